Background: an optimization exercise with open tools, aiming at small area and a short achievable clock period. Do not read the settings as production practice. Where RTL was checked, it was by simulation tests only, not by an equivalence proof against the original. Runs are listed by start time; runs that overlapped did not see each other's results, and the first one shown may already differ from the original design. Some runs may be left out. An edit can pass the tests and still lose a function that they never use. The RTL of runs 1 to 14, 17, 27, 32, 33, 41, 42 and 45 to 48 was laid out without a check of its function.

--- flow/run.sh ---
#!/bin/bash
# synth_recipe.tcl (not shown) runs the flow's synth.tcl, then flattens the netlist and writes it again
# the make line also repeats each setting of config.mk as NAME=value (left out here)
make -C /OpenROAD-flow-scripts/flow DESIGN_CONFIG=/design/flow/config.mk WORK_HOME=/design/flow/orfs CLKGATE_MAP_FILE= SYNTH_SCRIPT=/design/flow/synth_recipe.tcl finish
--- flow/config.mk ---
export PLATFORM = sky130hd
export DESIGN_NAME = top_module
export DESIGN_NICKNAME = top_module
export VERILOG_FILES = /design/flow/design.v
export SDC_FILE = /design/flow/constraint.sdc
export NUM_CORES = 4
export LEC_CHECK = 0
export CAP_MARGIN = 20
export CORE_MARGIN = 2
export CORE_UTILIZATION = 40
export SLEW_MARGIN = 20
--- flow/constraint.sdc ---
create_clock -name core_clock -period 16.0 [get_ports {clk}]
set_input_delay 3.2000 -clock core_clock [delete_from_list [all_inputs] [get_ports {clk}]]
set_output_delay 3.2000 -clock core_clock [all_outputs]
set_load 0.01 [all_outputs]
--- flow/design.v ---
`default_nettype none
module top_module(
    input [11:0] angleIn,
    input [11:0] setPoint,
    input [7:0] kp,
    input [7:0] ki,
    input [7:0] kd,
    input clk,
    input rst,
    output reg signed [8:0] dutyCycleOut
    ); 
    wire signed [12:0] error;
    errorCalc errCalcInst(angleIn, setPoint, error);   
    reg signed [12:0] prevError;
    wire signed [20:0] proportional;
    reg signed [28:0] integral;
    wire signed [21:0] derivative;
    reg signed [29:0] pidOut;
    wire signed [8:0] kpS = {1'b0, kp};
    wire signed [8:0] kiS = {1'b0, ki};
    wire signed [8:0] kdS = {1'b0, kd};
    assign proportional = error * kpS;
    assign derivative = (error - prevError) * kdS;
    always @(posedge clk) begin
        if (rst) begin
            integral <= 0;
            prevError <= 0;
            pidOut <= 0;
            dutyCycleOut <= 0;
        end else begin
        integral <= integral + (error * kiS);
        if(integral > 255) integral <= 255;
        if(integral < -255) integral <= -255;
        prevError <= error;
        pidOut <= proportional + integral + derivative;
        if(pidOut > 255) dutyCycleOut <= 255;
        else if(pidOut < -255) dutyCycleOut <= -255;
        else dutyCycleOut <= pidOut[8:0];
        end
    end
endmodule
module errorCalc(
    input [11:0] angleIn,
    input [11:0] setPoint,
    output signed [12:0] error
);
    wire [12:0] carryWire;
    assign carryWire[0] = 1'b1;
    assign error[0] = carryWire[0]^(setPoint[0]^(~angleIn[0]));
    assign carryWire[1] = (carryWire[0]&(setPoint[0]^(~angleIn[0])))|((~angleIn[0])&setPoint[0]);
    assign error[1] = carryWire[1]^(setPoint[1]^(~angleIn[1]));
    assign carryWire[2] = (carryWire[1]&(setPoint[1]^(~angleIn[1])))|((~angleIn[1])&setPoint[1]);
    assign error[2] = carryWire[2]^(setPoint[2]^(~angleIn[2]));
    assign carryWire[3] = (carryWire[2]&(setPoint[2]^(~angleIn[2])))|((~angleIn[2])&setPoint[2]);
    assign error[3] = carryWire[3]^(setPoint[3]^(~angleIn[3]));
    assign carryWire[4] = (carryWire[3]&(setPoint[3]^(~angleIn[3])))|((~angleIn[3])&setPoint[3]);
    assign error[4] = carryWire[4]^(setPoint[4]^(~angleIn[4]));
    assign carryWire[5] = (carryWire[4]&(setPoint[4]^(~angleIn[4])))|((~angleIn[4])&setPoint[4]);
    assign error[5] = carryWire[5]^(setPoint[5]^(~angleIn[5]));
    assign carryWire[6] = (carryWire[5]&(setPoint[5]^(~angleIn[5])))|((~angleIn[5])&setPoint[5]);
    assign error[6] = carryWire[6]^(setPoint[6]^(~angleIn[6]));
    assign carryWire[7] = (carryWire[6]&(setPoint[6]^(~angleIn[6])))|((~angleIn[6])&setPoint[6]);
    assign error[7] = carryWire[7]^(setPoint[7]^(~angleIn[7]));
    assign carryWire[8] = (carryWire[7]&(setPoint[7]^(~angleIn[7])))|((~angleIn[7])&setPoint[7]);
    assign error[8] = carryWire[8]^(setPoint[8]^(~angleIn[8]));
    assign carryWire[9] = (carryWire[8]&(setPoint[8]^(~angleIn[8])))|((~angleIn[8])&setPoint[8]);
    assign error[9] = carryWire[9]^(setPoint[9]^(~angleIn[9]));
    assign carryWire[10] = (carryWire[9]&(setPoint[9]^(~angleIn[9])))|((~angleIn[9])&setPoint[9]);
    assign error[10] = carryWire[10]^(setPoint[10]^(~angleIn[10]));
    assign carryWire[11] = (carryWire[10]&(setPoint[10]^(~angleIn[10])))|((~angleIn[10])&setPoint[10]);
    assign error[11] = carryWire[11]^(setPoint[11]^(~angleIn[11]));
    assign carryWire[12] = (carryWire[11]&(setPoint[11]^(~angleIn[11])))|((~angleIn[11])&setPoint[11]);
    assign error[12] = ~carryWire[12];
endmodule
==> results of run 1 <==
[worst max-delay path, delay by kind of cell]
kind | cells | cell delay [ns]
AO/OA/AOI/OAI | 9 | 2.12
XOR/XNOR | 2 | 0.32
adder cells (fa/ha/maj) | 20 | 7.91
buffers and inverters | 4 | 0.72
AND/OR/NAND/NOR | 9 | 1.47
[kinds of logic (layout without fill, tap and decap cells)]
kind of cell / after synthesis / in the layout / synth area share [%]
AO/OA/AOI/OAI: 285 / 285 / 10.4
XOR/XNOR: 109 / 109 / 5.28
adder cells (fa/ha/maj): 509 / 509 / 48.3
buffers and inverters: 456 / 526 / 9.47
flip-flops: 81 / 81 / 8.97
multiplexers: 3 / 3 / 0.173
AND/OR/NAND/NOR: 616 / 616 / 17.5
[flip-flops by register name (all words and copies together), names as in the netlist]
signal	flops
pidOut	30
integral	29
prevError	13
dutyCycleOut	9
[repair_timing]
item                       CTS  global route
gates resized for setup      0            22
setup buffers                0             1
setup endpoints to repair    0            10
[worst min path at each step]
stage	end	slack (ns)	depth (start not counted)
2_1_floorplan	dutyCycleOut[3]	0.44	1
3_3_place_gp	dutyCycleOut[5]	0.46	1
3_5_place_dp	dutyCycleOut[5]	0.46	1
4_1_cts	dutyCycleOut[5]	0.47	1
5_1_grt	dutyCycleOut[5]	0.50	1
6_report	dutyCycleOut[5]	0.47	1
[layer usage]
metal / vias to the layer above / wire (um)
met4: 4 / 662
li1: 6597 / -
met1: 6936 / 20400
met3: 42 / 1410
met5: - / 27
met2: 213 / 21700
[cells in the mapped netlist (5+ instances only)]
master	count
a211oi_1	7
a21o_1	43
a21oi_1	83
a31oi_1	9
and2_1	181
and3_1	13
clkbuf_1	56
dfxtp_1	81
fa_1	314
ha_1	195
inv_1	399
nand2_1	162
nand2b_1	9
nand3_1	21
nand4_1	14
nor2_1	101
nor2b_1	56
nor3_1	21
nor4_1	17
o211ai_1	6
o21a_1	15
o21ai_0	43
o21ai_1	18
o21bai_1	11
o31ai_1	5
or2_2	6
xnor2_1	67
xor2_1	42
[final cells by class]
| class | count | area [um^2] | area share, % |
|---|---|---|---|
| Multi-Input combinational cell | 1522 | 14900 | 74.3 |
| Sequential cell | 81 | 1620 | 8.11 |
| Inverter | 399 | 1500 | 7.49 |
| Timing Repair Buffer | 111 | 973 | 4.87 |
| Tap cell | 592 | 741 | 3.71 |
| Clock buffer | 9 | 225 | 1.13 |
| Clock inverter | 7 | 77.6 | 0.388 |
[metrics by stage]
stage,TNS (ns),hold WS [ns]
floorplan,0,0.441
global placement,-0.220,0.461
detailed placement,-1.14,0.457
CTS,0,0.472
global route,-0.0164,0.499
finish,0,0.465
==> flow_summary.ini, run 1 <==
[layout]
final_util_pct = 45.0
antennaDiodeCount = 0
final_cells = 2721
final_cell_mix = 399 x inv_1, 308 x fa_1, 191 x ha_1
nets = 2683
fin_area_um2 = 20000
area_growth_pct = 10.6
nFillCells = 4323
final_layout_size_suffix_gt1_share_pct = 5.26
final_common_cell = inv_1

[placed_design]
place_ws_ns = -0.337
dp.cells = 2704
gp_congestion = 0.872
placed_cell_area_um2 = 19600
port_buffers = 58
dp_hpwl_mm = 37.6

[grt]
grtUsageMet3_pct = 1.80
grt_pass1_vias = 14400
grt_pass1_wl_mm = 74.2
busiest_layer = met2
antenna_found_initial = 2
grt_max_degree = 55
grt.overflow.total = 0
use_met2_pct = 33.6
grtUsageMet1_pct = 27.0
grt_use_total_pct = 19.6

[setup_path]
reg2reg_from = prevError[0]
crit_path_start_kind = primary input
crit_fanout = 4
cpPeakStageDelay_ns = 0.70
r2r_cells = 37
reg2reg_slack_ns = 6.89
critical_path_class = in2reg
cpMostUsedCell = fa_1
worstSetupEndpointType = flop
required_ns = 16.22
critPathSlowestCell = fa_2
crit_end = pidOut[28]
crit_start = angleIn[0]
critPathArrivalTime_ns = 15.74
r2r_end = pidOut[28]

[logic_synthesis]
yosysWarnings = 1
yosysSeqAreaShare_pct = 8.97
async_reset_ff_share_pct = 0
synth_area_um2 = 18100
netlist_top_cells_area = fa_1 35%, ha_1 13%, dfxtp_1 9.0%
synth-edff-count = 0
synth_flop_cell = dfxtp_1
synth_cell_types = 66
synth_top_area_cell = fa_1
syn_area_per_cell_um2 = 8.78
synth_top_area_share_pct = 34.8
synth_cells = 2059
yosys_register_bits = 81

[clock_tree]
cts.sinks = 81
cts_buffer_depth = 2
cts_tree = done
clk_latency_ns = 0.35
path_clk_slew_ns = 0.06
htree_num_levels = 3
hold_buffers = 0
cts_root_buf = clkbuf_16
cts_buffers = 9

[floorplanning]
row_count = 77
dieArea_um2 = 46900
dieHeight_um = 217
die_w_um = 217
ios = 59
initial_core_util_pct = 40.7
core-area_um2 = 44400

[timing]
hold_viol_final = 0
slew_viol_final = 0
fmax_mhz = 64.4
setup_viol = 0
fin_worst_skew_ns = 0.0109
period_needed_ns = 15.52
worst_slew_pin_slew_ns = 1.05
timing.final.crit_share_pct = 97.0
worst_slack_ns = 0.476
relSlewSlack_pct = 29.5

[drt]
wire_per_inst_um = 16.2
vias = 13800
drc = 0
drt_wl_total_mm = 44.2
first_iter_violations = 769
drt_first_pass_iters = 5
via_per_inst = 5.07
ant_nets = 0

[flow_run]
drv_cap = 0

[status]
outcome = complete, no violations

[min_path]
holdCritPathClass = reg2reg
hp-start = pidOut[5]
Power of run 1 is not shown: default switching activity piles up to over one toggle a cycle in this logic, so the estimate is an artifact.
==> run 2: changes to the inputs <==
==> flow/design.v (replaced) <==
`default_nettype none
module top_module(
    input [11:0] angleIn,
    input [11:0] setPoint,
    input [7:0] kp,
    input [7:0] ki,
    input [7:0] kd,
    input clk,
    input rst,
    output signed [8:0] dutyCycleOut
    );
    reg signed [12:0] e_r;       
    reg signed [13:0] d_r;       
    reg [7:0] kp_r, ki_r, kd_r;
    reg rst_r;
    reg signed [20:0] integ;     
    reg signed [22:0] s_r;       
    wire signed [12:0] e = $signed({1'b0, setPoint}) - $signed({1'b0, angleIn});
    wire signed [13:0] d = $signed({2'b0, setPoint}) - $signed({2'b0, angleIn}) - e_r;
    wire signed [22:0] s = e_r * $signed({1'b0, kp_r}) + d_r * $signed({1'b0, kd_r}) + integ;
    wire signed [20:0] isum = integ + e_r * $signed({1'b0, ki_r});
    always @(posedge clk) begin
        rst_r <= rst;
        e_r <= rst ? 13'sd0 : e;
        d_r <= d;
        kp_r <= kp;
        ki_r <= ki;
        kd_r <= kd;
        if (rst_r) integ <= 0;
        else if (integ > 255) integ <= 255;
        else if (integ < -255) integ <= -255;
        else integ <= isum;
        s_r <= (rst | rst_r) ? 23'sd0 : s;
    end
    assign dutyCycleOut = (s_r > 255) ? 9'sd255 : (s_r < -255) ? -9'sd255 : s_r[8:0];
endmodule
==> flow_summary.ini, run 2 <==
[floorplanning]
die_w_um = 209
dieHeight_um = 209
row_count = 75
ios = 59
core-area_um2 = 41800
initial_core_util_pct = 40.3
dieArea_um2 = 43700

[layout]
area_growth_pct = 8.28
antennaDiodeCount = 0
top_register = s_r
reg_top3 = s_r x23, integ x21, d_r x14
final_layout_size_suffix_gt1_share_pct = 2.18
nets = 2413
final_cell_mix = 499 x inv_1, 331 x fa_1, 204 x and2_1
largest_register_ffs = 23
nFillCells = 4161
register_area_um2 = 1920
final_common_cell = inv_1
multi_input_area_um2 = 12900

[clock_tree]
path_clk_slew_ns = 0.08
htree_num_levels = 3
post_cts_resize_count = 0
cts_buffers = 9
cts_tree = done
cts_buffer_depth = 2
cts.sinks = 96
hold_buffers = 0
cts_root_buf = clkbuf_16
clk_latency_ns = 0.39
post_cts_buffers = 0

[placed_design]
place_ws_ns = 9.22
gp_congestion = 0.816
port_buffers = 58
dp_hpwl_mm = 31.8

[timing]
setup_viol = 0
grt_setup_unrepaired = false
timing.final.crit_share_pct = 39.7
worst_slew_pin_slew_ns = 0.883
period_needed_ns = 6.35
worst_slack_ns = 9.65
fmax_mhz = 157
relSlewSlack_pct = 40.3
hold_viol_final = 0
holdWs_ns = 0.614
fin_worst_skew_ns = 0.0169
fin_tns_setup_ns = 0
slew_viol_final = 0

[drt]
ant_nets = 0
wl_met2_mm = 18.4
drt_wl_total_mm = 37.6
drt_first_pass_iters = 5
met1Wirelength_mm = 16.9
wire_per_inst_um = 15.5
top_layer_used = met4
wl_met3_mm = 1.39
drc = 0
vias = 11700
via_per_inst = 4.83
first_iter_violations = 593

[logic_synthesis]
yosysSeqAreaShare_pct = 11.4
synth_top_area_share_pct = 39.4
synth-edff-count = 0
synth_cell_types = 58
synth_area_um2 = 16800
async_reset_ff_share_pct = 0
synth_cells = 1845
yosysMostFrequentCell = inv_1
synth_top_area_cell = fa_1
yosys_register_bits = 96
syn_area_per_cell_um2 = 9.12
netlist_top_cells_area = fa_1 39%, ha_1 12%, dfxtp_1 11%
synth_flop_cell = dfxtp_1
synth_commonest_cells = 499 x inv_1, 331 x fa_1, 204 x and2_1, 158 x ha_1, 139 x nand2_1
yosysWarnings = 1

[setup_path]
critical_path.cell_chain = clkdlybuf4s50_1, ha_1, inv_1, fa_1, a21o_1, a21oi_1, nor2b_1, o21a_1, o41ai_2, xnor2_1, ha_1, and2_1, a22o_1, a31oi_1, a21oi_1, xor2_1
cpPeakStageDelay_ns = 0.46
critPathSlowestCell = clkdlybuf4s50_1
required_ns = 16.27
critPathArrivalTime_ns = 6.62
crit_fanout = 5
cp_num_buf_inv = 2
worstSetupEndpointType = flop
critical_path_class = in2reg
crit_family = compound AO/OA/AOI/OAI gates
crit_path_start_kind = primary input

[grt]
grt_use_total_pct = 19.2
grt_pass1_wl_mm = 66.1
grt.overflow.total = 0
antenna_found_initial = 0
grt_pass1_vias = 13100
grt_max_degree = 20

[min_path]
holdCritPathClass = reg2reg

[flow_run]
drv_cap = 0

[status]
outcome = complete, no violations
run 2: cell types whose count changed in the layout (fill, tap and decap cells not counted), moves of 23 or more:
cell | previous run | this run
nor2_1 | 101 | 63
inv_1 | 399 | 499
o21ai_0 | 43 | 20
nor2b_1 | 56 | 23
buf_4 | 53 | 5
and2_1 | 180 | 204
a21o_1 | 43 | 10
a21oi_1 | 80 | 46
fa_1 | 308 | 331
nand2_1 | 162 | 139
xor2_1 | 42 | 14
ha_1 | 191 | 158
run 2: cell type report:
| type | instances | area share, % |
|---|---|---|
| clock buffer | 9 | 1.24 |
| clock inverter | 6 | 0.247 |
| inverter | 499 | 10.3 |
| multi-input combinational | 1205 | 70.6 |
| sequential | 96 | 10.5 |
| tap | 539 | 3.70 |
| timing repair buffer | 63 | 3.39 |
run 2: cell families (layout without fill, tap and decap cells):
kind of cell	count (synthesis)	count (layout)	synth area share, %
XOR/XNOR	65	65	3.38
AO/OA/AOI/OAI	145	145	6.13
flip-flops	96	96	11.4
buffers and inverters	544	577	12.1
adder cells (fa/ha/maj)	489	489	51.1
AND/OR/NAND/NOR	506	506	15.8
run 2: path summary, 6_finish.rpt:
path | from | endpoint | slack (ns) | depth (start not counted)
worst max-delay path | angleIn[0] | d_r[11] | 9.65 | 16
worst min-delay path | rst_r | integ[0] | 0.61 | 1
worst max register to register | e_r[12] | s_r[22] | 9.70 | 21
worst min register to register | rst_r | integ[0] | 0.61 | 1
run 2: metrics by stage:
step / utilization (%) / std cells / instance area, um^2
4_1_cts: 43.6 / 2417 / 18200
3_5_place_dp: 43.0 / 2402 / 18000
5_1_grt: 43.6 / 2417 / 18200
3_3_place_gp: 43.0 / 2402 / 18000
6_report: 43.6 / 2417 / 18200
2_1_floorplan: - / 1845 / 16800
run 2: per-layer routing:
metal / vias to the layer above / track usage, %
li1: 5523 / -
met1: 5944 / 25.1
met2: 189 / 33.5
met3: 28 / 2.87
met4: 0 / 4.85
met5: - / 0
Power of run 2 is left out for the same reason.
==> run 3: changes to the inputs <==
--- a/flow/config.mk
+++ b/flow/config.mk
@@ -7,2 +7,3 @@
 export LEC_CHECK = 0
+export ABC_CLOCK_PERIOD_IN_PS = 4000
 export CAP_MARGIN = 20
==> flow_summary.ini, run 3 <==
[status]
outcome = complete, no violations

[logic_synthesis]
synth_area_um2 = 16800
synth_cells = 1845
synth_flop_cell = dfxtp_1
yosys_register_bits = 96
netlist_top_cells_area = fa_1 39%, ha_1 12%, dfxtp_1 11%
async_reset_ff_share_pct = 0
synth-edff-count = 0
synth_top_area_share_pct = 39.4
synth_top_area_cell = fa_1
yosysMostFrequentCell = inv_1
synth_commonest_cells = 499 x inv_1, 331 x fa_1, 204 x and2_1, 158 x ha_1, 139 x nand2_1
synth_cell_types = 58
yosysSeqAreaShare_pct = 11.4
syn_area_per_cell_um2 = 9.12
yosysWarnings = 1

[grt]
grt_max_degree = 20
grt_pass1_wl_mm = 66.1
grt.overflow.total = 0
grt_use_total_pct = 19.2
grt_pass1_vias = 13100
antenna_found_initial = 0

[timing]
grt_setup_unrepaired = false
timing.final.crit_share_pct = 39.7
fin_tns_setup_ns = 0
fin_worst_skew_ns = 0.0169
slew_viol_final = 0
relSlewSlack_pct = 40.3
hold_viol_final = 0
period_needed_ns = 6.35
worst_slew_pin_slew_ns = 0.883
fmax_mhz = 157
setup_viol = 0

[drt]
vias = 11700
drt_first_pass_iters = 5
drc = 0
via_per_inst = 4.83
wire_per_inst_um = 15.5
first_iter_violations = 593
drt_wl_total_mm = 37.6
ant_nets = 0

[setup_path]
critical_path_class = in2reg
reg2reg_slack_ns = 9.70
crit_start = angleIn[0]
required_ns = 16.27
crit_fanout = 5
reg2reg_from = e_r[12]
critPathArrivalTime_ns = 6.62
worstSetupEndpointType = flop
crit_path_start_kind = primary input

[layout]
area_growth_pct = 8.28
largest_register_ffs = 23
nFillCells = 4161
final_layout_size_suffix_gt1_share_pct = 2.18
top_register = s_r
final_common_cell = inv_1
final_cell_mix = 499 x inv_1, 331 x fa_1, 204 x and2_1
nets = 2413
reg_top3 = s_r x23, integ x21, d_r x14
antennaDiodeCount = 0
final_cells = 2417

[clock_tree]
hold_buffers = 0
cts_buffers = 9
htree_num_levels = 3
path_clk_slew_ns = 0.08
cts_buffer_depth = 2
cts_root_buf = clkbuf_16
post_cts_resize_count = 0
post_cts_buffers = 0
cts_tree = done
cts.sinks = 96
clk_latency_ns = 0.39

[flow_run]
drv_cap = 0

[floorplanning]
initial_core_util_pct = 40.3
dieHeight_um = 209
core-area_um2 = 41800
ios = 59
die_w_um = 209
row_count = 75
dieArea_um2 = 43700

[placed_design]
dp.cells = 2402
gp_congestion = 0.816
dp_hpwl_mm = 31.8
port_buffers = 58

[min_path]
holdCritPathClass = reg2reg
hp-start = rst_r
-- run 3: cell counts in the layout (fill, tap and decap cells not counted) --
Identical to the previous run, type by type.
-- run 3: logic make-up after synthesis --
kind of cell    after synthesis  synth area share, %
buf+inv                     544                 12.1
simple gates                506                 15.8
fa+ha+maj                   489                 51.1
compound gates              145                 6.13
flops                        96                 11.4
xor+xnor                     65                 3.38
-- run 3: stage by stage --
stage | cell area, um^2 | utilization, % | hold WS [ns] | setup slack [ns]
after global placement | 18000 | 43.0 | 0.570 | 9.25
after CTS | 18200 | 43.6 | 0.611 | 9.64
after detailed placement | 18000 | 43.0 | 0.579 | 9.22
after floorplan | 16800 | - | 0.464 | 10.00
final | 18200 | 43.6 | 0.614 | 9.65
after global routing | 18200 | 43.6 | 0.631 | 9.29
-- run 3: area by class of cell --
| type | count | area [um^2] | share of cell area (%) |
|---|---|---|---|
| Multi-Input combinational cell | 1205 | 12900 | 70.6 |
| Sequential cell | 96 | 1920 | 10.5 |
| Inverter | 499 | 1870 | 10.3 |
| Tap cell | 539 | 674 | 3.70 |
| Timing Repair Buffer | 63 | 618 | 3.39 |
| Clock buffer | 9 | 225 | 1.24 |
| Clock inverter | 6 | 45.0 | 0.247 |
-- run 3: final timing paths --
check                                 to  depth (start not counted)
worst min register to register  integ[0]                          1
worst max-delay path             d_r[11]                         16
worst max register to register   s_r[22]                         21
worst min-delay path            integ[0]                          1
-- run 3: critical path: stages --
cell and delay [ns]:
clkdlybuf4s50_1 0.46, ha_1 0.16, inv_1 0.05, fa_1 0.39, a21o_1 0.17, a21oi_1 0.21
nor2b_1 0.08, o21a_1 0.21, o41ai_2 0.34, xnor2_1 0.19, ha_1 0.31, and2_1 0.18
a22o_1 0.19, a31oi_1 0.19, a21oi_1 0.14, xor2_1 0.15
-- run 3: per-layer routing --
metal  up-vias  part of all wire, %  track usage (%)
li1       5523                    -                -
met5         -                    0                0
met4         0                  2.1             4.85
met1      5944                   45             25.1
met3        28                  3.7             2.87
met2       189                   49             33.5
Power of run 3 is left out for the same reason.
==> run 4: too many edits to list; what changed since run 3 <==
flow/design.v: 36 -> 1228 lines; modules unchanged: 0
  top_module: edited, 35 -> 1227 lines, shown in part
==> module top_module, changes in run 4, first 27 of 1199 lines <==
@@ -18,4 +18,1196 @@
     wire signed [13:0] d = $signed({2'b0, setPoint}) - $signed({2'b0, angleIn}) - e_r;
-    wire signed [22:0] s = e_r * $signed({1'b0, kp_r}) + d_r * $signed({1'b0, kd_r}) + integ;
-    wire signed [20:0] isum = integ + e_r * $signed({1'b0, ki_r});
+    wire sxs1;
+    wire sxc2;
+    wire sxs3;
+    wire sxc4;
+    wire sxs5;
+    wire sxc6;
+    wire sxs7;
+    wire sxc8;
+    wire sxs9;
+    wire sxc10;
+    wire sxs11;
+    wire sxc12;
+    wire sxs13;
+    wire sxc14;
+    wire sxs15;
+    wire sxc16;
+    wire sxs17;
+    wire sxc18;
+    wire sxs19;
+    wire sxc20;
+    wire sxs21;
+    wire sxc22;
+    wire sxs23;
--- a/flow/config.mk
+++ b/flow/config.mk
@@ -7,3 +7,2 @@
 export LEC_CHECK = 0
-export ABC_CLOCK_PERIOD_IN_PS = 4000
 export CAP_MARGIN = 20
==> flow_summary.ini, run 4 <==
[grt]
grt_max_degree = 25
grt_use_total_pct = 20.4
grt_pass1_vias = 10900
antenna_found_initial = 0
grt.overflow.total = 0
grt_pass1_wl_mm = 56.8

[clock_tree]
cts_root_buf = clkbuf_16
post_cts_buffers = 0
post_cts_resize_count = 0
path_clk_slew_ns = 0.07
cts_buffers = 9
cts_buffer_depth = 2
cts_tree = done
clk_latency_ns = 0.38
hold_buffers = 0
cts.sinks = 96
htree_num_levels = 3

[placed_design]
dp_hpwl_mm = 26.9
dp.cells = 1956
port_buffers = 58
gp_congestion = 0.913
place_ws_ns = 8.99
placed_cell_area_um2 = 14800

[timing]
relSlewSlack_pct = 33.8
fin_tns_setup_ns = 0
period_needed_ns = 6.69
setup_viol = 0
worst_slack_ns = 9.31
fmax_mhz = 149
worst_slew_pin_slew_ns = 0.990
timing.final.crit_share_pct = 41.8
hold_viol_final = 0
fin_worst_skew_ns = 0.0138
grt_setup_unrepaired = false
slew_viol_final = 0

[setup_path]
crit_family = compound AO/OA/AOI/OAI gates
crit_fanout = 4
critical_path_class = in2reg
critPathArrivalTime_ns = 7.02
required_ns = 16.32
cpMostUsedCell = ha_1
critPathSlowestCell = clkdlybuf4s50_1
reg2reg_slack_ns = 9.55
cp_num_buf_inv = 2
worstSetupEndpointType = flop
crit_start = angleIn[0]
critical_path.cell_chain = clkdlybuf4s50_1, ha_1, inv_1, fa_1, a21o_1, a21oi_1, o21ai_0, a311oi_1, o21bai_1, xor2_1, ha_1, and3_1, a31oi_1, nand2_1, a41oi_1, o221a_2
cpPeakStageDelay_ns = 0.46
reg2reg_from = e_r[2]
crit_path_start_kind = primary input

[floorplanning]
row_count = 67
die_w_um = 189
dieHeight_um = 189
dieArea_um2 = 35800
core-area_um2 = 33700
ios = 59
initial_core_util_pct = 40.7

[logic_synthesis]
netlist_top_cells_area = fa_1 43%, dfxtp_1 14%, inv_1 8.2%
synth_cell_types = 64
synth-edff-count = 0
yosysMostFrequentCell = inv_1
synth_area_um2 = 13700
async_reset_ff_share_pct = 0
yosysSeqAreaShare_pct = 14.0
yosys_register_bits = 96
synth_cells = 1492
synth_top_area_cell = fa_1
synth_flop_cell = dfxtp_1
synth_commonest_cells = 300 x inv_1, 296 x fa_1, 201 x nand2_1, 149 x and2_1, 96 x dfxtp_1
synth_top_area_share_pct = 43.2
yosysWarnings = 1
syn_area_per_cell_um2 = 9.20

[layout]
final_cell_mix = 300 x inv_1, 296 x fa_1, 201 x nand2_1
top_register = s_r
nets = 1919
final_layout_size_suffix_gt1_share_pct = 2.95
final_common_cell = inv_1
register_area_um2 = 1920
final_cells = 1972
multi_input_area_um2 = 10500
fin_area_um2 = 15100
reg_top3 = s_r x23, integ x21, d_r x14
area_growth_pct = 10.0
largest_register_ffs = 23
nFillCells = 3313
antennaDiodeCount = 0

[drt]
vias = 9902
wire_per_inst_um = 16.8
via_per_inst = 5.02
drt_wl_total_mm = 33.1
first_iter_violations = 709
drt_first_pass_iters = 5
ant_nets = 0
drc = 0

[status]
outcome = complete, no violations

[min_path]
holdCritPathClass = reg2reg
hp-start = rst_r

[flow_run]
drv_cap = 0
[run 4: changes by cell type in the layout (fill, tap and decap cells not counted), moves of 11 or more]
| cell | previous run | this run |
|---|---|---|
| fa_1 | 331 | 296 |
| ha_1 | 158 | 54 |
| nor2b_1 | 23 | 12 |
| inv_1 | 499 | 300 |
| xnor2_1 | 51 | 28 |
| nand2_1 | 139 | 201 |
| and2_1 | 204 | 149 |
[run 4: through the flow]
step	utilization, %	hold slack, ns
floorplan	-	0.588
detailed placement	43.8	0.684
global placement	43.8	0.683
global route	44.8	0.739
CTS	44.8	0.705
finish	44.8	0.707
[run 4: cell type report]
| class | count | area share, % |
|---|---|---|
| multi-input combinational | 1044 | 69.5 |
| inverter | 300 | 7.45 |
| timing repair buffer | 68 | 4.34 |
| tap | 448 | 3.71 |
| clock buffer | 11 | 1.61 |
| clock inverter | 5 | 0.687 |
| sequential | 96 | 12.7 |
[run 4: kinds of logic (layout without fill, tap and decap cells)]
| group | Yosys count | after routing | synth area share (%) |
|---|---|---|---|
| buffers and inverters | 352 | 384 | 9.63 |
| and+or+nand+nor | 508 | 508 | 18.4 |
| AOI/OAI and AO/OA | 132 | 132 | 6.32 |
| muxes | 6 | 6 | 0.474 |
| adders and majority gates | 350 | 350 | 48.1 |
| xor gates and xnor gates | 48 | 48 | 3.06 |
| DFF | 96 | 96 | 14.0 |
[run 4: final timing paths]
path	end	depth (start not counted)
setup / recovery	d_r[13]	16
hold / removal	integ[4]	1
setup reg to reg	s_r[21]	19
hold reg to reg	integ[4]	1
[run 4: layer usage]
| metal | up-vias | part of all wire (%) | global-route usage [%] |
|---|---|---|---|
| met5 | - | 0 | 0 |
| met4 | 0 | 2.6 | 6.41 |
| met3 | 45 | 5.4 | 2.80 |
| met2 | 295 | 48 | 34.2 |
| met1 | 5019 | 44 | 27.5 |
| li1 | 4543 | - | - |
[run 4: worst register-to-register path, stage by stage, from the launching register on]
cell and delay (ns):
dfxtp_1 0.51, and2_1 0.26, fa_1 0.50, inv_1 0.05, fa_1 0.40, fa_1 0.40, fa_1 0.49, inv_1 0.05
fa_1 0.37, fa_1 0.38, fa_1 0.40, fa_1 0.39, fa_1 0.38, ha_1 0.36, nand4_1 0.13, or3_1 0.41
a21o_2 0.28, o311ai_4 0.27, mux2i_1 0.22, nand3_1 0.09
Power of run 4 is left out for the same reason.
==> run 5: too many edits to list; what changed since run 4 <==
flow/design.v: 1228 -> 1228 lines; modules unchanged: 0
  top_module: edited, 1227 -> 1227 lines, not shown
==> flow_summary.ini, run 5 <==
[timing]
relSlewSlack_pct = 42.5
slew_viol_final = 0
fin_tns_setup_ns = 0
holdWs_ns = 0.604
worst_slew_pin_slew_ns = 0.862
fin_worst_skew_ns = 0.0171
setup_viol = 0
timing.final.crit_share_pct = 39.9
hold_viol_final = 0
period_needed_ns = 6.38
fmax_mhz = 157
grt_setup_unrepaired = false

[setup_path]
cpMostUsedCell = ha_1
cp_num_buf_inv = 2
critical_path.cell_chain = clkdlybuf4s50_1, ha_1, inv_1, fa_1, a21o_1, a21oi_1, xnor2_1, ha_1, o21ai_0, or2b_2, a31oi_4, nor4bb_1, or3_1
crit_path_start_kind = primary input
cpPeakStageDelay_ns = 0.46
critical_path_class = in2reg
worstSetupEndpointType = flop
required_ns = 16.26
crit_family = adder cells
critPathSlowestCell = clkdlybuf4s50_1
critPathArrivalTime_ns = 6.64
crit_fanout = 4

[logic_synthesis]
synth_commonest_cells = 310 x inv_1, 296 x fa_1, 219 x nand2_1, 132 x and2_1, 96 x dfxtp_1
async_reset_ff_share_pct = 0
yosysMostFrequentCell = inv_1
yosys_register_bits = 96
synth_cell_types = 61
synth_top_area_share_pct = 43.4
yosysWarnings = 1
synth-edff-count = 0
synth_flop_cell = dfxtp_1
synth_area_um2 = 13700
syn_area_per_cell_um2 = 9.23
synth_top_area_cell = fa_1
netlist_top_cells_area = fa_1 43%, dfxtp_1 14%, inv_1 8.5%
synth_cells = 1481
yosysSeqAreaShare_pct = 14.1

[clock_tree]
path_clk_slew_ns = 0.09
htree_num_levels = 3
cts_tree = done
hold_buffers = 0
post_cts_resize_count = 0
post_cts_buffers = 0
cts.sinks = 96
cts_buffer_depth = 2
cts_root_buf = clkbuf_16
cts_buffers = 9
clk_latency_ns = 0.37

[layout]
final_cell_mix = 310 x inv_1, 296 x fa_1, 219 x nand2_1
largest_register_ffs = 23
final_common_cell = inv_1
top_register = s_r
reg_top3 = s_r x23, integ x21, d_r x14
final_layout_size_suffix_gt1_share_pct = 2.78
nets = 1905
area_growth_pct = 9.60

[drt]
vias = 9797
drt_first_pass_iters = 5
ant_nets = 0
drc = 0
wire_per_inst_um = 16.7
first_iter_violations = 560
via_per_inst = 5.00
drt_wl_total_mm = 32.8

[grt]
grt_pass1_wl_mm = 55.8
grt_use_total_pct = 20.2
grt_max_degree = 20
antenna_found_initial = 0
grt_pass1_vias = 10800
grt.overflow.total = 0

[floorplanning]
initial_core_util_pct = 40.7
row_count = 67
dieHeight_um = 189
dieArea_um2 = 35700
core-area_um2 = 33600
ios = 59
die_w_um = 189

[status]
outcome = complete, no violations

[min_path]
holdCritPathClass = reg2reg

[flow_run]
drv_cap = 0

[placed_design]
port_buffers = 58
gp_congestion = 0.832
dp_hpwl_mm = 26.7
-- run 5: cell count changes after synthesis, moves of 5 or more --
cell,change
a21o_1,+8
a211oi_1,+5
nor2_1,-24
and2_1,-17
inv_1,+10
o21a_1,-5
nor3_1,-12
nand2_1,+18
-- run 5: cell families (layout without fill, tap and decap cells) --
group                    count (synthesis)  in the layout  share of synthesized area (%)
other                                    0              1                              0
AO/OA/AOI/OAI                          136            136                           6.47
AND/OR/NAND/NOR                        484            484                           17.7
buffers and inverters                  361            390                           9.92
XOR/XNOR                                51             51                           3.27
multiplexers                             3              3                          0.238
adder cells (fa/ha/maj)                350            350                           48.3
flip-flops                              96             96                           14.1
-- run 5: final timing paths --
check / start / endpoint / slack (ns) / cells past startpoint
min: rst_r / integ[0] / 0.60 / 1
max reg2reg: e_r[3] / s_r[22] / 9.79 / 18
max: angleIn[0] / d_r[9] / 9.62 / 13
min reg2reg: rst_r / integ[0] / 0.60 / 1
-- run 5: worst register-to-register path, cell delays in order, from the launching register on --
cell and delay (ns):
dfxtp_1 0.77, nand2_1 0.19, fa_1 0.56, inv_1 0.05, fa_1 0.48, inv_1 0.05
fa_1 0.51, fa_1 0.44, fa_1 0.41, fa_1 0.38, fa_1 0.36, inv_1 0.07
fa_1 0.43, nor4b_2 0.21, nand4_1 0.18, a21oi_1 0.12, o211ai_1 0.29, a21oi_1 0.10
a2111oi_0 0.45
-- run 5: final cells by class --
cell class	count	area, um^2
well taps	448	561
repair buffers	64	626
diodes	1	2.50
fillers	3264	18600
clock inverters	7	83.8
inverters	310	1160
multi-input cells	1024	10400
flip-flops and latches	96	1920
clock buffers	9	225
-- run 5: metrics by stage --
stage                     cell area (um^2)  std cells  utilization, %  setup WS [ns]
after floorplan                      13700       1481               -          10.09
after global placement               14700       1942            43.6           9.25
after detailed placement             14700       1942            43.6           9.23
after CTS                            15000       1958            44.6           9.59
after global routing                 15000       1958            44.6           9.37
final                                15000       1959            44.6           9.62
-- run 5: per-layer routing --
layer | global-route usage [%] | part of all wire, % | vias to the layer above
li1 | - | - | 4499
met1 | 26.3 | 44 | 5023
met2 | 35.1 | 49 | 234
met3 | 2.19 | 4.0 | 41
met4 | 6.88 | 3.0 | 0
met5 | 0 | 0 | -
Power of run 5 is left out for the same reason.
--- run 6: outline of the changes from run 5 ---
flow/design.v: 1228 -> 997 lines; modules unchanged: 0
  top_module: edited, 1227 -> 988 lines, shown in part
  pid_fa: new, 4 lines
  pid_ha: new, 4 lines
==> module top_module, changes in run 6, first 12 of 2188 lines <==
@@ -11,1203 +11,961 @@
     reg signed [12:0] e_r;       
-    reg signed [13:0] d_r;       
-    reg [7:0] kp_r, ki_r, kd_r;
-    reg rst_r;
-    reg signed [20:0] integ;     
-    reg signed [22:0] s_r;       
+    reg [12:0] pen_r;            
+    reg [8:0] kpd_r;             
+    reg [7:0] kd_r, ki_r;
+    reg rst_r;                   
+    reg [20:0] in_r;             
==> module pid_fa as of run 6 <==
module pid_fa(input a, input b, input ci, output s, output co);
    assign s = a ^ b ^ ci;
    assign co = (a & b) | (ci & (a ^ b));
endmodule
==> module pid_ha as of run 6 <==
module pid_ha(input a, input b, output s, output co);
    assign s = a ^ b;
    assign co = a & b;
endmodule
--- a/flow/config.mk
+++ b/flow/config.mk
@@ -11 +11,2 @@
 export SLEW_MARGIN = 20
+export SYNTH_HIERARCHICAL = 1
==> flow_summary.ini, run 6 <==
[logic_synthesis]
synth_top_area_cell = fa_1
synth-edff-count = 0
yosysSeqAreaShare_pct = 12.5
synth_cell_types = 56
synth_flop_cell = dfxtp_1
synth_top_area_share_pct = 45.0
synth_cells = 1397
synth_area_um2 = 13100
syn_area_per_cell_um2 = 9.37
yosys_register_bits = 82
synth_commonest_cells = 303 x nand2_1, 294 x fa_1, 175 x inv_1, 82 x dfxtp_1, 80 x ha_1
yosysMostFrequentCell = nand2_1
async_reset_ff_share_pct = 0
yosysWarnings = 7
netlist_top_cells_area = fa_1 45%, dfxtp_1 13%, nand2_1 8.7%

[timing]
grt_setup_unrepaired = false
timing.final.crit_share_pct = 45.8
relSlewSlack_pct = 41.9
worst_slew_pin_slew_ns = 0.869
fin_tns_setup_ns = 0
setup_viol = 0
fmax_mhz = 136
slew_viol_final = 0
fin_worst_skew_ns = 0.0138
period_needed_ns = 7.33
hold_viol_final = 0

[grt]
grt_pass1_vias = 10300
grt_pass1_wl_mm = 53.7
antenna_found_initial = 0
grt_max_degree = 26
grt.overflow.total = 0
grt_use_total_pct = 20.5

[status]
outcome = complete, no violations

[layout]
multi_input_area_um2 = 10500
final_cell_mix = 303 x nand2_1, 294 x fa_1, 175 x inv_1
largest_register_ffs = 21
nFillCells = 3171
final_cells = 1844
fin_area_um2 = 14300
final_common_cell = nand2_1
register_area_um2 = 1640
area_growth_pct = 9.06
top_register = in_r
reg_top3 = in_r x21, e_r x13, pen_r x13
antennaDiodeCount = 0
nets = 1821
final_layout_size_suffix_gt1_share_pct = 2.57

[drt]
wire_per_inst_um = 17.6
first_iter_violations = 664
via_per_inst = 5.19
drc = 0
drt_first_pass_iters = 5
vias = 9566
ant_nets = 0
drt_wl_total_mm = 32.4

[floorplanning]
dieHeight_um = 185
ios = 59
die_w_um = 185
initial_core_util_pct = 40.4
dieArea_um2 = 34200
row_count = 66
core-area_um2 = 32400

[placed_design]
dp_hpwl_mm = 26.7
placed_cell_area_um2 = 14000
dp.cells = 1828
gp_congestion = 0.849
port_buffers = 58

[clock_tree]
post_cts_resize_count = 0
path_clk_slew_ns = 0.08
cts_root_buf = clkbuf_16
cts_tree = done
post_cts_buffers = 0
hold_buffers = 0
clk_latency_ns = 0.37
cts_buffer_depth = 2
htree_num_levels = 3
cts_buffers = 9
cts.sinks = 82

[setup_path]
required_ns = 16.24
worstSetupEndpointType = flop
critical_path_class = reg2reg
crit_fanout = 18
crit_path_start_kind = flop
critPathArrivalTime_ns = 7.57

[flow_run]
drv_cap = 0

[min_path]
holdCritPathClass = reg2reg
## run 6: changes by cell type after synthesis, moves of 14 or more
| cell | change |
|---|---|
| dfxtp_1 | -14 |
| and2_1 | -82 |
| o21ai_0 | +27 |
| inv_1 | -135 |
| nand2_1 | +84 |
| ha_1 | +26 |
| nor3_1 | +14 |
## run 6: per-module statistics from Yosys, one instance, submodules excluded
module	flip-flops and latches	cells inside	copies in the design
pid_fa	0	1	290
top_module	82	1106	1
pid_ha	0	1	1
## run 6: cell type report
type / instances / area share (%)
Clock inverter: 7 / 0.508
Clock buffer: 9 / 1.58
Tap cell: 442 / 3.87
Inverter: 175 / 4.60
Sequential cell: 82 / 11.5
Timing Repair Buffer: 61 / 4.22
Multi-Input combinational cell: 1068 / 73.7
## run 6: path summary, 6_finish.rpt
| check | start | to | slack (ns) | cells past startpoint |
|---|---|---|---|---|
| max reg2reg | e_r[7] | y_r[0] | 8.67 | 20 |
| min reg2reg | e_r[12] | pen_r[12] | 0.65 | 1 |
| max | e_r[7] | y_r[0] | 8.67 | 20 |
| min | e_r[12] | pen_r[12] | 0.65 | 1 |
## run 6: layer usage
layer / up-vias / track usage (%) / part of all wire, %
li1: 4353 / - / -
met1: 4863 / 26.8 / 42
met2: 305 / 35.4 / 50
met3: 45 / 3.40 / 5.7
met4: 0 / 5.37 / 2.3
met5: - / 0 / 0
## run 6: per-stage QoR
stage / hold WS [ns] / utilization, % / setup WS (ns)
after global placement: 0.627 / 43.2 / 8.90
after global routing: 0.706 / 44.1 / 8.32
after floorplan: 0.564 / - / 9.39
after CTS: 0.645 / 44.1 / 8.70
final: 0.646 / 44.1 / 8.67
after detailed placement: 0.628 / 43.2 / 8.74
## run 6: logic make-up (layout without fill, tap and decap cells)
logic type / Yosys count / after routing / share of synthesized area [%]
simple gates: 481 / 481 / 16.5
fa+ha+maj: 374 / 374 / 52.6
buf+inv: 247 / 252 / 7.10
compound gates: 167 / 167 / 8.17
flops: 82 / 82 / 12.5
xor+xnor: 42 / 42 / 2.81
mux: 4 / 4 / 0.306
## run 6: critical path, stage by stage (launching register included)
cell and delay (ns):
dfxtp_1 0.82, nand2_1 0.18, fa_1 0.48, fa_1 0.53, fa_1 0.47, fa_1 0.41, fa_1 0.46, fa_1 0.49
inv_1 0.04, ha_1 0.34, a211oi_1 0.34, nand2_1 0.17, o211a_1 0.27, nor2_1 0.19, o211ai_1 0.22, a311oi_1 0.42
nand4_1 0.14, or4_4 0.44, mux2i_1 0.20, a21oi_2 0.16, o41a_1 0.44
Power of run 6 is left out for the same reason.
==> run 7: changes to the inputs <==
==> flow/flow/run.sh (new file) <==
#!/bin/bash
# Standard layout, with timing repair aimed past the clock period (the SDC is
# unchanged) and ordinary buffers on the ports instead of delay cells.
set -euo pipefail
MARGIN=$(cat flow/margin.txt)
bash standard.sh SETUP_SLACK_MARGIN=$MARGIN \
  BUFFER_PORTS_ARGS="-buffer_cell sky130_fd_sc_hd__buf_2" finish > standard_make.log 2>&1
==> flow/flow/margin.txt (new file) <==
10
==> flow/standard.sh (new file) <==
#!/bin/bash
# synth_recipe.tcl (not shown) runs the flow's synth.tcl, then flattens the netlist and writes it again
# the make line also repeats each setting of config.mk as NAME=value (left out here)
make -C /OpenROAD-flow-scripts/flow DESIGN_CONFIG=/design/flow/config.mk WORK_HOME=/design/flow/orfs CLKGATE_MAP_FILE= SYNTH_SCRIPT=/design/flow/synth_recipe.tcl "${@:-finish}"
removed: flow/run.sh
==> flow_summary.ini, run 7 <==
[setup_path]
crit_path_start_kind = flop
crit_fanout = 6
reg2reg_slack_ns = 9.59
critical_path_class = reg2reg
required_ns = 16.26
reg2reg_from = kpd_r[2]
cp.depth = 21
cp_num_buf_inv = 2
cpMostUsedCell = fa_1
cpPeakStageDelay_ns = 0.58
worstSetupEndpointType = flop
crit_start = kpd_r[2]
critPathSlowestCell = fa_1
critical_path.cell_chain = buf_4, nand2_4, fa_1, fa_1, fa_1, fa_2, fa_1, fa_1, inv_2, ha_4, a211oi_2, nand2_1, o211a_1, nor2_2, o211ai_1, a311oi_2, nand4_1, or4_4, mux2i_2, a21oi_2, o41a_1
r2r_cells = 21
crit_family = adder cells
critPathArrivalTime_ns = 6.67
r2r_end = y_r[0]
crit_end = y_r[0]

[drt]
first_iter_violations = 765
ant_nets = 0
drt_first_pass_iters = 5
wire_per_inst_um = 17.9
vias = 10000
via_per_inst = 5.25
drt_wl_total_mm = 34.2
drc = 0

[timing]
slew_viol_final = 0
grt_setup_unrepaired = true
fin_tns_setup_ns = 0
setup_viol = 0
hold_viol_final = 0
worst_slew_pin_slew_ns = 1.02
timing.final.crit_share_pct = 40.1
relSlewSlack_pct = 31.9
period_needed_ns = 6.41
fmax_mhz = 156
fin_worst_skew_ns = 0.0137

[layout]
largest_register_ffs = 21
area_growth_pct = 14.7
top_register = in_r
final_cells = 1909
final_layout_size_suffix_gt1_share_pct = 17.7
reg_top3 = in_r x21, e_r x13, pen_r x13
final_util_pct = 46.4
final_cell_mix = 302 x nand2_1, 263 x fa_1, 174 x inv_1
final_common_cell = nand2_1
nets = 1886
antennaDiodeCount = 0

[grt]
grt.overflow.total = 0
antenna_found_initial = 0
grt_use_total_pct = 21.3
grt_max_degree = 26
grt_pass1_vias = 10800
grt_pass1_wl_mm = 55.9

[floorplanning]
die_w_um = 185
core-area_um2 = 32400
ios = 59
dieHeight_um = 185
dieArea_um2 = 34200
row_count = 66
initial_core_util_pct = 40.4

[logic_synthesis]
synth_flop_cell = dfxtp_1
yosysMostFrequentCell = nand2_1
yosys_register_bits = 82
async_reset_ff_share_pct = 0
netlist_top_cells_area = fa_1 45%, dfxtp_1 13%, nand2_1 8.7%
synth_top_area_share_pct = 45.0
synth_area_um2 = 13100
synth_cells = 1397
syn_area_per_cell_um2 = 9.37
synth_commonest_cells = 303 x nand2_1, 294 x fa_1, 175 x inv_1, 82 x dfxtp_1, 80 x ha_1
synth_cell_types = 56
synth-edff-count = 0
synth_top_area_cell = fa_1
yosysSeqAreaShare_pct = 12.5
yosysWarnings = 7

[flow_run]
drv_cap = 0

[clock_tree]
cts_buffers = 9
cts.sinks = 82
htree_num_levels = 3
hold_buffers = 0
cts_tree = done
path_clk_slew_ns = 0.07
cts_root_buf = clkbuf_16
clk_latency_ns = 0.37
cts_buffer_depth = 2

[placed_design]
dp.cells = 1827
gp_congestion = 0.899
port_buffers = 58
dp_hpwl_mm = 26.5

[min_path]
holdCritPathClass = reg2reg

[status]
outcome = complete, no violations
==> run 7: cell counts after synthesis <==
No cell type changed its count.
==> run 7: routing by layer <==
metal  track usage, %  vias up  routed length (um)
li1                 -     4485                   -
met1             27.7     5139               14700
met2             36.4      327               16800
met3             3.60       67                1860
met4             6.57        0                 878
met5                0        -                   0
==> run 7: worst min path at each step <==
stage / cells past startpoint / slack [ns] / from / endpoint
after floorplan: 2 / 0.56 / e_r[12] / pen_r[12]
after global placement: 1 / 0.60 / rst_r / in_r[2]
after detailed placement: 1 / 0.61 / rst_r / in_r[7]
after CTS: 1 / 0.50 / e_r[9] / pen_r[9]
after global routing: 1 / 0.51 / e_r[9] / pen_r[9]
final: 1 / 0.49 / e_r[9] / pen_r[9]
==> run 7: modules after synthesis, one instance, submodules excluded <==
module	cells inside	cell area, um^2
top_module	1106	7270
pid_ha	1	12.5
pid_fa	1	20.0
==> run 7: cell families after synthesis <==
family	count (synthesis)	share of synthesized area (%)
xor+xnor	42	2.81
simple gates	481	16.5
mux	4	0.306
fa+ha+maj	374	52.6
flops	82	12.5
compound gates	167	8.17
buf+inv	247	7.10
==> run 7: layout make-up <==
type                       instances  area [um^2]
clock buffer                       9          225
clock inverter                     7         81.3
fill                            3088        17400
inverter                         175          657
multi-input combinational       1068        10900
sequential                        82         1750
tap                              442          553
timing repair buffer             126          861
==> run 7: timing repair <==
action | 4_1_cts | 5_1_grt
gates resized for setup | 111 | 30
buffers inserted | 50 | 16
hold endpoints to repair | 0 | 0
gates cloned | 0 | 0
pin swaps | 23 | 24
endpoints found under the setup margin | 9 | 9
==> run 7: per-stage QoR <==
stage	hold slack (ns)	setup slack [ns]	instance area [um^2]
after global routing	0.509	9.43	15000
after floorplan	0.564	9.87	13300
final	0.492	9.59	15000
after CTS	0.497	9.66	14800
after global placement	0.598	9.09	13800
after detailed placement	0.608	8.96	13800
Power of run 7 is left out for the same reason.
==> run 8: changes to the inputs <==
==> flow/flow/margin.txt (replaced) <==
11.5
==> flow_summary.ini, run 8 <==
[status]
outcome = complete, no violations

[timing]
worst_slew_pin_slew_ns = 1.02
fin_tns_setup_ns = 0
timing.final.crit_share_pct = 39.7
relSlewSlack_pct = 32.1
slew_viol_final = 0
setup_viol = 0
fmax_mhz = 158
period_needed_ns = 6.34
grt_setup_unrepaired = true
hold_viol_final = 0
fin_worst_skew_ns = 0.0183

[layout]
top_register = in_r
multi_input_area_um2 = 11300
final_common_cell = nand2_1
antennaDiodeCount = 0
reg_top3 = in_r x21, e_r x13, pen_r x13
area_growth_pct = 21.2
nets = 1913
final_util_pct = 49.0
final_cell_mix = 291 x nand2_1, 245 x fa_1, 166 x inv_1
register_area_um2 = 1770
nFillCells = 3027
final_layout_size_suffix_gt1_share_pct = 25.4
largest_register_ffs = 21

[logic_synthesis]
synth_cell_types = 56
yosysSeqAreaShare_pct = 12.5
yosysMostFrequentCell = nand2_1
syn_area_per_cell_um2 = 9.37
yosys_register_bits = 82
synth_commonest_cells = 303 x nand2_1, 294 x fa_1, 175 x inv_1, 82 x dfxtp_1, 80 x ha_1
synth_top_area_share_pct = 45.0
synth-edff-count = 0
netlist_top_cells_area = fa_1 45%, dfxtp_1 13%, nand2_1 8.7%
synth_area_um2 = 13100
async_reset_ff_share_pct = 0
yosysWarnings = 7
synth_cells = 1397
synth_flop_cell = dfxtp_1
synth_top_area_cell = fa_1

[drt]
drt_wl_total_mm = 35.7
drc = 0
via_per_inst = 5.23
vias = 10100
ant_nets = 0
drt_first_pass_iters = 7
wire_per_inst_um = 18.4
first_iter_violations = 759

[placed_design]
gp_congestion = 0.881
dp_hpwl_mm = 26.4
port_buffers = 58

[floorplanning]
initial_core_util_pct = 40.4
dieHeight_um = 185
die_w_um = 185
core-area_um2 = 32400
row_count = 66
ios = 59
dieArea_um2 = 34200

[setup_path]
crit_path_start_kind = flop
critPathArrivalTime_ns = 6.58
crit_fanout = 5
required_ns = 16.24
reg2reg_slack_ns = 9.66
critical_path_class = reg2reg
reg2reg_from = kpd_r[2]
worstSetupEndpointType = flop
crit_start = kpd_r[2]

[clock_tree]
cts_tree = done
hold_buffers = 0
cts_root_buf = clkbuf_16
cts_buffers = 9
htree_num_levels = 3
path_clk_slew_ns = 0.06
cts.sinks = 82
clk_latency_ns = 0.37
cts_buffer_depth = 2

[flow_run]
drv_cap = 0

[grt]
grt.overflow.total = 0
antenna_found_initial = 0
grt_pass1_vias = 10800
grt_use_total_pct = 21.9
grt_pass1_wl_mm = 57.1
grt_max_degree = 26

[min_path]
holdCritPathClass = reg2reg
hp-start = e_r[12]
## run 8: cell counts after synthesis
No cell type changed its count.
## run 8: per-layer routing
metal,global-route usage (%),share of wire [%],vias to the layer above
met5,0,0,-
met4,6.44,2.2,0
met3,3.11,6.2,57
met2,37.7,50,336
met1,28.9,42,5189
li1,-,-,4541
## run 8: path summary, 6_finish.rpt
| kind | end | cells past startpoint |
|---|---|---|
| setup / recovery | y_r[0] | 21 |
| hold / removal | pen_r[12] | 1 |
| setup reg to reg | y_r[0] | 21 |
| hold reg to reg | pen_r[12] | 1 |
## run 8: metrics by stage
step / setup WS [ns] / instance area [um^2] / hold WS, ns / std cells
floorplan: 9.90 / 13500 / 0.548 / 1397
finish: 9.66 / 15900 / 0.505 / 1936
global placement: 8.99 / 13900 / 0.595 / 1829
global route: 9.45 / 15900 / 0.525 / 1936
detailed placement: 9.02 / 13900 / 0.606 / 1829
CTS: 9.73 / 15400 / 0.505 / 1912
## run 8: modules after synthesis (local to each module, per instance)
module      cells  flops+latches  times used
top_module   1106             82           1
pid_fa          1              0         290
pid_ha          1              0           1
## run 8: area by class of cell
class,instances,share of cell area [%]
Sequential cell,82,11.1
Timing Repair Buffer,153,7.63
Tap cell,442,3.48
Multi-Input combinational cell,1068,71.3
Clock inverter,7,0.780
Clock buffer,9,1.42
Inverter,175,4.26
## run 8: worst max-delay path, stage by stage (launching register included)
cell,delay (ns)
dfxtp_4,0.37
buf_12,0.13
nand2_4,0.06
fa_1,0.50
fa_1,0.55
fa_1,0.45
fa_2,0.36
fa_1,0.46
fa_1,0.51
inv_2,0.05
ha_4,0.23
a211oi_4,0.23
nand2_2,0.13
o211a_4,0.29
nor2_4,0.13
o211ai_1,0.15
a311oi_1,0.31
nand4_1,0.13
or4_4,0.55
mux2i_1,0.18
a21oi_2,0.10
o41a_1,0.38
## run 8: repair_timing
action / in CTS / in global routing
pin swaps: 55 / 76
resized for setup: 174 / 94
setup endpoints to repair: 24 / 24
buffers inserted: 67 / 24
## run 8: logic make-up after synthesis
| family | count (synthesis) | synth area share [%] |
|---|---|---|
| mux | 4 | 0.306 |
| xor+xnor | 42 | 2.81 |
| buf+inv | 247 | 7.10 |
| compound gates | 167 | 8.17 |
| flops | 82 | 12.5 |
| fa+ha+maj | 374 | 52.6 |
| simple gates | 481 | 16.5 |
Power of run 8 is left out for the same reason.
==> run 9: changes to the inputs <==
--- a/flow/design.v
+++ b/flow/design.v
@@ -967,6 +967,10 @@
     wire [22:0] scb = {1'b1, w434, w432, w430, w429, w427, w425, w423, w421, w419, w417, w415, w413, w411, w409, w407, w405, w403, w401, w399, w397, w395, w393};
-    wire signed [22:0] s = ~sca + ~scb;
+    wire [8:0] s_lo = ~(sca[8:0] + scb[8:0] + 9'd1);
+    wire [22:0] t_hi = sca + scb + 23'd257;
+    wire [22:0] t_lo = sca + scb - 23'd254;
+    wire s_pos = t_hi[22];       
+    wire s_neg = ~t_lo[22];      
     wire [20:0] ica = {~in_r[20], w617, w615, w612, w611, w609, w606, w604, w602, w600, w598, w596, w594, w592, w590, w588, w586, w584, w582, ~(e_r[0] & ki_r[1]), in_r[0]};
     wire [20:0] icb = {w618, w616, w614, w613, w610, w608, w607, w605, w603, w601, w599, w597, w595, w593, w591, w589, w587, w585, w583, w581, ~(e_r[0] & ki_r[0])};
-    wire signed [20:0] isum = ~ica + ~icb;
+    wire [20:0] isum_n = ica + icb + 21'd1;    
     always @(posedge clk) begin
@@ -981,7 +985,7 @@
         else if (integ < -255) in_r <= ~(-21'sd255);
-        else in_r <= ~isum;
+        else in_r <= isum_n;
         if (rst | rst_r) y_r <= 9'sd0;
-        else if (s > 255) y_r <= 9'sd255;
-        else if (s < -255) y_r <= -9'sd255;
-        else y_r <= s[8:0];
+        else if (s_pos) y_r <= 9'sd255;
+        else if (s_neg) y_r <= -9'sd255;
+        else y_r <= s_lo;
     end
==> flow_summary.ini, run 9 <==
[status]
outcome = complete, no violations

[placed_design]
dp.cells = 1748
gp_congestion = 0.886
port_buffers = 58
dp_hpwl_mm = 25.7

[grt]
grt_use_total_pct = 21.8
grtUsageMet1_pct = 27.4
grt_pass1_vias = 11000
busiest_layer = met2
grtUsageMet3_pct = 4.90
use_met2_pct = 36.9
grt_max_degree = 17
antenna_found_initial = 0
grt_pass1_wl_mm = 56.8
grt.overflow.total = 0

[logic_synthesis]
async_reset_ff_share_pct = 0
netlist_top_cells_area = fa_1 45%, dfxtp_1 13%, nand2_1 8.7%
yosysWarnings = 7
yosys_register_bits = 82
synth_commonest_cells = 301 x nand2_1, 295 x fa_1, 91 x inv_1, 82 x dfxtp_1, 81 x ha_1
synth_cell_types = 64
yosysSeqAreaShare_pct = 12.6
synth_top_area_share_pct = 45.5
synth_cells = 1323
synth_area_um2 = 13000
synth_flop_cell = dfxtp_1
synth-edff-count = 0
syn_area_per_cell_um2 = 9.81
synth_top_area_cell = fa_1
yosysMostFrequentCell = nand2_1

[layout]
final_cell_mix = 295 x nand2_1, 246 x fa_1, 100 x buf_4
final_cells = 1891
final_common_cell = nand2_1
reg_top3 = in_r x21, e_r x13, pen_r x13
nets = 1877
largest_register_ffs = 21
final_layout_size_suffix_gt1_share_pct = 27.4
top_register = in_r
register_area_um2 = 1770
nFillCells = 2906
antennaDiodeCount = 0
multi_input_area_um2 = 11500
area_growth_pct = 22.7

[clock_tree]
clk_latency_ns = 0.38
cts_buffers = 9
path_clk_slew_ns = 0.07
cts_tree = done
cts_root_buf = clkbuf_16
htree_num_levels = 3
cts.sinks = 82
cts_buffer_depth = 2

[floorplanning]
core-area_um2 = 31800
dieHeight_um = 184
initial_core_util_pct = 40.8
dieArea_um2 = 33900
row_count = 65
ios = 59
die_w_um = 184

[timing]
slew_viol_final = 0
grt_setup_unrepaired = true
fin_tns_setup_ns = 0
fmax_mhz = 167
period_needed_ns = 5.98
worst_slew_pin_slew_ns = 1.07
fin_worst_skew_ns = 0.0202
hold_viol_final = 0
setup_viol = 0
timing.final.crit_share_pct = 37.4
relSlewSlack_pct = 28.3

[drt]
first_iter_violations = 671
vias = 9998
drc = 0
drt_first_pass_iters = 5
wire_per_inst_um = 18.3
via_per_inst = 5.29
drt_wl_total_mm = 34.6
ant_nets = 0

[setup_path]
critical_path.cell_chain = clkbuf_4, buf_4, and2_1, ha_1, inv_1, fa_1, fa_1, fa_1, fa_1, fa_1, ha_4, a21oi_1, o21ai_2, a22o_1, a211o_1, a21oi_2, xnor2_2, nand4_1, and4b_4, xnor2_4, and3_1
required_ns = 16.26
r2r_end = y_r[8]
critPathArrivalTime_ns = 6.24
cpMostUsedCell = fa_1
cpPeakStageDelay_ns = 0.54
crit_fanout = 8
crit_family = adder cells
critical_path_class = reg2reg
reg2reg_from = kpd_r[7]
critPathSlowestCell = fa_1
cp_num_buf_inv = 3
worstSetupEndpointType = flop
crit_path_start_kind = flop
reg2reg_slack_ns = 10.02
r2r_cells = 21

[min_path]
worstHoldEndpoint = in_r[0]
hp-start = rst_r
holdCritPathClass = reg2reg
worstHoldPathCells = 2

[flow_run]
drv_cap = 0
## run 9: area by class of cell
cell class,count,share of cell area [%]
inverters,91,2.30
repair buffers,188,9.27
well taps,435,3.42
multi-input cells,1079,72.0
flip-flops and latches,82,11.1
clock inverters,7,0.534
clock buffers,9,1.41
## run 9: cells by family (layout without fill, tap and decap cells)
group	after synthesis	in the layout	synth area share [%]
xor+xnor	48	48	3.38
simple gates	472	472	16.3
mux	2	2	0.154
buf+inv	162	295	4.84
fa+ha+maj	376	376	53.3
flops	82	82	12.6
compound gates	181	181	9.42
## run 9: modules after synthesis (local to each module, per instance)
module	copies in the design	cell area [um^2]
pid_ha	1	12.5
pid_fa	290	20.0
top_module	1	7170
## run 9: repair_timing
| item | 4_1_cts | 5_1_grt |
|---|---|---|
| setup endpoints to repair | 25 | 25 |
| pin swaps | 55 | 46 |
| resized for setup | 181 | 57 |
| endpoints found under the hold margin | 0 | 0 |
| buffers inserted | 107 | 20 |
| hold buffers | 0 | 0 |
## run 9: routing by layer
metal / vias to the layer above / wire (um)
li1: 4504 / -
met1: 5059 / 14100
met2: 361 / 17000
met3: 74 / 2370
met4: 0 / 1070
met5: - / 0
## run 9: per-stage QoR
step | util, % | hold WS [ns] | instance area, um^2 | setup slack (ns)
2_1_floorplan | - | 0.479 | 13400 | 10.22
3_3_place_gp | 43.4 | 0.512 | 13800 | 9.34
3_5_place_dp | 43.4 | 0.522 | 13800 | 9.26
4_1_cts | 48.8 | 0.534 | 15500 | 10.10
5_1_grt | 50.1 | 0.611 | 15900 | 9.81
6_report | 50.1 | 0.535 | 15900 | 10.02
## run 9: worst reg2reg max path: stages, from the launching register on
cell and delay [ns]:
dfxtp_4 0.39, clkbuf_4 0.19, buf_4 0.15, and2_1 0.15
ha_1 0.29, inv_1 0.06, fa_1 0.43, fa_1 0.42
fa_1 0.53, fa_1 0.44, fa_1 0.54, ha_4 0.23
a21oi_1 0.17, o21ai_2 0.11, a22o_1 0.22, a211o_1 0.29
a21oi_2 0.19, xnor2_2 0.17, nand4_1 0.12, and4b_4 0.46
xnor2_4 0.13, and3_1 0.21
## run 9: worst max-delay path by stage
stage,slack (ns),start,to,cells after the start
3_3_place_gp,9.34,e_r[9],y_r[8],18
3_5_place_dp,9.26,e_r[9],y_r[8],18
6_report,10.02,kpd_r[7],y_r[8],21
4_1_cts,10.10,kpd_r[2],y_r[8],19
2_1_floorplan,10.22,e_r[9],y_r[8],21
5_1_grt,9.81,e_r[6],y_r[8],19
Power of run 9 is left out for the same reason.
==> run 10: changes to the inputs <==
--- a/flow/flow/run.sh
+++ b/flow/flow/run.sh
@@ -6,2 +6,2 @@
 bash standard.sh SETUP_SLACK_MARGIN=$MARGIN \
-  BUFFER_PORTS_ARGS="-buffer_cell sky130_fd_sc_hd__buf_2" finish > standard_make.log 2>&1
+  BUFFER_PORTS_ARGS="-buffer_cell sky130_fd_sc_hd__buf_2" MATCH_CELL_FOOTPRINT=0 finish > standard_make.log 2>&1
==> flow_summary.ini, run 10 <==
[status]
outcome = complete, no violations

[placed_design]
port_buffers = 58
place_ws_ns = 9.13
placed_cell_area_um2 = 13800
dp_hpwl_mm = 25.8
gp_congestion = 0.863

[floorplanning]
die_w_um = 184
dieArea_um2 = 33900
core-area_um2 = 31800
ios = 59
initial_core_util_pct = 40.8
dieHeight_um = 184
row_count = 65

[layout]
top_register = in_r
final_layout_size_suffix_gt1_share_pct = 25.1
largest_register_ffs = 21
antennaDiodeCount = 0
final_common_cell = nand2_1
reg_top3 = in_r x21, e_r x13, pen_r x13
nets = 1845
fin_area_um2 = 15700
area_growth_pct = 20.7
final_cell_mix = 295 x nand2_1, 258 x fa_1, 88 x inv_1
nFillCells = 2869

[setup_path]
r2r_cells = 19
required_ns = 16.26
critical_path_class = reg2reg
critPathSlowestCell = fa_2
cpPeakStageDelay_ns = 0.55
crit_path_start_kind = flop
crit_fanout = 8
cp_num_buf_inv = 1
critical_path.cell_chain = buf_8, and2_1, fa_2, fa_1, fa_1, fa_2, fa_1, fa_1, ha_4, and3_4, a221oi_4, nor2_1, a211oi_1, o21ai_2, xnor2_2, a2111oi_2, and4b_4, xnor2_4, and3_1
reg2reg_from = kpd_r[2]
worstSetupEndpointType = flop
crit_start = kpd_r[2]
cpMostUsedCell = fa_1
crit_family = adder cells
critPathArrivalTime_ns = 6.24
cp.depth = 19

[timing]
fmax_mhz = 167
holdWs_ns = 0.515
hold_viol_final = 0
slew_viol_final = 0
timing.final.crit_share_pct = 37.4
fin_tns_setup_ns = 0
worst_slew_pin_slew_ns = 1.03
worst_slack_ns = 10.02
grt_setup_unrepaired = true
setup_viol = 0
period_needed_ns = 5.98
fin_worst_skew_ns = 0.00874
relSlewSlack_pct = 31.1

[clock_tree]
cts.sinks = 82
cts_root_buf = clkbuf_16
htree_num_levels = 3
path_clk_slew_ns = 0.07
cts_buffer_depth = 2
cts_buffers = 9
cts_tree = done
clk_latency_ns = 0.36

[logic_synthesis]
syn_area_per_cell_um2 = 9.81
synth-edff-count = 0
async_reset_ff_share_pct = 0
yosysMostFrequentCell = nand2_1
yosysSeqAreaShare_pct = 12.6
synth_cell_types = 64
yosysWarnings = 7
synth_flop_cell = dfxtp_1
netlist_top_cells_area = fa_1 45%, dfxtp_1 13%, nand2_1 8.7%
synth_top_area_cell = fa_1
synth_area_um2 = 13000
synth_commonest_cells = 301 x nand2_1, 295 x fa_1, 91 x inv_1, 82 x dfxtp_1, 81 x ha_1
yosys_register_bits = 82
synth_cells = 1323
synth_top_area_share_pct = 45.5

[grt]
grtUsageMet1_pct = 28.0
grt_use_total_pct = 21.7
grt_max_degree = 19
grtUsageMet3_pct = 4.05
use_met2_pct = 36.8
antenna_found_initial = 0
grt.overflow.total = 0
grt_pass1_vias = 10700
grt_pass1_wl_mm = 56.3
busiest_layer = met2

[drt]
drt_first_pass_iters = 5
drt_wl_total_mm = 34.8
first_iter_violations = 710
ant_nets = 0
drc = 0
vias = 9867
wire_per_inst_um = 18.7
via_per_inst = 5.31

[min_path]
holdCritPathClass = reg2reg
hp-start = e_r[12]
worstHoldPathCells = 1

[flow_run]
drv_cap = 0
[run 10: cell count changes in the layout (fill, tap and decap cells not counted), sizes merged]
cell,previous run,this run
inv,94,93
clkinv,1,2
bufinv,1,2
clkinvlp,2,0
buf,187,156
[run 10: cell type report]
cell class	count	area, um^2	area share [%]
tap	435	544	3.47
inverter	91	357	2.28
clock inverter	6	97.6	0.623
timing repair buffer	156	1210	7.74
multi-input combinational	1079	11500	73.1
clock buffer	10	229	1.46
sequential	82	1770	11.3
[run 10: logic make-up after synthesis]
logic type,synth area share [%]
flip-flops,12.6
adder cells (fa/ha/maj),53.3
multiplexers,0.154
AND/OR/NAND/NOR,16.3
XOR/XNOR,3.38
buffers and inverters,4.84
AO/OA/AOI/OAI,9.42
[run 10: per-layer routing]
| metal | part of all wire (%) | vias to the layer above |
|---|---|---|
| li1 | - | 4429 |
| met4 | 2.9 | 0 |
| met1 | 42 | 5059 |
| met3 | 5.4 | 71 |
| met5 | 0 | - |
| met2 | 50 | 308 |
[run 10: per-module statistics from Yosys (local to each module, per instance)]
module,copies in the design,flip-flops and latches
pid_ha,1,0
pid_fa,290,0
top_module,1,82
[run 10: repair_timing]
action | in CTS | in global routing
hold buffers | 0 | 0
setup buffers | 74 | 22
endpoints found under the setup margin | 24 | 23
pin swaps | 48 | 33
resized for setup | 154 | 59
[run 10: path summary, 6_finish.rpt]
kind / end / slack (ns)
max: y_r[8] / 10.02
min: pen_r[12] / 0.51
max reg2reg: y_r[8] / 10.02
min reg2reg: pen_r[12] / 0.51
[run 10: stage by stage]
step                      std cells  util (%)
after floorplan                1323         -
after global placement         1747      43.4
after detailed placement       1747      43.4
after CTS                      1837      47.9
after global routing           1859      49.3
final                          1859      49.3
Power of run 10 is left out for the same reason.
==> run 11: changes to the inputs <==
--- a/flow/design.v
+++ b/flow/design.v
@@ -17,3 +17,5 @@
     reg [20:0] in_r;             
-    reg signed [8:0] y_r;
+    reg [8:0] ylo_r;             
+    reg inr_r;                   
+    reg pos_r;                   
     wire signed [12:0] e = $signed({1'b0, setPoint}) - $signed({1'b0, angleIn});
@@ -638,2 +640,106 @@
     wire w618;
+    wire w619;
+    wire w620;
+    wire w621;
+    wire w622;
+    wire w623;
+    wire w624;
+    wire w625;
+    wire w626;
+    wire w627;
+    wire w628;
+    wire w629;
+    wire w630;
+    wire w631;
+    wire w632;
+    wire w633;
+    wire w634;
+    wire w635;
+    wire w636;
+    wire w637;
+    wire w638;
+    wire w639;
+    wire w640;
+    wire w641;
+    wire w642;
+    wire w643;
+    wire w644;
+    wire w645;
+    wire w646;
+    wire w647;
+    wire w648;
+    wire w649;
+    wire w650;
+    wire w651;
+    wire w652;
+    wire w653;
+    wire w654;
+    wire w655;
+    wire w656;
+    wire w657;
+    wire w658;
+    wire w659;
+    wire w660;
+    wire w661;
+    wire w662;
+    wire w663;
+    wire w664;
+    wire w665;
+    wire w666;
+    wire w667;
+    wire w668;
+    wire w669;
+    wire w670;
+    wire w671;
+    wire w672;
+    wire w673;
+    wire w674;
+    wire w675;
+    wire w676;
+    wire w677;
+    wire w678;
+    wire w679;
+    wire w680;
+    wire w681;
+    wire w682;
+    wire w683;
+    wire w684;
+    wire w685;
+    wire w686;
+    wire w687;
+    wire w688;
+    wire w689;
+    wire w690;
+    wire w691;
+    wire w692;
+    wire w693;
+    wire w694;
+    wire w695;
+    wire w696;
+    wire w697;
+    wire w698;
+    wire w699;
+    wire w700;
+    wire w701;
+    wire w702;
+    wire w703;
+    wire w704;
+    wire w705;
+    wire w706;
+    wire w707;
+    wire w708;
+    wire w709;
+    wire w710;
+    wire w711;
+    wire w712;
+    wire w713;
+    wire w714;
+    wire w715;
+    wire w716;
+    wire w717;
+    wire w718;
+    wire w719;
+    wire w720;
+    wire [22:0] sca = {1'b0, w392, w433, w431, w428, w426, w424, w422, w420, w418, w416, w414, w412, w410, w408, w406, w404, w402, w400, w398, w396, w394, w351};
+    wire [22:0] scb = {1'b1, w434, w432, w430, w429, w427, w425, w423, w421, w419, w417, w415, w413, w411, w409, w407, w405, w403, w401, w399, w397, w395, w393};
     assign w1 = ~(in_r[5] ^ ~kd_r[5]);
@@ -647,8 +753,7 @@
     assign w14 = ~(e_r[0] & kpd_r[7]) | ~(pen_r[7] & kd_r[0]);
-    pid_fa u_fa6 (.a(in_r[8]), .b(~(e_r[8] & kpd_r[0])), .ci(~(e_r[7] & kpd_r[1])), .s(w15), .co(w16));
-    pid_fa u_fa7 (.a(~(e_r[6] & kpd_r[2])), .b(~(e_r[5] & kpd_r[3])), .ci(~(e_r[4] & kpd_r[4])), .s(w17), .co(w18));
-    pid_fa u_fa8 (.a(~(e_r[3] & kpd_r[5])), .b(~(e_r[2] & kpd_r[6])), .ci(~(e_r[1] & kpd_r[7])), .s(w19), .co(w20));
-    pid_fa u_fa9 (.a(~(e_r[0] & kpd_r[8])), .b(~(pen_r[8] & kd_r[0])), .ci(~(pen_r[7] & kd_r[1])), .s(w21), .co(w22));
-    assign w23 = ~(~(pen_r[6] & kd_r[2]) ^ ~(pen_r[5] & kd_r[3]));
-    assign w24 = ~(pen_r[6] & kd_r[2]) | ~(pen_r[5] & kd_r[3]);
+    pid_ha u_ha1 (.a(in_r[8]), .b(~(e_r[8] & kpd_r[0])), .s(w15), .co(w16));
+    pid_fa u_fa6 (.a(~(e_r[7] & kpd_r[1])), .b(~(e_r[6] & kpd_r[2])), .ci(~(e_r[5] & kpd_r[3])), .s(w17), .co(w18));
+    pid_fa u_fa7 (.a(~(e_r[4] & kpd_r[4])), .b(~(e_r[3] & kpd_r[5])), .ci(~(e_r[2] & kpd_r[6])), .s(w19), .co(w20));
+    pid_fa u_fa8 (.a(~(e_r[1] & kpd_r[7])), .b(~(e_r[0] & kpd_r[8])), .ci(~(pen_r[8] & kd_r[0])), .s(w21), .co(w22));
+    pid_fa u_fa9 (.a(~(pen_r[7] & kd_r[1])), .b(~(pen_r[6] & kd_r[2])), .ci(~(pen_r[5] & kd_r[3])), .s(w23), .co(w24));
     pid_fa u_fa10 (.a(in_r[9]), .b(~(e_r[9] & kpd_r[0])), .ci(~(e_r[8] & kpd_r[1])), .s(w25), .co(w26));
@@ -673,3 +778,3 @@
     pid_fa u_fa29 (.a(~(pen_r[10] & kd_r[2])), .b(~(pen_r[9] & kd_r[3])), .ci(~(pen_r[8] & kd_r[4])), .s(w63), .co(w64));
-    pid_ha u_ha1 (.a(in_r[13]), .b((e_r[12] & kpd_r[1])), .s(w65), .co(w66));
+    pid_ha u_ha2 (.a(in_r[13]), .b((e_r[12] & kpd_r[1])), .s(w65), .co(w66));
     pid_fa u_fa30 (.a(~(e_r[11] & kpd_r[2])), .b(~(e_r[10] & kpd_r[3])), .ci(~(e_r[9] & kpd_r[4])), .s(w67), .co(w68));
@@ -700,8 +805,8 @@
     pid_fa u_fa49 (.a(~(pen_r[4] & kd_r[4])), .b(~(pen_r[3] & kd_r[5])), .ci(~(pen_r[2] & kd_r[6])), .s(w111), .co(w112));
-    pid_fa u_fa50 (.a(~(pen_r[1] & kd_r[7])), .b(w14), .ci(w23), .s(w113), .co(w114));
+    pid_fa u_fa50 (.a(~(pen_r[1] & kd_r[7])), .b(w14), .ci(w15), .s(w113), .co(w114));
     pid_fa u_fa51 (.a(w8), .b(w10), .ci(w12), .s(w115), .co(w116));
-    pid_fa u_fa52 (.a(w15), .b(w17), .ci(w19), .s(w117), .co(w118));
+    pid_fa u_fa52 (.a(w17), .b(w19), .ci(w21), .s(w117), .co(w118));
     pid_fa u_fa53 (.a(~(pen_r[4] & kd_r[5])), .b(~(pen_r[3] & kd_r[6])), .ci(~(pen_r[2] & kd_r[7])), .s(w119), .co(w120));
-    pid_fa u_fa54 (.a(w24), .b(w16), .ci(w18), .s(w121), .co(w122));
-    pid_fa u_fa55 (.a(w20), .b(w22), .ci(w25), .s(w123), .co(w124));
+    pid_fa u_fa54 (.a(w16), .b(w18), .ci(w20), .s(w121), .co(w122));
+    pid_fa u_fa55 (.a(w22), .b(w24), .ci(w25), .s(w123), .co(w124));
     pid_fa u_fa56 (.a(w27), .b(w29), .ci(w31), .s(w125), .co(w126));
@@ -752,3 +857,3 @@
     pid_fa u_fa99 (.a(w104), .b(w106), .ci(w111), .s(w213), .co(w214));
-    pid_fa u_fa100 (.a(w21), .b(w113), .ci(w108), .s(w215), .co(w216));
+    pid_fa u_fa100 (.a(w23), .b(w113), .ci(w108), .s(w215), .co(w216));
     pid_fa u_fa101 (.a(w115), .b(w110), .ci(w117), .s(w217), .co(w218));
@@ -965,9 +1070,107 @@
     pid_fa u_fa290 (.a(in_r[19]), .b((e_r[12] & ki_r[7])), .ci(w580), .s(w617), .co(w618));
-    wire [22:0] sca = {1'b0, w392, w433, w431, w428, w426, w424, w422, w420, w418, w416, w414, w412, w410, w408, w406, w404, w402, w400, w398, w396, w394, w351};
-    wire [22:0] scb = {1'b1, w434, w432, w430, w429, w427, w425, w423, w421, w419, w417, w415, w413, w411, w409, w407, w405, w403, w401, w399, w397, w395, w393};
-    wire [8:0] s_lo = ~(sca[8:0] + scb[8:0] + 9'd1);
-    wire [22:0] t_hi = sca + scb + 23'd257;
-    wire [22:0] t_lo = sca + scb - 23'd254;
-    wire s_pos = t_hi[22];       
-    wire s_neg = ~t_lo[22];      
+    assign w620 = sca[0] ^ scb[0];
+    assign w619 = sca[0] | scb[0];       
+    assign w622 = sca[1] ^ scb[1];
+    assign w621 = sca[1] & scb[1];
+    assign w624 = sca[2] ^ scb[2];
+    assign w623 = sca[2] & scb[2];
+    assign w626 = sca[3] ^ scb[3];
+    assign w625 = sca[3] & scb[3];
+    assign w628 = sca[4] ^ scb[4];
+    assign w627 = sca[4] & scb[4];
+    assign w630 = sca[5] ^ scb[5];
+    assign w629 = sca[5] & scb[5];
+    assign w632 = sca[6] ^ scb[6];
+    assign w631 = sca[6] & scb[6];
+    assign w634 = sca[7] ^ scb[7];
+    assign w633 = sca[7] & scb[7];
+    assign w636 = sca[8] ^ scb[8];
+    assign w635 = sca[8] & scb[8];
+    assign w638 = sca[9] ^ scb[9];
+    assign w637 = sca[9] & scb[9];
+    assign w640 = sca[10] ^ scb[10];
+    assign w639 = sca[10] & scb[10];
+    assign w642 = sca[11] ^ scb[11];
+    assign w641 = sca[11] & scb[11];
+    assign w644 = sca[12] ^ scb[12];
+    assign w643 = sca[12] & scb[12];
+    assign w646 = sca[13] ^ scb[13];
+    assign w645 = sca[13] & scb[13];
+    assign w648 = sca[14] ^ scb[14];
+    assign w647 = sca[14] & scb[14];
+    assign w650 = sca[15] ^ scb[15];
+    assign w649 = sca[15] & scb[15];
+    assign w652 = sca[16] ^ scb[16];
+    assign w651 = sca[16] & scb[16];
+    assign w654 = sca[17] ^ scb[17];
+    assign w653 = sca[17] & scb[17];
+    assign w656 = sca[18] ^ scb[18];
+    assign w655 = sca[18] & scb[18];
+    assign w658 = sca[19] ^ scb[19];
+    assign w657 = sca[19] & scb[19];
+    assign w660 = sca[20] ^ scb[20];
+    assign w659 = sca[20] & scb[20];
+    assign w662 = sca[21] ^ scb[21];
+    assign w661 = sca[21] & scb[21];
+    assign w664 = sca[22] ^ scb[22];
+    assign w663 = sca[22] & scb[22];
+    assign w665 = w620 ^ 1'b1;
+    assign w666 = w622 ^ w619;
+    assign w668 = w621 | (w622 & w619);
+    assign w667 = w624 ^ w668;
+    assign w670 = w623 | (w624 & w668);
+    assign w669 = w626 ^ w670;
+    assign w672 = w625 | (w626 & w623);
+    assign w673 = w626 & w624;
+    assign w674 = w672 | (w673 & w668);
+    assign w671 = w628 ^ w674;
+    assign w676 = w627 | (w628 & w674);
+    assign w675 = w630 ^ w676;
+    assign w678 = w629 | (w630 & w627);
+    assign w679 = w630 & w628;
+    assign w680 = w678 | (w679 & w674);
+    assign w677 = w632 ^ w680;
+    assign w682 = w631 | (w632 & w678);
+    assign w683 = w632 & w679;
+    assign w684 = w682 | (w683 & w674);
+    assign w681 = w634 ^ w684;
+    assign w686 = w633 | (w634 & w631);
+    assign w687 = w634 & w632;
+    assign w688 = w686 | (w687 & w678);
+    assign w689 = w687 & w679;
+    assign w690 = w688 | (w689 & w674);
+    assign w685 = w636 ^ w690;
+    assign w692 = w637 | (w638 & w635);
+    assign w693 = w638 & w636;
+    assign w694 = w641 | (w642 & w639);
+    assign w695 = w642 & w640;
+    assign w696 = w694 | (w695 & w692);
+    assign w697 = w695 & w693;
+    assign w698 = w645 | (w646 & w643);
+    assign w699 = w646 & w644;
+    assign w700 = w649 | (w650 & w647);
+    assign w701 = w650 & w648;
+    assign w702 = w700 | (w701 & w698);
+    assign w703 = w701 & w699;
+    assign w704 = w702 | (w703 & w696);
+    assign w705 = w703 & w697;
+    assign w706 = w704 | (w705 & w690);
+    assign w707 = w653 | (w654 & w651);
+    assign w708 = w654 & w652;
+    assign w709 = w657 | (w658 & w655);
+    assign w710 = w658 & w656;
+    assign w711 = w709 | (w710 & w707);
+    assign w712 = w710 & w708;
+    assign w713 = w661 | (w662 & w659);
+    assign w714 = w662 & w660;
+    assign w715 = w713 | (w714 & w711);
+    assign w716 = w714 & w712;
+    assign w717 = w715 | (w716 & w706);
+    assign w691 = w664 ^ w717;
+    assign w718 = w635 | (w636 & w690);
+    assign w719 = (w638 ^ w718) & (w640 ^ w637) & (w642 ^ w639) & (w644 ^ w641) & (w646 ^ w643) & (w648 ^ w645) & (w650 ^ w647) & (w652 ^ w649) & (w654 ^ w651) & (w656 ^ w653) & (w658 ^ w655) & (w660 ^ w657) & (w662 ^ w659) & (w664 ^ w661);
+    assign w720 = ~w620 & (w622 ^ w619) & (w624 ^ w621) & (w626 ^ w623) & (w628 ^ w625) & (w630 ^ w627) & (w632 ^ w629) & (w634 ^ w631) & (w636 ^ w633);
+    wire in_range = w719;                       
+    wire s_pos = w691;                          
+    wire [8:0] y_lo = {w685, ~w681, ~w677, ~w675, ~w671, ~w669, ~w667, ~w666, ~w665 | w720};
     wire [20:0] ica = {~in_r[20], w617, w615, w612, w611, w609, w606, w604, w602, w600, w598, w596, w594, w592, w590, w588, w586, w584, w582, ~(e_r[0] & ki_r[1]), in_r[0]};
@@ -986,8 +1189,13 @@
         else in_r <= isum_n;
-        if (rst | rst_r) y_r <= 9'sd0;
-        else if (s_pos) y_r <= 9'sd255;
-        else if (s_neg) y_r <= -9'sd255;
-        else y_r <= s_lo;
+        if (rst | rst_r) begin
+            ylo_r <= 9'd0;
+            inr_r <= 1'b1;
+            pos_r <= 1'b0;
+        end else begin
+            ylo_r <= y_lo;
+            inr_r <= in_range;
+            pos_r <= s_pos;
+        end
     end
-    assign dutyCycleOut = y_r;
+    assign dutyCycleOut = inr_r ? ylo_r : pos_r ? 9'sd255 : -9'sd255;
 endmodule
==> flow/run.sh (new file) <==
#!/bin/bash
# synth_recipe.tcl (not shown) runs the flow's synth.tcl, then flattens the netlist and writes it again
# the make line also repeats each setting of config.mk as NAME=value (left out here)
make -C /OpenROAD-flow-scripts/flow DESIGN_CONFIG=/design/flow/config.mk WORK_HOME=/design/flow/orfs CLKGATE_MAP_FILE= SYNTH_SCRIPT=/design/flow/synth_recipe.tcl finish
removed: flow/flow/run.sh
removed: flow/flow/margin.txt
removed: flow/standard.sh
==> flow_summary.ini, run 11 <==
[logic_synthesis]
synth_cells = 1283
synthMuxAreaShare_pct = 0.263
synth_top_area_share_pct = 47.7
synthSimpleGateAreaFrac_pct = 16.5
synth_commonest_cells = 318 x nand2_1, 306 x fa_1, 97 x inv_1, 84 x dfxtp_1, 80 x ha_1
netlist_top_cells_area = fa_1 48%, dfxtp_1 13%, nand2_1 9.3%
yosysSeqAreaShare_pct = 13.1
synth_area_um2 = 12800
synth_compound_area_share_pct = 7.46
synth_cell_types = 66
synth-edff-count = 0
syn_area_per_cell_um2 = 10.0
yosys_register_bits = 84
synthAdderAreaFrac_pct = 55.5
synthXorXnorAreaFrac_pct = 2.18
synth_flop_cell = dfxtp_1
synth_top_area_cell = fa_1
synth_top_family_by_area = adder cells
async_reset_ff_share_pct = 0
yosysWarnings = 7
yosysMostFrequentCell = nand2_1

[drt]
ant_nets = 0
first_iter_violations = 564
drc = 0
drt_wl_total_mm = 31.8
vias = 9120
wire_per_inst_um = 18.8
via_per_inst = 5.39
drt_first_pass_iters = 5

[floorplanning]
initial_core_util_pct = 40.7
row_count = 65
core-area_um2 = 31600
ios = 59
die_w_um = 183
dieHeight_um = 183
dieArea_um2 = 33500

[clock_tree]
cts_buffer_depth = 2
cts_tree = done
post_cts_buffers = 0
cts_buffers = 9
clk_latency_ns = 0.36
hold_buffers = 0
htree_num_levels = 3
post_cts_resize_count = 0
path_clk_slew_ns = 0.08
cts_root_buf = clkbuf_16
cts.sinks = 84

[setup_path]
r2r_end = pos_r
r2r_cells = 14
crit_fanout = 18
worstSetupEndpointType = flop
crit_path_start_kind = flop
required_ns = 16.29
critical_path_class = reg2reg
reg2reg_from = e_r[11]
reg2reg_slack_ns = 10.45
critPathArrivalTime_ns = 5.84

[grt]
grt_max_degree = 22
grt_pass1_vias = 9936
grt_use_total_pct = 20.6
antenna_found_initial = 0
grt.overflow.total = 0
grt_pass1_wl_mm = 53.1

[layout]
multi_input_area_um2 = 10500
fin_area_um2 = 14000
antennaDiodeCount = 0
final_util_pct = 44.3
nFillCells = 3023
nets = 1720
top_register = in_r
final_layout_size_suffix_gt1_share_pct = 3.41
register_area_um2 = 1680
largest_register_ffs = 21
area_growth_pct = 8.81
final_common_cell = nand2_1
final_cell_mix = 318 x nand2_1, 306 x fa_1, 97 x inv_1
reg_top3 = in_r x21, e_r x13, pen_r x13

[min_path]
worstHoldEndpoint = pen_r[0]
hp-start = e_r[0]
worstHoldPathCells = 2
holdCritPathClass = reg2reg

[timing]
grt_setup_unrepaired = false
fmax_mhz = 180
worst_slack_ns = 10.45
fin_worst_skew_ns = 0.0110
slew_viol_final = 0
relSlewSlack_pct = 35.1
period_needed_ns = 5.55
timing.final.crit_share_pct = 34.7
hold_viol_final = 0
setup_viol = 0
fin_tns_setup_ns = 0
worst_slew_pin_slew_ns = 0.967

[placed_design]
dp_hpwl_mm = 25.5
gp_congestion = 0.841
port_buffers = 58
placed_cell_area_um2 = 13700
place_ws_ns = 10.38

[flow_run]
drv_cap = 0

[status]
outcome = complete, no violations
[run 11: changes by cell type after synthesis, sizes merged, moves of 7 or more]
| cell | change |
|---|---|
| a21o | -12 |
| a21oi | -23 |
| buf | -8 |
| clkbuf | +7 |
| fa | +11 |
| nand2 | +17 |
| nand2b | -9 |
| nor2 | -8 |
| nor3 | +10 |
| o21a | +9 |
| o21ai | -12 |
| xor2 | -10 |
[run 11: how the worst max path moves through the flow]
stage,from,endpoint,slack (ns)
global placement,angleIn[1],e_r[11],10.45
floorplan,e_r[10],pos_r,11.02
finish,e_r[11],pos_r,10.45
detailed placement,rst,pos_r,10.38
CTS,e_r[11],pos_r,10.52
global route,e_r[11],pos_r,10.22
[run 11: Yosys stat by module, one instance, submodules excluded]
| module | times used | area (um^2) | cells |
|---|---|---|---|
| pid_fa | 290 | 20.0 | 1 |
| top_module | 1 | 7000 | 991 |
| pid_ha | 2 | 12.5 | 1 |
[run 11: per-layer routing]
layer	vias to the layer above	wire length, um	track usage [%]
li1	4063	-	-
met1	4676	13500	27.3
met2	319	15100	33.8
met3	62	1980	3.83
met4	0	1170	7.65
met5	-	0	0
[run 11: logic make-up (layout without fill, tap and decap cells)]
family	count (synthesis)	after routing
compound gates	132	132
fa+ha+maj	386	386
xor+xnor	32	32
mux	3	3
simple gates	479	479
flops	84	84
buf+inv	167	173
[run 11: critical path, stage by stage (launching register included)]
cell       delay, ns
dfxtp_1         0.85
nand2_1         0.19
fa_1            0.50
fa_1            0.46
fa_1            0.48
fa_1            0.49
fa_1            0.51
fa_1            0.41
ha_1            0.20
fa_1            0.35
a31oi_1         0.13
nor2_1          0.09
a2111oi_0       0.49
o21ai_0         0.19
o21ai_0         0.12
[run 11: final cells by class]
| type | instances | area share (%) |
|---|---|---|
| flip-flops and latches | 84 | 12.0 |
| repair buffers | 60 | 4.26 |
| well taps | 402 | 3.60 |
| multi-input cells | 1032 | 75.3 |
| clock buffers | 9 | 1.61 |
| inverters | 97 | 2.61 |
| clock inverters | 7 | 0.547 |
[run 11: stage by stage]
stage / cells / hold slack, ns
final: 1691 / 0.607
after global routing: 1691 / 0.644
after CTS: 1691 / 0.610
after detailed placement: 1675 / 0.596
after global placement: 1675 / 0.596
after floorplan: 1283 / 0.564
Power of run 11 is left out for the same reason.
==> run 12: changes to the inputs <==
==> flow/flow/run.sh (new file) <==
#!/bin/bash
# Standard layout, with timing repair aimed past the clock period (the SDC is
# unchanged) and ordinary buffers on the ports instead of delay cells.
set -euo pipefail
MARGIN=$(cat flow/margin.txt)
bash standard.sh SETUP_SLACK_MARGIN=$MARGIN \
  BUFFER_PORTS_ARGS="-buffer_cell sky130_fd_sc_hd__buf_2" MATCH_CELL_FOOTPRINT=0 finish > standard_make.log 2>&1
==> flow/flow/margin.txt (new file) <==
11.5
==> flow/standard.sh (new file) <==
#!/bin/bash
# synth_recipe.tcl (not shown) runs the flow's synth.tcl, then flattens the netlist and writes it again
# the make line also repeats each setting of config.mk as NAME=value (left out here)
make -C /OpenROAD-flow-scripts/flow DESIGN_CONFIG=/design/flow/config.mk WORK_HOME=/design/flow/orfs CLKGATE_MAP_FILE= SYNTH_SCRIPT=/design/flow/synth_recipe.tcl "${@:-finish}"
removed: flow/run.sh
==> flow_summary.ini, run 12 <==
[layout]
top_register = in_r
antennaDiodeCount = 0
final_cell_mix = 318 x nand2_1, 286 x fa_1, 94 x inv_1
final_common_cell = nand2_1
largest_register_ffs = 21
final_layout_size_suffix_gt1_share_pct = 18.9
nets = 1776
reg_top3 = in_r x21, e_r x13, pen_r x13
area_growth_pct = 14.2

[logic_synthesis]
netlist_top_cells_area = fa_1 48%, dfxtp_1 13%, nand2_1 9.3%
yosysSeqAreaShare_pct = 13.1
synth_cells = 1283
yosysWarnings = 7
synth_commonest_cells = 318 x nand2_1, 306 x fa_1, 97 x inv_1, 84 x dfxtp_1, 80 x ha_1
synthXorXnorAreaFrac_pct = 2.18
synthMuxAreaShare_pct = 0.263
async_reset_ff_share_pct = 0
synth_top_area_share_pct = 47.7
synth_top_area_cell = fa_1
synth_top_family_by_area = adder cells
yosys_register_bits = 84
synthAdderAreaFrac_pct = 55.5
synth_flop_cell = dfxtp_1
synth_compound_area_share_pct = 7.46
synth_area_um2 = 12800
synth_cell_types = 66
synthSimpleGateAreaFrac_pct = 16.5
synth-edff-count = 0
yosysMostFrequentCell = nand2_1
syn_area_per_cell_um2 = 10.0

[grt]
grt.overflow.total = 0
antenna_found_initial = 0
grt_pass1_vias = 9944
grt_max_degree = 22
grt_pass1_wl_mm = 53.8
grt_use_total_pct = 20.9

[floorplanning]
row_count = 65
dieArea_um2 = 33500
die_w_um = 183
dieHeight_um = 183
initial_core_util_pct = 40.7
core-area_um2 = 31600
ios = 59

[clock_tree]
path_clk_slew_ns = 0.08
cts_buffer_depth = 2
cts_tree = done
cts.sinks = 84
cts_root_buf = clkbuf_16
htree_num_levels = 3
cts_buffers = 9
clk_latency_ns = 0.37

[min_path]
worstHoldEndpoint = pen_r[5]
worstHoldPathCells = 1
hp-start = e_r[5]
holdCritPathClass = reg2reg

[drt]
wire_per_inst_um = 19.2
drt_wl_total_mm = 33.5
ant_nets = 0
vias = 9379
via_per_inst = 5.37
drc = 0
drt_first_pass_iters = 7
first_iter_violations = 766

[timing]
grt_setup_unrepaired = true
slew_viol_final = 0
fin_worst_skew_ns = 0.00919
fin_tns_setup_ns = 0
relSlewSlack_pct = 41.5
fmax_mhz = 210
setup_viol = 0
timing.final.crit_share_pct = 29.7
hold_viol_final = 0
worst_slew_pin_slew_ns = 0.877
period_needed_ns = 4.76

[flow_run]
drv_cap = 0

[setup_path]
worstSetupEndpointType = flop
crit_fanout = 6
critPathArrivalTime_ns = 5.06
required_ns = 16.31
reg2reg_slack_ns = 11.24
r2r_end = pos_r
critical_path_class = reg2reg
r2r_cells = 13
reg2reg_from = kpd_r[2]
crit_path_start_kind = flop

[placed_design]
port_buffers = 58
dp_hpwl_mm = 26.0
gp_congestion = 0.861

[status]
outcome = complete, no violations
==> run 12: final cells by class <==
class / count / area, um^2
multi-input combinational: 1032 / 10800
sequential: 84 / 1800
fill: 2967 / 16900
timing repair buffer: 116 / 837
tap: 402 / 503
clock buffer: 9 / 225
clock inverter: 7 / 76.3
inverter: 97 / 384
==> run 12: how the worst max path moves through the flow <==
| stage | from | end | depth (start not counted) |
|---|---|---|---|
| finish | kpd_r[2] | pos_r | 13 |
| detailed placement | e_r[2] | pos_r | 12 |
| global route | kpd_r[4] | inr_r | 16 |
| global placement | e_r[3] | pos_r | 12 |
| CTS | kd_r[7] | pos_r | 15 |
| floorplan | setPoint[0] | e_r[10] | 9 |
==> run 12: cell families (layout without fill, tap and decap cells) <==
logic type               count (synthesis)  count (layout)
buffers and inverters                  167             229
adder cells (fa/ha/maj)                386             386
AND/OR/NAND/NOR                        479             479
XOR/XNOR                                32              32
flip-flops                              84              84
multiplexers                             3               3
AO/OA/AOI/OAI                          132             132
==> run 12: worst max-delay path: stages (launching register included) <==
cell	delay, ns
dfxtp_4	0.41
buf_6	0.14
nand2_1	0.08
fa_1	0.51
fa_1	0.55
fa_1	0.43
fa_1	0.41
fa_2	0.55
fa_1	0.41
ha_1	0.20
fa_1	0.41
a2111oi_4	0.33
nand2_1	0.12
o21ai_2	0.12
==> run 12: modules after synthesis, one instance, submodules excluded <==
module	flip-flops and latches	times used	cells
pid_fa	0	290	1
pid_ha	0	2	1
top_module	84	1	991
==> run 12: routing by layer <==
layer	global-route usage (%)	vias up	share of wire, %
met5	0	-	0
li1	-	4169	-
met2	35.8	319	50
met4	4.86	0	2.0
met3	2.70	52	5.3
met1	28.3	4839	43
==> run 12: stage by stage <==
step                      hold WS [ns]  cell area (um^2)  utilization, %  instances  worst slack [ns]
after floorplan                  0.564             13000               -       1283             11.13
after global placement           0.600             13500            42.7       1677             10.65
after detailed placement         0.608             13500            42.7       1677             10.58
after CTS                        0.505             14200            45.0       1719             11.20
after global routing             0.522             14700            46.4       1747             11.08
final                            0.504             14700            46.4       1747             11.24
==> run 12: what timing repair did <==
item                       CTS  global route
resized for setup           99            51
setup endpoints to repair   26            26
hold buffers                 0             0
buffers inserted            26            28
pin swaps                   11            18
Power of run 12 is left out for the same reason.
==> run 13: changes to the inputs <==
--- a/flow/design.v
+++ b/flow/design.v
@@ -20,3 +20,2 @@
     reg pos_r;                   
-    wire signed [12:0] e = $signed({1'b0, setPoint}) - $signed({1'b0, angleIn});
     wire signed [20:0] integ = ~in_r;
@@ -742,2 +741,108 @@
     wire w720;
+    wire w721;
+    wire w722;
+    wire w723;
+    wire w724;
+    wire w725;
+    wire w726;
+    wire w727;
+    wire w728;
+    wire w729;
+    wire w730;
+    wire w731;
+    wire w732;
+    wire w733;
+    wire w734;
+    wire w735;
+    wire w736;
+    wire w737;
+    wire w738;
+    wire w739;
+    wire w740;
+    wire w741;
+    wire w742;
+    wire w743;
+    wire w744;
+    wire w745;
+    wire w746;
+    wire w747;
+    wire w748;
+    wire w749;
+    wire w750;
+    wire w751;
+    wire w752;
+    wire w753;
+    wire w754;
+    wire w755;
+    wire w756;
+    wire w757;
+    wire w758;
+    wire w759;
+    wire w760;
+    wire w761;
+    wire w762;
+    wire w763;
+    wire w764;
+    wire w765;
+    wire w766;
+    wire w767;
+    wire w768;
+    wire w769;
+    wire w770;
+    wire w771;
+    wire w772;
+    wire w773;
+    wire w774;
+    wire w775;
+    wire w776;
+    wire w777;
+    wire w778;
+    wire w779;
+    wire w780;
+    wire w781;
+    wire w782;
+    wire w783;
+    wire w784;
+    wire w785;
+    wire w786;
+    wire w787;
+    wire w788;
+    wire w789;
+    wire w790;
+    wire w791;
+    wire w792;
+    wire w793;
+    wire w794;
+    wire w795;
+    wire w796;
+    wire w797;
+    wire w798;
+    wire w799;
+    wire w800;
+    wire w801;
+    wire w802;
+    wire w803;
+    wire w804;
+    wire w805;
+    wire w806;
+    wire w807;
+    wire w808;
+    wire w809;
+    wire w810;
+    wire w811;
+    wire w812;
+    wire w813;
+    wire w814;
+    wire w815;
+    wire w816;
+    wire w817;
+    wire w818;
+    wire w819;
+    wire w820;
+    wire w821;
+    wire w822;
+    wire w823;
+    wire w824;
+    wire w825;
+    wire w826;
     wire [22:0] sca = {1'b0, w392, w433, w431, w428, w426, w424, w422, w420, w418, w416, w414, w412, w410, w408, w406, w404, w402, w400, w398, w396, w394, w351};
@@ -1070,107 +1175,215 @@
     pid_fa u_fa290 (.a(in_r[19]), .b((e_r[12] & ki_r[7])), .ci(w580), .s(w617), .co(w618));
-    assign w620 = sca[0] ^ scb[0];
-    assign w619 = sca[0] | scb[0];       
-    assign w622 = sca[1] ^ scb[1];
-    assign w621 = sca[1] & scb[1];
-    assign w624 = sca[2] ^ scb[2];
-    assign w623 = sca[2] & scb[2];
-    assign w626 = sca[3] ^ scb[3];
-    assign w625 = sca[3] & scb[3];
-    assign w628 = sca[4] ^ scb[4];
-    assign w627 = sca[4] & scb[4];
-    assign w630 = sca[5] ^ scb[5];
-    assign w629 = sca[5] & scb[5];
-    assign w632 = sca[6] ^ scb[6];
-    assign w631 = sca[6] & scb[6];
-    assign w634 = sca[7] ^ scb[7];
-    assign w633 = sca[7] & scb[7];
-    assign w636 = sca[8] ^ scb[8];
-    assign w635 = sca[8] & scb[8];
-    assign w638 = sca[9] ^ scb[9];
-    assign w637 = sca[9] & scb[9];
-    assign w640 = sca[10] ^ scb[10];
-    assign w639 = sca[10] & scb[10];
-    assign w642 = sca[11] ^ scb[11];
-    assign w641 = sca[11] & scb[11];
-    assign w644 = sca[12] ^ scb[12];
-    assign w643 = sca[12] & scb[12];
-    assign w646 = sca[13] ^ scb[13];
-    assign w645 = sca[13] & scb[13];
-    assign w648 = sca[14] ^ scb[14];
-    assign w647 = sca[14] & scb[14];
-    assign w650 = sca[15] ^ scb[15];
-    assign w649 = sca[15] & scb[15];
-    assign w652 = sca[16] ^ scb[16];
-    assign w651 = sca[16] & scb[16];
-    assign w654 = sca[17] ^ scb[17];
-    assign w653 = sca[17] & scb[17];
-    assign w656 = sca[18] ^ scb[18];
-    assign w655 = sca[18] & scb[18];
-    assign w658 = sca[19] ^ scb[19];
-    assign w657 = sca[19] & scb[19];
-    assign w660 = sca[20] ^ scb[20];
-    assign w659 = sca[20] & scb[20];
-    assign w662 = sca[21] ^ scb[21];
-    assign w661 = sca[21] & scb[21];
-    assign w664 = sca[22] ^ scb[22];
-    assign w663 = sca[22] & scb[22];
-    assign w665 = w620 ^ 1'b1;
-    assign w666 = w622 ^ w619;
-    assign w668 = w621 | (w622 & w619);
-    assign w667 = w624 ^ w668;
-    assign w670 = w623 | (w624 & w668);
-    assign w669 = w626 ^ w670;
-    assign w672 = w625 | (w626 & w623);
-    assign w673 = w626 & w624;
-    assign w674 = w672 | (w673 & w668);
-    assign w671 = w628 ^ w674;
-    assign w676 = w627 | (w628 & w674);
-    assign w675 = w630 ^ w676;
-    assign w678 = w629 | (w630 & w627);
-    assign w679 = w630 & w628;
-    assign w680 = w678 | (w679 & w674);
-    assign w677 = w632 ^ w680;
-    assign w682 = w631 | (w632 & w678);
-    assign w683 = w632 & w679;
-    assign w684 = w682 | (w683 & w674);
-    assign w681 = w634 ^ w684;
-    assign w686 = w633 | (w634 & w631);
-    assign w687 = w634 & w632;
-    assign w688 = w686 | (w687 & w678);
-    assign w689 = w687 & w679;
-    assign w690 = w688 | (w689 & w674);
-    assign w685 = w636 ^ w690;
-    assign w692 = w637 | (w638 & w635);
-    assign w693 = w638 & w636;
-    assign w694 = w641 | (w642 & w639);
-    assign w695 = w642 & w640;
-    assign w696 = w694 | (w695 & w692);
-    assign w697 = w695 & w693;
-    assign w698 = w645 | (w646 & w643);
-    assign w699 = w646 & w644;
-    assign w700 = w649 | (w650 & w647);
-    assign w701 = w650 & w648;
-    assign w702 = w700 | (w701 & w698);
-    assign w703 = w701 & w699;
-    assign w704 = w702 | (w703 & w696);
-    assign w705 = w703 & w697;
-    assign w706 = w704 | (w705 & w690);
-    assign w707 = w653 | (w654 & w651);
-    assign w708 = w654 & w652;
-    assign w709 = w657 | (w658 & w655);
-    assign w710 = w658 & w656;
-    assign w711 = w709 | (w710 & w707);
-    assign w712 = w710 & w708;
-    assign w713 = w661 | (w662 & w659);
-    assign w714 = w662 & w660;
-    assign w715 = w713 | (w714 & w711);
-    assign w716 = w714 & w712;
-    assign w717 = w715 | (w716 & w706);
-    assign w691 = w664 ^ w717;
-    assign w718 = w635 | (w636 & w690);
-    assign w719 = (w638 ^ w718) & (w640 ^ w637) & (w642 ^ w639) & (w644 ^ w641) & (w646 ^ w643) & (w648 ^ w645) & (w650 ^ w647) & (w652 ^ w649) & (w654 ^ w651) & (w656 ^ w653) & (w658 ^ w655) & (w660 ^ w657) & (w662 ^ w659) & (w664 ^ w661);
-    assign w720 = ~w620 & (w622 ^ w619) & (w624 ^ w621) & (w626 ^ w623) & (w628 ^ w625) & (w630 ^ w627) & (w632 ^ w629) & (w634 ^ w631) & (w636 ^ w633);
-    wire in_range = w719;                       
-    wire s_pos = w691;                          
-    wire [8:0] y_lo = {w685, ~w681, ~w677, ~w675, ~w671, ~w669, ~w667, ~w666, ~w665 | w720};
+    assign w620 = setPoint[0] ^ ~angleIn[0];
+    assign w619 = setPoint[0] | ~angleIn[0];
+    assign w622 = setPoint[1] ^ ~angleIn[1];
+    assign w621 = setPoint[1] & ~angleIn[1];
+    assign w624 = setPoint[2] ^ ~angleIn[2];
+    assign w623 = setPoint[2] & ~angleIn[2];
+    assign w626 = setPoint[3] ^ ~angleIn[3];
+    assign w625 = setPoint[3] & ~angleIn[3];
+    assign w628 = setPoint[4] ^ ~angleIn[4];
+    assign w627 = setPoint[4] & ~angleIn[4];
+    assign w630 = setPoint[5] ^ ~angleIn[5];
+    assign w629 = setPoint[5] & ~angleIn[5];
+    assign w632 = setPoint[6] ^ ~angleIn[6];
+    assign w631 = setPoint[6] & ~angleIn[6];
+    assign w634 = setPoint[7] ^ ~angleIn[7];
+    assign w633 = setPoint[7] & ~angleIn[7];
+    assign w636 = setPoint[8] ^ ~angleIn[8];
+    assign w635 = setPoint[8] & ~angleIn[8];
+    assign w638 = setPoint[9] ^ ~angleIn[9];
+    assign w637 = setPoint[9] & ~angleIn[9];
+    assign w640 = setPoint[10] ^ ~angleIn[10];
+    assign w639 = setPoint[10] & ~angleIn[10];
+    assign w642 = setPoint[11] ^ ~angleIn[11];
+    assign w641 = setPoint[11] & ~angleIn[11];
+    assign w643 = w620 ^ 1'b1;
+    assign w644 = w622 ^ w619;
+    assign w645 = w621 | (w622 & w619);
+    assign w646 = w624 ^ w645;
+    assign w647 = w623 | (w624 & w645);
+    assign w648 = w626 ^ w647;
+    assign w649 = w625 | (w626 & w623);
+    assign w650 = w626 & w624;
+    assign w651 = w649 | (w650 & w645);
+    assign w652 = w628 ^ w651;
+    assign w653 = w627 | (w628 & w651);
+    assign w654 = w630 ^ w653;
+    assign w655 = w629 | (w630 & w627);
+    assign w656 = w630 & w628;
+    assign w657 = w655 | (w656 & w651);
+    assign w658 = w632 ^ w657;
+    assign w659 = w631 | (w632 & w655);
+    assign w660 = w632 & w656;
+    assign w661 = w659 | (w660 & w651);
+    assign w662 = w634 ^ w661;
+    assign w663 = w633 | (w634 & w631);
+    assign w664 = w634 & w632;
+    assign w665 = w663 | (w664 & w655);
+    assign w666 = w664 & w656;
+    assign w667 = w665 | (w666 & w651);
+    assign w668 = w636 ^ w667;
+    assign w669 = w635 | (w636 & w667);
+    assign w670 = w638 ^ w669;
+    assign w671 = w637 | (w638 & w635);
+    assign w672 = w638 & w636;
+    assign w673 = w671 | (w672 & w667);
+    assign w674 = w640 ^ w673;
+    assign w675 = w639 | (w640 & w671);
+    assign w676 = w640 & w672;
+    assign w677 = w675 | (w676 & w667);
+    assign w678 = w642 ^ w677;
+    assign w679 = w641 | (w642 & w639);
+    assign w680 = w642 & w640;
+    assign w681 = w679 | (w680 & w671);
+    assign w682 = w680 & w672;
+    assign w683 = w681 | (w682 & w667);
+    assign w685 = kp[0] ^ kd[0];
+    assign w684 = kp[0] & kd[0];
+    assign w687 = kp[1] ^ kd[1];
+    assign w686 = kp[1] & kd[1];
+    assign w689 = kp[2] ^ kd[2];
+    assign w688 = kp[2] & kd[2];
+    assign w691 = kp[3] ^ kd[3];
+    assign w690 = kp[3] & kd[3];
+    assign w693 = kp[4] ^ kd[4];
+    assign w692 = kp[4] & kd[4];
+    assign w695 = kp[5] ^ kd[5];
+    assign w694 = kp[5] & kd[5];
+    assign w697 = kp[6] ^ kd[6];
+    assign w696 = kp[6] & kd[6];
+    assign w699 = kp[7] ^ kd[7];
+    assign w698 = kp[7] & kd[7];
+    assign w700 = w685 ^ 1'b0;
+    assign w701 = w687 ^ w684;
+    assign w702 = w686 | (w687 & w684);
+    assign w703 = w689 ^ w702;
+    assign w704 = w688 | (w689 & w702);
+    assign w705 = w691 ^ w704;
+    assign w706 = w690 | (w691 & w688);
+    assign w707 = w691 & w689;
+    assign w708 = w706 | (w707 & w702);
+    assign w709 = w693 ^ w708;
+    assign w710 = w692 | (w693 & w708);
+    assign w711 = w695 ^ w710;
+    assign w712 = w694 | (w695 & w692);
+    assign w713 = w695 & w693;
+    assign w714 = w712 | (w713 & w708);
+    assign w715 = w697 ^ w714;
+    assign w716 = w696 | (w697 & w712);
+    assign w717 = w697 & w713;
+    assign w718 = w716 | (w717 & w708);
+    assign w719 = w699 ^ w718;
+    assign w720 = w698 | (w699 & w696);
+    assign w721 = w699 & w697;
+    assign w722 = w720 | (w721 & w712);
+    assign w723 = w721 & w713;
+    assign w724 = w722 | (w723 & w708);
+    assign w726 = sca[0] ^ scb[0];
+    assign w725 = sca[0] | scb[0];       
+    assign w728 = sca[1] ^ scb[1];
+    assign w727 = sca[1] & scb[1];
+    assign w730 = sca[2] ^ scb[2];
+    assign w729 = sca[2] & scb[2];
+    assign w732 = sca[3] ^ scb[3];
+    assign w731 = sca[3] & scb[3];
+    assign w734 = sca[4] ^ scb[4];
+    assign w733 = sca[4] & scb[4];
+    assign w736 = sca[5] ^ scb[5];
+    assign w735 = sca[5] & scb[5];
+    assign w738 = sca[6] ^ scb[6];
+    assign w737 = sca[6] & scb[6];
+    assign w740 = sca[7] ^ scb[7];
+    assign w739 = sca[7] & scb[7];
+    assign w742 = sca[8] ^ scb[8];
+    assign w741 = sca[8] & scb[8];
+    assign w744 = sca[9] ^ scb[9];
+    assign w743 = sca[9] & scb[9];
+    assign w746 = sca[10] ^ scb[10];
+    assign w745 = sca[10] & scb[10];
+    assign w748 = sca[11] ^ scb[11];
+    assign w747 = sca[11] & scb[11];
+    assign w750 = sca[12] ^ scb[12];
+    assign w749 = sca[12] & scb[12];
+    assign w752 = sca[13] ^ scb[13];
+    assign w751 = sca[13] & scb[13];
+    assign w754 = sca[14] ^ scb[14];
+    assign w753 = sca[14] & scb[14];
+    assign w756 = sca[15] ^ scb[15];
+    assign w755 = sca[15] & scb[15];
+    assign w758 = sca[16] ^ scb[16];
+    assign w757 = sca[16] & scb[16];
+    assign w760 = sca[17] ^ scb[17];
+    assign w759 = sca[17] & scb[17];
+    assign w762 = sca[18] ^ scb[18];
+    assign w761 = sca[18] & scb[18];
+    assign w764 = sca[19] ^ scb[19];
+    assign w763 = sca[19] & scb[19];
+    assign w766 = sca[20] ^ scb[20];
+    assign w765 = sca[20] & scb[20];
+    assign w768 = sca[21] ^ scb[21];
+    assign w767 = sca[21] & scb[21];
+    assign w770 = sca[22] ^ scb[22];
+    assign w769 = sca[22] & scb[22];
+    assign w771 = w726 ^ 1'b1;
+    assign w772 = w728 ^ w725;
+    assign w774 = w727 | (w728 & w725);
+    assign w773 = w730 ^ w774;
+    assign w776 = w729 | (w730 & w774);
+    assign w775 = w732 ^ w776;
+    assign w778 = w731 | (w732 & w729);
+    assign w779 = w732 & w730;
+    assign w780 = w778 | (w779 & w774);
+    assign w777 = w734 ^ w780;
+    assign w782 = w733 | (w734 & w780);
+    assign w781 = w736 ^ w782;
+    assign w784 = w735 | (w736 & w733);
+    assign w785 = w736 & w734;
+    assign w786 = w784 | (w785 & w780);
+    assign w783 = w738 ^ w786;
+    assign w788 = w737 | (w738 & w784);
+    assign w789 = w738 & w785;
+    assign w790 = w788 | (w789 & w780);
+    assign w787 = w740 ^ w790;
+    assign w792 = w739 | (w740 & w737);
+    assign w793 = w740 & w738;
+    assign w794 = w792 | (w793 & w784);
+    assign w795 = w793 & w785;
+    assign w796 = w794 | (w795 & w780);
+    assign w791 = w742 ^ w796;
+    assign w798 = w743 | (w744 & w741);
+    assign w799 = w744 & w742;
+    assign w800 = w747 | (w748 & w745);
+    assign w801 = w748 & w746;
+    assign w802 = w800 | (w801 & w798);
+    assign w803 = w801 & w799;
+    assign w804 = w751 | (w752 & w749);
+    assign w805 = w752 & w750;
+    assign w806 = w755 | (w756 & w753);
+    assign w807 = w756 & w754;
+    assign w808 = w806 | (w807 & w804);
+    assign w809 = w807 & w805;
+    assign w810 = w808 | (w809 & w802);
+    assign w811 = w809 & w803;
+    assign w812 = w810 | (w811 & w796);
+    assign w813 = w759 | (w760 & w757);
+    assign w814 = w760 & w758;
+    assign w815 = w763 | (w764 & w761);
+    assign w816 = w764 & w762;
+    assign w817 = w815 | (w816 & w813);
+    assign w818 = w816 & w814;
+    assign w819 = w767 | (w768 & w765);
+    assign w820 = w768 & w766;
+    assign w821 = w819 | (w820 & w817);
+    assign w822 = w820 & w818;
+    assign w823 = w821 | (w822 & w812);
+    assign w797 = w770 ^ w823;
+    assign w824 = w741 | (w742 & w796);
+    assign w825 = (w744 ^ w824) & (w746 ^ w743) & (w748 ^ w745) & (w750 ^ w747) & (w752 ^ w749) & (w754 ^ w751) & (w756 ^ w753) & (w758 ^ w755) & (w760 ^ w757) & (w762 ^ w759) & (w764 ^ w761) & (w766 ^ w763) & (w768 ^ w765) & (w770 ^ w767);
+    assign w826 = ~w726 & (w728 ^ w725) & (w730 ^ w727) & (w732 ^ w729) & (w734 ^ w731) & (w736 ^ w733) & (w738 ^ w735) & (w740 ^ w737) & (w742 ^ w739);
+    wire in_range = w825;                       
+    wire s_pos = w797;                          
+    wire [8:0] y_lo = {w791, ~w787, ~w783, ~w781, ~w777, ~w775, ~w773, ~w772, ~w771 | w826};
+    wire [12:0] e = {~w683, w678, w674, w670, w668, w662, w658, w654, w652, w648, w646, w644, w643};           
+    wire [8:0] kpd = {w724, w719, w715, w711, w709, w705, w703, w701, w700};        
     wire [20:0] ica = {~in_r[20], w617, w615, w612, w611, w609, w606, w604, w602, w600, w598, w596, w594, w592, w590, w588, w586, w584, w582, ~(e_r[0] & ki_r[1]), in_r[0]};
@@ -1180,5 +1393,5 @@
         rst_r <= rst;
-        e_r <= rst ? 13'sd0 : e;
-        pen_r <= ~e_r;
-        kpd_r <= kp + kd;
+        e_r <= e;
+        pen_r <= rst_r ? 13'h1fff : ~e_r;    
+        kpd_r <= kpd;
         kd_r <= kd;
==> flow_summary.ini, run 13 <==
[status]
outcome = complete, no violations

[floorplanning]
ios = 59
core-area_um2 = 30700
dieHeight_um = 181
die_w_um = 181
dieArea_um2 = 32800
row_count = 64
initial_core_util_pct = 40.9

[grt]
grt_pass1_wl_mm = 53.4
grt.overflow.total = 0
antenna_found_initial = 0
grt_max_degree = 27
grt_pass1_vias = 10100
grt_use_total_pct = 21.2

[logic_synthesis]
netlist_top_cells_area = fa_1 50%, dfxtp_1 13%, nand2_1 9.7%
yosysWarnings = 7
yosysSeqAreaShare_pct = 13.4
synth_area_um2 = 12600
async_reset_ff_share_pct = 0
synth-edff-count = 0
synth_flop_cell = dfxtp_1
yosys_register_bits = 84
syn_area_per_cell_um2 = 10.2
yosysMostFrequentCell = nand2_1
synth_cells = 1236
synth_top_area_cell = fa_1
synth_commonest_cells = 325 x nand2_1, 311 x fa_1, 86 x inv_1, 84 x dfxtp_1, 78 x ha_1
synth_top_area_share_pct = 49.5
synth_cell_types = 54

[timing]
setup_viol = 0
timing.final.crit_share_pct = 30.6
hold_viol_final = 0
fmax_mhz = 205
worst_slew_pin_slew_ns = 0.967
relSlewSlack_pct = 35.2
grt_setup_unrepaired = true
fin_tns_setup_ns = 0
slew_viol_final = 0
period_needed_ns = 4.89
fin_worst_skew_ns = 0.0148

[min_path]
hp-start = e_r[10]
holdCritPathClass = reg2reg

[setup_path]
reg2reg_from = e_r[8]
worstSetupEndpointType = flop
required_ns = 16.27
critical_path_class = reg2reg
crit_path_start_kind = flop
crit_start = e_r[8]
critPathArrivalTime_ns = 5.16
crit_fanout = 5

[layout]
final_cell_mix = 321 x nand2_1, 274 x fa_1, 79 x inv_1
top_register = in_r
final_layout_size_suffix_gt1_share_pct = 22.0
area_growth_pct = 16.5
antennaDiodeCount = 0
nets = 1761
reg_top3 = in_r x21, e_r x13, pen_r x13
final_util_pct = 47.6
final_common_cell = nand2_1
largest_register_ffs = 21

[clock_tree]
path_clk_slew_ns = 0.08
htree_num_levels = 3
clk_latency_ns = 0.37
cts_buffers = 9
cts.sinks = 84
cts_root_buf = clkbuf_16
cts_buffer_depth = 2
cts_tree = done

[drt]
drt_wl_total_mm = 33.1
drt_first_pass_iters = 5
via_per_inst = 5.28
vias = 9104
ant_nets = 0
drc = 0
wire_per_inst_um = 19.2
first_iter_violations = 639

[flow_run]
drv_cap = 0

[placed_design]
dp_hpwl_mm = 25.2
gp_congestion = 0.872
port_buffers = 58
[run 13: layer usage]
metal	routed length, um	GRT usage, %	share of wire (%)	vias up
li1	-	-	-	4036
met1	13800	26.9	42	4698
met2	16400	36.3	50	316
met3	2020	4.56	6.1	54
met4	885	6.28	2.7	0
met5	0	0	0	-
[run 13: logic make-up (layout without fill, tap and decap cells)]
group,Yosys count,after routing,synth area share [%]
fa+ha+maj,389,389,57.3
xor+xnor,37,37,2.58
simple gates,460,460,16.2
flops,84,84,13.4
compound gates,110,110,5.74
buf+inv,155,246,4.72
mux,1,1,0.0797
[run 13: stage by stage]
stage	std cells	hold WS (ns)	setup slack, ns	area, um^2
6_report	1723	0.504	11.11	14600
5_1_grt	1723	0.530	10.95	14600
4_1_cts	1710	0.511	11.11	14300
3_5_place_dp	1626	0.620	10.50	13200
3_3_place_gp	1626	0.613	10.56	13200
2_1_floorplan	1236	0.425	11.27	12700
[run 13: final timing paths]
check	to	slack, ns	cells after the start
hold reg to reg	pen_r[10]	0.50	1
hold / removal	pen_r[10]	0.50	1
setup / recovery	pos_r	11.11	16
setup reg to reg	pos_r	11.11	16
[run 13: critical path, stage by stage (launching register included)]
cell and delay (ns):
dfxtp_4 0.37, buf_4 0.14, buf_4 0.12, nand2_2 0.06
fa_2 0.46, fa_2 0.55, fa_2 0.44, fa_2 0.39
fa_2 0.48, fa_2 0.39, ha_2 0.19, fa_1 0.35
a31oi_1 0.16, nor4_1 0.07, nor3_1 0.22, o21ai_2 0.12
o41ai_2 0.29
[run 13: timing repair]
| item | 4_1_cts | 5_1_grt |
|---|---|---|
| resized for setup | 109 | 65 |
| setup buffers | 68 | 13 |
| hold buffers | 0 | 0 |
| endpoints found under the setup margin | 22 | 27 |
| pin swaps | 16 | 38 |
[run 13: final cells by class]
class	count	area, um^2
Clock buffer	9	225
Clock inverter	7	70.1
Sequential cell	84	1810
Timing Repair Buffer	144	1060
Multi-Input combinational cell	997	10600
Inverter	86	330
Fill cell	2846	16100
Tap cell	396	495
[run 13: Yosys stat by module, one instance, submodules excluded]
module      cells inside  area, um^2  copies in the design  flip-flops and latches
pid_fa                 1        20.0                   290                       0
pid_ha                 1        12.5                     2                       0
top_module           944        6740                     1                      84
Power of run 13 is left out for the same reason.
==> run 14: changes to the inputs <==
--- a/flow/config.mk
+++ b/flow/config.mk
@@ -9,3 +9,3 @@
 export CORE_MARGIN = 2
-export CORE_UTILIZATION = 40
+export CORE_UTILIZATION = 60
 export SLEW_MARGIN = 20
==> flow_summary.ini, run 14 <==
[floorplanning]
core-area_um2 = 20400
initial_core_util_pct = 61.7
dieArea_um2 = 22100
ios = 59
row_count = 52
dieHeight_um = 149
die_w_um = 149

[drt]
drt_wl_total_mm = 32.6
drc = 0
via_per_inst = 5.84
first_iter_violations = 652
wire_per_inst_um = 20.5
ant_nets = 0
drt_first_pass_iters = 5
vias = 9256

[clock_tree]
cts.sinks = 84
cts_root_buf = clkbuf_16
htree_num_levels = 3
cts_tree = done
cts_buffers = 9
cts_buffer_depth = 2
path_clk_slew_ns = 0.08
clk_latency_ns = 0.37

[layout]
nets = 1749
final_cells = 1586
final_util_pct = 70.6
final_common_cell = nand2_1
top_register = in_r
final_layout_size_suffix_gt1_share_pct = 20.9
final_cell_mix = 318 x nand2_1, 279 x fa_1, 77 x inv_1
nFillCells = 1575
reg_top3 = in_r x21, e_r x13, pen_r x13
largest_register_ffs = 21
area_growth_pct = 14.4

[timing]
fmax_mhz = 209
worst_slew_pin_slew_ns = 0.941
setup_viol = 0
timing.final.crit_share_pct = 29.9
hold_viol_final = 0
worst_slack_ns = 11.21
fin_tns_setup_ns = 0
relSlewSlack_pct = 37.1
fin_worst_skew_ns = 0.0156
period_needed_ns = 4.79
slew_viol_final = 0
grt_setup_unrepaired = true

[logic_synthesis]
synth_cells = 1236
synth_commonest_cells = 325 x nand2_1, 311 x fa_1, 86 x inv_1, 84 x dfxtp_1, 78 x ha_1
yosysSeqAreaShare_pct = 13.4
synth_flop_cell = dfxtp_1
synth_top_area_share_pct = 49.5
synth-edff-count = 0
syn_area_per_cell_um2 = 10.2
synth_area_um2 = 12600
netlist_top_cells_area = fa_1 50%, dfxtp_1 13%, nand2_1 9.7%
yosysWarnings = 7
yosysMostFrequentCell = nand2_1
async_reset_ff_share_pct = 0
synth_top_area_cell = fa_1
synth_cell_types = 54
yosys_register_bits = 84

[setup_path]
crit_path_start_kind = flop
critical_path_class = reg2reg
crit_fanout = 6
required_ns = 16.28
worstSetupEndpointType = flop
crit_family = adder cells
cpMostUsedCell = fa_1
critPathArrivalTime_ns = 5.07
cpPeakStageDelay_ns = 0.60
cp_num_buf_inv = 1
critPathSlowestCell = fa_1
critical_path.cell_chain = buf_6, nand2_1, fa_1, fa_1, fa_1, fa_1, fa_1, fa_1, fa_1, a31oi_1, nor4_1, nor3_1, o21ai_1, o41ai_2

[status]
outcome = complete, no violations

[placed_design]
dp.cells = 1498
gp_congestion = 0.911
place_ws_ns = 10.66
dp_hpwl_mm = 24.6
port_buffers = 58

[grt]
grtUsageMet1_pct = 39.5
grtUsageMet3_pct = 5.18
grt_pass1_wl_mm = 52.3
grt.overflow.total = 0
grt_max_degree = 27
grt_pass1_vias = 10000
use_met2_pct = 54.6
grt_use_total_pct = 31.6
antenna_found_initial = 1
busiest_layer = met2

[flow_run]
drv_cap = 0

[min_path]
holdCritPathClass = reg2reg
## run 14: metrics by stage
stage,cell area (um^2),hold WS [ns]
floorplan,12700,0.425
global placement,13000,0.668
detailed placement,13000,0.686
CTS,13900,0.533
global route,14400,0.546
finish,14400,0.535
## run 14: routing by layer
metal	up-vias	wire, um
li1	4010	-
met1	4748	12400
met2	397	16500
met3	101	2190
met4	0	1520
met5	-	0
## run 14: worst register-to-register path: cells and delay by family (launching register included)
| family | cells | cell delay [ns] |
|---|---|---|
| AO/OA/AOI/OAI | 3 | 0.55 |
| flip-flops | 1 | 0.40 |
| AND/OR/NAND/NOR | 3 | 0.30 |
| buffers and inverters | 1 | 0.14 |
| adder cells (fa/ha/maj) | 7 | 3.32 |
## run 14: final cells by class
| class | count | area, um^2 | share of cell area, % |
|---|---|---|---|
| Timing Repair Buffer | 132 | 950 | 6.61 |
| Inverter | 86 | 330 | 2.30 |
| Antenna cell | 1 | 2.50 | 0.0174 |
| Clock buffer | 10 | 239 | 1.66 |
| Clock inverter | 6 | 53.8 | 0.374 |
| Tap cell | 270 | 338 | 2.35 |
| Sequential cell | 84 | 1820 | 12.6 |
| Multi-Input combinational cell | 997 | 10600 | 74.1 |
## run 14: cells by family after synthesis
family / after synthesis / share of synthesized area [%]
AOI/OAI and AO/OA: 110 / 5.74
DFF: 84 / 13.4
and+or+nand+nor: 460 / 16.2
xor gates and xnor gates: 37 / 2.58
muxes: 1 / 0.0797
buffers and inverters: 155 / 4.72
adders and majority gates: 389 / 57.3
## run 14: modules after synthesis (local to each module, per instance)
module	flops+latches	cells	times used	area (um^2)
pid_ha	0	1	2	12.5
top_module	84	944	1	6740
pid_fa	0	1	290	20.0
## run 14: final timing paths
kind                            slack (ns)  endpoint      from  cells past startpoint
worst max-delay path                 11.21     pos_r  kpd_r[5]                     14
worst min-delay path                  0.54  pen_r[0]    e_r[0]                      1
worst max register to register       11.21     pos_r  kpd_r[5]                     14
worst min register to register        0.54  pen_r[0]    e_r[0]                      1
## run 14: what timing repair did
action | 4_1_cts | 5_1_grt
gates resized for setup | 94 | 88
pin swaps | 6 | 34
buffers inserted | 50 | 21
setup endpoints to repair | 24 | 24
hold buffers | 0 | 0
Power of run 14 is left out for the same reason.
## Run 15: large edit since run 14, in outline
flow/design.v: 1422 -> 1413 lines; modules unchanged: 2
  top_module: edited, 1413 -> 1404 lines, shown in part
==> module top_module, changes in run 15, first 19 of 637 lines <==
@@ -838,10 +838,2 @@
     wire w818;
-    wire w819;
-    wire w820;
-    wire w821;
-    wire w822;
-    wire w823;
-    wire w824;
-    wire w825;
-    wire w826;
     wire [22:0] sca = {1'b0, w392, w433, w431, w428, w426, w424, w422, w420, w418, w416, w414, w412, w410, w408, w406, w404, w402, w400, w398, w396, w394, w351};
@@ -1074,317 +1066,316 @@
     pid_fa u_fa206 (.a(w350), .b(w391), .ci(w390), .s(w433), .co(w434));
-    assign w435 = ~in_r[12];
-    assign w436 = in_r[12];
-    assign w437 = ~(in_r[5] ^ ~(e_r[5] & ki_r[0]));
-    assign w438 = in_r[5] | ~(e_r[5] & ki_r[0]);
-    pid_fa u_fa207 (.a(in_r[6]), .b(~(e_r[6] & ki_r[0])), .ci(~(e_r[5] & ki_r[1])), .s(w439), .co(w440));
-    assign w441 = ~(~(e_r[4] & ki_r[2]) ^ ~(e_r[3] & ki_r[3]));
==> flow_summary.ini, run 15 <==
[floorplanning]
dieArea_um2 = 21800
initial_core_util_pct = 61.1
ios = 59
die_w_um = 148
dieHeight_um = 148
core-area_um2 = 20200
row_count = 52

[logic_synthesis]
synth_cells = 1229
synth_flop_cell = dfxtp_1
yosysSeqAreaShare_pct = 13.6
yosysMostFrequentCell = nand2_1
synthXorXnorAreaFrac_pct = 2.91
async_reset_ff_share_pct = 0
synth_top_area_share_pct = 49.2
synth_area_um2 = 12400
synthMuxAreaShare_pct = 0.0810
synth_compound_area_share_pct = 5.03
synth_top_area_cell = fa_1
synthSimpleGateAreaFrac_pct = 16.2
synth_top_family_by_area = adder cells
syn_area_per_cell_um2 = 10.1
synth-edff-count = 0
yosysWarnings = 7
synth_cell_types = 43
netlist_top_cells_area = fa_1 49%, dfxtp_1 14%, nand2_1 9.7%
yosys_register_bits = 84
synth_commonest_cells = 318 x nand2_1, 304 x fa_1, 95 x inv_1, 84 x dfxtp_1, 78 x ha_1
synthAdderAreaFrac_pct = 57.1

[clock_tree]
cts_tree = done
clk_latency_ns = 0.36
cts.sinks = 84
cts_buffer_depth = 2
cts_root_buf = clkbuf_16
cts_buffers = 9
htree_num_levels = 3
path_clk_slew_ns = 0.07

[drt]
wire_per_inst_um = 20.6
ant_nets = 0
first_iter_violations = 641
via_per_inst = 5.77
drt_first_pass_iters = 7
vias = 9091
drt_wl_total_mm = 32.4
drc = 0

[placed_design]
dp_hpwl_mm = 24.2
gp_congestion = 0.862
placed_cell_area_um2 = 12800
port_buffers = 58
place_ws_ns = 10.88

[layout]
area_growth_pct = 14.3
final_cell_mix = 317 x nand2_1, 270 x fa_1, 92 x inv_1
top_register = in_r
largest_register_ffs = 21
fin_area_um2 = 14100
final_layout_size_suffix_gt1_share_pct = 20.4
antennaDiodeCount = 0
reg_top3 = in_r x21, e_r x13, pen_r x13
nets = 1733
final_common_cell = nand2_1
nFillCells = 1581

[timing]
grt_setup_unrepaired = true
fin_tns_setup_ns = 0
fmax_mhz = 215
fin_worst_skew_ns = 0.00568
worst_slew_pin_slew_ns = 1.09
slew_viol_final = 0
timing.final.crit_share_pct = 29.1
period_needed_ns = 4.65
hold_viol_final = 0
relSlewSlack_pct = 27.3
worst_slack_ns = 11.35
setup_viol = 0

[setup_path]
worstSetupEndpointType = flop
critPathArrivalTime_ns = 4.94
crit_path_start_kind = flop
critical_path_class = reg2reg
required_ns = 16.29
crit_fanout = 10

[grt]
grt_pass1_wl_mm = 51.2
grt.overflow.total = 0
grt_pass1_vias = 9850
antenna_found_initial = 0
grt_max_degree = 25
grt_use_total_pct = 31.0

[min_path]
holdCritPathClass = reg2reg

[status]
outcome = complete, no violations

[flow_run]
drv_cap = 0
==> run 15: cell count changes in the layout (fill, tap and decap cells not counted), sizes merged, moves of 4 or more <==
| cell | previous run | this run |
|---|---|---|
| inv | 90 | 98 |
| nor3 | 7 | 3 |
| nand3 | 4 | 8 |
| nand2 | 325 | 318 |
| o21ai | 28 | 37 |
| fa | 311 | 304 |
==> run 15: modules after synthesis, one instance, submodules excluded <==
module | cells inside | times used | flops+latches | cell area (um^2)
top_module | 944 | 1 | 84 | 6670
pid_ha | 1 | 2 | 0 | 12.5
pid_fa | 1 | 283 | 0 | 20.0
==> run 15: metal layers <==
layer,part of all wire [%],vias to the layer above,global-route usage (%)
met1,39,4670,39.2
li1,-,3960,-
met2,51,363,53.7
met4,4.9,0,14.1
met5,0,-,0
met3,5.5,98,3.80
==> run 15: path summary, 6_finish.rpt <==
kind                                from   endpoint  slack, ns  depth (start not counted)
worst max-delay path            kpd_r[5]      inr_r      11.35                         13
worst min-delay path             e_r[11]  pen_r[11]       0.50                          1
worst min register to register   e_r[11]  pen_r[11]       0.50                          1
worst max register to register  kpd_r[5]      inr_r      11.35                         13
==> run 15: layout make-up <==
cell class                 count  area, um^2  share of cell area [%]
inverter                      95         364                    2.58
timing repair buffer         132         960                    6.80
multi-input combinational    979       10300                    73.2
clock inverter                 7        71.3                   0.505
tap                          270         338                    2.39
clock buffer                   9         225                    1.59
sequential                    84        1820                    12.9
==> run 15: logic make-up (layout without fill, tap and decap cells) <==
kind of cell,count (synthesis),in the layout
AND/OR/NAND/NOR,453,453
multiplexers,1,1
XOR/XNOR,41,41
buffers and inverters,166,243
AO/OA/AOI/OAI,102,102
flip-flops,84,84
adder cells (fa/ha/maj),382,382
==> run 15: metrics by stage <==
| step | instances | hold slack, ns | utilization (%) |
|---|---|---|---|
| floorplan | 1229 | 0.425 | - |
| global placement | 1489 | 0.690 | 63.2 |
| CTS | 1528 | 0.512 | 66.6 |
| detailed placement | 1489 | 0.696 | 63.2 |
| global route | 1576 | 0.519 | 69.8 |
| finish | 1576 | 0.504 | 69.8 |
==> run 15: repair_timing <==
item | 4_1_cts | 5_1_grt
hold endpoints to repair | 0 | 0
setup buffers | 23 | 48
pin swaps | 4 | 33
setup endpoints to repair | 30 | 29
hold buffers | 0 | 0
gates resized for setup | 90 | 78
==> run 15: critical path, stage by stage, from the launching register on <==
cell     delay, ns
dfxtp_4       0.44
buf_4         0.17
nand2_1       0.08
fa_1          0.43
fa_1          0.50
fa_1          0.45
fa_1          0.48
fa_1          0.51
fa_1          0.41
ha_1          0.20
fa_1          0.47
and4b_1       0.19
nand4_1       0.11
o21ai_1       0.13
Power of run 15 is left out for the same reason.
==> run 16: changes to the inputs <==
==> flow/flow/margin.txt (replaced) <==
12.5
==> flow_summary.ini, run 16 <==
[logic_synthesis]
synth_top_area_share_pct = 49.2
yosysMostFrequentCell = nand2_1
yosysWarnings = 7
synth_cell_types = 43
synth_cells = 1229
synth_flop_cell = dfxtp_1
synth_commonest_cells = 318 x nand2_1, 304 x fa_1, 95 x inv_1, 84 x dfxtp_1, 78 x ha_1
netlist_top_cells_area = fa_1 49%, dfxtp_1 14%, nand2_1 9.7%
synth_top_area_cell = fa_1
yosys_register_bits = 84
synth_area_um2 = 12400
yosysSeqAreaShare_pct = 13.6
syn_area_per_cell_um2 = 10.1
async_reset_ff_share_pct = 0
synth-edff-count = 0

[placed_design]
port_buffers = 58
gp_congestion = 0.881
dp.cells = 1492
dp_hpwl_mm = 23.8
place_ws_ns = 10.77
placed_cell_area_um2 = 13100

[setup_path]
critPathArrivalTime_ns = 4.97
worstSetupEndpointType = flop
crit_path_start_kind = flop
critical_path_class = reg2reg
reg2reg_slack_ns = 11.32
critical_path.cell_chain = buf_12, nand2_1, fa_1, inv_1, ha_1, inv_1, fa_2, fa_1, fa_1, ha_1, nand2_1, a21oi_2, o211ai_1, nand2_2, fa_2, xnor2_2, nor4_2, nand4_1, o21ai_1
cpMostUsedCell = fa_1
required_ns = 16.28
crit_fanout = 5
r2r_end = inr_r
critPathSlowestCell = fa_1
reg2reg_from = e_r[4]
crit_start = e_r[4]
r2r_cells = 19
cpPeakStageDelay_ns = 0.52

[timing]
worst_slack_ns = 11.32
fin_tns_setup_ns = 0
setup_viol = 0
fmax_mhz = 214
grt_setup_unrepaired = true
timing.final.crit_share_pct = 29.3
hold_viol_final = 0
relSlewSlack_pct = 24.5
worst_slew_pin_slew_ns = 1.12
slew_viol_final = 0
fin_worst_skew_ns = 0.0155
period_needed_ns = 4.68

[layout]
fin_area_um2 = 15000
reg_top3 = in_r x21, e_r x13, pen_r x13
largest_register_ffs = 21
final_layout_size_suffix_gt1_share_pct = 29.2
area_growth_pct = 21.7
nets = 1756
nFillCells = 1435
antennaDiodeCount = 0
final_common_cell = nand2_1
top_register = in_r
final_cell_mix = 287 x nand2_1, 251 x fa_1, 87 x inv_1
final_cells = 1598

[floorplanning]
dieArea_um2 = 21800
die_w_um = 148
row_count = 52
initial_core_util_pct = 61.1
core-area_um2 = 20200
dieHeight_um = 148
ios = 59

[min_path]
worstHoldPathCells = 1
hp-start = e_r[5]
holdCritPathClass = reg2reg
worstHoldEndpoint = pen_r[5]

[clock_tree]
cts_tree = done
clk_latency_ns = 0.36
cts.sinks = 84
cts_buffer_depth = 2
cts_root_buf = clkbuf_16
hold_buffers = 0
path_clk_slew_ns = 0.08
htree_num_levels = 3
cts_buffers = 9

[drt]
via_per_inst = 5.77
first_iter_violations = 677
drt_first_pass_iters = 6
ant_nets = 0
wire_per_inst_um = 20.9
drc = 0
drt_wl_total_mm = 33.4
vias = 9222

[flow_run]
drv_cap = 0

[grt]
grt.overflow.total = 0
grt_use_total_pct = 32.5
grt_pass1_vias = 10100
grt_max_degree = 25
antenna_found_initial = 0
grt_pass1_wl_mm = 53.4

[status]
outcome = complete, no violations
## run 16: cell count changes in the layout (fill, tap and decap cells not counted), moves of 11 or more
cell and delta:
buf_6 +24, nand2_2 +25, fa_2 +19, ha_4 +11, fa_1 -19, o21ai_0 -15
ha_1 -14, nand2_1 -30
## run 16: timing repair
item                                    in CTS  in global routing
endpoints found under the setup margin      53                 52
cloned                                       1                  0
pin swaps                                   76                 42
setup buffers                               82                  8
gates resized for setup                    193                 53
## run 16: metrics by stage
| stage | utilization (%) | hold slack [ns] |
|---|---|---|
| after global routing | 74.3 | 0.505 |
| final | 74.3 | 0.491 |
| after detailed placement | 64.8 | 0.530 |
| after CTS | 72.9 | 0.482 |
| after global placement | 64.8 | 0.529 |
| after floorplan | - | 0.408 |
## run 16: cell families (layout without fill, tap and decap cells)
group           after synthesis  count (layout)  share of synthesized area [%]
xor+xnor                     41              41                           2.91
compound gates              102             102                           5.03
simple gates                453             453                           16.2
fa+ha+maj                   382             382                           57.1
flops                        84              84                           13.6
buf+inv                     166             265                           5.06
mux                           1               1                         0.0810
## run 16: worst max-delay path by stage
| stage | endpoint | cells past startpoint |
|---|---|---|
| final | inr_r | 19 |
| after global routing | pos_r | 15 |
| after CTS | pos_r | 15 |
| after detailed placement | inr_r | 14 |
| after global placement | e_r[8] | 10 |
| after floorplan | e_r[8] | 9 |
## run 16: per-layer routing
metal  track usage, %  vias up  wire length, um
met5                0        -                0
met4             12.5        0             1110
met3             6.51       58             2510
met2             54.0      385            16300
met1             42.5     4761            13500
li1                 -     4018                -
## run 16: critical path, delay by kind of cell (launching register included)
family	cells	cell delay, ns
compound gates	3	0.47
xor+xnor	1	0.16
fa+ha+maj	7	2.75
buf+inv	3	0.23
flops	1	0.37
simple gates	5	0.63
## run 16: Yosys stat by module, one instance, submodules excluded
module | cells | flip-flops and latches
top_module | 944 | 84
pid_fa | 1 | 0
pid_ha | 1 | 0
## run 16: cell type report
type	count	area, um^2	area share (%)
multi-input combinational	979	10900	72.2
sequential	84	1830	12.2
timing repair buffer	155	1330	8.85
inverter	95	364	2.42
tap	270	338	2.25
clock buffer	10	229	1.52
clock inverter	5	85.1	0.566
Power of run 16 is left out for the same reason.
## Run 17: large edit since run 16, in outline
flow/design.v: 1413 -> 1456 lines; modules unchanged: 2
  top_module: edited, 1404 -> 1443 lines, shown in part
  pid_hao: new, 4 lines
==> module top_module, changes in run 17, first 40 of 471 lines <==
@@ -838,2 +838,43 @@
     wire w818;
+    wire w819;
+    wire w820;
+    wire w821;
+    wire w822;
+    wire w823;
+    wire w824;
+    wire w825;
+    wire w826;
+    wire w827;
+    wire w828;
+    wire w829;
+    wire w830;
+    wire w831;
+    wire w832;
+    wire w833;
+    wire w834;
+    wire w835;
+    wire w836;
+    wire w837;
+    wire w838;
+    wire w839;
+    wire w840;
+    wire w841;
+    wire w842;
+    wire w843;
+    wire w844;
+    wire w845;
+    wire w846;
+    wire w847;
+    wire w848;
+    wire w849;
+    wire w850;
+    wire w851;
+    wire w852;
+    wire w853;
+    wire w854;
+    wire w855;
+    wire w856;
==> module pid_hao as of run 17 <==
module pid_hao(input a, input b, output s, output co);
    assign s = a ^ b;
    assign co = a | b;
endmodule
==> flow/flow/margin.txt (replaced) <==
11.5
==> flow_summary.ini, run 17 <==
[status]
outcome = complete, no violations

[layout]
top_register = in_r
final_common_cell = nand2_1
final_cells = 1616
fin_area_um2 = 14300
largest_register_ffs = 21
nets = 1756
area_growth_pct = 15.2
final_cell_mix = 299 x nand2_1, 262 x fa_1, 70 x inv_1
final_layout_size_suffix_gt1_share_pct = 21.5
antennaDiodeCount = 0
reg_top3 = in_r x21, e_r x13, pen_r x13

[clock_tree]
cts_root_buf = clkbuf_16
cts_buffers = 9
hold_buffers = 0
path_clk_slew_ns = 0.08
cts_buffer_depth = 2
cts.sinks = 84
cts_tree = done
clk_latency_ns = 0.36
htree_num_levels = 3

[logic_synthesis]
synth_cells = 1265
synth_top_area_cell = fa_1
netlist_top_cells_area = fa_1 46%, dfxtp_1 14%, nand2_1 9.2%
yosysMostFrequentCell = nand2_1
synth_flop_cell = dfxtp_1
synth-edff-count = 0
syn_area_per_cell_um2 = 9.83
yosysWarnings = 7
yosysSeqAreaShare_pct = 13.5
yosys_register_bits = 84
async_reset_ff_share_pct = 0
synth_commonest_cells = 304 x nand2_1, 284 x fa_1, 84 x dfxtp_1, 81 x ha_1, 76 x inv_1
synth_cell_types = 57
synth_top_area_share_pct = 45.7
synth_area_um2 = 12400

[placed_design]
dp.cells = 1528
placed_cell_area_um2 = 12900
dp_hpwl_mm = 24.2
port_buffers = 58
gp_congestion = 0.907
place_ws_ns = 10.72

[drt]
drt_wl_total_mm = 32.8
drc = 0
first_iter_violations = 588
ant_nets = 0
drt_first_pass_iters = 5
wire_per_inst_um = 20.3
via_per_inst = 5.89
vias = 9513

[grt]
grt_pass1_wl_mm = 53.4
grt_pass1_vias = 10200
grt.overflow.total = 0
antenna_found_initial = 0
grt_use_total_pct = 32.0
grt_max_degree = 26

[timing]
relSlewSlack_pct = 36.8
fin_worst_skew_ns = 0.00930
period_needed_ns = 4.85
fin_tns_setup_ns = 0
fmax_mhz = 206
grt_setup_unrepaired = true
worst_slew_pin_slew_ns = 0.946
worst_slack_ns = 11.15
slew_viol_final = 0
hold_viol_final = 0
setup_viol = 0
timing.final.crit_share_pct = 30.3

[setup_path]
r2r_cells = 16
cp.depth = 16
critPathArrivalTime_ns = 5.03
critical_path.cell_chain = buf_6, buf_6, buf_6, nand2_2, fa_1, fa_1, fa_1, fa_1, ha_4, a21o_1, a211oi_2, o31ai_4, or2_4, a221o_1, xnor2_1, o21ai_1
crit_fanout = 7
critPathSlowestCell = fa_1
cp_num_buf_inv = 3
worstSetupEndpointType = flop
critical_path_class = reg2reg
crit_path_start_kind = flop
crit_family = adder cells
required_ns = 16.18
cpMostUsedCell = fa_1
cpPeakStageDelay_ns = 0.55

[floorplanning]
initial_core_util_pct = 61.3
ios = 59
dieHeight_um = 148
row_count = 52
core-area_um2 = 20300
die_w_um = 148
dieArea_um2 = 21900

[flow_run]
drv_cap = 0

[min_path]
holdCritPathClass = reg2reg
worstHoldPathCells = 1
==> run 17: cell types whose count changed after synthesis, moves of 6 or more <==
cell and delta:
nand2b_1 +7, nor2_1 +27, o22ai_1 +8, inv_1 -19
nand2_1 -14, xor2_1 +12, a21oi_1 +6, fa_1 -20
xnor2_1 +8
==> run 17: per-stage QoR <==
stage               hold slack (ns)  utilization [%]
floorplan                     0.425                -
global route                  0.559             70.6
detailed placement            0.612             63.7
global placement              0.618             63.7
CTS                           0.524             69.1
finish                        0.519             70.6
==> run 17: timing repair <==
action                                  in CTS  in global routing
resized for setup                          122                 54
setup buffers                               61                 11
pin swaps                                   31                 37
endpoints found under the setup margin      26                 18
hold endpoints to repair                     0                  0
==> run 17: layout make-up <==
cell class	instances	area (um^2)
multi-input combinational	1036	10600
inverter	76	303
clock buffer	9	225
fill	1602	5970
tap	270	338
sequential	84	1810
clock inverter	7	71.3
timing repair buffer	134	928
==> run 17: worst paths after layout <==
check,start,endpoint,slack [ns]
worst max register to register,e_r[7],in_r[16],11.15
worst min register to register,e_r[12],pen_r[12],0.52
worst max-delay path,e_r[7],in_r[16],11.15
worst min-delay path,e_r[12],pen_r[12],0.52
==> run 17: kinds of logic after synthesis <==
group	Yosys count	share of synthesized area, %
compound gates	129	6.72
xor+xnor	61	4.30
fa+ha+maj	365	53.9
buf+inv	145	4.38
flops	84	13.5
mux	2	0.161
other cells	2	0.0604
simple gates	477	17.0
==> run 17: routing by layer <==
metal / share of wire, % / global-route usage (%)
met5: 0 / 0
met3: 5.4 / 3.92
met2: 51 / 55.4
met1: 40 / 41.3
met4: 4.1 / 12.4
==> run 17: per-module statistics from Yosys (local to each module, per instance) <==
module / copies in the design / cell area [um^2] / flip-flops and latches
top_module: 1 / 6190 / 84
pid_ha: 43 / 12.5 / 0
pid_hao: 2 / 23.8 / 0
pid_fa: 283 / 20.0 / 0
Power of run 17 is left out for the same reason.
==> run 18: changes to the inputs <==
==> flow/design.v: back to that of run 15 <==
==> flow/flow/margin.txt (replaced) <==
11
==> flow_summary.ini, run 18 <==
[grt]
antenna_found_initial = 0
grt_max_degree = 25
grt.overflow.total = 0
grt_pass1_wl_mm = 49.0
grt_use_total_pct = 29.6
grt_pass1_vias = 9403

[timing]
fin_worst_skew_ns = 0.0132
grt_setup_unrepaired = true
relSlewSlack_pct = 33.6
period_needed_ns = 4.82
setup_viol = 0
timing.final.crit_share_pct = 30.1
worst_slew_pin_slew_ns = 0.994
slew_viol_final = 0
hold_viol_final = 0
fmax_mhz = 207
fin_tns_setup_ns = 0

[logic_synthesis]
synth-edff-count = 0
synth_commonest_cells = 318 x nand2_1, 304 x fa_1, 95 x inv_1, 84 x dfxtp_1, 78 x ha_1
synthXorXnorAreaFrac_pct = 2.91
synth_top_area_share_pct = 49.2
syn_area_per_cell_um2 = 10.1
yosysWarnings = 7
synth_area_um2 = 12400
synth_flop_cell = dfxtp_1
synthMuxAreaShare_pct = 0.0810
synth_top_family_by_area = adder cells
yosys_register_bits = 84
synthSimpleGateAreaFrac_pct = 16.2
synthAdderAreaFrac_pct = 57.1
yosysSeqAreaShare_pct = 13.6
yosysMostFrequentCell = nand2_1
synth_cell_types = 43
netlist_top_cells_area = fa_1 49%, dfxtp_1 14%, nand2_1 9.7%
async_reset_ff_share_pct = 0
synth_compound_area_share_pct = 5.03
synth_cells = 1229
synth_top_area_cell = fa_1

[drt]
wire_per_inst_um = 19.7
drt_wl_total_mm = 29.7
vias = 8654
via_per_inst = 5.75
first_iter_violations = 553
ant_nets = 0
drc = 0
drt_first_pass_iters = 5

[clock_tree]
cts_buffers = 9
cts_root_buf = clkbuf_16
cts.sinks = 84
path_clk_slew_ns = 0.07
cts_buffer_depth = 2
cts_tree = done
clk_latency_ns = 0.36
htree_num_levels = 3
hold_buffers = 0

[min_path]
worstHoldPathCells = 1
hp-start = e_r[10]
worstHoldEndpoint = pen_r[10]
holdCritPathClass = reg2reg

[layout]
fin_area_um2 = 13200
nFillCells = 1636
area_growth_pct = 6.60
final_common_cell = nand2_1
reg_top3 = in_r x21, e_r x13, pen_r x13
final_cell_mix = 318 x nand2_1, 304 x fa_1, 95 x inv_1
top_register = in_r
nets = 1663
final_layout_size_suffix_gt1_share_pct = 9.22
largest_register_ffs = 21
antennaDiodeCount = 0

[setup_path]
cp_num_buf_inv = 1
crit_fanout = 18
crit_family = adder cells
crit_path_start_kind = flop
critical_path.cell_chain = buf_4, nand2_1, fa_1, fa_1, fa_1, fa_1, fa_1, ha_1, o211ai_1, nand2_1, fa_1, xnor2_1, nor4_1, nand4_1, o21ai_0
worstSetupEndpointType = flop
critical_path_class = reg2reg
cpMostUsedCell = fa_1
reg2reg_slack_ns = 11.18
cpPeakStageDelay_ns = 0.57
critPathSlowestCell = fa_1
r2r_cells = 15
r2r_end = inr_r
required_ns = 16.28
reg2reg_from = e_r[0]
critPathArrivalTime_ns = 5.10

[placed_design]
dp_hpwl_mm = 23.2
port_buffers = 58
placed_cell_area_um2 = 12700
gp_congestion = 0.880

[floorplanning]
row_count = 52
die_w_um = 148
dieHeight_um = 148
dieArea_um2 = 21800
initial_core_util_pct = 61.1
ios = 59
core-area_um2 = 20200

[flow_run]
drv_cap = 0

[status]
outcome = complete, no violations
[run 18: cell type report]
class	instances	area (um^2)	share of cell area, %
Clock buffer	9	225	1.71
Inverter	95	357	2.71
Sequential cell	84	1750	13.3
Timing Repair Buffer	62	320	2.43
Multi-Input combinational cell	979	10100	76.3
Tap cell	270	338	2.56
Clock inverter	7	128	0.969
[run 18: worst register-to-register path, stage by stage (launching register included)]
cell and delay [ns]:
dfxtp_1 0.31, buf_4 0.27, nand2_1 0.15, fa_1 0.41, fa_1 0.57, fa_1 0.44
fa_1 0.55, fa_1 0.44, ha_1 0.32, o211ai_1 0.14, nand2_1 0.12, fa_1 0.38
xnor2_1 0.15, nor4_1 0.19, nand4_1 0.13, o21ai_0 0.16
[run 18: repair_timing]
item / CTS / global route
gates resized for setup: 12 / 35
buffers inserted: 0 / 0
setup endpoints to repair: 7 / 8
[run 18: metrics by stage]
step	instances	setup slack [ns]	hold slack, ns	util [%]
after floorplan	1229	11.07	0.425	-
after global placement	1490	10.62	0.634	63.0
after detailed placement	1490	10.54	0.627	63.0
after CTS	1506	10.94	0.593	64.8
after global routing	1506	10.94	0.575	65.1
final	1506	11.18	0.548	65.1
[run 18: kinds of logic (layout without fill, tap and decap cells)]
| group | after synthesis | count (layout) |
|---|---|---|
| AO/OA/AOI/OAI | 102 | 102 |
| multiplexers | 1 | 1 |
| AND/OR/NAND/NOR | 453 | 453 |
| adder cells (fa/ha/maj) | 382 | 382 |
| XOR/XNOR | 41 | 41 |
| buffers and inverters | 166 | 173 |
| flip-flops | 84 | 84 |
[run 18: worst max path at each step]
stage | start | to | slack, ns | cells past startpoint
6_report | e_r[0] | inr_r | 11.18 | 15
5_1_grt | kd_r[1] | inr_r | 10.94 | 14
4_1_cts | kd_r[0] | inr_r | 10.94 | 14
3_5_place_dp | angleIn[2] | e_r[11] | 10.54 | 10
3_3_place_gp | angleIn[0] | e_r[11] | 10.62 | 10
2_1_floorplan | setPoint[0] | e_r[11] | 11.07 | 10
[run 18: per-layer routing]
| metal | wire length [um] | global-route usage [%] |
|---|---|---|
| met3 | 1790 | 4.01 |
| met4 | 901 | 9.86 |
| met1 | 12000 | 39.1 |
| met5 | 0 | 0 |
| met2 | 14900 | 50.9 |
[run 18: Yosys stat by module (local to each module, per instance)]
| module | area [um^2] | flip-flops and latches |
|---|---|---|
| pid_fa | 20.0 | 0 |
| pid_ha | 12.5 | 0 |
| top_module | 6670 | 84 |
Power of run 18 is left out for the same reason.
==> run 19: changes to the inputs <==
==> flow/flow/margin.txt (replaced) <==
10
==> flow_summary.ini, run 19 <==
[status]
outcome = complete, no violations

[drt]
vias = 8675
top_layer_used = met4
wl_met2_mm = 14.9
ant_nets = 0
wl_met3_mm = 1.74
first_iter_violations = 587
via_per_inst = 5.76
drt_first_pass_iters = 5
wire_per_inst_um = 19.7
met1Wirelength_mm = 12.1
drc = 0
drt_wl_total_mm = 29.6

[logic_synthesis]
synth_cell_types = 43
synth-edff-count = 0
synth_cells = 1229
synth_top_area_share_pct = 49.2
syn_area_per_cell_um2 = 10.1
yosysSeqAreaShare_pct = 13.6
synth_commonest_cells = 318 x nand2_1, 304 x fa_1, 95 x inv_1, 84 x dfxtp_1, 78 x ha_1
yosys_register_bits = 84
netlist_top_cells_area = fa_1 49%, dfxtp_1 14%, nand2_1 9.7%
synth_area_um2 = 12400
yosysWarnings = 7
synth_flop_cell = dfxtp_1
yosysMostFrequentCell = nand2_1
async_reset_ff_share_pct = 0
synth_top_area_cell = fa_1

[floorplanning]
ios = 59
dieArea_um2 = 21800
core-area_um2 = 20200
initial_core_util_pct = 61.1
row_count = 52
die_w_um = 148
dieHeight_um = 148

[min_path]
holdCritPathClass = reg2reg

[layout]
final_common_cell = nand2_1
largest_register_ffs = 21
final_layout_size_suffix_gt1_share_pct = 6.55
area_growth_pct = 6.04
nets = 1663
final_cell_mix = 318 x nand2_1, 304 x fa_1, 95 x inv_1
antennaDiodeCount = 0
reg_top3 = in_r x21, e_r x13, pen_r x13
top_register = in_r

[flow_run]
drv_cap = 0

[timing]
period_needed_ns = 5.36
fin_worst_skew_ns = 0.0118
fmax_mhz = 187
slew_viol_final = 0
fin_tns_setup_ns = 0
relSlewSlack_pct = 31.2
grt_setup_unrepaired = false
timing.final.crit_share_pct = 33.5
hold_viol_final = 0
worst_slew_pin_slew_ns = 1.03
setup_viol = 0

[setup_path]
crit_path_start_kind = flop
worstSetupEndpointType = flop
required_ns = 16.28
critPathArrivalTime_ns = 5.64
critical_path_class = reg2reg
crit_fanout = 18
reg2reg_slack_ns = 10.64

[clock_tree]
post_cts_resize_count = 0
cts_buffer_depth = 2
post_cts_buffers = 0
cts_tree = done
cts.sinks = 84
hold_buffers = 0
htree_num_levels = 3
clk_latency_ns = 0.36
cts_root_buf = clkbuf_16
path_clk_slew_ns = 0.07
cts_buffers = 9

[grt]
grt.overflow.total = 0
grt_max_degree = 25
antenna_found_initial = 0
grt_pass1_vias = 9392
grt_pass1_wl_mm = 49.0
grt_use_total_pct = 29.5

[placed_design]
gp_congestion = 0.880
port_buffers = 58
dp_hpwl_mm = 23.2
run 19: changes by cell type in the layout (fill, tap and decap cells not counted), moves of 2 or more:
cell,change
dfxtp_2,-22
o21ai_1,-2
dfxtp_4,-11
dfxtp_1,+33
o21ai_0,+2
run 19: cell families (layout without fill, tap and decap cells):
kind of cell / after synthesis / count (layout) / synth area share [%]
xor+xnor: 41 / 41 / 2.91
compound gates: 102 / 102 / 5.03
buf+inv: 166 / 173 / 5.06
fa+ha+maj: 382 / 382 / 57.1
mux: 1 / 1 / 0.0810
simple gates: 453 / 453 / 16.2
flops: 84 / 84 / 13.6
run 19: cell type report:
| class | instances | area [um^2] |
|---|---|---|
| Multi-Input combinational cell | 979 | 10100 |
| Fill cell | 1644 | 7130 |
| Sequential cell | 84 | 1680 |
| Inverter | 95 | 357 |
| Tap cell | 270 | 338 |
| Timing Repair Buffer | 62 | 320 |
| Clock buffer | 9 | 225 |
| Clock inverter | 7 | 128 |
run 19: per-module statistics from Yosys, one instance, submodules excluded:
module	cell area (um^2)	flip-flops and latches
top_module	6670	84
pid_fa	20.0	0
pid_ha	12.5	0
run 19: metrics by stage:
| stage | util [%] | area [um^2] | cells | hold slack (ns) | setup slack (ns) |
|---|---|---|---|---|---|
| 4_1_cts | 64.7 | 13100 | 1506 | 0.666 | 10.73 |
| 3_5_place_dp | 63.0 | 12700 | 1490 | 0.627 | 10.54 |
| 2_1_floorplan | - | 12400 | 1229 | 0.425 | 11.07 |
| 5_1_grt | 64.8 | 13100 | 1506 | 0.687 | 10.41 |
| 3_3_place_gp | 63.0 | 12700 | 1490 | 0.634 | 10.62 |
| 6_report | 64.8 | 13100 | 1506 | 0.659 | 10.64 |
run 19: final timing paths:
path,startpoint,endpoint,depth (start not counted)
setup / recovery,e_r[5],inr_r,14
hold reg to reg,e_r[0],pen_r[0],2
hold / removal,e_r[0],pen_r[0],2
setup reg to reg,e_r[5],inr_r,14
run 19: critical path, cell delays in order, from the launching register on:
cell,delay (ns)
dfxtp_1,1.00
nand2_1,0.18
fa_1,0.50
fa_1,0.59
fa_1,0.44
fa_1,0.51
fa_1,0.41
ha_1,0.35
o211ai_1,0.16
nand2_1,0.11
fa_1,0.38
xnor2_1,0.15
nor4_1,0.19
nand4_1,0.13
o21ai_0,0.16
run 19: per-layer routing:
layer | vias up | GRT usage (%)
met2 | 325 | 50.8
met3 | 56 | 4.01
met1 | 4477 | 39.1
li1 | 3817 | -
met4 | 0 | 9.86
met5 | - | 0
Power of run 19 is left out for the same reason.
==> run 20: changes to the inputs <==
==> flow/flow/margin.txt (replaced) <==
10.5
==> flow_summary.ini, run 20 <==
[floorplanning]
initial_core_util_pct = 61.1
die_w_um = 148
row_count = 52
ios = 59
core-area_um2 = 20200
dieArea_um2 = 21800
dieHeight_um = 148

[logic_synthesis]
yosysSeqAreaShare_pct = 13.6
synthMuxAreaShare_pct = 0.0810
synth_top_family_by_area = adder cells
synthXorXnorAreaFrac_pct = 2.91
async_reset_ff_share_pct = 0
synth_top_area_cell = fa_1
synth-edff-count = 0
synth_compound_area_share_pct = 5.03
yosysWarnings = 7
synth_top_area_share_pct = 49.2
yosysMostFrequentCell = nand2_1
yosys_register_bits = 84
synthAdderAreaFrac_pct = 57.1
synth_cells = 1229
synthSimpleGateAreaFrac_pct = 16.2
synth_flop_cell = dfxtp_1
syn_area_per_cell_um2 = 10.1
netlist_top_cells_area = fa_1 49%, dfxtp_1 14%, nand2_1 9.7%
synth_area_um2 = 12400
synth_commonest_cells = 318 x nand2_1, 304 x fa_1, 95 x inv_1, 84 x dfxtp_1, 78 x ha_1
synth_cell_types = 43

[layout]
top_register = in_r
final_layout_size_suffix_gt1_share_pct = 6.88
area_growth_pct = 6.08
antennaDiodeCount = 0
largest_register_ffs = 21
reg_top3 = in_r x21, e_r x13, pen_r x13
nets = 1663
final_common_cell = nand2_1
final_cell_mix = 318 x nand2_1, 304 x fa_1, 95 x inv_1
final_cells = 1506

[grt]
grt_max_degree = 25
grt_use_total_pct = 29.5
grt_pass1_vias = 9392
antenna_found_initial = 0
grt_pass1_wl_mm = 49.0
grt.overflow.total = 0

[placed_design]
dp_hpwl_mm = 23.2
dp.cells = 1490
gp_congestion = 0.880
port_buffers = 58

[drt]
drt_wl_total_mm = 29.6
top_layer_used = met4
met1Wirelength_mm = 12.2
drc = 0
via_per_inst = 5.71
wl_met2_mm = 14.9
wl_met3_mm = 1.54
drt_first_pass_iters = 4
vias = 8604
ant_nets = 0
wire_per_inst_um = 19.7
first_iter_violations = 526

[timing]
hold_viol_final = 0
relSlewSlack_pct = 37.2
slew_viol_final = 0
setup_viol = 0
period_needed_ns = 5.26
worst_slew_pin_slew_ns = 0.941
fmax_mhz = 190
timing.final.crit_share_pct = 32.9
fin_tns_setup_ns = 0
fin_worst_skew_ns = 0.0130
grt_setup_unrepaired = false

[clock_tree]
cts_buffer_depth = 2
cts_root_buf = clkbuf_16
cts_buffers = 9
clk_latency_ns = 0.36
hold_buffers = 0
cts.sinks = 84
htree_num_levels = 3
cts_tree = done
path_clk_slew_ns = 0.07

[setup_path]
worstSetupEndpointType = flop
crit_path_start_kind = flop
critical_path_class = reg2reg
required_ns = 16.28
crit_fanout = 18
critPathArrivalTime_ns = 5.54

[min_path]
holdCritPathClass = reg2reg

[flow_run]
drv_cap = 0

[status]
outcome = complete, no violations
run 20: worst max-delay path, cell delays in order (launching register included):
cell and delay, ns:
dfxtp_1 0.92, nand2_1 0.19, fa_1 0.60, fa_1 0.43, fa_1 0.54, fa_1 0.44
fa_1 0.46, ha_1 0.32, o211ai_1 0.14, nand2_1 0.11, fa_1 0.38, xnor2_1 0.15
nor4_1 0.19, nand4_1 0.13, o21ai_0 0.16
run 20: logic make-up after synthesis:
group | count (synthesis)
XOR/XNOR | 41
AO/OA/AOI/OAI | 102
AND/OR/NAND/NOR | 453
multiplexers | 1
adder cells (fa/ha/maj) | 382
buffers and inverters | 166
flip-flops | 84
run 20: routing by layer:
metal  up-vias  GRT usage [%]
met5         -              0
li1       3814              -
met4         0           9.86
met1      4450           39.1
met2       286           50.8
met3        54           4.01
run 20: final timing paths:
path,from,cells past startpoint,slack [ns],to
worst max-delay path,e_r[6],14,10.74,inr_r
worst min-delay path,e_r[2],1,0.63,pen_r[2]
worst max register to register,e_r[6],14,10.74,inr_r
worst min register to register,e_r[2],1,0.63,pen_r[2]
run 20: layout make-up:
| class | instances | area, um^2 |
|---|---|---|
| Clock inverter | 7 | 128 |
| Fill cell | 1641 | 7120 |
| Timing Repair Buffer | 62 | 320 |
| Tap cell | 270 | 338 |
| Clock buffer | 9 | 225 |
| Sequential cell | 84 | 1690 |
| Multi-Input combinational cell | 979 | 10100 |
| Inverter | 95 | 357 |
run 20: Yosys stat by module, one instance, submodules excluded:
module	flops+latches	copies in the design	cells inside	area (um^2)
pid_fa	0	283	1	20.0
pid_ha	0	2	1	12.5
top_module	84	1	944	6670
run 20: stage by stage:
step	hold WS, ns	utilization [%]	setup WS (ns)	cell area, um^2
floorplan	0.425	-	11.07	12400
global placement	0.634	63.0	10.62	12700
detailed placement	0.627	63.0	10.54	12700
CTS	0.666	64.7	10.73	13100
global route	0.647	64.8	10.51	13100
finish	0.625	64.8	10.74	13100
run 20: repair_timing:
item                                    4_1_cts  5_1_grt
buffers inserted                              0        0
endpoints found under the setup margin        0        1
gates resized for setup                       0        4
Power of run 20 is left out for the same reason.
==> run 21: changes to the inputs <==
==> flow/flow/margin.txt (replaced) <==
11.2
==> flow_summary.ini, run 21 <==
[timing]
fin_worst_skew_ns = 0.0174
period_needed_ns = 4.73
fin_tns_setup_ns = 0
grt_setup_unrepaired = true
timing.final.crit_share_pct = 29.6
hold_viol_final = 0
relSlewSlack_pct = 35.6
fmax_mhz = 211
slew_viol_final = 0
setup_viol = 0
worst_slew_pin_slew_ns = 0.964

[setup_path]
crit_family = adder cells
critPathSlowestCell = fa_1
critPathArrivalTime_ns = 5.04
critical_path.cell_chain = nand2_1, fa_1, fa_1, fa_1, fa_1, fa_1, ha_4, o211ai_1, nand2_1, fa_2, xnor2_2, nor4_2, nand4_1, o21ai_1
worstSetupEndpointType = flop
cp_num_buf_inv = 0
crit_path_start_kind = flop
required_ns = 16.30
crit_fanout = 7
critical_path_class = reg2reg
r2r_end = inr_r
cpPeakStageDelay_ns = 0.59
reg2reg_slack_ns = 11.27
cpMostUsedCell = fa_1
reg2reg_from = kpd_r[3]
r2r_cells = 14

[placed_design]
dp_hpwl_mm = 23.6
dp.cells = 1490
gp_congestion = 0.891
placed_cell_area_um2 = 12800
port_buffers = 58

[layout]
final_cell_mix = 318 x nand2_1, 290 x fa_1, 95 x inv_1
top_register = in_r
final_cells = 1564
antennaDiodeCount = 0
final_util_pct = 67.9
final_common_cell = nand2_1
final_layout_size_suffix_gt1_share_pct = 16.0
nFillCells = 1634
nets = 1721
largest_register_ffs = 21
register_area_um2 = 1810
fin_area_um2 = 13700
area_growth_pct = 11.2
multi_input_area_um2 = 10100
reg_top3 = in_r x21, e_r x13, pen_r x13

[clock_tree]
cts_buffer_depth = 2
cts_root_buf = clkbuf_16
htree_num_levels = 3
path_clk_slew_ns = 0.08
hold_buffers = 0
cts.sinks = 84
cts_buffers = 9
clk_latency_ns = 0.36
cts_tree = done

[floorplanning]
die_w_um = 148
ios = 59
row_count = 52
initial_core_util_pct = 61.1
dieHeight_um = 148
dieArea_um2 = 21800
core-area_um2 = 20200

[grt]
grt.overflow.total = 0
grt_max_degree = 25
grt_use_total_pct = 29.9
antenna_found_initial = 0
grt_pass1_wl_mm = 49.5
grt_pass1_vias = 9522

[logic_synthesis]
syn_area_per_cell_um2 = 10.1
synth_compound_area_share_pct = 5.03
synthMuxAreaShare_pct = 0.0810
async_reset_ff_share_pct = 0
synth_cell_types = 43
synth_top_area_share_pct = 49.2
synthAdderAreaFrac_pct = 57.1
synth_area_um2 = 12400
synth_flop_cell = dfxtp_1
yosys_register_bits = 84
synth_cells = 1229
synth_top_area_cell = fa_1
synth_top_family_by_area = adder cells
yosysSeqAreaShare_pct = 13.6
synthSimpleGateAreaFrac_pct = 16.2
netlist_top_cells_area = fa_1 49%, dfxtp_1 14%, nand2_1 9.7%
synthXorXnorAreaFrac_pct = 2.91
synth_commonest_cells = 318 x nand2_1, 304 x fa_1, 95 x inv_1, 84 x dfxtp_1, 78 x ha_1
yosysMostFrequentCell = nand2_1
yosysWarnings = 7
synth-edff-count = 0

[drt]
wire_per_inst_um = 20.0
drt_wl_total_mm = 31.2
first_iter_violations = 602
ant_nets = 0
drt_first_pass_iters = 5
via_per_inst = 5.76
vias = 9010
drc = 0

[min_path]
hp-start = e_r[11]
holdCritPathClass = reg2reg
worstHoldEndpoint = pen_r[11]
worstHoldPathCells = 1

[status]
outcome = complete, no violations

[flow_run]
drv_cap = 0
## run 21: cell counts after synthesis
No cell type changed its count.
## run 21: per-layer routing
metal,up-vias,global-route usage (%),part of all wire [%]
met4,0,11.3,3.3
met2,355,51.8,51
met3,62,3.73,5.8
li1,3930,-,-
met1,4663,39.0,40
met5,-,0,0
## run 21: worst max-delay path by stage
stage | startpoint | end | cells after the start
4_1_cts | e_r[5] | inr_r | 14
2_1_floorplan | setPoint[0] | e_r[9] | 9
3_5_place_dp | e_r[2] | inr_r | 14
5_1_grt | kpd_r[3] | inr_r | 14
3_3_place_gp | angleIn[0] | e_r[8] | 9
6_report | kpd_r[3] | inr_r | 14
## run 21: per-stage QoR
step	hold slack (ns)	setup slack [ns]
floorplan	0.425	11.20
global placement	0.631	10.88
detailed placement	0.644	10.84
CTS	0.561	11.18
global route	0.507	11.08
finish	0.498	11.27
## run 21: final cells by class
cell class | count | share of cell area (%)
multi-input combinational | 979 | 73.8
tap | 270 | 2.46
clock inverter | 6 | 0.337
sequential | 84 | 13.2
clock buffer | 10 | 1.74
timing repair buffer | 120 | 5.91
inverter | 95 | 2.59
## run 21: what timing repair did
| action | 4_1_cts | 5_1_grt |
|---|---|---|
| gates resized for setup | 29 | 78 |
| pin swaps | 0 | 9 |
| gates cloned | 0 | 1 |
| setup buffers | 0 | 57 |
| setup endpoints to repair | 11 | 15 |
## run 21: cell families (layout without fill, tap and decap cells)
family | Yosys count | after routing
buffers and inverters | 166 | 231
xor gates and xnor gates | 41 | 41
DFF | 84 | 84
AOI/OAI and AO/OA | 102 | 102
and+or+nand+nor | 453 | 453
adders and majority gates | 382 | 382
muxes | 1 | 1
## run 21: Yosys stat by module (local to each module, per instance)
module      cells  cell area (um^2)
pid_fa          1              20.0
pid_ha          1              12.5
top_module    944              6670
## run 21: worst reg2reg max path, delay by kind of cell (launching register included)
kind,cells,cell delay [ns]
compound gates,2,0.24
simple gates,4,0.61
fa+ha+maj,7,3.28
xor+xnor,1,0.17
flops,1,0.41
Power of run 21 is left out for the same reason.
==> run 22: changes to the inputs <==
==> flow/flow/margin.txt (replaced) <==
11.35
==> flow_summary.ini, run 22 <==
[setup_path]
crit_end = pos_r
worstSetupEndpointType = flop
reg2reg_slack_ns = 11.32
reg2reg_from = kpd_r[1]
required_ns = 16.29
crit_path_start_kind = flop
critical_path.cell_chain = buf_4, nand2_1, fa_1, fa_1, fa_1, fa_2, fa_1, fa_1, ha_1, fa_1, a31oi_1, nor4_1, nor3_1, o21ai_1, a21oi_1
cpMostUsedCell = fa_1
cp.depth = 15
critPathArrivalTime_ns = 4.97
r2r_cells = 15
critPathSlowestCell = fa_1
cp_num_buf_inv = 1
crit_fanout = 8
crit_start = kpd_r[1]
crit_family = adder cells
r2r_end = pos_r
critical_path_class = reg2reg
cpPeakStageDelay_ns = 0.54

[floorplanning]
initial_core_util_pct = 61.1
die_w_um = 148
ios = 59
row_count = 52
core-area_um2 = 20200
dieHeight_um = 148
dieArea_um2 = 21800

[layout]
nets = 1732
final_layout_size_suffix_gt1_share_pct = 18.9
largest_register_ffs = 21
multi_input_area_um2 = 10200
final_common_cell = nand2_1
reg_top3 = in_r x21, e_r x13, pen_r x13
antennaDiodeCount = 0
area_growth_pct = 13.1
nFillCells = 1614
final_cell_mix = 317 x nand2_1, 280 x fa_1, 91 x inv_1
top_register = in_r
register_area_um2 = 1830

[timing]
setup_viol = 0
holdWs_ns = 0.498
worst_slew_pin_slew_ns = 0.967
hold_viol_final = 0
fin_tns_setup_ns = 0
relSlewSlack_pct = 35.4
fin_worst_skew_ns = 0.0122
period_needed_ns = 4.68
slew_viol_final = 0
fmax_mhz = 214
timing.final.crit_share_pct = 29.2
grt_setup_unrepaired = true

[drt]
first_iter_violations = 557
via_per_inst = 5.82
drt_wl_total_mm = 32.0
drc = 0
drt_first_pass_iters = 5
vias = 9173
ant_nets = 0
wire_per_inst_um = 20.3

[logic_synthesis]
synth_flop_cell = dfxtp_1
synth_top_family_by_area = adder cells
yosysSeqAreaShare_pct = 13.6
synth_area_um2 = 12400
synth-edff-count = 0
yosysMostFrequentCell = nand2_1
synthSimpleGateAreaFrac_pct = 16.2
synth_top_area_share_pct = 49.2
synthXorXnorAreaFrac_pct = 2.91
yosysWarnings = 7
async_reset_ff_share_pct = 0
yosys_register_bits = 84
synth_top_area_cell = fa_1
netlist_top_cells_area = fa_1 49%, dfxtp_1 14%, nand2_1 9.7%
synth_compound_area_share_pct = 5.03
synthAdderAreaFrac_pct = 57.1
synth_commonest_cells = 318 x nand2_1, 304 x fa_1, 95 x inv_1, 84 x dfxtp_1, 78 x ha_1
synth_cell_types = 43
synth_cells = 1229
synthMuxAreaShare_pct = 0.0810
syn_area_per_cell_um2 = 10.1

[clock_tree]
clk_latency_ns = 0.36
cts.sinks = 84
cts_buffer_depth = 2
cts_root_buf = clkbuf_16
htree_num_levels = 3
hold_buffers = 0
cts_buffers = 9
cts_tree = done
path_clk_slew_ns = 0.07

[min_path]
holdCritPathClass = reg2reg

[grt]
grt_pass1_wl_mm = 50.7
antenna_found_initial = 0
grt.overflow.total = 0
grt_max_degree = 25
grt_use_total_pct = 30.7
grt_pass1_vias = 9753

[placed_design]
dp_hpwl_mm = 23.8
port_buffers = 58
gp_congestion = 0.860

[flow_run]
drv_cap = 0

[status]
outcome = complete, no violations
==> run 22: how the worst min path moves through the flow <==
stage                     cells past startpoint  slack [ns]   endpoint     from
after floorplan                               1        0.42  pen_r[12]  e_r[12]
after global placement                        1        0.70  pen_r[12]  e_r[12]
after detailed placement                      1        0.69  pen_r[12]  e_r[12]
after CTS                                     1        0.53   pen_r[5]   e_r[5]
after global routing                          1        0.52   pen_r[7]   e_r[7]
final                                         1        0.50  pen_r[12]  e_r[12]
==> run 22: cell type report <==
type                            count  area share [%]
Clock buffer                       10            1.64
Clock inverter                      6           0.510
Inverter                           95            2.61
Multi-Input combinational cell    979            73.3
Sequential cell                    84            13.1
Tap cell                          270            2.42
Timing Repair Buffer              131            6.45
==> run 22: logic make-up after synthesis <==
kind of cell | count (synthesis)
compound gates | 102
xor+xnor | 41
fa+ha+maj | 382
buf+inv | 166
flops | 84
mux | 1
simple gates | 453
==> run 22: per-layer routing <==
metal	vias up	global-route usage, %	share of wire [%]
met5	-	0	0
met4	0	14.0	4.9
met3	102	4.07	7.3
met2	434	51.6	49
met1	4682	40.1	39
li1	3955	-	-
==> run 22: repair_timing <==
action | in CTS | in global routing
pin swaps | 0 | 12
endpoints found under the setup margin | 16 | 22
gates cloned | 0 | 0
gates resized for setup | 68 | 78
setup buffers | 23 | 47
==> run 22: stage by stage <==
stage | area (um^2) | setup slack, ns | cells | util [%]
floorplan | 12400 | 11.24 | 1229 | -
global placement | 12800 | 10.94 | 1489 | 63.2
detailed placement | 12800 | 10.83 | 1489 | 63.2
CTS | 13400 | 11.34 | 1528 | 66.1
global route | 14000 | 11.15 | 1575 | 69.1
finish | 14000 | 11.32 | 1575 | 69.1
==> run 22: worst register-to-register path, delay by kind of cell, from the launching register on <==
family / cells / cell delay [ns]
flops: 1 / 0.41
simple gates: 3 / 0.28
buf+inv: 1 / 0.19
fa+ha+maj: 8 / 3.35
compound gates: 3 / 0.38
==> run 22: Yosys stat by module, one instance, submodules excluded <==
module / cell area (um^2) / cells / copies in the design
pid_fa: 20.0 / 1 / 283
top_module: 6670 / 944 / 1
pid_ha: 12.5 / 1 / 2
Power of run 22 is left out for the same reason.
==> run 23: changes to the inputs <==
==> flow/flow/margin.txt (replaced) <==
10.8
==> flow_summary.ini, run 23 <==
[layout]
reg_top3 = in_r x21, e_r x13, pen_r x13
fin_area_um2 = 13100
final_cells = 1506
register_area_um2 = 1710
multi_input_area_um2 = 10100
final_common_cell = nand2_1
final_util_pct = 64.9
largest_register_ffs = 21
antennaDiodeCount = 0
nets = 1663
final_layout_size_suffix_gt1_share_pct = 8.41
nFillCells = 1638
final_cell_mix = 318 x nand2_1, 304 x fa_1, 95 x inv_1
top_register = in_r
area_growth_pct = 6.28

[logic_synthesis]
synth-edff-count = 0
synth_cell_types = 43
yosysWarnings = 7
synth_area_um2 = 12400
synth_flop_cell = dfxtp_1
yosysMostFrequentCell = nand2_1
synth_cells = 1229
syn_area_per_cell_um2 = 10.1
synth_top_area_cell = fa_1
netlist_top_cells_area = fa_1 49%, dfxtp_1 14%, nand2_1 9.7%
async_reset_ff_share_pct = 0
synth_commonest_cells = 318 x nand2_1, 304 x fa_1, 95 x inv_1, 84 x dfxtp_1, 78 x ha_1
yosysSeqAreaShare_pct = 13.6
yosys_register_bits = 84
synth_top_area_share_pct = 49.2

[min_path]
worstHoldPathCells = 1
hp-start = e_r[12]
holdCritPathClass = reg2reg
worstHoldEndpoint = pen_r[12]

[clock_tree]
clk_latency_ns = 0.36
cts_tree = done
cts_buffer_depth = 2
cts_buffers = 9
htree_num_levels = 3
path_clk_slew_ns = 0.07
cts_root_buf = clkbuf_16
cts.sinks = 84

[grt]
busiest_layer = met2
use_met2_pct = 50.8
grt_pass1_wl_mm = 49.0
antenna_found_initial = 0
grt_use_total_pct = 29.5
grt_pass1_vias = 9393
grtUsageMet3_pct = 4.01
grt.overflow.total = 0
grt_max_degree = 25
grtUsageMet1_pct = 39.1

[timing]
grt_setup_unrepaired = true
fin_worst_skew_ns = 0.0130
worst_slew_pin_slew_ns = 0.925
relSlewSlack_pct = 38.2
hold_viol_final = 0
fmax_mhz = 200
setup_viol = 0
timing.final.crit_share_pct = 31.2
fin_tns_setup_ns = 0
period_needed_ns = 4.99
slew_viol_final = 0

[placed_design]
dp_hpwl_mm = 23.2
port_buffers = 58
dp.cells = 1490
gp_congestion = 0.880
placed_cell_area_um2 = 12700

[setup_path]
critPathArrivalTime_ns = 5.27
r2r_end = inr_r
crit_fanout = 18
critical_path_class = reg2reg
critPathSlowestCell = dfxtp_2
cpPeakStageDelay_ns = 0.69
required_ns = 16.28
reg2reg_from = e_r[5]
critical_path.cell_chain = nand2_1, fa_1, fa_1, fa_1, fa_1, fa_1, ha_1, o211ai_1, nand2_1, fa_1, xnor2_1, nor4_1, nand4_1, o21ai_0
worstSetupEndpointType = flop
r2r_cells = 14
reg2reg_slack_ns = 11.01
cpMostUsedCell = fa_1
crit_start = e_r[5]
crit_path_start_kind = flop

[floorplanning]
die_w_um = 148
initial_core_util_pct = 61.1
row_count = 52
core-area_um2 = 20200
dieHeight_um = 148
dieArea_um2 = 21800
ios = 59

[drt]
drc = 0
wire_per_inst_um = 19.7
drt_wl_total_mm = 29.6
via_per_inst = 5.73
ant_nets = 0
first_iter_violations = 496
drt_first_pass_iters = 5
vias = 8632

[flow_run]
drv_cap = 0

[status]
outcome = complete, no violations
[run 23: changes by cell type in the layout (fill, tap and decap cells not counted), moves of 4 or more]
cell / change
dfxtp_1: +27
dfxtp_2: +7
ha_1: +7
buf_4: -59
fa_1: +24
o21ai_1: -4
inv_1: +4
o21ai_0: +7
buf_6: -4
fa_2: -24
dfxtp_4: -34
ha_4: -6
[run 23: how the worst max path moves through the flow]
stage	to	cells past startpoint	slack, ns
finish	inr_r	14	11.01
global placement	e_r[11]	10	10.62
detailed placement	e_r[11]	10	10.54
floorplan	e_r[11]	10	11.07
CTS	inr_r	14	10.81
global route	inr_r	14	10.79
[run 23: critical path, delay by kind of cell (launching register included)]
family          cells  cell delay [ns]
compound gates      2             0.32
xor+xnor            1             0.15
fa+ha+maj           7             3.14
flops               1             0.69
simple gates        4             0.59
[run 23: cell families (layout without fill, tap and decap cells)]
family | count (synthesis) | in the layout | synth area share (%)
simple gates | 453 | 453 | 16.2
buf+inv | 166 | 173 | 5.06
mux | 1 | 1 | 0.0810
flops | 84 | 84 | 13.6
compound gates | 102 | 102 | 5.03
xor+xnor | 41 | 41 | 2.91
fa+ha+maj | 382 | 382 | 57.1
[run 23: per-stage QoR]
step	hold slack (ns)	setup slack, ns
final	0.561	11.01
after global routing	0.590	10.79
after CTS	0.628	10.81
after detailed placement	0.627	10.54
after global placement	0.634	10.62
after floorplan	0.425	11.07
[run 23: routing by layer]
metal / wire (um) / vias up
li1: - / 3809
met1: 12200 / 4495
met2: 15000 / 276
met3: 1540 / 52
met4: 895 / 0
met5: 0 / -
[run 23: per-module statistics from Yosys (local to each module, per instance)]
module	cell area (um^2)	flip-flops and latches	times used	cells inside
pid_fa	20.0	0	283	1
top_module	6670	84	1	944
pid_ha	12.5	0	2	1
[run 23: timing repair]
action,in CTS,in global routing
pin swaps,0,0
hold buffers,0,0
buffers inserted,0,0
gates resized for setup,5,18
endpoints found under the setup margin,2,6
[run 23: layout make-up]
| cell class | instances | area share [%] |
|---|---|---|
| multi-input cells | 979 | 76.6 |
| flip-flops and latches | 84 | 13.0 |
| inverters | 95 | 2.71 |
| well taps | 270 | 2.57 |
| repair buffers | 62 | 2.44 |
| clock buffers | 9 | 1.71 |
| clock inverters | 7 | 0.972 |
Power of run 23 is left out for the same reason.
==> run 24: changes to the inputs <==
==> flow/flow/margin.txt (replaced) <==
10.9
==> flow_summary.ini, run 24 <==
[logic_synthesis]
yosys_register_bits = 84
syn_area_per_cell_um2 = 10.1
synth_area_um2 = 12400
yosysMostFrequentCell = nand2_1
synth_flop_cell = dfxtp_1
synth_top_area_share_pct = 49.2
yosysWarnings = 7
synth_cell_types = 43
netlist_top_cells_area = fa_1 49%, dfxtp_1 14%, nand2_1 9.7%
synth_cells = 1229
synth-edff-count = 0
async_reset_ff_share_pct = 0
synth_top_area_cell = fa_1
yosysSeqAreaShare_pct = 13.6
synth_commonest_cells = 318 x nand2_1, 304 x fa_1, 95 x inv_1, 84 x dfxtp_1, 78 x ha_1

[grt]
grt_max_degree = 25
grtUsageMet3_pct = 4.01
busiest_layer = met2
antenna_found_initial = 0
grt_pass1_vias = 9391
use_met2_pct = 50.8
grtUsageMet1_pct = 39.1
grt_use_total_pct = 29.5
grt_pass1_wl_mm = 49.0
grt.overflow.total = 0

[drt]
via_per_inst = 5.72
drt_first_pass_iters = 5
vias = 8619
ant_nets = 0
first_iter_violations = 498
drc = 0
drt_wl_total_mm = 29.6
wire_per_inst_um = 19.7

[clock_tree]
path_clk_slew_ns = 0.07
cts.sinks = 84
htree_num_levels = 3
clk_latency_ns = 0.36
cts_root_buf = clkbuf_16
cts_buffers = 9
post_cts_buffers = 0
cts_tree = done
cts_buffer_depth = 2

[flow_run]
drv_cap = 0

[layout]
nets = 1663
area_growth_pct = 6.45
antennaDiodeCount = 0
top_register = in_r
largest_register_ffs = 21
register_area_um2 = 1730
final_common_cell = nand2_1
multi_input_area_um2 = 10100
reg_top3 = in_r x21, e_r x13, pen_r x13
final_cell_mix = 318 x nand2_1, 304 x fa_1, 95 x inv_1
nFillCells = 1635
final_layout_size_suffix_gt1_share_pct = 8.66

[setup_path]
reg2reg_slack_ns = 11.10
worstSetupEndpointType = flop
critPathArrivalTime_ns = 5.18
critical_path_class = reg2reg
crit_path_start_kind = flop
crit_fanout = 14
required_ns = 16.28

[status]
outcome = complete, no violations

[timing]
holdWs_ns = 0.561
period_needed_ns = 4.90
slew_viol_final = 0
fin_tns_setup_ns = 0
relSlewSlack_pct = 35.7
fin_worst_skew_ns = 0.0120
hold_viol_final = 0
fmax_mhz = 204
worst_slew_pin_slew_ns = 0.963
setup_viol = 0
timing.final.crit_share_pct = 30.6
grt_setup_unrepaired = true

[floorplanning]
dieArea_um2 = 21800
die_w_um = 148
dieHeight_um = 148
core-area_um2 = 20200
initial_core_util_pct = 61.1
row_count = 52
ios = 59

[min_path]
holdCritPathClass = reg2reg

[placed_design]
dp_hpwl_mm = 23.2
port_buffers = 58
gp_congestion = 0.880
run 24: cell counts after synthesis:
No cell type changed its count.
run 24: repair_timing:
action | CTS | global route
gates cloned | 0 | 0
gates resized for setup | 10 | 25
hold buffers | 0 | 0
endpoints found under the setup margin | 2 | 5
run 24: cell families after synthesis:
logic type      share of synthesized area (%)
xor+xnor                                 2.91
compound gates                           5.03
buf+inv                                  5.06
fa+ha+maj                                57.1
simple gates                             16.2
mux                                    0.0810
flops                                    13.6
run 24: layout make-up:
type | instances | area share, %
clock buffer | 9 | 1.71
inverter | 95 | 2.71
sequential | 84 | 13.2
clock inverter | 7 | 0.970
tap | 270 | 2.57
timing repair buffer | 62 | 2.43
multi-input combinational | 979 | 76.4
run 24: metal layers:
| layer | wire [um] | vias to the layer above | part of all wire (%) |
|---|---|---|---|
| met5 | 0 | - | 0 |
| met4 | 901 | 0 | 3.0 |
| met3 | 1640 | 52 | 5.5 |
| met2 | 14900 | 305 | 50 |
| met1 | 12200 | 4450 | 41 |
| li1 | - | 3812 | - |
run 24: worst max-delay path: stages, from the launching register on:
cell and delay (ns):
dfxtp_1 0.70, nand2_1 0.16, fa_1 0.42, fa_1 0.52, fa_1 0.44, fa_1 0.55
fa_1 0.44, ha_1 0.32, o211ai_1 0.14, nand2_1 0.11, fa_1 0.38, xnor2_1 0.15
nor4_1 0.19, nand4_1 0.13, o21ai_0 0.16
run 24: per-module statistics from Yosys (local to each module, per instance):
| module | copies in the design | cells inside |
|---|---|---|
| top_module | 1 | 944 |
| pid_fa | 283 | 1 |
| pid_ha | 2 | 1 |
run 24: stage by stage:
stage	cells	setup WS, ns	utilization [%]	instance area, um^2
2_1_floorplan	1229	11.07	-	12400
3_3_place_gp	1490	10.62	63.0	12700
3_5_place_dp	1490	10.54	63.0	12700
4_1_cts	1506	10.92	64.8	13100
5_1_grt	1506	10.87	65.0	13200
6_report	1506	11.10	65.0	13200
run 24: worst paths after layout:
path | startpoint | endpoint | cells after the start
hold reg to reg | e_r[7] | pen_r[7] | 1
setup reg to reg | kd_r[5] | inr_r | 14
setup / recovery | kd_r[5] | inr_r | 14
hold / removal | e_r[7] | pen_r[7] | 1
Power of run 24 is left out for the same reason.
==> run 25: changes to the inputs <==
--- a/flow/flow/run.sh
+++ b/flow/flow/run.sh
@@ -6,2 +6,2 @@
 bash standard.sh SETUP_SLACK_MARGIN=$MARGIN \
-  BUFFER_PORTS_ARGS="-buffer_cell sky130_fd_sc_hd__buf_2" MATCH_CELL_FOOTPRINT=0 finish > standard_make.log 2>&1
+  BUFFER_PORTS_ARGS="-buffer_cell sky130_fd_sc_hd__buf_2" MATCH_CELL_FOOTPRINT=0 SETUP_MOVE_SEQUENCE=unbuffer,sizeup,swap finish > standard_make.log 2>&1
==> flow/flow/margin.txt (replaced) <==
12
==> flow_summary.ini, run 25 <==
[timing]
worst_slew_pin_slew_ns = 0.726
hold_viol_final = 0
grt_setup_unrepaired = true
fin_worst_skew_ns = 0.00803
fin_tns_setup_ns = 0
timing.final.crit_share_pct = 29.0
relSlewSlack_pct = 51.4
slew_viol_final = 0
period_needed_ns = 4.65
fmax_mhz = 215
setup_viol = 0
holdWs_ns = 0.523

[logic_synthesis]
synth_commonest_cells = 318 x nand2_1, 304 x fa_1, 95 x inv_1, 84 x dfxtp_1, 78 x ha_1
synthAdderAreaFrac_pct = 57.1
synth_cells = 1229
netlist_top_cells_area = fa_1 49%, dfxtp_1 14%, nand2_1 9.7%
synthSimpleGateAreaFrac_pct = 16.2
synthXorXnorAreaFrac_pct = 2.91
synth_area_um2 = 12400
synth_compound_area_share_pct = 5.03
yosysMostFrequentCell = nand2_1
synthMuxAreaShare_pct = 0.0810
synth_top_area_share_pct = 49.2
yosysWarnings = 7
synth-edff-count = 0
async_reset_ff_share_pct = 0
synth_cell_types = 43
yosys_register_bits = 84
yosysSeqAreaShare_pct = 13.6
synth_top_area_cell = fa_1
syn_area_per_cell_um2 = 10.1
synth_flop_cell = dfxtp_1
synth_top_family_by_area = adder cells

[floorplanning]
initial_core_util_pct = 61.1
dieHeight_um = 148
core-area_um2 = 20200
ios = 59
dieArea_um2 = 21800
row_count = 52
die_w_um = 148

[setup_path]
crit_path_start_kind = flop
required_ns = 16.28
r2r_cells = 12
crit_family = adder cells
critical_path.cell_chain = nand2_1, fa_1, fa_1, fa_1, fa_1, fa_1, fa_1, ha_1, fa_1, and4b_1, nand4_1, o21ai_1
cp_num_buf_inv = 0
cpMostUsedCell = fa_1
critPathArrivalTime_ns = 4.93
crit_fanout = 18
cpPeakStageDelay_ns = 0.52
reg2reg_from = e_r[7]
worstSetupEndpointType = flop
r2r_end = inr_r
critical_path_class = reg2reg
critPathSlowestCell = dfxtp_4
reg2reg_slack_ns = 11.35

[min_path]
hp-start = e_r[12]
holdCritPathClass = reg2reg
worstHoldPathCells = 1
worstHoldEndpoint = pen_r[12]

[clock_tree]
htree_num_levels = 3
post_cts_buffers = 0
hold_buffers = 0
cts.sinks = 84
path_clk_slew_ns = 0.07
cts_tree = done
clk_latency_ns = 0.36
cts_root_buf = clkbuf_16
cts_buffer_depth = 2
cts_buffers = 9

[grt]
grt.overflow.total = 0
grt_use_total_pct = 31.0
grt_max_degree = 24
grt_pass1_wl_mm = 51.1
antenna_found_initial = 0
grt_pass1_vias = 9794

[drt]
vias = 8748
via_per_inst = 5.81
drc = 0
first_iter_violations = 447
drt_first_pass_iters = 5
ant_nets = 0
drt_wl_total_mm = 30.9
wire_per_inst_um = 20.5

[layout]
top_register = in_r
antennaDiodeCount = 0
fin_area_um2 = 13900
area_growth_pct = 12.3
nets = 1663
final_layout_size_suffix_gt1_share_pct = 21.5
final_common_cell = nand2_1
reg_top3 = in_r x21, e_r x13, pen_r x13
largest_register_ffs = 21
final_util_pct = 68.6
final_cell_mix = 284 x nand2_1, 259 x fa_1, 90 x inv_1

[placed_design]
dp_hpwl_mm = 24.2
gp_congestion = 0.892
placed_cell_area_um2 = 12900
port_buffers = 58

[status]
outcome = complete, no violations

[flow_run]
drv_cap = 0
[run 25: cell counts after synthesis]
Identical to the previous run, type by type.
[run 25: worst max path at each step]
stage,start,slack [ns],to,cells after the start
2_1_floorplan,setPoint[0],11.24,e_r[8],9
3_3_place_gp,setPoint[0],10.94,e_r[8],10
3_5_place_dp,e_r[5],10.91,inr_r,14
4_1_cts,e_r[6],11.35,inr_r,14
5_1_grt,e_r[7],11.13,inr_r,14
6_report,e_r[7],11.35,inr_r,12
[run 25: final cells by class]
cell class              instances  area, um^2
multi-input cells             979       10700
clock buffers                   9         225
fillers                      1602        6360
inverters                      95         367
clock inverters                 7        67.6
flip-flops and latches         84        1830
repair buffers                 62         375
well taps                     270         338
[run 25: timing repair]
action,4_1_cts,5_1_grt
setup endpoints to repair,48,43
resized for setup,140,67
pin swaps,23,25
gates cloned,0,0
[run 25: modules after synthesis, one instance, submodules excluded]
module | flip-flops and latches | area (um^2) | times used
pid_fa | 0 | 20.0 | 283
top_module | 84 | 6670 | 1
pid_ha | 0 | 12.5 | 2
[run 25: metrics by stage]
| stage | cells | setup WS (ns) |
|---|---|---|
| after floorplan | 1229 | 11.24 |
| after global placement | 1490 | 10.94 |
| after detailed placement | 1490 | 10.91 |
| after CTS | 1506 | 11.35 |
| after global routing | 1506 | 11.13 |
| final | 1506 | 11.35 |
[run 25: routing by layer]
metal | track usage [%] | wire [um]
met5 | 0 | 0
met4 | 12.8 | 1240
met3 | 5.22 | 1810
met2 | 54.1 | 16000
met1 | 38.6 | 11900
[run 25: kinds of logic after synthesis]
kind of cell               count (synthesis)
buffers and inverters                    166
AOI/OAI and AO/OA                        102
xor gates and xnor gates                  41
DFF                                       84
and+or+nand+nor                          453
muxes                                      1
adders and majority gates                382
Power of run 25 is left out for the same reason.
==> run 26: changes to the inputs <==
==> flow/flow/margin.txt (replaced) <==
11.5
==> flow_summary.ini, run 26 <==
[timing]
holdWs_ns = 0.543
timing.final.crit_share_pct = 29.2
setup_viol = 0
hold_viol_final = 0
fin_worst_skew_ns = 0.00676
period_needed_ns = 4.67
relSlewSlack_pct = 31.1
slew_viol_final = 0
grt_setup_unrepaired = true
worst_slew_pin_slew_ns = 1.03
fin_tns_setup_ns = 0
fmax_mhz = 214

[min_path]
worstHoldPathCells = 1
worstHoldEndpoint = pen_r[12]
holdCritPathClass = reg2reg
hp-start = e_r[12]

[logic_synthesis]
synth_area_um2 = 12400
synth_cell_types = 43
synth_top_area_share_pct = 49.2
synth-edff-count = 0
yosysWarnings = 7
synth_flop_cell = dfxtp_1
yosysSeqAreaShare_pct = 13.6
yosys_register_bits = 84
syn_area_per_cell_um2 = 10.1
netlist_top_cells_area = fa_1 49%, dfxtp_1 14%, nand2_1 9.7%
synth_commonest_cells = 318 x nand2_1, 304 x fa_1, 95 x inv_1, 84 x dfxtp_1, 78 x ha_1
async_reset_ff_share_pct = 0
yosysMostFrequentCell = nand2_1
synth_top_area_cell = fa_1
synth_cells = 1229

[floorplanning]
dieHeight_um = 148
core-area_um2 = 20200
row_count = 52
initial_core_util_pct = 61.1
dieArea_um2 = 21800
die_w_um = 148
ios = 59

[layout]
antennaDiodeCount = 0
final_common_cell = nand2_1
area_growth_pct = 9.20
fin_area_um2 = 13500
nets = 1662
largest_register_ffs = 21
final_layout_size_suffix_gt1_share_pct = 15.5
final_cell_mix = 304 x nand2_1, 281 x fa_1, 92 x inv_1
reg_top3 = in_r x21, e_r x13, pen_r x13
top_register = in_r

[setup_path]
r2r_cells = 14
crit_start = e_r[5]
r2r_end = inr_r
crit_path_start_kind = flop
crit_fanout = 18
required_ns = 16.29
reg2reg_from = e_r[5]
critical_path_class = reg2reg
worstSetupEndpointType = flop
critPathArrivalTime_ns = 4.96
reg2reg_slack_ns = 11.33

[grt]
grt.overflow.total = 0
grt_pass1_vias = 9749
grt_pass1_wl_mm = 50.7
grt_use_total_pct = 30.7
grt_max_degree = 25
antenna_found_initial = 0

[drt]
vias = 8727
drt_wl_total_mm = 30.5
wire_per_inst_um = 20.3
via_per_inst = 5.80
drc = 0
ant_nets = 0
drt_first_pass_iters = 5
first_iter_violations = 564

[flow_run]
drv_cap = 0

[clock_tree]
post_cts_buffers = 0
clk_latency_ns = 0.36
cts_buffers = 9
cts_buffer_depth = 2
cts_tree = done
cts.sinks = 84
path_clk_slew_ns = 0.07
hold_buffers = 0
cts_root_buf = clkbuf_16
htree_num_levels = 3

[placed_design]
placed_cell_area_um2 = 12800
gp_congestion = 0.862
port_buffers = 58
dp_hpwl_mm = 24.2

[status]
outcome = complete, no violations
[run 26: worst max path at each step]
stage	end	slack (ns)	cells after the start
global placement	e_r[8]	10.93	10
detailed placement	pos_r	10.88	14
CTS	pos_r	11.35	14
global route	inr_r	11.13	15
floorplan	e_r[8]	11.24	9
finish	inr_r	11.33	14
[run 26: repair_timing]
action,4_1_cts,5_1_grt
cloned,0,0
endpoints found under the setup margin,30,22
endpoints found under the hold margin,0,0
resized for setup,100,49
pin swaps,12,19
[run 26: critical path: stages (launching register included)]
cell	delay [ns]
dfxtp_4	0.54
nand2_4	0.07
fa_1	0.56
fa_1	0.44
fa_2	0.59
fa_1	0.45
fa_1	0.58
ha_4	0.22
o211ai_1	0.10
nand2_1	0.10
fa_2	0.34
xnor2_1	0.15
nor4_2	0.25
nand4_1	0.10
o21ai_1	0.12
[run 26: area by class of cell]
class / instances / area (um^2)
inverter: 95 / 364
sequential: 84 / 1820
timing repair buffer: 61 / 345
tap: 270 / 338
multi-input combinational: 979 / 10300
clock inverter: 7 / 71.3
fill: 1652 / 6740
clock buffer: 9 / 225
[run 26: stage by stage]
| stage | setup WS [ns] | cells | util, % |
|---|---|---|---|
| finish | 11.33 | 1505 | 66.7 |
| CTS | 11.35 | 1505 | 65.8 |
| global placement | 10.93 | 1489 | 63.2 |
| floorplan | 11.24 | 1229 | - |
| detailed placement | 10.88 | 1489 | 63.2 |
| global route | 11.13 | 1505 | 66.7 |
[run 26: modules after synthesis, one instance, submodules excluded]
module	cells inside	area, um^2	times used
top_module	944	6670	1
pid_fa	1	20.0	283
pid_ha	1	12.5	2
[run 26: logic make-up after synthesis]
kind of cell	synth area share, %
buffers and inverters	5.06
DFF	13.6
xor gates and xnor gates	2.91
and+or+nand+nor	16.2
adders and majority gates	57.1
muxes	0.0810
AOI/OAI and AO/OA	5.03
[run 26: layer usage]
metal / vias to the layer above / track usage [%] / part of all wire (%)
met5: - / 0 / 0
met2: 319 / 53.1 / 51
met1: 4512 / 38.5 / 40
met3: 79 / 3.86 / 4.5
met4: 0 / 14.6 / 4.7
li1: 3817 / - / -
Power of run 26 is left out for the same reason.
## Run 27: large edit since run 26, in outline
flow/design.v: 1413 -> 1309 lines; modules unchanged: 2
  top_module: edited, 1404 -> 1296 lines, shown in part
  pid_hao: new, 4 lines
==> module top_module, changes in run 27, first 31 of 1181 lines <==
@@ -11,5 +11,6 @@
     reg signed [12:0] e_r;       
-    reg [12:0] pen_r;            
-    reg [8:0] kpd_r;             
-    reg [7:0] kd_r, ki_r;
+    reg [12:0] pe_r;             
+    reg [4:0] bp_one, bp_two, bp_neg;    
+    reg [4:0] bd_one, bd_two, bd_neg;    
+    reg [7:0] ki_r;
     reg rst_r;                   
@@ -746,636 +747,527 @@
     wire w726;
-    wire w727;
-    wire w728;
-    wire w729;
-    wire w730;
-    wire w731;
-    wire w732;
-    wire w733;
-    wire w734;
-    wire w735;
-    wire w736;
-    wire w737;
-    wire w738;
-    wire w739;
-    wire w740;
-    wire w741;
-    wire w742;
-    wire w743;
-    wire w744;
-    wire w745;
==> module pid_hao as of run 27 <==
module pid_hao(input a, input b, output s, output co);
    assign s = a ^ b;
    assign co = a | b;
endmodule
==> flow_summary.ini, run 27 <==
[setup_path]
cpMostUsedCell = fa_1
critPathSlowestCell = dfxtp_1
crit_fanout = 13
crit_start = bp_two[3]
crit_end = pos_r
crit_path_start_kind = flop
cpPeakStageDelay_ns = 0.77
r2r_end = pos_r
crit_family = adder cells
cp.depth = 14
critical_path.cell_chain = a22oi_1, xnor2_2, fa_1, fa_1, fa_2, fa_1, fa_1, ha_1, fa_1, a31oi_1, o21ai_1, and4_1, a311oi_2, o211ai_1
required_ns = 16.24
r2r_cells = 14
reg2reg_slack_ns = 10.98
cp_num_buf_inv = 0
worstSetupEndpointType = flop
critical_path_class = reg2reg
reg2reg_from = bp_two[3]
critPathArrivalTime_ns = 5.26

[clock_tree]
cts_buffer_depth = 2
cts_root_buf = clkbuf_16
cts_buffers = 9
cts_tree = done
htree_num_levels = 3
cts.sinks = 94
hold_buffers = 0
path_clk_slew_ns = 0.07
clk_latency_ns = 0.36

[placed_design]
port_buffers = 58
dp_hpwl_mm = 26.3
dp.cells = 1555
place_ws_ns = 10.66
placed_cell_area_um2 = 13400
gp_congestion = 0.863

[logic_synthesis]
yosysSeqAreaShare_pct = 14.6
synthAdderAreaFrac_pct = 44.1
synthXorXnorAreaFrac_pct = 10.7
synth_top_family_by_area = adder cells
netlist_top_cells_area = fa_1 35%, dfxtp_1 15%, ha_1 9.6%
synth-edff-count = 0
synth_area_um2 = 12900
synth_cells = 1306
synthSimpleGateAreaFrac_pct = 10.8
synth_top_area_share_pct = 34.5
yosys_register_bits = 94
yosysMostFrequentCell = fa_1
yosysWarnings = 7
synth_cell_types = 64
synthMuxAreaShare_pct = 0.165
async_reset_ff_share_pct = 0
synth_top_area_cell = fa_1
synth_flop_cell = dfxtp_1
syn_area_per_cell_um2 = 9.86
synth_commonest_cells = 222 x fa_1, 133 x nand2_1, 114 x xnor2_1, 109 x inv_1, 107 x a22oi_1
synth_compound_area_share_pct = 13.5

[floorplanning]
row_count = 53
dieArea_um2 = 22600
initial_core_util_pct = 61.2
core-area_um2 = 21000
die_w_um = 150
ios = 59
dieHeight_um = 150

[timing]
grt_setup_unrepaired = true
timing.final.crit_share_pct = 31.4
fmax_mhz = 199
relSlewSlack_pct = 21.7
fin_tns_setup_ns = 0
hold_viol_final = 0
period_needed_ns = 5.02
setup_viol = 0
worst_slew_pin_slew_ns = 1.17
fin_worst_skew_ns = 0.00833
slew_viol_final = 0
worst_slack_ns = 10.98

[grt]
busiest_layer = met2
grt_use_total_pct = 32.2
grt_pass1_wl_mm = 54.6
grt_max_degree = 25
grt.overflow.total = 0
use_met2_pct = 53.7
grtUsageMet3_pct = 4.61
antenna_found_initial = 0
grtUsageMet1_pct = 43.2
grt_pass1_vias = 9841

[min_path]
holdCritPathClass = reg2reg

[layout]
top_register = in_r
largest_register_ffs = 21
multi_input_area_um2 = 10900
nFillCells = 1658
final_common_cell = fa_1
nets = 1662
antennaDiodeCount = 0
final_cells = 1570
final_cell_mix = 203 x fa_1, 122 x nand2_1, 104 x inv_1
register_area_um2 = 1970
reg_top3 = in_r x21, e_r x13, pe_r x13
final_layout_size_suffix_gt1_share_pct = 19.2
fin_area_um2 = 14400
area_growth_pct = 11.6

[status]
outcome = complete, no violations

[drt]
ant_nets = 0
vias = 9581
drt_wl_total_mm = 34.4
drt_first_pass_iters = 5
via_per_inst = 6.10
first_iter_violations = 751
wire_per_inst_um = 21.9
drc = 0

[flow_run]
drv_cap = 0
## run 27: cell types whose count changed after synthesis, moves of 14 or more
cell | previous run | this run
a22oi_1 | 0 | 107
fa_1 | 304 | 222
nor2_1 | 14 | 31
inv_1 | 95 | 109
xor2_1 | 17 | 44
and2_1 | 51 | 37
xnor2_1 | 24 | 114
nor2b_1 | 3 | 20
nand2_1 | 318 | 133
ha_1 | 78 | 99
## run 27: how the worst min path moves through the flow
| stage | start | end | slack [ns] | cells after the start |
|---|---|---|---|---|
| 6_report | e_r[3] | pe_r[3] | 0.63 | 1 |
| 5_1_grt | e_r[6] | pe_r[6] | 0.65 | 1 |
| 4_1_cts | e_r[3] | pe_r[3] | 0.62 | 1 |
| 3_5_place_dp | rst_r | pe_r[3] | 0.67 | 2 |
| 3_3_place_gp | rst_r | pe_r[12] | 0.67 | 2 |
| 2_1_floorplan | rst_r | pe_r[0] | 0.45 | 1 |
## run 27: what timing repair did
action / CTS / global route
hold endpoints to repair: 0 / 0
endpoints found under the setup margin: 30 / 25
buffers inserted: 0 / 0
gates resized for setup: 79 / 80
pin swaps: 23 / 55
## run 27: cells by family (layout without fill, tap and decap cells)
family,Yosys count,after routing
AND/OR/NAND/NOR,288,288
other,2,2
multiplexers,2,2
AO/OA/AOI/OAI,243,243
flip-flops,94,94
adder cells (fa/ha/maj),321,321
buffers and inverters,198,187
XOR/XNOR,158,158
## run 27: modules after synthesis (local to each module, per instance)
module,flops+latches,copies in the design,cells,area [um^2]
top_module,94,1,1090,8640
pid_ha,0,12,1,12.5
pid_fa,0,204,1,20.0
## run 27: final cells by class
cell class / count / area share (%)
Tap cell: 275 / 2.40
Multi-Input combinational cell: 1014 / 76.2
Timing Repair Buffer: 61 / 2.41
Clock inverter: 5 / 0.584
Inverter: 111 / 3.06
Clock buffer: 10 / 1.59
Sequential cell: 94 / 13.7
## run 27: through the flow
stage	hold WS (ns)	util, %
2_1_floorplan	0.446	-
3_3_place_gp	0.670	63.8
3_5_place_dp	0.670	63.8
4_1_cts	0.618	66.5
5_1_grt	0.653	68.3
6_report	0.626	68.3
## run 27: worst register-to-register path, stage by stage, from the launching register on
cell      delay (ns)
dfxtp_1         0.77
a22oi_1         0.22
xnor2_2         0.21
fa_1            0.57
fa_1            0.45
fa_2            0.37
fa_1            0.54
fa_1            0.43
ha_1            0.21
fa_1            0.36
a31oi_1         0.15
o21ai_1         0.09
and4_1          0.22
a311oi_2        0.18
o211ai_1        0.12
## run 27: per-layer routing
metal  wire length [um]  vias up  part of all wire [%]
li1                   -     4273                     -
met1              13900     4867                    40
met2              17200      381                    50
met3               2190       60                   6.4
met4               1170        0                   3.4
met5                  0        -                     0
Power of run 27 is left out for the same reason.
==> run 28: changes to the inputs <==
==> flow/design.v: back to that of run 15 <==
--- a/flow/config.mk
+++ b/flow/config.mk
@@ -9,3 +9,3 @@
 export CORE_MARGIN = 2
-export CORE_UTILIZATION = 60
+export CORE_UTILIZATION = 75
 export SLEW_MARGIN = 20
==> flow_summary.ini, run 28 <==
[grt]
grt.overflow.total = 0
grt_max_degree = 25
grt_use_total_pct = 37.5
busiest_layer = met2
grt_pass1_wl_mm = 50.3
use_met2_pct = 64.2
grtUsageMet1_pct = 46.1
grt_pass1_vias = 10100
antenna_found_initial = 0
grtUsageMet3_pct = 6.69

[layout]
top_register = in_r
antennaDiodeCount = 0
register_area_um2 = 1820
multi_input_area_um2 = 10400
largest_register_ffs = 21
final_common_cell = nand2_1
final_layout_size_suffix_gt1_share_pct = 17.6
reg_top3 = in_r x21, e_r x13, pen_r x13
nFillCells = 910
nets = 1663
final_cell_mix = 291 x nand2_1, 271 x fa_1, 91 x inv_1
area_growth_pct = 9.87

[clock_tree]
cts_buffer_depth = 2
cts_root_buf = clkbuf_16
cts_buffers = 9
clk_latency_ns = 0.35
htree_num_levels = 3
cts.sinks = 84
cts_tree = done
path_clk_slew_ns = 0.06
hold_buffers = 0

[setup_path]
reg2reg_slack_ns = 11.26
cpMostUsedCell = fa_1
worstSetupEndpointType = flop
critical_path.cell_chain = nand2_1, fa_2, fa_1, fa_1, fa_1, fa_1, ha_1, o211ai_1, nand2_1, fa_1, xnor2_1, nor4_1, nand4_1, o21ai_1
required_ns = 16.28
cpPeakStageDelay_ns = 0.58
critPathSlowestCell = fa_1
critPathArrivalTime_ns = 5.03
crit_fanout = 18
crit_path_start_kind = flop
reg2reg_from = e_r[2]
crit_start = e_r[2]
critical_path_class = reg2reg

[logic_synthesis]
synth_flop_cell = dfxtp_1
yosys_register_bits = 84
netlist_top_cells_area = fa_1 49%, dfxtp_1 14%, nand2_1 9.7%
yosysMostFrequentCell = nand2_1
synth_area_um2 = 12400
synth_top_area_share_pct = 49.2
synth_commonest_cells = 318 x nand2_1, 304 x fa_1, 95 x inv_1, 84 x dfxtp_1, 78 x ha_1
synth_top_area_cell = fa_1
syn_area_per_cell_um2 = 10.1
yosysWarnings = 7
synth_cell_types = 43
async_reset_ff_share_pct = 0
synth_cells = 1229
yosysSeqAreaShare_pct = 13.6
synth-edff-count = 0

[flow_run]
drv_cap = 0

[floorplanning]
row_count = 46
ios = 59
dieArea_um2 = 17500
dieHeight_um = 132
core-area_um2 = 16000
die_w_um = 132
initial_core_util_pct = 77.2

[drt]
drt_first_pass_iters = 5
wire_per_inst_um = 21.4
ant_nets = 0
first_iter_violations = 851
via_per_inst = 6.34
vias = 9198
drt_wl_total_mm = 31.0
drc = 0

[min_path]
holdCritPathClass = reg2reg
hp-start = e_r[12]

[timing]
worst_slew_pin_slew_ns = 1.15
fmax_mhz = 211
period_needed_ns = 4.74
hold_viol_final = 0
slew_viol_final = 0
fin_tns_setup_ns = 0
fin_worst_skew_ns = 0.00696
timing.final.crit_share_pct = 29.6
relSlewSlack_pct = 22.9
setup_viol = 0
grt_setup_unrepaired = true

[placed_design]
port_buffers = 58
dp_hpwl_mm = 23.0
gp_congestion = 0.883

[status]
outcome = complete, no violations
==> run 28: changes by cell type after synthesis, moves of 14 or more <==
cell     before  now
nand2_1     133  318
a22oi_1     107    0
xnor2_1     114   24
fa_1        222  304
xor2_1       44   17
ha_1         99   78
nor2_1       31   14
nor2b_1      20    3
and2_1       37   51
inv_1       109   95
==> run 28: logic make-up after synthesis <==
family          after synthesis  share of synthesized area [%]
flops                        84                           13.6
xor+xnor                     41                           2.91
mux                           1                         0.0810
simple gates                453                           16.2
compound gates              102                           5.03
fa+ha+maj                   382                           57.1
buf+inv                     166                           5.06
==> run 28: per-module statistics from Yosys, one instance, submodules excluded <==
module	cell area, um^2	cells	flops+latches
pid_fa	20.0	1	0
top_module	6670	944	84
pid_ha	12.5	1	0
==> run 28: critical path, delay by kind of cell (launching register included) <==
kind                     cells  cell delay [ns]
AND/OR/NAND/NOR              4             0.60
XOR/XNOR                     1             0.15
AO/OA/AOI/OAI                2             0.25
adder cells (fa/ha/maj)      7             3.17
flip-flops                   1             0.52
==> run 28: per-layer routing <==
metal	wire, um	part of all wire (%)
met3	2440	7.8
met2	15900	51
met5	0	0
met4	1600	5.1
met1	11100	36
==> run 28: area by class of cell <==
| type | count | share of cell area, % |
|---|---|---|
| multi-input cells | 979 | 76.9 |
| flip-flops and latches | 84 | 13.4 |
| inverters | 95 | 2.68 |
| repair buffers | 62 | 2.63 |
| well taps | 216 | 1.99 |
| clock buffers | 11 | 1.71 |
| clock inverters | 4 | 0.728 |
==> run 28: final timing paths <==
path               end  cells after the start
min          pen_r[12]                      1
max reg2reg      inr_r                     14
max              inr_r                     14
min reg2reg  pen_r[12]                      1
==> run 28: timing repair <==
item / 4_1_cts / 5_1_grt
resized for setup: 116 / 72
pin swaps: 13 / 28
setup buffers: 0 / 0
endpoints found under the setup margin: 29 / 30
==> run 28: through the flow <==
stage | hold WS (ns) | setup WS [ns] | cells | area (um^2) | utilization [%]
detailed placement | 0.622 | 10.86 | 1436 | 12700 | 79.5
global route | 0.545 | 11.02 | 1451 | 13600 | 84.9
global placement | 0.622 | 10.93 | 1436 | 12700 | 79.5
CTS | 0.530 | 11.31 | 1451 | 13300 | 83.4
floorplan | 0.425 | 11.24 | 1229 | 12500 | -
finish | 0.529 | 11.26 | 1451 | 13600 | 84.9
Power of run 28 is left out for the same reason.
==> run 29: changes to the inputs <==
==> flow/flow/run.sh (replaced) <==
#!/bin/bash
# Standard layout, with timing repair aimed past the clock period (the SDC is
# unchanged) and ordinary buffers on the ports instead of delay cells.
set -euo pipefail
MARGIN=$(cat flow/margin.txt)
bash standard.sh SETUP_SLACK_MARGIN=$MARGIN \
  BUFFER_PORTS_ARGS="-buffer_cell sky130_fd_sc_hd__buf_1" MATCH_CELL_FOOTPRINT=0 SETUP_MOVE_SEQUENCE=unbuffer,sizeup,swap finish > standard_make.log 2>&1
--- a/flow/config.mk
+++ b/flow/config.mk
@@ -9,3 +9,4 @@
 export CORE_MARGIN = 2
-export CORE_UTILIZATION = 75
+export CORE_UTILIZATION = 60
+export CTS_BUF_LIST = sky130_fd_sc_hd__clkbuf_8
 export SLEW_MARGIN = 20
==> flow_summary.ini, run 29 <==
[placed_design]
port_buffers = 58
dp.cells = 1490
dp_hpwl_mm = 23.5
gp_congestion = 0.891
placed_cell_area_um2 = 12700

[drt]
via_per_inst = 5.71
ant_nets = 0
first_iter_violations = 575
drt_wl_total_mm = 29.9
wire_per_inst_um = 19.9
vias = 8596
drt_first_pass_iters = 5
drc = 0

[timing]
worst_slew_pin_slew_ns = 1.06
fin_tns_setup_ns = 0
hold_viol_final = 0
fmax_mhz = 214
grt_setup_unrepaired = true
setup_viol = 0
fin_worst_skew_ns = 0.00961
timing.final.crit_share_pct = 29.3
relSlewSlack_pct = 29.1
period_needed_ns = 4.68
slew_viol_final = 0

[setup_path]
crit_path_start_kind = flop
reg2reg_from = e_r[5]
cpMostUsedCell = fa_1
required_ns = 16.32
critPathSlowestCell = fa_1
crit_start = e_r[5]
critical_path_class = reg2reg
worstSetupEndpointType = flop
critical_path.cell_chain = nand2_2, fa_1, fa_1, fa_1, fa_1, fa_1, ha_1, o211ai_1, nand2_1, fa_1, xnor2_1, nor4_2, nand4_1, o21ai_1
critPathArrivalTime_ns = 5.01
cpPeakStageDelay_ns = 0.59
crit_fanout = 18

[flow_run]
drv_cap = 0

[min_path]
hp-start = e_r[12]
holdCritPathClass = reg2reg

[logic_synthesis]
yosysSeqAreaShare_pct = 13.6
async_reset_ff_share_pct = 0
syn_area_per_cell_um2 = 10.1
yosysMostFrequentCell = nand2_1
netlist_top_cells_area = fa_1 49%, dfxtp_1 14%, nand2_1 9.7%
synth_area_um2 = 12400
synth_cell_types = 43
synth_top_area_cell = fa_1
synth_flop_cell = dfxtp_1
yosys_register_bits = 84
synth_cells = 1229
synth_top_area_share_pct = 49.2
synth-edff-count = 0
synth_commonest_cells = 318 x nand2_1, 304 x fa_1, 95 x inv_1, 84 x dfxtp_1, 78 x ha_1
yosysWarnings = 7

[layout]
register_area_um2 = 1810
largest_register_ffs = 21
final_util_pct = 66.7
top_register = in_r
nFillCells = 1647
fin_area_um2 = 13500
final_cells = 1506
final_layout_size_suffix_gt1_share_pct = 14.5
final_cell_mix = 280 x nand2_1, 270 x fa_1, 92 x inv_1
nets = 1663
final_common_cell = nand2_1
area_growth_pct = 9.18
reg_top3 = in_r x21, e_r x13, pen_r x13
antennaDiodeCount = 0
multi_input_area_um2 = 10500

[grt]
antenna_found_initial = 0
grt_max_degree = 24
grt_pass1_wl_mm = 49.4
grt.overflow.total = 0
grt_pass1_vias = 9402
grt_use_total_pct = 29.8

[clock_tree]
cts_buffers = 9
hold_buffers = 0
htree_num_levels = 3
path_clk_slew_ns = 0.10
cts_tree = done
cts_root_buf = clkbuf_8
cts.sinks = 84
cts_buffer_depth = 2
post_cts_buffers = 0
clk_latency_ns = 0.39

[floorplanning]
initial_core_util_pct = 61.1
die_w_um = 148
dieHeight_um = 148
dieArea_um2 = 21800
row_count = 52
core-area_um2 = 20200
ios = 59

[status]
outcome = complete, no violations
run 29: cell counts after synthesis:
No cell type changed its count.
run 29: metrics by stage:
step | hold slack [ns] | worst slack [ns]
2_1_floorplan | 0.425 | 11.24
3_3_place_gp | 0.626 | 10.85
3_5_place_dp | 0.636 | 10.81
4_1_cts | 0.535 | 11.26
5_1_grt | 0.549 | 11.16
6_report | 0.530 | 11.32
run 29: repair_timing:
item | CTS | global route
gates resized for setup | 96 | 106
endpoints found under the setup margin | 31 | 30
pin swaps | 8 | 26
cloned | 0 | 0
run 29: layer usage:
metal	track usage (%)	share of wire, %
met1	39.4	41
met5	0	0
met4	10.9	3.3
met2	51.0	51
met3	3.70	4.3
run 29: area by class of cell:
type	instances	area share, %
timing repair buffer	62	2.18
sequential	84	13.4
tap	270	2.50
clock buffer	9	0.918
inverter	95	2.70
multi-input combinational	979	77.6
clock inverter	7	0.732
run 29: worst paths after layout:
path	depth (start not counted)	slack, ns	to
worst max register to register	14	11.32	inr_r
worst max-delay path	14	11.32	inr_r
worst min register to register	1	0.53	pen_r[12]
worst min-delay path	1	0.53	pen_r[12]
run 29: worst max-delay path: cells and delay by family, from the launching register on:
kind,cells,cell delay (ns)
simple gates,4,0.46
xor+xnor,1,0.16
flops,1,0.55
compound gates,2,0.28
fa+ha+maj,7,3.17
run 29: cell families after synthesis:
family,share of synthesized area (%)
simple gates,16.2
fa+ha+maj,57.1
buf+inv,5.06
compound gates,5.03
flops,13.6
xor+xnor,2.91
mux,0.0810
run 29: per-module statistics from Yosys (local to each module, per instance):
module | times used | flip-flops and latches | cells inside | area, um^2
pid_ha | 2 | 0 | 1 | 12.5
pid_fa | 283 | 0 | 1 | 20.0
top_module | 1 | 84 | 944 | 6670
Power of run 29 is left out for the same reason.
==> run 30: changes to the inputs <==
==> flow/flow/margin.txt (replaced) <==
11.3
==> flow_summary.ini, run 30 <==
[clock_tree]
cts.sinks = 84
cts_root_buf = clkbuf_8
clk_latency_ns = 0.41
cts_buffer_depth = 2
htree_num_levels = 3
post_cts_buffers = 0
path_clk_slew_ns = 0.11
hold_buffers = 0
cts_buffers = 9
cts_tree = done

[timing]
fmax_mhz = 212
hold_viol_final = 0
period_needed_ns = 4.71
timing.final.crit_share_pct = 29.5
relSlewSlack_pct = 27.1
worst_slew_pin_slew_ns = 1.09
slew_viol_final = 0
grt_setup_unrepaired = true
setup_viol = 0
fin_worst_skew_ns = 0.0133
fin_tns_setup_ns = 0

[status]
outcome = complete, no violations

[setup_path]
required_ns = 16.34
reg2reg_from = e_r[7]
worstSetupEndpointType = flop
r2r_cells = 14
cp_num_buf_inv = 0
crit_path_start_kind = flop
crit_end = pos_r
cpPeakStageDelay_ns = 0.54
critical_path.cell_chain = nand2_1, fa_1, fa_1, fa_1, fa_1, fa_1, fa_1, ha_1, fa_1, a31oi_1, nor4_1, nor3_1, o21ai_0, a21oi_1
crit_fanout = 18
critical_path_class = reg2reg
r2r_end = pos_r
cpMostUsedCell = fa_1
critPathArrivalTime_ns = 5.05
critPathSlowestCell = dfxtp_4
cp.depth = 14
crit_family = adder cells
crit_start = e_r[7]
reg2reg_slack_ns = 11.29

[layout]
nFillCells = 1695
final_layout_size_suffix_gt1_share_pct = 8.25
largest_register_ffs = 21
antennaDiodeCount = 0
final_cell_mix = 310 x nand2_1, 292 x fa_1, 93 x inv_1
nets = 1664
final_common_cell = nand2_1
area_growth_pct = 6.40
reg_top3 = in_r x21, e_r x13, pen_r x13
fin_area_um2 = 13200
top_register = in_r

[logic_synthesis]
synth_top_family_by_area = adder cells
synth_area_um2 = 12400
synth-edff-count = 0
syn_area_per_cell_um2 = 10.1
synth_cells = 1229
synth_commonest_cells = 318 x nand2_1, 304 x fa_1, 95 x inv_1, 84 x dfxtp_1, 78 x ha_1
synthXorXnorAreaFrac_pct = 2.91
yosysWarnings = 7
netlist_top_cells_area = fa_1 49%, dfxtp_1 14%, nand2_1 9.7%
yosysMostFrequentCell = nand2_1
synth_compound_area_share_pct = 5.03
synth_flop_cell = dfxtp_1
synthMuxAreaShare_pct = 0.0810
synth_top_area_share_pct = 49.2
synthSimpleGateAreaFrac_pct = 16.2
async_reset_ff_share_pct = 0
synth_cell_types = 43
synth_top_area_cell = fa_1
yosys_register_bits = 84
synthAdderAreaFrac_pct = 57.1
yosysSeqAreaShare_pct = 13.6

[drt]
via_per_inst = 5.77
wl_met2_mm = 15.2
wl_met3_mm = 1.56
ant_nets = 0
drt_wl_total_mm = 29.7
drc = 0
first_iter_violations = 570
wire_per_inst_um = 19.7
vias = 8692
top_layer_used = met4
met1Wirelength_mm = 12.0
drt_first_pass_iters = 5

[floorplanning]
die_w_um = 148
initial_core_util_pct = 61.1
ios = 59
row_count = 52
dieArea_um2 = 21800
core-area_um2 = 20200
dieHeight_um = 148

[grt]
grt_use_total_pct = 29.6
grt.overflow.total = 0
grt_pass1_wl_mm = 48.9
grt_pass1_vias = 9504
grt_max_degree = 25
antenna_found_initial = 0

[min_path]
holdCritPathClass = reg2reg

[flow_run]
drv_cap = 0

[placed_design]
dp_hpwl_mm = 23.5
gp_congestion = 0.872
placed_cell_area_um2 = 12700
port_buffers = 58
[run 30: cell count changes in the layout (fill, tap and decap cells not counted), sizes merged]
cell and delta:
bufinv -2, clkinv -2, clkinvlp +2, inv +2, buf +1
[run 30: what timing repair did]
action	in CTS	in global routing
endpoints found under the setup margin	20	14
pin swaps	3	1
resized for setup	74	31
[run 30: final cells by class]
| cell class | instances | area (um^2) | share of cell area (%) |
|---|---|---|---|
| Clock buffer | 9 | 124 | 0.942 |
| Clock inverter | 7 | 66.3 | 0.504 |
| Inverter | 95 | 364 | 2.77 |
| Multi-Input combinational cell | 979 | 10200 | 77.4 |
| Sequential cell | 84 | 1800 | 13.7 |
| Tap cell | 270 | 338 | 2.57 |
| Timing Repair Buffer | 63 | 282 | 2.14 |
[run 30: per-layer routing]
layer  GRT usage (%)  vias up
li1                -     3817
met1            38.1     4482
met2            51.3      325
met3            4.51       68
met4            10.5        0
met5               0        -
[run 30: kinds of logic (layout without fill, tap and decap cells)]
group | Yosys count | after routing
and+or+nand+nor | 453 | 453
adders and majority gates | 382 | 382
buffers and inverters | 166 | 174
AOI/OAI and AO/OA | 102 | 102
DFF | 84 | 84
xor gates and xnor gates | 41 | 41
muxes | 1 | 1
[run 30: per-stage QoR]
step	hold slack, ns	utilization (%)	setup slack [ns]	instances
final	0.527	65.0	11.29	1507
after global routing	0.548	65.0	11.05	1507
after CTS	0.554	64.5	11.27	1507
after detailed placement	0.624	62.8	10.79	1491
after global placement	0.617	62.8	10.92	1491
after floorplan	0.425	-	11.24	1229
[run 30: worst min-delay path by stage]
stage	startpoint	to	slack, ns	cells past startpoint
6_report	e_r[12]	pen_r[12]	0.53	1
2_1_floorplan	e_r[12]	pen_r[12]	0.42	1
5_1_grt	e_r[12]	pen_r[12]	0.55	1
4_1_cts	e_r[4]	pen_r[4]	0.55	1
3_3_place_gp	e_r[1]	pen_r[1]	0.62	2
3_5_place_dp	e_r[1]	pen_r[1]	0.62	2
[run 30: worst reg2reg max path, stage by stage, from the launching register on]
cell     delay, ns
dfxtp_4       0.54
nand2_1       0.14
fa_1          0.47
fa_1          0.53
fa_1          0.45
fa_1          0.45
fa_1          0.51
fa_1          0.41
ha_1          0.20
fa_1          0.36
a31oi_1       0.15
nor4_1        0.06
nor3_1        0.13
o21ai_0       0.11
a21oi_1       0.15
[run 30: modules after synthesis, one instance, submodules excluded]
| module | flip-flops and latches | times used | cells inside |
|---|---|---|---|
| top_module | 84 | 1 | 944 |
| pid_fa | 0 | 283 | 1 |
| pid_ha | 0 | 2 | 1 |
Power of run 30 is left out for the same reason.
==> run 31: changes to the inputs <==
==> flow/flow/margin.txt (replaced) <==
11.7
==> flow_summary.ini, run 31 <==
[setup_path]
critPathArrivalTime_ns = 5.02
critical_path_class = reg2reg
crit_fanout = 18
crit_path_start_kind = flop
required_ns = 16.32
worstSetupEndpointType = flop

[logic_synthesis]
async_reset_ff_share_pct = 0
synth_commonest_cells = 318 x nand2_1, 304 x fa_1, 95 x inv_1, 84 x dfxtp_1, 78 x ha_1
synth_cell_types = 43
syn_area_per_cell_um2 = 10.1
synth_flop_cell = dfxtp_1
synth_top_area_cell = fa_1
netlist_top_cells_area = fa_1 49%, dfxtp_1 14%, nand2_1 9.7%
yosys_register_bits = 84
yosysWarnings = 7
synth_area_um2 = 12400
yosysSeqAreaShare_pct = 13.6
synth_cells = 1229
synth_top_area_share_pct = 49.2
yosysMostFrequentCell = nand2_1
synth-edff-count = 0

[layout]
final_common_cell = nand2_1
area_growth_pct = 10.1
reg_top3 = in_r x21, e_r x13, pen_r x13
final_layout_size_suffix_gt1_share_pct = 15.4
nFillCells = 1670
largest_register_ffs = 21
top_register = in_r
antennaDiodeCount = 0
final_cell_mix = 291 x nand2_1, 266 x fa_1, 91 x inv_1
nets = 1662

[drt]
drc = 0
drt_first_pass_iters = 5
vias = 8736
drt_wl_total_mm = 30.6
via_per_inst = 5.81
ant_nets = 0
wire_per_inst_um = 20.3
first_iter_violations = 490

[grt]
grt_pass1_vias = 9838
grt_use_total_pct = 30.5
grt.overflow.total = 0
grt_max_degree = 25
grt_pass1_wl_mm = 50.3
antenna_found_initial = 0

[floorplanning]
core-area_um2 = 20200
ios = 59
initial_core_util_pct = 61.1
dieHeight_um = 148
row_count = 52
die_w_um = 148
dieArea_um2 = 21800

[clock_tree]
cts_tree = done
cts_root_buf = clkbuf_8
post_cts_buffers = 0
cts_buffers = 9
cts_buffer_depth = 2
hold_buffers = 0
clk_latency_ns = 0.38
htree_num_levels = 3
cts.sinks = 84
path_clk_slew_ns = 0.09

[timing]
fin_worst_skew_ns = 0.0133
relSlewSlack_pct = 19.9
setup_viol = 0
fmax_mhz = 213
hold_viol_final = 0
grt_setup_unrepaired = true
timing.final.crit_share_pct = 29.4
holdWs_ns = 0.536
slew_viol_final = 0
period_needed_ns = 4.70
worst_slew_pin_slew_ns = 1.20
fin_tns_setup_ns = 0

[min_path]
holdCritPathClass = reg2reg

[flow_run]
drv_cap = 0

[placed_design]
port_buffers = 58
dp_hpwl_mm = 23.7
gp_congestion = 0.917

[status]
outcome = complete, no violations
==> run 31: cell count changes in the layout (fill, tap and decap cells not counted), moves of 5 or more <==
cell     change
o21ai_0      -5
dfxtp_4      +6
dfxtp_2      -5
a21oi_2      +7
nand2_1     -19
fa_1        -26
ha_1        -10
ha_4         +9
fa_2        +26
a21oi_1      -9
nand2_2     +16
buf_1        -5
==> run 31: cell families (layout without fill, tap and decap cells) <==
logic type	Yosys count	after routing	synth area share [%]
adders and majority gates	382	382	57.1
DFF	84	84	13.6
and+or+nand+nor	453	453	16.2
xor gates and xnor gates	41	41	2.91
buffers and inverters	166	171	5.06
AOI/OAI and AO/OA	102	102	5.03
muxes	1	1	0.0810
==> run 31: critical path: stages, from the launching register on <==
cell and delay (ns):
dfxtp_4 0.54, nand2_1 0.13, fa_1 0.58, fa_2 0.46, fa_1 0.49, fa_2 0.38, fa_1 0.51, fa_1 0.42
ha_2 0.19, fa_1 0.37, a31oi_2 0.15, nor4_2 0.05, nor3_1 0.17, o21ai_1 0.08, a21oi_1 0.10
==> run 31: timing repair <==
| item | in CTS | in global routing |
|---|---|---|
| endpoints found under the setup margin | 40 | 36 |
| pin swaps | 22 | 34 |
| resized for setup | 133 | 69 |
==> run 31: final cells by class <==
cell class	count	area, um^2	area share [%]
clock buffers	11	151	1.11
clock inverters	4	56.3	0.414
inverters	95	364	2.67
multi-input cells	979	10600	77.9
flip-flops and latches	84	1820	13.4
well taps	270	338	2.48
repair buffers	61	284	2.09
==> run 31: path summary, 6_finish.rpt <==
check	slack, ns	endpoint	cells after the start	start
hold reg to reg	0.54	pen_r[12]	1	e_r[12]
setup reg to reg	11.30	pos_r	14	e_r[8]
hold / removal	0.54	pen_r[12]	1	e_r[12]
setup / recovery	11.30	pos_r	14	e_r[8]
==> run 31: modules after synthesis, one instance, submodules excluded <==
module,flip-flops and latches,cells inside
pid_fa,0,1
top_module,84,944
pid_ha,0,1
==> run 31: routing by layer <==
layer  vias to the layer above  track usage (%)  share of wire (%)
met5                         -                0                  0
met4                         0             10.5                2.9
li1                       3818                -                  -
met3                        57             4.35                6.2
met1                      4530             39.0                 39
met2                       331             53.6                 52
==> run 31: metrics by stage <==
| stage | setup WS, ns | utilization (%) | std cells | area (um^2) |
|---|---|---|---|---|
| after global routing | 11.08 | 67.3 | 1504 | 13600 |
| after floorplan | 11.24 | - | 1229 | 12600 |
| final | 11.30 | 67.3 | 1504 | 13600 |
| after CTS | 11.32 | 65.8 | 1504 | 13300 |
| after global placement | 10.85 | 63.1 | 1489 | 12800 |
| after detailed placement | 10.83 | 63.1 | 1489 | 12800 |
Power of run 31 is left out for the same reason.
==> run 32: too many edits to list; what changed since run 31 <==
flow/design.v: 1413 -> 1671 lines; modules unchanged: 2
  top_module: edited, 1404 -> 1658 lines, shown in part
  pid_hao: new, 4 lines
==> module top_module, changes in run 32, first 40 of 644 lines <==
@@ -838,2 +838,129 @@
     wire w818;
+    wire w819;
+    wire w820;
+    wire w821;
+    wire w822;
+    wire w823;
+    wire w824;
+    wire w825;
+    wire w826;
+    wire w827;
+    wire w828;
+    wire w829;
+    wire w830;
+    wire w831;
+    wire w832;
+    wire w833;
+    wire w834;
+    wire w835;
+    wire w836;
+    wire w837;
+    wire w838;
+    wire w839;
+    wire w840;
+    wire w841;
+    wire w842;
+    wire w843;
+    wire w844;
+    wire w845;
+    wire w846;
+    wire w847;
+    wire w848;
+    wire w849;
+    wire w850;
+    wire w851;
+    wire w852;
+    wire w853;
+    wire w854;
+    wire w855;
+    wire w856;
==> module pid_hao as of run 32 <==
module pid_hao(input a, input b, output s, output co);
    assign s = a ^ b;
    assign co = a | b;
endmodule
==> flow/flow/margin.txt (replaced) <==
11.3
==> flow_summary.ini, run 32 <==
[placed_design]
dp_hpwl_mm = 23.2
gp_congestion = 0.890
port_buffers = 58
dp.cells = 1444

[setup_path]
r2r_end = pos_r
critical_path.cell_chain = nand2_1, fa_1, fa_1, fa_1, fa_2, fa_1, fa_1, ha_1, fa_1, a311o_1, a21oi_1, nor4_1, o31a_1, nor4_2
critPathArrivalTime_ns = 5.19
critPathSlowestCell = dfxtp_4
cpPeakStageDelay_ns = 0.54
crit_family = adder cells
worstSetupEndpointType = flop
cp_num_buf_inv = 0
reg2reg_slack_ns = 11.13
crit_fanout = 18
reg2reg_from = e_r[6]
critical_path_class = reg2reg
required_ns = 16.32
cpMostUsedCell = fa_1
crit_path_start_kind = flop
r2r_cells = 14

[layout]
multi_input_area_um2 = 10100
final_cell_mix = 280 x nand2_1, 275 x fa_1, 89 x inv_1
area_growth_pct = 7.60
final_cells = 1460
reg_top3 = in_r x21, e_r x13, pen_r x13
final_layout_size_suffix_gt1_share_pct = 12.7
nets = 1620
largest_register_ffs = 21
antennaDiodeCount = 0
final_common_cell = nand2_1
nFillCells = 1637
top_register = in_r
register_area_um2 = 1820

[grt]
grt_use_total_pct = 30.3
grt.overflow.total = 0
antenna_found_initial = 0
grt_pass1_vias = 9273
grt_max_degree = 21
grt_pass1_wl_mm = 49.1

[timing]
grt_setup_unrepaired = true
setup_viol = 0
worst_slew_pin_slew_ns = 0.826
fmax_mhz = 205
slew_viol_final = 0
fin_tns_setup_ns = 0
period_needed_ns = 4.87
hold_viol_final = 0
timing.final.crit_share_pct = 30.5
fin_worst_skew_ns = 0.0147
relSlewSlack_pct = 44.7

[logic_synthesis]
yosysSeqAreaShare_pct = 13.8
yosysWarnings = 7
yosysMostFrequentCell = nand2_1
synth_commonest_cells = 309 x nand2_1, 308 x fa_1, 90 x inv_1, 84 x dfxtp_1, 77 x ha_1
synth_top_area_share_pct = 50.6
netlist_top_cells_area = fa_1 51%, dfxtp_1 14%, nand2_1 9.5%
async_reset_ff_share_pct = 0
synth_cells = 1181
synth_top_area_cell = fa_1
synth_area_um2 = 12200
synth_flop_cell = dfxtp_1
synth_cell_types = 49
syn_area_per_cell_um2 = 10.3
yosys_register_bits = 84
synth-edff-count = 0

[min_path]
worstHoldEndpoint = pen_r[12]
worstHoldPathCells = 1
hp-start = e_r[12]
holdCritPathClass = reg2reg

[clock_tree]
clk_latency_ns = 0.40
path_clk_slew_ns = 0.11
cts_buffer_depth = 2
htree_num_levels = 3
cts_buffers = 9
cts_root_buf = clkbuf_8
cts_tree = done
cts.sinks = 84
hold_buffers = 0

[drt]
vias = 8309
via_per_inst = 5.69
drc = 0
drt_first_pass_iters = 5
wire_per_inst_um = 20.3
ant_nets = 0
first_iter_violations = 461
drt_wl_total_mm = 29.6

[floorplanning]
die_w_um = 146
row_count = 52
initial_core_util_pct = 60.6
core-area_um2 = 20100
dieArea_um2 = 21500
ios = 59
dieHeight_um = 146

[status]
outcome = complete, no violations

[flow_run]
drv_cap = 0
run 32: logic make-up (layout without fill, tap and decap cells):
kind of cell,count (synthesis),after routing,share of synthesized area [%]
AO/OA/AOI/OAI,84,84,4.73
adder cells (fa/ha/maj),385,385,58.5
buffers and inverters,158,167,4.87
flip-flops,84,84,13.8
XOR/XNOR,31,31,2.23
AND/OR/NAND/NOR,439,439,15.8
run 32: what timing repair did:
item / in CTS / in global routing
resized for setup: 94 / 63
setup endpoints to repair: 11 / 14
pin swaps: 11 / 18
setup buffers: 0 / 0
run 32: worst max-delay path by stage:
stage,start,to,slack [ns],cells past startpoint
after detailed placement,e_r[7],pos_r,10.58,14
after global routing,e_r[5],pos_r,10.95,14
after CTS,e_r[7],pos_r,11.02,14
final,e_r[6],pos_r,11.13,14
after global placement,e_r[7],pos_r,10.65,14
after floorplan,setPoint[0],e_r[8],11.11,10
run 32: through the flow:
step                      instance area [um^2]  util (%)  setup WS [ns]  hold WS (ns)
after floorplan                          12200         -          11.11         0.425
after global placement                   12500      62.3          10.65         0.619
after detailed placement                 12500      62.3          10.58         0.621
after CTS                                12900      64.3          11.02         0.535
after global routing                     13100      65.2          10.95         0.577
final                                    13100      65.2          11.13         0.529
run 32: metal layers:
layer	up-vias	global-route usage [%]	part of all wire, %
met4	0	8.64	2.7
met5	-	0	0
met3	60	4.34	5.1
met2	290	52.6	51
met1	4293	40.2	41
li1	3666	-	-
run 32: final cells by class:
| type | instances | area share [%] |
|---|---|---|
| multi-input combinational | 939 | 77.3 |
| sequential | 84 | 13.9 |
| inverter | 91 | 2.66 |
| tap | 270 | 2.58 |
| timing repair buffer | 60 | 1.94 |
| clock buffer | 10 | 1.05 |
| clock inverter | 6 | 0.602 |
run 32: modules after synthesis, one instance, submodules excluded:
module / cell area (um^2) / flip-flops and latches / cells
pid_fa: 20.0 / 0 / 1
top_module: 6490 / 84 / 896
pid_ha: 12.5 / 0 / 1
Power of run 32 is left out for the same reason.
==> run 33: changes to the inputs <==
==> flow/flow/margin.txt (replaced) <==
11.5
==> flow_summary.ini, run 33 <==
[status]
outcome = complete, no violations

[placed_design]
dp_hpwl_mm = 23.1
port_buffers = 58
gp_congestion = 0.881

[flow_run]
drv_cap = 0

[setup_path]
reg2reg_from = e_r[7]
r2r_end = pos_r
critical_path.cell_chain = nand2_4, fa_1, fa_1, fa_1, fa_2, fa_1, fa_1, ha_2, fa_1, a311o_1, a21oi_2, nor4_1, o31a_1, nor4_2
crit_path_start_kind = flop
cpMostUsedCell = fa_1
crit_start = e_r[7]
crit_fanout = 18
critPathArrivalTime_ns = 5.23
r2r_cells = 14
reg2reg_slack_ns = 11.08
critical_path_class = reg2reg
crit_end = pos_r
critPathSlowestCell = fa_1
cpPeakStageDelay_ns = 0.57
worstSetupEndpointType = flop
required_ns = 16.31

[layout]
multi_input_area_um2 = 10200
antennaDiodeCount = 0
final_common_cell = nand2_1
final_util_pct = 65.7
top_register = in_r
nFillCells = 1639
register_area_um2 = 1820
nets = 1622
final_layout_size_suffix_gt1_share_pct = 13.6
area_growth_pct = 8.39
reg_top3 = in_r x21, e_r x13, pen_r x13
final_cell_mix = 288 x nand2_1, 269 x fa_1, 90 x inv_1
largest_register_ffs = 21

[grt]
grt.overflow.total = 0
grt_max_degree = 21
grt_use_total_pct = 30.1
antenna_found_initial = 0
grt_pass1_vias = 9299
grt_pass1_wl_mm = 49.0

[clock_tree]
cts.sinks = 84
htree_num_levels = 3
path_clk_slew_ns = 0.10
cts_buffer_depth = 2
cts_buffers = 9
cts_root_buf = clkbuf_8
clk_latency_ns = 0.39
cts_tree = done
hold_buffers = 0

[drt]
wire_per_inst_um = 20.1
drt_first_pass_iters = 5
via_per_inst = 5.69
ant_nets = 0
drc = 0
first_iter_violations = 423
drt_wl_total_mm = 29.4
vias = 8309

[logic_synthesis]
synth-edff-count = 0
synth_top_area_cell = fa_1
synth_area_um2 = 12200
yosysSeqAreaShare_pct = 13.8
yosysWarnings = 7
yosysMostFrequentCell = nand2_1
yosys_register_bits = 84
netlist_top_cells_area = fa_1 51%, dfxtp_1 14%, nand2_1 9.5%
synth_cell_types = 49
synth_top_area_share_pct = 50.6
synth_cells = 1181
synth_flop_cell = dfxtp_1
syn_area_per_cell_um2 = 10.3
synth_commonest_cells = 309 x nand2_1, 308 x fa_1, 90 x inv_1, 84 x dfxtp_1, 77 x ha_1
async_reset_ff_share_pct = 0

[floorplanning]
dieArea_um2 = 21500
die_w_um = 146
dieHeight_um = 146
core-area_um2 = 20100
initial_core_util_pct = 60.6
row_count = 52
ios = 59

[timing]
fin_tns_setup_ns = 0
slew_viol_final = 0
fmax_mhz = 203
timing.final.crit_share_pct = 30.7
grt_setup_unrepaired = true
hold_viol_final = 0
holdWs_ns = 0.549
setup_viol = 0
fin_worst_skew_ns = 0.0203
worst_slew_pin_slew_ns = 0.817
relSlewSlack_pct = 45.3
period_needed_ns = 4.92

[min_path]
holdCritPathClass = reg2reg
run 33: cell counts after synthesis:
No cell type changed its count.
run 33: modules after synthesis (local to each module, per instance):
module | copies in the design | area [um^2]
pid_fa | 283 | 20.0
top_module | 1 | 6490
pid_ha | 2 | 12.5
run 33: kinds of logic after synthesis:
family	synth area share, %
adder cells (fa/ha/maj)	58.5
buffers and inverters	4.87
flip-flops	13.8
AND/OR/NAND/NOR	15.8
XOR/XNOR	2.23
AO/OA/AOI/OAI	4.73
run 33: final cells by class:
| type | instances | share of cell area, % |
|---|---|---|
| Timing Repair Buffer | 62 | 2.26 |
| Inverter | 91 | 2.64 |
| Tap cell | 270 | 2.56 |
| Clock inverter | 6 | 0.256 |
| Multi-Input combinational cell | 939 | 77.6 |
| Clock buffer | 9 | 0.938 |
| Sequential cell | 84 | 13.8 |
run 33: critical path, delay by kind of cell (launching register included):
kind            cells  cell delay [ns]
fa+ha+maj           8             3.44
simple gates        3             0.27
compound gates      3             0.56
flops               1             0.56
run 33: how the worst min path moves through the flow:
stage,depth (start not counted),endpoint,start
2_1_floorplan,1,pen_r[12],e_r[12]
3_3_place_gp,2,pen_r[1],e_r[1]
3_5_place_dp,2,pen_r[0],e_r[0]
4_1_cts,1,pen_r[3],e_r[3]
5_1_grt,1,pen_r[12],e_r[12]
6_report,1,pen_r[12],e_r[12]
run 33: routing by layer:
layer	up-vias	part of all wire [%]	GRT usage (%)
met5	-	0	0
met4	0	3.6	10.9
met3	65	3.8	3.44
met2	259	51	52.1
met1	4309	42	39.7
li1	3676	-	-
run 33: stage by stage:
step / cell area (um^2) / worst slack [ns] / cells
final: 13200 / 11.08 / 1461
after global routing: 13200 / 10.93 / 1461
after CTS: 13000 / 11.06 / 1461
after detailed placement: 12600 / 10.52 / 1446
after global placement: 12600 / 10.66 / 1446
after floorplan: 12400 / 11.11 / 1181
run 33: what timing repair did:
item	CTS	global route
pin swaps	16	18
setup endpoints to repair	30	24
hold endpoints to repair	0	0
resized for setup	100	67
setup buffers	0	0
Power of run 33 is left out for the same reason.
==> run 34: changes to the inputs <==
--- a/flow/design.v
+++ b/flow/design.v
@@ -839,129 +839,2 @@
     wire w818;
-    wire w819;
-    wire w820;
-    wire w821;
-    wire w822;
-    wire w823;
-    wire w824;
-    wire w825;
-    wire w826;
-    wire w827;
-    wire w828;
-    wire w829;
-    wire w830;
-    wire w831;
-    wire w832;
-    wire w833;
-    wire w834;
-    wire w835;
-    wire w836;
-    wire w837;
-    wire w838;
-    wire w839;
-    wire w840;
-    wire w841;
-    wire w842;
-    wire w843;
-    wire w844;
-    wire w845;
-    wire w846;
-    wire w847;
-    wire w848;
-    wire w849;
-    wire w850;
-    wire w851;
-    wire w852;
-    wire w853;
-    wire w854;
-    wire w855;
-    wire w856;
-    wire w857;
-    wire w858;
-    wire w859;
-    wire w860;
-    wire w861;
-    wire w862;
-    wire w863;
-    wire w864;
-    wire w865;
-    wire w866;
-    wire w867;
-    wire w868;
-    wire w869;
-    wire w870;
-    wire w871;
-    wire w872;
-    wire w873;
-    wire w874;
-    wire w875;
-    wire w876;
-    wire w877;
-    wire w878;
-    wire w879;
-    wire w880;
-    wire w881;
-    wire w882;
-    wire w883;
-    wire w884;
-    wire w885;
-    wire w886;
-    wire w887;
-    wire w888;
-    wire w889;
-    wire w890;
-    wire w891;
-    wire w892;
-    wire w893;
-    wire w894;
-    wire w895;
-    wire w896;
-    wire w897;
-    wire w898;
-    wire w899;
-    wire w900;
-    wire w901;
-    wire w902;
-    wire w903;
-    wire w904;
-    wire w905;
-    wire w906;
-    wire w907;
-    wire w908;
-    wire w909;
-    wire w910;
-    wire w911;
-    wire w912;
-    wire w913;
-    wire w914;
-    wire w915;
-    wire w916;
-    wire w917;
-    wire w918;
-    wire w919;
-    wire w920;
-    wire w921;
-    wire w922;
-    wire w923;
-    wire w924;
-    wire w925;
-    wire w926;
-    wire w927;
-    wire w928;
-    wire w929;
-    wire w930;
-    wire w931;
-    wire w932;
-    wire w933;
-    wire w934;
-    wire w935;
-    wire w936;
-    wire w937;
-    wire w938;
-    wire w939;
-    wire w940;
-    wire w941;
-    wire w942;
-    wire w943;
-    wire w944;
-    wire w945;
     wire [22:0] sca = {1'b0, w392, w433, w431, w428, w426, w424, w422, w420, w418, w416, w414, w412, w410, w408, w406, w404, w402, w400, w398, w396, w394, w351};
@@ -1501,129 +1374,2 @@
     assign w818 = ~w717 & (w719 ^ w718) & (w721 ^ w720) & (w723 ^ w722) & (w725 ^ w724) & (w727 ^ w726) & (w729 ^ w728) & (w731 ^ w730) & (w733 ^ w732);
-    assign w819 = ica[0] ^ icb[0];
-    assign w820 = ica[0] | icb[0];
-    assign w821 = ica[1] ^ icb[1];
-    assign w822 = ica[1] & icb[1];
-    assign w823 = ica[2] ^ icb[2];
-    assign w824 = ica[2] & icb[2];
-    assign w825 = ica[3] ^ icb[3];
-    assign w826 = ica[3] & icb[3];
-    assign w827 = ica[4] ^ icb[4];
-    assign w828 = ica[4] & icb[4];
-    assign w829 = ica[5] ^ icb[5];
-    assign w830 = ica[5] & icb[5];
-    assign w831 = ica[6] ^ icb[6];
-    assign w832 = ica[6] & icb[6];
-    assign w833 = ica[7] ^ icb[7];
-    assign w834 = ica[7] & icb[7];
-    assign w835 = ica[8] ^ icb[8];
-    assign w836 = ica[8] & icb[8];
-    assign w837 = ica[9] ^ icb[9];
-    assign w838 = ica[9] & icb[9];
-    assign w839 = ica[10] ^ icb[10];
-    assign w840 = ica[10] & icb[10];
-    assign w841 = ica[11] ^ icb[11];
-    assign w842 = ica[11] & icb[11];
-    assign w843 = ica[12] ^ icb[12];
-    assign w844 = ica[12] & icb[12];
-    assign w845 = ica[13] ^ icb[13];
-    assign w846 = ica[13] & icb[13];
-    assign w847 = ica[14] ^ icb[14];
-    assign w848 = ica[14] & icb[14];
-    assign w849 = ica[15] ^ icb[15];
-    assign w850 = ica[15] & icb[15];
-    assign w851 = ica[16] ^ icb[16];
-    assign w852 = ica[16] & icb[16];
-    assign w853 = ica[17] ^ icb[17];
-    assign w854 = ica[17] & icb[17];
-    assign w855 = ica[18] ^ icb[18];
-    assign w856 = ica[18] & icb[18];
-    assign w857 = ica[19] ^ icb[19];
-    assign w858 = ica[19] & icb[19];
-    assign w859 = ica[20] ^ icb[20];
-    assign w860 = ica[20] & icb[20];
-    assign w861 = w819 ^ 1'b1;
-    assign w862 = w821 ^ w820;
-    assign w863 = w822 | (w821 & w820);
-    assign w864 = w823 ^ w863;
-    assign w865 = w824 | (w823 & w863);
-    assign w866 = w825 ^ w865;
-    assign w867 = w826 | (w825 & w824);
-    assign w868 = w825 & w823;
-    assign w869 = w867 | (w868 & w863);
-    assign w870 = w827 ^ w869;
-    assign w871 = w828 | (w827 & w869);
-    assign w872 = w829 ^ w871;
-    assign w873 = w830 | (w829 & w828);
-    assign w874 = w829 & w827;
-    assign w875 = w873 | (w874 & w869);
-    assign w876 = w831 ^ w875;
-    assign w877 = w832 | (w831 & w873);
-    assign w878 = w831 & w874;
-    assign w879 = w877 | (w878 & w869);
-    assign w880 = w833 ^ w879;
-    assign w881 = w834 | (w833 & w832);
-    assign w882 = w833 & w831;
-    assign w883 = w881 | (w882 & w873);
-    assign w884 = w882 & w874;
-    assign w885 = w883 | (w884 & w869);
-    assign w886 = w835 ^ w885;
-    assign w887 = w836 | (w835 & w885);
-    assign w888 = w837 ^ w887;
-    assign w889 = w838 | (w837 & w836);
-    assign w890 = w837 & w835;
-    assign w891 = w889 | (w890 & w885);
-    assign w892 = w839 ^ w891;
-    assign w893 = w840 | (w839 & w889);
-    assign w894 = w839 & w890;
-    assign w895 = w893 | (w894 & w885);
-    assign w896 = w841 ^ w895;
-    assign w897 = w842 | (w841 & w840);
-    assign w898 = w841 & w839;
-    assign w899 = w897 | (w898 & w889);
-    assign w900 = w898 & w890;
-    assign w901 = w899 | (w900 & w885);
-    assign w902 = w843 ^ w901;
-    assign w903 = w844 | (w843 & w899);
-    assign w904 = w843 & w900;
-    assign w905 = w903 | (w904 & w885);
-    assign w906 = w845 ^ w905;
-    assign w907 = w846 | (w845 & w844);
-    assign w908 = w845 & w843;
-    assign w909 = w907 | (w908 & w899);
-    assign w910 = w908 & w900;
-    assign w911 = w909 | (w910 & w885);
-    assign w912 = w847 ^ w911;
-    assign w913 = w848 | (w847 & w907);
-    assign w914 = w847 & w908;
-    assign w915 = w913 | (w914 & w899);
-    assign w916 = w914 & w900;
-    assign w917 = w915 | (w916 & w885);
-    assign w918 = w849 ^ w917;
-    assign w919 = w850 | (w849 & w848);
-    assign w920 = w849 & w847;
-    assign w921 = w919 | (w920 & w907);
-    assign w922 = w920 & w908;
-    assign w923 = w921 | (w922 & w899);
-    assign w924 = w922 & w900;
-    assign w925 = w923 | (w924 & w885);
-    assign w926 = w851 ^ w925;
-    assign w927 = w852 | (w851 & w925);
-    assign w928 = w853 ^ w927;
-    assign w929 = w854 | (w853 & w852);
-    assign w930 = w853 & w851;
-    assign w931 = w929 | (w930 & w925);
-    assign w932 = w855 ^ w931;
-    assign w933 = w856 | (w855 & w929);
-    assign w934 = w855 & w930;
-    assign w935 = w933 | (w934 & w925);
-    assign w936 = w857 ^ w935;
-    assign w937 = w858 | (w857 & w856);
-    assign w938 = w857 & w855;
-    assign w939 = w937 | (w938 & w929);
-    assign w940 = w938 & w930;
-    assign w941 = w939 | (w940 & w925);
-    assign w942 = w859 ^ w941;
-    assign w943 = w860 | (w859 & w939);
-    assign w944 = w859 & w940;
-    assign w945 = w943 | (w944 & w925);
     wire in_range = w817;                       
@@ -1635,3 +1381,3 @@
     wire [20:0] icb = {1'b1, w610, w608, w606, w605, w602, w601, w599, w597, w595, w593, w591, w589, w587, w585, w583, w581, w579, w577, w575, ~(e_r[0] & ki_r[0])};
-    wire [20:0] isum_n = {w942, w936, w932, w928, w926, w918, w912, w906, w902, w896, w892, w888, w886, w880, w876, w872, w870, w866, w864, w862, w861};    
+    wire [20:0] isum_n = ica + icb + 21'd1;    
     always @(posedge clk) begin
@@ -1650,3 +1396,2 @@
             inr_r <= 1'b1;
-            pos_r <= 1'b0;
         end else begin
@@ -1654,4 +1399,4 @@
             inr_r <= in_range;
-            pos_r <= s_pos;
         end
+        pos_r <= s_pos;
     end
==> flow/flow/margin.txt (replaced) <==
11.3
==> flow_summary.ini, run 34 <==
[status]
outcome = complete, no violations

[clock_tree]
clk_latency_ns = 0.40
path_clk_slew_ns = 0.10
htree_num_levels = 3
hold_buffers = 0
cts_buffer_depth = 2
cts_tree = done
cts.sinks = 84
cts_root_buf = clkbuf_8
cts_buffers = 9

[layout]
nFillCells = 1669
top_register = in_r
multi_input_area_um2 = 10200
reg_top3 = in_r x21, e_r x13, pen_r x13
final_layout_size_suffix_gt1_share_pct = 7.44
final_cells = 1506
nets = 1663
final_common_cell = nand2_1
area_growth_pct = 5.74
largest_register_ffs = 21
antennaDiodeCount = 0
register_area_um2 = 1790
final_cell_mix = 314 x nand2_1, 295 x fa_1, 94 x inv_1

[drt]
vias = 8574
ant_nets = 0
drt_wl_total_mm = 29.6
drt_first_pass_iters = 7
drc = 0
first_iter_violations = 469
via_per_inst = 5.69
wire_per_inst_um = 19.7

[setup_path]
required_ns = 16.33
crit_path_start_kind = flop
critPathArrivalTime_ns = 5.06
r2r_cells = 14
critical_path_class = reg2reg
worstSetupEndpointType = flop
crit_fanout = 18

[timing]
fin_tns_setup_ns = 0
worst_slack_ns = 11.27
relSlewSlack_pct = 46.7
holdWs_ns = 0.548
fmax_mhz = 212
setup_viol = 0
slew_viol_final = 0
hold_viol_final = 0
fin_worst_skew_ns = 0.0213
worst_slew_pin_slew_ns = 0.795
timing.final.crit_share_pct = 29.5
grt_setup_unrepaired = true
period_needed_ns = 4.73

[grt]
antenna_found_initial = 0
grt_use_total_pct = 29.3
grt_pass1_vias = 9136
grt_pass1_wl_mm = 48.9
grt_max_degree = 25
grt.overflow.total = 0

[logic_synthesis]
synth_cells = 1227
synth_commonest_cells = 316 x nand2_1, 304 x fa_1, 95 x inv_1, 84 x dfxtp_1, 78 x ha_1
synth-edff-count = 0
synth_flop_cell = dfxtp_1
netlist_top_cells_area = fa_1 49%, dfxtp_1 14%, nand2_1 9.6%
syn_area_per_cell_um2 = 10.1
yosys_register_bits = 84
synth_cell_types = 52
yosysWarnings = 7
synth_top_area_cell = fa_1
synth_top_area_share_pct = 49.1
yosysSeqAreaShare_pct = 13.6
async_reset_ff_share_pct = 0
yosysMostFrequentCell = nand2_1
synth_area_um2 = 12400

[placed_design]
dp.cells = 1490
place_ws_ns = 10.80
dp_hpwl_mm = 23.8
port_buffers = 58
gp_congestion = 0.888

[floorplanning]
die_w_um = 148
dieArea_um2 = 21800
dieHeight_um = 148
initial_core_util_pct = 61.2
row_count = 52
core-area_um2 = 20200
ios = 59

[min_path]
worstHoldPathCells = 1
holdCritPathClass = reg2reg

[flow_run]
drv_cap = 0
## run 34: per-layer routing
layer | vias to the layer above | track usage [%] | share of wire [%]
li1 | 3813 | - | -
met1 | 4397 | 42.3 | 44
met2 | 336 | 46.3 | 47
met3 | 28 | 6.39 | 7.5
met4 | 0 | 6.78 | 1.6
met5 | - | 0 | 0
## run 34: worst max-delay path, stage by stage, from the launching register on
cell      delay [ns]
dfxtp_4         0.54
nand2_2         0.09
fa_1            0.57
fa_1            0.46
fa_1            0.56
fa_1            0.43
fa_1            0.56
ha_4            0.22
o211ai_1        0.13
nand2_1         0.11
fa_2            0.37
xnor2_2         0.17
nor4_2          0.22
nand4_1         0.12
o21ai_1         0.12
## run 34: modules after synthesis (local to each module, per instance)
module,area (um^2),flops+latches,times used
pid_fa,20.0,0,283
pid_ha,12.5,0,2
top_module,6700,84,1
## run 34: final cells by class
| type | instances | share of cell area [%] |
|---|---|---|
| Tap cell | 270 | 2.58 |
| Timing Repair Buffer | 63 | 1.99 |
| Clock inverter | 7 | 0.497 |
| Multi-Input combinational cell | 977 | 77.5 |
| Inverter | 96 | 2.81 |
| Clock buffer | 9 | 0.945 |
| Sequential cell | 84 | 13.6 |
## run 34: worst paths after layout
kind,start,to,slack [ns]
max,e_r[6],inr_r,11.27
max reg2reg,e_r[6],inr_r,11.27
min reg2reg,e_r[5],pen_r[5],0.55
min,e_r[5],pen_r[5],0.55
## run 34: what timing repair did
| item | in CTS | in global routing |
|---|---|---|
| pin swaps | 1 | 5 |
| gates resized for setup | 59 | 22 |
| endpoints found under the hold margin | 0 | 0 |
| cloned | 0 | 0 |
| setup endpoints to repair | 17 | 23 |
| setup buffers | 0 | 0 |
## run 34: metrics by stage
stage | cell area [um^2] | utilization (%)
final | 13100 | 64.8
after global routing | 13100 | 64.8
after CTS | 13000 | 64.5
after detailed placement | 12700 | 63.0
after global placement | 12700 | 63.0
after floorplan | 12400 | -
## run 34: kinds of logic (layout without fill, tap and decap cells)
family                     Yosys count  count (layout)  share of synthesized area, %
xor gates and xnor gates            40              40                          2.83
buffers and inverters              166             175                          5.06
muxes                                1               1                        0.0808
AOI/OAI and AO/OA                  102             102                          5.20
and+or+nand+nor                    452             452                          16.3
adders and majority gates          382             382                          57.0
DFF                                 84              84                          13.6
Power of run 34 is left out for the same reason.
==> run 35: changes to the inputs <==
==> flow/flow/margin.txt (replaced) <==
11.4
==> flow_summary.ini, run 35 <==
[layout]
final_layout_size_suffix_gt1_share_pct = 11.1
largest_register_ffs = 21
antennaDiodeCount = 0
register_area_um2 = 1820
nets = 1661
nFillCells = 1675
area_growth_pct = 7.14
final_common_cell = nand2_1
top_register = in_r
reg_top3 = in_r x21, e_r x13, pen_r x13
multi_input_area_um2 = 10300
final_cell_mix = 304 x nand2_1, 278 x fa_1, 93 x inv_1

[clock_tree]
cts_buffer_depth = 2
clk_latency_ns = 0.39
hold_buffers = 0
cts_root_buf = clkbuf_8
post_cts_buffers = 0
cts.sinks = 84
cts_tree = done
htree_num_levels = 3
cts_buffers = 9
path_clk_slew_ns = 0.11

[floorplanning]
dieHeight_um = 148
initial_core_util_pct = 61.2
dieArea_um2 = 21800
core-area_um2 = 20200
row_count = 52
die_w_um = 148
ios = 59

[grt]
grt.overflow.total = 0
grt_pass1_wl_mm = 50.3
antenna_found_initial = 0
grt_pass1_vias = 9453
grt_max_degree = 25
grt_use_total_pct = 30.3

[placed_design]
dp_hpwl_mm = 24.0
port_buffers = 58
gp_congestion = 0.938

[logic_synthesis]
synth_top_area_share_pct = 49.1
synth-edff-count = 0
synthMuxAreaShare_pct = 0.0808
synthSimpleGateAreaFrac_pct = 16.3
yosys_register_bits = 84
syn_area_per_cell_um2 = 10.1
synth_top_family_by_area = adder cells
synth_commonest_cells = 316 x nand2_1, 304 x fa_1, 95 x inv_1, 84 x dfxtp_1, 78 x ha_1
synthAdderAreaFrac_pct = 57.0
synth_cell_types = 52
synth_area_um2 = 12400
synth_flop_cell = dfxtp_1
yosysSeqAreaShare_pct = 13.6
synth_top_area_cell = fa_1
synth_cells = 1227
synthXorXnorAreaFrac_pct = 2.83
yosysMostFrequentCell = nand2_1
async_reset_ff_share_pct = 0
synth_compound_area_share_pct = 5.20
yosysWarnings = 7
netlist_top_cells_area = fa_1 49%, dfxtp_1 14%, nand2_1 9.6%

[min_path]
worstHoldEndpoint = pen_r[12]
hp-start = e_r[12]
holdCritPathClass = reg2reg
worstHoldPathCells = 1

[timing]
fin_tns_setup_ns = 0
period_needed_ns = 4.68
fin_worst_skew_ns = 0.0154
fmax_mhz = 214
slew_viol_final = 0
grt_setup_unrepaired = true
relSlewSlack_pct = 48.4
setup_viol = 0
timing.final.crit_share_pct = 29.2
hold_viol_final = 0
worst_slew_pin_slew_ns = 0.769

[drt]
first_iter_violations = 448
drt_wl_total_mm = 30.6
via_per_inst = 5.74
drc = 0
wire_per_inst_um = 20.4
vias = 8639
ant_nets = 0
drt_first_pass_iters = 6

[setup_path]
crit_fanout = 11
worstSetupEndpointType = primary output
r2r_cells = 12
crit_path_start_kind = flop
critPathArrivalTime_ns = 1.48
critical_path_class = reg2out
reg2reg_from = e_r[10]
required_ns = 12.80
r2r_end = inr_r
reg2reg_slack_ns = 11.36

[flow_run]
drv_cap = 0

[status]
outcome = complete, no violations
## run 35: cell counts after synthesis
No cell type changed its count.
## run 35: critical path, stage by stage, from the launching register on
cell and delay [ns]:
dfxtp_1 0.56, nand2b_1 0.30, nand2_1 0.09, buf_1 0.14
## run 35: worst max-delay path by stage
stage	startpoint	end	slack, ns	cells after the start
2_1_floorplan	setPoint[0]	e_r[9]	11.26	9
3_3_place_gp	e_r[2]	inr_r	10.81	14
3_5_place_dp	e_r[2]	inr_r	10.75	14
4_1_cts	e_r[2]	inr_r	11.27	14
5_1_grt	e_r[4]	inr_r	11.13	18
6_report	inr_r	dutyCycleOut[7]	11.32	3
## run 35: timing repair
action / CTS / global route
gates resized for setup: 110 / 22
endpoints found under the hold margin: 0 / 0
pin swaps: 8 / 9
endpoints found under the setup margin: 23 / 24
## run 35: kinds of logic (layout without fill, tap and decap cells)
kind of cell / Yosys count / in the layout
xor+xnor: 40 / 40
flops: 84 / 84
simple gates: 452 / 452
fa+ha+maj: 382 / 382
compound gates: 102 / 102
mux: 1 / 1
buf+inv: 166 / 173
## run 35: through the flow
| step | worst slack (ns) | instance area [um^2] | hold slack, ns | utilization [%] | std cells |
|---|---|---|---|---|---|
| 2_1_floorplan | 11.26 | 12500 | 0.425 | - | 1227 |
| 3_3_place_gp | 10.81 | 12800 | 0.689 | 63.1 | 1488 |
| 3_5_place_dp | 10.75 | 12800 | 0.698 | 63.1 | 1488 |
| 4_1_cts | 11.27 | 13200 | 0.536 | 65.4 | 1504 |
| 5_1_grt | 11.13 | 13300 | 0.559 | 65.6 | 1504 |
| 6_report | 11.32 | 13300 | 0.527 | 65.6 | 1504 |
## run 35: Yosys stat by module, one instance, submodules excluded
module,flip-flops and latches,cells inside
top_module,84,942
pid_fa,0,1
pid_ha,0,1
## run 35: final cells by class
class / instances / share of cell area [%]
multi-input cells: 977 / 77.7
flip-flops and latches: 84 / 13.7
inverters: 96 / 2.77
well taps: 270 / 2.54
repair buffers: 61 / 1.87
clock buffers: 9 / 0.933
clock inverters: 7 / 0.462
## run 35: per-layer routing
metal / up-vias / track usage, % / part of all wire (%)
met5: - / 0 / 0
met4: 0 / 7.16 / 1.3
met3: 24 / 5.99 / 7.7
met2: 318 / 49.7 / 48
met1: 4481 / 42.3 / 43
li1: 3816 / - / -
Power of run 35 is left out for the same reason.
==> run 36: changes to the inputs <==
==> flow/flow/run.sh (replaced) <==
#!/bin/bash
# The standard layout (standard.sh, unchanged synthesis), with:
#  - timing repair aimed past the clock period: SETUP_SLACK_MARGIN from
#    flow/margin.txt, repair limited to sizing moves (the SDC is unchanged);
#  - plain buffers (buf_1, resized as needed) on the ports instead of delay cells;
#  - sizing not restricted to the same cell footprint.
set -euo pipefail
MARGIN=$(cat flow/margin.txt)
bash standard.sh SETUP_SLACK_MARGIN=$MARGIN \
  BUFFER_PORTS_ARGS="-buffer_cell sky130_fd_sc_hd__buf_1" MATCH_CELL_FOOTPRINT=0 \
  SETUP_MOVE_SEQUENCE=unbuffer,sizeup,swap finish > standard_make.log 2>&1
==> flow_summary.ini, run 36 <==
[grt]
grt.overflow.total = 0
grt_use_total_pct = 30.3
grt_pass1_vias = 9453
antenna_found_initial = 0
grt_max_degree = 25
grt_pass1_wl_mm = 50.3

[layout]
top_register = in_r
largest_register_ffs = 21
final_common_cell = nand2_1
nFillCells = 1675
area_growth_pct = 7.14
final_cell_mix = 304 x nand2_1, 278 x fa_1, 93 x inv_1
antennaDiodeCount = 0
nets = 1661
reg_top3 = in_r x21, e_r x13, pen_r x13
final_layout_size_suffix_gt1_share_pct = 11.1

[setup_path]
crit_family = flip-flops
crit_path_start_kind = flop
critical_path_class = reg2out
cp_num_buf_inv = 1
worstSetupEndpointType = primary output
required_ns = 12.80
critPathSlowestCell = dfxtp_1
reg2reg_slack_ns = 11.36
cpPeakStageDelay_ns = 0.56
crit_fanout = 11
critical_path.cell_chain = nand2b_1, nand2_1, buf_1
reg2reg_from = e_r[10]
critPathArrivalTime_ns = 1.48
crit_start = inr_r

[logic_synthesis]
yosys_register_bits = 84
async_reset_ff_share_pct = 0
synth_commonest_cells = 316 x nand2_1, 304 x fa_1, 95 x inv_1, 84 x dfxtp_1, 78 x ha_1
synth_compound_area_share_pct = 5.20
yosysSeqAreaShare_pct = 13.6
synthMuxAreaShare_pct = 0.0808
synth_top_family_by_area = adder cells
synthAdderAreaFrac_pct = 57.0
synthSimpleGateAreaFrac_pct = 16.3
synthXorXnorAreaFrac_pct = 2.83
synth_cells = 1227
yosysMostFrequentCell = nand2_1
synth_top_area_cell = fa_1
synth-edff-count = 0
syn_area_per_cell_um2 = 10.1
netlist_top_cells_area = fa_1 49%, dfxtp_1 14%, nand2_1 9.6%
yosysWarnings = 7
synth_top_area_share_pct = 49.1
synth_area_um2 = 12400
synth_flop_cell = dfxtp_1
synth_cell_types = 52

[floorplanning]
die_w_um = 148
initial_core_util_pct = 61.2
dieHeight_um = 148
dieArea_um2 = 21800
core-area_um2 = 20200
row_count = 52
ios = 59

[drt]
first_iter_violations = 448
vias = 8639
drt_wl_total_mm = 30.6
drt_first_pass_iters = 6
via_per_inst = 5.74
drc = 0
wire_per_inst_um = 20.4
ant_nets = 0

[min_path]
hp-start = e_r[12]
holdCritPathClass = reg2reg

[placed_design]
port_buffers = 58
gp_congestion = 0.938
dp_hpwl_mm = 24.0

[timing]
slew_viol_final = 0
relSlewSlack_pct = 48.4
fin_tns_setup_ns = 0
fin_worst_skew_ns = 0.0154
grt_setup_unrepaired = true
setup_viol = 0
timing.final.crit_share_pct = 29.2
hold_viol_final = 0
period_needed_ns = 4.68
worst_slew_pin_slew_ns = 0.769
fmax_mhz = 214

[clock_tree]
cts_root_buf = clkbuf_8
path_clk_slew_ns = 0.11
cts_tree = done
clk_latency_ns = 0.39
hold_buffers = 0
cts_buffer_depth = 2
post_cts_buffers = 0
cts.sinks = 84
htree_num_levels = 3
cts_buffers = 9

[flow_run]
drv_cap = 0

[status]
outcome = complete, no violations
run 36: area by class of cell:
class	instances	area [um^2]	area share [%]
Clock buffer	9	124	0.933
Multi-Input combinational cell	977	10300	77.7
Timing Repair Buffer	61	248	1.87
Tap cell	270	338	2.54
Inverter	96	368	2.77
Clock inverter	7	61.3	0.462
Sequential cell	84	1820	13.7
run 36: through the flow:
stage	std cells	hold slack, ns	setup slack [ns]	instance area (um^2)	util, %
2_1_floorplan	1227	0.425	11.26	12500	-
3_3_place_gp	1488	0.689	10.81	12800	63.1
3_5_place_dp	1488	0.698	10.75	12800	63.1
4_1_cts	1504	0.536	11.27	13200	65.4
5_1_grt	1504	0.559	11.13	13300	65.6
6_report	1504	0.527	11.32	13300	65.6
run 36: logic make-up (layout without fill, tap and decap cells):
| kind of cell | Yosys count | after routing |
|---|---|---|
| and+or+nand+nor | 452 | 452 |
| adders and majority gates | 382 | 382 |
| buffers and inverters | 166 | 173 |
| AOI/OAI and AO/OA | 102 | 102 |
| DFF | 84 | 84 |
| xor gates and xnor gates | 40 | 40 |
| muxes | 1 | 1 |
run 36: per-module statistics from Yosys, one instance, submodules excluded:
module / cells / flip-flops and latches
pid_fa: 1 / 0
pid_ha: 1 / 0
top_module: 942 / 84
run 36: path summary, 6_finish.rpt:
check,end,cells after the start
hold reg to reg,pen_r[12],1
setup / recovery,dutyCycleOut[7],3
setup reg to reg,inr_r,12
hold / removal,pen_r[12],1
run 36: layer usage:
metal,wire length [um],GRT usage (%),vias to the layer above
met4,393,7.16,0
met2,14800,49.7,318
li1,-,-,3816
met1,13100,42.3,4481
met5,0,0,-
met3,2350,5.99,24
run 36: what timing repair did:
| action | 4_1_cts | 5_1_grt |
|---|---|---|
| pin swaps | 8 | 9 |
| gates resized for setup | 110 | 22 |
| endpoints found under the setup margin | 23 | 24 |
| gates cloned | 0 | 0 |
| hold endpoints to repair | 0 | 0 |
Power of run 36 is left out for the same reason.
==> run 37: changes to the inputs <==
==> flow/flow/margin.txt (replaced) <==
11.5
==> flow_summary.ini, run 37 <==
[layout]
final_layout_size_suffix_gt1_share_pct = 13.3
final_common_cell = nand2_1
antennaDiodeCount = 0
largest_register_ffs = 21
area_growth_pct = 8.56
multi_input_area_um2 = 10400
final_cells = 1507
final_cell_mix = 299 x nand2_1, 272 x fa_1, 92 x inv_1
top_register = in_r
nets = 1664
nFillCells = 1644
register_area_um2 = 1810
reg_top3 = in_r x21, e_r x13, pen_r x13

[min_path]
holdCritPathClass = reg2reg

[placed_design]
dp.cells = 1491
dp_hpwl_mm = 23.9
port_buffers = 58
gp_congestion = 0.908

[grt]
grt_max_degree = 25
grt.overflow.total = 0
grtUsageMet3_pct = 4.69
grtUsageMet1_pct = 42.2
antenna_found_initial = 0
grt_pass1_vias = 9422
grt_pass1_wl_mm = 49.9
use_met2_pct = 49.8
grt_use_total_pct = 30.2
busiest_layer = met2

[timing]
timing.final.crit_share_pct = 29.1
grt_setup_unrepaired = true
relSlewSlack_pct = 47.1
fin_worst_skew_ns = 0.0138
fin_tns_setup_ns = 0
worst_slew_pin_slew_ns = 0.791
period_needed_ns = 4.66
slew_viol_final = 0
hold_viol_final = 0
fmax_mhz = 215
setup_viol = 0

[setup_path]
cp_num_buf_inv = 1
critPathSlowestCell = dfxtp_1
critical_path.cell_chain = nand2b_1, nand2_1, buf_1
crit_path_start_kind = flop
required_ns = 12.80
crit_family = flip-flops
critical_path_class = reg2out
crit_fanout = 11
cpPeakStageDelay_ns = 0.56
worstSetupEndpointType = primary output
critPathArrivalTime_ns = 1.46

[drt]
drc = 0
ant_nets = 0
via_per_inst = 5.72
drt_first_pass_iters = 5
drt_wl_total_mm = 30.7
wire_per_inst_um = 20.4
first_iter_violations = 494
vias = 8627

[logic_synthesis]
synth_top_area_cell = fa_1
synth_cells = 1227
yosysSeqAreaShare_pct = 13.6
synth_top_area_share_pct = 49.1
synthMuxAreaShare_pct = 0.0808
synth_area_um2 = 12400
synth_flop_cell = dfxtp_1
synth_cell_types = 52
yosysWarnings = 7
synth-edff-count = 0
synthXorXnorAreaFrac_pct = 2.83
netlist_top_cells_area = fa_1 49%, dfxtp_1 14%, nand2_1 9.6%
synthAdderAreaFrac_pct = 57.0
synth_compound_area_share_pct = 5.20
yosysMostFrequentCell = nand2_1
synthSimpleGateAreaFrac_pct = 16.3
syn_area_per_cell_um2 = 10.1
synth_commonest_cells = 316 x nand2_1, 304 x fa_1, 95 x inv_1, 84 x dfxtp_1, 78 x ha_1
synth_top_family_by_area = adder cells
yosys_register_bits = 84
async_reset_ff_share_pct = 0

[clock_tree]
clk_latency_ns = 0.40
cts_tree = done
post_cts_buffers = 0
cts.sinks = 84
cts_buffers = 9
cts_root_buf = clkbuf_8
htree_num_levels = 3
path_clk_slew_ns = 0.11
cts_buffer_depth = 2

[floorplanning]
row_count = 52
dieHeight_um = 148
die_w_um = 148
core-area_um2 = 20200
ios = 59
initial_core_util_pct = 61.2
dieArea_um2 = 21800

[flow_run]
drv_cap = 0

[status]
outcome = complete, no violations
## run 37: Yosys stat by module, one instance, submodules excluded
module,times used,cells,cell area (um^2)
top_module,1,942,6700
pid_ha,2,1,12.5
pid_fa,283,1,20.0
## run 37: stage by stage
stage / util, % / setup WS, ns / hold slack [ns] / cell area [um^2]
4_1_cts: 65.8 / 11.26 / 0.534 / 13300
6_report: 66.5 / 11.34 / 0.540 / 13500
3_3_place_gp: 63.2 / 10.80 / 0.616 / 12800
5_1_grt: 66.5 / 11.22 / 0.554 / 13500
3_5_place_dp: 63.2 / 10.76 / 0.611 / 12800
2_1_floorplan: - / 11.26 / 0.425 / 12500
## run 37: kinds of logic after synthesis
kind of cell | count (synthesis)
compound gates | 102
xor+xnor | 40
fa+ha+maj | 382
buf+inv | 166
flops | 84
mux | 1
simple gates | 452
## run 37: cell type report
| class | instances | area share, % |
|---|---|---|
| repair buffers | 64 | 2.46 |
| clock buffers | 10 | 1.02 |
| well taps | 270 | 2.51 |
| clock inverters | 6 | 0.400 |
| flip-flops and latches | 84 | 13.5 |
| inverters | 96 | 2.73 |
| multi-input cells | 977 | 77.4 |
## run 37: path summary, 6_finish.rpt
kind,startpoint,to,slack [ns],cells after the start
worst max-delay path,inr_r,dutyCycleOut[3],11.34,3
worst min-delay path,e_r[12],pen_r[12],0.54,1
worst max register to register,e_r[5],inr_r,11.38,14
worst min register to register,e_r[12],pen_r[12],0.54,1
## run 37: timing repair
item | in CTS | in global routing
hold buffers | 0 | 0
endpoints found under the setup margin | 31 | 27
pin swaps | 14 | 13
gates resized for setup | 128 | 39
## run 37: routing by layer
metal / wire length, um / vias to the layer above / share of wire [%]
met4: 659 / 0 / 2.1
met2: 14800 / 344 / 48
li1: - / 3823 / -
met5: 0 / - / 0
met1: 13300 / 4421 / 43
met3: 1960 / 39 / 6.4
Power of run 37 is left out for the same reason.
==> run 38: changes to the inputs <==
==> flow/flow/margin.txt (replaced) <==
11.4
--- a/flow/config.mk
+++ b/flow/config.mk
@@ -9,3 +9,3 @@
 export CORE_MARGIN = 2
-export CORE_UTILIZATION = 60
+export CORE_UTILIZATION = 55
 export CTS_BUF_LIST = sky130_fd_sc_hd__clkbuf_8
==> flow_summary.ini, run 38 <==
[logic_synthesis]
yosysMostFrequentCell = nand2_1
async_reset_ff_share_pct = 0
synth_top_area_cell = fa_1
synth_cells = 1227
synth-edff-count = 0
yosysSeqAreaShare_pct = 13.6
netlist_top_cells_area = fa_1 49%, dfxtp_1 14%, nand2_1 9.6%
yosys_register_bits = 84
syn_area_per_cell_um2 = 10.1
synth_commonest_cells = 316 x nand2_1, 304 x fa_1, 95 x inv_1, 84 x dfxtp_1, 78 x ha_1
synth_area_um2 = 12400
synth_top_area_share_pct = 49.1
yosysWarnings = 7
synth_cell_types = 52
synth_flop_cell = dfxtp_1

[layout]
top_register = in_r
final_cell_mix = 307 x nand2_1, 280 x fa_1, 93 x inv_1
multi_input_area_um2 = 10300
nets = 1662
final_common_cell = nand2_1
nFillCells = 1881
fin_area_um2 = 13300
largest_register_ffs = 21
register_area_um2 = 1810
reg_top3 = in_r x21, e_r x13, pen_r x13
final_layout_size_suffix_gt1_share_pct = 10.9
area_growth_pct = 7.28
antennaDiodeCount = 0

[flow_run]
drv_cap = 0

[clock_tree]
cts_buffer_depth = 2
clk_latency_ns = 0.40
htree_num_levels = 3
cts_buffers = 9
cts.sinks = 84
post_cts_buffers = 0
cts_root_buf = clkbuf_8
cts_tree = done
path_clk_slew_ns = 0.11
hold_buffers = 0

[setup_path]
crit_family = flip-flops
worstSetupEndpointType = primary output
cp.depth = 3
critical_path.cell_chain = nand2b_1, nand2_1, buf_1
crit_path_start_kind = flop
crit_fanout = 11
cp_num_buf_inv = 1
critPathArrivalTime_ns = 1.46
critical_path_class = reg2out
r2r_cells = 14
required_ns = 12.80
cpPeakStageDelay_ns = 0.57
critPathSlowestCell = dfxtp_1

[placed_design]
port_buffers = 58
gp_congestion = 0.887
place_ws_ns = 10.75
dp_hpwl_mm = 24.1
placed_cell_area_um2 = 12800

[drt]
ant_nets = 0
first_iter_violations = 495
drt_wl_total_mm = 30.6
wire_per_inst_um = 20.2
drt_first_pass_iters = 5
via_per_inst = 5.67
drc = 0
vias = 8596

[grt]
antenna_found_initial = 0
grt_use_total_pct = 27.8
grt.overflow.total = 0
grt_pass1_wl_mm = 50.3
grt_pass1_vias = 9284
grt_max_degree = 25

[floorplanning]
row_count = 54
die_w_um = 154
initial_core_util_pct = 56.4
ios = 59
dieHeight_um = 154
core-area_um2 = 22000
dieArea_um2 = 23700

[timing]
relSlewSlack_pct = 40.9
holdWs_ns = 0.521
hold_viol_final = 0
setup_viol = 0
worst_slew_pin_slew_ns = 0.885
fin_tns_setup_ns = 0
slew_viol_final = 0
period_needed_ns = 4.66
grt_setup_unrepaired = true
worst_slack_ns = 11.34
fin_worst_skew_ns = 0.0220
fmax_mhz = 215
timing.final.crit_share_pct = 29.1

[min_path]
worstHoldPathCells = 1
holdCritPathClass = reg2reg

[status]
outcome = complete, no violations
## run 38: cell counts after synthesis
Identical to the previous run, type by type.
## run 38: worst reg2reg max path, stage by stage, from the launching register on
cell	delay [ns]
dfxtp_4	0.53
nand2_2	0.10
fa_1	0.54
fa_1	0.45
fa_1	0.53
fa_1	0.44
fa_1	0.62
ha_4	0.22
o211ai_1	0.11
nand2_1	0.11
fa_2	0.37
xnor2_2	0.17
nor4_2	0.15
nand4_1	0.13
o21ai_1	0.13
## run 38: worst paths after layout
kind                            startpoint              end  slack [ns]
worst max-delay path                 inr_r  dutyCycleOut[3]       11.34
worst min register to register     e_r[12]        pen_r[12]        0.52
worst max register to register      e_r[5]            inr_r       11.35
worst min-delay path               e_r[12]        pen_r[12]        0.52
## run 38: logic make-up after synthesis
| kind of cell | share of synthesized area [%] |
|---|---|
| adder cells (fa/ha/maj) | 57.0 |
| XOR/XNOR | 2.83 |
| AND/OR/NAND/NOR | 16.3 |
| AO/OA/AOI/OAI | 5.20 |
| multiplexers | 0.0808 |
| flip-flops | 13.6 |
| buffers and inverters | 5.06 |
## run 38: timing repair
action,in CTS,in global routing
hold endpoints to repair,0,0
gates resized for setup,114,18
endpoints found under the setup margin,24,23
pin swaps,12,2
gates cloned,0,0
## run 38: Yosys stat by module, one instance, submodules excluded
module | flip-flops and latches | copies in the design | cells
top_module | 84 | 1 | 942
pid_fa | 0 | 283 | 1
pid_ha | 0 | 2 | 1
## run 38: per-stage QoR
stage | std cells | util, %
finish | 1515 | 60.5
detailed placement | 1499 | 58.2
global route | 1515 | 60.5
CTS | 1515 | 60.3
floorplan | 1227 | -
global placement | 1499 | 58.2
## run 38: metal layers
metal,global-route usage (%),up-vias,wire (um)
met5,0,-,0
met3,4.11,33,1960
met1,40.0,4441,13800
met2,44.9,309,14300
met4,6.85,0,544
li1,-,3813,-
## run 38: final cells by class
cell class,instances,area share [%]
well taps,280,2.64
flip-flops and latches,84,13.6
clock inverters,7,0.395
inverters,96,2.77
multi-input cells,977,77.5
clock buffers,9,0.932
repair buffers,62,2.13
Power of run 38 is left out for the same reason.
==> run 39: changes to the inputs <==
--- a/flow/config.mk
+++ b/flow/config.mk
@@ -9,3 +9,3 @@
 export CORE_MARGIN = 2
-export CORE_UTILIZATION = 55
+export CORE_UTILIZATION = 65
 export CTS_BUF_LIST = sky130_fd_sc_hd__clkbuf_8
==> flow_summary.ini, run 39 <==
[grt]
grt_pass1_wl_mm = 47.9
grt.overflow.total = 0
grt_use_total_pct = 31.4
grt_pass1_vias = 9118
grt_max_degree = 25
antenna_found_initial = 0

[placed_design]
gp_congestion = 0.905
port_buffers = 58
dp_hpwl_mm = 23.1

[clock_tree]
post_cts_buffers = 0
htree_num_levels = 3
cts_buffer_depth = 2
path_clk_slew_ns = 0.10
cts_root_buf = clkbuf_8
hold_buffers = 0
cts_buffers = 9
clk_latency_ns = 0.40
cts_tree = done
cts.sinks = 84

[timing]
fin_worst_skew_ns = 0.0176
grt_setup_unrepaired = true
slew_viol_final = 0
fmax_mhz = 216
holdWs_ns = 0.514
fin_tns_setup_ns = 0
timing.final.crit_share_pct = 28.9
relSlewSlack_pct = 48.8
period_needed_ns = 4.62
hold_viol_final = 0
setup_viol = 0
worst_slew_pin_slew_ns = 0.764

[drt]
ant_nets = 0
vias = 8573
first_iter_violations = 466
wire_per_inst_um = 20.0
via_per_inst = 5.84
drc = 0
drt_first_pass_iters = 5
drt_wl_total_mm = 29.4

[logic_synthesis]
synth_commonest_cells = 316 x nand2_1, 304 x fa_1, 95 x inv_1, 84 x dfxtp_1, 78 x ha_1
synth_cells = 1227
synth_cell_types = 52
synth_top_area_share_pct = 49.1
yosysMostFrequentCell = nand2_1
async_reset_ff_share_pct = 0
yosysWarnings = 7
synth_top_area_cell = fa_1
syn_area_per_cell_um2 = 10.1
netlist_top_cells_area = fa_1 49%, dfxtp_1 14%, nand2_1 9.6%
yosys_register_bits = 84
synth-edff-count = 0
synth_area_um2 = 12400
synth_flop_cell = dfxtp_1
yosysSeqAreaShare_pct = 13.6

[setup_path]
reg2reg_from = e_r[7]
crit_fanout = 18
r2r_end = pos_r
critPathSlowestCell = fa_1
critical_path_class = reg2reg
critPathArrivalTime_ns = 4.91
cpMostUsedCell = fa_1
cpPeakStageDelay_ns = 0.56
required_ns = 16.29
critical_path.cell_chain = nand2_1, fa_1, fa_1, fa_1, fa_1, fa_1, fa_1, ha_4, o21ai_2, a31oi_1, o211ai_1, nand2b_1, a21oi_1
reg2reg_slack_ns = 11.38
cp_num_buf_inv = 0
crit_path_start_kind = flop
worstSetupEndpointType = flop
crit_family = adder cells
r2r_cells = 13

[layout]
nFillCells = 1404
area_growth_pct = 7.69
final_cell_mix = 296 x nand2_1, 263 x fa_1, 91 x inv_1
top_register = in_r
final_common_cell = nand2_1
final_layout_size_suffix_gt1_share_pct = 13.7
reg_top3 = in_r x21, e_r x13, pen_r x13
antennaDiodeCount = 0
nets = 1662
largest_register_ffs = 21

[flow_run]
drv_cap = 0

[min_path]
holdCritPathClass = reg2reg
worstHoldEndpoint = pen_r[12]
hp-start = e_r[12]
worstHoldPathCells = 1

[floorplanning]
ios = 59
initial_core_util_pct = 66.2
row_count = 50
die_w_um = 142
dieHeight_um = 142
dieArea_um2 = 20200
core-area_um2 = 18700

[status]
outcome = complete, no violations
==> run 39: cell count changes in the layout (fill, tap and decap cells not counted), moves of 4 or more <==
cell | before | now
dfxtp_1 | 38 | 34
dfxtp_2 | 16 | 20
fa_1 | 280 | 263
fa_2 | 24 | 41
nand2_1 | 307 | 296
nand2_2 | 9 | 19
==> run 39: how the worst max path moves through the flow <==
stage / startpoint / cells past startpoint / endpoint
6_report: e_r[7] / 13 / pos_r
5_1_grt: e_r[7] / 14 / inr_r
4_1_cts: e_r[6] / 14 / inr_r
3_5_place_dp: e_r[2] / 14 / inr_r
3_3_place_gp: e_r[2] / 14 / inr_r
2_1_floorplan: setPoint[0] / 9 / e_r[9]
==> run 39: final cells by class <==
cell class / count / area, um^2 / share of cell area (%)
inverters: 96 / 368 / 2.76
clock buffers: 10 / 138 / 1.03
repair buffers: 62 / 287 / 2.15
clock inverters: 6 / 53.8 / 0.403
flip-flops and latches: 84 / 1820 / 13.6
multi-input cells: 977 / 10400 / 77.8
well taps: 234 / 293 / 2.19
==> run 39: metal layers <==
layer | vias to the layer above | wire [um] | GRT usage [%]
met3 | 42 | 2440 | 7.07
met1 | 4341 | 12100 | 43.0
met2 | 362 | 14100 | 51.0
li1 | 3828 | - | -
met5 | - | 0 | 0
met4 | 0 | 782 | 9.32
==> run 39: per-module statistics from Yosys, one instance, submodules excluded <==
| module | flops+latches | cells | area (um^2) |
|---|---|---|---|
| top_module | 84 | 942 | 6700 |
| pid_fa | 0 | 1 | 20.0 |
| pid_ha | 0 | 1 | 12.5 |
==> run 39: stage by stage <==
| stage | std cells | utilization [%] | instance area [um^2] | setup WS, ns |
|---|---|---|---|---|
| after floorplan | 1227 | - | 12500 | 11.26 |
| after global placement | 1453 | 68.0 | 12700 | 10.87 |
| after detailed placement | 1453 | 68.0 | 12700 | 10.79 |
| after CTS | 1469 | 70.2 | 13100 | 11.28 |
| after global routing | 1469 | 71.3 | 13300 | 11.26 |
| final | 1469 | 71.3 | 13300 | 11.38 |
==> run 39: kinds of logic (layout without fill, tap and decap cells) <==
| logic type | after synthesis | count (layout) | synth area share, % |
|---|---|---|---|
| compound gates | 102 | 102 | 5.20 |
| flops | 84 | 84 | 13.6 |
| fa+ha+maj | 382 | 382 | 57.0 |
| mux | 1 | 1 | 0.0808 |
| xor+xnor | 40 | 40 | 2.83 |
| simple gates | 452 | 452 | 16.3 |
| buf+inv | 166 | 174 | 5.06 |
==> run 39: worst register-to-register path: cells and delay by family, from the launching register on <==
family	cells	cell delay [ns]
DFF	1	0.54
adders and majority gates	7	3.22
and+or+nand+nor	2	0.25
AOI/OAI and AO/OA	4	0.52
==> run 39: repair_timing <==
action / in CTS / in global routing
gates cloned: 0 / 0
pin swaps: 6 / 15
resized for setup: 87 / 82
endpoints found under the setup margin: 23 / 22
Power of run 39 is left out for the same reason.
==> run 40: changes to the inputs <==
--- a/flow/flow/run.sh
+++ b/flow/flow/run.sh
@@ -9,3 +9,3 @@
 bash standard.sh SETUP_SLACK_MARGIN=$MARGIN \
-  BUFFER_PORTS_ARGS="-buffer_cell sky130_fd_sc_hd__buf_1" MATCH_CELL_FOOTPRINT=0 \
+  BUFFER_PORTS_ARGS="-buffer_cell sky130_fd_sc_hd__buf_2" MATCH_CELL_FOOTPRINT=0 \
   SETUP_MOVE_SEQUENCE=unbuffer,sizeup,swap finish > standard_make.log 2>&1
--- a/flow/config.mk
+++ b/flow/config.mk
@@ -9,3 +9,3 @@
 export CORE_MARGIN = 2
-export CORE_UTILIZATION = 65
+export CORE_UTILIZATION = 60
 export CTS_BUF_LIST = sky130_fd_sc_hd__clkbuf_8
==> flow_summary.ini, run 40 <==
[min_path]
worstHoldPathCells = 1
hp-start = e_r[12]
worstHoldEndpoint = pen_r[12]
holdCritPathClass = reg2reg

[drt]
first_iter_violations = 548
via_per_inst = 5.69
ant_nets = 0
drt_wl_total_mm = 30.1
wire_per_inst_um = 20.0
drt_first_pass_iters = 5
vias = 8558
drc = 0

[timing]
hold_viol_final = 0
setup_viol = 0
fin_tns_setup_ns = 0
fmax_mhz = 214
relSlewSlack_pct = 47.3
timing.final.crit_share_pct = 29.2
worst_slew_pin_slew_ns = 0.789
period_needed_ns = 4.67
grt_setup_unrepaired = true
slew_viol_final = 0
fin_worst_skew_ns = 0.0138

[logic_synthesis]
synthXorXnorAreaFrac_pct = 2.83
yosysWarnings = 7
yosys_register_bits = 84
synth_compound_area_share_pct = 5.20
synth_cell_types = 52
synthSimpleGateAreaFrac_pct = 16.3
netlist_top_cells_area = fa_1 49%, dfxtp_1 14%, nand2_1 9.6%
synthAdderAreaFrac_pct = 57.0
synth_commonest_cells = 316 x nand2_1, 304 x fa_1, 95 x inv_1, 84 x dfxtp_1, 78 x ha_1
synth_area_um2 = 12400
yosysSeqAreaShare_pct = 13.6
syn_area_per_cell_um2 = 10.1
synth_cells = 1227
synth-edff-count = 0
synthMuxAreaShare_pct = 0.0808
synth_top_area_cell = fa_1
synth_top_family_by_area = adder cells
synth_flop_cell = dfxtp_1
yosysMostFrequentCell = nand2_1
async_reset_ff_share_pct = 0
synth_top_area_share_pct = 49.1

[grt]
grt_max_degree = 25
grt_pass1_wl_mm = 50.5
antenna_found_initial = 0
grt_use_total_pct = 30.3
grt.overflow.total = 0
grt_pass1_vias = 9401

[clock_tree]
post_cts_buffers = 0
cts.sinks = 84
cts_root_buf = clkbuf_8
cts_buffer_depth = 2
htree_num_levels = 3
cts_buffers = 9
cts_tree = done
path_clk_slew_ns = 0.10
clk_latency_ns = 0.39

[floorplanning]
row_count = 52
dieHeight_um = 148
die_w_um = 148
core-area_um2 = 20200
ios = 59
dieArea_um2 = 21800
initial_core_util_pct = 61.2

[setup_path]
cpPeakStageDelay_ns = 0.54
required_ns = 16.33
worstSetupEndpointType = flop
reg2reg_slack_ns = 11.33
critPathArrivalTime_ns = 5.00
critPathSlowestCell = fa_1
reg2reg_from = e_r[10]
critical_path.cell_chain = nand2_1, fa_1, fa_1, fa_1, fa_1, fa_1, fa_1, ha_1, fa_1, and4b_1, nand4_1, o21ai_1
crit_fanout = 18
critical_path_class = reg2reg
cpMostUsedCell = fa_1
r2r_cells = 12
r2r_end = inr_r
crit_path_start_kind = flop

[placed_design]
dp_hpwl_mm = 24.0
placed_cell_area_um2 = 12800
port_buffers = 58
gp_congestion = 0.912

[status]
outcome = complete, no violations

[layout]
nets = 1661
final_common_cell = nand2_1
fin_area_um2 = 13400
reg_top3 = in_r x21, e_r x13, pen_r x13
top_register = in_r
final_cell_mix = 300 x nand2_1, 277 x fa_1, 92 x inv_1
area_growth_pct = 7.90
largest_register_ffs = 21
final_layout_size_suffix_gt1_share_pct = 16.2
antennaDiodeCount = 0

[flow_run]
drv_cap = 0
[run 40: cells by family (layout without fill, tap and decap cells)]
family,count (synthesis),count (layout)
muxes,1,1
xor gates and xnor gates,40,40
DFF,84,84
AOI/OAI and AO/OA,102,102
buffers and inverters,166,173
and+or+nand+nor,452,452
adders and majority gates,382,382
[run 40: final cells by class]
type                    count  area (um^2)
inverters                  96          368
repair buffers             61          319
well taps                 270          338
flip-flops and latches     84         1810
clock inverters             7         81.3
fillers                  1666         6860
clock buffers               9          124
multi-input cells         977        10300
[run 40: worst max path at each step]
stage,startpoint,end,slack (ns),cells past startpoint
after CTS,inr_r,dutyCycleOut[7],11.28,3
after detailed placement,e_r[2],inr_r,10.74,14
after global placement,e_r[2],inr_r,10.82,14
after global routing,e_r[4],inr_r,11.15,18
after floorplan,setPoint[0],e_r[9],11.26,9
final,e_r[10],inr_r,11.33,12
[run 40: layer usage]
layer	track usage [%]	wire length (um)	part of all wire, %
met5	0	0	0
met4	6.39	546	1.8
met3	5.68	2080	6.9
met2	49.0	14200	47
met1	43.6	13200	44
[run 40: critical path: cells and delay by family, from the launching register on]
family / cells / cell delay, ns
adders and majority gates: 8 / 3.57
AOI/OAI and AO/OA: 1 / 0.13
DFF: 1 / 0.50
and+or+nand+nor: 3 / 0.40
[run 40: Yosys stat by module (local to each module, per instance)]
| module | cells inside | copies in the design |
|---|---|---|
| top_module | 942 | 1 |
| pid_fa | 1 | 283 |
| pid_ha | 1 | 2 |
[run 40: what timing repair did]
| action | in CTS | in global routing |
|---|---|---|
| pin swaps | 9 | 18 |
| setup endpoints to repair | 21 | 26 |
| resized for setup | 94 | 38 |
| hold buffers | 0 | 0 |
[run 40: stage by stage]
stage          std cells  util (%)  worst slack, ns  hold WS [ns]
2_1_floorplan       1227         -            11.26         0.425
3_3_place_gp        1488      63.4            10.82         0.681
3_5_place_dp        1488      63.4            10.74         0.688
4_1_cts             1504      65.6            11.28         0.541
5_1_grt             1504      66.1            11.15         0.565
6_report            1504      66.1            11.33         0.541
Power of run 40 is left out for the same reason.
==> run 41: too many edits to list; what changed since run 40 <==
flow/design.v: 1416 -> 1406 lines; modules unchanged: 3
  top_module: edited, 1403 -> 1393 lines, shown in part
==> module top_module, changes in run 41, first 9 of 642 lines <==
@@ -19,2 +19,4 @@
     reg pos_r;                   
+    reg outr_r;                  
+    reg neg_r;                   
     wire signed [20:0] integ = ~in_r;
@@ -840,228 +842,219 @@
     wire [22:0] scb = {1'b1, w434, w432, w430, w429, w427, w425, w423, w421, w419, w417, w415, w413, w411, w409, w407, w405, w403, w401, w399, w397, w395, w393};
-    assign w1 = ~(in_r[5] ^ ~kd_r[5]);
-    assign w2 = in_r[5] | ~kd_r[5];
--- a/flow/flow/run.sh
+++ b/flow/flow/run.sh
@@ -9,3 +9,3 @@
 bash standard.sh SETUP_SLACK_MARGIN=$MARGIN \
-  BUFFER_PORTS_ARGS="-buffer_cell sky130_fd_sc_hd__buf_2" MATCH_CELL_FOOTPRINT=0 \
+  BUFFER_PORTS_ARGS="-buffer_cell sky130_fd_sc_hd__buf_1" MATCH_CELL_FOOTPRINT=0 \
   SETUP_MOVE_SEQUENCE=unbuffer,sizeup,swap finish > standard_make.log 2>&1
==> flow_summary.ini, run 41 <==
[timing]
hold_viol_final = 0
setup_viol = 0
period_needed_ns = 4.85
timing.final.crit_share_pct = 30.3
fin_worst_skew_ns = 0.00986
fin_tns_setup_ns = 0
relSlewSlack_pct = 33.1
fmax_mhz = 206
grt_setup_unrepaired = true
worst_slew_pin_slew_ns = 0.999
slew_viol_final = 0
holdWs_ns = 0.524

[logic_synthesis]
yosysSeqAreaShare_pct = 13.9
synth_flop_cell = dfxtp_1
synth_cell_types = 54
netlist_top_cells_area = fa_1 52%, dfxtp_1 14%, nand2_1 10%
yosysMostFrequentCell = nand2_1
synth_area_um2 = 12400
synth_top_area_cell = fa_1
yosysWarnings = 7
synth-edff-count = 0
yosys_register_bits = 86
syn_area_per_cell_um2 = 10.3
synth_commonest_cells = 337 x nand2_1, 320 x fa_1, 86 x dfxtp_1, 76 x inv_1, 62 x ha_1
synth_cells = 1205
synth_top_area_share_pct = 51.6
async_reset_ff_share_pct = 0

[layout]
antennaDiodeCount = 0
final_layout_size_suffix_gt1_share_pct = 13.4
final_util_pct = 67.1
largest_register_ffs = 21
final_common_cell = nand2_1
multi_input_area_um2 = 10600
final_cell_mix = 317 x nand2_1, 284 x fa_1, 74 x inv_1
top_register = in_r
nets = 1659
nFillCells = 1652
reg_top3 = in_r x21, e_r x13, pen_r x13
area_growth_pct = 9.47
register_area_um2 = 1860

[status]
outcome = complete, no violations

[floorplanning]
core-area_um2 = 20200
dieHeight_um = 148
initial_core_util_pct = 61.3
die_w_um = 148
dieArea_um2 = 21800
row_count = 52
ios = 59

[clock_tree]
cts_root_buf = clkbuf_8
hold_buffers = 0
cts_tree = done
clk_latency_ns = 0.38
cts_buffer_depth = 2
cts.sinks = 86
cts_buffers = 9
path_clk_slew_ns = 0.09
post_cts_buffers = 0
htree_num_levels = 3

[drt]
via_per_inst = 5.74
first_iter_violations = 529
drt_wl_total_mm = 29.8
vias = 8621
ant_nets = 0
drc = 0
drt_first_pass_iters = 6
wire_per_inst_um = 19.8

[grt]
antenna_found_initial = 0
grt.overflow.total = 0
grt_max_degree = 19
grt_pass1_vias = 9736
grt_use_total_pct = 29.7
grt_pass1_wl_mm = 49.4

[setup_path]
cp.depth = 12
crit_fanout = 3
worstSetupEndpointType = flop
required_ns = 16.29
critical_path.cell_chain = buf_8, inv_8, ha_4, fa_2, nor2b_2, o21ai_2, a21boi_2, o21ai_4, a21oi_2, inv_1, fa_2, inv_1
cp_num_buf_inv = 4
r2r_cells = 13
crit_path_start_kind = primary input
crit_family = adder cells
cpPeakStageDelay_ns = 0.51
critical_path_class = in2reg
critPathSlowestCell = fa_2
critPathArrivalTime_ns = 5.14

[placed_design]
port_buffers = 58
gp_congestion = 0.898
dp_hpwl_mm = 23.5

[min_path]
holdCritPathClass = reg2reg
worstHoldPathCells = 1

[flow_run]
drv_cap = 0
==> run 41: final timing paths <==
| path | start | endpoint | slack [ns] |
|---|---|---|---|
| worst max-delay path | setPoint[0] | e_r[8] | 11.15 |
| worst min-delay path | e_r[12] | pen_r[12] | 0.52 |
| worst max register to register | e_r[9] | outr_r | 11.21 |
| worst min register to register | e_r[12] | pen_r[12] | 0.52 |
==> run 41: Yosys stat by module (local to each module, per instance) <==
module,area [um^2],copies in the design,cells inside,flops+latches
top_module,6390,1,904,86
pid_ha,12.5,2,1,0
pid_fa,20.0,299,1,0
==> run 41: per-layer routing <==
layer  part of all wire (%)  global-route usage, %  vias up  wire length, um
met1                     41                   38.6     4511            12100
met3                    4.8                   4.29       56             1430
met4                    2.8                   9.33        0              824
met2                     52                   52.2      260            15400
met5                      0                      0        -                0
li1                       -                      -     3794                -
==> run 41: area by class of cell <==
type / instances / share of cell area [%]
clock buffer: 9 / 0.912
clock inverter: 6 / 0.516
inverter: 76 / 2.16
multi-input combinational: 991 / 78.0
sequential: 86 / 13.7
tap: 270 / 2.49
timing repair buffer: 63 / 2.26
==> run 41: cell families after synthesis <==
family,Yosys count,share of synthesized area [%]
simple gates,447,15.3
xor+xnor,37,2.61
buf+inv,143,4.33
other cells,1,0.0302
fa+ha+maj,382,57.9
mux,1,0.0908
compound gates,108,5.86
flops,86,13.9
==> run 41: what timing repair did <==
item / CTS / global route
gates cloned: 0 / 0
setup endpoints to repair: 23 / 24
pin swaps: 14 / 33
gates resized for setup: 117 / 66
==> run 41: metrics by stage <==
stage,area [um^2],instances,setup WS (ns)
final,13600,1501,11.15
after global routing,13600,1501,10.97
after CTS,13400,1501,11.20
after detailed placement,12800,1486,10.55
after global placement,12800,1486,10.59
after floorplan,12600,1220,11.04
Power of run 41 is left out for the same reason.
## Run 42: large edit since run 41, in outline
flow/design.v: 1406 -> 1422 lines; modules unchanged: 3
  top_module: edited, 1393 -> 1409 lines, not shown
==> flow_summary.ini, run 42 <==
[timing]
fin_worst_skew_ns = 0.0120
setup_viol = 0
relSlewSlack_pct = 50.4
period_needed_ns = 4.80
grt_setup_unrepaired = true
hold_viol_final = 0
slew_viol_final = 0
worst_slew_pin_slew_ns = 0.740
fin_tns_setup_ns = 0
fmax_mhz = 209
timing.final.crit_share_pct = 30.0
worst_slack_ns = 11.20

[min_path]
holdCritPathClass = reg2reg
worstHoldPathCells = 1

[drt]
drc = 0
drt_wl_total_mm = 29.8
wire_per_inst_um = 19.8
vias = 8710
first_iter_violations = 479
drt_first_pass_iters = 5
via_per_inst = 5.80
ant_nets = 0

[layout]
nFillCells = 1681
register_area_um2 = 1850
top_register = in_r
nets = 1659
area_growth_pct = 7.74
multi_input_area_um2 = 10400
final_common_cell = fa_1
final_cell_mix = 277 x fa_1, 276 x nand2_1, 92 x inv_1
largest_register_ffs = 21
antennaDiodeCount = 0
final_layout_size_suffix_gt1_share_pct = 11.6
reg_top3 = in_r x21, e_r x13, pen_r x13

[setup_path]
r2r_end = outr_r
cpPeakStageDelay_ns = 0.57
crit_start = e_r[2]
cp.depth = 17
critPathArrivalTime_ns = 5.07
crit_fanout = 18
cpMostUsedCell = fa_1
crit_family = adder cells
worstSetupEndpointType = flop
critPathSlowestCell = fa_1
cp_num_buf_inv = 3
reg2reg_from = e_r[2]
crit_path_start_kind = flop
required_ns = 16.28
reg2reg_slack_ns = 11.20
critical_path_class = reg2reg
critical_path.cell_chain = nand2_4, fa_2, fa_1, fa_1, fa_1, fa_1, ha_2, inv_1, fa_1, inv_1, a31o_1, fa_2, xnor2_2, nor4_2, nand4_1, o21ai_1, inv_1
r2r_cells = 17
crit_end = outr_r

[grt]
grt_max_degree = 26
grt_pass1_wl_mm = 49.1
antenna_found_initial = 0
grt_pass1_vias = 9501
grt_use_total_pct = 29.5
grt.overflow.total = 0

[clock_tree]
cts_tree = done
clk_latency_ns = 0.38
cts_buffers = 9
cts_buffer_depth = 2
cts.sinks = 86
path_clk_slew_ns = 0.10
htree_num_levels = 3
cts_root_buf = clkbuf_8

[placed_design]
gp_congestion = 0.877
place_ws_ns = 10.64
port_buffers = 58
dp_hpwl_mm = 23.5

[flow_run]
drv_cap = 0

[logic_synthesis]
synth_top_area_share_pct = 48.9
yosysWarnings = 7
synth_flop_cell = dfxtp_1
syn_area_per_cell_um2 = 10.2
netlist_top_cells_area = fa_1 49%, dfxtp_1 14%, nand2_1 9.0%
yosysMostFrequentCell = fa_1
synth_area_um2 = 12500
yosys_register_bits = 86
synth_cell_types = 54
synth_top_area_cell = fa_1
yosysSeqAreaShare_pct = 13.8
synth-edff-count = 0
async_reset_ff_share_pct = 0
synth_cells = 1223
synth_commonest_cells = 304 x fa_1, 297 x nand2_1, 95 x inv_1, 86 x dfxtp_1, 78 x ha_1

[floorplanning]
ios = 59
initial_core_util_pct = 61.3
core-area_um2 = 20300
die_w_um = 148
dieArea_um2 = 21900
dieHeight_um = 148
row_count = 52

[status]
outcome = complete, no violations
## run 42: cell types whose count changed after synthesis, moves of 14 or more
cell / change
o21ai_0: -19
ha_1: +16
and2_1: +14
o21ai_1: +23
inv_1: +19
nand2b_1: +20
nand2_1: -40
fa_1: -16
## run 42: per-layer routing
metal / global-route usage, % / share of wire (%) / up-vias
li1: - / - / 3813
met1: 38.6 / 41 / 4545
met2: 50.3 / 50 / 276
met3: 3.68 / 4.2 / 76
met4: 12.6 / 4.5 / 0
met5: 0 / 0 / -
## run 42: kinds of logic (layout without fill, tap and decap cells)
family	Yosys count	in the layout	share of synthesized area, %
xor+xnor	40	40	2.81
simple gates	442	442	15.8
fa+ha+maj	382	382	56.7
flops	86	86	13.8
mux	3	3	0.251
buf+inv	165	174	4.97
compound gates	105	105	5.64
## run 42: cell type report
class	instances	share of cell area, %
clock buffer	9	0.923
clock inverter	7	0.709
inverter	95	2.75
multi-input combinational	972	77.2
sequential	86	13.8
tap	270	2.52
timing repair buffer	63	2.14
## run 42: per-stage QoR
stage / cells / utilization, % / hold WS, ns / cell area, um^2
floorplan: 1223 / - / 0.423 / 12600
global placement: 1486 / 63.2 / 0.616 / 12800
detailed placement: 1486 / 63.2 / 0.615 / 12800
CTS: 1502 / 65.6 / 0.529 / 13300
global route: 1502 / 66.1 / 0.561 / 13400
finish: 1502 / 66.1 / 0.527 / 13400
## run 42: how the worst min path moves through the flow
stage | from | to | slack [ns]
after CTS | e_r[12] | pen_r[12] | 0.53
after detailed placement | e_r[0] | pen_r[0] | 0.61
after floorplan | e_r[12] | pen_r[12] | 0.42
final | e_r[12] | pen_r[12] | 0.53
after global routing | e_r[12] | pen_r[12] | 0.56
after global placement | e_r[0] | pen_r[0] | 0.62
## run 42: worst register-to-register path, stage by stage (launching register included)
cell and delay, ns:
dfxtp_4 0.54, nand2_4 0.09, fa_2 0.38, fa_1 0.57, fa_1 0.44, fa_1 0.54
fa_1 0.42, ha_2 0.19, inv_1 0.06, fa_1 0.16, inv_1 0.04, a31o_1 0.22
fa_2 0.37, xnor2_2 0.16, nor4_2 0.14, nand4_1 0.13, o21ai_1 0.19, inv_1 0.05
## run 42: repair_timing
action | 4_1_cts | 5_1_grt
setup endpoints to repair | 20 | 19
hold buffers | 0 | 0
gates resized for setup | 118 | 29
setup buffers | 0 | 0
pin swaps | 26 | 9
## run 42: per-module statistics from Yosys, one instance, submodules excluded
module,flip-flops and latches,cells inside
pid_ha,0,1
pid_fa,0,1
top_module,86,938
Power of run 42 is left out for the same reason.
==> run 43: changes to the inputs <==
--- a/flow/design.v
+++ b/flow/design.v
@@ -20,4 +20,2 @@
     reg pos_r;                   
-    reg outr_r;                  
-    reg neg_r;                   
     wire signed [20:0] integ = ~in_r;
@@ -1398,3 +1396,2 @@
             inr_r <= 1'b1;
-            outr_r <= 1'b0;
         end else begin
@@ -1402,9 +1399,6 @@
             inr_r <= in_range;
-            outr_r <= ~in_range;
         end
         pos_r <= s_pos;
-        neg_r <= ~s_pos;
     end
-    assign dutyCycleOut[3:0] = inr_r ? ylo_r[3:0] : {{3{pos_r}}, 1'b1};
-    assign dutyCycleOut[8:4] = outr_r ? {neg_r, {4{~neg_r}}} : ylo_r[8:4];
+    assign dutyCycleOut = inr_r ? ylo_r : pos_r ? 9'sd255 : -9'sd255;
 endmodule
--- a/flow/flow/run.sh
+++ b/flow/flow/run.sh
@@ -10,2 +10,2 @@
   BUFFER_PORTS_ARGS="-buffer_cell sky130_fd_sc_hd__buf_1" MATCH_CELL_FOOTPRINT=0 \
-  SETUP_MOVE_SEQUENCE=unbuffer,sizeup,swap finish > standard_make.log 2>&1
+  SETUP_MOVE_SEQUENCE=unbuffer,sizeup,swap,clone finish > standard_make.log 2>&1
==> flow_summary.ini, run 43 <==
[status]
outcome = complete, no violations

[logic_synthesis]
synth_area_um2 = 12400
synth_commonest_cells = 316 x nand2_1, 304 x fa_1, 95 x inv_1, 84 x dfxtp_1, 78 x ha_1
synth_flop_cell = dfxtp_1
syn_area_per_cell_um2 = 10.1
yosysWarnings = 7
async_reset_ff_share_pct = 0
synth_top_area_share_pct = 49.1
synth_top_area_cell = fa_1
yosys_register_bits = 84
synth_cells = 1227
synth_cell_types = 52
yosysSeqAreaShare_pct = 13.6
netlist_top_cells_area = fa_1 49%, dfxtp_1 14%, nand2_1 9.6%
synth-edff-count = 0
yosysMostFrequentCell = nand2_1

[setup_path]
reg2reg_slack_ns = 11.36
r2r_end = inr_r
cp_num_buf_inv = 1
crit_family = flip-flops
critPathSlowestCell = dfxtp_1
crit_path_start_kind = flop
cpPeakStageDelay_ns = 0.56
reg2reg_from = e_r[10]
r2r_cells = 12
critical_path.cell_chain = nand2b_1, nand2_1, buf_1
required_ns = 12.80
cp.depth = 3
critical_path_class = reg2out
critPathArrivalTime_ns = 1.48
worstSetupEndpointType = primary output
crit_fanout = 11

[layout]
antennaDiodeCount = 0
final_cell_mix = 304 x nand2_1, 278 x fa_1, 93 x inv_1
final_cells = 1504
top_register = in_r
fin_area_um2 = 13300
largest_register_ffs = 21
area_growth_pct = 7.14
nFillCells = 1675
reg_top3 = in_r x21, e_r x13, pen_r x13
final_layout_size_suffix_gt1_share_pct = 11.1
nets = 1661
final_common_cell = nand2_1

[clock_tree]
hold_buffers = 0
cts_tree = done
cts_root_buf = clkbuf_8
cts.sinks = 84
htree_num_levels = 3
path_clk_slew_ns = 0.11
cts_buffers = 9
post_cts_buffers = 0
clk_latency_ns = 0.39
cts_buffer_depth = 2

[drt]
wire_per_inst_um = 20.4
ant_nets = 0
drt_first_pass_iters = 6
first_iter_violations = 448
drt_wl_total_mm = 30.6
drc = 0
via_per_inst = 5.74
vias = 8639

[grt]
grt_pass1_vias = 9453
grt_max_degree = 25
antenna_found_initial = 0
grt_use_total_pct = 30.3
grt_pass1_wl_mm = 50.3
grt.overflow.total = 0

[floorplanning]
row_count = 52
core-area_um2 = 20200
die_w_um = 148
ios = 59
dieArea_um2 = 21800
dieHeight_um = 148
initial_core_util_pct = 61.2

[timing]
fmax_mhz = 214
grt_setup_unrepaired = true
timing.final.crit_share_pct = 29.2
setup_viol = 0
fin_tns_setup_ns = 0
fin_worst_skew_ns = 0.0154
relSlewSlack_pct = 48.4
slew_viol_final = 0
period_needed_ns = 4.68
hold_viol_final = 0
worst_slew_pin_slew_ns = 0.769

[min_path]
hp-start = e_r[12]
holdCritPathClass = reg2reg
worstHoldPathCells = 1
worstHoldEndpoint = pen_r[12]

[placed_design]
dp_hpwl_mm = 24.0
placed_cell_area_um2 = 12800
port_buffers = 58
gp_congestion = 0.938
dp.cells = 1488

[flow_run]
drv_cap = 0
[run 43: metrics by stage]
stage	util, %	setup WS [ns]	hold slack (ns)
2_1_floorplan	-	11.26	0.425
3_3_place_gp	63.1	10.81	0.689
3_5_place_dp	63.1	10.75	0.698
4_1_cts	65.4	11.27	0.536
5_1_grt	65.6	11.13	0.559
6_report	65.6	11.32	0.527
[run 43: timing repair]
action / in CTS / in global routing
setup endpoints to repair: 23 / 24
pin swaps: 8 / 9
gates cloned: 0 / 0
resized for setup: 110 / 22
[run 43: per-module statistics from Yosys (local to each module, per instance)]
| module | cell area [um^2] | cells inside | flip-flops and latches |
|---|---|---|---|
| top_module | 6700 | 942 | 84 |
| pid_fa | 20.0 | 1 | 0 |
| pid_ha | 12.5 | 1 | 0 |
[run 43: how the worst max path moves through the flow]
stage                                  to         from  slack (ns)
after global placement              inr_r       e_r[2]       10.81
final                     dutyCycleOut[7]        inr_r       11.32
after floorplan                    e_r[9]  setPoint[0]       11.26
after CTS                           inr_r       e_r[2]       11.27
after detailed placement            inr_r       e_r[2]       10.75
after global routing                inr_r       e_r[4]       11.13
[run 43: per-layer routing]
layer / vias to the layer above / wire [um] / global-route usage (%)
met1: 4481 / 13100 / 42.3
met3: 24 / 2350 / 5.99
met2: 318 / 14800 / 49.7
met4: 0 / 393 / 7.16
li1: 3816 / - / -
met5: - / 0 / 0
[run 43: cell type report]
class | count | area (um^2) | share of cell area (%)
Sequential cell | 84 | 1820 | 13.7
Timing Repair Buffer | 61 | 248 | 1.87
Tap cell | 270 | 338 | 2.54
Inverter | 96 | 368 | 2.77
Clock inverter | 7 | 61.3 | 0.462
Clock buffer | 9 | 124 | 0.933
Multi-Input combinational cell | 977 | 10300 | 77.7
[run 43: cells by family after synthesis]
logic type / synth area share, %
buffers and inverters: 5.06
AO/OA/AOI/OAI: 5.20
XOR/XNOR: 2.83
multiplexers: 0.0808
flip-flops: 13.6
adder cells (fa/ha/maj): 57.0
AND/OR/NAND/NOR: 16.3
Power of run 43 is left out for the same reason.
==> run 44: changes to the inputs <==
==> flow/flow/margin.txt (replaced) <==
11.6
==> flow_summary.ini, run 44 <==
[logic_synthesis]
yosys_register_bits = 84
async_reset_ff_share_pct = 0
synth-edff-count = 0
synth_commonest_cells = 316 x nand2_1, 304 x fa_1, 95 x inv_1, 84 x dfxtp_1, 78 x ha_1
synth_top_family_by_area = adder cells
synth_compound_area_share_pct = 5.20
synthXorXnorAreaFrac_pct = 2.83
yosysMostFrequentCell = nand2_1
synth_cells = 1227
synth_top_area_cell = fa_1
synthMuxAreaShare_pct = 0.0808
synth_flop_cell = dfxtp_1
yosysSeqAreaShare_pct = 13.6
synthAdderAreaFrac_pct = 57.0
syn_area_per_cell_um2 = 10.1
synthSimpleGateAreaFrac_pct = 16.3
netlist_top_cells_area = fa_1 49%, dfxtp_1 14%, nand2_1 9.6%
yosysWarnings = 7
synth_area_um2 = 12400
synth_top_area_share_pct = 49.1
synth_cell_types = 52

[grt]
use_met2_pct = 48.1
grt_pass1_vias = 9369
grt_use_total_pct = 29.9
grtUsageMet3_pct = 6.73
grt_max_degree = 25
grt.overflow.total = 0
grtUsageMet1_pct = 41.3
antenna_found_initial = 0
busiest_layer = met2
grt_pass1_wl_mm = 49.7

[timing]
hold_viol_final = 0
fin_worst_skew_ns = 0.0166
setup_viol = 0
grt_setup_unrepaired = true
period_needed_ns = 4.71
fmax_mhz = 212
worst_slew_pin_slew_ns = 0.760
timing.final.crit_share_pct = 29.4
fin_tns_setup_ns = 0
slew_viol_final = 0
relSlewSlack_pct = 49.2

[min_path]
holdCritPathClass = reg2reg
worstHoldPathCells = 1
hp-start = e_r[12]

[floorplanning]
dieArea_um2 = 21800
die_w_um = 148
dieHeight_um = 148
ios = 59
initial_core_util_pct = 61.2
core-area_um2 = 20200
row_count = 52

[setup_path]
worstSetupEndpointType = flop
crit_family = adder cells
cpMostUsedCell = fa_1
crit_start = e_r[6]
critical_path_class = reg2reg
critical_path.cell_chain = nand2_2, fa_1, fa_1, fa_1, fa_2, fa_1, ha_4, o211ai_1, nand2_2, fa_2, xnor2_2, nor4_2, nand4_1, o21ai_0
reg2reg_from = e_r[6]
cpPeakStageDelay_ns = 0.57
required_ns = 16.33
reg2reg_slack_ns = 11.29
crit_path_start_kind = flop
r2r_end = inr_r
r2r_cells = 14
cp.depth = 14
crit_end = inr_r
crit_fanout = 18
critPathArrivalTime_ns = 5.04
critPathSlowestCell = fa_1
cp_num_buf_inv = 0

[status]
outcome = complete, no violations

[placed_design]
port_buffers = 58
placed_cell_area_um2 = 12800
gp_congestion = 0.912
dp_hpwl_mm = 23.8

[drt]
drt_first_pass_iters = 5
drt_wl_total_mm = 30.2
ant_nets = 0
via_per_inst = 5.65
drc = 0
wire_per_inst_um = 20.1
first_iter_violations = 531
vias = 8491

[layout]
reg_top3 = in_r x21, e_r x13, pen_r x13
fin_area_um2 = 13400
top_register = in_r
final_common_cell = nand2_1
nFillCells = 1664
antennaDiodeCount = 0
final_layout_size_suffix_gt1_share_pct = 12.0
largest_register_ffs = 21
final_cell_mix = 305 x nand2_1, 280 x fa_1, 91 x inv_1
nets = 1661
area_growth_pct = 8.14

[clock_tree]
cts_buffers = 9
clk_latency_ns = 0.39
htree_num_levels = 3
cts_root_buf = clkbuf_8
post_cts_buffers = 0
cts_buffer_depth = 2
cts_tree = done
cts.sinks = 84
path_clk_slew_ns = 0.10

[flow_run]
drv_cap = 0
==> run 44: cell counts after synthesis <==
No cell type changed its count.
==> run 44: how the worst min path moves through the flow <==
stage	endpoint	slack, ns
after CTS	pen_r[12]	0.53
after global placement	pen_r[12]	0.56
after global routing	pen_r[12]	0.57
final	pen_r[12]	0.54
after floorplan	pen_r[12]	0.41
after detailed placement	pen_r[12]	0.56
==> run 44: worst reg2reg max path, delay by kind of cell (launching register included) <==
kind	cells	cell delay [ns]
compound gates	2	0.26
simple gates	4	0.53
fa+ha+maj	7	3.17
flops	1	0.51
xor+xnor	1	0.17
==> run 44: metal layers <==
metal  vias up  part of all wire, %
li1       3810                    -
met1      4345                   43
met2       302                   47
met3        34                  7.2
met4         0                  2.2
met5         -                    0
==> run 44: kinds of logic after synthesis <==
group | after synthesis
and+or+nand+nor | 452
adders and majority gates | 382
buffers and inverters | 166
AOI/OAI and AO/OA | 102
DFF | 84
xor gates and xnor gates | 40
muxes | 1
==> run 44: per-stage QoR <==
stage          utilization, %  std cells  hold slack (ns)  setup slack, ns
5_1_grt                  66.2       1504            0.570            11.09
6_report                 66.2       1504            0.544            11.29
2_1_floorplan               -       1227            0.408            11.26
3_5_place_dp             63.1       1488            0.558            10.78
3_3_place_gp             63.1       1488            0.559            10.84
4_1_cts                  65.2       1504            0.535            11.21
==> run 44: repair_timing <==
| item | in CTS | in global routing |
|---|---|---|
| setup endpoints to repair | 35 | 30 |
| resized for setup | 81 | 59 |
| gates cloned | 0 | 0 |
| pin swaps | 1 | 18 |
| hold buffers | 0 | 0 |
==> run 44: layout make-up <==
class | instances | area, um^2 | area share, %
Clock buffer | 9 | 124 | 0.924
Timing Repair Buffer | 61 | 279 | 2.08
Clock inverter | 7 | 115 | 0.859
Multi-Input combinational cell | 977 | 10400 | 77.4
Inverter | 96 | 368 | 2.75
Tap cell | 270 | 338 | 2.52
Sequential cell | 84 | 1810 | 13.5
==> run 44: Yosys stat by module, one instance, submodules excluded <==
module,flip-flops and latches,cells
top_module,84,942
pid_ha,0,1
pid_fa,0,1
Power of run 44 is left out for the same reason.
==> run 45: changes to the inputs <==
--- a/flow/design.v
+++ b/flow/design.v
@@ -20,2 +20,4 @@
     reg pos_r;                   
+    reg outr_r;                  
+    reg neg_r;                   
     wire signed [20:0] integ = ~in_r;
@@ -839,2 +841,129 @@
     wire w818;
+    wire w819;
+    wire w820;
+    wire w821;
+    wire w822;
+    wire w823;
+    wire w824;
+    wire w825;
+    wire w826;
+    wire w827;
+    wire w828;
+    wire w829;
+    wire w830;
+    wire w831;
+    wire w832;
+    wire w833;
+    wire w834;
+    wire w835;
+    wire w836;
+    wire w837;
+    wire w838;
+    wire w839;
+    wire w840;
+    wire w841;
+    wire w842;
+    wire w843;
+    wire w844;
+    wire w845;
+    wire w846;
+    wire w847;
+    wire w848;
+    wire w849;
+    wire w850;
+    wire w851;
+    wire w852;
+    wire w853;
+    wire w854;
+    wire w855;
+    wire w856;
+    wire w857;
+    wire w858;
+    wire w859;
+    wire w860;
+    wire w861;
+    wire w862;
+    wire w863;
+    wire w864;
+    wire w865;
+    wire w866;
+    wire w867;
+    wire w868;
+    wire w869;
+    wire w870;
+    wire w871;
+    wire w872;
+    wire w873;
+    wire w874;
+    wire w875;
+    wire w876;
+    wire w877;
+    wire w878;
+    wire w879;
+    wire w880;
+    wire w881;
+    wire w882;
+    wire w883;
+    wire w884;
+    wire w885;
+    wire w886;
+    wire w887;
+    wire w888;
+    wire w889;
+    wire w890;
+    wire w891;
+    wire w892;
+    wire w893;
+    wire w894;
+    wire w895;
+    wire w896;
+    wire w897;
+    wire w898;
+    wire w899;
+    wire w900;
+    wire w901;
+    wire w902;
+    wire w903;
+    wire w904;
+    wire w905;
+    wire w906;
+    wire w907;
+    wire w908;
+    wire w909;
+    wire w910;
+    wire w911;
+    wire w912;
+    wire w913;
+    wire w914;
+    wire w915;
+    wire w916;
+    wire w917;
+    wire w918;
+    wire w919;
+    wire w920;
+    wire w921;
+    wire w922;
+    wire w923;
+    wire w924;
+    wire w925;
+    wire w926;
+    wire w927;
+    wire w928;
+    wire w929;
+    wire w930;
+    wire w931;
+    wire w932;
+    wire w933;
+    wire w934;
+    wire w935;
+    wire w936;
+    wire w937;
+    wire w938;
+    wire w939;
+    wire w940;
+    wire w941;
+    wire w942;
+    wire w943;
+    wire w944;
+    wire w945;
     wire [22:0] sca = {1'b0, w392, w433, w431, w428, w426, w424, w422, w420, w418, w416, w414, w412, w410, w408, w406, w404, w402, w400, w398, w396, w394, w351};
@@ -1374,2 +1503,129 @@
     assign w818 = ~w717 & (w719 ^ w718) & (w721 ^ w720) & (w723 ^ w722) & (w725 ^ w724) & (w727 ^ w726) & (w729 ^ w728) & (w731 ^ w730) & (w733 ^ w732);
+    assign w819 = ica[0] ^ icb[0];
+    assign w820 = ica[0] | icb[0];
+    assign w821 = ica[1] ^ icb[1];
+    assign w822 = ica[1] & icb[1];
+    assign w823 = ica[2] ^ icb[2];
+    assign w824 = ica[2] & icb[2];
+    assign w825 = ica[3] ^ icb[3];
+    assign w826 = ica[3] & icb[3];
+    assign w827 = ica[4] ^ icb[4];
+    assign w828 = ica[4] & icb[4];
+    assign w829 = ica[5] ^ icb[5];
+    assign w830 = ica[5] & icb[5];
+    assign w831 = ica[6] ^ icb[6];
+    assign w832 = ica[6] & icb[6];
+    assign w833 = ica[7] ^ icb[7];
+    assign w834 = ica[7] & icb[7];
+    assign w835 = ica[8] ^ icb[8];
+    assign w836 = ica[8] & icb[8];
+    assign w837 = ica[9] ^ icb[9];
+    assign w838 = ica[9] & icb[9];
+    assign w839 = ica[10] ^ icb[10];
+    assign w840 = ica[10] & icb[10];
+    assign w841 = ica[11] ^ icb[11];
+    assign w842 = ica[11] & icb[11];
+    assign w843 = ica[12] ^ icb[12];
+    assign w844 = ica[12] & icb[12];
+    assign w845 = ica[13] ^ icb[13];
+    assign w846 = ica[13] & icb[13];
+    assign w847 = ica[14] ^ icb[14];
+    assign w848 = ica[14] & icb[14];
+    assign w849 = ica[15] ^ icb[15];
+    assign w850 = ica[15] & icb[15];
+    assign w851 = ica[16] ^ icb[16];
+    assign w852 = ica[16] & icb[16];
+    assign w853 = ica[17] ^ icb[17];
+    assign w854 = ica[17] & icb[17];
+    assign w855 = ica[18] ^ icb[18];
+    assign w856 = ica[18] & icb[18];
+    assign w857 = ica[19] ^ icb[19];
+    assign w858 = ica[19] & icb[19];
+    assign w859 = ica[20] ^ icb[20];
+    assign w860 = ica[20] & icb[20];
+    assign w861 = w819 ^ 1'b1;
+    assign w862 = w821 ^ w820;
+    assign w863 = w822 | (w821 & w820);
+    assign w864 = w823 ^ w863;
+    assign w865 = w824 | (w823 & w863);
+    assign w866 = w825 ^ w865;
+    assign w867 = w826 | (w825 & w824);
+    assign w868 = w825 & w823;
+    assign w869 = w867 | (w868 & w863);
+    assign w870 = w827 ^ w869;
+    assign w871 = w828 | (w827 & w869);
+    assign w872 = w829 ^ w871;
+    assign w873 = w830 | (w829 & w828);
+    assign w874 = w829 & w827;
+    assign w875 = w873 | (w874 & w869);
+    assign w876 = w831 ^ w875;
+    assign w877 = w832 | (w831 & w873);
+    assign w878 = w831 & w874;
+    assign w879 = w877 | (w878 & w869);
+    assign w880 = w833 ^ w879;
+    assign w881 = w834 | (w833 & w832);
+    assign w882 = w833 & w831;
+    assign w883 = w881 | (w882 & w873);
+    assign w884 = w882 & w874;
+    assign w885 = w883 | (w884 & w869);
+    assign w886 = w835 ^ w885;
+    assign w887 = w836 | (w835 & w885);
+    assign w888 = w837 ^ w887;
+    assign w889 = w838 | (w837 & w836);
+    assign w890 = w837 & w835;
+    assign w891 = w889 | (w890 & w885);
+    assign w892 = w839 ^ w891;
+    assign w893 = w840 | (w839 & w889);
+    assign w894 = w839 & w890;
+    assign w895 = w893 | (w894 & w885);
+    assign w896 = w841 ^ w895;
+    assign w897 = w842 | (w841 & w840);
+    assign w898 = w841 & w839;
+    assign w899 = w897 | (w898 & w889);
+    assign w900 = w898 & w890;
+    assign w901 = w899 | (w900 & w885);
+    assign w902 = w843 ^ w901;
+    assign w903 = w844 | (w843 & w899);
+    assign w904 = w843 & w900;
+    assign w905 = w903 | (w904 & w885);
+    assign w906 = w845 ^ w905;
+    assign w907 = w846 | (w845 & w844);
+    assign w908 = w845 & w843;
+    assign w909 = w907 | (w908 & w899);
+    assign w910 = w908 & w900;
+    assign w911 = w909 | (w910 & w885);
+    assign w912 = w847 ^ w911;
+    assign w913 = w848 | (w847 & w907);
+    assign w914 = w847 & w908;
+    assign w915 = w913 | (w914 & w899);
+    assign w916 = w914 & w900;
+    assign w917 = w915 | (w916 & w885);
+    assign w918 = w849 ^ w917;
+    assign w919 = w850 | (w849 & w848);
+    assign w920 = w849 & w847;
+    assign w921 = w919 | (w920 & w907);
+    assign w922 = w920 & w908;
+    assign w923 = w921 | (w922 & w899);
+    assign w924 = w922 & w900;
+    assign w925 = w923 | (w924 & w885);
+    assign w926 = w851 ^ w925;
+    assign w927 = w852 | (w851 & w925);
+    assign w928 = w853 ^ w927;
+    assign w929 = w854 | (w853 & w852);
+    assign w930 = w853 & w851;
+    assign w931 = w929 | (w930 & w925);
+    assign w932 = w855 ^ w931;
+    assign w933 = w856 | (w855 & w929);
+    assign w934 = w855 & w930;
+    assign w935 = w933 | (w934 & w925);
+    assign w936 = w857 ^ w935;
+    assign w937 = w858 | (w857 & w856);
+    assign w938 = w857 & w855;
+    assign w939 = w937 | (w938 & w929);
+    assign w940 = w938 & w930;
+    assign w941 = w939 | (w940 & w925);
+    assign w942 = w859 ^ w941;
+    assign w943 = w860 | (w859 & w939);
+    assign w944 = w859 & w940;
+    assign w945 = w943 | (w944 & w925);
     wire in_range = w817;                       
@@ -1381,3 +1637,3 @@
     wire [20:0] icb = {1'b1, w610, w608, w606, w605, w602, w601, w599, w597, w595, w593, w591, w589, w587, w585, w583, w581, w579, w577, w575, ~(e_r[0] & ki_r[0])};
-    wire [20:0] isum_n = ica + icb + 21'd1;    
+    wire [20:0] isum_n = {w942, w936, w932, w928, w926, w918, w912, w906, w902, w896, w892, w888, w886, w880, w876, w872, w870, w866, w864, w862, w861};    
     always @(posedge clk) begin
@@ -1396,2 +1652,3 @@
             inr_r <= 1'b1;
+            outr_r <= 1'b0;
         end else begin
@@ -1399,6 +1656,9 @@
             inr_r <= in_range;
+            outr_r <= ~in_range;
         end
         pos_r <= s_pos;
+        neg_r <= ~s_pos;
     end
-    assign dutyCycleOut = inr_r ? ylo_r : pos_r ? 9'sd255 : -9'sd255;
+    assign dutyCycleOut[3:0] = inr_r ? ylo_r[3:0] : {{3{pos_r}}, 1'b1};
+    assign dutyCycleOut[8:4] = outr_r ? {neg_r, {4{~neg_r}}} : ylo_r[8:4];
 endmodule
--- a/flow/flow/run.sh
+++ b/flow/flow/run.sh
@@ -10,2 +10,2 @@
   BUFFER_PORTS_ARGS="-buffer_cell sky130_fd_sc_hd__buf_1" MATCH_CELL_FOOTPRINT=0 \
-  SETUP_MOVE_SEQUENCE=unbuffer,sizeup,swap,clone finish > standard_make.log 2>&1
+  SETUP_MOVE_SEQUENCE=unbuffer,sizeup,swap finish > standard_make.log 2>&1
==> flow/flow/margin.txt (replaced) <==
11.4
==> flow_summary.ini, run 45 <==
[setup_path]
crit_family = adder cells
crit_path_start_kind = flop
cpPeakStageDelay_ns = 0.55
critical_path_class = reg2reg
crit_start = pen_r[5]
required_ns = 16.28
critPathArrivalTime_ns = 4.97
worstSetupEndpointType = flop
cpMostUsedCell = fa_1
reg2reg_slack_ns = 11.31
cp_num_buf_inv = 1
reg2reg_from = pen_r[5]
crit_fanout = 8
critPathSlowestCell = fa_2
critical_path.cell_chain = nand2_1, fa_1, fa_2, fa_1, fa_2, fa_1, ha_4, o211ai_1, nand2_1, fa_1, xor2_2, nand4_1, o21ai_1, inv_1

[timing]
fmax_mhz = 213
slew_viol_final = 0
setup_viol = 0
hold_viol_final = 0
fin_tns_setup_ns = 0
grt_setup_unrepaired = true
worst_slew_pin_slew_ns = 0.845
period_needed_ns = 4.69
fin_worst_skew_ns = 0.0153
worst_slack_ns = 11.31
timing.final.crit_share_pct = 29.3
relSlewSlack_pct = 43.6

[logic_synthesis]
synth_top_area_cell = fa_1
synth_cell_types = 52
synth_commonest_cells = 308 x fa_1, 300 x nand2_1, 95 x inv_1, 86 x dfxtp_1, 77 x ha_1
synthAdderAreaFrac_pct = 58.2
async_reset_ff_share_pct = 0
yosys_register_bits = 86
synthXorXnorAreaFrac_pct = 2.22
netlist_top_cells_area = fa_1 50%, dfxtp_1 14%, nand2_1 9.2%
yosysMostFrequentCell = fa_1
synth_cells = 1184
synthMuxAreaShare_pct = 0.0920
synth_top_area_share_pct = 50.4
yosysSeqAreaShare_pct = 14.1
synth_area_um2 = 12200
synth_top_family_by_area = adder cells
synth-edff-count = 0
syn_area_per_cell_um2 = 10.3
synth_compound_area_share_pct = 4.92
synth_flop_cell = dfxtp_1
synthSimpleGateAreaFrac_pct = 15.5
yosysWarnings = 7

[drt]
drt_first_pass_iters = 5
drc = 0
first_iter_violations = 451
drt_wl_total_mm = 28.6
ant_nets = 0
via_per_inst = 5.72
wire_per_inst_um = 19.5
vias = 8398

[layout]
top_register = in_r
final_cell_mix = 278 x nand2_1, 270 x fa_1, 94 x inv_1
multi_input_area_um2 = 10200
area_growth_pct = 8.32
nFillCells = 1622
final_layout_size_suffix_gt1_share_pct = 12.9
register_area_um2 = 1840
final_cells = 1468
largest_register_ffs = 21
final_common_cell = nand2_1
reg_top3 = in_r x21, e_r x13, pen_r x13
nets = 1628
antennaDiodeCount = 0

[grt]
grt_use_total_pct = 28.9
grt_pass1_wl_mm = 47.5
grt.overflow.total = 0
grtUsageMet3_pct = 3.85
use_met2_pct = 50.1
busiest_layer = met2
grtUsageMet1_pct = 37.8
antenna_found_initial = 0
grt_max_degree = 21
grt_pass1_vias = 9146

[floorplanning]
initial_core_util_pct = 60.9
dieArea_um2 = 21600
die_w_um = 147
dieHeight_um = 147
row_count = 52
core-area_um2 = 20100
ios = 59

[clock_tree]
cts_buffers = 9
cts.sinks = 86
path_clk_slew_ns = 0.10
cts_root_buf = clkbuf_8
cts_buffer_depth = 2
clk_latency_ns = 0.39
htree_num_levels = 3
hold_buffers = 0
cts_tree = done

[placed_design]
gp_congestion = 0.856
dp_hpwl_mm = 22.7
place_ws_ns = 10.69
dp.cells = 1452
port_buffers = 58

[min_path]
hp-start = e_r[12]
holdCritPathClass = reg2reg

[status]
outcome = complete, no violations

[flow_run]
drv_cap = 0
-- run 45: logic make-up after synthesis --
group           count (synthesis)
simple gates                  430
fa+ha+maj                     385
buf+inv                       162
compound gates                 89
flops                          86
xor+xnor                       31
mux                             1
-- run 45: final timing paths --
path / endpoint / depth (start not counted)
max reg2reg: outr_r / 14
max: outr_r / 14
min: pen_r[12] / 1
min reg2reg: pen_r[12] / 1
-- run 45: Yosys stat by module, one instance, submodules excluded --
module,cells,flip-flops and latches
pid_ha,1,0
top_module,899,86
pid_fa,1,0
-- run 45: cell type report --
type	count	share of cell area, %
inverters	96	2.77
clock inverters	5	0.311
clock buffers	11	1.14
well taps	270	2.55
multi-input cells	936	76.8
flip-flops and latches	86	13.9
repair buffers	64	2.53
-- run 45: per-layer routing --
metal / wire [um] / vias to the layer above
met1: 11800 / 4400
met3: 1320 / 53
met2: 14700 / 259
li1: - / 3686
met5: 0 / -
met4: 891 / 0
-- run 45: what timing repair did --
item	4_1_cts	5_1_grt
endpoints found under the hold margin	0	0
gates resized for setup	126	32
setup buffers	0	0
setup endpoints to repair	14	11
pin swaps	14	10
-- run 45: metrics by stage --
stage	util [%]	hold WS (ns)	instance area, um^2
finish	66.0	0.517	13300
global route	66.0	0.542	13300
CTS	65.4	0.519	13100
detailed placement	62.9	0.599	12600
global placement	62.9	0.601	12600
floorplan	-	0.423	12400
Power of run 45 is left out for the same reason.
--- run 46: outline of the changes from run 45 ---
flow/design.v: 1676 -> 1400 lines; modules unchanged: 3
  top_module: edited, 1663 -> 1387 lines, shown in part
==> module top_module as of run 46, first 40 of 1387 lines <==
module top_module(
    input [11:0] angleIn,
    input [11:0] setPoint,
    input [7:0] kp,
    input [7:0] ki,
    input [7:0] kd,
    input clk,
    input rst,
    output signed [8:0] dutyCycleOut
    );
    reg signed [12:0] e_r;       
    reg [12:0] pen_r;            
    reg [8:0] kpd_r;             
    reg [7:0] kd_r, ki_r;
    reg rst_r;                   
    reg [20:0] in_r;             
    reg [8:0] ylo_r;             
    reg inr_r;                   
    reg pos_r;                   
    wire signed [20:0] integ = ~in_r;
    wire w1;
    wire w2;
    wire w3;
    wire w4;
    wire w5;
    wire w6;
    wire w7;
    wire w8;
    wire w9;
    wire w10;
    wire w11;
    wire w12;
    wire w13;
    wire w14;
    wire w15;
    wire w16;
    wire w17;
    wire w18;
    wire w19;
    wire w20;
==> flow_summary.ini, run 46 <==
[min_path]
worstHoldPathCells = 1
hp-start = e_r[12]
holdCritPathClass = reg2reg
worstHoldEndpoint = pen_r[12]

[placed_design]
gp_congestion = 0.889
port_buffers = 58
place_ws_ns = 10.72
dp_hpwl_mm = 24.4

[layout]
top_register = in_r
nets = 1674
reg_top3 = in_r x21, e_r x13, pen_r x13
final_cell_mix = 343 x nand2_1, 297 x fa_1, 63 x inv_1
largest_register_ffs = 21
antennaDiodeCount = 0
final_util_pct = 66.1
area_growth_pct = 7.64
final_common_cell = nand2_1
final_layout_size_suffix_gt1_share_pct = 10.9

[grt]
grt_pass1_vias = 9842
grt_max_degree = 22
antenna_found_initial = 0
grt.overflow.total = 0
grt_use_total_pct = 30.4
grt_pass1_wl_mm = 50.9

[timing]
worst_slew_pin_slew_ns = 0.881
fin_tns_setup_ns = 0
hold_viol_final = 0
fmax_mhz = 209
fin_worst_skew_ns = 0.0184
worst_slack_ns = 11.22
relSlewSlack_pct = 40.9
slew_viol_final = 0
period_needed_ns = 4.78
timing.final.crit_share_pct = 29.8
setup_viol = 0
grt_setup_unrepaired = true

[status]
outcome = complete, no violations

[drt]
first_iter_violations = 578
ant_nets = 0
drt_wl_total_mm = 30.7
vias = 8883
drc = 0
drt_first_pass_iters = 7
via_per_inst = 5.86
wire_per_inst_um = 20.3

[setup_path]
crit_path_start_kind = flop
worstSetupEndpointType = flop
required_ns = 16.33
critPathArrivalTime_ns = 5.11
crit_fanout = 18
critical_path_class = reg2reg
r2r_end = inr_r
r2r_cells = 17
reg2reg_slack_ns = 11.22
reg2reg_from = e_r[4]

[floorplanning]
dieArea_um2 = 22000
ios = 59
die_w_um = 148
core-area_um2 = 20400
dieHeight_um = 148
initial_core_util_pct = 61.4
row_count = 52

[logic_synthesis]
synth_flop_cell = dfxtp_1
synth_top_area_share_pct = 51.3
synth_top_area_cell = fa_1
yosysSeqAreaShare_pct = 13.5
synth_commonest_cells = 358 x nand2_1, 320 x fa_1, 84 x dfxtp_1, 67 x inv_1, 62 x ha_1
yosysWarnings = 7
netlist_top_cells_area = fa_1 51%, dfxtp_1 13%, nand2_1 11%
async_reset_ff_share_pct = 0
syn_area_per_cell_um2 = 10.2
yosysMostFrequentCell = nand2_1
synth_cells = 1225
yosys_register_bits = 84
synth_area_um2 = 12500
synth_cell_types = 59
synth-edff-count = 0

[clock_tree]
cts_buffers = 9
clk_latency_ns = 0.40
path_clk_slew_ns = 0.10
post_cts_buffers = 0
cts.sinks = 84
htree_num_levels = 3
cts_buffer_depth = 2
cts_tree = done
cts_root_buf = clkbuf_8

[flow_run]
drv_cap = 0
## run 46: cell count changes after synthesis, sizes merged, moves of 12 or more
| cell | before | now |
|---|---|---|
| and2 | 50 | 34 |
| ha | 77 | 62 |
| inv | 96 | 67 |
| nand2 | 300 | 358 |
| fa | 308 | 320 |
| buf | 1 | 13 |
| nand2b | 20 | 6 |
## run 46: final cells by class
type | instances | area (um^2)
Clock inverter | 7 | 76.3
Sequential cell | 84 | 1810
Inverter | 67 | 259
Multi-Input combinational cell | 1017 | 10600
Clock buffer | 9 | 124
Fill cell | 1710 | 6910
Tap cell | 270 | 338
Timing Repair Buffer | 63 | 294
## run 46: kinds of logic after synthesis
group,share of synthesized area [%]
simple gates,16.2
fa+ha+maj,57.5
buf+inv,4.23
compound gates,6.03
flops,13.5
xor+xnor,2.52
other cells,0.0300
mux,0.0801
## run 46: layer usage
| metal | vias up | part of all wire, % | GRT usage, % |
|---|---|---|---|
| met2 | 325 | 51 | 52.3 |
| li1 | 3861 | - | - |
| met5 | - | 0 | 0 |
| met4 | 0 | 3.2 | 10.8 |
| met3 | 58 | 5.5 | 3.68 |
| met1 | 4639 | 40 | 40.3 |
## run 46: how the worst max path moves through the flow
stage | cells past startpoint | to | from
6_report | 17 | inr_r | e_r[4]
3_5_place_dp | 12 | e_r[8] | setPoint[0]
5_1_grt | 14 | pos_r | e_r[10]
4_1_cts | 14 | pos_r | kd_r[1]
2_1_floorplan | 11 | e_r[9] | setPoint[0]
3_3_place_gp | 12 | e_r[8] | setPoint[0]
## run 46: per-module statistics from Yosys, one instance, submodules excluded
module | copies in the design | cell area (um^2)
pid_fa | 299 | 20.0
top_module | 1 | 6490
pid_ha | 2 | 12.5
## run 46: stage by stage
step | cells | hold slack (ns) | instance area [um^2]
2_1_floorplan | 1240 | 0.441 | 12700
3_3_place_gp | 1501 | 0.574 | 12900
3_5_place_dp | 1501 | 0.566 | 12900
4_1_cts | 1517 | 0.530 | 13300
5_1_grt | 1517 | 0.541 | 13500
6_report | 1517 | 0.527 | 13500
## run 46: worst max-delay path, cell delays in order (launching register included)
cell and delay, ns:
dfxtp_4 0.52, nand2_2 0.08, fa_1 0.51, fa_1 0.45, fa_2 0.36, fa_1 0.47, fa_2 0.60, ha_4 0.21
nand2_1 0.09, a21oi_2 0.05, o21a_1 0.21, nand2_2 0.09, nand2_2 0.06, fa_2 0.33, xnor2_1 0.14, nor4_1 0.25
nand4_1 0.13, o21ai_1 0.14
## run 46: timing repair
item	4_1_cts	5_1_grt
pin swaps	14	20
endpoints found under the setup margin	22	20
hold endpoints to repair	0	0
hold buffers	0	0
resized for setup	92	47
Power of run 46 is left out for the same reason.
--- run 47: outline of the changes from run 46 ---
flow/design.v: 1400 -> 1670 lines; modules unchanged: 3
  top_module: edited, 1387 -> 1657 lines, shown in part
==> module top_module, changes in run 47, first 50 of 886 lines <==
@@ -838,221 +838,357 @@
     wire w818;
+    wire w819;
+    wire w820;
+    wire w821;
+    wire w822;
+    wire w823;
+    wire w824;
+    wire w825;
+    wire w826;
+    wire w827;
+    wire w828;
+    wire w829;
+    wire w830;
+    wire w831;
+    wire w832;
+    wire w833;
+    wire w834;
+    wire w835;
+    wire w836;
+    wire w837;
+    wire w838;
+    wire w839;
+    wire w840;
+    wire w841;
+    wire w842;
+    wire w843;
+    wire w844;
+    wire w845;
+    wire w846;
+    wire w847;
+    wire w848;
+    wire w849;
+    wire w850;
+    wire w851;
+    wire w852;
+    wire w853;
+    wire w854;
+    wire w855;
+    wire w856;
+    wire w857;
+    wire w858;
+    wire w859;
+    wire w860;
+    wire w861;
+    wire w862;
+    wire w863;
+    wire w864;
+    wire w865;
+    wire w866;
==> flow_summary.ini, run 47 <==
[logic_synthesis]
async_reset_ff_share_pct = 0
synth_top_area_cell = fa_1
yosysSeqAreaShare_pct = 13.8
yosys_register_bits = 84
yosysWarnings = 7
synth_flop_cell = dfxtp_1
synth_commonest_cells = 309 x nand2_1, 308 x fa_1, 90 x inv_1, 84 x dfxtp_1, 77 x ha_1
synth_area_um2 = 12200
synth-edff-count = 0
synth_cells = 1181
synth_cell_types = 50
yosysMostFrequentCell = nand2_1
netlist_top_cells_area = fa_1 51%, dfxtp_1 14%, nand2_1 9.5%
synth_top_area_share_pct = 50.6
syn_area_per_cell_um2 = 10.3

[floorplanning]
ios = 59
die_w_um = 146
core-area_um2 = 20100
initial_core_util_pct = 60.6
dieArea_um2 = 21400
dieHeight_um = 146
row_count = 52

[timing]
holdWs_ns = 0.533
period_needed_ns = 4.92
grt_setup_unrepaired = true
hold_viol_final = 0
slew_viol_final = 0
fin_tns_setup_ns = 0
worst_slew_pin_slew_ns = 1.05
worst_slack_ns = 11.08
timing.final.crit_share_pct = 30.8
relSlewSlack_pct = 29.5
fmax_mhz = 203
fin_worst_skew_ns = 0.0261
setup_viol = 0

[clock_tree]
cts_buffer_depth = 2
cts_tree = done
cts_root_buf = clkbuf_8
cts.sinks = 84
path_clk_slew_ns = 0.12
cts_buffers = 9
htree_num_levels = 3
hold_buffers = 0
clk_latency_ns = 0.40

[grt]
grt_pass1_vias = 9215
grt.overflow.total = 0
grt_use_total_pct = 29.4
antenna_found_initial = 0
grt_max_degree = 21
grt_pass1_wl_mm = 47.8

[layout]
reg_top3 = in_r x21, e_r x13, pen_r x13
area_growth_pct = 7.93
antennaDiodeCount = 0
final_common_cell = nand2_1
top_register = in_r
final_cell_mix = 285 x nand2_1, 281 x fa_1, 89 x inv_1
largest_register_ffs = 21
final_layout_size_suffix_gt1_share_pct = 12.2
nets = 1623
final_util_pct = 65.4

[setup_path]
crit_start = e_r[5]
critical_path_class = reg2reg
crit_path_start_kind = flop
cp_num_buf_inv = 0
crit_fanout = 18
crit_end = pos_r
required_ns = 16.33
critPathSlowestCell = fa_2
reg2reg_slack_ns = 11.08
reg2reg_from = e_r[5]
cp.depth = 12
critPathArrivalTime_ns = 5.25
cpMostUsedCell = fa_2
critical_path.cell_chain = nand2_2, fa_2, fa_2, fa_2, fa_2, fa_1, fa_1, ha_1, fa_1, a311o_1, or3_1, a211oi_1
r2r_end = pos_r
crit_family = adder cells
r2r_cells = 12
worstSetupEndpointType = flop
cpPeakStageDelay_ns = 0.61

[min_path]
worstHoldPathCells = 1
holdCritPathClass = reg2reg

[placed_design]
gp_congestion = 0.897
port_buffers = 58
dp_hpwl_mm = 23.0
place_ws_ns = 10.51

[drt]
wire_per_inst_um = 19.9
drt_wl_total_mm = 29.1
ant_nets = 0
vias = 8329
drc = 0
via_per_inst = 5.69
first_iter_violations = 432
drt_first_pass_iters = 5

[flow_run]
drv_cap = 0

[status]
outcome = complete, no violations
[run 47: cell types whose count changed in the layout (fill, tap and decap cells not counted), moves of 9 or more]
cell / before / now
and2_1: 33 / 50
conb_1: 16 / 0
fa_1: 297 / 281
ha_1: 55 / 71
inv_1: 63 / 89
nand2_1: 343 / 285
nand2_2: 15 / 24
nand2b_1: 5 / 18
o21ai_0: 23 / 11
[run 47: area by class of cell]
| cell class | count | area, um^2 |
|---|---|---|
| multi-input cells | 939 | 10200 |
| well taps | 270 | 338 |
| fillers | 1642 | 6960 |
| clock inverters | 7 | 66.3 |
| inverters | 91 | 349 |
| flip-flops and latches | 84 | 1810 |
| clock buffers | 9 | 124 |
| repair buffers | 63 | 307 |
[run 47: worst min-delay path by stage]
stage | from | slack [ns] | to
after global placement | e_r[1] | 0.61 | pen_r[1]
after global routing | e_r[12] | 0.55 | pen_r[12]
after detailed placement | e_r[2] | 0.62 | pen_r[2]
after CTS | e_r[12] | 0.53 | pen_r[12]
after floorplan | e_r[12] | 0.42 | pen_r[12]
final | e_r[12] | 0.53 | pen_r[12]
[run 47: modules after synthesis, one instance, submodules excluded]
module	times used	flip-flops and latches	cell area (um^2)
pid_fa	283	0	20.0
top_module	1	84	6480
pid_ha	2	0	12.5
[run 47: kinds of logic (layout without fill, tap and decap cells)]
group                      Yosys count  in the layout  share of synthesized area [%]
and+or+nand+nor                    439            439                           15.8
buffers and inverters              158            170                           4.87
xor gates and xnor gates            31             31                           2.23
DFF                                 84             84                           13.8
adders and majority gates          385            385                           58.6
AOI/OAI and AO/OA                   84             84                           4.72
[run 47: timing repair]
action                                  4_1_cts  5_1_grt
endpoints found under the setup margin       22       20
resized for setup                            89       59
pin swaps                                    14       20
setup buffers                                 0        0
[run 47: metrics by stage]
| stage | instance area [um^2] | std cells |
|---|---|---|
| after floorplan | 12300 | 1181 |
| after global placement | 12600 | 1447 |
| after detailed placement | 12600 | 1447 |
| after CTS | 13000 | 1463 |
| after global routing | 13100 | 1463 |
| final | 13100 | 1463 |
[run 47: metal layers]
layer	share of wire, %	global-route usage (%)
met2	52	51.7
met4	3.0	9.76
met5	0	0
met1	40	37.9
met3	4.4	4.00
Power of run 47 is left out for the same reason.
==> run 48: changes to the inputs <==
--- a/flow/design.v
+++ b/flow/design.v
@@ -839,129 +839,2 @@
     wire w818;
-    wire w819;
-    wire w820;
-    wire w821;
-    wire w822;
-    wire w823;
-    wire w824;
-    wire w825;
-    wire w826;
-    wire w827;
-    wire w828;
-    wire w829;
-    wire w830;
-    wire w831;
-    wire w832;
-    wire w833;
-    wire w834;
-    wire w835;
-    wire w836;
-    wire w837;
-    wire w838;
-    wire w839;
-    wire w840;
-    wire w841;
-    wire w842;
-    wire w843;
-    wire w844;
-    wire w845;
-    wire w846;
-    wire w847;
-    wire w848;
-    wire w849;
-    wire w850;
-    wire w851;
-    wire w852;
-    wire w853;
-    wire w854;
-    wire w855;
-    wire w856;
-    wire w857;
-    wire w858;
-    wire w859;
-    wire w860;
-    wire w861;
-    wire w862;
-    wire w863;
-    wire w864;
-    wire w865;
-    wire w866;
-    wire w867;
-    wire w868;
-    wire w869;
-    wire w870;
-    wire w871;
-    wire w872;
-    wire w873;
-    wire w874;
-    wire w875;
-    wire w876;
-    wire w877;
-    wire w878;
-    wire w879;
-    wire w880;
-    wire w881;
-    wire w882;
-    wire w883;
-    wire w884;
-    wire w885;
-    wire w886;
-    wire w887;
-    wire w888;
-    wire w889;
-    wire w890;
-    wire w891;
-    wire w892;
-    wire w893;
-    wire w894;
-    wire w895;
-    wire w896;
-    wire w897;
-    wire w898;
-    wire w899;
-    wire w900;
-    wire w901;
-    wire w902;
-    wire w903;
-    wire w904;
-    wire w905;
-    wire w906;
-    wire w907;
-    wire w908;
-    wire w909;
-    wire w910;
-    wire w911;
-    wire w912;
-    wire w913;
-    wire w914;
-    wire w915;
-    wire w916;
-    wire w917;
-    wire w918;
-    wire w919;
-    wire w920;
-    wire w921;
-    wire w922;
-    wire w923;
-    wire w924;
-    wire w925;
-    wire w926;
-    wire w927;
-    wire w928;
-    wire w929;
-    wire w930;
-    wire w931;
-    wire w932;
-    wire w933;
-    wire w934;
-    wire w935;
-    wire w936;
-    wire w937;
-    wire w938;
-    wire w939;
-    wire w940;
-    wire w941;
-    wire w942;
-    wire w943;
-    wire w944;
-    wire w945;
     wire [22:0] sca = {1'b0, w392, w433, w431, w428, w426, w424, w422, w420, w418, w416, w414, w412, w410, w408, w406, w404, w402, w400, w398, w396, w394, w351};
@@ -1401,46 +1274,24 @@
     assign w718 = sca[0] | scb[0];
-    assign w719 = sca[1] ^ scb[1];
-    assign w720 = sca[1] & scb[1];
-    assign w721 = sca[2] ^ scb[2];
-    assign w722 = sca[2] & scb[2];
-    assign w723 = sca[3] ^ scb[3];
-    assign w724 = sca[3] & scb[3];
-    assign w725 = sca[4] ^ scb[4];
-    assign w726 = sca[4] & scb[4];
-    assign w727 = sca[5] ^ scb[5];
-    assign w728 = sca[5] & scb[5];
-    assign w729 = sca[6] ^ scb[6];
-    assign w730 = sca[6] & scb[6];
-    assign w731 = sca[7] ^ scb[7];
-    assign w732 = sca[7] & scb[7];
-    assign w733 = sca[8] ^ scb[8];
-    assign w734 = sca[8] & scb[8];
-    assign w735 = sca[9] ^ scb[9];
-    assign w736 = sca[9] & scb[9];
-    assign w737 = sca[10] ^ scb[10];
-    assign w738 = sca[10] & scb[10];
-    assign w739 = sca[11] ^ scb[11];
-    assign w740 = sca[11] & scb[11];
-    assign w741 = sca[12] ^ scb[12];
-    assign w742 = sca[12] & scb[12];
-    assign w743 = sca[13] ^ scb[13];
-    assign w744 = sca[13] & scb[13];
-    assign w745 = sca[14] ^ scb[14];
-    assign w746 = sca[14] & scb[14];
-    assign w747 = sca[15] ^ scb[15];
-    assign w748 = sca[15] & scb[15];
-    assign w749 = sca[16] ^ scb[16];
-    assign w750 = sca[16] & scb[16];
-    assign w751 = sca[17] ^ scb[17];
-    assign w752 = sca[17] & scb[17];
-    assign w753 = sca[18] ^ scb[18];
-    assign w754 = sca[18] & scb[18];
-    assign w755 = sca[19] ^ scb[19];
-    assign w756 = sca[19] & scb[19];
-    assign w757 = sca[20] ^ scb[20];
-    assign w758 = sca[20] & scb[20];
-    assign w759 = sca[21] ^ scb[21];
-    assign w760 = sca[21] & scb[21];
-    assign w761 = sca[22] ^ scb[22];
-    assign w762 = sca[22] & scb[22];
+    pid_ha u_ha3 (.a(sca[1]), .b(scb[1]), .s(w719), .co(w720));
+    pid_ha u_ha4 (.a(sca[2]), .b(scb[2]), .s(w721), .co(w722));
+    pid_ha u_ha5 (.a(sca[3]), .b(scb[3]), .s(w723), .co(w724));
+    pid_ha u_ha6 (.a(sca[4]), .b(scb[4]), .s(w725), .co(w726));
+    pid_ha u_ha7 (.a(sca[5]), .b(scb[5]), .s(w727), .co(w728));
+    pid_ha u_ha8 (.a(sca[6]), .b(scb[6]), .s(w729), .co(w730));
+    pid_ha u_ha9 (.a(sca[7]), .b(scb[7]), .s(w731), .co(w732));
+    pid_ha u_ha10 (.a(sca[8]), .b(scb[8]), .s(w733), .co(w734));
+    pid_ha u_ha11 (.a(sca[9]), .b(scb[9]), .s(w735), .co(w736));
+    pid_ha u_ha12 (.a(sca[10]), .b(scb[10]), .s(w737), .co(w738));
+    pid_ha u_ha13 (.a(sca[11]), .b(scb[11]), .s(w739), .co(w740));
+    pid_ha u_ha14 (.a(sca[12]), .b(scb[12]), .s(w741), .co(w742));
+    pid_ha u_ha15 (.a(sca[13]), .b(scb[13]), .s(w743), .co(w744));
+    pid_ha u_ha16 (.a(sca[14]), .b(scb[14]), .s(w745), .co(w746));
+    pid_ha u_ha17 (.a(sca[15]), .b(scb[15]), .s(w747), .co(w748));
+    pid_ha u_ha18 (.a(sca[16]), .b(scb[16]), .s(w749), .co(w750));
+    pid_ha u_ha19 (.a(sca[17]), .b(scb[17]), .s(w751), .co(w752));
+    pid_ha u_ha20 (.a(sca[18]), .b(scb[18]), .s(w753), .co(w754));
+    pid_ha u_ha21 (.a(sca[19]), .b(scb[19]), .s(w755), .co(w756));
+    pid_ha u_ha22 (.a(sca[20]), .b(scb[20]), .s(w757), .co(w758));
+    pid_ha u_ha23 (.a(sca[21]), .b(scb[21]), .s(w759), .co(w760));
+    pid_ha u_ha24 (.a(sca[22]), .b(scb[22]), .s(w761), .co(w762));
     assign w763 = w717 ^ 1'b1;
@@ -1501,129 +1352,2 @@
     assign w818 = ~w717 & (w719 ^ w718) & (w721 ^ w720) & (w723 ^ w722) & (w725 ^ w724) & (w727 ^ w726) & (w729 ^ w728) & (w731 ^ w730) & (w733 ^ w732);
-    assign w819 = ica[0] ^ icb[0];
-    assign w820 = ica[0] | icb[0];
-    assign w821 = ica[1] ^ icb[1];
-    assign w822 = ica[1] & icb[1];
-    assign w823 = ica[2] ^ icb[2];
-    assign w824 = ica[2] & icb[2];
-    assign w825 = ica[3] ^ icb[3];
-    assign w826 = ica[3] & icb[3];
-    assign w827 = ica[4] ^ icb[4];
-    assign w828 = ica[4] & icb[4];
-    assign w829 = ica[5] ^ icb[5];
-    assign w830 = ica[5] & icb[5];
-    assign w831 = ica[6] ^ icb[6];
-    assign w832 = ica[6] & icb[6];
-    assign w833 = ica[7] ^ icb[7];
-    assign w834 = ica[7] & icb[7];
-    assign w835 = ica[8] ^ icb[8];
-    assign w836 = ica[8] & icb[8];
-    assign w837 = ica[9] ^ icb[9];
-    assign w838 = ica[9] & icb[9];
-    assign w839 = ica[10] ^ icb[10];
-    assign w840 = ica[10] & icb[10];
-    assign w841 = ica[11] ^ icb[11];
-    assign w842 = ica[11] & icb[11];
-    assign w843 = ica[12] ^ icb[12];
-    assign w844 = ica[12] & icb[12];
-    assign w845 = ica[13] ^ icb[13];
-    assign w846 = ica[13] & icb[13];
-    assign w847 = ica[14] ^ icb[14];
-    assign w848 = ica[14] & icb[14];
-    assign w849 = ica[15] ^ icb[15];
-    assign w850 = ica[15] & icb[15];
-    assign w851 = ica[16] ^ icb[16];
-    assign w852 = ica[16] & icb[16];
-    assign w853 = ica[17] ^ icb[17];
-    assign w854 = ica[17] & icb[17];
-    assign w855 = ica[18] ^ icb[18];
-    assign w856 = ica[18] & icb[18];
-    assign w857 = ica[19] ^ icb[19];
-    assign w858 = ica[19] & icb[19];
-    assign w859 = ica[20] ^ icb[20];
-    assign w860 = ica[20] & icb[20];
-    assign w861 = w819 ^ 1'b1;
-    assign w862 = w821 ^ w820;
-    assign w863 = w822 | (w821 & w820);
-    assign w864 = w823 ^ w863;
-    assign w865 = w824 | (w823 & w863);
-    assign w866 = w825 ^ w865;
-    assign w867 = w826 | (w825 & w824);
-    assign w868 = w825 & w823;
-    assign w869 = w867 | (w868 & w863);
-    assign w870 = w827 ^ w869;
-    assign w871 = w828 | (w827 & w869);
-    assign w872 = w829 ^ w871;
-    assign w873 = w830 | (w829 & w828);
-    assign w874 = w829 & w827;
-    assign w875 = w873 | (w874 & w869);
-    assign w876 = w831 ^ w875;
-    assign w877 = w832 | (w831 & w873);
-    assign w878 = w831 & w874;
-    assign w879 = w877 | (w878 & w869);
-    assign w880 = w833 ^ w879;
-    assign w881 = w834 | (w833 & w832);
-    assign w882 = w833 & w831;
-    assign w883 = w881 | (w882 & w873);
-    assign w884 = w882 & w874;
-    assign w885 = w883 | (w884 & w869);
-    assign w886 = w835 ^ w885;
-    assign w887 = w836 | (w835 & w885);
-    assign w888 = w837 ^ w887;
-    assign w889 = w838 | (w837 & w836);
-    assign w890 = w837 & w835;
-    assign w891 = w889 | (w890 & w885);
-    assign w892 = w839 ^ w891;
-    assign w893 = w840 | (w839 & w889);
-    assign w894 = w839 & w890;
-    assign w895 = w893 | (w894 & w885);
-    assign w896 = w841 ^ w895;
-    assign w897 = w842 | (w841 & w840);
-    assign w898 = w841 & w839;
-    assign w899 = w897 | (w898 & w889);
-    assign w900 = w898 & w890;
-    assign w901 = w899 | (w900 & w885);
-    assign w902 = w843 ^ w901;
-    assign w903 = w844 | (w843 & w899);
-    assign w904 = w843 & w900;
-    assign w905 = w903 | (w904 & w885);
-    assign w906 = w845 ^ w905;
-    assign w907 = w846 | (w845 & w844);
-    assign w908 = w845 & w843;
-    assign w909 = w907 | (w908 & w899);
-    assign w910 = w908 & w900;
-    assign w911 = w909 | (w910 & w885);
-    assign w912 = w847 ^ w911;
-    assign w913 = w848 | (w847 & w907);
-    assign w914 = w847 & w908;
-    assign w915 = w913 | (w914 & w899);
-    assign w916 = w914 & w900;
-    assign w917 = w915 | (w916 & w885);
-    assign w918 = w849 ^ w917;
-    assign w919 = w850 | (w849 & w848);
-    assign w920 = w849 & w847;
-    assign w921 = w919 | (w920 & w907);
-    assign w922 = w920 & w908;
-    assign w923 = w921 | (w922 & w899);
-    assign w924 = w922 & w900;
-    assign w925 = w923 | (w924 & w885);
-    assign w926 = w851 ^ w925;
-    assign w927 = w852 | (w851 & w925);
-    assign w928 = w853 ^ w927;
-    assign w929 = w854 | (w853 & w852);
-    assign w930 = w853 & w851;
-    assign w931 = w929 | (w930 & w925);
-    assign w932 = w855 ^ w931;
-    assign w933 = w856 | (w855 & w929);
-    assign w934 = w855 & w930;
-    assign w935 = w933 | (w934 & w925);
-    assign w936 = w857 ^ w935;
-    assign w937 = w858 | (w857 & w856);
-    assign w938 = w857 & w855;
-    assign w939 = w937 | (w938 & w929);
-    assign w940 = w938 & w930;
-    assign w941 = w939 | (w940 & w925);
-    assign w942 = w859 ^ w941;
-    assign w943 = w860 | (w859 & w939);
-    assign w944 = w859 & w940;
-    assign w945 = w943 | (w944 & w925);
     wire in_range = w817;                       
@@ -1635,3 +1359,3 @@
     wire [20:0] icb = {1'b1, w610, w608, w606, w605, w602, w601, w599, w597, w595, w593, w591, w589, w587, w585, w583, w581, w579, w577, w575, ~(e_r[0] & ki_r[0])};
-    wire [20:0] isum_n = {w942, w936, w932, w928, w926, w918, w912, w906, w902, w896, w892, w888, w886, w880, w876, w872, w870, w866, w864, w862, w861};    
+    wire [20:0] isum_n = ica + icb + 21'd1;    
     always @(posedge clk) begin
==> flow_summary.ini, run 48 <==
[status]
outcome = complete, no violations

[logic_synthesis]
synthAdderAreaFrac_pct = 56.7
synthXorXnorAreaFrac_pct = 2.49
yosys_register_bits = 84
synth_compound_area_share_pct = 6.46
yosysSeqAreaShare_pct = 13.7
synth_top_area_share_pct = 47.4
synth_top_family_by_area = adder cells
syn_area_per_cell_um2 = 10.0
synth_cell_types = 52
netlist_top_cells_area = fa_1 47%, dfxtp_1 14%, nand2_1 10%
synth_flop_cell = dfxtp_1
yosysMostFrequentCell = nand2_1
yosysWarnings = 7
synth_cells = 1224
synth_commonest_cells = 326 x nand2_1, 291 x fa_1, 92 x ha_1, 84 x dfxtp_1, 77 x inv_1
async_reset_ff_share_pct = 0
synthMuxAreaShare_pct = 0
synthSimpleGateAreaFrac_pct = 16.2
synth-edff-count = 0
synth_top_area_cell = fa_1
synth_area_um2 = 12300

[grt]
grt_max_degree = 20
grt_pass1_vias = 9494
grt_use_total_pct = 30.2
grt_pass1_wl_mm = 50.0
grt.overflow.total = 0
antenna_found_initial = 0

[timing]
fin_tns_setup_ns = 0
slew_viol_final = 0
holdWs_ns = 0.546
relSlewSlack_pct = 64.6
period_needed_ns = 5.06
grt_setup_unrepaired = true
fmax_mhz = 198
setup_viol = 0
worst_slew_pin_slew_ns = 0.531
fin_worst_skew_ns = 0.0185
hold_viol_final = 0
timing.final.crit_share_pct = 31.6

[drt]
drt_first_pass_iters = 5
drt_wl_total_mm = 30.4
ant_nets = 0
first_iter_violations = 652
drc = 0
wire_per_inst_um = 20.2
vias = 8804
via_per_inst = 5.84

[setup_path]
required_ns = 16.33
worstSetupEndpointType = flop
crit_fanout = 18
critPathSlowestCell = fa_2
critical_path_class = reg2reg
r2r_cells = 14
critical_path.cell_chain = nand2_1, fa_1, fa_2, fa_1, fa_1, fa_2, fa_1, ha_1, a21oi_1, o21ai_0, nand3_1, o211ai_1, a2111oi_2, xnor2_1
critPathArrivalTime_ns = 5.39
cpPeakStageDelay_ns = 0.59
cpMostUsedCell = fa_1
crit_path_start_kind = flop

[layout]
final_common_cell = nand2_1
nets = 1666
final_cells = 1508
nFillCells = 1636
area_growth_pct = 9.42
reg_top3 = in_r x21, e_r x13, pen_r x13
final_cell_mix = 311 x nand2_1, 262 x fa_1, 79 x ha_1
largest_register_ffs = 21
multi_input_area_um2 = 10500
antennaDiodeCount = 0
final_layout_size_suffix_gt1_share_pct = 13.0
top_register = in_r
register_area_um2 = 1810

[placed_design]
dp_hpwl_mm = 24.2
dp.cells = 1492
gp_congestion = 0.885
port_buffers = 58

[floorplanning]
row_count = 52
initial_core_util_pct = 61.0
dieArea_um2 = 21700
core-area_um2 = 20200
dieHeight_um = 147
die_w_um = 147
ios = 59

[clock_tree]
cts_buffers = 9
htree_num_levels = 3
cts.sinks = 84
cts_buffer_depth = 2
clk_latency_ns = 0.40
cts_root_buf = clkbuf_8
path_clk_slew_ns = 0.11
cts_tree = done

[min_path]
worstHoldPathCells = 1
holdCritPathClass = reg2reg

[flow_run]
drv_cap = 0
[run 48: routing by layer]
layer,part of all wire [%],vias up,GRT usage (%)
li1,-,3904,-
met1,43,4470,42.4
met2,47,380,48.2
met3,7.8,50,6.74
met4,2.2,0,8.17
met5,0,-,0
[run 48: metrics by stage]
stage,util (%),instance area (um^2),worst slack [ns]
after global routing,66.7,13500,10.70
final,66.7,13500,10.94
after floorplan,-,12500,11.15
after CTS,65.4,13200,10.96
after global placement,62.9,12700,10.60
after detailed placement,62.9,12700,10.50
[run 48: layout make-up]
cell class                      instances  area share (%)
Clock inverter                          7           0.632
Timing Repair Buffer                   64            2.35
Tap cell                              270            2.51
Inverter                               77            2.20
Sequential cell                        84            13.5
Clock buffer                            9           0.921
Multi-Input combinational cell        997            77.9
[run 48: repair_timing]
item                                    4_1_cts  5_1_grt
setup buffers                                 0        0
resized for setup                           109       67
endpoints found under the setup margin       23       15
pin swaps                                    21       22
hold buffers                                  0        0
[run 48: path summary, 6_finish.rpt]
kind                              from  endpoint  slack, ns
worst min-delay path            e_r[3]  pen_r[3]       0.55
worst max-delay path            e_r[7]     pos_r      10.94
worst max register to register  e_r[7]     pos_r      10.94
worst min register to register  e_r[3]  pen_r[3]       0.55
[run 48: critical path: cells and delay by family, from the launching register on]
| family | cells | cell delay [ns] |
|---|---|---|
| compound gates | 4 | 0.79 |
| xor+xnor | 1 | 0.16 |
| simple gates | 2 | 0.21 |
| fa+ha+maj | 7 | 3.31 |
| flops | 1 | 0.51 |
[run 48: kinds of logic after synthesis]
logic type,Yosys count
buffers and inverters,143
DFF,84
adders and majority gates,383
xor gates and xnor gates,35
AOI/OAI and AO/OA,116
other,2
and+or+nand+nor,461
[run 48: modules after synthesis (local to each module, per instance)]
| module | cells | copies in the design |
|---|---|---|
| pid_ha | 1 | 24 |
| pid_fa | 1 | 283 |
| top_module | 917 | 1 |
Power of run 48 is left out for the same reason.

==> port drivers added, routing unchanged <==
No port has a modelled driver above. Below, the same layouts with a new extraction and two added sets of constraints. Step 1 assumes that a clkbuf_16 drives the clock port and a buf_2 every other input. Step 2 times the ports against the registers' clock, not the clock port: input delays grow and output delays shrink by t, the midpoint of the rising clock arrivals with the driver on. Three values: ideal, step 1, step 2; two values: the first two.
| run | t, ns | slack for setup (ns) | hold WS [ns] | latest minus earliest clock arrival (ns) | worst slew at a driven data input, ns |
|---|---|---|---|---|---|
| run 1 | 0.396 | 0.476 / 0.501 / 0.105 | 0.465 / 0.465 / 0.465 | 0.013 / 0.012 | 0.05 |
| run 2 | 0.441 | 9.649 / 9.677 / 9.236 | 0.614 / 0.614 / 0.614 | 0.017 / 0.017 | 0.05 |
| run 3 | 0.441 | 9.649 / 9.677 / 9.236 | 0.614 / 0.614 / 0.614 | 0.017 / 0.017 | 0.05 |
| run 4 | 0.416 | 9.306 / 9.324 / 8.908 | 0.707 / 0.707 / 0.707 | 0.014 / 0.014 | 0.04 |
| run 5 | 0.412 | 9.623 / 9.644 / 9.231 | 0.604 / 0.604 / 0.604 | 0.017 / 0.017 | 0.04 |
| run 6 | 0.410 | 8.673 / 8.673 / 8.673 | 0.646 / 0.646 / 0.646 | 0.014 / 0.014 | 0.03 |
| run 7 | 0.414 | 9.589 / 9.589 / 9.589 | 0.492 / 0.492 / 0.492 | 0.015 / 0.014 | 0.03 |
| run 8 | 0.414 | 9.656 / 9.656 / 9.656 | 0.505 / 0.505 / 0.505 | 0.019 / 0.019 | 0.06 |
| run 9 | 0.415 | 10.020 / 10.020 / 10.020 | 0.535 / 0.535 / 0.535 | 0.020 / 0.020 | 0.07 |
| run 10 | 0.408 | 10.016 / 10.016 / 10.016 | 0.515 / 0.515 / 0.515 | 0.008 / 0.009 | 0.05 |
| run 11 | 0.404 | 10.453 / 10.453 / 10.323 | 0.607 / 0.607 / 0.607 | 0.012 / 0.011 | 0.05 |
| run 12 | 0.416 | 11.245 / 11.245 / 10.877 | 0.504 / 0.504 / 0.504 | 0.010 / 0.009 | 0.05 |
| run 13 | 0.409 | 11.111 / 11.111 / 11.075 | 0.504 / 0.504 / 0.504 | 0.015 / 0.015 | 0.04 |
| run 14 | 0.408 | 11.211 / 11.211 / 11.009 | 0.535 / 0.535 / 0.535 | 0.015 / 0.016 | 0.05 |
| run 15 | 0.405 | 11.348 / 11.348 / 11.013 | 0.504 / 0.504 / 0.504 | 0.005 / 0.006 | 0.05 |
| run 16 | 0.402 | 11.317 / 11.317 / 10.925 | 0.491 / 0.491 / 0.491 | 0.016 / 0.016 | 0.05 |
| run 17 | 0.408 | 11.153 / 11.153 / 11.018 | 0.519 / 0.519 / 0.519 | 0.010 / 0.010 | 0.05 |
| run 18 | 0.401 | 11.180 / 11.180 / 10.834 | 0.548 / 0.548 / 0.548 | 0.014 / 0.014 | 0.03 |
| run 19 | 0.400 | 10.641 / 10.641 / 10.638 | 0.659 / 0.659 / 0.659 | 0.013 / 0.013 | 0.03 |
| run 20 | 0.401 | 10.738 / 10.738 / 10.637 | 0.625 / 0.625 / 0.625 | 0.014 / 0.014 | 0.03 |
| run 21 | 0.401 | 11.267 / 11.267 / 10.957 | 0.498 / 0.498 / 0.498 | 0.019 / 0.018 | 0.03 |
| run 22 | 0.399 | 11.323 / 11.323 / 10.959 | 0.498 / 0.498 / 0.498 | 0.012 / 0.012 | 0.04 |
| run 23 | 0.400 | 11.006 / 11.006 / 10.643 | 0.561 / 0.561 / 0.561 | 0.014 / 0.014 | 0.03 |
| run 24 | 0.401 | 11.099 / 11.099 / 10.755 | 0.561 / 0.561 / 0.561 | 0.013 / 0.013 | 0.03 |
| run 25 | 0.398 | 11.355 / 11.355 / 10.988 | 0.523 / 0.523 / 0.523 | 0.008 / 0.008 | 0.06 |
| run 26 | 0.403 | 11.332 / 11.332 / 10.975 | 0.543 / 0.543 / 0.543 | 0.007 / 0.007 | 0.05 |
| run 27 | 0.405 | 10.977 / 10.977 / 10.802 | 0.626 / 0.626 / 0.626 | 0.008 / 0.008 | 0.06 |
| run 28 | 0.391 | 11.258 / 11.258 / 10.949 | 0.529 / 0.529 / 0.529 | 0.009 / 0.009 | 0.05 |
| run 29 | 0.423 | 11.319 / 11.319 / 11.020 | 0.530 / 0.530 / 0.530 | 0.009 / 0.009 | 0.05 |
| run 30 | 0.446 | 11.285 / 11.285 / 10.974 | 0.527 / 0.527 / 0.527 | 0.015 / 0.015 | 0.03 |
| run 31 | 0.421 | 11.302 / 11.302 / 11.022 | 0.536 / 0.536 / 0.536 | 0.013 / 0.013 | 0.05 |
| run 32 | 0.439 | 11.127 / 11.127 / 10.924 | 0.529 / 0.529 / 0.529 | 0.015 / 0.015 | 0.04 |
| run 33 | 0.425 | 11.081 / 11.081 / 10.836 | 0.549 / 0.549 / 0.549 | 0.021 / 0.021 | 0.05 |
| run 34 | 0.429 | 11.275 / 11.275 / 10.997 | 0.548 / 0.548 / 0.548 | 0.022 / 0.022 | 0.03 |
| run 35 | 0.429 | 11.321 / 11.275 / 11.032 | 0.527 / 0.527 / 0.527 | 0.015 / 0.015 | 0.04 |
| run 36 | 0.429 | 11.321 / 11.275 / 11.032 | 0.527 / 0.527 / 0.527 | 0.015 / 0.015 | 0.04 |
| run 37 | 0.438 | 11.341 / 11.299 / 11.022 | 0.540 / 0.540 / 0.540 | 0.015 / 0.015 | 0.05 |
| run 38 | 0.426 | 11.341 / 11.299 / 11.017 | 0.521 / 0.521 / 0.521 | 0.022 / 0.022 | 0.05 |
| run 39 | 0.434 | 11.380 / 11.380 / 11.007 | 0.514 / 0.514 / 0.514 | 0.018 / 0.017 | 0.05 |
| run 40 | 0.422 | 11.327 / 11.288 / 11.019 | 0.541 / 0.541 / 0.541 | 0.013 / 0.014 | 0.04 |
| run 41 | 0.422 | 11.151 / 11.128 / 10.706 | 0.524 / 0.524 / 0.524 | 0.010 / 0.010 | 0.07 |
| run 42 | 0.420 | 11.204 / 11.204 / 10.784 | 0.527 / 0.527 / 0.527 | 0.012 / 0.012 | 0.06 |
| run 43 | 0.429 | 11.321 / 11.275 / 11.032 | 0.527 / 0.527 / 0.527 | 0.015 / 0.015 | 0.04 |
| run 44 | 0.427 | 11.291 / 11.291 / 11.057 | 0.544 / 0.544 / 0.544 | 0.017 / 0.017 | 0.05 |
| run 45 | 0.426 | 11.312 / 11.312 / 10.903 | 0.517 / 0.517 / 0.517 | 0.017 / 0.017 | 0.05 |
| run 46 | 0.438 | 11.225 / 11.225 / 10.846 | 0.527 / 0.527 / 0.527 | 0.022 / 0.022 | 0.05 |
| run 47 | 0.430 | 11.078 / 11.078 / 10.898 | 0.533 / 0.533 / 0.533 | 0.026 / 0.026 | 0.05 |
| run 48 | 0.429 | 10.942 / 10.942 / 10.925 | 0.546 / 0.546 / 0.546 | 0.021 / 0.020 | 0.04 |
After both steps every run listed still meets setup and hold. The setup slack of run 41, which loses most, moves by -0.023 ns with the drivers and by -0.445 ns with both steps.
